This design comes from an exercise in tuning for small area on the open sky130 flow, not from production work. At most, simulation tests tie the RTL to the original design; equivalence was not proved. Runs are listed by start time; runs that overlapped did not see each other's results, and the first one shown may already differ from the original design. The series may have gaps, and a smaller design here may also do less where the tests do not look. For runs 7 to 9, 17, 18 and 26 to 28, only the layout was checked, not whether the RTL still works. The clock port is modelled as an ideal driver; clocking choices that lean on that would not hold on a real chip. Power figures rest on the tool's default switching activity, not on a simulated workload.

`flow/config.mk`:
```
export PLATFORM = sky130hd
export DESIGN_NAME = cache
export DESIGN_NICKNAME = cache
export VERILOG_FILES = /design/flow/design.v
export SDC_FILE = /design/flow/constraint.sdc
export NUM_CORES = 4
export LEC_CHECK = 0
export CAP_MARGIN = 20
export CORE_MARGIN = 2
export CORE_UTILIZATION = 40
export SLEW_MARGIN = 20
```
`flow/constraint.sdc`:
```
create_clock -name core_clock -period 7.0 [get_ports {clk}]
set_input_delay 1.4000 -clock core_clock [delete_from_list [all_inputs] [get_ports {clk}]]
set_output_delay 1.4000 -clock core_clock [all_outputs]
set_load 0.01 [all_outputs]
```
`flow/design.v`:
```
module cache(
    input clk,
    input reset,
    input i_fetch_valid,
    input i_rfread_valid,
    input [5:0] i_current_pc,
    input i_is_br_instr_rfread,
    input [5:0] i_target_pc,
    output logic [5:0] o_prediction_pc,
	output logic o_prediction_fastcall,
	output logic fastz_d,
	output logic fastz_dd,
	input [15:0] i_ir_rfread
);
	localparam OP_MV_X = 4'b0000, OP_ADD_X = 4'b0001, OP_SUB_X = 4'b0010, OP_CMP_X = 4'b0011, OP_LD = 4'b0100, OP_ST = 4'b0101, OP_MVHI = 4'b0110, OP_J_X = 4'b1000, OP_JZ_X = 4'b1001, OP_JN_X = 4'b1010, OP_CALL_X = 4'b1100;
	logic [5:0][14:0] lut;
	logic [5:0] current_pc_rfread;
	logic [5:0] current_pc_rfread_d;
	logic is_br_instr_execute;
	logic [2:0] counter;
	logic [5:0] o_current_pc_execute;
	logic [5:0] o_current_pc_rfread_dd;
	logic [5:0] final_o_current_pc_execute;
	logic fastcall;
	logic fastz;
	logic o_prediction_fastz;
	always_ff @(posedge clk) begin
		if(reset) begin
			fastz_d <= 1'b0;
			fastz_dd <= 1'b0;
		end
		else begin
			fastz_d <= o_prediction_fastz;
			fastz_dd <= fastz_d;
		end
	end
	always_comb begin
		final_o_current_pc_execute = o_current_pc_execute;
		fastcall = 1'b0;
		fastz = 1'b0;
		case(i_ir_rfread[3:0])
			OP_J_X: begin
				if(i_ir_rfread[4]) final_o_current_pc_execute = o_current_pc_rfread_dd;
			end
			OP_JZ_X: begin
				if(i_ir_rfread[4]) begin 
					fastz = 1'b1; 
					final_o_current_pc_execute = o_current_pc_rfread_dd;
				end	
			end
			OP_CALL_X: begin 
				if(i_ir_rfread[4]) begin 
					fastcall = 1'b1; 
					final_o_current_pc_execute = o_current_pc_rfread_dd;
				end	
			end
		endcase  
	end	
	always_ff @(posedge clk) begin
		if (reset) begin
			current_pc_rfread <= 6'd0;
			current_pc_rfread_d <= 6'd0;
			o_current_pc_rfread_dd <= 6'd0;
		end
		else begin
			current_pc_rfread <= i_current_pc;
			current_pc_rfread_d <= current_pc_rfread;
			o_current_pc_rfread_dd <= current_pc_rfread_d;
		end
	end
	always_ff @(posedge clk) begin
		if (reset) begin
			o_current_pc_execute <= 6'd0;
			is_br_instr_execute <= 1'b0;
		end
		else begin			
			if (i_fetch_valid) begin
				is_br_instr_execute <= i_is_br_instr_rfread;
				o_current_pc_execute <= current_pc_rfread;
			end
		end
	end
	always_comb begin
		if (lut[0][0] & (i_current_pc[5:0] == lut[0][6:1])) begin
			o_prediction_pc = lut[0][12:7];
			o_prediction_fastcall = lut[0][13];
			o_prediction_fastz = lut[0][14];
		end
		else if (lut[1][0] & (i_current_pc[5:0] == lut[1][6:1])) begin
			o_prediction_pc = lut[1][12:7];
			o_prediction_fastcall = lut[1][13];
			o_prediction_fastz = lut[1][14];
		end
		else if (lut[2][0] & (i_current_pc[5:0] == lut[2][6:1])) begin
			o_prediction_pc = lut[2][12:7];
			o_prediction_fastcall = lut[2][13];
			o_prediction_fastz = lut[2][14];
		end
		else if (lut[3][0] & (i_current_pc[5:0] == lut[3][6:1])) begin
			o_prediction_pc = lut[3][12:7];
			o_prediction_fastcall = lut[3][13];
			o_prediction_fastz = lut[3][14];
		end
		else if (lut[4][0] & (i_current_pc[5:0] == lut[4][6:1])) begin
			o_prediction_pc = lut[4][12:7];
			o_prediction_fastcall = lut[4][13];
			o_prediction_fastz = lut[4][14];
		end
		else if (lut[5][0] & (i_current_pc[5:0] == lut[5][6:1])) begin
			o_prediction_pc = lut[5][12:7];
			o_prediction_fastcall = lut[5][13];
			o_prediction_fastz = lut[5][14];
		end
		else begin
			o_prediction_pc = i_current_pc + 1'b1;
			o_prediction_fastcall = 1'b0;
			o_prediction_fastz = 1'b0;
		end
	end
	always_ff @(posedge clk) begin
		if (reset) begin
			counter <= 3'd0;
			lut[0] <= 15'd0;
			lut[1] <= 15'd0;
			lut[2] <= 15'd0;
			lut[3] <= 15'd0;
			lut[4] <= 15'd0;
			lut[5] <= 15'd0;
		end
		else if (i_rfread_valid & is_br_instr_execute) begin
				if (counter == 3'd7) begin
					counter <= 3'd7;
				end
				else begin
					counter <= counter + 1'b1;
					case (counter)
						3'd0: begin
							lut[0][0] <= 1'b1;
							lut[0][6:1] <= final_o_current_pc_execute[5:0];
							lut[0][12:7] <= i_target_pc[5:0];
							lut[0][13] <= fastcall;
							lut[0][14] <= fastz;
						end
						3'd1: begin
							lut[1][0] <= 1'b1;
							lut[1][6:1] <= final_o_current_pc_execute[5:0];
							lut[1][12:7] <= i_target_pc[5:0];
							lut[1][13] <= fastcall;
							lut[1][14] <= fastz;
						end
						3'd2: begin
							lut[2][0] <= 1'b1;
							lut[2][6:1] <= final_o_current_pc_execute[5:0];
							lut[2][12:7] <= i_target_pc[5:0];
							lut[2][13] <= fastcall;
							lut[2][14] <= fastz;
						end
						3'd3: begin
							lut[3][0] <= 1'b1;
							lut[3][6:1] <= final_o_current_pc_execute[5:0];
							lut[3][12:7] <= i_target_pc[5:0];
							lut[3][13] <= fastcall;
							lut[3][14] <= fastz;
						end
						3'd4: begin
							lut[4][0] <= 1'b1;
							lut[4][6:1] <= final_o_current_pc_execute[5:0];
							lut[4][12:7] <= i_target_pc[5:0];
							lut[4][13] <= fastcall;
							lut[4][14] <= fastz;
						end
						3'd5: begin
							lut[5][0] <= 1'b1;
							lut[5][6:1] <=  final_o_current_pc_execute[5:0];
							lut[5][12:7] <= i_target_pc[5:0];
							lut[5][13] <= fastcall;
							lut[5][14] <= fastz;
						end
					endcase
				end
			end
		end
endmodule
```
`flow/run.sh`:
```
#!/bin/bash
# synth_recipe.tcl (not shown) runs the flow's synth.tcl, then flattens the netlist and writes it again
# the make line also repeats each setting of config.mk as NAME=value (left out here)
make -C /OpenROAD-flow-scripts/flow DESIGN_CONFIG=/design/flow/config.mk WORK_HOME=/design/flow/orfs CLKGATE_MAP_FILE= SYNTH_SCRIPT=/design/flow/synth_recipe.tcl finish
```
==> implementation parameters, run 1 <==
Parameter                              Value

Outcome
  Outcome ... complete, no violations

Synth
  Number of enable flip-flop cells after synthesis ... 0
  Mean Syn Cell Area ... between 8 and 9 um^2
  Area fraction of the dominant cell type after synthesis ... 46.7%
  Register bit total from synthesis ... 120
  Area leader, netlist ... dfxtp_1
  Share of the yosys chip area belonging to registers ... 46.7%
  Combined area of all synthesized cells ... 5150 um^2
  Ranking of synthesized cells by area ... dfxtp_1 (47%), nand2_1 (8.5%), a211oi_1 (6.1%)
  Flip-flop cell with the highest count after synthesis ... dfxtp_1
  Synth unique cells ... 51
  Mapped Nets ... 628
  Async S/R FF share, synth ... 0%
  Synth warn ... 1
  Number of instances in the synthesized netlist ... 590

GRT
  Antenna violations before repair ... 0
  Via count of the first global-routing pass ... 3953
  First-pass GRT wire length ... 20700 um
  Total global routing overflow ... 0
  GRT Total Usage ... roughly a fifth
  Largest net degree at the start of global routing ... 74

Floorplan
  Die extent in y ... 117 um
  Floorplan core area ... around 13000 um^2
  Standard-cell rows ... a little over 40
  Chip width ... 117 um
  Starting utilization of the core area ... 40.9%
  I/O pin count ... 42
  Total Die Area ... 13800 um^2

CTS
  Clock tree from TritonCTS ... yes
  Post-CTS Hold Buffers ... 0
  Number of setup buffers added after CTS ... 0
  Number of clock buffers inserted by TritonCTS ... 17
  Clock Sink Count ... between 100 and 150
  Clock buffer depth ... 2
  Clk latency of the worst-skew pair ... between 400 and 500 ps
  Number of gates given a new drive strength after cts ... 0
  Clock input transition at the sequential cells of the worst setup and hold paths ... 50 ps
  # H-tree levels ... 4
  Root buffer selected by CTS ... clkbuf_16

STA
  RSZ-0062 raised after global routing ... no
  FMAX ... 159 MHz
  Relative slew slack ... 33.7%
  Post-route fraction of the period consumed by the critical path ... roughly nine tenths
  Post-Route Setup TNS ... 0 ps
  Clock Skews ... roughly 3.8 ps
  Final setup viols ... 0
  Shortest clock period the worst path allows after layout ... between 6000 and 7000 ps
  Final slew viol count ... 0
  Worst Setup Slack, final ... between 600 and 700 ps
  Hold Violations, Final ... 0
  Worst Tran Pin Value ... about 970 ps

Finish
  Layout fillers ... 1235
  Layout overhead on the synthesized area ... 19.9%
  Final non-filler cell total ... 796
  Utilization after layout ... between 40% and 50%
  Diode insertion count for antenna repair ... 0
  Layout Cell Area excl Fill ... between 6000 and 7000 um^2
  Area of combinational cells with multiple inputs ... 2540 um^2
  Fraction of final layout cells sized beyond drive strength 1 ... 8.01%
  NumNets Final ... 649
  Storage cell area ... 2400 um^2

Placed design
  Worst slack after detailed placement ... 773 ps
  DP Area ... 5550 um^2
  Routability cong. ... 0.885
  Cell count after placement ... 764
  Sum of net half-perimeters after detailed placement ... 8500 um
  Port bufs ... 30

Critical path
  Data required time of the worst path ... 5600 ps
  Arrival time worst endpoint ... 4910 ps
  Critical path launch point type ... input pin
  Critical path class ... input pin to output pin
  Crit Path Max Fanout ... 16
  Nature of the critical path endpoint ... output pin

Pwr
  Power per standard cell area ... 278 nW/um^2
  Leakage ... 2.13 nW
  Worst IR drop on VDD ... ~0.00019 V

Routing
  Via density ... 5.21
  Number of detailed-route iterations in the first pass ... 5
  DRC violation count after routing ... 0
  Remaining antenna violation count ... 0
  Starting DRT DRC Count ... 412
  Total wirelength of the detailed-routed design ... about 13000 um
  Overall via count from detail_route ... just over 4000
  Routed wire length per instance ... 16.0 um

Min path
  Hold/Removal Path Class ... flop to flop

Job
  Maxcap violations ... 0
-- through the flow --
| stage | total power [mW] | hold WS (ps) |
|---|---|---|
| floorplan | 0.773 | 414 |
| global placement | 0.809 | 420 |
| detailed placement | 0.811 | 428 |
| CTS | 1.73 | 447 |
| global route | 1.77 | 451 |
| finish | 1.71 | 440 |
-- critical path, cell delays in order --
cell,delay [ps]
clkdlybuf4s50_1,850
xnor2_1,180
nand4_1,170
nor4_4,710
a22oi_1,200
o211a_1,170
o41ai_1,570
clkdlybuf4s50_1,650
-- cell families (layout without fill, tap and decap cells) --
| logic type | count (synthesis) | after routing | share of synthesized area (%) |
|---|---|---|---|
| compound gates | 129 | 129 | 16.4 |
| xor+xnor | 38 | 38 | 7.12 |
| fa+ha+maj | 5 | 5 | 1.22 |
| buf+inv | 43 | 77 | 3.96 |
| flops | 120 | 120 | 46.7 |
| mux | 18 | 18 | 3.53 |
| simple gates | 237 | 237 | 21.1 |
-- cell usage after synthesis, types with 3 or more instances --
cell / instances
nor2b_1: 18
nand3b_1: 3
nand2_1: 117
nand4_1: 6
o22ai_1: 6
a211o_1: 3
dfxtp_1: 120
nor2_1: 64
xor2_1: 14
clkbuf_1: 27
nor3b_1: 5
and2_1: 6
a211oi_1: 42
buf_6: 5
o221ai_1: 3
mux2i_1: 17
inv_1: 6
a21oi_1: 58
buf_2: 4
xnor2_1: 21
ha_1: 5
-- worst paths after layout --
path	startpoint	end	slack [ps]	cells after the start
worst min-delay path	current_pc_rfread_d[1]	o_current_pc_rfread_dd[1]	440	1
worst max register to register	lut[62]	fastz_d	4790	6
worst max-delay path	i_current_pc[1]	o_prediction_pc[4]	690	8
worst min register to register	current_pc_rfread_d[1]	o_current_pc_rfread_dd[1]	440	1
-- routing by layer --
layer | vias to the layer above | track usage [%] | share of wire [%] | wire (um)
li1 | 2062 | - | - | -
met1 | 1973 | 26.1 | 48 | 6070
met2 | 93 | 30.1 | 46 | 5890
met3 | 17 | 5.89 | 4.7 | 600
met4 | 0 | 5.95 | 1.4 | 181
met5 | - | 0 | 0 | 0
-- placed cells by master, fill, tap and decap left out, types with 6 or more instances in the layout --
| cell type | n |
|---|---|
| inv_1 | 6 |
| nor2_1 | 64 |
| xnor2_1 | 21 |
| nand2_1 | 117 |
| mux2i_1 | 17 |
| clkdlybuf4s50_1 | 29 |
| buf_4 | 10 |
| nand4_1 | 6 |
| a211oi_1 | 42 |
| o22ai_1 | 6 |
| dfxtp_1 | 120 |
| a21oi_1 | 58 |
| clkbuf_16 | 17 |
| nor2b_1 | 18 |
| and2_1 | 6 |
| xor2_1 | 14 |
-- registers in the layout, summed over array words and instances (netlist names) --
name / count
counter: 3
fastz_d: 1
is_br_instr_execute: 1
o_current_pc_rfread_dd: 6
fastz_dd: 1
current_pc_rfread: 6
current_pc_rfread_d: 6
lut: 90
o_current_pc_execute: 6
-- cell type report --
class | instances | share of cell area (%)
inverters | 6 | 0.365
clock inverters | 8 | 2.31
multi-input cells | 427 | 41.2
repair buffers | 39 | 5.92
flip-flops and latches | 120 | 38.9
clock buffers | 24 | 7.81
well taps | 172 | 3.49
-- where the power goes --
part           internal, mW  switching (mW)  total, mW
clock                 0.621           0.294      0.916
combinational        0.0417          0.0556     0.0973
sequential            0.694         0.00523      0.699
total                  1.36           0.355       1.71
==> run 2: changes to the inputs <==
==> flow/design.v (replaced) <==
module cache(
    input clk,
    input reset,
    input i_fetch_valid,
    input i_rfread_valid,
    input [5:0] i_current_pc,
    input i_is_br_instr_rfread,
    input [5:0] i_target_pc,
    output logic [5:0] o_prediction_pc,
	output logic o_prediction_fastcall,
	output logic fastz_d,
	output logic fastz_dd,
	input [15:0] i_ir_rfread
);
	logic [5:0] e_pc  [0:5];
	logic [5:0] e_tgt [0:5];
	logic [5:0] e_call;
	logic [5:0] e_z;
	logic [5:0] v;
	logic [5:0] pc1, pc2, pc3, pc_ex;
	logic br_ex;
	wire f = i_ir_rfread[4];
	wire [3:0] op = i_ir_rfread[3:0];
	wire use_pc3 = f & ((op == 4'b1000) | (op == 4'b1001) | (op == 4'b1100));
	wire rec_call = f & (op == 4'b1100);
	wire rec_z = f & (op == 4'b1001);
	wire [5:0] rec_pc = use_pc3 ? pc3 : pc_ex;
	wire rec = i_rfread_valid & br_ex;
	always_ff @(posedge clk) begin
		if (reset) begin
			pc1 <= 6'd0;
			pc2 <= 6'd0;
			pc_ex <= 6'd0;
			br_ex <= 1'b0;
		end else begin
			pc1 <= i_current_pc;
			pc2 <= pc1;
			if (i_fetch_valid) begin
				pc_ex <= pc1;
				br_ex <= i_is_br_instr_rfread;
			end
		end
	end
	always_ff @(posedge clk)
		pc3 <= pc2;
	wire [5:0] we = {6{rec}} & v ^ {6{rec}} & {v[4:0], 1'b1};
	always_ff @(posedge clk) begin
		if (reset) v <= 6'd0;
		else if (rec) v <= {v[4:0], 1'b1};
	end
	genvar i;
	generate
		for (i = 0; i < 6; i = i + 1) begin : g_ent
			always_ff @(posedge clk) begin
				if (we[i]) begin
					e_pc[i] <= rec_pc;
					e_tgt[i] <= i_target_pc;
					e_call[i] <= rec_call;
					e_z[i] <= rec_z;
				end
			end
		end
	endgenerate
	logic fz;
	always_comb begin
		o_prediction_pc = i_current_pc + 6'd1;
		o_prediction_fastcall = 1'b0;
		fz = 1'b0;
		for (int k = 5; k >= 0; k = k - 1) begin
			if (v[k] && e_pc[k] == i_current_pc) begin
				o_prediction_pc = e_tgt[k];
				o_prediction_fastcall = e_call[k];
				fz = e_z[k];
			end
		end
	end
	always_ff @(posedge clk) begin
		if (reset) begin
			fastz_d <= 1'b0;
			fastz_dd <= 1'b0;
		end else begin
			fastz_d <= fz;
			fastz_dd <= fastz_d;
		end
	end
endmodule
==> run 2 against run 1 <==
Largest power group unchanged. Die area is 8.8% lower. Synthesized cell count down 43%. Sequential power grew 7.9%. Largest cell class is now sequential cells. Sequential share of layout area is 17 points higher. Register-to-register slack about the same. Fmax is 8.4% higher. Clock skew increased by 3.1 ps. Critical path depth unchanged. Worst hold slack worse by 120 ps. Clock power decreased by 7.9%.
==> implementation parameters, run 2 <==
Parameter                              Value

Critical path
  Nature of the critical path endpoint ... output pin (unchanged)
  Worst R2R Start ... e_pc[5][5] (was lut[62])
  Arrival time worst endpoint ... 4420 ps (was 4910 ps)
  Reg2reg setup slack ... 4800 ps (was 4790 ps)
  Crit Path Max Fanout ... 10 (was 16)
  Critical path class ... input pin to output pin (unchanged)
  Terminus of the critical flop-to-flop path ... fastz_d (unchanged)
  Worst reg-to-reg path cell count ... 6 (unchanged)
  Data required time of the worst path ... 5600 ps (about the same)
  Critical path launch point type ... input pin (unchanged)

Synth
  List of most frequent post-synthesis cells ... edfxtp_1 (84), xnor2_1 (37), dfxtp_1 (33) (was dfxtp_1 (120), nand2_1 (117), nor2_1 (64))
  Area fraction of the dominant cell type after synthesis ... 53.9% (was 46.7%)
  Share of the yosys chip area belonging to registers ... 68.0% (was 46.7%)
  Number of instances in the synthesized netlist ... 337 (was 590)
  Flip-flop cell with the highest count after synthesis ... edfxtp_1 (was dfxtp_1)
  Register bit total from synthesis ... 117 (was 120)
  Mapped Nets ... 371 (was 628)
  Area leader, netlist ... edfxtp_1 (was dfxtp_1)
  Combined area of all synthesized cells ... 4680 um^2 (was 5150 um^2)
  Number of enable flip-flop cells after synthesis ... 84 (was 0)
  Cell with the most instances after synthesis ... edfxtp_1 (was dfxtp_1)
  Mean Syn Cell Area ... 13.9 um^2 (was 8.72 um^2)
  Synth unique cells ... 43 (was 51)
  Synth warn ... 3 (was 1)
  Ranking of synthesized cells by area ... edfxtp_1 (54%), dfxtp_1 (14%), xnor2_1 (6.9%) (was dfxtp_1 (47%), nand2_1 (8.5%), a211oi_1 (6.1%))
  Async S/R FF share, synth ... 0% (unchanged)

STA
  Worst Tran Pin Value ... 1080 ps (was 967 ps)
  Worst Setup Slack, final ... 1180 ps (was 691 ps)
  Final setup viols ... 0 (unchanged)
  Shortest clock period the worst path allows after layout ... 5820 ps (was 6310 ps)
  FMAX ... 172 MHz (was 159 MHz)
  RSZ-0062 raised after global routing ... no (unchanged)
  Final slew viol count ... 0 (unchanged)
  Relative slew slack ... 28.0% (was 33.7%)
  Post-Route Setup TNS ... 0 ps (unchanged)
  Post-route fraction of the period consumed by the critical path ... 83.1% (was 90.1%)
  Clock Skews ... 6.82 ps (was 3.77 ps)
  Hold Violations, Final ... 0 (unchanged)

Routing
  Number of detailed-route iterations in the first pass ... 4 (was 5)
  Starting DRT DRC Count ... 164 (was 412)
  Remaining antenna violation count ... 0 (unchanged)
  Via density ... 5.12 (was 5.21)
  Total wirelength of the detailed-routed design ... 9600 um (was 12700 um)
  DRC violation count after routing ... 0 (unchanged)
  Routed wire length per instance ... 18.0 um (was 16.0 um)
  Overall via count from detail_route ... 2722 (was 4145)

Floorplan
  Chip width ... 112 um (was 117 um)
  Floorplan core area ... 11400 um^2 (was 12600 um^2)
  Total Die Area ... 12600 um^2 (was 13800 um^2)
  I/O pin count ... 42 (unchanged)
  Die extent in y ... 112 um (was 117 um)
  Starting utilization of the core area ... 41.0% (was 40.9%)
  Standard-cell rows ... 39 (was 41)

Min path
  Hold/Removal Path Class ... flop to flop (unchanged)
  Hold Path Origin ... pc2[3] (was current_pc_rfread_d[1])
  Terminating pin of the worst hold path ... pc3[3] (was o_current_pc_rfread_dd[1])
  Hold Crit Depth ... 0 (was 1)

Finish
  Area of combinational cells with multiple inputs ... 1390 um^2 (was 2540 um^2)
  Layout fillers ... 999 (was 1235)
  Diode insertion count for antenna repair ... 0 (unchanged)
  Most common library cell in the layout ignoring fill and taps ... edfxtp_1 (was dfxtp_1)
  Storage cell area ... 3180 um^2 (was 2400 um^2)
  Biggest regs ... e_pc (36), e_tgt (36)
  Layout overhead on the synthesized area ... 21.6% (was 19.9%)
  Fraction of final layout cells sized beyond drive strength 1 ... 12.1% (was 8.01%)
  NumNets Final ... 410 (was 649)
  Commonest non-fill, non-tap cells in the layout ... edfxtp_1 (84), xnor2_1 (37), dfxtp_1 (33), clkdlybuf4s50_1 (30), nor2_1 (27) (was dfxtp_1 (120), nand2_1 (117), nor2_1 (64), a21oi_1 (58), a211oi_1 (42))

Placed design
  Routability cong. ... 0.781 (was 0.885)
  Sum of net half-perimeters after detailed placement ... 6240 um (was 8500 um)
  Worst slack after detailed placement ... 1140 ps (was 773 ps)
  Port bufs ... 30 (unchanged)

Pwr
  Power per standard cell area ... 293 nW/um^2 (was 278 nW/um^2)
  Leakage ... 1.92 nW (was 2.13 nW)
  Worst IR drop on VDD ... 0.000124 V (was 0.000188 V)

CTS
  Clock input transition at the sequential cells of the worst setup and hold paths ... 50 ps (about the same)
  Post-CTS Hold Buffers ... 0 (unchanged)
  Number of gates given a new drive strength after cts ... 0 (unchanged)
  Clk latency of the worst-skew pair ... 410 ps (was 420 ps)
  Root buffer selected by CTS ... clkbuf_16 (unchanged)
  Number of clock buffers inserted by TritonCTS ... 17 (unchanged)
  Clock tree from TritonCTS ... yes (unchanged)
  Number of setup buffers added after CTS ... 0 (unchanged)
  # H-tree levels ... 4 (unchanged)
  Clock Sink Count ... 117 (was 120)
  Clock buffer depth ... 2 (unchanged)

Outcome
  Outcome ... complete, no violations (unchanged)

Job
  Maxcap violations ... 0 (unchanged)

GRT
  GRT Total Usage ... 16.4% (was 19.4%)
  Via count of the first global-routing pass ... 2754 (was 3953)
  First-pass GRT wire length ... 15100 um (was 20700 um)
  Largest net degree at the start of global routing ... 28 (was 74)
  Total global routing overflow ... 0 (unchanged)
  Antenna violations before repair ... 0 (unchanged)
run 2: cell count changes in the layout (fill, tap and decap cells not counted), sizes merged, moves of 14 or more:
cell / change
nor2: -34
dfxtp: -87
xnor2: +14
a211oi: -41
edfxtp: +84
a21oi: -43
nand2: -99
run 2: worst max-delay path by stage:
stage	end	slack, ps	cells after the start	from
6_report	o_prediction_pc[3]	1180	8	i_current_pc[2]
5_1_grt	o_prediction_pc[1]	990	8	i_current_pc[2]
4_1_cts	o_prediction_pc[3]	1130	8	i_current_pc[2]
3_5_place_dp	o_prediction_pc[3]	1140	8	i_current_pc[2]
3_3_place_gp	o_prediction_pc[4]	1190	8	i_current_pc[2]
2_1_floorplan	o_prediction_fastcall	2710	8	i_current_pc[4]
run 2: layout make-up:
class	instances	area share (%)
flip-flops and latches	117	56.0
multi-input cells	203	24.4
clock buffers	24	9.24
repair buffers	36	6.07
well taps	143	3.15
clock inverters	8	1.17
inverters	1	0.0660
run 2: metal layers:
| metal | track usage [%] | routed length (um) | vias up |
|---|---|---|---|
| li1 | - | - | 1316 |
| met1 | 21.1 | 4420 | 1321 |
| met2 | 25.7 | 4590 | 62 |
| met3 | 4.86 | 368 | 23 |
| met4 | 7.80 | 222 | 0 |
| met5 | 0 | 0 | - |
run 2: logic make-up (layout without fill, tap and decap cells):
group,count (synthesis),count (layout),share of synthesized area (%)
flops,117,117,68.0
xor+xnor,45,45,8.58
simple gates,92,92,9.81
compound gates,48,48,7.01
fa+ha+maj,1,1,0.267
mux,17,17,3.82
buf+inv,17,69,2.49
run 2: power by group:
part / switching (mW) / total [mW] / internal, mW
sequential: 0.00353 / 0.754 / 0.750
combinational: 0.0360 / 0.0696 / 0.0336
clock: 0.288 / 0.844 / 0.556
run 2: critical path, stage by stage:
cell             delay, ps
clkdlybuf4s50_1        740
xor2_1                 300
nor3_1                 300
nand4_1                400
nor2_1                 390
a221oi_1               140
o32ai_1                170
clkdlybuf4s50_1        580
run 2: metrics by stage:
step                instances  instance area [um^2]  power (mW)  utilization [%]  hold WS, ps
finish                    532                  5690        1.67             49.8          325
global route              532                  5690        1.72             49.8          335
CTS                       532                  5690        1.68             49.8          327
detailed placement        500                  5100       0.838             44.6          315
global placement          500                  5100       0.837             44.6          310
floorplan                 337                  4680       0.809                -          310
==> run 3: changes to the inputs <==
==> flow/flow/run.sh (new file) <==
#!/bin/bash
# Standard ORFS layout with extra make variables, one per line in flow/args.txt.
mapfile -t ARGS < flow/args.txt
bash standard.sh "${ARGS[@]}" finish > standard.log 2>&1
==> flow/flow/args.txt (new file) <==
CTS_ARGS=-sink_clustering_enable -repair_clock_nets -dont_use_dummy_load
BUFFER_PORTS_ARGS=-buffer_cell sky130_fd_sc_hd__buf_1
==> flow/standard.sh (new file) <==
#!/bin/bash
# synth_recipe.tcl (not shown) runs the flow's synth.tcl, then flattens the netlist and writes it again
# the make line also repeats each setting of config.mk as NAME=value (left out here)
make -C /OpenROAD-flow-scripts/flow DESIGN_CONFIG=/design/flow/config.mk WORK_HOME=/design/flow/orfs CLKGATE_MAP_FILE= SYNTH_SCRIPT=/design/flow/synth_recipe.tcl "${@:-finish}"
removed: flow/run.sh
==> run 3 against run 2 <==
Still clean on timing, DRC and antenna. Cell area down 6.2%. Routed wire length is 0.42% higher. Synthesized cell count did not move. Clock-buffer cell count fell by 7. Clock power is 22% lower. Die area is the same. Sequential share of layout area is 3.7 points higher. Power shrank 12%. Non-clock buffer count stayed put. Global-route usage rose by 0.17 points. Critical path type unchanged. Critical endpoint is now o_prediction_pc[4].
==> implementation parameters, run 3 <==
Parameter                              Value

Synth
  Xor and xnor fraction of the mapped netlist area ... 8.58% (unchanged)
  Area fraction of the dominant cell type after synthesis ... 53.9% (unchanged)
  Cell with the most instances after synthesis ... edfxtp_1 (unchanged)
  Register bit total from synthesis ... 117 (unchanged)
  Largest family of logic cells by synthesized area ... simple AND/OR/NAND/NOR gates (unchanged)
  Adder-Cell Fraction of Synth Area ... 0.267% (unchanged)
  Synth unique cells ... 43 (unchanged)
  Mean Syn Cell Area ... 13.9 um^2 (unchanged)
  Mapped Nets ... 371 (unchanged)
  List of most frequent post-synthesis cells ... edfxtp_1 (84), xnor2_1 (37), dfxtp_1 (33) (unchanged)
  Compound-Gate Fraction of Synth Area ... 7.01% (unchanged)
  Simple-gate portion of the synthesized area ... 9.81% (unchanged)
  Multiplexer fraction of the synthesized cell area ... 3.82% (unchanged)
  Flip-flop cell with the highest count after synthesis ... edfxtp_1 (unchanged)
  Combined area of all synthesized cells ... 4680 um^2 (unchanged)
  Number of enable flip-flop cells after synthesis ... 84 (unchanged)
  Number of instances in the synthesized netlist ... 337 (unchanged)
  Share of the yosys chip area belonging to registers ... 68.0% (unchanged)
  Async S/R FF share, synth ... 0% (unchanged)
  Area leader, netlist ... edfxtp_1 (unchanged)
  Ranking of synthesized cells by area ... edfxtp_1 (54%), dfxtp_1 (14%), xnor2_1 (6.9%) (unchanged)
  Synth warn ... 3 (unchanged)

GRT
  Total global routing overflow ... 0 (unchanged)
  First-pass GRT wire length ... 15200 um (was 15100 um)
  Via count of the first global-routing pass ... 2736 (was 2754)
  Antenna violations before repair ... 0 (unchanged)
  Largest net degree at the start of global routing ... 28 (unchanged)
  GRT Total Usage ... 16.6% (was 16.4%)

STA
  Relative slew slack ... 30.1% (was 28.0%)
  Post-Route Setup TNS ... 0 ps (unchanged)
  Final setup viols ... 0 (unchanged)
  FMAX ... 186 MHz (was 172 MHz)
  Clock Skews ... 16.5 ps (was 6.82 ps)
  Post-route fraction of the period consumed by the critical path ... 76.8% (was 83.1%)
  Final slew viol count ... 0 (unchanged)
  Hold Violations, Final ... 0 (unchanged)
  Worst Tran Pin Value ... 1040 ps (was 1080 ps)
  Shortest clock period the worst path allows after layout ... 5370 ps (was 5820 ps)
  Worst Setup Slack, final ... 1630 ps (was 1180 ps)
  RSZ-0062 raised after global routing ... no (unchanged)

Floorplan
  I/O pin count ... 42 (unchanged)
  Chip width ... 112 um (unchanged)
  Standard-cell rows ... 39 (unchanged)
  Starting utilization of the core area ... 41.0% (unchanged)
  Total Die Area ... 12600 um^2 (unchanged)
  Die extent in y ... 112 um (unchanged)
  Floorplan core area ... 11400 um^2 (unchanged)

CTS
  # H-tree levels ... 4 (unchanged)
  Clock buffer depth ... 2 (unchanged)
  Number of gates given a new drive strength after cts ... 0 (unchanged)
  Clk latency of the worst-skew pair ... 400 ps (was 410 ps)
  Clock Sink Count ... 117 (unchanged)
  Root buffer selected by CTS ... clkbuf_16 (unchanged)
  Number of clock buffers inserted by TritonCTS ... 17 (unchanged)
  Post-CTS Hold Buffers ... 0 (unchanged)
  Clock input transition at the sequential cells of the worst setup and hold paths ... 50 ps (about the same)
  Number of setup buffers added after CTS ... 0 (unchanged)
  Clock tree from TritonCTS ... yes (unchanged)

Routing
  Via density ... 5.24 (was 5.12)
  Routed wire length per instance ... 18.6 um (was 18.0 um)
  Total wirelength of the detailed-routed design ... 9640 um (was 9600 um)
  Overall via count from detail_route ... 2710 (was 2722)
  DRC violation count after routing ... 0 (unchanged)
  Starting DRT DRC Count ... 151 (was 164)
  Remaining antenna violation count ... 0 (unchanged)
  Number of detailed-route iterations in the first pass ... 4 (unchanged)

Placed design
  Port bufs ... 30 (unchanged)
  Cell count after placement ... 500 (unchanged)
  DP Area ... 4910 um^2 (was 5100 um^2)
  Sum of net half-perimeters after detailed placement ... 6290 um (was 6240 um)
  Worst slack after detailed placement ... 1640 ps (was 1140 ps)
  Routability cong. ... 0.775 (was 0.781)

Critical path
  Critical path launch point type ... input pin (unchanged)
  Arrival time worst endpoint ... 3970 ps (was 4420 ps)
  Data required time of the worst path ... 5600 ps (about the same)
  Critical path class ... input pin to output pin (unchanged)
  Crit Path Max Fanout ... 10 (unchanged)
  Nature of the critical path endpoint ... output pin (unchanged)

Finish
  Layout Cell Area excl Fill ... 5330 um^2 (was 5690 um^2)
  Fraction of final layout cells sized beyond drive strength 1 ... 9.63% (was 12.1%)
  Commonest non-fill, non-tap cells in the layout ... edfxtp_1 (84), xnor2_1 (37), dfxtp_1 (33), buf_1 (30), nor2_1 (27) (was edfxtp_1 (84), xnor2_1 (37), dfxtp_1 (33), clkdlybuf4s50_1 (30), nor2_1 (27))
  Diode insertion count for antenna repair ... 0 (unchanged)
  Final non-filler cell total ... 517 (was 532)
  NumNets Final ... 410 (unchanged)
  Biggest regs ... e_pc (36), e_tgt (36) (unchanged)
  Layout fillers ... 1033 (was 999)
  Layout overhead on the synthesized area ... 14.0% (was 21.6%)
  Most common library cell in the layout ignoring fill and taps ... edfxtp_1 (unchanged)

Pwr
  Power per standard cell area ... 276 nW/um^2 (was 293 nW/um^2)
  Leakage ... 1.76 nW (was 1.92 nW)
  Worst IR drop on VDD ... 0.000130 V (was 0.000124 V)

Outcome
  Outcome ... complete, no violations (unchanged)

Min path
  Hold/Removal Path Class ... flop to flop (unchanged)

Job
  Maxcap violations ... 0 (unchanged)
==> run 3: report_power, final <==
group          switching, mW  internal, mW  leakage (nW)
Sequential           0.00343         0.752          1.05
Clock                  0.240         0.416         0.209
Combinational         0.0364        0.0227         0.498
==> run 3: final cells by class <==
class	count	area (um^2)	area share, %
clock buffers	17	425	7.98
inverters	1	3.75	0.0704
multi-input cells	203	1390	26.0
flip-flops and latches	117	3180	59.7
well taps	143	179	3.35
repair buffers	36	158	2.96
==> run 3: logic make-up after synthesis <==
| logic type | after synthesis |
|---|---|
| AOI/OAI and AO/OA | 48 |
| buffers and inverters | 17 |
| and+or+nand+nor | 92 |
| DFF | 117 |
| xor gates and xnor gates | 45 |
| adders and majority gates | 1 |
| muxes | 17 |
==> run 3: metal layers <==
layer / GRT usage, % / routed length (um)
met1: 21.0 / 4290
met2: 27.1 / 4800
met3: 4.32 / 439
met4: 6.99 / 111
met5: 0 / 0
==> run 3: path summary, 6_finish.rpt <==
path	from	slack, ps	end	cells past startpoint
max reg2reg	e_pc[1][5]	4710	fastz_d	6
min reg2reg	pc2[2]	320	pc3[2]	0
min	pc2[2]	320	pc3[2]	0
max	i_current_pc[3]	1630	o_prediction_pc[4]	8
==> run 3: critical path: stages <==
cell	delay, ps
buf_1	560
xnor2_1	190
nand4_1	160
nor2_1	820
nor2_1	250
a221oi_1	310
o32ai_1	130
buf_1	140
==> run 3: per-stage QoR <==
stage | utilization, % | hold WS [ps] | power, mW
2_1_floorplan | - | 310 | 0.809
3_3_place_gp | 43.0 | 310 | 0.826
3_5_place_dp | 43.0 | 314 | 0.828
4_1_cts | 46.7 | 315 | 1.49
5_1_grt | 46.7 | 332 | 1.52
6_report | 46.7 | 319 | 1.47
==> run 4: changes to the inputs <==
==> flow/flow/args.txt (replaced) <==
CTS_ARGS=-sink_clustering_enable -repair_clock_nets -dont_use_dummy_load -buf_list sky130_fd_sc_hd__clkbuf_8 -sink_clustering_size 30 -sink_clustering_max_diameter 100
BUFFER_PORTS_ARGS=-buffer_cell sky130_fd_sc_hd__buf_1
==> run 4 against run 3 <==
Worst hold slack worse by 5.8 ps. Clock power is 35% lower. Worst setup slack better by 22 ps. Routed wire length is 0.64% lower. Highest routed layer unchanged. Area after synthesis stayed put. Utilization is 1.7 points lower. Final cell count stayed put. Sequential power hardly changed. Largest cell class unchanged. Cell area is 3.6% lower.
==> implementation parameters, run 4 <==
Parameter                              Value

Critical path
  Nature of the critical path endpoint ... output pin (unchanged)
  Critical path launch point type ... input pin (unchanged)
  Data required time of the worst path ... 5600 ps (about the same)
  Reg2reg setup slack ... 4750 ps (was 4710 ps)
  Critical path class ... input pin to output pin (unchanged)
  Crit Path Max Fanout ... 10 (unchanged)
  Arrival time worst endpoint ... 3950 ps (was 3970 ps)

Synth
  Number of instances in the synthesized netlist ... 337 (unchanged)
  Combined area of all synthesized cells ... 4680 um^2 (unchanged)
  Register bit total from synthesis ... 117 (unchanged)
  Number of enable flip-flop cells after synthesis ... 84 (unchanged)
  List of most frequent post-synthesis cells ... edfxtp_1 (84), xnor2_1 (37), dfxtp_1 (33) (unchanged)
  Synth warn ... 3 (unchanged)
  Share of the yosys chip area belonging to registers ... 68.0% (unchanged)
  Async S/R FF share, synth ... 0% (unchanged)
  Flip-flop cell with the highest count after synthesis ... edfxtp_1 (unchanged)
  Synth unique cells ... 43 (unchanged)
  Area fraction of the dominant cell type after synthesis ... 53.9% (unchanged)
  Mean Syn Cell Area ... 13.9 um^2 (unchanged)
  Mapped Nets ... 371 (unchanged)
  Ranking of synthesized cells by area ... edfxtp_1 (54%), dfxtp_1 (14%), xnor2_1 (6.9%) (unchanged)
  Area leader, netlist ... edfxtp_1 (unchanged)
  Cell with the most instances after synthesis ... edfxtp_1 (unchanged)

CTS
  Number of clock buffers inserted by TritonCTS ... 17 (unchanged)
  Clock Sink Count ... 117 (unchanged)
  # H-tree levels ... 4 (unchanged)
  Clock tree from TritonCTS ... yes (unchanged)
  Number of setup buffers added after CTS ... 0 (unchanged)
  Post-CTS Hold Buffers ... 0 (unchanged)
  Clock input transition at the sequential cells of the worst setup and hold paths ... 60 ps (was 50 ps)
  Root buffer selected by CTS ... clkbuf_8 (was clkbuf_16)
  Clock buffer depth ... 2 (unchanged)
  Number of gates given a new drive strength after cts ... 0 (unchanged)
  Clk latency of the worst-skew pair ... 420 ps (was 400 ps)

GRT
  Global Route met2 Usage ... 27.1% (about the same)
  Met1 Usage GRT ... 20.8% (was 21.0%)
  Total global routing overflow ... 0 (unchanged)
  Antenna violations before repair ... 0 (unchanged)
  Met3 global-route usage ... 4.48% (was 4.32%)
  Via count of the first global-routing pass ... 2736 (unchanged)
  GRT Total Usage ... 16.4% (was 16.6%)
  First-pass GRT wire length ... 15100 um (was 15200 um)
  Most heavily used metal layer in global routing ... met2 (unchanged)
  Largest net degree at the start of global routing ... 28 (unchanged)

STA
  Final setup viols ... 0 (unchanged)
  Post-Route Setup TNS ... 0 ps (unchanged)
  Clock Skews ... 19.8 ps (was 16.5 ps)
  Hold Violations, Final ... 0 (unchanged)
  Worst Tran Pin Value ... 1050 ps (was 1040 ps)
  RSZ-0062 raised after global routing ... no (unchanged)
  Final slew viol count ... 0 (unchanged)
  Relative slew slack ... 30.2% (was 30.1%)
  Post-route fraction of the period consumed by the critical path ... 76.5% (was 76.8%)
  Shortest clock period the worst path allows after layout ... 5350 ps (was 5370 ps)
  FMAX ... 187 MHz (was 186 MHz)

Routing
  Total wirelength of the detailed-routed design ... 9580 um (was 9640 um)
  DRC violation count after routing ... 0 (unchanged)
  Number of detailed-route iterations in the first pass ... 4 (unchanged)
  Remaining antenna violation count ... 0 (unchanged)
  Via density ... 5.26 (was 5.24)
  Overall via count from detail_route ... 2719 (was 2710)
  Starting DRT DRC Count ... 131 (was 151)
  Routed wire length per instance ... 18.5 um (was 18.6 um)

Pwr
  Internal power of the cells ... 0.985 mW (was 1.19 mW)
  Power per standard cell area ... 240 nW/um^2 (was 276 nW/um^2)
  Fraction of power spent switching nets ... 20.3% (was 19.0%)
  Share of power burned in the clock network ... 34.3% (was 44.6%)
  Comb pwr share ... 4.8% (was 4.0%)
  Reported net switching power ... 0.251 mW (was 0.280 mW)
  Worst IR drop on VDD ... 0.0000960 V (was 0.000130 V)
  Leakage ... 1.67 nW (was 1.76 nW)
  Sequential Power Share ... 60.9% (was 51.3%)

Placed design
  Sum of net half-perimeters after detailed placement ... 6290 um (unchanged)
  Routability cong. ... 0.775 (unchanged)
  Port bufs ... 30 (unchanged)

Finish
  Most common library cell in the layout ignoring fill and taps ... edfxtp_1 (unchanged)
  Layout overhead on the synthesized area ... 9.89% (was 14.0%)
  Diode insertion count for antenna repair ... 0 (unchanged)
  Utilization after layout ... 45.0% (was 46.7%)
  Biggest regs ... e_pc (36), e_tgt (36) (unchanged)
  Commonest non-fill, non-tap cells in the layout ... edfxtp_1 (84), xnor2_1 (37), dfxtp_1 (33), buf_1 (30), nor2_1 (27) (unchanged)
  NumNets Final ... 410 (unchanged)
  Fraction of final layout cells sized beyond drive strength 1 ... 9.63% (unchanged)

Min path
  Hold/Removal Path Class ... flop to flop (unchanged)

Floorplan
  Starting utilization of the core area ... 41.0% (unchanged)
  Die extent in y ... 112 um (unchanged)
  Floorplan core area ... 11400 um^2 (unchanged)
  Chip width ... 112 um (unchanged)
  I/O pin count ... 42 (unchanged)
  Total Die Area ... 12600 um^2 (unchanged)
  Standard-cell rows ... 39 (unchanged)

Job
  Maxcap violations ... 0 (unchanged)

Outcome
  Outcome ... complete, no violations (unchanged)
-- run 4: layout make-up --
cell class,count,area (um^2)
repair buffers,36,158
well taps,143,179
inverters,1,3.75
fillers,1052,6280
flip-flops and latches,117,3180
multi-input cells,203,1390
clock buffers,17,234
-- run 4: per-layer routing --
layer	wire length [um]	up-vias	part of all wire (%)
li1	-	1297	-
met5	0	-	0
met1	4430	1353	46
met3	377	12	3.9
met4	106	0	1.1
met2	4670	57	49
-- run 4: final timing paths --
path                        endpoint  cells after the start             from
setup / recovery  o_prediction_pc[4]                      8  i_current_pc[3]
hold / removal                pc3[2]                      0           pc2[2]
setup reg to reg             fastz_d                      6       e_pc[1][5]
hold reg to reg               pc3[2]                      0           pc2[2]
-- run 4: power groups by stage --
stage | sequential (mW) | clock [mW] | combinational (mW)
6_report | 0.753 | 0.424 | 0.0591
5_1_grt | 0.754 | 0.460 | 0.0660
4_1_cts | 0.753 | 0.436 | 0.0603
3_5_place_dp | 0.768 | 0 | 0.0601
3_3_place_gp | 0.767 | 0 | 0.0588
2_1_floorplan | 0.767 | 0 | 0.0423
-- run 4: metrics by stage --
step                      hold slack, ps  worst slack [ps]  cells  area (um^2)  power (mW)
after CTS                            315              1630    517         5140        1.25
final                                313              1650    517         5140        1.24
after global placement               310              1720    500         4910       0.826
after global routing                 332              1390    517         5140        1.28
after floorplan                      310              2710    337         4680       0.809
after detailed placement             314              1640    500         4910       0.828
-- run 4: critical path: stages --
cell      delay [ps]
buf_1            560
xnor2_1          190
nand4_1          160
nor2_1           790
nor2_1           260
a221oi_1         310
o32ai_1          130
buf_1            140
-- run 4: logic make-up (layout without fill, tap and decap cells) --
| logic type | count (synthesis) | in the layout | share of synthesized area, % |
|---|---|---|---|
| flip-flops | 117 | 117 | 68.0 |
| multiplexers | 17 | 17 | 3.82 |
| XOR/XNOR | 45 | 45 | 8.58 |
| buffers and inverters | 17 | 54 | 2.49 |
| AND/OR/NAND/NOR | 92 | 92 | 9.81 |
| adder cells (fa/ha/maj) | 1 | 1 | 0.267 |
| AO/OA/AOI/OAI | 48 | 48 | 7.01 |
==> run 5: changes to the inputs <==
==> flow/flow/args.txt (replaced) <==
CTS_ARGS=-repair_clock_nets -dont_use_dummy_load -buf_list sky130_fd_sc_hd__clkbuf_16
BUFFER_PORTS_ARGS=-buffer_cell sky130_fd_sc_hd__buf_1
==> run 5 against run 4 <==
Via count fell by 0.33%. Worst setup slack got worse by 22 ps. Combinational power barely moved. Largest cell class unchanged.
==> implementation parameters, run 5 <==
Parameter                              Value

GRT
  Met1 Usage GRT ... 21.0% (was 20.8%)
  Total global routing overflow ... 0 (unchanged)
  Global Route met2 Usage ... 27.1% (about the same)
  Most heavily used metal layer in global routing ... met2 (unchanged)
  GRT Total Usage ... 16.6% (was 16.4%)
  Antenna violations before repair ... 0 (unchanged)
  Met3 global-route usage ... 4.32% (was 4.48%)
  Largest net degree at the start of global routing ... 28 (unchanged)
  Via count of the first global-routing pass ... 2736 (unchanged)
  First-pass GRT wire length ... 15200 um (was 15100 um)

CTS
  Number of clock buffers inserted by TritonCTS ... 17 (unchanged)
  Clock tree from TritonCTS ... yes (unchanged)
  Clock buffer depth ... 2 (unchanged)
  # H-tree levels ... 4 (unchanged)
  Clk latency of the worst-skew pair ... 400 ps (was 420 ps)
  Number of gates given a new drive strength after cts ... 0 (unchanged)
  Number of setup buffers added after CTS ... 0 (unchanged)
  Clock Sink Count ... 117 (unchanged)
  Post-CTS Hold Buffers ... 0 (unchanged)
  Root buffer selected by CTS ... clkbuf_16 (was clkbuf_8)
  Clock input transition at the sequential cells of the worst setup and hold paths ... 50 ps (was 60 ps)

Synth
  Mean Syn Cell Area ... 13.9 um^2 (unchanged)
  Combined area of all synthesized cells ... 4680 um^2 (unchanged)
  Register bit total from synthesis ... 117 (unchanged)
  Async S/R FF share, synth ... 0% (unchanged)
  List of most frequent post-synthesis cells ... edfxtp_1 (84), xnor2_1 (37), dfxtp_1 (33) (unchanged)
  Flip-flop cell with the highest count after synthesis ... edfxtp_1 (unchanged)
  Synth unique cells ... 43 (unchanged)
  Area fraction of the dominant cell type after synthesis ... 53.9% (unchanged)
  Cell with the most instances after synthesis ... edfxtp_1 (unchanged)
  Synth warn ... 3 (unchanged)
  Number of instances in the synthesized netlist ... 337 (unchanged)
  Share of the yosys chip area belonging to registers ... 68.0% (unchanged)
  Ranking of synthesized cells by area ... edfxtp_1 (54%), dfxtp_1 (14%), xnor2_1 (6.9%) (unchanged)
  Number of enable flip-flop cells after synthesis ... 84 (unchanged)
  Mapped Nets ... 371 (unchanged)
  Area leader, netlist ... edfxtp_1 (unchanged)

Pwr
  Post-layout power ... 1.47 mW (was 1.24 mW)
  Power per standard cell area ... 276 nW/um^2 (was 240 nW/um^2)
  Worst IR drop on VDD ... 0.000130 V (was 0.0000960 V)
  Leakage ... 1.76 nW (was 1.67 nW)

Critical path
  Cell type of the slowest stage on the worst timing path ... nor2_1 (unchanged)
  Critical path launch point type ... input pin (unchanged)
  Data required time of the worst path ... 5600 ps (about the same)
  Critical path cell sequence ... buf_1 > xnor2_1 > nand4_1 > nor2_1 > nor2_1 > a221oi_1 > o32ai_1 > buf_1 (unchanged)
  Crit Path Max Fanout ... 10 (unchanged)
  Arrival time worst endpoint ... 3970 ps (was 3950 ps)
  Critical path class ... input pin to output pin (unchanged)
  Longest individual stage delay on the worst path ... 820 ps (was 790 ps)
  Nature of the critical path endpoint ... output pin (unchanged)

Finish
  Fraction of final layout cells sized beyond drive strength 1 ... 9.63% (unchanged)
  Biggest regs ... e_pc (36), e_tgt (36) (unchanged)
  Storage cell area ... 3180 um^2 (unchanged)
  Commonest non-fill, non-tap cells in the layout ... edfxtp_1 (84), xnor2_1 (37), dfxtp_1 (33), buf_1 (30), nor2_1 (27) (unchanged)
  Diode insertion count for antenna repair ... 0 (unchanged)
  Layout fillers ... 1033 (was 1052)
  Area of combinational cells with multiple inputs ... 1390 um^2 (unchanged)
  Layout overhead on the synthesized area ... 14.0% (was 9.89%)
  NumNets Final ... 410 (unchanged)
  Layout Cell Area excl Fill ... 5330 um^2 (was 5140 um^2)
  Most common library cell in the layout ignoring fill and taps ... edfxtp_1 (unchanged)

Placed design
  Port bufs ... 30 (unchanged)
  DP Area ... 4910 um^2 (unchanged)
  Routability cong. ... 0.775 (unchanged)
  Sum of net half-perimeters after detailed placement ... 6290 um (unchanged)
  Worst slack after detailed placement ... 1640 ps (unchanged)

STA
  Clock Skews ... 16.5 ps (was 19.8 ps)
  RSZ-0062 raised after global routing ... no (unchanged)
  Worst Tran Pin Value ... 1040 ps (was 1050 ps)
  Relative slew slack ... 30.1% (was 30.2%)
  Hold Violations, Final ... 0 (unchanged)
  FMAX ... 186 MHz (was 187 MHz)
  Post-Route Setup TNS ... 0 ps (unchanged)
  Worst Setup Slack, final ... 1630 ps (was 1650 ps)
  Final slew viol count ... 0 (unchanged)
  Final setup viols ... 0 (unchanged)
  Shortest clock period the worst path allows after layout ... 5370 ps (was 5350 ps)
  Post-route fraction of the period consumed by the critical path ... 76.8% (was 76.5%)

Min path
  Hold/Removal Path Class ... flop to flop (unchanged)

Routing
  Total wirelength of the detailed-routed design ... 9640 um (was 9580 um)
  Starting DRT DRC Count ... 151 (was 131)
  Via density ... 5.24 (was 5.26)
  Number of detailed-route iterations in the first pass ... 4 (unchanged)
  Routed wire length per instance ... 18.6 um (was 18.5 um)
  Remaining antenna violation count ... 0 (unchanged)
  Overall via count from detail_route ... 2710 (was 2719)
  DRC violation count after routing ... 0 (unchanged)

Floorplan
  Standard-cell rows ... 39 (unchanged)
  I/O pin count ... 42 (unchanged)
  Chip width ... 112 um (unchanged)
  Total Die Area ... 12600 um^2 (unchanged)
  Starting utilization of the core area ... 41.0% (unchanged)
  Floorplan core area ... 11400 um^2 (unchanged)
  Die extent in y ... 112 um (unchanged)

Job
  Maxcap violations ... 0 (unchanged)

Outcome
  Outcome ... complete, no violations (unchanged)
[run 5: cell counts after synthesis]
No cell type changed its count.
[run 5: area by class of cell]
type,count,share of cell area [%]
multi-input cells,203,26.0
clock buffers,17,7.98
flip-flops and latches,117,59.7
inverters,1,0.0704
repair buffers,36,2.96
well taps,143,3.35
[run 5: worst max-delay path, delay by kind of cell]
kind,cells,cell delay [ps]
AOI/OAI and AO/OA,2,440
and+or+nand+nor,3,1230
buffers and inverters,2,700
xor gates and xnor gates,1,190
[run 5: path summary, 6_finish.rpt]
kind	startpoint	endpoint	slack (ps)	cells after the start
hold / removal	pc2[2]	pc3[2]	320	0
setup / recovery	i_current_pc[3]	o_prediction_pc[4]	1630	8
setup reg to reg	e_pc[1][5]	fastz_d	4710	6
hold reg to reg	pc2[2]	pc3[2]	320	0
[run 5: metrics by stage]
step | instances | hold WS (ps) | util, %
2_1_floorplan | 337 | 310 | -
3_3_place_gp | 500 | 310 | 43.0
3_5_place_dp | 500 | 314 | 43.0
4_1_cts | 517 | 315 | 46.7
5_1_grt | 517 | 332 | 46.7
6_report | 517 | 319 | 46.7
[run 5: kinds of logic after synthesis]
logic type               share of synthesized area, %
AO/OA/AOI/OAI                                    7.01
XOR/XNOR                                         8.58
buffers and inverters                            2.49
adder cells (fa/ha/maj)                         0.267
AND/OR/NAND/NOR                                  9.81
multiplexers                                     3.82
flip-flops                                       68.0
[run 5: report_power, final]
group          total [mW]  internal [mW]  switching, mW
Combinational      0.0591         0.0227         0.0364
Clock               0.657          0.416          0.240
Sequential          0.755          0.752        0.00343
Total                1.47           1.19          0.280
[run 5: per-layer routing]
metal | vias to the layer above | share of wire, %
li1 | 1301 | -
met1 | 1331 | 44
met2 | 70 | 50
met3 | 8 | 4.6
met4 | 0 | 1.2
met5 | - | 0
==> run 6: changes to the inputs <==
==> flow/flow/args.txt (replaced) <==
CTS_ARGS=-sink_clustering_enable -repair_clock_nets -dont_use_dummy_load -buf_list sky130_fd_sc_hd__clkbuf_16 -sink_clustering_size 60 -sink_clustering_max_diameter 300
BUFFER_PORTS_ARGS=-buffer_cell sky130_fd_sc_hd__buf_1
==> run 6 against run 5 <==
First-iteration DRC count is the same. Global-route usage is the same. Cell area is the same. Power is the same. Combinational power is essentially flat. Worst hold slack is the same. Area after synthesis is the same. Sequential share of layout area is the same. Clock skew is the same. Worst setup slack is the same. Synthesized cell count is the same. Clock power is essentially flat. Critical path type unchanged. Critical endpoint unchanged.
==> implementation parameters, run 6 <==
Parameter                              Value

Pwr
  Power per standard cell area ... 276 nW/um^2 (unchanged)
  Worst IR drop on VDD ... 0.000130 V (unchanged)
  Leakage ... 1.76 nW (unchanged)

GRT
  GRT Total Usage ... 16.6% (unchanged)
  Via count of the first global-routing pass ... 2736 (unchanged)
  Total global routing overflow ... 0 (unchanged)
  First-pass GRT wire length ... 15200 um (unchanged)
  Met3 global-route usage ... 4.32% (unchanged)
  Most heavily used metal layer in global routing ... met2 (unchanged)
  Global Route met2 Usage ... 27.1% (unchanged)
  Met1 Usage GRT ... 21.0% (unchanged)
  Antenna violations before repair ... 0 (unchanged)
  Largest net degree at the start of global routing ... 28 (unchanged)

STA
  Relative slew slack ... 30.1% (unchanged)
  Worst hold margin ... 319 ps (unchanged)
  Post-route fraction of the period consumed by the critical path ... 76.8% (unchanged)
  Clock Skews ... 16.5 ps (unchanged)
  Worst Setup Slack, final ... 1630 ps (unchanged)
  Hold Violations, Final ... 0 (unchanged)
  FMAX ... 186 MHz (unchanged)
  RSZ-0062 raised after global routing ... no (unchanged)
  Post-Route Setup TNS ... 0 ps (unchanged)
  Final slew viol count ... 0 (unchanged)
  Final setup viols ... 0 (unchanged)
  Shortest clock period the worst path allows after layout ... 5370 ps (unchanged)
  Worst Tran Pin Value ... 1040 ps (unchanged)

Synth
  Mean Syn Cell Area ... 13.9 um^2 (unchanged)
  Number of instances in the synthesized netlist ... 337 (unchanged)
  Register bit total from synthesis ... 117 (unchanged)
  Mapped Nets ... 371 (unchanged)
  Async S/R FF share, synth ... 0% (unchanged)
  Ranking of synthesized cells by area ... edfxtp_1 (54%), dfxtp_1 (14%), xnor2_1 (6.9%) (unchanged)
  List of most frequent post-synthesis cells ... edfxtp_1 (84), xnor2_1 (37), dfxtp_1 (33) (unchanged)
  Area fraction of the dominant cell type after synthesis ... 53.9% (unchanged)
  Synth unique cells ... 43 (unchanged)
  Area leader, netlist ... edfxtp_1 (unchanged)
  Share of the yosys chip area belonging to registers ... 68.0% (unchanged)
  Synth warn ... 3 (unchanged)
  Cell with the most instances after synthesis ... edfxtp_1 (unchanged)
  Number of enable flip-flop cells after synthesis ... 84 (unchanged)
  Flip-flop cell with the highest count after synthesis ... edfxtp_1 (unchanged)
  Combined area of all synthesized cells ... 4680 um^2 (unchanged)

Critical path
  Cell type of the slowest stage on the worst timing path ... nor2_1 (unchanged)
  WP buf/inv ... 2 (unchanged)
  Nature of the critical path endpoint ... output pin (unchanged)
  Worst reg-to-reg path cell count ... 6 (unchanged)
  Stages on the worst setup path ... 8 (unchanged)
  Data required time of the worst path ... 5600 ps (about the same)
  Top delay family on crit path ... simple AND/OR/NAND/NOR gates (unchanged)
  Longest individual stage delay on the worst path ... 820 ps (about the same)
  Critical path cell sequence ... buf_1 > xnor2_1 > nand4_1 > nor2_1 > nor2_1 > a221oi_1 > o32ai_1 > buf_1 (unchanged)
  Arrival time worst endpoint ... 3970 ps (about the same)
  Critical path class ... input pin to output pin (unchanged)
  Critical path launch point type ... input pin (unchanged)
  Crit Path Max Fanout ... 10 (unchanged)

CTS
  Number of setup buffers added after CTS ... 0 (unchanged)
  Post-CTS Hold Buffers ... 0 (unchanged)
  Root buffer selected by CTS ... clkbuf_16 (unchanged)
  Clock Sink Count ... 117 (unchanged)
  Clk latency of the worst-skew pair ... 400 ps (about the same)
  Clock tree from TritonCTS ... yes (unchanged)
  Clock buffer depth ... 2 (unchanged)
  Number of gates given a new drive strength after cts ... 0 (unchanged)
  Number of clock buffers inserted by TritonCTS ... 17 (unchanged)
  # H-tree levels ... 4 (unchanged)
  Clock input transition at the sequential cells of the worst setup and hold paths ... 50 ps (about the same)

Routing
  DRC violation count after routing ... 0 (unchanged)
  Number of detailed-route iterations in the first pass ... 4 (unchanged)
  Starting DRT DRC Count ... 151 (unchanged)
  Total wirelength of the detailed-routed design ... 9640 um (unchanged)
  Via density ... 5.24 (unchanged)
  Remaining antenna violation count ... 0 (unchanged)
  Routed wire length per instance ... 18.6 um (unchanged)
  Overall via count from detail_route ... 2710 (unchanged)

Floorplan
  Floorplan core area ... 11400 um^2 (unchanged)
  Die extent in y ... 112 um (unchanged)
  Standard-cell rows ... 39 (unchanged)
  I/O pin count ... 42 (unchanged)
  Starting utilization of the core area ... 41.0% (unchanged)
  Total Die Area ... 12600 um^2 (unchanged)
  Chip width ... 112 um (unchanged)

Placed design
  Sum of net half-perimeters after detailed placement ... 6290 um (unchanged)
  Cell count after placement ... 500 (unchanged)
  Routability cong. ... 0.775 (unchanged)
  Port bufs ... 30 (unchanged)
  Worst slack after detailed placement ... 1640 ps (unchanged)
  DP Area ... 4910 um^2 (unchanged)

Finish
  Layout overhead on the synthesized area ... 14.0% (unchanged)
  Diode insertion count for antenna repair ... 0 (unchanged)
  Most common library cell in the layout ignoring fill and taps ... edfxtp_1 (unchanged)
  Layout Cell Area excl Fill ... 5330 um^2 (unchanged)
  NumNets Final ... 410 (unchanged)
  Final non-filler cell total ... 517 (unchanged)
  Commonest non-fill, non-tap cells in the layout ... edfxtp_1 (84), xnor2_1 (37), dfxtp_1 (33), buf_1 (30), nor2_1 (27) (unchanged)
  Biggest regs ... e_pc (36), e_tgt (36) (unchanged)
  Layout fillers ... 1033 (unchanged)
  Fraction of final layout cells sized beyond drive strength 1 ... 9.63% (unchanged)

Outcome
  Outcome ... complete, no violations (unchanged)

Job
  Maxcap violations ... 0 (unchanged)

Min path
  Hold Crit Depth ... 0 (unchanged)
  Hold/Removal Path Class ... flop to flop (unchanged)
[run 6: cell families after synthesis]
| logic type | after synthesis | share of synthesized area, % |
|---|---|---|
| XOR/XNOR | 45 | 8.58 |
| adder cells (fa/ha/maj) | 1 | 0.267 |
| AO/OA/AOI/OAI | 48 | 7.01 |
| multiplexers | 17 | 3.82 |
| AND/OR/NAND/NOR | 92 | 9.81 |
| buffers and inverters | 17 | 2.49 |
| flip-flops | 117 | 68.0 |
[run 6: layout make-up]
cell class	instances	area [um^2]	area share (%)
tap	143	179	3.35
clock buffer	17	425	7.98
timing repair buffer	36	158	2.96
inverter	1	3.75	0.0704
multi-input combinational	203	1390	26.0
sequential	117	3180	59.7
[run 6: power breakdown]
group | leakage [nW] | switching (mW) | internal (mW)
Combinational | 0.498 | 0.0364 | 0.0227
Clock | 0.209 | 0.240 | 0.416
Sequential | 1.05 | 0.00343 | 0.752
Total | 1.76 | 0.280 | 1.19
[run 6: per-layer routing]
metal  vias to the layer above  routed length (um)
met4                         0                 111
met2                        70                4800
met1                      1331                4290
met3                         8                 439
met5                         -                   0
li1                       1301                   -
[run 6: worst paths after layout]
| kind | startpoint | end | slack, ps |
|---|---|---|---|
| setup / recovery | i_current_pc[3] | o_prediction_pc[4] | 1630 |
| hold / removal | pc2[2] | pc3[2] | 320 |
| setup reg to reg | e_pc[1][5] | fastz_d | 4710 |
| hold reg to reg | pc2[2] | pc3[2] | 320 |
[run 6: metrics by stage]
stage | utilization [%] | power (mW)
floorplan | - | 0.809
global placement | 43.0 | 0.826
detailed placement | 43.0 | 0.828
CTS | 46.7 | 1.49
global route | 46.7 | 1.52
finish | 46.7 | 1.47
==> run 7: changes to the inputs <==
==> flow/design.v (replaced) <==
module cache(
    input clk,
    input reset,
    input i_fetch_valid,
    input i_rfread_valid,
    input [5:0] i_current_pc,
    input i_is_br_instr_rfread,
    input [5:0] i_target_pc,
    output logic [5:0] o_prediction_pc,
	output logic o_prediction_fastcall,
	output logic fastz_d,
	output logic fastz_dd,
	input [15:0] i_ir_rfread
);
	logic [13:0] ent [0:5];
	logic [5:0] v;
	logic [5:0] pc1, pc2, pc3, pc_ex;
	logic br_ex;
	wire f = i_ir_rfread[4];
	wire [3:0] op = i_ir_rfread[3:0];
	wire use_pc3 = f & ((op == 4'b1000) | (op == 4'b1001) | (op == 4'b1100));
	wire rec_call = f & (op == 4'b1100);
	wire rec_z = f & (op == 4'b1001);
	wire [5:0] rec_pc = use_pc3 ? pc3 : pc_ex;
	wire [13:0] rec_data = {rec_z, rec_call, i_target_pc, rec_pc};
	wire rec = i_rfread_valid & br_ex;
	always_ff @(posedge clk) begin
		if (reset) begin
			pc1 <= 6'd0;
			pc2 <= 6'd0;
			br_ex <= 1'b0;
		end else begin
			pc1 <= i_current_pc;
			pc2 <= pc1;
			if (i_fetch_valid)
				br_ex <= i_is_br_instr_rfread;
		end
	end
	always_ff @(posedge clk) begin
		pc3 <= pc2;
		if (i_fetch_valid)
			pc_ex <= pc1;
	end
	always_ff @(posedge clk) begin
		if (reset) v <= 6'd0;
		else if (rec) v <= {v[4:0], 1'b1};
	end
	genvar i;
	generate
		for (i = 0; i < 6; i = i + 1) begin : g_ent
			always_ff @(posedge clk)
				if (!v[i])
					ent[i] <= rec_data;
		end
	endgenerate
	logic fz;
	always_comb begin
		o_prediction_pc = i_current_pc + 6'd1;
		o_prediction_fastcall = 1'b0;
		fz = 1'b0;
		for (int k = 5; k >= 0; k = k - 1) begin
			if (v[k] && ent[k][5:0] == i_current_pc) begin
				o_prediction_pc = ent[k][11:6];
				o_prediction_fastcall = ent[k][12];
				fz = ent[k][13];
			end
		end
	end
	always_ff @(posedge clk) begin
		if (reset) begin
			fastz_d <= 1'b0;
			fastz_dd <= 1'b0;
		end else begin
			fastz_d <= fz;
			fastz_dd <= fastz_d;
		end
	end
endmodule
==> flow/flow/args.txt (replaced) <==
CTS_ARGS=-sink_clustering_enable -repair_clock_nets -dont_use_dummy_load -buf_list sky130_fd_sc_hd__clkbuf_4
BUFFER_PORTS_ARGS=-buffer_cell sky130_fd_sc_hd__buf_1
==> run 7 against run 6 <==
Sequential share of layout area up 6.6 points. Worst hold slack worse by 15 ps. Synthesized cell count down 11%. Power down 20%. First-iteration DRC count up 7.3%. Largest cell class unchanged. Critical endpoint is now o_prediction_pc[0]. Combinational power up 14%. Clock power down 53%. Clock-buffer cell count unchanged. Flip-flop and latch count unchanged.
==> implementation parameters, run 7 <==
Parameter                              Value

GRT
  Via count of the first global-routing pass ... 2597 (was 2736)
  Antenna violations before repair ... 0 (unchanged)
  Largest net degree at the start of global routing ... 22 (was 28)
  First-pass GRT wire length ... 14200 um (was 15200 um)
  Total global routing overflow ... 0 (unchanged)
  GRT Total Usage ... 15.3% (was 16.6%)

Synth
  List of most frequent post-synthesis cells ... edfxtp_1 (90), dfxtp_1 (27), xnor2_1 (20), xor2_1 (20), nand2_1 (14) (was edfxtp_1 (84), xnor2_1 (37), dfxtp_1 (33))
  Mapped Nets ... 335 (was 371)
  Share of the yosys chip area belonging to registers ... 71.2% (was 68.0%)
  Synth unique cells ... 45 (was 43)
  Flip-flop cell with the highest count after synthesis ... edfxtp_1 (unchanged)
  Synth warn ... 2 (was 3)
  Ranking of synthesized cells by area ... edfxtp_1 (59%), dfxtp_1 (12%), xnor2_1 (3.8%) (was edfxtp_1 (54%), dfxtp_1 (14%), xnor2_1 (6.9%))
  Area fraction of the dominant cell type after synthesis ... 59.3% (was 53.9%)
  Combined area of all synthesized cells ... 4550 um^2 (was 4680 um^2)
  Cell with the most instances after synthesis ... edfxtp_1 (unchanged)
  Async S/R FF share, synth ... 0% (unchanged)
  Number of enable flip-flop cells after synthesis ... 90 (was 84)
  Mean Syn Cell Area ... 15.1 um^2 (was 13.9 um^2)
  Area leader, netlist ... edfxtp_1 (unchanged)
  Number of instances in the synthesized netlist ... 301 (was 337)
  Register bit total from synthesis ... 117 (unchanged)

Finish
  Diode insertion count for antenna repair ... 0 (unchanged)
  Most common library cell in the layout ignoring fill and taps ... edfxtp_1 (unchanged)
  Layout fillers ... 980 (was 1033)
  Top reg by flops ... ent
  Storage cell area ... 3240 um^2 (was 3180 um^2)
  Layout overhead on the synthesized area ... 7.42% (was 14.0%)
  Flip-flop count of the largest register, all copies and words added ... 84
  Area of combinational cells with multiple inputs ... 1190 um^2 (was 1390 um^2)
  Commonest non-fill, non-tap cells in the layout ... edfxtp_1 (90), buf_1 (30), dfxtp_1 (27), xor2_1 (20), xnor2_1 (20) (was edfxtp_1 (84), xnor2_1 (37), dfxtp_1 (33), buf_1 (30), nor2_1 (27))
  NumNets Final ... 373 (was 410)
  Fraction of final layout cells sized beyond drive strength 1 ... 10.1% (was 9.63%)

Floorplan
  Floorplan core area ... 11000 um^2 (was 11400 um^2)
  I/O pin count ... 42 (unchanged)
  Starting utilization of the core area ... 41.5% (was 41.0%)
  Chip width ... 111 um (was 112 um)
  Standard-cell rows ... 38 (was 39)
  Die extent in y ... 111 um (was 112 um)
  Total Die Area ... 12300 um^2 (was 12600 um^2)

Routing
  Number of detailed-route iterations in the first pass ... 8 (was 4)
  Via density ... 5.27 (was 5.24)
  DRC violation count after routing ... 0 (unchanged)
  Starting DRT DRC Count ... 162 (was 151)
  Total wirelength of the detailed-routed design ... 8960 um (was 9640 um)
  Remaining antenna violation count ... 0 (unchanged)
  Overall via count from detail_route ... 2512 (was 2710)
  Routed wire length per instance ... 18.8 um (was 18.6 um)

STA
  Shortest clock period the worst path allows after layout ... 5490 ps (was 5370 ps)
  Relative slew slack ... 18.8% (was 30.1%)
  Worst Tran Pin Value ... 1210 ps (was 1040 ps)
  Clock Skews ... 46.3 ps (was 16.5 ps)
  FMAX ... 182 MHz (was 186 MHz)
  Final slew viol count ... 0 (unchanged)
  Post-route fraction of the period consumed by the critical path ... 78.5% (was 76.8%)
  Worst hold margin ... 304 ps (was 319 ps)
  RSZ-0062 raised after global routing ... no (unchanged)
  Hold Violations, Final ... 0 (unchanged)
  Post-Route Setup TNS ... 0 ps (unchanged)
  Final setup viols ... 0 (unchanged)

CTS
  # H-tree levels ... 4 (unchanged)
  Clock tree from TritonCTS ... yes (unchanged)
  Root buffer selected by CTS ... clkbuf_4 (was clkbuf_16)
  Clock input transition at the sequential cells of the worst setup and hold paths ... 110 ps (was 50 ps)
  Number of clock buffers inserted by TritonCTS ... 17 (unchanged)
  Clock buffer depth ... 2 (unchanged)
  Number of gates given a new drive strength after cts ... 0 (unchanged)
  Clk latency of the worst-skew pair ... 480 ps (was 400 ps)
  Post-CTS Hold Buffers ... 0 (unchanged)
  Number of setup buffers added after CTS ... 0 (unchanged)
  Clock Sink Count ... 117 (unchanged)

Placed design
  Routability cong. ... 0.708 (was 0.775)
  Sum of net half-perimeters after detailed placement ... 5910 um (was 6290 um)
  Port bufs ... 30 (unchanged)

Pwr
  Worst IR drop on VDD ... 0.000130 V (about the same)
  Power per standard cell area ... 239 nW/um^2 (was 276 nW/um^2)
  Post-layout power ... 1.17 mW (was 1.47 mW)
  Leakage ... 1.71 nW (was 1.76 nW)

Job
  Maxcap violations ... 0 (unchanged)

Critical path
  Critical path launch point type ... input pin (unchanged)
  Crit Path Max Fanout ... 10 (unchanged)
  Critical path class ... input pin to output pin (unchanged)
  Nature of the critical path endpoint ... output pin (unchanged)
  Data required time of the worst path ... 5600 ps (about the same)
  Arrival time worst endpoint ... 4090 ps (was 3970 ps)

Min path
  Hold/Removal Path Class ... flop to flop (unchanged)

Outcome
  Outcome ... complete, no violations (unchanged)
-- run 7: cell types whose count changed after synthesis, moves of 5 or more --
cell      delta
a21oi_1      -7
a22oi_1      +6
clkbuf_1     -5
dfxtp_1      -6
edfxtp_1     +6
inv_1        +7
mux2i_1      -7
nor2_1      -20
nor3_1       -5
xnor2_1     -17
xor2_1      +13
-- run 7: where the power goes --
group | switching, mW | internal [mW]
Combinational | 0.0398 | 0.0275
Sequential | 0.0126 | 0.783
Clock | 0.198 | 0.111
-- run 7: worst paths after layout --
| path | startpoint | endpoint | slack [ps] | depth (start not counted) |
|---|---|---|---|---|
| setup / recovery | i_current_pc[0] | o_prediction_pc[0] | 1510 | 7 |
| hold / removal | pc2[1] | pc3[1] | 300 | 0 |
| setup reg to reg | ent[4][4] | fastz_d | 4640 | 6 |
| hold reg to reg | pc2[1] | pc3[1] | 300 | 0 |
-- run 7: area by class of cell --
cell class	instances	area share, %
timing repair buffer	32	2.61
clock buffer	17	2.61
tap	140	3.58
multi-input combinational	163	24.3
inverter	8	0.614
sequential	117	66.3
-- run 7: logic make-up after synthesis --
logic type / synth area share [%]
flops: 71.2
simple gates: 8.68
compound gates: 6.92
xor+xnor: 7.69
buf+inv: 2.83
mux: 2.39
fa+ha+maj: 0.275
-- run 7: critical path: stages --
cell	delay, ps
buf_1	550
xnor2_1	190
nand4_1	160
nor4_1	940
nor2_1	390
a32oi_1	300
buf_1	170
-- run 7: metal layers --
layer | GRT usage, % | part of all wire [%] | vias up
li1 | - | - | 1193
met1 | 19.7 | 45 | 1247
met2 | 25.6 | 50 | 68
met3 | 4.10 | 4.8 | 4
met4 | 4.33 | 0.69 | 0
met5 | 0 | 0 | -
-- run 7: stage by stage --
stage          std cells  setup slack (ps)  utilization, %  instance area, um^2
2_1_floorplan        301              2470               -                 4550
3_3_place_gp         460              1650            43.4                 4760
3_5_place_dp         460              1540            43.4                 4760
4_1_cts              477              1540            44.5                 4890
5_1_grt              477              1390            44.5                 4890
6_report             477              1510            44.5                 4890
==> run 8: changes to the inputs <==
==> flow/flow/run.sh (replaced) <==
#!/bin/bash
# Standard ORFS layout with extra make variables, one per line in flow/args.txt.
mapfile -t ARGS < flow/args.txt
for i in "${!ARGS[@]}"; do ARGS[$i]=${ARGS[$i]//@FLOW@/$PWD/flow}; done
bash standard.sh "${ARGS[@]}" finish > standard.log 2>&1
==> flow/flow/args.txt (replaced) <==
CTS_ARGS=-sink_clustering_enable -repair_clock_nets -dont_use_dummy_load -buf_list sky130_fd_sc_hd__clkbuf_4
BUFFER_PORTS_ARGS=-buffer_cell sky130_fd_sc_hd__buf_1
SYNTH_SCRIPT=@FLOW@/my_synth.tcl
MY_ABC_SCRIPT=@FLOW@/c1.abc
==> flow/flow/c1.abc (new file) <==
strash
dch -f
amap
topo
==> flow/flow/my_synth.tcl (new file) <==
proc synth {args} { yosys synth -nofsm -noshare {*}$args }
proc abc {args} {
  if {[info exists ::env(MY_ABC_SCRIPT)] && $::env(MY_ABC_SCRIPT) ne ""} {
    set i [lsearch -exact $args -script]
    if {$i >= 0} { lset args [expr {$i + 1}] $::env(MY_ABC_SCRIPT) }
  }
  yosys abc {*}$args
}
source $::env(SCRIPTS_DIR)/synth.tcl
# left out here: clear keep_hierarchy, flatten, clean up, hide names made inside functions, write 1_2_yosys.v
==> run 8 against run 7 <==
Register-to-register slack lost 460 ps. Critical path type unchanged. Worst hold slack improved by 28 ps. Via count up 8.4%. Power rose by 2.8%. First-iteration DRC count increased by 22%. Die area shrank 4.3%. Synthesized cell count is 6.6% higher. Critical path depth up 7. Utilization hardly changed. Sequential power up 3.0%. Clock skew fell by 9.8 ps. Area after synthesis is 4.5% lower.
==> implementation parameters, run 8 <==
Parameter                              Value

Outcome
  Outcome ... complete, no violations (unchanged)

GRT
  Largest net degree at the start of global routing ... 22 (unchanged)
  First-pass GRT wire length ... 13600 um (was 14200 um)
  GRT Total Usage ... 16.1% (was 15.3%)
  Via count of the first global-routing pass ... 2658 (was 2597)
  Antenna violations before repair ... 1 (was 0)
  Total global routing overflow ... 0 (unchanged)

Synth
  Register bit total from synthesis ... 117 (unchanged)
  Cell with the most instances after synthesis ... edfxtp_1 (unchanged)
  Flip-flop cell with the highest count after synthesis ... edfxtp_1 (unchanged)
  List of most frequent post-synthesis cells ... edfxtp_1 (90), nor2_1 (37), dfxtp_1 (27), o21ai_0 (27), clkinv_1 (24) (was edfxtp_1 (90), dfxtp_1 (27), xnor2_1 (20), xor2_1 (20), nand2_1 (14))
  Mean Syn Cell Area ... 13.5 um^2 (was 15.1 um^2)
  Area leader, netlist ... edfxtp_1 (unchanged)
  Synth unique cells ... 26 (was 45)
  Mapped Nets ... 355 (was 335)
  Synth warn ... 2 (unchanged)
  Number of instances in the synthesized netlist ... 321 (was 301)
  Area fraction of the dominant cell type after synthesis ... 62.1% (was 59.3%)
  Async S/R FF share, synth ... 0% (unchanged)
  Ranking of synthesized cells by area ... edfxtp_1 (62%), dfxtp_1 (12%), nor2_1 (3.2%) (was edfxtp_1 (59%), dfxtp_1 (12%), xnor2_1 (3.8%))
  Share of the yosys chip area belonging to registers ... 74.6% (was 71.2%)
  Combined area of all synthesized cells ... 4350 um^2 (was 4550 um^2)
  Number of enable flip-flop cells after synthesis ... 90 (unchanged)

Routing
  Total wirelength of the detailed-routed design ... 8640 um (was 8960 um)
  Via density ... 5.34 (was 5.27)
  Remaining antenna violation count ... 0 (unchanged)
  DRC violation count after routing ... 0 (unchanged)
  Starting DRT DRC Count ... 198 (was 162)
  Routed wire length per instance ... 16.9 um (was 18.8 um)
  Number of detailed-route iterations in the first pass ... 4 (was 8)
  Overall via count from detail_route ... 2722 (was 2512)

Pwr
  Worst IR drop on VDD ... 0.000111 V (was 0.000130 V)
  Power per standard cell area ... 251 nW/um^2 (was 239 nW/um^2)
  Reported net switching power ... 0.265 mW (was 0.250 mW)
  Post-layout power ... 1.20 mW (was 1.17 mW)
  Share of power burned in the clock network ... 25.2% (was 26.4%)
  Fraction of power spent switching nets ... 22.0% (was 21.3%)
  Sequential Power Share ... 68.1% (was 67.9%)
  Internal power of the cells ... 0.939 mW (was 0.921 mW)
  Comb pwr share ... 6.8% (was 5.7%)
  Leakage ... 1.63 nW (was 1.71 nW)

CTS
  # H-tree levels ... 4 (unchanged)
  Clock tree from TritonCTS ... yes (unchanged)
  Number of clock buffers inserted by TritonCTS ... 17 (unchanged)
  Number of setup buffers added after CTS ... 0 (unchanged)
  Clock buffer depth ... 2 (unchanged)
  Clk latency of the worst-skew pair ... 500 ps (was 480 ps)
  Number of gates given a new drive strength after cts ... 0 (unchanged)
  Clock Sink Count ... 117 (unchanged)
  Clock input transition at the sequential cells of the worst setup and hold paths ... 80 ps (was 110 ps)
  Root buffer selected by CTS ... clkbuf_4 (unchanged)
  Post-CTS Hold Buffers ... 0 (unchanged)

STA
  RSZ-0062 raised after global routing ... no (unchanged)
  Shortest clock period the worst path allows after layout ... 5470 ps (was 5490 ps)
  Final setup viols ... 0 (unchanged)
  Post-Route Setup TNS ... 0 ps (unchanged)
  Worst Tran Pin Value ... 906 ps (was 1210 ps)
  Hold Violations, Final ... 0 (unchanged)
  Relative slew slack ... 39.6% (was 18.8%)
  Clock Skews ... 36.5 ps (was 46.3 ps)
  Final slew viol count ... 0 (unchanged)
  Post-route fraction of the period consumed by the critical path ... 78.1% (was 78.5%)
  FMAX ... 183 MHz (was 182 MHz)

Critical path
  Arrival time worst endpoint ... 4070 ps (was 4090 ps)
  Crit Path Max Fanout ... 14 (was 10)
  Critical path class ... input pin to output pin (unchanged)
  Nature of the critical path endpoint ... output pin (unchanged)
  Critical path launch point type ... input pin (unchanged)
  Data required time of the worst path ... 5600 ps (about the same)

Finish
  Most common library cell in the layout ignoring fill and taps ... edfxtp_1 (unchanged)
  Fraction of final layout cells sized beyond drive strength 1 ... 5.42% (was 10.1%)
  Commonest non-fill, non-tap cells in the layout ... edfxtp_1 (90), nor2_1 (37), buf_1 (30), o21ai_0 (27), dfxtp_1 (27) (was edfxtp_1 (90), buf_1 (30), dfxtp_1 (27), xor2_1 (20), xnor2_1 (20))
  Top reg by flops ... ent (unchanged)
  Flip-flop count of the largest register, all copies and words added ... 84 (unchanged)
  NumNets Final ... 405 (was 373)
  Layout overhead on the synthesized area ... 10.1% (was 7.42%)

Floorplan
  Starting utilization of the core area ... 40.5% (was 41.5%)
  Standard-cell rows ... 38 (unchanged)
  Chip width ... 108 um (was 111 um)
  I/O pin count ... 42 (unchanged)
  Total Die Area ... 11700 um^2 (was 12300 um^2)
  Die extent in y ... 108 um (was 111 um)
  Floorplan core area ... 10700 um^2 (was 11000 um^2)

Job
  Maxcap violations ... 0 (unchanged)

Placed design
  Sum of net half-perimeters after detailed placement ... 5770 um (was 5910 um)
  Routability cong. ... 0.789 (was 0.708)
  Port bufs ... 30 (unchanged)

Min path
  Hold/Removal Path Class ... flop to flop (unchanged)
==> run 8: cell count changes in the layout (fill, tap and decap cells not counted), moves of 10 or more <==
cell / before / now
xnor2_1: 20 / 0
o22ai_1: 4 / 17
o21ai_0: 2 / 27
xor2_1: 20 / 0
a221oi_1: 1 / 11
nor2_1: 9 / 37
clkinv_1: 0 / 24
==> run 8: layout make-up <==
| type | count | area [um^2] |
|---|---|---|
| fillers | 1020 | 5960 |
| flip-flops and latches | 117 | 3240 |
| multi-input cells | 180 | 1030 |
| well taps | 140 | 175 |
| clock buffers | 17 | 128 |
| repair buffers | 31 | 120 |
| inverters | 24 | 90.1 |
| diodes | 1 | 2.50 |
==> run 8: metal layers <==
layer  share of wire, %  vias up  track usage (%)  routed length [um]
met3                4.9       12             5.97                 419
met5                  0        -                0                   0
met4                2.1        0             7.42                 180
met1                 47     1305             20.6                4030
met2                 46       66             24.3                4010
li1                   -     1339                -                   -
==> run 8: worst max-delay path: stages <==
cell and delay, ps:
buf_1 160, clkinv_1 390, o22ai_1 290, a211oi_1 70
nand4_1 280, clkinv_1 330, a221oi_1 310, a21oi_1 70
o21ai_0 150, o22ai_1 100, nor2_1 100, a211oi_1 70
o21ai_0 170, buf_1 170
==> run 8: metrics by stage <==
step	instances	hold slack, ps	instance area, um^2	utilization (%)	setup slack, ps
finish	510	331	4790	44.6	1530
global route	510	336	4790	44.6	1010
global placement	492	310	4650	43.3	1510
floorplan	321	310	4350	-	1580
detailed placement	492	314	4650	43.3	1510
CTS	509	334	4780	44.5	1510
==> run 8: path summary, 6_finish.rpt <==
path,from,cells after the start,end,slack [ps]
max,i_current_pc[3],14,o_prediction_pc[2],1530
min,pc2[5],0,pc3[5],330
max reg2reg,v[4],8,fastz_d,4180
min reg2reg,pc2[5],0,pc3[5],330
==> run 8: cells by family after synthesis <==
logic type               after synthesis  synth area share [%]
adder cells (fa/ha/maj)                1                 0.288
flip-flops                           117                  74.6
AND/OR/NAND/NOR                       79                  7.83
buffers and inverters                 24                  2.07
AO/OA/AOI/OAI                        100                  15.2
==> run 8: power groups by stage <==
stage               clock network [mW]  logic [mW]  registers, mW
floorplan                            0      0.0506          0.830
global placement                     0      0.0801          0.832
detailed placement                   0      0.0827          0.835
CTS                              0.315      0.0830          0.819
global route                     0.343      0.0932          0.825
finish                           0.303      0.0818          0.819
==> run 9: changes to the inputs <==
--- a/flow/design.v
+++ b/flow/design.v
@@ -45,12 +45,12 @@
 		if (reset) v <= 6'd0;
 		else if (rec) v <= {v[4:0], 1'b1};
 	end
+	wire [5:0] nxt = ~v & {v[4:0], 1'b1};
 	genvar i;
 	generate
 		for (i = 0; i < 6; i = i + 1) begin : g_ent
 			always_ff @(posedge clk)
-				if (!v[i])
-					ent[i] <= rec_data;
+				ent[i] <= (ent[i] & {14{v[i]}}) | (rec_data & {14{nxt[i]}});
 		end
 	endgenerate
 	logic fz;
--- a/flow/flow/args.txt
+++ b/flow/flow/args.txt
@@ -2,3 +2,4 @@
 BUFFER_PORTS_ARGS=-buffer_cell sky130_fd_sc_hd__buf_1
 SYNTH_SCRIPT=@FLOW@/my_synth.tcl
 MY_ABC_SCRIPT=@FLOW@/c1.abc
+CORE_UTILIZATION=65
==> run 9 against run 8 <==
Still clean. Fmax fell by 6.5%. Die area fell by 38%. Global-route usage rose by 14 points. Critical endpoint is now o_prediction_pc[3].
==> implementation parameters, run 9 <==
Parameter                              Value

Finish
  Fraction of final layout cells sized beyond drive strength 1 ... 4.63% (was 5.42%)
  Most common library cell in the layout ignoring fill and taps ... dfxtp_1 (was edfxtp_1)
  Commonest non-fill, non-tap cells in the layout ... dfxtp_1 (97), clkinv_1 (75), o22ai_1 (75), nand2_1 (53), o21ai_0 (36) (was edfxtp_1 (90), nor2_1 (37), buf_1 (30), o21ai_0 (27), dfxtp_1 (27))
  NumNets Final ... 533 (was 405)
  Layout overhead on the synthesized area ... 8.84% (was 10.1%)
  Diode insertion count for antenna repair ... 0 (was 1)
  Final non-filler cell total ... 574 (was 510)

CTS
  # H-tree levels ... 4 (unchanged)
  Number of setup buffers added after CTS ... 0 (unchanged)
  Clock buffer depth ... 2 (unchanged)
  Clock Sink Count ... 117 (unchanged)
  Post-CTS Hold Buffers ... 0 (unchanged)
  Number of gates given a new drive strength after cts ... 0 (unchanged)
  Number of clock buffers inserted by TritonCTS ... 17 (unchanged)
  Root buffer selected by CTS ... clkbuf_4 (unchanged)
  Clk latency of the worst-skew pair ... 520 ps (was 500 ps)
  Clock input transition at the sequential cells of the worst setup and hold paths ... 100 ps (was 80 ps)
  Clock tree from TritonCTS ... yes (unchanged)

Pwr
  Post-layout power ... 1.12 mW (was 1.20 mW)
  Leakage ... 1.54 nW (was 1.63 nW)
  Power per standard cell area ... 240 nW/um^2 (was 251 nW/um^2)
  Worst IR drop on VDD ... 0.000215 V (was 0.000111 V)

Routing
  Total wirelength of the detailed-routed design ... 10300 um (was 8640 um)
  Overall via count from detail_route ... 3660 (was 2722)
  DRC violation count after routing ... 0 (unchanged)
  Routed wire length per instance ... 18.0 um (was 16.9 um)
  Starting DRT DRC Count ... 312 (was 198)
  Remaining antenna violation count ... 0 (unchanged)
  Via density ... 6.38 (was 5.34)
  Number of detailed-route iterations in the first pass ... 5 (was 4)

Synth
  Synth unique cells ... 29 (was 26)
  Share of the yosys chip area belonging to registers ... 59.1% (was 74.6%)
  Adder-Cell Fraction of Synth Area ... 0.291% (was 0.288%)
  Multiplexer fraction of the synthesized cell area ... 0% (unchanged)
  Register bit total from synthesis ... 117 (unchanged)
  Synth warn ... 2 (unchanged)
  List of most frequent post-synthesis cells ... dfxtp_1 (97), clkinv_1 (75), o22ai_1 (75) (was edfxtp_1 (90), nor2_1 (37), dfxtp_1 (27), o21ai_0 (27), clkinv_1 (24))
  Number of instances in the synthesized netlist ... 445 (was 321)
  Compound-Gate Fraction of Synth Area ... 25.3% (was 15.2%)
  Cell with the most instances after synthesis ... dfxtp_1 (was edfxtp_1)
  Area leader, netlist ... dfxtp_1 (was edfxtp_1)
  Mapped Nets ... 479 (was 355)
  Mean Syn Cell Area ... 9.67 um^2 (was 13.5 um^2)
  Async S/R FF share, synth ... 0% (unchanged)
  Combined area of all synthesized cells ... 4300 um^2 (was 4350 um^2)
  Ranking of synthesized cells by area ... dfxtp_1 (45%), edfxtp_1 (14%), o22ai_1 (11%) (was edfxtp_1 (62%), dfxtp_1 (12%), nor2_1 (3.2%))
  Xor and xnor fraction of the mapped netlist area ... 0% (unchanged)
  Area fraction of the dominant cell type after synthesis ... 45.1% (was 62.1%)
  Flip-flop cell with the highest count after synthesis ... dfxtp_1 (was edfxtp_1)
  Simple-gate portion of the synthesized area ... 8.81% (was 7.83%)
  Largest family of logic cells by synthesized area ... compound AO/OA/AOI/OAI gates (unchanged)
  Number of enable flip-flop cells after synthesis ... 20 (was 90)

Floorplan
  Total Die Area ... 7290 um^2 (was 11700 um^2)
  Starting utilization of the core area ... 67.4% (was 40.5%)
  Standard-cell rows ... 29 (was 38)
  Floorplan core area ... 6390 um^2 (was 10700 um^2)
  Die extent in y ... 85.4 um (was 108 um)
  I/O pin count ... 42 (unchanged)
  Chip width ... 85.4 um (was 108 um)

Critical path
  Worst reg-to-reg path cell count ... 10 (was 8)
  Critical path cell sequence ... buf_1 > clkinv_1 > o22ai_1 > a221oi_1 > nand4_1 > clkinv_1 > a221oi_1 > a21oi_1 > a221oi_1 > o32ai_1 > o22ai_1 > o21ai_0 > buf_1 (was buf_1 > clkinv_1 > o22ai_1 > a211oi_1 > nand4_1 > clkinv_1 > a221oi_1 > a21oi_1 > o21ai_0 > o22ai_1 > nor2_1 > a211oi_1 > o21ai_0 > buf_1)
  Longest individual stage delay on the worst path ... 490 ps (was 390 ps)
  Reg2reg setup slack ... 4420 ps (was 4180 ps)
  Critical Path Start ... i_current_pc[2] (was i_current_pc[3])
  CP most frequent cell ... a221oi_1
  Critical path class ... input pin to output pin (unchanged)
  Crit Path Max Fanout ... 11 (was 14)
  Cell type of the slowest stage on the worst timing path ... clkinv_1 (unchanged)
  Data required time of the worst path ... 5600 ps (about the same)
  Critical Path Sink ... o_prediction_pc[3] (was o_prediction_pc[2])
  Nature of the critical path endpoint ... output pin (unchanged)
  Worst R2R Start ... v[4] (unchanged)
  Critical path launch point type ... input pin (unchanged)
  Terminus of the critical flop-to-flop path ... fastz_d (unchanged)
  Arrival time worst endpoint ... 4450 ps (was 4070 ps)

Placed design
  Cell count after placement ... 557 (was 492)
  Port bufs ... 30 (unchanged)
  Worst slack after detailed placement ... 1260 ps (was 1510 ps)
  Routability cong. ... 0.849 (was 0.789)
  Sum of net half-perimeters after detailed placement ... 7050 um (was 5770 um)

STA
  Final setup viols ... 0 (unchanged)
  Worst Tran Pin Value ... 939 ps (was 906 ps)
  Post-Route Setup TNS ... 0 ps (unchanged)
  Worst Setup Slack, final ... 1150 ps (was 1530 ps)
  Hold Violations, Final ... 0 (unchanged)
  Final slew viol count ... 0 (unchanged)
  Relative slew slack ... 37.4% (was 39.6%)
  Post-route fraction of the period consumed by the critical path ... 83.5% (was 78.1%)
  Shortest clock period the worst path allows after layout ... 5850 ps (was 5470 ps)
  FMAX ... 171 MHz (was 183 MHz)
  RSZ-0062 raised after global routing ... no (unchanged)
  Clock Skews ... 57.8 ps (was 36.5 ps)

GRT
  Largest net degree at the start of global routing ... 22 (unchanged)
  First-pass GRT wire length ... 16700 um (was 13600 um)
  Total global routing overflow ... 0 (unchanged)
  Via count of the first global-routing pass ... 3393 (was 2658)
  Antenna violations before repair ... 0 (was 1)
  GRT Total Usage ... 30.4% (was 16.1%)

Outcome
  Outcome ... complete, no violations (unchanged)

Min path
  Hold/Removal Path Class ... flop to flop (unchanged)

Job
  Maxcap violations ... 0 (unchanged)
[run 9: where the power goes]
group	total (mW)	leakage (nW)	internal, mW	switching, mW
Sequential	0.723	1.00	0.709	0.0134
Clock	0.311	0.0782	0.111	0.200
Combinational	0.0914	0.464	0.0296	0.0618
[run 9: worst min path at each step]
stage,start,endpoint,slack (ps),depth (start not counted)
3_5_place_dp,pc2[3],pc3[3],310,0
4_1_cts,pc2[1],pc3[1],340,0
6_report,pc2[1],pc3[1],340,0
5_1_grt,pc2[3],pc3[3],340,0
3_3_place_gp,pc2[4],pc3[4],310,0
2_1_floorplan,pc2[0],pc3[0],310,0
[run 9: logic make-up (layout without fill, tap and decap cells)]
logic type,after synthesis,count (layout)
AO/OA/AOI/OAI,163,163
flip-flops,117,117
AND/OR/NAND/NOR,89,89
buffers and inverters,75,127
adder cells (fa/ha/maj),1,1
[run 9: through the flow]
step / area (um^2) / hold WS (ps) / util [%]
finish: 4680 / 342 / 73.4
CTS: 4680 / 339 / 73.4
floorplan: 4300 / 310 / -
global placement: 4560 / 310 / 71.4
detailed placement: 4560 / 313 / 71.4
global route: 4680 / 345 / 73.4
[run 9: worst max-delay path: cells and delay by family]
kind | cells | cell delay (ps)
and+or+nand+nor | 1 | 260
buffers and inverters | 4 | 1260
AOI/OAI and AO/OA | 8 | 1520
[run 9: final cells by class]
type                       instances  area, um^2
sequential                       117        2540
fill                             514        1700
multi-input combinational        253        1490
inverter                          75         282
timing repair buffer              35         150
clock buffer                      17         128
tap                               77        96.3
[run 9: per-layer routing]
metal / track usage, % / wire length, um / vias to the layer above
met1: 41.3 / 4360 / 1711
met5: 0 / 0 / -
met4: 8.66 / 106 / 0
li1: - / - / 1760
met2: 46.0 / 4760 / 176
met3: 11.2 / 1080 / 13
==> run 10: changes to the inputs <==
==> flow/design.v (replaced) <==
module cache(
    input clk,
    input reset,
    input i_fetch_valid,
    input i_rfread_valid,
    input [5:0] i_current_pc,
    input i_is_br_instr_rfread,
    input [5:0] i_target_pc,
    output logic [5:0] o_prediction_pc,
	output logic o_prediction_fastcall,
	output logic fastz_d,
	output logic fastz_dd,
	input [15:0] i_ir_rfread
);
	logic [5:0] pc1_n, pc2, pc3, pc_ex;
	logic br_ex;
	logic [5:0] v;
	logic [13:0] ent0, ent1, ent2, ent3, ent4, ent5;
	wire rst_n;
	wire [5:0] pc1_n_d, pc2_d;
	g_inv u_rst_n (.a(reset), .y(rst_n));
	genvar k;
	generate
		for (k = 0; k < 6; k = k + 1) begin : g_pc
			g_nand2 u_pc1 (.a(rst_n), .b(i_current_pc[k]), .y(pc1_n_d[k]));
			g_nor2 u_pc2 (.a(reset), .b(pc1_n[k]), .y(pc2_d[k]));
		end
	endgenerate
	always_ff @(posedge clk) begin
		pc1_n <= pc1_n_d;
		pc2 <= pc2_d;
		pc3 <= pc2;
		if (i_fetch_valid)
			pc_ex <= pc2_d;
	end
	wire br_mux_n, br_ex_d;
	g_mux2i u_br_mux (.s(i_fetch_valid), .a0(br_ex), .a1(i_is_br_instr_rfread), .y(br_mux_n));
	g_nor2 u_br_rst (.a(reset), .b(br_mux_n), .y(br_ex_d));
	always_ff @(posedge clk)
		br_ex <= br_ex_d;
	wire rec;
	g_and2 u_rec (.a(i_rfread_valid), .b(br_ex), .y(rec));
	wire use_pc3, rec_call, rec_z;
	rec_decode u_dec (.ir(i_ir_rfread[4:0]), .use_pc3(use_pc3), .call(rec_call), .z(rec_z));
	wire [5:0] rec_pc_n;
	generate
		for (k = 0; k < 6; k = k + 1) begin : g_recpc
			g_mux2i u_m (.s(use_pc3), .a0(pc_ex[k]), .a1(pc3[k]), .y(rec_pc_n[k]));
		end
	endgenerate
	wire [13:0] rec_data = {rec_z, rec_call, i_target_pc, rec_pc_n};
	wire [5:0] v_d, nxt;
	valid_ctl u_vc (.reset(reset), .rst_n(rst_n), .rec(rec), .v(v), .v_d(v_d), .nxt(nxt));
	always_ff @(posedge clk)
		v <= v_d;
	wire [13:0] ent0_d, ent1_d, ent2_d, ent3_d, ent4_d, ent5_d;
	generate
		for (k = 0; k < 14; k = k + 1) begin : g_tab
			g_a22o u_e0 (.a1(ent0[k]), .a2(v[0]), .b1(rec_data[k]), .b2(nxt[0]), .x(ent0_d[k]));
			g_a22o u_e1 (.a1(ent1[k]), .a2(v[1]), .b1(rec_data[k]), .b2(nxt[1]), .x(ent1_d[k]));
			g_a22o u_e2 (.a1(ent2[k]), .a2(v[2]), .b1(rec_data[k]), .b2(nxt[2]), .x(ent2_d[k]));
			g_a22o u_e3 (.a1(ent3[k]), .a2(v[3]), .b1(rec_data[k]), .b2(nxt[3]), .x(ent3_d[k]));
			g_a22o u_e4 (.a1(ent4[k]), .a2(v[4]), .b1(rec_data[k]), .b2(nxt[4]), .x(ent4_d[k]));
			g_a22o u_e5 (.a1(ent5[k]), .a2(v[5]), .b1(rec_data[k]), .b2(nxt[5]), .x(ent5_d[k]));
		end
	endgenerate
	always_ff @(posedge clk) begin
		ent0 <= ent0_d;
		ent1 <= ent1_d;
		ent2 <= ent2_d;
		ent3 <= ent3_d;
		ent4 <= ent4_d;
		ent5 <= ent5_d;
	end
	wire [5:0] hit, sel;
	wire nohit;
	hit_cmp u_h0 (.p_n(ent0[5:0]), .cur(i_current_pc), .v(v[0]), .hit(hit[0]));
	hit_cmp u_h1 (.p_n(ent1[5:0]), .cur(i_current_pc), .v(v[1]), .hit(hit[1]));
	hit_cmp u_h2 (.p_n(ent2[5:0]), .cur(i_current_pc), .v(v[2]), .hit(hit[2]));
	hit_cmp u_h3 (.p_n(ent3[5:0]), .cur(i_current_pc), .v(v[3]), .hit(hit[3]));
	hit_cmp u_h4 (.p_n(ent4[5:0]), .cur(i_current_pc), .v(v[4]), .hit(hit[4]));
	hit_cmp u_h5 (.p_n(ent5[5:0]), .cur(i_current_pc), .v(v[5]), .hit(hit[5]));
	first_hit u_fh (.hit(hit), .sel(sel[5:1]), .nohit(nohit));
	assign sel[0] = hit[0];
	wire [5:0] inc_n;
	inc_gate u_inc (.cur(i_current_pc), .en(nohit), .y_n(inc_n));
	generate
		for (k = 0; k < 6; k = k + 1) begin : g_out
			sel_or7 u_o (.sel(sel),
				.t({ent5[6 + k], ent4[6 + k], ent3[6 + k], ent2[6 + k], ent1[6 + k], ent0[6 + k]}),
				.extra_n(inc_n[k]), .y(o_prediction_pc[k]));
		end
	endgenerate
	sel_or6 u_call (.sel(sel),
		.t({ent5[12], ent4[12], ent3[12], ent2[12], ent1[12], ent0[12]}),
		.y(o_prediction_fastcall));
	wire fz_a_n, fz_b_n, fastz_d_d, fastz_dd_d;
	g_a222oi u_fz_a (.a1(sel[0]), .a2(ent0[13]), .b1(sel[1]), .b2(ent1[13]), .c1(sel[2]), .c2(ent2[13]), .y(fz_a_n));
	g_a222oi u_fz_b (.a1(sel[3]), .a2(ent3[13]), .b1(sel[4]), .b2(ent4[13]), .c1(sel[5]), .c2(ent5[13]), .y(fz_b_n));
	g_a21oi u_fz_d (.a1(fz_a_n), .a2(fz_b_n), .b1(reset), .y(fastz_d_d));
	g_nor2b u_fz_dd (.a(reset), .b_n(fastz_d), .y(fastz_dd_d));
	always_ff @(posedge clk) begin
		fastz_d <= fastz_d_d;
		fastz_dd <= fastz_dd_d;
	end
endmodule
module g_inv(input a, output y);
	assign y = ~a;
endmodule
module g_and2(input a, input b, output y);
	assign y = a & b;
endmodule
module g_nand2(input a, input b, output y);
	assign y = ~(a & b);
endmodule
module g_nor2(input a, input b, output y);
	assign y = ~(a | b);
endmodule
module g_nor2b(input a, input b_n, output y);
	assign y = ~(a | ~b_n);
endmodule
module g_nor3(input a, input b, input c, output y);
	assign y = ~(a | b | c);
endmodule
module g_nor3b(input a, input b, input c_n, output y);
	assign y = ~(a | b | ~c_n);
endmodule
module g_nor4b(input a, input b, input c, input d_n, output y);
	assign y = ~(a | b | c | ~d_n);
endmodule
module g_or4(input a, input b, input c, input d, output x);
	assign x = a | b | c | d;
endmodule
module g_nand3b(input a_n, input b, input c, output y);
	assign y = ~(~a_n & b & c);
endmodule
module g_mux2i(input s, input a0, input a1, output y);
	assign y = ~(s ? a1 : a0);
endmodule
module g_a21oi(input a1, input a2, input b1, output y);
	assign y = ~((a1 & a2) | b1);
endmodule
module g_o21a(input a1, input a2, input b1, output x);
	assign x = (a1 | a2) & b1;
endmodule
module g_a22o(input a1, input a2, input b1, input b2, output x);
	assign x = (a1 & a2) | (b1 & b2);
endmodule
module g_a222oi(input a1, input a2, input b1, input b2, input c1, input c2, output y);
	assign y = ~((a1 & a2) | (b1 & b2) | (c1 & c2));
endmodule
module rec_decode(input [4:0] ir, output use_pc3, output call, output z);
	wire g_n;
	g_nand3b u_g (.a_n(ir[1]), .b(ir[4]), .c(ir[3]), .y(g_n));
	g_a21oi u_p (.a1(ir[2]), .a2(ir[0]), .b1(g_n), .y(use_pc3));
	g_nor3b u_c (.a(g_n), .b(ir[0]), .c_n(ir[2]), .y(call));
	g_nor3b u_z (.a(g_n), .b(ir[2]), .c_n(ir[0]), .y(z));
endmodule
module valid_ctl(input reset, input rst_n, input rec, input [5:0] v,
		output [5:0] v_d, output [5:0] nxt);
	g_o21a u_v0 (.a1(v[0]), .a2(rec), .b1(rst_n), .x(v_d[0]));
	g_inv u_n0 (.a(v[0]), .y(nxt[0]));
	genvar i;
	generate
		for (i = 1; i < 6; i = i + 1) begin : g_v
			wire keep_n;
			g_a21oi u_k (.a1(rec), .a2(v[i - 1]), .b1(v[i]), .y(keep_n));
			g_nor2 u_r (.a(reset), .b(keep_n), .y(v_d[i]));
			g_nor2b u_n (.a(v[i]), .b_n(v[i - 1]), .y(nxt[i]));
		end
	endgenerate
endmodule
module hit_cmp(input [5:0] p_n, input [5:0] cur, input v, output hit);
	assign hit = v & ((p_n ^ cur) == 6'b111111);
endmodule
module first_hit(input [5:0] hit, output [5:1] sel, output nohit);
	wire any4;
	g_nor2b u_s1 (.a(hit[0]), .b_n(hit[1]), .y(sel[1]));
	g_nor3b u_s2 (.a(hit[0]), .b(hit[1]), .c_n(hit[2]), .y(sel[2]));
	g_nor4b u_s3 (.a(hit[0]), .b(hit[1]), .c(hit[2]), .d_n(hit[3]), .y(sel[3]));
	g_or4 u_a4 (.a(hit[0]), .b(hit[1]), .c(hit[2]), .d(hit[3]), .x(any4));
	g_nor2b u_s4 (.a(any4), .b_n(hit[4]), .y(sel[4]));
	g_nor3b u_s5 (.a(any4), .b(hit[4]), .c_n(hit[5]), .y(sel[5]));
	g_nor3 u_nh (.a(any4), .b(hit[4]), .c(hit[5]), .y(nohit));
endmodule
module inc_gate(input [5:0] cur, input en, output [5:0] y_n);
	assign y_n = ~({6{en}} & (cur + 6'd1));
endmodule
module sel_or7(input [5:0] sel, input [5:0] t, input extra_n, output y);
	assign y = (|(sel & t)) | ~extra_n;
endmodule
module sel_or6(input [5:0] sel, input [5:0] t, output y);
	wire a_n, b_n;
	g_a222oi u_a (.a1(sel[0]), .a2(t[0]), .b1(sel[1]), .b2(t[1]), .c1(sel[2]), .c2(t[2]), .y(a_n));
	g_a222oi u_b (.a1(sel[3]), .a2(t[3]), .b1(sel[4]), .b2(t[4]), .c1(sel[5]), .c2(t[5]), .y(b_n));
	g_nand2 u_o (.a(a_n), .b(b_n), .y(y));
endmodule
==> flow/flow/run.sh (replaced) <==
#!/bin/bash
# Layout flow: the standard ORFS flow (standard.sh), with
#  - synthesis through flow/my_synth.tcl: synth_recipe.tcl plus an area-oriented
#    ABC script (flow/area.abc) for the logic mapping; registers are mapped by
#    the standard dfflibmap step as before;
#  - buf_1 port buffers;
#  - clock tree built from clkbuf_4 buffers, without dummy loads.
# Each tool's output goes to logs under orfs/logs (ORFS) and standard.log here.
set -e
F=$PWD/flow
EXTRA=()
[ -f "$F/extra.txt" ] && mapfile -t EXTRA < "$F/extra.txt"
bash standard.sh \
  SYNTH_SCRIPT=$F/my_synth.tcl \
  MY_ABC_SCRIPT=$F/area.abc \
  "BUFFER_PORTS_ARGS=-buffer_cell sky130_fd_sc_hd__buf_1" \
  "CTS_ARGS=-sink_clustering_enable -repair_clock_nets -dont_use_dummy_load -buf_list sky130_fd_sc_hd__clkbuf_4" \
  "${EXTRA[@]}" \
  finish > standard.log 2>&1
==> flow/flow/area.abc (new file) <==
strash
dch -f
amap
topo
--- a/flow/config.mk
+++ b/flow/config.mk
@@ -7,5 +7,7 @@
 export LEC_CHECK = 0
 export CAP_MARGIN = 20
 export CORE_MARGIN = 2
-export CORE_UTILIZATION = 40
+export CORE_UTILIZATION = 65
 export SLEW_MARGIN = 20
+export SYNTH_HIERARCHICAL = 1
+export SYNTH_MINIMUM_KEEP_SIZE = 0
removed: flow/flow/args.txt
removed: flow/flow/c1.abc
==> run 10 against run 9 <==
First-iteration DRC count rose by 45%. Non-clock buffer count increased by 4. Area after synthesis fell by 4.6%. Critical path type unchanged. Clock skew is 29 ps lower. Cell area down 3.4%. Still clean on timing, DRC and antenna. Critical path depth shrank 4. Largest cell class unchanged. Power down 4.0%.
==> implementation parameters, run 10 <==
Parameter                              Value

Routing
  Via density ... 7.01 (was 6.38)
  Remaining antenna violation count ... 0 (unchanged)
  Starting DRT DRC Count ... 452 (was 312)
  DRC violation count after routing ... 0 (unchanged)
  Number of detailed-route iterations in the first pass ... 6 (was 5)
  Routed wire length per instance ... 21.5 um (was 18.0 um)
  Overall via count from detail_route ... 3478 (was 3660)
  Total wirelength of the detailed-routed design ... 10700 um (was 10300 um)

STA
  Clock Skews ... 28.6 ps (was 57.8 ps)
  Post-Route Setup TNS ... 0 ps (unchanged)
  Final slew viol count ... 0 (unchanged)
  Worst Setup Slack, final ... 1200 ps (was 1150 ps)
  Worst Tran Pin Value ... 1140 ps (was 939 ps)
  Hold Violations, Final ... 0 (unchanged)
  Final setup viols ... 0 (unchanged)
  RSZ-0062 raised after global routing ... no (unchanged)
  Shortest clock period the worst path allows after layout ... 5800 ps (was 5850 ps)
  Post-route fraction of the period consumed by the critical path ... 82.8% (was 83.5%)
  Relative slew slack ... 23.6% (was 37.4%)
  FMAX ... 172 MHz (was 171 MHz)

Pwr
  Post-layout power ... 1.08 mW (was 1.12 mW)
  Leakage ... 1.64 nW (was 1.54 nW)
  Power per standard cell area ... 239 nW/um^2 (was 240 nW/um^2)
  Worst IR drop on VDD ... 0.000159 V (was 0.000215 V)

Critical path
  Nature of the critical path endpoint ... output pin (unchanged)
  Longest individual stage delay on the worst path ... 650 ps (was 490 ps)
  Top delay family on crit path ... simple AND/OR/NAND/NOR gates (was compound AO/OA/AOI/OAI gates)
  Critical path cell sequence ... buf_1 > a221oi_1 > nor4b_2 > buf_4 > or4_1 > nor3b_2 > a222oi_1 > nand4_1 > buf_1 (was buf_1 > clkinv_1 > o22ai_1 > a221oi_1 > nand4_1 > clkinv_1 > a221oi_1 > a21oi_1 > a221oi_1 > o32ai_1 > o22ai_1 > o21ai_0 > buf_1)
  Arrival time worst endpoint ... 4400 ps (was 4450 ps)
  Critical Path Start ... i_current_pc[0] (was i_current_pc[2])
  CP most frequent cell ... buf_1 (was a221oi_1)
  Crit Path Max Fanout ... 16 (was 11)
  Worst R2R Start ... v[1] (was v[4])
  Critical path launch point type ... input pin (unchanged)
  Data required time of the worst path ... 5600 ps (about the same)
  Critical path class ... input pin to output pin (unchanged)
  Cell type of the slowest stage on the worst timing path ... nor3b_2 (was clkinv_1)
  WP buf/inv ... 3 (was 4)

Synth
  Async S/R FF share, synth ... 0% (unchanged)
  Synth unique cells ... 26 (was 29)
  Synth warn ... 7 (was 2)
  Number of instances in the synthesized netlist ... 365 (was 445)
  Number of enable flip-flop cells after synthesis ... 6 (was 20)
  Mapped Nets ... 399 (was 479)
  Share of the yosys chip area belonging to registers ... 58.5% (was 59.1%)
  Area fraction of the dominant cell type after synthesis ... 54.1% (was 45.1%)
  Area leader, netlist ... dfxtp_1 (unchanged)
  Cell with the most instances after synthesis ... dfxtp_1 (unchanged)
  Mean Syn Cell Area ... 11.3 um^2 (was 9.67 um^2)
  Ranking of synthesized cells by area ... dfxtp_1 (54%), a22o_1 (18%), edfxtp_1 (4.4%) (was dfxtp_1 (45%), edfxtp_1 (14%), o22ai_1 (11%))
  List of most frequent post-synthesis cells ... dfxtp_1 (111), a22o_1 (84), nand2_1 (28) (was dfxtp_1 (97), clkinv_1 (75), o22ai_1 (75))
  Combined area of all synthesized cells ... 4110 um^2 (was 4300 um^2)
  Register bit total from synthesis ... 117 (unchanged)
  Flip-flop cell with the highest count after synthesis ... dfxtp_1 (unchanged)

Floorplan
  I/O pin count ... 42 (unchanged)
  Starting utilization of the core area ... 68.1% (was 67.4%)
  Chip width ... 83.5 um (was 85.4 um)
  Total Die Area ... 6970 um^2 (was 7290 um^2)
  Floorplan core area ... 6030 um^2 (was 6390 um^2)
  Standard-cell rows ... 28 (was 29)
  Die extent in y ... 83.5 um (was 85.4 um)

GRT
  Via count of the first global-routing pass ... 3304 (was 3393)
  First-pass GRT wire length ... 16900 um (was 16700 um)
  Largest net degree at the start of global routing ... 20 (was 22)
  Antenna violations before repair ... 0 (unchanged)
  GRT Total Usage ... 31.7% (was 30.4%)
  Total global routing overflow ... 0 (unchanged)

CTS
  Number of gates given a new drive strength after cts ... 0 (unchanged)
  Clock Sink Count ... 117 (unchanged)
  Post-CTS Hold Buffers ... 0 (unchanged)
  Clock tree from TritonCTS ... yes (unchanged)
  Number of clock buffers inserted by TritonCTS ... 17 (unchanged)
  Clock input transition at the sequential cells of the worst setup and hold paths ... 100 ps (about the same)
  Number of setup buffers added after CTS ... 0 (unchanged)
  # H-tree levels ... 4 (unchanged)
  Root buffer selected by CTS ... clkbuf_4 (unchanged)
  Clock buffer depth ... 2 (unchanged)
  Clk latency of the worst-skew pair ... 510 ps (was 520 ps)

Job
  Maxcap violations ... 0 (unchanged)

Finish
  Diode insertion count for antenna repair ... 0 (unchanged)
  Most common library cell in the layout ignoring fill and taps ... dfxtp_1 (unchanged)
  Fraction of final layout cells sized beyond drive strength 1 ... 7.36% (was 4.63%)
  Layout overhead on the synthesized area ... 10.2% (was 8.84%)
  Commonest non-fill, non-tap cells in the layout ... dfxtp_1 (111), a22o_1 (84), buf_1 (30), nand2_1 (28), nor2_1 (20) (was dfxtp_1 (97), clkinv_1 (75), o22ai_1 (75), nand2_1 (53), o21ai_0 (36))
  NumNets Final ... 457 (was 533)
  Final non-filler cell total ... 496 (was 574)
  Layout fillers ... 425 (was 514)

Placed design
  Cell count after placement ... 479 (was 557)
  Port bufs ... 30 (unchanged)
  Routability cong. ... 0.845 (was 0.849)
  Sum of net half-perimeters after detailed placement ... 6690 um (was 7050 um)
  Worst slack after detailed placement ... 804 ps (was 1260 ps)

Min path
  Hold/Removal Path Class ... flop to flop (unchanged)
  Hold Path Origin ... pc2[1] (unchanged)

Outcome
  Outcome ... complete, no violations (unchanged)
run 10: worst reg2reg max path: cells and delay by family, from the launching register on:
| family | cells | cell delay, ps |
|---|---|---|
| flip-flops | 1 | 810 |
| AND/OR/NAND/NOR | 2 | 1250 |
| AO/OA/AOI/OAI | 3 | 590 |
run 10: stage by stage:
step           area, um^2  util, %  hold WS (ps)
2_1_floorplan        4110        -           310
3_3_place_gp         4390     72.8           310
3_5_place_dp         4390     72.8           315
4_1_cts              4520     75.0           325
5_1_grt              4530     75.1           330
6_report             4530     75.1           322
run 10: cells by family after synthesis:
logic type | after synthesis | share of synthesized area [%]
buf+inv | 12 | 1.10
flops | 117 | 58.5
fa+ha+maj | 1 | 0.305
compound gates | 156 | 30.4
simple gates | 79 | 9.66
run 10: modules after synthesis (local to each module, per instance), excerpt:
module | times used | cell area (um^2) | cells inside | flops+latches
g_and2 | 1 | 6.26 | 1 | 0
g_nor3b | 4 | 7.51 | 1 | 0
cache | 1 | 2400 | 117 | 117
g_inv | 2 | 3.75 | 1 | 0
g_a222oi | 4 | 10.0 | 1 | 0
g_nor2 | 12 | 3.75 | 1 | 0
g_or4 | 1 | 7.51 | 1 | 0
hit_cmp | 6 | 61.3 | 10 | 0
g_nand2 | 7 | 3.75 | 1 | 0
g_o21a | 1 | 7.51 | 1 | 0
g_nand3b | 1 | 7.51 | 1 | 0
g_nor4b | 1 | 8.76 | 1 | 0
run 10: per-layer routing:
layer | GRT usage [%] | part of all wire, %
met1 | 43.2 | 42
met2 | 46.8 | 44
met3 | 10.5 | 12
met4 | 12.9 | 1.5
met5 | 0 | 0
run 10: final cells by class:
| class | instances | area (um^2) | share of cell area [%] |
|---|---|---|---|
| timing repair buffer | 39 | 180 | 3.98 |
| sequential | 117 | 2400 | 53.1 |
| inverter | 12 | 45.0 | 0.995 |
| multi-input combinational | 236 | 1680 | 37.1 |
| tap | 75 | 93.8 | 2.07 |
| clock buffer | 17 | 128 | 2.82 |
run 10: power by group:
part	switching (mW)	leakage, nW	total (mW)	internal [mW]
clock	0.200	0.0782	0.310	0.111
sequential	0.00980	0.967	0.699	0.689
combinational	0.0458	0.599	0.0712	0.0254
total	0.255	1.64	1.08	0.825
run 10: path summary, 6_finish.rpt:
kind	end	slack, ps	cells after the start
worst max-delay path	o_prediction_pc[3]	1200	9
worst min-delay path	pc3[1]	320	0
worst max register to register	fastz_d	4260	5
worst min register to register	pc3[1]	320	0
==> run 11: changes to the inputs <==
--- a/flow/config.mk
+++ b/flow/config.mk
@@ -8,6 +8,7 @@
 export CAP_MARGIN = 20
 export CORE_MARGIN = 2
 export CORE_UTILIZATION = 65
+export GPL_TIMING_DRIVEN = 0
 export SLEW_MARGIN = 20
 export SYNTH_HIERARCHICAL = 1
 export SYNTH_MINIMUM_KEEP_SIZE = 0
==> run 11 against run 10 <==
Cell area fell by 0.86%. Combinational power is 5.9% lower. Worst hold slack better by 15 ps. Via count shrank 2.6%. Final cell count shrank 1.2%. Critical path depth rose by 5. Die area unchanged. Utilization fell by 0.64 points. Clock skew up 5.9 ps. First-iteration DRC count fell by 28%. Clock power fell by 2%. Critical endpoint is now o_prediction_pc[5]. Largest cell class unchanged. Largest power group unchanged.
==> implementation parameters, run 11 <==
Parameter                              Value

Min path
  Hold/Removal Path Class ... flop to flop (unchanged)

Finish
  Storage cell area ... 2400 um^2 (unchanged)
  NumNets Final ... 451 (was 457)
  Commonest non-fill, non-tap cells in the layout ... dfxtp_1 (111), a22o_1 (84), buf_1 (30), nand2_1 (28), nor2_1 (20) (unchanged)
  Fraction of final layout cells sized beyond drive strength 1 ... 6.51% (was 7.36%)
  Most common library cell in the layout ignoring fill and taps ... dfxtp_1 (unchanged)
  Area of combinational cells with multiple inputs ... 1690 um^2 (was 1680 um^2)
  Layout overhead on the synthesized area ... 9.29% (was 10.2%)
  Diode insertion count for antenna repair ... 0 (unchanged)
  Layout fillers ... 440 (was 425)

Job
  Maxcap violations ... 0 (unchanged)

STA
  RSZ-0062 raised after global routing ... no (unchanged)
  Post-route fraction of the period consumed by the critical path ... 86.0% (was 82.8%)
  Worst hold margin ... 337 ps (was 322 ps)
  Worst Tran Pin Value ... 1160 ps (was 1140 ps)
  Post-Route Setup TNS ... 0 ps (unchanged)
  Hold Violations, Final ... 0 (unchanged)
  Relative slew slack ... 22.5% (was 23.6%)
  FMAX ... 166 MHz (was 172 MHz)
  Clock Skews ... 34.5 ps (was 28.6 ps)
  Shortest clock period the worst path allows after layout ... 6020 ps (was 5800 ps)
  Final slew viol count ... 0 (unchanged)
  Final setup viols ... 0 (unchanged)

Critical path
  Longest individual stage delay on the worst path ... 610 ps (was 650 ps)
  Critical path launch point type ... input pin (unchanged)
  Arrival time worst endpoint ... 4620 ps (was 4400 ps)
  Critical path class ... input pin to output pin (unchanged)
  Nature of the critical path endpoint ... output pin (unchanged)
  Crit Path Max Fanout ... 16 (unchanged)
  WP buf/inv ... 4 (was 3)
  Critical path cell sequence ... buf_1 > nand2_1 > o21ai_0 > a221oi_1 > o211ai_1 > nor4b_2 > buf_2 > or4_1 > nor3_1 > clkinv_1 > a21oi_1 > o21ai_0 > nand4_1 > buf_1 (was buf_1 > a221oi_1 > nor4b_2 > buf_4 > or4_1 > nor3b_2 > a222oi_1 > nand4_1 > buf_1)
  Cell type of the slowest stage on the worst timing path ... or4_1 (was nor3b_2)
  Top delay family on crit path ... simple AND/OR/NAND/NOR gates (unchanged)
  Data required time of the worst path ... 5600 ps (about the same)

CTS
  Clock input transition at the sequential cells of the worst setup and hold paths ... 90 ps (was 100 ps)
  Number of gates given a new drive strength after cts ... 0 (unchanged)
  Post-CTS Hold Buffers ... 0 (unchanged)
  Clk latency of the worst-skew pair ... 500 ps (was 510 ps)
  Number of clock buffers inserted by TritonCTS ... 17 (unchanged)
  Clock Sink Count ... 117 (unchanged)
  Clock buffer depth ... 2 (unchanged)
  Root buffer selected by CTS ... clkbuf_4 (unchanged)
  # H-tree levels ... 4 (unchanged)
  Clock tree from TritonCTS ... yes (unchanged)
  Number of setup buffers added after CTS ... 0 (unchanged)

Routing
  DRC violation count after routing ... 0 (unchanged)
  Remaining antenna violation count ... 0 (unchanged)
  Total wirelength of the detailed-routed design ... 10300 um (was 10700 um)
  Starting DRT DRC Count ... 325 (was 452)
  Via density ... 6.92 (was 7.01)
  Overall via count from detail_route ... 3389 (was 3478)
  Number of detailed-route iterations in the first pass ... 5 (was 6)
  Routed wire length per instance ... 20.9 um (was 21.5 um)

Floorplan
  Chip width ... 83.5 um (unchanged)
  Die extent in y ... 83.5 um (unchanged)
  I/O pin count ... 42 (unchanged)
  Total Die Area ... 6970 um^2 (unchanged)
  Standard-cell rows ... 28 (unchanged)
  Starting utilization of the core area ... 68.1% (unchanged)
  Floorplan core area ... 6030 um^2 (unchanged)

GRT
  Via count of the first global-routing pass ... 3199 (was 3304)
  GRT Total Usage ... 30.4% (was 31.7%)
  Total global routing overflow ... 0 (unchanged)
  Largest net degree at the start of global routing ... 20 (unchanged)
  Antenna violations before repair ... 0 (unchanged)
  First-pass GRT wire length ... 16400 um (was 16900 um)

Pwr
  Share of power burned in the clock network ... 28.4% (was 28.7%)
  Sequential Power Share ... 65.4% (was 64.7%)
  Leakage ... 1.62 nW (was 1.64 nW)
  Reported net switching power ... 0.247 mW (was 0.255 mW)
  Comb pwr share ... 6.3% (was 6.6%)
  Power per standard cell area ... 239 nW/um^2 (about the same)
  Fraction of power spent switching nets ... 23.1% (was 23.6%)
  Internal power of the cells ... 0.824 mW (was 0.825 mW)
  Worst IR drop on VDD ... 0.000160 V (was 0.000159 V)

Placed design
  Routability cong. ... 0.826 (was 0.845)
  Port bufs ... 30 (unchanged)
  Sum of net half-perimeters after detailed placement ... 6360 um (was 6690 um)

Synth
  Mapped Nets ... 399 (unchanged)
  Combined area of all synthesized cells ... 4110 um^2 (unchanged)
  Flip-flop cell with the highest count after synthesis ... dfxtp_1 (unchanged)
  Ranking of synthesized cells by area ... dfxtp_1 (54%), a22o_1 (18%), edfxtp_1 (4.4%) (unchanged)
  List of most frequent post-synthesis cells ... dfxtp_1 (111), a22o_1 (84), nand2_1 (28) (unchanged)
  Register bit total from synthesis ... 117 (unchanged)
  Mean Syn Cell Area ... 11.3 um^2 (unchanged)
  Synth unique cells ... 26 (unchanged)
  Async S/R FF share, synth ... 0% (unchanged)
  Cell with the most instances after synthesis ... dfxtp_1 (unchanged)
  Number of enable flip-flop cells after synthesis ... 6 (unchanged)
  Synth warn ... 7 (unchanged)
  Area fraction of the dominant cell type after synthesis ... 54.1% (unchanged)
  Number of instances in the synthesized netlist ... 365 (unchanged)
  Area leader, netlist ... dfxtp_1 (unchanged)
  Share of the yosys chip area belonging to registers ... 58.5% (unchanged)

Outcome
  Outcome ... complete, no violations (unchanged)
## run 11: changes by cell type in the layout (fill, tap and decap cells not counted)
cell,previous run,this run
buf_4,9,0
nor3b_1,3,2
nor4b_1,6,5
nor3b_2,1,2
buf_2,0,2
clkbuf_4,17,18
nor4b_2,1,2
## run 11: final cells by class
cell class	instances	area share [%]
flip-flops and latches	117	53.5
multi-input cells	236	37.6
repair buffers	33	2.90
clock buffers	17	2.84
well taps	75	2.09
inverters	12	1.00
## run 11: cell families after synthesis
logic type	share of synthesized area [%]
simple gates	9.66
compound gates	30.4
flops	58.5
buf+inv	1.10
fa+ha+maj	0.305
## run 11: power groups by stage
stage / Clock [mW] / Combinational (mW) / Sequential, mW
floorplan: 0 / 0.0359 / 0.712
global placement: 0 / 0.0633 / 0.715
detailed placement: 0 / 0.0654 / 0.716
CTS: 0.309 / 0.0657 / 0.700
global route: 0.340 / 0.0728 / 0.703
finish: 0.304 / 0.0670 / 0.701
## run 11: through the flow
stage               setup WS, ps  total power [mW]  cells  utilization (%)  cell area [um^2]
floorplan                   1840             0.748    365                -              4110
global placement            18.6             0.778    470             71.6              4310
detailed placement           698             0.781    472             72.0              4340
CTS                          683              1.08    489             74.1              4470
global route                 677              1.12    490             74.5              4490
finish                       979              1.07    490             74.5              4490
## run 11: worst paths after layout
| kind | from | depth (start not counted) | end | slack, ps |
|---|---|---|---|---|
| worst min register to register | pc2[2] | 0 | pc3[2] | 340 |
| worst min-delay path | pc2[2] | 0 | pc3[2] | 340 |
| worst max-delay path | i_current_pc[2] | 14 | o_prediction_pc[5] | 980 |
| worst max register to register | v[0] | 7 | fastz_d | 3860 |
## run 11: per-layer routing
layer | vias to the layer above | global-route usage, % | routed length (um)
met4 | 0 | 8.21 | 169
met3 | 25 | 9.30 | 883
li1 | 1571 | - | -
met5 | - | 0 | 0
met2 | 167 | 47.1 | 4690
met1 | 1626 | 41.9 | 4520
## run 11: Yosys stat by module, one instance, submodules excluded, excerpt
module | flops+latches | cell area (um^2) | cells inside
cache | 117 | 2400 | 117
inc_gate | 0 | 88.8 | 16
sel_or7 | 0 | 27.5 | 4
g_a222oi | 0 | 10.0 | 1
g_a22o | 0 | 8.76 | 1
g_nor3b | 0 | 7.51 | 1
g_nand3b | 0 | 7.51 | 1
g_a21oi | 0 | 5.00 | 1
g_nand2 | 0 | 3.75 | 1
g_inv | 0 | 3.75 | 1
==> run 12: changes to the inputs <==
--- a/flow/design.v
+++ b/flow/design.v
@@ -166,7 +166,7 @@
 			wire keep_n;
 			g_a21oi u_k (.a1(rec), .a2(v[i - 1]), .b1(v[i]), .y(keep_n));
 			g_nor2 u_r (.a(reset), .b(keep_n), .y(v_d[i]));
-			g_nor2b u_n (.a(v[i]), .b_n(v[i - 1]), .y(nxt[i]));
+			g_inv u_n (.a(v[i]), .y(nxt[i]));
 		end
 	endgenerate
 endmodule
==> run 12 against run 11 <==
Combinational power is 33% higher. Clock power is essentially flat. Cell area down 0.56%. Synthesized cell count is the same.
==> implementation parameters, run 12 <==
Parameter                              Value

CTS
  Clock Sink Count ... 117 (unchanged)
  Clock input transition at the sequential cells of the worst setup and hold paths ... 70 ps (was 90 ps)
  Number of clock buffers inserted by TritonCTS ... 17 (unchanged)
  Clk latency of the worst-skew pair ... 480 ps (was 500 ps)
  Clock buffer depth ... 2 (unchanged)
  Post-CTS Hold Buffers ... 0 (unchanged)
  Number of gates given a new drive strength after cts ... 0 (unchanged)
  Root buffer selected by CTS ... clkbuf_4 (unchanged)
  Clock tree from TritonCTS ... yes (unchanged)
  Number of setup buffers added after CTS ... 0 (unchanged)
  # H-tree levels ... 4 (unchanged)

Synth
  Number of instances in the synthesized netlist ... 365 (unchanged)
  Share of the yosys chip area belonging to registers ... 58.7% (was 58.5%)
  Async S/R FF share, synth ... 0% (unchanged)
  Flip-flop cell with the highest count after synthesis ... dfxtp_1 (unchanged)
  Cell with the most instances after synthesis ... dfxtp_1 (unchanged)
  Mapped Nets ... 399 (unchanged)
  Synth warn ... 7 (unchanged)
  Area leader, netlist ... dfxtp_1 (unchanged)
  Combined area of all synthesized cells ... 4090 um^2 (was 4110 um^2)
  Ranking of synthesized cells by area ... dfxtp_1 (54%), a22o_1 (18%), edfxtp_1 (4.4%) (unchanged)
  Number of enable flip-flop cells after synthesis ... 6 (unchanged)
  Register bit total from synthesis ... 117 (unchanged)
  Area fraction of the dominant cell type after synthesis ... 54.3% (was 54.1%)
  Mean Syn Cell Area ... 11.2 um^2 (was 11.3 um^2)
  Synth unique cells ... 26 (unchanged)
  List of most frequent post-synthesis cells ... dfxtp_1 (111), a22o_1 (84), nand2_1 (28) (unchanged)

Routing
  DRC violation count after routing ... 0 (unchanged)
  Starting DRT DRC Count ... 430 (was 325)
  Remaining antenna violation count ... 0 (unchanged)
  Via density ... 6.82 (was 6.92)
  Routed wire length per instance ... 20.6 um (was 20.9 um)
  Total wirelength of the detailed-routed design ... 10100 um (was 10300 um)
  Number of detailed-route iterations in the first pass ... 5 (unchanged)
  Overall via count from detail_route ... 3342 (was 3389)

Placed design
  Sum of net half-perimeters after detailed placement ... 6290 um (was 6360 um)
  Routability cong. ... 0.798 (was 0.826)
  Cell count after placement ... 472 (unchanged)
  Port bufs ... 30 (unchanged)

STA
  Final slew viol count ... 0 (unchanged)
  Relative slew slack ... 33.1% (was 22.5%)
  Shortest clock period the worst path allows after layout ... 6000 ps (was 6020 ps)
  Worst Tran Pin Value ... 1000 ps (was 1160 ps)
  Final setup viols ... 0 (unchanged)
  Post-route fraction of the period consumed by the critical path ... 85.8% (was 86.0%)
  Hold Violations, Final ... 0 (unchanged)
  RSZ-0062 raised after global routing ... no (unchanged)
  Worst hold margin ... 330 ps (was 337 ps)
  Clock Skews ... 38.1 ps (was 34.5 ps)
  FMAX ... 167 MHz (was 166 MHz)

Finish
  Diode insertion count for antenna repair ... 0 (unchanged)
  Fraction of final layout cells sized beyond drive strength 1 ... 5.54% (was 6.51%)
  Area of combinational cells with multiple inputs ... 1650 um^2 (was 1690 um^2)
  Most common library cell in the layout ignoring fill and taps ... dfxtp_1 (unchanged)
  Layout overhead on the synthesized area ... 9.02% (was 9.29%)
  Storage cell area ... 2400 um^2 (unchanged)
  NumNets Final ... 451 (unchanged)
  Commonest non-fill, non-tap cells in the layout ... dfxtp_1 (111), a22o_1 (84), buf_1 (30), nand2_1 (28), nor2_1 (20) (unchanged)
  Final non-filler cell total ... 490 (unchanged)
  Layout fillers ... 432 (was 440)

Critical path
  Cell type of the slowest stage on the worst timing path ... nor4b_2 (was or4_1)
  Worst R2R Start ... v[0] (unchanged)
  Data required time of the worst path ... 5600 ps (about the same)
  Arrival time worst endpoint ... 4600 ps (was 4620 ps)
  Longest individual stage delay on the worst path ... 610 ps (about the same)
  Critical path class ... input pin to output pin (unchanged)
  CP most frequent cell ... buf_1
  Critical path launch point type ... input pin (unchanged)
  Nature of the critical path endpoint ... output pin (unchanged)
  Critical path cell sequence ... buf_1 > o21ai_0 > a221oi_1 > o211ai_1 > nor4b_2 > buf_4 > or4_1 > nor3b_1 > buf_2 > a222oi_1 > nand4_1 > buf_1 (was buf_1 > nand2_1 > o21ai_0 > a221oi_1 > o211ai_1 > nor4b_2 > buf_2 > or4_1 > nor3_1 > clkinv_1 > a21oi_1 > o21ai_0 > nand4_1 > buf_1)
  Reg2reg setup slack ... 3970 ps (was 3860 ps)
  Crit Path Max Fanout ... 15 (was 16)
  Critical Path Start ... i_current_pc[5] (was i_current_pc[2])

Floorplan
  Total Die Area ... 6950 um^2 (was 6970 um^2)
  Starting utilization of the core area ... 68.3% (was 68.1%)
  Chip width ... 83.4 um (was 83.5 um)
  Standard-cell rows ... 28 (unchanged)
  Die extent in y ... 83.4 um (was 83.5 um)
  Floorplan core area ... 5990 um^2 (was 6030 um^2)
  I/O pin count ... 42 (unchanged)

GRT
  Antenna violations before repair ... 0 (unchanged)
  Global Route met2 Usage ... 45.9% (was 47.1%)
  Met1 Usage GRT ... 41.7% (was 41.9%)
  Met3 global-route usage ... 9.34% (was 9.30%)
  First-pass GRT wire length ... 16200 um (was 16400 um)
  Largest net degree at the start of global routing ... 19 (was 20)
  Total global routing overflow ... 0 (unchanged)
  Via count of the first global-routing pass ... 3144 (was 3199)
  Most heavily used metal layer in global routing ... met2 (unchanged)
  GRT Total Usage ... 30.1% (was 30.4%)

Min path
  Hold/Removal Path Class ... flop to flop (unchanged)
  Hold Path Origin ... pc2[0] (was pc2[2])

Pwr
  Sequential Power Share ... 65.2% (was 65.4%)
  Internal power of the cells ... 0.864 mW (was 0.824 mW)
  Power per standard cell area ... 253 nW/um^2 (was 239 nW/um^2)
  Leakage ... 1.66 nW (was 1.62 nW)
  Reported net switching power ... 0.264 mW (was 0.247 mW)
  Fraction of power spent switching nets ... 23.4% (was 23.1%)
  Worst IR drop on VDD ... 0.000188 V (was 0.000160 V)
  Comb pwr share ... 7.9% (was 6.3%)
  Share of power burned in the clock network ... 26.9% (was 28.4%)

Job
  Maxcap violations ... 0 (unchanged)

Outcome
  Outcome ... complete, no violations (unchanged)
run 12: changes by cell type after synthesis:
cell,delta
nor2b_1,-5
clkinv_1,+5
run 12: path summary, 6_finish.rpt:
| check | to | cells past startpoint |
|---|---|---|
| max | o_prediction_pc[3] | 12 |
| min | pc3[0] | 0 |
| max reg2reg | fastz_d | 8 |
| min reg2reg | pc3[0] | 0 |
run 12: routing by layer:
| layer | up-vias | routed length (um) |
|---|---|---|
| met4 | 0 | 99 |
| met3 | 10 | 942 |
| met1 | 1596 | 4340 |
| li1 | 1560 | - |
| met5 | - | 0 |
| met2 | 176 | 4720 |
run 12: cell families (layout without fill, tap and decap cells):
family                   after synthesis  in the layout  synth area share [%]
AO/OA/AOI/OAI                        156            156                  30.5
flip-flops                           117            117                  58.7
AND/OR/NAND/NOR                       74             74                  8.92
buffers and inverters                 17             67                  1.56
adder cells (fa/ha/maj)                1              1                 0.306
run 12: power groups by stage:
| stage | registers [mW] | logic (mW) | clock network [mW] |
|---|---|---|---|
| after floorplan | 0.742 | 0.0583 | 0 |
| after global placement | 0.748 | 0.0856 | 0 |
| after detailed placement | 0.749 | 0.0886 | 0 |
| after CTS | 0.735 | 0.0886 | 0.310 |
| after global routing | 0.740 | 0.0982 | 0.339 |
| final | 0.735 | 0.0893 | 0.303 |
run 12: layout make-up:
| cell class | instances | area share, % |
|---|---|---|
| inverters | 17 | 1.43 |
| repair buffers | 33 | 2.92 |
| well taps | 75 | 2.10 |
| clock buffers | 17 | 2.86 |
| multi-input cells | 231 | 36.9 |
| flip-flops and latches | 117 | 53.8 |
run 12: critical path, delay by kind of cell:
family,cells,cell delay [ps]
simple gates,4,1050
buf+inv,4,1180
compound gates,4,940
run 12: modules after synthesis, one instance, submodules excluded, a selection:
module | flops+latches | area (um^2)
g_and2 | 0 | 6.26
g_nor2 | 0 | 3.75
inc_gate | 0 | 88.8
g_mux2i | 0 | 10.0
g_nor3 | 0 | 5.00
g_a22o | 0 | 8.76
g_nand3b | 0 | 7.51
hit_cmp | 0 | 61.3
g_o21a | 0 | 7.51
g_nand2 | 0 | 3.75
g_a21oi | 0 | 5.00
g_or4 | 0 | 7.51
g_nor2b | 0 | 6.26
g_a222oi | 0 | 10.0
g_nor3b | 0 | 7.51
run 12: metrics by stage:
stage	setup slack, ps	TNS, ps	utilization (%)	total power [mW]	instance area [um^2]
final	995	0	74.5	1.13	4460
after global routing	787	0	74.5	1.18	4460
after CTS	776	0	74.3	1.13	4450
after detailed placement	784	0	72.2	0.838	4330
after global placement	-23.3	-46.4	71.8	0.834	4300
after floorplan	1840	0	-	0.801	4090
==> run 13: changes to the inputs <==
--- a/flow/flow/run.sh
+++ b/flow/flow/run.sh
@@ -10,6 +10,7 @@
 F=$PWD/flow
 EXTRA=()
 [ -f "$F/extra.txt" ] && mapfile -t EXTRA < "$F/extra.txt"
+for i in "${!EXTRA[@]}"; do EXTRA[$i]=${EXTRA[$i]//@FLOW@/$F}; done
 bash standard.sh \
   SYNTH_SCRIPT=$F/my_synth.tcl \
   MY_ABC_SCRIPT=$F/area.abc \
==> flow/flow/clock_tree.tcl (new file) <==
# Clock tree built before CTS (PRE_CTS_TCL): the flip-flops are split by
# recursive bisection of their positions into groups of at most
# CLOCK_TREE_GROUP sinks; each group gets a leaf cell (CLOCK_TREE_LEAF) at
# its centre, and one root cell (CLOCK_TREE_ROOT), the only cell the clock
# port drives, drives all leaves. Root and leaves are both buffers or both
# inverters, so the flip-flops see the clock's own polarity. TritonCTS then
# finds the clock already buffered and leaves it alone.
set group_max $::env(CLOCK_TREE_GROUP)
set leaf_cell $::env(CLOCK_TREE_LEAF)
set root_cell $::env(CLOCK_TREE_ROOT)
set db [ord::get_db]
set block [ord::get_db_block]
set dbu [$block getDbUnitsPerMicron]
set clk_net [$block findNet clk]

proc io_pins {master} {
  set in ""; set out ""
  foreach mt [$master getMTerms] {
    set sig [$mt getSigType]
    if {$sig eq "POWER" || $sig eq "GROUND"} continue
    if {[$mt getIoType] eq "OUTPUT"} { set out [$mt getName] } else { set in [$mt getName] }
  }
  return [list $in $out]
}

# insert a cell driven by net $from that drives the iterms $loads
proc add_driver {cell name net_name from loads x y} {
  global db block dbu
  set master [$db findMaster $cell]
  lassign [io_pins $master] in out
  set inst [odb::dbInst_create $block $master $name]
  set net [odb::dbNet_create $block $net_name]
  $net setSigType CLOCK
  foreach it $loads { $it disconnect; $it connect $net }
  [$inst findITerm $in] connect $from
  [$inst findITerm $out] connect $net
  $inst setLocation [expr {int($x * $dbu - [$master getWidth] / 2)}] [expr {int($y * $dbu)}]
  $inst setPlacementStatus PLACED
  return $inst
}

set sinks {}
foreach it [$clk_net getITerms] {
  set bb [[$it getInst] getBBox]
  lappend sinks [list $it [expr {([$bb xMin] + [$bb xMax]) / 2.0 / $dbu}] \
                          [expr {([$bb yMin] + [$bb yMax]) / 2.0 / $dbu}]]
}
set n [llength $sinks]
set k_total [expr {($n + $group_max - 1) / $group_max}]

proc split_groups {sinks k} {
  if {$k <= 1} { return [list $sinks] }
  set xs [lmap s $sinks {lindex $s 1}]
  set ys [lmap s $sinks {lindex $s 2}]
  set w [expr {[tcl::mathfunc::max {*}$xs] - [tcl::mathfunc::min {*}$xs]}]
  set h [expr {[tcl::mathfunc::max {*}$ys] - [tcl::mathfunc::min {*}$ys]}]
  set sorted [lsort -real -index [expr {$w >= $h ? 1 : 2}] $sinks]
  set k1 [expr {$k / 2}]
  set n1 [expr {int(round([llength $sorted] * double($k1) / $k))}]
  return [concat [split_groups [lrange $sorted 0 [expr {$n1 - 1}]] $k1] \
                 [split_groups [lrange $sorted $n1 end] [expr {$k - $k1}]]]
}

set groups [split_groups $sinks $k_total]
puts "clock_tree: $n sinks in [llength $groups] groups of $leaf_cell, root $root_cell"
set leaves {}
set lx 0.0; set ly 0.0; set i 0
foreach g $groups {
  set cx [expr {[tcl::mathop::+ {*}[lmap s $g {lindex $s 1}]] / [llength $g]}]
  set cy [expr {[tcl::mathop::+ {*}[lmap s $g {lindex $s 2}]] / [llength $g]}]
  set lx [expr {$lx + $cx}]; set ly [expr {$ly + $cy}]
  puts "clock_tree: leaf $i: [llength $g] sinks at [format %.1f $cx] [format %.1f $cy]"
  set inst [add_driver $leaf_cell clk_leaf_$i clk_leaf_net_$i $clk_net [lmap s $g {lindex $s 0}] $cx $cy]
  lassign [io_pins [$inst getMaster]] in out
  lappend leaves [$inst findITerm $in]
  incr i
}
set ng [llength $groups]
add_driver $root_cell clk_root clk_root_net $clk_net $leaves [expr {$lx / $ng}] [expr {$ly / $ng}]
# The port now drives only the root; the root's input stays on net clk.
==> flow/flow/extra.txt (new file) <==
PRE_CTS_TCL=@FLOW@/clock_tree.tcl
CLOCK_TREE_GROUP=8
CLOCK_TREE_LEAF=sky130_fd_sc_hd__clkbuf_4
CLOCK_TREE_ROOT=sky130_fd_sc_hd__clkbuf_8
--- a/flow/config.mk
+++ b/flow/config.mk
@@ -5,10 +5,10 @@
 export SDC_FILE = /design/flow/constraint.sdc
 export NUM_CORES = 4
 export LEC_CHECK = 0
-export CAP_MARGIN = 20
+export CAP_MARGIN = 0
 export CORE_MARGIN = 2
 export CORE_UTILIZATION = 65
 export GPL_TIMING_DRIVEN = 0
-export SLEW_MARGIN = 20
+export SLEW_MARGIN = 0
 export SYNTH_HIERARCHICAL = 1
 export SYNTH_MINIMUM_KEEP_SIZE = 0
==> run 13 against run 12 <==
The flow now stops in clock tree synthesis. Area after synthesis did not move. Synthesized cell count stayed put.
==> implementation parameters, run 13 <==
Parameter                              Value

Outcome
  Outcome ... stopped before the end (was complete, no violations)
  Failing step ... clock tree synthesis
  Tool Error ... Error: cts.tcl, 6 can't read "db": no such variable

Synth
  Share of the yosys chip area belonging to registers ... 58.7% (unchanged)
  Combined area of all synthesized cells ... 4090 um^2 (unchanged)
  List of most frequent post-synthesis cells ... dfxtp_1 (111), a22o_1 (84), nand2_1 (28) (unchanged)
  Mean Syn Cell Area ... 11.2 um^2 (unchanged)
  Mapped Nets ... 399 (unchanged)
  Number of instances in the synthesized netlist ... 365 (unchanged)
  Register bit total from synthesis ... 117 (unchanged)
  Async S/R FF share, synth ... 0% (unchanged)
  Number of enable flip-flop cells after synthesis ... 6 (unchanged)
  Synth warn ... 7 (unchanged)
  Flip-flop cell with the highest count after synthesis ... dfxtp_1 (unchanged)
  Area leader, netlist ... dfxtp_1 (unchanged)
  Cell with the most instances after synthesis ... dfxtp_1 (unchanged)
  Ranking of synthesized cells by area ... dfxtp_1 (54%), a22o_1 (18%), edfxtp_1 (4.4%) (unchanged)
  Area fraction of the dominant cell type after synthesis ... 54.3% (unchanged)
  Synth unique cells ... 26 (unchanged)

Placed design
  Sum of net half-perimeters after detailed placement ... 6250 um (was 6290 um)
  Port bufs ... 30 (unchanged)
  Routability cong. ... 0.798 (unchanged)
  DP Area ... 4320 um^2 (was 4330 um^2)
  Cell count after placement ... 471 (was 472)

Floorplan
  Standard-cell rows ... 28 (unchanged)
  Die extent in y ... 83.4 um (unchanged)
  Chip width ... 83.4 um (unchanged)
  Starting utilization of the core area ... 68.3% (unchanged)
  I/O pin count ... 42 (unchanged)
==> run 13: cell counts after synthesis <==
No cell type changed its count.
==> run 13: logic make-up after synthesis <==
kind of cell	share of synthesized area, %
AOI/OAI and AO/OA	30.5
adders and majority gates	0.306
and+or+nand+nor	8.92
DFF	58.7
buffers and inverters	1.56
==> run 13: worst max-delay path by stage <==
stage / start / end / slack (ps) / cells after the start
floorplan: i_current_pc[2] / o_prediction_pc[0] / 1840 / 9
global placement: i_current_pc[5] / o_prediction_pc[3] / -20 / 9
detailed placement: i_current_pc[2] / o_prediction_pc[3] / 770 / 12
==> run 13: stage by stage <==
stage,hold WS [ps],worst slack [ps]
after floorplan,310,1840
after detailed placement,315,775
after global placement,310,-23.3
==> run 13: Yosys stat by module (local to each module, per instance), excerpt <==
module    cells  copies in the design  flops+latches
hit_cmp      10                     6              0
g_nand3b      1                     1              0
g_or4         1                     1              0
g_a222oi      1                     4              0
g_o21a        1                     1              0
g_a22o        1                    84              0
g_nor2        1                    12              0
g_inv         1                     7              0
g_nor4b       1                     1              0
g_nor2b       1                     3              0
==> run 13: power groups by stage <==
stage                     clock, mW  combinational, mW  sequential (mW)
after floorplan                   0             0.0583            0.742
after global placement            0             0.0856            0.748
after detailed placement          0             0.0888            0.749
==> run 14: changes to the inputs <==
==> flow/flow/extra.txt (replaced) <==
PRE_CTS_TCL=@FLOW@/clock_tree.tcl
CLOCK_TREE_GROUP=8
CLOCK_TREE_LEAF=sky130_fd_sc_hd__inv_4
CLOCK_TREE_ROOT=sky130_fd_sc_hd__inv_12
==> run 14 against run 13 <==
The flow again stops in clock tree synthesis. Area after synthesis unchanged. Synthesized cell count unchanged.
==> implementation parameters, run 14 <==
Parameter                              Value

Outcome
  Outcome ... stopped before the end (unchanged)
  Failing step ... clock tree synthesis (unchanged)
  Tool Error ... Error: cts.tcl, 6 can't read "db": no such variable (unchanged)

Placed design
  Port bufs ... 30 (unchanged)
  Cell count after placement ... 471 (unchanged)
  Sum of net half-perimeters after detailed placement ... 6250 um (unchanged)
  DP Area ... 4320 um^2 (unchanged)
  Worst slack after detailed placement ... 775 ps (unchanged)
  Routability cong. ... 0.798 (unchanged)

Synth
  Flip-flop cell with the highest count after synthesis ... dfxtp_1 (unchanged)
  Synth warn ... 7 (unchanged)
  Share of the yosys chip area belonging to registers ... 58.7% (unchanged)
  Synth unique cells ... 26 (unchanged)
  Area fraction of the dominant cell type after synthesis ... 54.3% (unchanged)
  List of most frequent post-synthesis cells ... dfxtp_1 (111), a22o_1 (84), nand2_1 (28) (unchanged)
  Combined area of all synthesized cells ... 4090 um^2 (unchanged)
  Number of instances in the synthesized netlist ... 365 (unchanged)
  Area leader, netlist ... dfxtp_1 (unchanged)
  Register bit total from synthesis ... 117 (unchanged)
  Number of enable flip-flop cells after synthesis ... 6 (unchanged)
  Mapped Nets ... 399 (unchanged)
  Async S/R FF share, synth ... 0% (unchanged)
  Ranking of synthesized cells by area ... dfxtp_1 (54%), a22o_1 (18%), edfxtp_1 (4.4%) (unchanged)
  Mean Syn Cell Area ... 11.2 um^2 (unchanged)
  Cell with the most instances after synthesis ... dfxtp_1 (unchanged)

Floorplan
  Starting utilization of the core area ... 68.3% (unchanged)
  I/O pin count ... 42 (unchanged)
  Standard-cell rows ... 28 (unchanged)
  Die extent in y ... 83.4 um (unchanged)
  Chip width ... 83.4 um (unchanged)
run 14: cell counts after synthesis:
No cell type changed its count.
run 14: worst max-delay path by stage:
stage | end | depth (start not counted) | from | slack, ps
after floorplan | o_prediction_pc[0] | 9 | i_current_pc[2] | 1840
after global placement | o_prediction_pc[3] | 9 | i_current_pc[5] | -20
after detailed placement | o_prediction_pc[3] | 12 | i_current_pc[2] | 770
run 14: logic make-up after synthesis:
kind of cell / share of synthesized area [%]
buffers and inverters: 1.56
AO/OA/AOI/OAI: 30.5
AND/OR/NAND/NOR: 8.92
adder cells (fa/ha/maj): 0.306
flip-flops: 58.7
run 14: per-stage QoR:
step                setup TNS, ps  hold slack (ps)
floorplan                       0              310
global placement            -46.4              310
detailed placement              0              315
run 14: power by group through the flow:
stage	clock network [mW]	registers, mW	logic (mW)
3_5_place_dp	0	0.749	0.0888
3_3_place_gp	0	0.748	0.0856
2_1_floorplan	0	0.742	0.0583
run 14: per-module statistics from Yosys, one instance, submodules excluded, a selection:
module	cells inside	area (um^2)	times used	flops+latches
g_or4	1	7.51	1	0
cache	117	2400	1	117
g_nor3b	1	7.51	4	0
hit_cmp	10	61.3	6	0
g_nor2b	1	6.26	3	0
g_o21a	1	7.51	1	0
==> run 15: changes to the inputs <==
--- a/flow/flow/clock_tree.tcl
+++ b/flow/flow/clock_tree.tcl
@@ -25,8 +25,9 @@
 
 # insert a cell driven by net $from that drives the iterms $loads
 proc add_driver {cell name net_name from loads x y} {
-  global db block dbu
-  set master [$db findMaster $cell]
+  set block [ord::get_db_block]
+  set dbu [$block getDbUnitsPerMicron]
+  set master [[ord::get_db] findMaster $cell]
   lassign [io_pins $master] in out
   set inst [odb::dbInst_create $block $master $name]
   set net [odb::dbNet_create $block $net_name]
==> flow/flow/extra.txt (replaced) <==
PRE_CTS_TCL=@FLOW@/clock_tree.tcl
CLOCK_TREE_GROUP=8
CLOCK_TREE_LEAF=sky130_fd_sc_hd__clkbuf_4
CLOCK_TREE_ROOT=sky130_fd_sc_hd__clkbuf_8
==> run 15 against run 14 <==
Now clean on timing, DRC and antenna. Area after synthesis unchanged. Synthesized cell count did not move.
==> implementation parameters, run 15 <==
Parameter                              Value

Outcome
  Outcome ... complete, no violations (was stopped before the end)

Critical path
  Longest individual stage delay on the worst path ... between 900 and 1000 ps
  Top delay family on crit path ... simple AND/OR/NAND/NOR gates
  Crit Path Max Fanout ... 16
  Terminus of the critical flop-to-flop path ... fastz_d
  CP most frequent cell ... buf_1
  Reg2reg setup slack ... 3840 ps
  Critical path launch point type ... input pin
  Data required time of the worst path ... approximately 5600 ps
  Critical path cell sequence ... buf_1 > nand2_1 > o21ai_0 > a221oi_1 > o211ai_1 > nor4b_2 > buf_4 > or4_1 > nor3b_1 > a222oi_1 > nand4_1 > buf_1
  Arrival time worst endpoint ... roughly 5000 ps
  WP buf/inv ... 3
  Nature of the critical path endpoint ... output pin
  Worst R2R Start ... v[0]
  Cell type of the slowest stage on the worst timing path ... nor3b_1
  Critical path class ... input pin to output pin
  Worst reg-to-reg path cell count ... 7

Routing
  Via density ... between 6 and 7
  Number of detailed-route iterations in the first pass ... 5
  Total wirelength of the detailed-routed design ... between 10000 and 15000 um
  DRC violation count after routing ... 0
  Routed wire length per instance ... 20.7 um
  Remaining antenna violation count ... 0
  Overall via count from detail_route ... 3676
  Starting DRT DRC Count ... 530

Finish
  Fraction of final layout cells sized beyond drive strength 1 ... 14.6%
  Layout Cell Area excl Fill ... slightly below 5000 um^2
  Diode insertion count for antenna repair ... 0
  Most common library cell in the layout ignoring fill and taps ... dfxtp_1
  Commonest non-fill, non-tap cells in the layout ... dfxtp_1 (111), a22o_1 (84), clkbuf_4 (63), buf_1 (30), nand2_1 (28)
  NumNets Final ... 496
  Layout overhead on the synthesized area ... 17.4%
  Layout fillers ... around 400

GRT
  GRT Total Usage ... around a third
  Antenna violations before repair ... 0
  Largest net degree at the start of global routing ... 19
  Via count of the first global-routing pass ... 3757
  First-pass GRT wire length ... 17700 um
  Total global routing overflow ... 0

Synth
  Synth warn ... 7 (unchanged)
  Number of enable flip-flop cells after synthesis ... 6 (unchanged)
  Combined area of all synthesized cells ... 4090 um^2 (unchanged)
  Register bit total from synthesis ... 117 (unchanged)
  Ranking of synthesized cells by area ... dfxtp_1 (54%), a22o_1 (18%), edfxtp_1 (4.4%) (unchanged)
  Cell with the most instances after synthesis ... dfxtp_1 (unchanged)
  Number of instances in the synthesized netlist ... 365 (unchanged)
  Synth unique cells ... 26 (unchanged)
  Mapped Nets ... 399 (unchanged)
  Area fraction of the dominant cell type after synthesis ... 54.3% (unchanged)
  List of most frequent post-synthesis cells ... dfxtp_1 (111), a22o_1 (84), nand2_1 (28) (unchanged)
  Async S/R FF share, synth ... 0% (unchanged)
  Flip-flop cell with the highest count after synthesis ... dfxtp_1 (unchanged)
  Area leader, netlist ... dfxtp_1 (unchanged)
  Mean Syn Cell Area ... 11.2 um^2 (unchanged)
  Share of the yosys chip area belonging to registers ... 58.7% (unchanged)

Placed design
  DP Area ... 4320 um^2 (unchanged)
  Port bufs ... 30 (unchanged)
  Sum of net half-perimeters after detailed placement ... 6250 um (unchanged)
  Worst slack after detailed placement ... 775 ps (unchanged)
  Routability cong. ... 0.798 (unchanged)

CTS
  Clock input transition at the sequential cells of the worst setup and hold paths ... 50 ps
  Number of setup buffers added after CTS ... 0
  Clock tree from TritonCTS ... yes
  Number of gates given a new drive strength after cts ... 0
  Clk latency of the worst-skew pair ... 840 ps
  Post-CTS Hold Buffers ... 0

STA
  Shortest clock period the worst path allows after layout ... 6350 ps
  Hold Violations, Final ... 0
  FMAX ... between 150 and 200 MHz
  RSZ-0062 raised after global routing ... no
  Post-route fraction of the period consumed by the critical path ... 90.8%
  Relative slew slack ... between 20% and 30%
  Clock Skews ... 43.5 ps
  Post-Route Setup TNS ... 0 ps
  Final slew viol count ... 0
  Worst Tran Pin Value ... 1190 ps
  Worst Setup Slack, final ... ~650 ps
  Final setup viols ... 0

Floorplan
  Standard-cell rows ... 28 (unchanged)
  I/O pin count ... 42 (unchanged)
  Die extent in y ... 83.4 um (unchanged)
  Total Die Area ... slightly below 7000 um^2
  Starting utilization of the core area ... 68.3% (unchanged)
  Chip width ... 83.4 um (unchanged)
  Floorplan core area ... 5990 um^2

Min path
  Terminating pin of the worst hold path ... pc3[1]
  Hold Crit Depth ... 0
  Hold/Removal Path Class ... flop to flop
  Hold Path Origin ... pc2[1]

Pwr
  Worst IR drop on VDD ... 0.000252 V
  Power per standard cell area ... ~320 nW/um^2
  Leakage ... roughly 1.9 nW

Job
  Maxcap violations ... 0
-- run 15: cell counts after synthesis --
Identical to the previous run, type by type.
-- run 15: layout make-up, without the clock buffers --
class                      count  area [um^2]  share of cell area (%)
inverter                      17         63.8                    1.33
timing repair buffer          31          120                    2.50
buffer                        16          126                    2.63
sequential                   117         2400                    50.0
multi-input combinational    231         1640                    34.1
tap                           75         93.8                    1.95
-- run 15: metal layers --
metal / track usage (%) / vias up / share of wire (%)
met5: 0 / - / 0
met4: 20.3 / 0 / 2.8
met3: 12.3 / 41 / 9.4
met2: 48.1 / 210 / 45
met1: 40.4 / 1759 / 43
li1: - / 1666 / -
-- run 15: modules after synthesis, one instance, submodules excluded, a selection --
module,copies in the design,cells inside,flip-flops and latches,area [um^2]
g_and2,1,1,0,6.26
sel_or7,6,4,0,27.5
g_nand3b,1,1,0,7.51
hit_cmp,6,10,0,61.3
g_or4,1,1,0,7.51
g_nor2,12,1,0,3.75
g_o21a,1,1,0,7.51
g_nor3b,4,1,0,7.51
g_a222oi,4,1,0,10.0
g_a21oi,7,1,0,5.00
g_nor2b,3,1,0,6.26
g_nand2,7,1,0,3.75
cache,1,117,117,2400
g_mux2i,7,2,0,10.0
-- run 15: cells by family after synthesis --
| kind of cell | count (synthesis) | share of synthesized area [%] |
|---|---|---|
| AOI/OAI and AO/OA | 156 | 30.5 |
| adders and majority gates | 1 | 0.306 |
| buffers and inverters | 17 | 1.56 |
| DFF | 117 | 58.7 |
| and+or+nand+nor | 74 | 8.92 |
-- run 15: through the flow --
stage	total power [mW]	hold WS, ps	cells	utilization (%)
3_5_place_dp	0.838	315	471	72.1
2_1_floorplan	0.801	310	365	-
4_1_cts	1.56	318	535	80.2
5_1_grt	1.61	324	535	80.2
6_report	1.54	315	535	80.2
3_3_place_gp	0.834	310	470	71.8
-- run 15: worst max path at each step --
stage / start / to / slack, ps / depth (start not counted)
2_1_floorplan: i_current_pc[2] / o_prediction_pc[0] / 1840 / 9
3_3_place_gp: i_current_pc[5] / o_prediction_pc[3] / -20 / 9
5_1_grt: i_current_pc[2] / o_prediction_pc[3] / 490 / 12
4_1_cts: i_current_pc[2] / o_prediction_pc[3] / 770 / 12
6_report: i_current_pc[2] / o_prediction_pc[3] / 650 / 12
3_5_place_dp: i_current_pc[2] / o_prediction_pc[3] / 770 / 12
-- run 15: worst register-to-register path: stages, from the launching register on --
cell      delay, ps
dfxtp_1         560
o211ai_1        240
nor4b_2         130
buf_4           190
or4_1           580
nor3b_1         990
a222oi_1        210
a21oi_1         190
-- run 15: power by group --
group	switching (mW)	internal [mW]
clock	0.296	0.417
combinational	0.0473	0.0432
sequential	0.0261	0.712
total	0.369	1.17
==> run 16: changes to the inputs <==
--- a/flow/flow/run.sh
+++ b/flow/flow/run.sh
@@ -10,7 +10,6 @@
 F=$PWD/flow
 EXTRA=()
 [ -f "$F/extra.txt" ] && mapfile -t EXTRA < "$F/extra.txt"
-for i in "${!EXTRA[@]}"; do EXTRA[$i]=${EXTRA[$i]//@FLOW@/$F}; done
 bash standard.sh \
   SYNTH_SCRIPT=$F/my_synth.tcl \
   MY_ABC_SCRIPT=$F/area.abc \
removed: flow/flow/clock_tree.tcl
removed: flow/flow/extra.txt
==> run 16 against run 15 <==
Fmax about the same. Routed wire length decreased by 8.9%. Register-to-register slack about the same. Worst setup slack got worse by 5.1 ps. Power decreased by 27%. Combinational power decreased by 0.9%. Critical endpoint unchanged. Via count decreased by 8.4%. Highest routed layer unchanged. Die area unchanged. Utilization decreased by 6.0 points. Still clean. Sequential power about the same. First-iteration DRC count decreased by 38%. Clock skew increased by 4.5 ps. Critical path type unchanged.
==> implementation parameters, run 16 <==
Parameter                              Value

Synth
  Cell with the most instances after synthesis ... dfxtp_1 (unchanged)
  Async S/R FF share, synth ... 0% (unchanged)
  Combined area of all synthesized cells ... 4090 um^2 (unchanged)
  Mapped Nets ... 399 (unchanged)
  Area leader, netlist ... dfxtp_1 (unchanged)
  Mean Syn Cell Area ... 11.2 um^2 (unchanged)
  Area fraction of the dominant cell type after synthesis ... 54.3% (unchanged)
  Flip-flop cell with the highest count after synthesis ... dfxtp_1 (unchanged)
  Number of instances in the synthesized netlist ... 365 (unchanged)
  Share of the yosys chip area belonging to registers ... 58.7% (unchanged)
  Ranking of synthesized cells by area ... dfxtp_1 (54%), a22o_1 (18%), edfxtp_1 (4.4%) (unchanged)
  Number of enable flip-flop cells after synthesis ... 6 (unchanged)
  Synth unique cells ... 26 (unchanged)
  Register bit total from synthesis ... 117 (unchanged)
  List of most frequent post-synthesis cells ... dfxtp_1 (111), a22o_1 (84), nand2_1 (28) (unchanged)
  Synth warn ... 7 (unchanged)

GRT
  First-pass GRT wire length ... 16000 um (was 17700 um)
  Antenna violations before repair ... 0 (unchanged)
  Largest net degree at the start of global routing ... 19 (unchanged)
  Via count of the first global-routing pass ... 3138 (was 3757)
  GRT Total Usage ... 29.6% (was 32.6%)
  Total global routing overflow ... 0 (unchanged)

Pwr
  Reported net switching power ... 0.269 mW (was 0.369 mW)
  Sequential Power Share ... 64.9% (was 47.9%)
  Worst IR drop on VDD ... 0.000185 V (was 0.000252 V)
  Post-layout power ... 1.13 mW (was 1.54 mW)
  Internal power of the cells ... 0.864 mW (was 1.17 mW)
  Fraction of power spent switching nets ... 23.7% (was 24.0%)
  Comb pwr share ... 7.9% (was 5.9%)
  Leakage ... 1.64 nW (was 1.86 nW)
  Share of power burned in the clock network ... 27.1% (was 46.3%)
  Power per standard cell area ... 255 nW/um^2 (was 321 nW/um^2)

CTS
  Clock buffer depth ... 2
  Number of clock buffers inserted by TritonCTS ... 17
  Root buffer selected by CTS ... clkbuf_4
  Number of gates given a new drive strength after cts ... 0 (unchanged)
  Number of setup buffers added after CTS ... 0 (unchanged)
  Clk latency of the worst-skew pair ... 490 ps (was 840 ps)
  Clock tree from TritonCTS ... yes (unchanged)
  # H-tree levels ... 4
  Clock Sink Count ... 117
  Clock input transition at the sequential cells of the worst setup and hold paths ... 110 ps (was 50 ps)
  Post-CTS Hold Buffers ... 0 (unchanged)

STA
  Worst Setup Slack, final ... 641 ps (was 646 ps)
  Worst hold margin ... 339 ps (was 315 ps)
  Worst Tran Pin Value ... 1200 ps (was 1190 ps)
  Hold Violations, Final ... 0 (unchanged)
  FMAX ... 157 MHz (about the same)
  Final slew viol count ... 0 (unchanged)
  Clock Skews ... 47.9 ps (was 43.5 ps)
  Post-Route Setup TNS ... 0 ps (unchanged)
  Shortest clock period the worst path allows after layout ... 6360 ps (was 6350 ps)
  Post-route fraction of the period consumed by the critical path ... 90.8% (about the same)
  RSZ-0062 raised after global routing ... no (unchanged)
  Final setup viols ... 0 (unchanged)
  Relative slew slack ... 19.7% (was 20.3%)

Floorplan
  Chip width ... 83.4 um (unchanged)
  Die extent in y ... 83.4 um (unchanged)
  Standard-cell rows ... 28 (unchanged)
  Starting utilization of the core area ... 68.3% (unchanged)
  Floorplan core area ... 5990 um^2 (unchanged)
  I/O pin count ... 42 (unchanged)
  Total Die Area ... 6950 um^2 (unchanged)

Min path
  Hold/Removal Path Class ... flop to flop (unchanged)

Finish
  Most common library cell in the layout ignoring fill and taps ... dfxtp_1 (unchanged)
  Layout overhead on the synthesized area ... 8.65% (was 17.4%)
  Diode insertion count for antenna repair ... 0 (unchanged)
  Layout fillers ... 439 (was 399)
  Layout Cell Area excl Fill ... 4450 um^2 (was 4810 um^2)
  Fraction of final layout cells sized beyond drive strength 1 ... 4.84% (was 14.6%)
  Commonest non-fill, non-tap cells in the layout ... dfxtp_1 (111), a22o_1 (84), buf_1 (30), nand2_1 (28), nor2_1 (20) (was dfxtp_1 (111), a22o_1 (84), clkbuf_4 (63), buf_1 (30), nand2_1 (28))
  NumNets Final ... 449 (was 496)

Placed design
  Worst slack after detailed placement ... 775 ps (unchanged)
  Routability cong. ... 0.798 (unchanged)
  Sum of net half-perimeters after detailed placement ... 6250 um (unchanged)
  Port bufs ... 30 (unchanged)
  DP Area ... 4320 um^2 (unchanged)

Job
  Maxcap violations ... 0 (unchanged)

Critical path
  Nature of the critical path endpoint ... output pin (unchanged)
  Crit Path Max Fanout ... 16 (unchanged)
  Arrival time worst endpoint ... 4960 ps (was 4950 ps)
  Critical path launch point type ... input pin (unchanged)
  Data required time of the worst path ... 5600 ps (about the same)
  Critical path class ... input pin to output pin (unchanged)

Routing
  DRC violation count after routing ... 0 (unchanged)
  Remaining antenna violation count ... 0 (unchanged)
  Total wirelength of the detailed-routed design ... 10100 um (was 11000 um)
  Routed wire length per instance ... 20.6 um (was 20.7 um)
  Overall via count from detail_route ... 3368 (was 3676)
  Starting DRT DRC Count ... 327 (was 530)
  Via density ... 6.90 (was 6.87)
  Number of detailed-route iterations in the first pass ... 5 (unchanged)

Outcome
  Outcome ... complete, no violations (unchanged)
run 16: cell count changes in the layout (fill, tap and decap cells not counted), sizes merged:
cell / before / now
clkbuf: 64 / 17
run 16: path summary, 6_finish.rpt:
check	start	end	slack (ps)	cells after the start
max	i_current_pc[2]	o_prediction_pc[3]	640	12
min	pc2[2]	pc3[2]	340	0
max reg2reg	v[0]	fastz_d	3840	7
min reg2reg	pc2[2]	pc3[2]	340	0
run 16: critical path, stage by stage:
cell	delay (ps)
buf_1	620
nand2_1	90
o21ai_0	100
a221oi_1	70
o211ai_1	150
nor4b_2	130
buf_4	190
or4_1	570
nor3b_1	1000
a222oi_1	300
nand4_1	160
buf_1	160
run 16: routing by layer:
layer  GRT usage (%)  vias to the layer above  part of all wire, %
li1                -                     1561                    -
met5               0                        -                    0
met2            47.0                      160                   46
met3            9.64                       14                  9.3
met4            7.00                        0                 0.90
met1            39.6                     1633                   44
run 16: stage by stage:
stage | util, % | std cells
finish | 74.2 | 488
CTS | 74.2 | 488
global route | 74.2 | 488
floorplan | - | 365
global placement | 71.8 | 470
detailed placement | 72.1 | 471
run 16: cells by family after synthesis:
kind of cell               after synthesis  synth area share, %
and+or+nand+nor                         74                 8.92
buffers and inverters                   17                 1.56
AOI/OAI and AO/OA                      156                 30.5
DFF                                    117                 58.7
adders and majority gates                1                0.306
run 16: layout make-up:
cell class	count	area [um^2]	area share [%]
flip-flops and latches	117	2400	54.0
multi-input cells	231	1640	36.9
clock buffers	17	128	2.87
repair buffers	31	120	2.70
well taps	75	93.8	2.11
inverters	17	63.8	1.43
run 16: Yosys stat by module, one instance, submodules excluded, excerpt:
module	flip-flops and latches	area, um^2
g_or4	0	7.51
g_a222oi	0	10.0
g_nor2	0	3.75
g_and2	0	6.26
g_inv	0	3.75
g_a21oi	0	5.00
g_nor3	0	5.00
g_mux2i	0	10.0
g_a22o	0	8.76
inc_gate	0	88.8
g_nor3b	0	7.51
g_nand3b	0	7.51
g_nor4b	0	8.76
cache	117	2400
run 16: power by group through the flow:
stage	sequential, mW	clock (mW)	combinational, mW
finish	0.735	0.307	0.0897
global route	0.739	0.337	0.0984
CTS	0.735	0.311	0.0888
detailed placement	0.749	0	0.0888
global placement	0.748	0	0.0856
floorplan	0.742	0	0.0583
==> run 17: changes to the inputs <==
--- a/flow/design.v
+++ b/flow/design.v
@@ -134,6 +134,12 @@
 module g_nand3b(input a_n, input b, input c, output y);
 	assign y = ~(~a_n & b & c);
 endmodule
+module g_nand2b(input a_n, input b, output y);
+	assign y = ~(~a_n & b);
+endmodule
+module g_o211ai(input a1, input a2, input b1, input c1, output y);
+	assign y = ~((a1 | a2) & b1 & c1);
+endmodule
 module g_mux2i(input s, input a0, input a1, output y);
 	assign y = ~(s ? a1 : a0);
 endmodule
@@ -184,7 +190,19 @@
 	g_nor3 u_nh (.a(any4), .b(hit[4]), .c(hit[5]), .y(nohit));
 endmodule
 module inc_gate(input [5:0] cur, input en, output [5:0] y_n);
-	assign y_n = ~({6{en}} & (cur + 6'd1));
+	wire [6:2] k_n;
+	wire [5:2] k;
+	g_nand2b u_y0 (.a_n(cur[0]), .b(en), .y(y_n[0]));
+	g_nand2 u_k2 (.a(cur[1]), .b(cur[0]), .y(k_n[2]));
+	g_o211ai u_y1 (.a1(cur[1]), .a2(cur[0]), .b1(en), .c1(k_n[2]), .y(y_n[1]));
+	genvar b;
+	generate
+		for (b = 2; b < 6; b = b + 1) begin : g_b
+			g_inv u_k (.a(k_n[b]), .y(k[b]));
+			g_nand2 u_kn (.a(cur[b]), .b(k[b]), .y(k_n[b + 1]));
+			g_o211ai u_y (.a1(cur[b]), .a2(k[b]), .b1(en), .c1(k_n[b + 1]), .y(y_n[b]));
+		end
+	endgenerate
 endmodule
 module sel_or7(input [5:0] sel, input [5:0] t, input extra_n, output y);
 	assign y = (|(sel & t)) | ~extra_n;
--- a/flow/flow/run.sh
+++ b/flow/flow/run.sh
@@ -10,6 +10,7 @@
 F=$PWD/flow
 EXTRA=()
 [ -f "$F/extra.txt" ] && mapfile -t EXTRA < "$F/extra.txt"
+for i in "${!EXTRA[@]}"; do EXTRA[$i]=${EXTRA[$i]//@FLOW@/$F}; done
 bash standard.sh \
   SYNTH_SCRIPT=$F/my_synth.tcl \
   MY_ABC_SCRIPT=$F/area.abc \
==> flow/flow/clock_tree.tcl: back to that of run 15 <==
==> flow/flow/extra.txt (new file) <==
PRE_CTS_TCL=@FLOW@/clock_tree.tcl
CTS_ARGS=-clk_nets clk -repair_clock_nets -dont_use_dummy_load -buf_list sky130_fd_sc_hd__clkbuf_4
CLOCK_TREE_GROUP=8
CLOCK_TREE_LEAF=sky130_fd_sc_hd__clkbuf_4
CLOCK_TREE_ROOT=sky130_fd_sc_hd__clkbuf_8
==> run 17 against run 16 <==
Routed wire length up 0.69%. Synthesized cell count decreased by 0.27%. Combinational power decreased by 2%. Cell area shrank 0.28%. Fmax is 2.9% higher. Largest cell class unchanged.
==> implementation parameters, run 17 <==
Parameter                              Value

Synth
  Cell with the most instances after synthesis ... dfxtp_1 (unchanged)
  Area leader, netlist ... dfxtp_1 (unchanged)
  Register bit total from synthesis ... 117 (unchanged)
  Number of instances in the synthesized netlist ... 364 (was 365)
  Mapped Nets ... 397 (was 399)
  Mean Syn Cell Area ... 11.2 um^2 (about the same)
  Flip-flop cell with the highest count after synthesis ... dfxtp_1 (unchanged)
  Synth unique cells ... 23 (was 26)
  List of most frequent post-synthesis cells ... dfxtp_1 (111), a22o_1 (84), nand2_1 (30) (was dfxtp_1 (111), a22o_1 (84), nand2_1 (28))
  Combined area of all synthesized cells ... 4080 um^2 (was 4090 um^2)
  Share of the yosys chip area belonging to registers ... 58.8% (was 58.7%)
  Area fraction of the dominant cell type after synthesis ... 54.4% (was 54.3%)
  Ranking of synthesized cells by area ... dfxtp_1 (54%), a22o_1 (18%), edfxtp_1 (4.4%) (unchanged)
  Synth warn ... 7 (unchanged)
  Number of enable flip-flop cells after synthesis ... 6 (unchanged)
  Async S/R FF share, synth ... 0% (unchanged)

Finish
  NumNets Final ... 446 (was 449)
  Fraction of final layout cells sized beyond drive strength 1 ... 4.62% (was 4.84%)
  Most common library cell in the layout ignoring fill and taps ... dfxtp_1 (unchanged)
  Storage cell area ... 2400 um^2 (unchanged)
  Layout fillers ... 435 (was 439)
  Utilization after layout ... 74.0% (was 74.2%)
  Area of combinational cells with multiple inputs ... 1630 um^2 (was 1640 um^2)
  Layout overhead on the synthesized area ... 8.64% (was 8.65%)
  Commonest non-fill, non-tap cells in the layout ... dfxtp_1 (111), a22o_1 (84), nand2_1 (30), buf_1 (30) (was dfxtp_1 (111), a22o_1 (84), buf_1 (30), nand2_1 (28), nor2_1 (20))
  Diode insertion count for antenna repair ... 0 (unchanged)
  Final non-filler cell total ... 486 (was 488)

Critical path
  Crit Path Max Fanout ... 15 (was 16)
  Critical path class ... input pin to output pin (unchanged)
  Data required time of the worst path ... 5600 ps (about the same)
  Critical path launch point type ... input pin (unchanged)
  Cell type of the slowest stage on the worst timing path ... nor3b_1 (unchanged)
  Nature of the critical path endpoint ... output pin (unchanged)
  WP buf/inv ... 2 (was 3)
  CP most frequent cell ... buf_1 (unchanged)
  Top delay family on crit path ... simple AND/OR/NAND/NOR gates (unchanged)
  Arrival time worst endpoint ... 4780 ps (was 4960 ps)
  Critical path cell sequence ... buf_1 > o21ai_0 > a221oi_1 > o211ai_1 > nor4b_1 > nor3b_1 > a22oi_1 > nand4_1 > buf_1 (was buf_1 > nand2_1 > o21ai_0 > a221oi_1 > o211ai_1 > nor4b_2 > buf_4 > or4_1 > nor3b_1 > a222oi_1 > nand4_1 > buf_1)
  Longest individual stage delay on the worst path ... 1110 ps (was 1000 ps)

Pwr
  Power per standard cell area ... 256 nW/um^2 (was 255 nW/um^2)
  Leakage ... 1.63 nW (was 1.64 nW)
  Worst IR drop on VDD ... 0.000193 V (was 0.000185 V)

STA
  Shortest clock period the worst path allows after layout ... 6180 ps (was 6360 ps)
  RSZ-0062 raised after global routing ... no (unchanged)
  Worst Tran Pin Value ... 1310 ps (was 1200 ps)
  Post-route fraction of the period consumed by the critical path ... 88.2% (was 90.8%)
  Hold Violations, Final ... 0 (unchanged)
  Clock Skews ... 11.8 ps (was 47.9 ps)
  Final slew viol count ... 0 (unchanged)
  Final setup viols ... 0 (unchanged)
  Post-Route Setup TNS ... 0 ps (unchanged)
  FMAX ... 162 MHz (was 157 MHz)
  Relative slew slack ... 12.5% (was 19.7%)

Routing
  Remaining antenna violation count ... 0 (unchanged)
  Routed wire length per instance ... 20.8 um (was 20.6 um)
  Starting DRT DRC Count ... 381 (was 327)
  Number of detailed-route iterations in the first pass ... 5 (unchanged)
  Total wirelength of the detailed-routed design ... 10100 um (about the same)
  Overall via count from detail_route ... 3409 (was 3368)
  Via density ... 7.01 (was 6.90)
  DRC violation count after routing ... 0 (unchanged)

Floorplan
  Chip width ... 83.3 um (was 83.4 um)
  Total Die Area ... 6930 um^2 (was 6950 um^2)
  Floorplan core area ... 5990 um^2 (unchanged)
  I/O pin count ... 42 (unchanged)
  Die extent in y ... 83.3 um (was 83.4 um)
  Standard-cell rows ... 28 (unchanged)
  Starting utilization of the core area ... 68.1% (was 68.3%)

GRT
  Total global routing overflow ... 0 (unchanged)
  Antenna violations before repair ... 0 (unchanged)
  Largest net degree at the start of global routing ... 19 (unchanged)
  GRT Total Usage ... 27.9% (was 29.6%)
  First-pass GRT wire length ... 15900 um (was 16000 um)
  Via count of the first global-routing pass ... 3186 (was 3138)

CTS
  Number of gates given a new drive strength after cts ... 0 (unchanged)
  Post-CTS Hold Buffers ... 0 (unchanged)
  Clk latency of the worst-skew pair ... 410 ps (was 490 ps)
  Number of setup buffers added after CTS ... 0 (unchanged)
  Clock input transition at the sequential cells of the worst setup and hold paths ... 80 ps (was 110 ps)

Min path
  Hold/Removal Path Class ... flop to flop (unchanged)

Job
  Maxcap violations ... 0 (unchanged)

Placed design
  Cell count after placement ... 470 (was 471)
  Sum of net half-perimeters after detailed placement ... 6310 um (was 6250 um)
  Routability cong. ... 0.815 (was 0.798)
  Port bufs ... 30 (unchanged)

Outcome
  Outcome ... complete, no violations (unchanged)
-- run 17: final cells by class --
class	instances	area share [%]
plain buffers	16	2.85
flip-flops and latches	117	54.2
repair buffers	31	2.71
inverters	18	1.52
well taps	75	2.12
multi-input cells	229	36.6
-- run 17: worst register-to-register path, delay by kind of cell, from the launching register on --
kind | cells | cell delay [ps]
flip-flops | 1 | 850
AO/OA/AOI/OAI | 3 | 570
AND/OR/NAND/NOR | 2 | 1710
-- run 17: kinds of logic (layout without fill, tap and decap cells) --
group                  count (synthesis)  after routing  synth area share, %
AO/OA/AOI/OAI                        156            156                 30.7
buffers and inverters                 18             65                 1.65
AND/OR/NAND/NOR                       73             73                 8.83
flip-flops                           117            117                 58.8
-- run 17: worst paths after layout --
kind / from / cells past startpoint / to / slack [ps]
setup / recovery: i_current_pc[5] / 9 / o_prediction_pc[2] / 820
hold / removal: pc2[0] / 0 / pc3[0] / 330
setup reg to reg: v[2] / 5 / fastz_d / 3800
hold reg to reg: pc2[0] / 0 / pc3[0] / 330
-- run 17: per-module statistics from Yosys (local to each module, per instance), excerpt --
module | cells inside | copies in the design
hit_cmp | 10 | 6
g_a222oi | 1 | 4
g_a22o | 1 | 84
g_nor4b | 1 | 1
g_o211ai | 1 | 5
g_o21a | 1 | 1
g_nand3b | 1 | 1
g_or4 | 1 | 1
g_nand2b | 1 | 1
g_a21oi | 1 | 7
g_nor2 | 1 | 12
g_inv | 1 | 11
-- run 17: report_power, final --
| part | switching [mW] | internal, mW |
|---|---|---|
| Sequential | 0.0262 | 0.709 |
| Clock | 0.201 | 0.112 |
| Combinational | 0.0453 | 0.0429 |
-- run 17: layer usage --
layer  global-route usage, %  part of all wire, %  vias to the layer above
met5                       0                    0                        -
met4                    9.09                  2.3                        0
met3                    2.49                  9.7                       27
met2                    44.9                   46                      192
met1                    40.0                   42                     1643
li1                        -                    -                     1547
-- run 17: metrics by stage --
stage / hold WS [ps] / cell area, um^2 / power [mW] / setup slack [ps]
6_report: 331 / 4440 / 1.14 / 823
5_1_grt: 335 / 4440 / 1.18 / 615
4_1_cts: 312 / 4440 / 1.07 / 932
3_5_place_dp: 312 / 4310 / 0.837 / 953
3_3_place_gp: 310 / 4290 / 0.832 / -76.4
2_1_floorplan: 310 / 4080 / 0.800 / 1840
==> run 18: changes to the inputs <==
==> flow/flow/extra.txt (replaced) <==
PRE_CTS_TCL=@FLOW@/clock_tree.tcl
CTS_ARGS=-clk_nets clk -repair_clock_nets -dont_use_dummy_load -buf_list sky130_fd_sc_hd__clkbuf_4
CLOCK_TREE_GROUP=8
CLOCK_TREE_LEAF=sky130_fd_sc_hd__inv_4
CLOCK_TREE_ROOT=sky130_fd_sc_hd__inv_12
==> run 18 against run 17 <==
The layout now fails its checks (max-capacitance violations, max-slew violations). Routed wire length grew 25%. Worst hold slack lost 14 ps. Utilization is 15 points higher. Sequential share of layout area is 8.9 points lower. Register-to-register slack got worse by 180 ps. Worst setup slack got worse by 300 ps. Sequential power rose by 1%. Largest cell class unchanged.
==> implementation parameters, run 18 <==
Parameter                              Value

Routing
  Remaining antenna violation count ... 0 (unchanged)
  Total wirelength of the detailed-routed design ... 12700 um (was 10100 um)
  Overall via count from detail_route ... 4082 (was 3409)
  Starting DRT DRC Count ... 507 (was 381)
  Number of detailed-route iterations in the first pass ... 6 (was 5)
  Via density ... 6.75 (was 7.01)
  DRC violation count after routing ... 0 (unchanged)
  Routed wire length per instance ... 20.9 um (was 20.8 um)

Synth
  List of most frequent post-synthesis cells ... dfxtp_1 (111), a22o_1 (84), nand2_1 (30) (unchanged)
  Area leader, netlist ... dfxtp_1 (unchanged)
  Number of instances in the synthesized netlist ... 364 (unchanged)
  Flip-flop cell with the highest count after synthesis ... dfxtp_1 (unchanged)
  Combined area of all synthesized cells ... 4080 um^2 (unchanged)
  Cell with the most instances after synthesis ... dfxtp_1 (unchanged)
  Share of the yosys chip area belonging to registers ... 58.8% (unchanged)
  Ranking of synthesized cells by area ... dfxtp_1 (54%), a22o_1 (18%), edfxtp_1 (4.4%) (unchanged)
  Register bit total from synthesis ... 117 (unchanged)
  Number of enable flip-flop cells after synthesis ... 6 (unchanged)
  Mean Syn Cell Area ... 11.2 um^2 (unchanged)
  Mapped Nets ... 397 (unchanged)
  Async S/R FF share, synth ... 0% (unchanged)
  Area fraction of the dominant cell type after synthesis ... 54.4% (unchanged)
  Synth unique cells ... 23 (unchanged)
  Synth warn ... 7 (unchanged)

Critical path
  Data required time of the worst path ... 5600 ps (about the same)
  Worst reg-to-reg path cell count ... 5 (unchanged)
  Critical path class ... input pin to output pin (unchanged)
  Cell type of the slowest stage on the worst timing path ... nor3b_1 (unchanged)
  Arrival time worst endpoint ... 5070 ps (was 4780 ps)
  Longest individual stage delay on the worst path ... 1260 ps (was 1110 ps)
  Critical path launch point type ... input pin (unchanged)
  Nature of the critical path endpoint ... output pin (unchanged)
  Terminus of the critical flop-to-flop path ... fastz_d (unchanged)
  Top delay family on crit path ... simple AND/OR/NAND/NOR gates (unchanged)
  Critical path cell sequence ... buf_1 > o21ai_0 > a221oi_1 > o211ai_1 > nor4b_1 > nor3b_1 > a22oi_1 > nand4_1 > buf_1 (unchanged)
  Reg2reg setup slack ... 3620 ps (was 3800 ps)
  Crit Path Max Fanout ... 15 (unchanged)
  WP buf/inv ... 2 (unchanged)
  CP most frequent cell ... buf_1 (unchanged)
  Worst R2R Start ... v[2] (unchanged)

Min path
  Hold/Removal Path Class ... flop to flop (unchanged)
  Hold Crit Depth ... 0 (unchanged)
  Hold Path Origin ... pc2[4] (was pc2[0])
  Terminating pin of the worst hold path ... pc3[4] (was pc3[0])

STA
  Hold Violations, Final ... 0 (unchanged)
  Shortest clock period the worst path allows after layout ... 6470 ps (was 6180 ps)
  Clock Skews ... 106 ps (was 11.8 ps)
  RSZ-0062 raised after global routing ... no (unchanged)
  Final setup viols ... 0 (unchanged)
  Post-Route Setup TNS ... 0 ps (unchanged)
  FMAX ... 154 MHz (was 162 MHz)
  Worst Tran Pin Value ... 1510 ps (was 1310 ps)
  Final slew viol count ... 9 (was 0)
  Worst Setup Slack, final ... 526 ps (was 823 ps)
  Relative slew slack ... -0.625% (was 12.5%)
  Post-route fraction of the period consumed by the critical path ... 92.5% (was 88.2%)

Floorplan
  Standard-cell rows ... 28 (unchanged)
  Total Die Area ... 6930 um^2 (unchanged)
  Floorplan core area ... 5990 um^2 (unchanged)
  Chip width ... 83.3 um (unchanged)
  I/O pin count ... 42 (unchanged)
  Starting utilization of the core area ... 68.1% (unchanged)
  Die extent in y ... 83.3 um (unchanged)

CTS
  Clk latency of the worst-skew pair ... 940 ps (was 410 ps)
  Clock tree from TritonCTS ... yes
  Number of gates given a new drive strength after cts ... 0 (unchanged)
  Number of setup buffers added after CTS ... 0 (unchanged)
  Number of clock buffers inserted by TritonCTS ... 3
  Clock input transition at the sequential cells of the worst setup and hold paths ... 40 ps (was 80 ps)
  Post-CTS Hold Buffers ... 0 (unchanged)

Pwr
  Worst IR drop on VDD ... 0.000330 V (was 0.000193 V)
  Power per standard cell area ... 418 nW/um^2 (was 256 nW/um^2)
  Leakage ... 2.20 nW (was 1.63 nW)

Job
  Maxcap violations ... 1 (was 0)

Finish
  Fraction of final layout cells sized beyond drive strength 1 ... 26.0% (was 4.62%)
  NumNets Final ... 565 (was 446)
  Diode insertion count for antenna repair ... 0 (unchanged)
  Layout fillers ... 285 (was 435)
  Commonest non-fill, non-tap cells in the layout ... inv_4 (117), dfxtp_1 (111), a22o_1 (84), nand2_1 (30), buf_1 (30) (was dfxtp_1 (111), a22o_1 (84), nand2_1 (30), buf_1 (30))
  Layout overhead on the synthesized area ... 30.0% (was 8.64%)
  Most common library cell in the layout ignoring fill and taps ... inv_4 (was dfxtp_1)

GRT
  Antenna violations before repair ... 0 (unchanged)
  GRT Total Usage ... 36.7% (was 27.9%)
  Largest net degree at the start of global routing ... 19 (unchanged)
  Via count of the first global-routing pass ... 4260 (was 3186)
  Total global routing overflow ... 0 (unchanged)
  First-pass GRT wire length ... 20300 um (was 15900 um)

Outcome
  Layout check failures ... max-capacitance violations, max-slew violations
  Outcome ... complete, but fails checks (was complete, no violations)

Placed design
  Port bufs ... 30 (unchanged)
  Sum of net half-perimeters after detailed placement ... 6310 um (unchanged)
  Worst slack after detailed placement ... 953 ps (unchanged)
  Routability cong. ... 0.815 (unchanged)
run 18: report_power, final:
part           internal, mW  switching (mW)
clock                 0.394           0.989
sequential            0.715          0.0276
combinational        0.0429          0.0485
run 18: cell type report, without the clock buffers:
| class | count | area [um^2] | area share [%] |
|---|---|---|---|
| Tap cell | 75 | 93.8 | 1.77 |
| Sequential cell | 117 | 2400 | 45.3 |
| Timing Repair Buffer | 31 | 120 | 2.26 |
| Clock inverter | 132 | 976 | 18.4 |
| Inverter | 18 | 67.6 | 1.27 |
| Multi-Input combinational cell | 229 | 1630 | 30.6 |
run 18: kinds of logic after synthesis:
family                 Yosys count  share of synthesized area (%)
AO/OA/AOI/OAI                  156                           30.7
buffers and inverters           18                           1.65
AND/OR/NAND/NOR                 73                           8.83
flip-flops                     117                           58.8
run 18: through the flow:
| step | hold WS, ps | total power, mW | utilization, % | cells | cell area, um^2 |
|---|---|---|---|---|---|
| floorplan | 310 | 0.800 | - | 364 | 4080 |
| global placement | 310 | 0.832 | 71.6 | 469 | 4290 |
| detailed placement | 312 | 0.837 | 71.9 | 470 | 4310 |
| CTS | 320 | 2.24 | 88.6 | 605 | 5310 |
| global route | 326 | 2.33 | 88.6 | 605 | 5310 |
| finish | 317 | 2.22 | 88.6 | 605 | 5310 |
run 18: how the worst max path moves through the flow:
stage | start | endpoint | slack (ps) | cells past startpoint
after global routing | i_current_pc[5] | o_prediction_fastcall | 470 | 9
after global placement | i_current_pc[5] | o_prediction_pc[2] | -80 | 9
after CTS | i_current_pc[5] | o_prediction_pc[2] | 780 | 9
after floorplan | i_current_pc[2] | o_prediction_pc[0] | 1840 | 9
final | i_current_pc[5] | o_prediction_pc[2] | 530 | 9
after detailed placement | i_current_pc[2] | o_prediction_pc[2] | 950 | 11
run 18: per-layer routing:
layer,global-route usage [%],routed length (um),vias to the layer above
met2,57.2,6150,312
met4,20.7,271,0
met3,14.1,1580,45
met1,43.4,4660,1919
met5,0,0,-
li1,-,-,1806
run 18: worst reg2reg max path, delay by kind of cell, from the launching register on:
family             cells  cell delay, ps
AOI/OAI and AO/OA      3             630
and+or+nand+nor        2            1930
DFF                    1             830
run 18: modules after synthesis, one instance, submodules excluded, a selection:
module	flops+latches	cells	times used	area (um^2)
g_nor3	0	1	1	5.00
sel_or7	0	4	6	27.5
hit_cmp	0	10	6	61.3
g_and2	0	1	1	6.26
g_a22o	0	1	84	8.76
g_nor2b	0	1	3	6.26
g_mux2i	0	2	7	10.0
g_o21a	0	1	1	7.51
g_nand2	0	1	12	3.75
g_nor3b	0	1	4	7.51
g_nand2b	0	1	1	6.26
g_or4	0	1	1	7.51
g_a21oi	0	1	7	5.00
g_nand3b	0	1	1	7.51
==> run 19: changes to the inputs <==
--- a/flow/design.v
+++ b/flow/design.v
@@ -14,7 +14,6 @@
 );
 	logic [5:0] pc1_n, pc2, pc3, pc_ex;
 	logic br_ex;
-	logic [5:0] v;
 	logic [13:0] ent0, ent1, ent2, ent3, ent4, ent5;
 	wire rst_n;
 	wire [5:0] pc1_n_d, pc2_d;
@@ -49,19 +48,30 @@
 		end
 	endgenerate
 	wire [13:0] rec_data = {rec_z, rec_call, i_target_pc, rec_pc_n};
-	wire [5:0] v_d, nxt;
-	valid_ctl u_vc (.reset(reset), .rst_n(rst_n), .rec(rec), .v(v), .v_d(v_d), .nxt(nxt));
-	always_ff @(posedge clk)
-		v <= v_d;
+	wire [5:0] v, ld, hold;
+	slot_first u_s0 (.rec(rec), .call(ent0[12]), .z(ent0[13]), .v(v[0]), .ld(ld[0]), .hold(hold[0]));
+	slot_next u_s1 (.rec(rec), .prev_v(v[0]), .call(ent1[12]), .z(ent1[13]), .v(v[1]), .ld(ld[1]), .hold(hold[1]));
+	slot_next u_s2 (.rec(rec), .prev_v(v[1]), .call(ent2[12]), .z(ent2[13]), .v(v[2]), .ld(ld[2]), .hold(hold[2]));
+	slot_next u_s3 (.rec(rec), .prev_v(v[2]), .call(ent3[12]), .z(ent3[13]), .v(v[3]), .ld(ld[3]), .hold(hold[3]));
+	slot_next u_s4 (.rec(rec), .prev_v(v[3]), .call(ent4[12]), .z(ent4[13]), .v(v[4]), .ld(ld[4]), .hold(hold[4]));
+	slot_next u_s5 (.rec(rec), .prev_v(v[4]), .call(ent5[12]), .z(ent5[13]), .v(v[5]), .ld(ld[5]), .hold(hold[5]));
 	wire [13:0] ent0_d, ent1_d, ent2_d, ent3_d, ent4_d, ent5_d;
 	generate
-		for (k = 0; k < 14; k = k + 1) begin : g_tab
-			g_a22o u_e0 (.a1(ent0[k]), .a2(v[0]), .b1(rec_data[k]), .b2(nxt[0]), .x(ent0_d[k]));
-			g_a22o u_e1 (.a1(ent1[k]), .a2(v[1]), .b1(rec_data[k]), .b2(nxt[1]), .x(ent1_d[k]));
-			g_a22o u_e2 (.a1(ent2[k]), .a2(v[2]), .b1(rec_data[k]), .b2(nxt[2]), .x(ent2_d[k]));
-			g_a22o u_e3 (.a1(ent3[k]), .a2(v[3]), .b1(rec_data[k]), .b2(nxt[3]), .x(ent3_d[k]));
-			g_a22o u_e4 (.a1(ent4[k]), .a2(v[4]), .b1(rec_data[k]), .b2(nxt[4]), .x(ent4_d[k]));
-			g_a22o u_e5 (.a1(ent5[k]), .a2(v[5]), .b1(rec_data[k]), .b2(nxt[5]), .x(ent5_d[k]));
+		for (k = 0; k < 12; k = k + 1) begin : g_tab
+			g_a22o u_e0 (.a1(ent0[k]), .a2(hold[0]), .b1(rec_data[k]), .b2(ld[0]), .x(ent0_d[k]));
+			g_a22o u_e1 (.a1(ent1[k]), .a2(hold[1]), .b1(rec_data[k]), .b2(ld[1]), .x(ent1_d[k]));
+			g_a22o u_e2 (.a1(ent2[k]), .a2(hold[2]), .b1(rec_data[k]), .b2(ld[2]), .x(ent2_d[k]));
+			g_a22o u_e3 (.a1(ent3[k]), .a2(hold[3]), .b1(rec_data[k]), .b2(ld[3]), .x(ent3_d[k]));
+			g_a22o u_e4 (.a1(ent4[k]), .a2(hold[4]), .b1(rec_data[k]), .b2(ld[4]), .x(ent4_d[k]));
+			g_a22o u_e5 (.a1(ent5[k]), .a2(hold[5]), .b1(rec_data[k]), .b2(ld[5]), .x(ent5_d[k]));
+		end
+		for (k = 12; k < 14; k = k + 1) begin : g_flag
+			g_a221o u_e0 (.a1(ent0[k]), .a2(hold[0]), .b1(rec_data[k]), .b2(ld[0]), .c1(reset), .x(ent0_d[k]));
+			g_a221o u_e1 (.a1(ent1[k]), .a2(hold[1]), .b1(rec_data[k]), .b2(ld[1]), .c1(reset), .x(ent1_d[k]));
+			g_a221o u_e2 (.a1(ent2[k]), .a2(hold[2]), .b1(rec_data[k]), .b2(ld[2]), .c1(reset), .x(ent2_d[k]));
+			g_a221o u_e3 (.a1(ent3[k]), .a2(hold[3]), .b1(rec_data[k]), .b2(ld[3]), .c1(reset), .x(ent3_d[k]));
+			g_a221o u_e4 (.a1(ent4[k]), .a2(hold[4]), .b1(rec_data[k]), .b2(ld[4]), .c1(reset), .x(ent4_d[k]));
+			g_a221o u_e5 (.a1(ent5[k]), .a2(hold[5]), .b1(rec_data[k]), .b2(ld[5]), .c1(reset), .x(ent5_d[k]));
 		end
 	endgenerate
 	always_ff @(posedge clk) begin
@@ -140,14 +150,20 @@
 module g_o211ai(input a1, input a2, input b1, input c1, output y);
 	assign y = ~((a1 | a2) & b1 & c1);
 endmodule
+module g_nand3(input a, input b, input c, output y);
+	assign y = ~(a & b & c);
+endmodule
+module g_nand4(input a, input b, input c, input d, output y);
+	assign y = ~(a & b & c & d);
+endmodule
+module g_a221o(input a1, input a2, input b1, input b2, input c1, output x);
+	assign x = (a1 & a2) | (b1 & b2) | c1;
+endmodule
 module g_mux2i(input s, input a0, input a1, output y);
 	assign y = ~(s ? a1 : a0);
 endmodule
 module g_a21oi(input a1, input a2, input b1, output y);
 	assign y = ~((a1 & a2) | b1);
-endmodule
-module g_o21a(input a1, input a2, input b1, output x);
-	assign x = (a1 | a2) & b1;
 endmodule
 module g_a22o(input a1, input a2, input b1, input b2, output x);
 	assign x = (a1 & a2) | (b1 & b2);
@@ -162,19 +178,15 @@
 	g_nor3b u_c (.a(g_n), .b(ir[0]), .c_n(ir[2]), .y(call));
 	g_nor3b u_z (.a(g_n), .b(ir[2]), .c_n(ir[0]), .y(z));
 endmodule
-module valid_ctl(input reset, input rst_n, input rec, input [5:0] v,
-		output [5:0] v_d, output [5:0] nxt);
-	g_o21a u_v0 (.a1(v[0]), .a2(rec), .b1(rst_n), .x(v_d[0]));
-	g_inv u_n0 (.a(v[0]), .y(nxt[0]));
-	genvar i;
-	generate
-		for (i = 1; i < 6; i = i + 1) begin : g_v
-			wire keep_n;
-			g_a21oi u_k (.a1(rec), .a2(v[i - 1]), .b1(v[i]), .y(keep_n));
-			g_nor2 u_r (.a(reset), .b(keep_n), .y(v_d[i]));
-			g_inv u_n (.a(v[i]), .y(nxt[i]));
-		end
-	endgenerate
+module slot_first(input rec, input call, input z, output v, output ld, output hold);
+	g_nand2 u_v (.a(call), .b(z), .y(v));
+	g_nand3 u_h (.a(rec), .b(call), .c(z), .y(hold));
+	g_inv u_l (.a(hold), .y(ld));
+endmodule
+module slot_next(input rec, input prev_v, input call, input z, output v, output ld, output hold);
+	g_nand2 u_v (.a(call), .b(z), .y(v));
+	g_nand4 u_h (.a(rec), .b(prev_v), .c(call), .d(z), .y(hold));
+	g_inv u_l (.a(hold), .y(ld));
 endmodule
 module hit_cmp(input [5:0] p_n, input [5:0] cur, input v, output hit);
 	assign hit = v & ((p_n ^ cur) == 6'b111111);
==> flow/flow/extra.txt (replaced) <==
PRE_CTS_TCL=@FLOW@/clock_tree.tcl
CTS_ARGS=-clk_nets clk -repair_clock_nets -dont_use_dummy_load -buf_list sky130_fd_sc_hd__clkbuf_4
CLOCK_TREE_GROUP=10
CLOCK_TREE_LEAF=sky130_fd_sc_hd__clkbuf_4
CLOCK_TREE_ROOT=sky130_fd_sc_hd__clkbuf_8
==> run 19 against run 18 <==
Routed wire length fell by 20%. Sequential share of layout area rose by 7.6 points. Combinational power rose by 58%. Now clean on timing, DRC and antenna. Highest routed layer unchanged. Worst hold slack improved by 15 ps. Register-to-register slack barely moved. Worst setup slack got worse by 180 ps. Die area fell by 2.3%. Synthesized cell count fell by 1.4%. Power fell by 46%. Utilization fell by 16 points.
==> implementation parameters, run 19 <==
Parameter                              Value

Critical path
  Nature of the critical path endpoint ... output pin (unchanged)
  Data required time of the worst path ... 5600 ps (about the same)
  Critical path class ... input pin to output pin (unchanged)
  Arrival time worst endpoint ... 5260 ps (was 5070 ps)
  Critical path launch point type ... input pin (unchanged)
  Reg2reg setup slack ... 3610 ps (was 3620 ps)
  Crit Path Max Fanout ... 15 (unchanged)

Synth
  Flip-flop cell with the highest count after synthesis ... dfxtp_1 (unchanged)
  Synth unique cells ... 24 (was 23)
  Cell with the most instances after synthesis ... dfxtp_1 (unchanged)
  Synth warn ... 7 (unchanged)
  Share of the yosys chip area belonging to registers ... 57.3% (was 58.8%)
  Area leader, netlist ... dfxtp_1 (unchanged)
  Area fraction of the dominant cell type after synthesis ... 52.7% (was 54.4%)
  Number of enable flip-flop cells after synthesis ... 6 (unchanged)
  Combined area of all synthesized cells ... 3990 um^2 (was 4080 um^2)
  Mapped Nets ... 392 (was 397)
  Register bit total from synthesis ... 111 (was 117)
  Ranking of synthesized cells by area ... dfxtp_1 (53%), a22o_1 (16%), edfxtp_1 (4.5%) (was dfxtp_1 (54%), a22o_1 (18%), edfxtp_1 (4.4%))
  List of most frequent post-synthesis cells ... dfxtp_1 (105), a22o_1 (72), nand2_1 (36) (was dfxtp_1 (111), a22o_1 (84), nand2_1 (30))
  Mean Syn Cell Area ... 11.1 um^2 (was 11.2 um^2)
  Async S/R FF share, synth ... 0% (unchanged)
  Number of instances in the synthesized netlist ... 359 (was 364)

Floorplan
  Starting utilization of the core area ... 67.3% (was 68.1%)
  Standard-cell rows ... 28 (unchanged)
  Total Die Area ... 6770 um^2 (was 6930 um^2)
  I/O pin count ... 42 (unchanged)
  Die extent in y ... 82.3 um (was 83.3 um)
  Chip width ... 82.3 um (was 83.3 um)
  Floorplan core area ... 5920 um^2 (was 5990 um^2)

Pwr
  Power per standard cell area ... 277 nW/um^2 (was 418 nW/um^2)
  Reported net switching power ... 0.307 mW (was 1.06 mW)
  Internal power of the cells ... 0.890 mW (was 1.15 mW)
  Sequential Power Share ... 64.7% (was 33.5%)
  Worst IR drop on VDD ... 0.000165 V (was 0.000330 V)
  Share of power burned in the clock network ... 23.2% (was 62.4%)
  Fraction of power spent switching nets ... 25.7% (was 48.0%)
  Post-layout power ... 1.20 mW (was 2.22 mW)
  Comb pwr share ... 12.1% (was 4.1%)
  Leakage ... 1.63 nW (was 2.20 nW)

Placed design
  Worst slack after detailed placement ... 663 ps (was 953 ps)
  Sum of net half-perimeters after detailed placement ... 6600 um (was 6310 um)
  DP Area ... 4210 um^2 (was 4310 um^2)
  Port bufs ... 30 (unchanged)
  Routability cong. ... 0.861 (was 0.815)
  Cell count after placement ... 465 (was 470)

STA
  Post-route fraction of the period consumed by the critical path ... 95.1% (was 92.5%)
  Worst Tran Pin Value ... 1440 ps (was 1510 ps)
  FMAX ... 150 MHz (was 154 MHz)
  Worst hold margin ... 332 ps (was 317 ps)
  Post-Route Setup TNS ... 0 ps (unchanged)
  Hold Violations, Final ... 0 (unchanged)
  Final slew viol count ... 0 (was 9)
  Final setup viols ... 0 (unchanged)
  RSZ-0062 raised after global routing ... no (unchanged)
  Worst Setup Slack, final ... 344 ps (was 526 ps)
  Clock Skews ... 13.2 ps (was 106 ps)
  Relative slew slack ... 3.96% (was -0.625%)
  Shortest clock period the worst path allows after layout ... 6660 ps (was 6470 ps)

CTS
  Clk latency of the worst-skew pair ... 400 ps (was 940 ps)
  Number of gates given a new drive strength after cts ... 0 (unchanged)
  Post-CTS Hold Buffers ... 0 (unchanged)
  Clock input transition at the sequential cells of the worst setup and hold paths ... 80 ps (was 40 ps)
  Number of setup buffers added after CTS ... 0 (unchanged)

Routing
  Starting DRT DRC Count ... 428 (was 507)
  Overall via count from detail_route ... 3372 (was 4082)
  Via density ... 7.05 (was 6.75)
  Remaining antenna violation count ... 0 (unchanged)
  Number of detailed-route iterations in the first pass ... 6 (unchanged)
  Total wirelength of the detailed-routed design ... 10200 um (was 12700 um)
  DRC violation count after routing ... 0 (unchanged)
  Routed wire length per instance ... 21.3 um (was 20.9 um)

Finish
  Commonest non-fill, non-tap cells in the layout ... dfxtp_1 (105), a22o_1 (72), nand2_1 (36), buf_1 (30), clkinv_1 (18) (was inv_4 (117), dfxtp_1 (111), a22o_1 (84), nand2_1 (30), buf_1 (30))
  Layout Cell Area excl Fill ... 4320 um^2 (was 5310 um^2)
  Fraction of final layout cells sized beyond drive strength 1 ... 3.97% (was 26.0%)
  NumNets Final ... 438 (was 565)
  Layout overhead on the synthesized area ... 8.29% (was 30.0%)
  Most common library cell in the layout ignoring fill and taps ... dfxtp_1 (was inv_4)
  Layout fillers ... 438 (was 285)
  Utilization after layout ... 72.9% (was 88.6%)
  Diode insertion count for antenna repair ... 0 (unchanged)
  Final non-filler cell total ... 478 (was 605)

Min path
  Hold/Removal Path Class ... flop to flop (unchanged)

GRT
  Antenna violations before repair ... 0 (unchanged)
  Via count of the first global-routing pass ... 2876 (was 4260)
  Total global routing overflow ... 0 (unchanged)
  GRT Total Usage ... 30.1% (was 36.7%)
  Largest net degree at the start of global routing ... 23 (was 19)
  First-pass GRT wire length ... 15600 um (was 20300 um)

Outcome
  Outcome ... complete, no violations (was complete, but fails checks)

Job
  Maxcap violations ... 0 (was 1)
[run 19: layout make-up]
cell class,count,area [um^2],share of cell area [%]
buffer,13,104,2.41
inverter,18,67.6,1.57
multi-input combinational,230,1650,38.2
sequential,111,2280,52.9
tap,75,93.8,2.17
timing repair buffer,31,120,2.78
[run 19: final timing paths]
| kind | startpoint | to | cells after the start |
|---|---|---|---|
| setup reg to reg | ent0[2] | fastz_d | 10 |
| setup / recovery | i_current_pc[2] | o_prediction_pc[4] | 12 |
| hold / removal | pc2[0] | pc3[0] | 0 |
| hold reg to reg | pc2[0] | pc3[0] | 0 |
[run 19: power groups by stage]
| stage | Clock (mW) | Sequential, mW | Combinational (mW) |
|---|---|---|---|
| 2_1_floorplan | 0 | 0.770 | 0.103 |
| 3_3_place_gp | 0 | 0.782 | 0.136 |
| 3_5_place_dp | 0 | 0.784 | 0.144 |
| 4_1_cts | 0.203 | 0.788 | 0.143 |
| 5_1_grt | 0.301 | 0.783 | 0.160 |
| 6_report | 0.278 | 0.775 | 0.144 |
[run 19: critical path, stage by stage]
cell      delay (ps)
buf_1            600
nand2_1          130
o21ai_0          140
a221oi_1         110
o211ai_1         170
nor4b_2          100
buf_4            190
or4_1            560
nor3b_1         1170
a222oi_1         330
nand4_1          170
buf_1            160
[run 19: per-layer routing]
metal  vias up  global-route usage (%)  routed length, um
li1       1553                       -                  -
met1      1587                    49.1               4680
met2       211                    42.2               4230
met3        21                    3.59               1120
met4         0                    6.67                168
met5         -                       0                  0
[run 19: Yosys stat by module (local to each module, per instance), a selection]
module    copies in the design  flip-flops and latches  cell area [um^2]  cells inside
g_nand3                      1                       0              5.00             1
g_nor3b                      4                       0              7.51             1
g_nor3                       1                       0              5.00             1
cache                        1                     111              2280           111
g_or4                        1                       0              7.51             1
hit_cmp                      6                       0              61.3            10
g_nor2                       7                       0              3.75             1
g_and2                       1                       0              6.26             1
g_a22o                      72                       0              8.76             1
g_o211ai                     5                       0              7.51             1
g_a221o                     12                       0              10.0             1
g_nand4                      5                       0              6.26             1
[run 19: logic make-up (layout without fill, tap and decap cells)]
family / after synthesis / after routing / synth area share, %
compound gates: 150 / 150 / 31.0
buf+inv: 18 / 62 / 1.70
flops: 111 / 111 / 57.3
simple gates: 80 / 80 / 10.0
==> run 20: changes to the inputs <==
==> flow/flow/extra.txt (replaced) <==
PRE_CTS_TCL=@FLOW@/clock_tree.tcl
CTS_ARGS=-clk_nets clk -repair_clock_nets -dont_use_dummy_load -buf_list sky130_fd_sc_hd__clkbuf_4
CLOCK_TREE_GROUP=11
CLOCK_TREE_LEAF=sky130_fd_sc_hd__clkbuf_4
CLOCK_TREE_ROOT=sky130_fd_sc_hd__clkbuf_8
--- a/flow/config.mk
+++ b/flow/config.mk
@@ -5,10 +5,10 @@
 export SDC_FILE = /design/flow/constraint.sdc
 export NUM_CORES = 4
 export LEC_CHECK = 0
-export CAP_MARGIN = 0
+export CAP_MARGIN = 10
 export CORE_MARGIN = 2
 export CORE_UTILIZATION = 65
 export GPL_TIMING_DRIVEN = 0
-export SLEW_MARGIN = 0
+export SLEW_MARGIN = 5
 export SYNTH_HIERARCHICAL = 1
 export SYNTH_MINIMUM_KEEP_SIZE = 0
==> run 20 against run 19 <==
Still clean on timing, DRC and antenna. Combinational power hardly changed. Sequential share of layout area hardly changed. Routed wire length is 0.64% higher. Global-route usage is 0.058 points lower. Area after synthesis stayed put. Clock skew is 2.5 ps higher. Critical endpoint unchanged. Largest cell class unchanged. Largest power group unchanged.
==> implementation parameters, run 20 <==
Parameter                              Value

Routing
  Remaining antenna violation count ... 0 (unchanged)
  Total wirelength of the detailed-routed design ... 10300 um (was 10200 um)
  Overall via count from detail_route ... 3397 (was 3372)
  Routed wire length per instance ... 21.4 um (was 21.3 um)
  DRC violation count after routing ... 0 (unchanged)
  Via density ... 7.11 (was 7.05)
  Number of detailed-route iterations in the first pass ... 6 (unchanged)
  Starting DRT DRC Count ... 434 (was 428)

STA
  Worst Tran Pin Value ... 1290 ps (was 1440 ps)
  Post-route fraction of the period consumed by the critical path ... 92.9% (was 95.1%)
  RSZ-0062 raised after global routing ... no (unchanged)
  FMAX ... 154 MHz (was 150 MHz)
  Relative slew slack ... 13.8% (was 3.96%)
  Worst Setup Slack, final ... 498 ps (was 344 ps)
  Hold Violations, Final ... 0 (unchanged)
  Worst hold margin ... 334 ps (was 332 ps)
  Final setup viols ... 0 (unchanged)
  Post-Route Setup TNS ... 0 ps (unchanged)
  Clock Skews ... 15.7 ps (was 13.2 ps)
  Final slew viol count ... 0 (unchanged)
  Shortest clock period the worst path allows after layout ... 6500 ps (was 6660 ps)

GRT
  GRT Total Usage ... 30.0% (was 30.1%)
  Largest net degree at the start of global routing ... 23 (unchanged)
  Via count of the first global-routing pass ... 2938 (was 2876)
  First-pass GRT wire length ... 15600 um (about the same)
  Total global routing overflow ... 0 (unchanged)
  Antenna violations before repair ... 0 (unchanged)

Min path
  Hold Path Origin ... pc2[0] (unchanged)
  Terminating pin of the worst hold path ... pc3[0] (unchanged)
  Hold/Removal Path Class ... flop to flop (unchanged)
  Hold Crit Depth ... 0 (unchanged)

Finish
  Layout overhead on the synthesized area ... 8.23% (was 8.29%)
  NumNets Final ... 438 (unchanged)
  Area of combinational cells with multiple inputs ... 1650 um^2 (unchanged)
  Diode insertion count for antenna repair ... 0 (unchanged)
  Commonest non-fill, non-tap cells in the layout ... dfxtp_1 (105), a22o_1 (72), nand2_1 (36), buf_1 (30), clkinv_1 (18) (unchanged)
  Fraction of final layout cells sized beyond drive strength 1 ... 3.97% (unchanged)
  Most common library cell in the layout ignoring fill and taps ... dfxtp_1 (unchanged)
  Utilization after layout ... 72.8% (was 72.9%)
  Layout fillers ... 443 (was 438)
  Storage cell area ... 2280 um^2 (unchanged)

Placed design
  Worst slack after detailed placement ... 656 ps (was 663 ps)
  Sum of net half-perimeters after detailed placement ... 6610 um (was 6600 um)
  Port bufs ... 30 (unchanged)
  Routability cong. ... 0.861 (unchanged)

Synth
  Register bit total from synthesis ... 111 (unchanged)
  Mean Syn Cell Area ... 11.1 um^2 (unchanged)
  Number of instances in the synthesized netlist ... 359 (unchanged)
  Combined area of all synthesized cells ... 3990 um^2 (unchanged)
  Async S/R FF share, synth ... 0% (unchanged)
  Area fraction of the dominant cell type after synthesis ... 52.7% (unchanged)
  Number of enable flip-flop cells after synthesis ... 6 (unchanged)
  Area leader, netlist ... dfxtp_1 (unchanged)
  Synth unique cells ... 24 (unchanged)
  List of most frequent post-synthesis cells ... dfxtp_1 (105), a22o_1 (72), nand2_1 (36) (unchanged)
  Flip-flop cell with the highest count after synthesis ... dfxtp_1 (unchanged)
  Synth warn ... 7 (unchanged)
  Mapped Nets ... 392 (unchanged)
  Ranking of synthesized cells by area ... dfxtp_1 (53%), a22o_1 (16%), edfxtp_1 (4.5%) (unchanged)
  Share of the yosys chip area belonging to registers ... 57.3% (unchanged)
  Cell with the most instances after synthesis ... dfxtp_1 (unchanged)

Floorplan
  Starting utilization of the core area ... 67.3% (unchanged)
  I/O pin count ... 42 (unchanged)
  Floorplan core area ... 5920 um^2 (unchanged)
  Standard-cell rows ... 28 (unchanged)
  Chip width ... 82.3 um (unchanged)
  Total Die Area ... 6770 um^2 (unchanged)
  Die extent in y ... 82.3 um (unchanged)

Outcome
  Outcome ... complete, no violations (unchanged)

Pwr
  Power per standard cell area ... 276 nW/um^2 (was 277 nW/um^2)
  Leakage ... 1.63 nW (about the same)
  Worst IR drop on VDD ... 0.000169 V (was 0.000165 V)

CTS
  Post-CTS Hold Buffers ... 0 (unchanged)
  Clock input transition at the sequential cells of the worst setup and hold paths ... 90 ps (was 80 ps)
  Number of gates given a new drive strength after cts ... 0 (unchanged)
  Number of setup buffers added after CTS ... 0 (unchanged)
  Clk latency of the worst-skew pair ... 390 ps (was 400 ps)

Critical path
  Critical path class ... input pin to output pin (unchanged)
  Data required time of the worst path ... 5600 ps (about the same)
  Terminus of the critical flop-to-flop path ... fastz_d (unchanged)
  Nature of the critical path endpoint ... output pin (unchanged)
  Worst R2R Start ... ent0[2] (unchanged)
  Arrival time worst endpoint ... 5100 ps (was 5260 ps)
  Critical path launch point type ... input pin (unchanged)
  Crit Path Max Fanout ... 15 (unchanged)
  Worst reg-to-reg path cell count ... 10 (unchanged)
  Reg2reg setup slack ... 3720 ps (was 3610 ps)

Job
  Maxcap violations ... 0 (unchanged)
## run 20: cell counts after synthesis
No cell type changed its count.
## run 20: power by group
| group | total [mW] | internal [mW] | switching (mW) |
|---|---|---|---|
| Combinational | 0.146 | 0.0773 | 0.0686 |
| Clock | 0.269 | 0.0866 | 0.183 |
| Sequential | 0.774 | 0.720 | 0.0541 |
## run 20: final cells by class
class / count / share of cell area [%]
inverters: 18 / 1.57
plain buffers: 12 / 2.23
repair buffers: 32 / 2.90
flip-flops and latches: 111 / 52.9
well taps: 75 / 2.18
multi-input cells: 230 / 38.2
## run 20: routing by layer
metal	GRT usage (%)	vias to the layer above	share of wire, %
met4	8.00	0	2.3
li1	-	1551	-
met2	42.3	200	41
met3	3.37	20	10
met5	0	-	0
met1	48.3	1626	46
## run 20: Yosys stat by module, one instance, submodules excluded, excerpt
module	cell area (um^2)	flip-flops and latches
g_inv	3.75	0
g_nand2	3.75	0
g_mux2i	10.0	0
g_nor3b	7.51	0
g_nand3b	7.51	0
g_a221o	10.0	0
cache	2280	111
g_nor2b	6.26	0
g_nand2b	6.26	0
g_o211ai	7.51	0
## run 20: through the flow
| stage | cells | area [um^2] | total power, mW |
|---|---|---|---|
| after floorplan | 359 | 3990 | 0.873 |
| after global placement | 464 | 4190 | 0.917 |
| after detailed placement | 465 | 4210 | 0.929 |
| after CTS | 477 | 4310 | 1.13 |
| after global routing | 478 | 4310 | 1.24 |
| final | 478 | 4310 | 1.19 |
## run 20: logic make-up after synthesis
group,synth area share [%]
flops,57.3
simple gates,10.0
compound gates,31.0
buf+inv,1.70
## run 20: worst max path at each step
| stage | start | endpoint | cells past startpoint |
|---|---|---|---|
| after detailed placement | i_current_pc[2] | o_prediction_pc[4] | 12 |
| after global placement | i_current_pc[5] | o_prediction_fastcall | 9 |
| after global routing | i_current_pc[2] | o_prediction_pc[1] | 12 |
| after CTS | i_current_pc[2] | o_prediction_pc[4] | 12 |
| after floorplan | i_current_pc[2] | o_prediction_pc[0] | 9 |
| final | i_current_pc[2] | o_prediction_pc[4] | 12 |
## run 20: critical path: stages
cell      delay (ps)
buf_1            580
nand2_1          130
o21ai_0          140
a221oi_1         110
o211ai_1         160
nor4b_2          110
buf_4            190
or4_1            560
nor3b_1         1060
a222oi_1         320
nand4_1          160
buf_1            160
==> run 21: changes to the inputs <==
==> flow/flow/extra.txt (replaced) <==
PRE_CTS_TCL=@FLOW@/clock_tree.tcl
CTS_ARGS=-clk_nets clk -repair_clock_nets -dont_use_dummy_load -buf_list sky130_fd_sc_hd__clkbuf_4
CLOCK_TREE_GROUP=12
CLOCK_TREE_LEAF=sky130_fd_sc_hd__clkbuf_4
CLOCK_TREE_ROOT=sky130_fd_sc_hd__clkbuf_8
--- a/flow/config.mk
+++ b/flow/config.mk
@@ -7,7 +7,7 @@
 export LEC_CHECK = 0
 export CAP_MARGIN = 10
 export CORE_MARGIN = 2
-export CORE_UTILIZATION = 65
+export CORE_UTILIZATION = 80
 export GPL_TIMING_DRIVEN = 0
 export SLEW_MARGIN = 5
 export SYNTH_HIERARCHICAL = 1
==> run 21 against run 20 <==
Final cell count down 2.1%. Via count up 7.5%. Clock power down 2%. Synthesized cell count unchanged. Cell area down 0.41%. Area after synthesis unchanged. Flip-flop and latch count unchanged. Global-route usage up 11 points. Die area down 18%. Largest power group unchanged.
==> implementation parameters, run 21 <==
Parameter                              Value

Synth
  Number of instances in the synthesized netlist ... 359 (unchanged)
  Ranking of synthesized cells by area ... dfxtp_1 (53%), a22o_1 (16%), edfxtp_1 (4.5%) (unchanged)
  Cell with the most instances after synthesis ... dfxtp_1 (unchanged)
  Register bit total from synthesis ... 111 (unchanged)
  Combined area of all synthesized cells ... 3990 um^2 (unchanged)
  Mapped Nets ... 392 (unchanged)
  Async S/R FF share, synth ... 0% (unchanged)
  Area leader, netlist ... dfxtp_1 (unchanged)
  Number of enable flip-flop cells after synthesis ... 6 (unchanged)
  Flip-flop cell with the highest count after synthesis ... dfxtp_1 (unchanged)
  Share of the yosys chip area belonging to registers ... 57.3% (unchanged)
  List of most frequent post-synthesis cells ... dfxtp_1 (105), a22o_1 (72), nand2_1 (36) (unchanged)
  Area fraction of the dominant cell type after synthesis ... 52.7% (unchanged)
  Synth warn ... 7 (unchanged)
  Synth unique cells ... 24 (unchanged)
  Mean Syn Cell Area ... 11.1 um^2 (unchanged)

Critical path
  Worst reg-to-reg path cell count ... 10 (unchanged)
  Critical path cell sequence ... buf_1 > nand2_1 > o21ai_0 > a221oi_1 > o211ai_1 > nor4b_2 > buf_4 > or4_1 > nor3b_1 > a222oi_1 > nand4_1 > buf_1 (unchanged)
  Nature of the critical path endpoint ... output pin (unchanged)
  Data required time of the worst path ... 5600 ps (about the same)
  CP most frequent cell ... buf_1 (unchanged)
  Critical path launch point type ... input pin (unchanged)
  Critical path class ... input pin to output pin (unchanged)
  Top delay family on crit path ... simple AND/OR/NAND/NOR gates (unchanged)
  Crit Path Max Fanout ... 15 (unchanged)
  WP buf/inv ... 3 (unchanged)
  Arrival time worst endpoint ... 5070 ps (was 5100 ps)
  Longest individual stage delay on the worst path ... 1010 ps (was 1060 ps)
  Cell type of the slowest stage on the worst timing path ... nor3b_1 (unchanged)
  Stages on the worst setup path ... 12 (unchanged)

Finish
  Commonest non-fill, non-tap cells in the layout ... dfxtp_1 (105), a22o_1 (72), nand2_1 (36), buf_1 (30), clkinv_1 (18) (unchanged)
  Most common library cell in the layout ignoring fill and taps ... dfxtp_1 (unchanged)
  Layout fillers ... 221 (was 443)
  Diode insertion count for antenna repair ... 0 (unchanged)
  Layout Cell Area excl Fill ... 4300 um^2 (was 4310 um^2)
  Storage cell area ... 2280 um^2 (unchanged)
  Final non-filler cell total ... 468 (was 478)
  Fraction of final layout cells sized beyond drive strength 1 ... 3.74% (was 3.97%)
  Utilization after layout ... 90.3% (was 72.8%)
  Layout overhead on the synthesized area ... 7.79% (was 8.23%)
  NumNets Final ... 436 (was 438)
  Area of combinational cells with multiple inputs ... 1650 um^2 (about the same)

Pwr
  Power per standard cell area ... 279 nW/um^2 (was 276 nW/um^2)
  Post-layout power ... 1.20 mW (was 1.19 mW)
  Share of power burned in the clock network ... 22.1% (was 22.7%)
  Reported net switching power ... 0.319 mW (was 0.306 mW)
  Sequential Power Share ... 65.2% (was 65.1%)
  Internal power of the cells ... 0.877 mW (was 0.883 mW)
  Fraction of power spent switching nets ... 26.7% (was 25.7%)
  Leakage ... 1.62 nW (was 1.63 nW)
  Comb pwr share ... 12.7% (was 12.3%)
  Worst IR drop on VDD ... 0.000223 V (was 0.000169 V)

STA
  Final setup viols ... 0 (unchanged)
  Post-Route Setup TNS ... 0 ps (unchanged)
  FMAX ... 155 MHz (was 154 MHz)
  Worst hold margin ... 339 ps (was 334 ps)
  Hold Violations, Final ... 0 (unchanged)
  Worst Tran Pin Value ... 1270 ps (was 1290 ps)
  Clock Skews ... 9.86 ps (was 15.7 ps)
  Shortest clock period the worst path allows after layout ... 6470 ps (was 6500 ps)
  Worst Setup Slack, final ... 533 ps (was 498 ps)
  Post-route fraction of the period consumed by the critical path ... 92.4% (was 92.9%)
  Relative slew slack ... 15.1% (was 13.8%)
  Final slew viol count ... 0 (unchanged)
  RSZ-0062 raised after global routing ... no (unchanged)

Placed design
  Cell count after placement ... 457 (was 465)
  Port bufs ... 30 (unchanged)
  Routability cong. ... 0.893 (was 0.861)
  Worst slack after detailed placement ... 699 ps (was 656 ps)
  Sum of net half-perimeters after detailed placement ... 7310 um (was 6610 um)
  DP Area ... 4200 um^2 (was 4210 um^2)

CTS
  Clk latency of the worst-skew pair ... 390 ps (about the same)
  Post-CTS Hold Buffers ... 0 (unchanged)
  Clock input transition at the sequential cells of the worst setup and hold paths ... 110 ps (was 90 ps)
  Number of setup buffers added after CTS ... 0 (unchanged)
  Number of gates given a new drive strength after cts ... 0 (unchanged)

Floorplan
  Total Die Area ... 5560 um^2 (was 6770 um^2)
  Die extent in y ... 74.6 um (was 82.3 um)
  I/O pin count ... 42 (unchanged)
  Starting utilization of the core area ... 83.8% (was 67.3%)
  Standard-cell rows ... 25 (was 28)
  Chip width ... 74.6 um (was 82.3 um)
  Floorplan core area ... 4750 um^2 (was 5920 um^2)

Routing
  DRC violation count after routing ... 0 (unchanged)
  Starting DRT DRC Count ... 576 (was 434)
  Via density ... 7.80 (was 7.11)
  Remaining antenna violation count ... 0 (unchanged)
  Number of detailed-route iterations in the first pass ... 5 (was 6)
  Total wirelength of the detailed-routed design ... 11400 um (was 10300 um)
  Routed wire length per instance ... 24.4 um (was 21.4 um)
  Overall via count from detail_route ... 3651 (was 3397)

Min path
  Hold Crit Depth ... 0 (unchanged)
  Hold/Removal Path Class ... flop to flop (unchanged)

GRT
  Largest net degree at the start of global routing ... 23 (unchanged)
  Total global routing overflow ... 0 (unchanged)
  First-pass GRT wire length ... 17300 um (was 15600 um)
  Via count of the first global-routing pass ... 3387 (was 2938)
  Antenna violations before repair ... 0 (unchanged)
  GRT Total Usage ... 40.9% (was 30.0%)

Job
  Maxcap violations ... 0 (unchanged)

Outcome
  Outcome ... complete, no violations (unchanged)
-- run 21: cell count changes in the layout (fill, tap and decap cells not counted), sizes merged --
| cell | previous run | this run |
|---|---|---|
| clkbuf | 12 | 11 |
| buf | 32 | 31 |
-- run 21: Yosys stat by module (local to each module, per instance), excerpt --
module,copies in the design,flops+latches,cells inside,area [um^2]
hit_cmp,6,0,10,61.3
g_nand2,18,0,1,3.75
g_a221o,12,0,1,10.0
g_a21oi,2,0,1,5.00
g_nor4b,1,0,1,8.76
g_nor2,7,0,1,3.75
g_nand3b,1,0,1,7.51
g_nand2b,1,0,1,6.26
g_a222oi,4,0,1,10.0
-- run 21: final timing paths --
kind,end,slack (ps),from
max,o_prediction_pc[4],530,i_current_pc[2]
min,pc3[5],340,pc2[5]
max reg2reg,fastz_d,3770,ent0[2]
min reg2reg,pc3[5],340,pc2[5]
-- run 21: cell families after synthesis --
group	synth area share, %
AOI/OAI and AO/OA	31.0
buffers and inverters	1.70
DFF	57.3
and+or+nand+nor	10.0
-- run 21: layout make-up --
type	count	share of cell area, %
Sequential cell	111	53.1
Multi-Input combinational cell	230	38.5
Timing Repair Buffer	31	2.80
Buffer	11	2.07
Tap cell	67	1.95
Inverter	18	1.57
-- run 21: power groups by stage --
| stage | combinational [mW] | sequential [mW] | clock [mW] |
|---|---|---|---|
| after floorplan | 0.103 | 0.770 | 0 |
| after global placement | 0.134 | 0.781 | 0 |
| after detailed placement | 0.147 | 0.789 | 0 |
| after CTS | 0.148 | 0.792 | 0.188 |
| after global routing | 0.162 | 0.786 | 0.279 |
| final | 0.152 | 0.781 | 0.264 |
-- run 21: per-layer routing --
metal,global-route usage (%),vias to the layer above,wire length [um]
met5,0,-,0
met4,13.9,0,451
met3,6.23,54,1490
met2,66.0,336,5210
met1,56.8,1708,4280
li1,-,1553,-
==> run 22: changes to the inputs <==
--- a/flow/config.mk
+++ b/flow/config.mk
@@ -7,7 +7,7 @@
 export LEC_CHECK = 0
 export CAP_MARGIN = 10
 export CORE_MARGIN = 2
-export CORE_UTILIZATION = 80
+export CORE_UTILIZATION = 90
 export GPL_TIMING_DRIVEN = 0
 export SLEW_MARGIN = 5
 export SYNTH_HIERARCHICAL = 1
==> run 22 against run 21 <==
The flow now stops in global placement without I/O. Area after synthesis stayed put. Synthesized cell count did not move.
==> implementation parameters, run 22 <==
Parameter                              Value

Outcome
  Outcome ... stopped before the end (was complete, no violations)
  Failing step ... global placement without I/O
  Tool Error ... [ERROR GPL-0301] Utilization 105.152 % exceeds 100%.

Synth
  Area leader, netlist ... dfxtp_1 (unchanged)
  Flip-flop cell with the highest count after synthesis ... dfxtp_1 (unchanged)
  Synth unique cells ... 24 (unchanged)
  List of most frequent post-synthesis cells ... dfxtp_1 (105), a22o_1 (72), nand2_1 (36) (unchanged)
  Cell with the most instances after synthesis ... dfxtp_1 (unchanged)
  Ranking of synthesized cells by area ... dfxtp_1 (53%), a22o_1 (16%), edfxtp_1 (4.5%) (unchanged)
  Number of enable flip-flop cells after synthesis ... 6 (unchanged)
  Combined area of all synthesized cells ... 3990 um^2 (unchanged)
  Synth warn ... 7 (unchanged)
  Mapped Nets ... 392 (unchanged)
  Mean Syn Cell Area ... 11.1 um^2 (unchanged)
  Area fraction of the dominant cell type after synthesis ... 52.7% (unchanged)
  Share of the yosys chip area belonging to registers ... 57.3% (unchanged)
  Number of instances in the synthesized netlist ... 359 (unchanged)
  Async S/R FF share, synth ... 0% (unchanged)
  Register bit total from synthesis ... 111 (unchanged)

Floorplan
  Standard-cell rows ... 24 (was 25)
  Die extent in y ... 70.5 um (was 74.6 um)
  Chip width ... 70.5 um (was 74.6 um)
  Starting utilization of the core area ... 92.2% (was 83.8%)
-- run 22: cell counts after synthesis --
Identical to the previous run, type by type.
-- run 22: logic make-up after synthesis --
kind of cell,share of synthesized area [%]
buf+inv,1.70
flops,57.3
compound gates,31.0
simple gates,10.0
-- run 22: Yosys stat by module, one instance, submodules excluded, a selection --
module | cells | flip-flops and latches | area, um^2 | copies in the design
g_a221o | 1 | 0 | 10.0 | 12
g_and2 | 1 | 0 | 6.26 | 1
g_nand4 | 1 | 0 | 6.26 | 5
g_o211ai | 1 | 0 | 7.51 | 5
g_nand2 | 1 | 0 | 3.75 | 18
g_nor2 | 1 | 0 | 3.75 | 7
==> run 23: changes to the inputs <==
--- a/flow/config.mk
+++ b/flow/config.mk
@@ -7,7 +7,7 @@
 export LEC_CHECK = 0
 export CAP_MARGIN = 10
 export CORE_MARGIN = 2
-export CORE_UTILIZATION = 90
+export CORE_UTILIZATION = 65
 export GPL_TIMING_DRIVEN = 0
 export SLEW_MARGIN = 5
 export SYNTH_HIERARCHICAL = 1
==> run 23 against run 22 <==
Now clean on timing, DRC and antenna. Synthesized cell count unchanged. Area after synthesis unchanged.
==> implementation parameters, run 23 <==
Parameter                              Value

STA
  Relative slew slack ... 11.8%
  Final setup viols ... 0
  Worst Tran Pin Value ... 1320 ps
  FMAX ... 153 MHz
  Worst Setup Slack, final ... 444 ps
  RSZ-0062 raised after global routing ... no
  Post-Route Setup TNS ... 0 ps
  Shortest clock period the worst path allows after layout ... about 6600 ps
  Final slew viol count ... 0
  Post-route fraction of the period consumed by the critical path ... about 94%
  Clock Skews ... 10.6 ps
  Hold Violations, Final ... 0
  Worst hold margin ... 337 ps

Pwr
  Fraction of power spent switching nets ... roughly 26%
  Comb pwr share ... 12.4%
  Internal power of the cells ... about 0.9 mW
  Share of power burned in the clock network ... 22.1%
  Reported net switching power ... around 0.3 mW
  Sequential Power Share ... 65.5%
  Post-layout power ... 1.18 mW
  Worst IR drop on VDD ... 0.000220 V
  Leakage ... 1.62 nW
  Power per standard cell area ... roughly 270 nW/um^2

Critical path
  Critical path class ... input pin to output pin
  Arrival time worst endpoint ... 5160 ps
  Crit Path Max Fanout ... 15
  Nature of the critical path endpoint ... output pin
  Critical path launch point type ... input pin
  Data required time of the worst path ... 5600 ps

Floorplan
  Starting utilization of the core area ... 67.3% (was 92.2%)
  Die extent in y ... 82.3 um (was 70.5 um)
  Total Die Area ... between 6000 and 7000 um^2
  Standard-cell rows ... 28 (was 24)
  Chip width ... 82.3 um (was 70.5 um)
  I/O pin count ... 42
  Floorplan core area ... ~5900 um^2

Finish
  Commonest non-fill, non-tap cells in the layout ... dfxtp_1 (105), a22o_1 (72), nand2_1 (36), buf_1 (30), clkinv_1 (18)
  Diode insertion count for antenna repair ... 0
  Most common library cell in the layout ignoring fill and taps ... dfxtp_1
  Storage cell area ... ~2300 um^2
  Fraction of final layout cells sized beyond drive strength 1 ... 3.73%
  Layout fillers ... about 440
  Area of combinational cells with multiple inputs ... 1650 um^2
  NumNets Final ... 437
  Layout overhead on the synthesized area ... 8.04%

Placed design
  Worst slack after detailed placement ... 656 ps
  Sum of net half-perimeters after detailed placement ... around 6600 um
  Routability cong. ... roughly 0.86
  Port bufs ... 30

CTS
  Post-CTS Hold Buffers ... 0
  Clock input transition at the sequential cells of the worst setup and hold paths ... about 100 ps
  Number of gates given a new drive strength after cts ... 0
  Clk latency of the worst-skew pair ... a little under 400 ps
  Number of setup buffers added after CTS ... 0

Synth
  Flip-flop cell with the highest count after synthesis ... dfxtp_1 (unchanged)
  Mean Syn Cell Area ... 11.1 um^2 (unchanged)
  Number of enable flip-flop cells after synthesis ... 6 (unchanged)
  Register bit total from synthesis ... 111 (unchanged)
  Async S/R FF share, synth ... 0% (unchanged)
  Area leader, netlist ... dfxtp_1 (unchanged)
  Share of the yosys chip area belonging to registers ... 57.3% (unchanged)
  Mapped Nets ... 392 (unchanged)
  Synth warn ... 7 (unchanged)
  Ranking of synthesized cells by area ... dfxtp_1 (53%), a22o_1 (16%), edfxtp_1 (4.5%) (unchanged)
  Number of instances in the synthesized netlist ... 359 (unchanged)
  Area fraction of the dominant cell type after synthesis ... 52.7% (unchanged)
  List of most frequent post-synthesis cells ... dfxtp_1 (105), a22o_1 (72), nand2_1 (36) (unchanged)
  Combined area of all synthesized cells ... 3990 um^2 (unchanged)
  Synth unique cells ... 24 (unchanged)
  Cell with the most instances after synthesis ... dfxtp_1 (unchanged)

Routing
  Routed wire length per instance ... about 22 um
  Total wirelength of the detailed-routed design ... about 10000 um
  DRC violation count after routing ... 0
  Via density ... approximately 7
  Remaining antenna violation count ... 0
  Number of detailed-route iterations in the first pass ... 6
  Starting DRT DRC Count ... 423
  Overall via count from detail_route ... between 3000 and 4000

GRT
  Largest net degree at the start of global routing ... 23
  GRT Total Usage ... 30.1%
  First-pass GRT wire length ... approximately 16000 um
  Antenna violations before repair ... 0
  Via count of the first global-routing pass ... 2926
  Total global routing overflow ... 0

Job
  Maxcap violations ... 0

Min path
  Hold/Removal Path Class ... flop to flop

Outcome
  Outcome ... complete, no violations (was stopped before the end)
run 23: cell counts after synthesis:
Identical to the previous run, type by type.
run 23: power by group through the flow:
stage | clock network, mW | registers [mW] | logic [mW]
3_5_place_dp | 0 | 0.785 | 0.144
6_report | 0.261 | 0.774 | 0.146
4_1_cts | 0.188 | 0.787 | 0.144
3_3_place_gp | 0 | 0.782 | 0.136
2_1_floorplan | 0 | 0.770 | 0.103
5_1_grt | 0.287 | 0.781 | 0.160
run 23: per-layer routing:
| metal | global-route usage, % | part of all wire (%) |
|---|---|---|
| met3 | 3.26 | 11 |
| met2 | 42.5 | 42 |
| met4 | 8.67 | 2.7 |
| met5 | 0 | 0 |
| met1 | 48.3 | 45 |
run 23: per-stage QoR:
stage | area, um^2 | instances | utilization (%)
2_1_floorplan | 3990 | 359 | -
3_3_place_gp | 4190 | 464 | 70.8
3_5_place_dp | 4210 | 465 | 71.1
4_1_cts | 4300 | 476 | 72.6
5_1_grt | 4310 | 477 | 72.7
6_report | 4310 | 477 | 72.7
run 23: final cells by class:
cell class                      instances  share of cell area (%)
Timing Repair Buffer                   32                    2.91
Tap cell                               75                    2.18
Multi-Input combinational cell        230                    38.3
Inverter                               18                    1.57
Sequential cell                       111                    53.0
Buffer                                 11                    2.06
run 23: worst paths after layout:
kind                         from                 end  slack [ps]  cells after the start
setup reg to reg          ent0[2]             fastz_d        3700                     10
hold reg to reg            pc2[0]              pc3[0]         340                      0
setup / recovery  i_current_pc[2]  o_prediction_pc[4]         440                     12
hold / removal             pc2[0]              pc3[0]         340                      0
run 23: worst max-delay path: stages:
cell	delay, ps
buf_1	590
nand2_1	130
o21ai_0	140
a221oi_1	110
o211ai_1	170
nor4b_2	120
buf_4	190
or4_1	560
nor3b_1	1080
a222oi_1	320
nand4_1	170
buf_1	160
run 23: modules after synthesis (local to each module, per instance), excerpt:
module	cells inside	flip-flops and latches
hit_cmp	10	0
g_nor2b	1	0
g_nand2b	1	0
sel_or7	4	0
cache	111	111
g_and2	1	0
g_nand4	1	0
g_a222oi	1	0
g_o211ai	1	0
g_nor3b	1	0
g_a21oi	1	0
g_inv	1	0
g_nand2	1	0
g_nor3	1	0
g_nor2	1	0
g_a221o	1	0
run 23: cells by family after synthesis:
logic type | synth area share, %
compound gates | 31.0
simple gates | 10.0
flops | 57.3
buf+inv | 1.70
==> run 24: changes to the inputs <==
==> flow/flow/run.sh (replaced) <==
#!/bin/bash
# Layout flow: the standard ORFS flow (standard.sh) with these changes:
#  - synthesis runs flow/my_synth.tcl, which is synth_recipe.tcl with the ABC
#    logic-mapping script replaced by an area-oriented one (flow/area.abc);
#    registers are mapped by the standard dfflibmap step, as before;
#  - port buffers are buf_1;
#  - the clock tree is built before CTS by flow/clock_tree.tcl when
#    PRE_CTS_TCL is given in flow/extra.txt (clkbuf leaves, one clkbuf root
#    driven by the clock port); TritonCTS is then limited to net clk, which
#    it skips, and adds no dummy loads.
# Extra make variables come one per line from flow/extra.txt (@FLOW@ is
# replaced by this flow folder). ORFS writes each step's log under
# orfs/logs; standard.sh's own output goes to standard.log here.
set -e
F=$PWD/flow
EXTRA=()
[ -f "$F/extra.txt" ] && mapfile -t EXTRA < "$F/extra.txt"
for i in "${!EXTRA[@]}"; do EXTRA[$i]=${EXTRA[$i]//@FLOW@/$F}; done
bash standard.sh \
  SYNTH_SCRIPT=$F/my_synth.tcl \
  MY_ABC_SCRIPT=$F/area.abc \
  "BUFFER_PORTS_ARGS=-buffer_cell sky130_fd_sc_hd__buf_1" \
  "CTS_ARGS=-sink_clustering_enable -repair_clock_nets -dont_use_dummy_load -buf_list sky130_fd_sc_hd__clkbuf_4" \
  "${EXTRA[@]}" \
  finish > standard.log 2>&1
--- a/flow/flow/my_synth.tcl
+++ b/flow/flow/my_synth.tcl
@@ -1,4 +1,6 @@
 proc synth {args} { yosys synth -nofsm -noshare {*}$args }
+# synth_recipe.tcl, except that ABC's logic mapping uses the script named by
+# MY_ABC_SCRIPT (an area-oriented one) instead of ORFS's speed script.
 proc abc {args} {
   if {[info exists ::env(MY_ABC_SCRIPT)] && $::env(MY_ABC_SCRIPT) ne ""} {
     set i [lsearch -exact $args -script]
--- a/flow/config.mk
+++ b/flow/config.mk
@@ -7,7 +7,7 @@
 export LEC_CHECK = 0
 export CAP_MARGIN = 10
 export CORE_MARGIN = 2
-export CORE_UTILIZATION = 65
+export CORE_UTILIZATION = 80
 export GPL_TIMING_DRIVEN = 0
 export SLEW_MARGIN = 5
 export SYNTH_HIERARCHICAL = 1
==> run 24 against run 23 <==
Critical endpoint unchanged. Critical path depth stayed put. Final cell count fell by 1.9%. Power is 1.3% higher. Fmax increased by 1.4%. Highest routed layer unchanged. Clock skew fell by 0.71 ps. Combinational power rose by 4%. Die area fell by 18%.
==> implementation parameters, run 24 <==
Parameter                              Value

STA
  Worst Setup Slack, final ... 533 ps (was 444 ps)
  Post-Route Setup TNS ... 0 ps (unchanged)
  Clock Skews ... 9.86 ps (was 10.6 ps)
  Worst hold margin ... 339 ps (was 337 ps)
  Final slew viol count ... 0 (unchanged)
  Final setup viols ... 0 (unchanged)
  Hold Violations, Final ... 0 (unchanged)
  Worst Tran Pin Value ... 1270 ps (was 1320 ps)
  Post-route fraction of the period consumed by the critical path ... 92.4% (was 93.7%)
  RSZ-0062 raised after global routing ... no (unchanged)
  Shortest clock period the worst path allows after layout ... 6470 ps (was 6560 ps)
  FMAX ... 155 MHz (was 153 MHz)
  Relative slew slack ... 15.1% (was 11.8%)

Synth
  Adder-Cell Fraction of Synth Area ... 0% (unchanged)
  Mean Syn Cell Area ... 11.1 um^2 (unchanged)
  Xor and xnor fraction of the mapped netlist area ... 0% (unchanged)
  Number of instances in the synthesized netlist ... 359 (unchanged)
  Compound-Gate Fraction of Synth Area ... 31.0% (unchanged)
  Number of enable flip-flop cells after synthesis ... 6 (unchanged)
  Flip-flop cell with the highest count after synthesis ... dfxtp_1 (unchanged)
  Register bit total from synthesis ... 111 (unchanged)
  Simple-gate portion of the synthesized area ... 10.0% (unchanged)
  Ranking of synthesized cells by area ... dfxtp_1 (53%), a22o_1 (16%), edfxtp_1 (4.5%) (unchanged)
  Area fraction of the dominant cell type after synthesis ... 52.7% (unchanged)
  Mapped Nets ... 392 (unchanged)
  Area leader, netlist ... dfxtp_1 (unchanged)
  List of most frequent post-synthesis cells ... dfxtp_1 (105), a22o_1 (72), nand2_1 (36) (unchanged)
  Multiplexer fraction of the synthesized cell area ... 0% (unchanged)
  Async S/R FF share, synth ... 0% (unchanged)
  Cell with the most instances after synthesis ... dfxtp_1 (unchanged)
  Combined area of all synthesized cells ... 3990 um^2 (unchanged)
  Largest family of logic cells by synthesized area ... compound AO/OA/AOI/OAI gates (unchanged)
  Share of the yosys chip area belonging to registers ... 57.3% (unchanged)
  Synth unique cells ... 24 (unchanged)
  Synth warn ... 7 (unchanged)

Pwr
  Worst IR drop on VDD ... 0.000223 V (was 0.000220 V)
  Leakage ... 1.62 nW (about the same)
  Power per standard cell area ... 279 nW/um^2 (was 274 nW/um^2)
  Post-layout power ... 1.20 mW (was 1.18 mW)

Critical path
  Critical path launch point type ... input pin (unchanged)
  Worst R2R Start ... ent0[2] (unchanged)
  Critical path class ... input pin to output pin (unchanged)
  Arrival time worst endpoint ... 5070 ps (was 5160 ps)
  Nature of the critical path endpoint ... output pin (unchanged)
  Data required time of the worst path ... 5600 ps (about the same)
  Crit Path Max Fanout ... 15 (unchanged)
  Critical Path Start ... i_current_pc[2] (unchanged)

Routing
  Number of detailed-route iterations in the first pass ... 5 (was 6)
  DRC violation count after routing ... 0 (unchanged)
  Via density ... 7.80 (was 7.16)
  Routed wire length per instance ... 24.4 um (was 21.5 um)
  Overall via count from detail_route ... 3651 (was 3417)
  Remaining antenna violation count ... 0 (unchanged)
  Total wirelength of the detailed-routed design ... 11400 um (was 10300 um)
  Starting DRT DRC Count ... 576 (was 423)

GRT
  GRT Total Usage ... 40.9% (was 30.1%)
  Total global routing overflow ... 0 (unchanged)
  Largest net degree at the start of global routing ... 23 (unchanged)
  First-pass GRT wire length ... 17300 um (was 15700 um)
  Via count of the first global-routing pass ... 3387 (was 2926)
  Antenna violations before repair ... 0 (unchanged)

Finish
  NumNets Final ... 436 (was 437)
  Fraction of final layout cells sized beyond drive strength 1 ... 3.74% (was 3.73%)
  Final non-filler cell total ... 468 (was 477)
  Layout fillers ... 221 (was 441)
  Layout Cell Area excl Fill ... 4300 um^2 (was 4310 um^2)
  Layout overhead on the synthesized area ... 7.79% (was 8.04%)
  Commonest non-fill, non-tap cells in the layout ... dfxtp_1 (105), a22o_1 (72), nand2_1 (36), buf_1 (30), clkinv_1 (18) (unchanged)
  Most common library cell in the layout ignoring fill and taps ... dfxtp_1 (unchanged)
  Utilization after layout ... 90.3% (was 72.7%)
  Diode insertion count for antenna repair ... 0 (unchanged)

Job
  Maxcap violations ... 0 (unchanged)

Min path
  Hold/Removal Path Class ... flop to flop (unchanged)
  Hold Path Origin ... pc2[5] (was pc2[0])

Floorplan
  I/O pin count ... 42 (unchanged)
  Starting utilization of the core area ... 83.8% (was 67.3%)
  Floorplan core area ... 4750 um^2 (was 5920 um^2)
  Standard-cell rows ... 25 (was 28)
  Chip width ... 74.6 um (was 82.3 um)
  Total Die Area ... 5560 um^2 (was 6770 um^2)
  Die extent in y ... 74.6 um (was 82.3 um)

Placed design
  Port bufs ... 30 (unchanged)
  Sum of net half-perimeters after detailed placement ... 7310 um (was 6610 um)
  Cell count after placement ... 457 (was 465)
  DP Area ... 4200 um^2 (was 4210 um^2)
  Worst slack after detailed placement ... 699 ps (was 656 ps)
  Routability cong. ... 0.893 (was 0.861)

CTS
  Number of setup buffers added after CTS ... 0 (unchanged)
  Clk latency of the worst-skew pair ... 390 ps (about the same)
  Number of gates given a new drive strength after cts ... 0 (unchanged)
  Post-CTS Hold Buffers ... 0 (unchanged)
  Clock input transition at the sequential cells of the worst setup and hold paths ... 110 ps (was 100 ps)

Outcome
  Outcome ... complete, no violations (unchanged)
## run 24: metal layers
layer	track usage (%)	part of all wire, %	routed length, um
met5	0	0	0
met2	66.0	46	5210
met4	13.9	3.9	451
met3	6.23	13	1490
met1	56.8	37	4280
## run 24: worst paths after layout
check | end | slack (ps) | depth (start not counted)
worst max-delay path | o_prediction_pc[4] | 530 | 12
worst min-delay path | pc3[5] | 340 | 0
worst max register to register | fastz_d | 3770 | 10
worst min register to register | pc3[5] | 340 | 0
## run 24: modules after synthesis, one instance, submodules excluded, excerpt
module,cells,times used,area [um^2],flops+latches
g_nand4,1,5,6.26,0
g_nand2b,1,1,6.26,0
g_mux2i,2,7,10.0,0
g_nor2,1,7,3.75,0
g_nand3,1,1,5.00,0
g_inv,1,11,3.75,0
hit_cmp,10,6,61.3,0
g_nand3b,1,1,7.51,0
g_nor2b,1,3,6.26,0
g_a21oi,1,2,5.00,0
g_a22o,1,72,8.76,0
g_a222oi,1,4,10.0,0
g_nor3,1,1,5.00,0
## run 24: power breakdown
group | internal (mW) | leakage (nW) | switching (mW) | total [mW]
clock network | 0.0801 | 0.0532 | 0.184 | 0.264
logic | 0.0776 | 0.643 | 0.0740 | 0.152
registers | 0.720 | 0.927 | 0.0609 | 0.781
## run 24: area by class of cell
cell class	instances	area, um^2	share of cell area (%)
Sequential cell	111	2280	53.1
Multi-Input combinational cell	230	1650	38.5
Timing Repair Buffer	31	120	2.80
Buffer	11	88.8	2.07
Tap cell	67	83.8	1.95
Inverter	18	67.6	1.57
## run 24: worst max-delay path, cell delays in order
cell and delay (ps):
buf_1 560, nand2_1 130, o21ai_0 110, a221oi_1 90, o211ai_1 170, nor4b_2 150
buf_4 200, or4_1 570, nor3b_1 1010, a222oi_1 320, nand4_1 170, buf_1 160
## run 24: cells by family (layout without fill, tap and decap cells)
logic type	after synthesis	count (layout)
compound gates	150	150
simple gates	80	80
buf+inv	18	60
flops	111	111
==> run 25: changes to the inputs <==
==> flow/flow/extra.txt (replaced) <==
PRE_CTS_TCL=@FLOW@/clock_tree.tcl
CTS_ARGS=-clk_nets clk -repair_clock_nets -dont_use_dummy_load -buf_list sky130_fd_sc_hd__clkbuf_4
CLOCK_TREE_GROUP=12
CLOCK_TREE_LEAF=sky130_fd_sc_hd__clkbuf_4
CLOCK_TREE_ROOT=sky130_fd_sc_hd__clkbuf_4
==> run 25 against run 24 <==
Still clean. Global-route usage decreased by 0.51 points. Register-to-register slack got worse by 30 ps. Sequential power about the same. Power decreased by 0.93%. Fmax decreased by 0.91%. Clock power decreased by 4%. Via count decreased by 0.63%. Critical path type unchanged. Largest power group unchanged.
==> implementation parameters, run 25 <==
Parameter                              Value

Outcome
  Outcome ... complete, no violations (unchanged)

Synth
  Register bit total from synthesis ... 111 (unchanged)
  Area leader, netlist ... dfxtp_1 (unchanged)
  Synth unique cells ... 24 (unchanged)
  Ranking of synthesized cells by area ... dfxtp_1 (53%), a22o_1 (16%), edfxtp_1 (4.5%) (unchanged)
  List of most frequent post-synthesis cells ... dfxtp_1 (105), a22o_1 (72), nand2_1 (36) (unchanged)
  Combined area of all synthesized cells ... 3990 um^2 (unchanged)
  Number of enable flip-flop cells after synthesis ... 6 (unchanged)
  Number of instances in the synthesized netlist ... 359 (unchanged)
  Mapped Nets ... 392 (unchanged)
  Async S/R FF share, synth ... 0% (unchanged)
  Flip-flop cell with the highest count after synthesis ... dfxtp_1 (unchanged)
  Mean Syn Cell Area ... 11.1 um^2 (unchanged)
  Synth warn ... 7 (unchanged)
  Share of the yosys chip area belonging to registers ... 57.3% (unchanged)
  Area fraction of the dominant cell type after synthesis ... 52.7% (unchanged)
  Cell with the most instances after synthesis ... dfxtp_1 (unchanged)

Critical path
  Worst R2R Start ... ent0[2] (unchanged)
  Terminus of the critical flop-to-flop path ... fastz_d (unchanged)
  Critical path launch point type ... input pin (unchanged)
  Crit Path Max Fanout ... 15 (unchanged)
  Stages on the worst setup path ... 12 (unchanged)
  Critical path cell sequence ... buf_1 > nand2_1 > o21ai_0 > a221oi_1 > o211ai_1 > nor4b_2 > buf_4 > or4_1 > nor3b_1 > a222oi_1 > nand4_1 > buf_1 (unchanged)
  WP buf/inv ... 3 (unchanged)
  Arrival time worst endpoint ... 5130 ps (was 5070 ps)
  Nature of the critical path endpoint ... output pin (unchanged)
  Top delay family on crit path ... simple AND/OR/NAND/NOR gates (unchanged)
  Critical path class ... input pin to output pin (unchanged)
  Reg2reg setup slack ... 3740 ps (was 3770 ps)
  Longest individual stage delay on the worst path ... 1030 ps (was 1010 ps)
  CP most frequent cell ... buf_1 (unchanged)
  Cell type of the slowest stage on the worst timing path ... nor3b_1 (unchanged)
  Worst reg-to-reg path cell count ... 10 (unchanged)
  Data required time of the worst path ... 5600 ps (about the same)
  Critical Path Start ... i_current_pc[2] (unchanged)
  Critical Path Sink ... o_prediction_pc[4] (unchanged)

CTS
  Clock input transition at the sequential cells of the worst setup and hold paths ... 110 ps (about the same)
  Post-CTS Hold Buffers ... 0 (unchanged)
  Clk latency of the worst-skew pair ... 470 ps (was 390 ps)
  Number of setup buffers added after CTS ... 0 (unchanged)
  Number of gates given a new drive strength after cts ... 0 (unchanged)

Floorplan
  Standard-cell rows ... 25 (unchanged)
  Chip width ... 74.6 um (unchanged)
  Starting utilization of the core area ... 83.8% (unchanged)
  Total Die Area ... 5560 um^2 (unchanged)
  Floorplan core area ... 4750 um^2 (unchanged)
  Die extent in y ... 74.6 um (unchanged)
  I/O pin count ... 42 (unchanged)

STA
  Final setup viols ... 0 (unchanged)
  Clock Skews ... 11.7 ps (was 9.86 ps)
  Hold Violations, Final ... 0 (unchanged)
  Post-Route Setup TNS ... 0 ps (unchanged)
  FMAX ... 153 MHz (was 155 MHz)
  Final slew viol count ... 0 (unchanged)
  Relative slew slack ... 17.2% (was 15.1%)
  Worst Tran Pin Value ... 1240 ps (was 1270 ps)
  Shortest clock period the worst path allows after layout ... 6530 ps (was 6470 ps)
  Worst hold margin ... 339 ps (about the same)
  RSZ-0062 raised after global routing ... no (unchanged)
  Post-route fraction of the period consumed by the critical path ... 93.2% (was 92.4%)

GRT
  First-pass GRT wire length ... 17100 um (was 17300 um)
  Largest net degree at the start of global routing ... 23 (unchanged)
  Antenna violations before repair ... 0 (unchanged)
  Via count of the first global-routing pass ... 3351 (was 3387)
  Total global routing overflow ... 0 (unchanged)
  GRT Total Usage ... 40.4% (was 40.9%)

Routing
  Remaining antenna violation count ... 0 (unchanged)
  Starting DRT DRC Count ... 546 (was 576)
  Number of detailed-route iterations in the first pass ... 5 (unchanged)
  DRC violation count after routing ... 0 (unchanged)
  Via density ... 7.75 (was 7.80)
  Routed wire length per instance ... 23.8 um (was 24.4 um)
  Overall via count from detail_route ... 3628 (was 3651)
  Total wirelength of the detailed-routed design ... 11100 um (was 11400 um)

Finish
  Final non-filler cell total ... 468 (unchanged)
  Layout overhead on the synthesized area ... 7.63% (was 7.79%)
  Utilization after layout ... 90.2% (was 90.3%)
  Diode insertion count for antenna repair ... 0 (unchanged)
  NumNets Final ... 436 (unchanged)
  Fraction of final layout cells sized beyond drive strength 1 ... 3.74% (unchanged)
  Commonest non-fill, non-tap cells in the layout ... dfxtp_1 (105), a22o_1 (72), nand2_1 (36), buf_1 (30), clkinv_1 (18) (unchanged)
  Most common library cell in the layout ignoring fill and taps ... dfxtp_1 (unchanged)

Pwr
  Worst IR drop on VDD ... 0.000221 V (was 0.000223 V)
  Leakage ... 1.62 nW (about the same)
  Power per standard cell area ... 276 nW/um^2 (was 279 nW/um^2)

Min path
  Hold Crit Depth ... 0 (unchanged)
  Hold/Removal Path Class ... flop to flop (unchanged)

Placed design
  Port bufs ... 30 (unchanged)
  Cell count after placement ... 457 (unchanged)
  Sum of net half-perimeters after detailed placement ... 7310 um (unchanged)
  Routability cong. ... 0.893 (unchanged)

Job
  Maxcap violations ... 0 (unchanged)
run 25: cell types whose count changed in the layout (fill, tap and decap cells not counted):
cell      before  now
clkbuf_4      10   11
clkbuf_8       1    0
run 25: per-layer routing:
layer	up-vias	wire length, um	track usage, %
met5	-	0	0
li1	1547	-	-
met3	39	1420	5.56
met2	322	5100	65.2
met4	0	354	12.7
met1	1720	4260	56.9
run 25: logic make-up (layout without fill, tap and decap cells):
group,after synthesis,count (layout),share of synthesized area [%]
AO/OA/AOI/OAI,150,150,31.0
flip-flops,111,111,57.3
AND/OR/NAND/NOR,80,80,10.0
buffers and inverters,18,60,1.70
run 25: cell type report:
cell class	count	area, um^2
plain buffers	11	82.6
fillers	222	465
multi-input cells	230	1650
inverters	18	67.6
repair buffers	31	120
flip-flops and latches	111	2280
well taps	67	83.8
run 25: per-module statistics from Yosys, one instance, submodules excluded, excerpt:
module   flops+latches  cells  cell area, um^2
g_or4                0      1             7.51
g_a221o              0      1             10.0
g_nor2               0      1             3.75
g_inv                0      1             3.75
g_nand3              0      1             5.00
sel_or7              0      4             27.5
g_nor3               0      1             5.00
run 25: worst min-delay path by stage:
stage / start / endpoint / slack (ps)
CTS: pc2[5] / pc3[5] / 310
finish: pc2[5] / pc3[5] / 340
floorplan: pc2[0] / pc3[0] / 310
global placement: pc2[3] / pc3[3] / 310
detailed placement: pc2[5] / pc3[5] / 310
global route: pc2[5] / pc3[5] / 350
run 25: metrics by stage:
| stage | setup slack [ps] | total power [mW] | instance area, um^2 |
|---|---|---|---|
| after global routing | 391 | 1.22 | 4290 |
| after global placement | 37.5 | 0.915 | 4180 |
| after detailed placement | 699 | 0.935 | 4200 |
| after floorplan | 1850 | 0.873 | 3990 |
| final | 473 | 1.19 | 4290 |
| after CTS | 704 | 1.12 | 4280 |
run 25: report_power, final:
group | internal [mW] | switching, mW
registers | 0.720 | 0.0603
clock network | 0.0727 | 0.181
logic | 0.0776 | 0.0744
run 25: worst reg2reg max path, cell delays in order, from the launching register on:
cell	delay, ps
dfxtp_1	410
nand2_1	80
o21ai_0	110
a221oi_1	90
o211ai_1	170
nor4b_2	150
buf_4	200
or4_1	570
nor3b_1	1030
a222oi_1	150
a21oi_1	200
==> run 26: changes to the inputs <==
--- a/flow/design.v
+++ b/flow/design.v
@@ -217,7 +217,10 @@
 	endgenerate
 endmodule
 module sel_or7(input [5:0] sel, input [5:0] t, input extra_n, output y);
-	assign y = (|(sel & t)) | ~extra_n;
+	wire a_n, b_n;
+	g_a222oi u_a (.a1(sel[0]), .a2(t[0]), .b1(sel[1]), .b2(t[1]), .c1(sel[2]), .c2(t[2]), .y(a_n));
+	g_a222oi u_b (.a1(sel[3]), .a2(t[3]), .b1(sel[4]), .b2(t[4]), .c1(sel[5]), .c2(t[5]), .y(b_n));
+	g_nand3 u_o (.a(a_n), .b(b_n), .c(extra_n), .y(y));
 endmodule
 module sel_or6(input [5:0] sel, input [5:0] t, output y);
 	wire a_n, b_n;
==> flow/flow/extra.txt (replaced) <==
PRE_CTS_TCL=@FLOW@/clock_tree.tcl
CTS_ARGS=-clk_nets clk -repair_clock_nets -dont_use_dummy_load -buf_list sky130_fd_sc_hd__clkbuf_4
CLOCK_TREE_GROUP=12
CLOCK_TREE_LEAF=sky130_fd_sc_hd__clkbuf_4
CLOCK_TREE_ROOT=sky130_fd_sc_hd__clkbuf_8
==> run 26 against run 25 <==
Largest power group unchanged. Worst setup slack improved by 190 ps. Global-route usage rose by 0.77 points. Routed wire length rose by 2.3%. Flip-flop and latch count did not move. Cell area fell by 0.32%. Clock skew rose by 3.0 ps. Synthesized cell count fell by 1.7%.
==> implementation parameters, run 26 <==
Parameter                              Value

Critical path
  Arrival time worst endpoint ... 4930 ps (was 5130 ps)
  Worst R2R Start ... ent0[2] (unchanged)
  Crit Path Max Fanout ... 15 (unchanged)
  Critical path launch point type ... input pin (unchanged)
  Critical path class ... input pin to output pin (unchanged)
  Worst reg-to-reg path cell count ... 10 (unchanged)
  Critical Path Start ... i_current_pc[2] (unchanged)
  Data required time of the worst path ... 5600 ps (about the same)
  Nature of the critical path endpoint ... output pin (unchanged)

CTS
  Post-CTS Hold Buffers ... 0 (unchanged)
  Clock input transition at the sequential cells of the worst setup and hold paths ... 100 ps (was 110 ps)
  Number of gates given a new drive strength after cts ... 0 (unchanged)
  Number of setup buffers added after CTS ... 0 (unchanged)
  Clk latency of the worst-skew pair ... 380 ps (was 470 ps)

Placed design
  Cell count after placement ... 451 (was 457)
  Worst slack after detailed placement ... 898 ps (was 699 ps)
  Routability cong. ... 0.887 (was 0.893)
  Port bufs ... 30 (unchanged)
  Sum of net half-perimeters after detailed placement ... 7390 um (was 7310 um)

GRT
  Largest net degree at the start of global routing ... 23 (unchanged)
  Via count of the first global-routing pass ... 3449 (was 3351)
  GRT Total Usage ... 41.2% (was 40.4%)
  First-pass GRT wire length ... 17500 um (was 17100 um)
  Antenna violations before repair ... 0 (unchanged)
  Total global routing overflow ... 0 (unchanged)

Pwr
  Worst IR drop on VDD ... 0.000228 V (was 0.000221 V)
  Leakage ... 1.62 nW (about the same)
  Power per standard cell area ... 279 nW/um^2 (was 276 nW/um^2)

STA
  Worst Setup Slack, final ... 667 ps (was 473 ps)
  Relative slew slack ... 22.0% (was 17.2%)
  Worst Tran Pin Value ... 1170 ps (was 1240 ps)
  Post-Route Setup TNS ... 0 ps (unchanged)
  RSZ-0062 raised after global routing ... no (unchanged)
  Clock Skews ... 14.7 ps (was 11.7 ps)
  Post-route fraction of the period consumed by the critical path ... 90.5% (was 93.2%)
  Shortest clock period the worst path allows after layout ... 6330 ps (was 6530 ps)
  Final slew viol count ... 0 (unchanged)
  FMAX ... 158 MHz (was 153 MHz)
  Final setup viols ... 0 (unchanged)
  Hold Violations, Final ... 0 (unchanged)
  Worst hold margin ... 339 ps (about the same)

Floorplan
  Standard-cell rows ... 25 (unchanged)
  Chip width ... 74.4 um (was 74.6 um)
  Die extent in y ... 74.4 um (was 74.6 um)
  I/O pin count ... 42 (unchanged)
  Floorplan core area ... 4750 um^2 (unchanged)
  Starting utilization of the core area ... 83.5% (was 83.8%)
  Total Die Area ... 5540 um^2 (was 5560 um^2)

Min path
  Hold Path Origin ... pc2[2] (was pc2[5])
  Hold Crit Depth ... 0 (unchanged)
  Hold/Removal Path Class ... flop to flop (unchanged)

Synth
  List of most frequent post-synthesis cells ... dfxtp_1 (105), a22o_1 (72), nand2_1 (30) (was dfxtp_1 (105), a22o_1 (72), nand2_1 (36))
  Cell with the most instances after synthesis ... dfxtp_1 (unchanged)
  Synth unique cells ... 23 (was 24)
  Synth warn ... 7 (unchanged)
  Number of instances in the synthesized netlist ... 353 (was 359)
  Area leader, netlist ... dfxtp_1 (unchanged)
  Area fraction of the dominant cell type after synthesis ... 52.9% (was 52.7%)
  Number of enable flip-flop cells after synthesis ... 6 (unchanged)
  Mapped Nets ... 386 (was 392)
  Mean Syn Cell Area ... 11.2 um^2 (was 11.1 um^2)
  Share of the yosys chip area belonging to registers ... 57.5% (was 57.3%)
  Async S/R FF share, synth ... 0% (unchanged)
  Register bit total from synthesis ... 111 (unchanged)
  Flip-flop cell with the highest count after synthesis ... dfxtp_1 (unchanged)
  Combined area of all synthesized cells ... 3970 um^2 (was 3990 um^2)
  Ranking of synthesized cells by area ... dfxtp_1 (53%), a22o_1 (16%), edfxtp_1 (4.5%) (unchanged)

Outcome
  Outcome ... complete, no violations (unchanged)

Job
  Maxcap violations ... 0 (unchanged)

Routing
  Total wirelength of the detailed-routed design ... 11400 um (was 11100 um)
  Via density ... 7.88 (was 7.75)
  DRC violation count after routing ... 0 (unchanged)
  Starting DRT DRC Count ... 614 (was 546)
  Remaining antenna violation count ... 0 (unchanged)
  Routed wire length per instance ... 24.7 um (was 23.8 um)
  Number of detailed-route iterations in the first pass ... 8 (was 5)
  Overall via count from detail_route ... 3641 (was 3628)

Finish
  NumNets Final ... 430 (was 436)
  Final non-filler cell total ... 462 (was 468)
  Most common library cell in the layout ignoring fill and taps ... dfxtp_1 (unchanged)
  Layout overhead on the synthesized area ... 7.69% (was 7.63%)
  Commonest non-fill, non-tap cells in the layout ... dfxtp_1 (105), a22o_1 (72), nand2_1 (30), buf_1 (30), clkinv_1 (18) (was dfxtp_1 (105), a22o_1 (72), nand2_1 (36), buf_1 (30), clkinv_1 (18))
  Diode insertion count for antenna repair ... 0 (unchanged)
  Fraction of final layout cells sized beyond drive strength 1 ... 3.54% (was 3.74%)
==> run 26: changes by cell type in the layout (fill, tap and decap cells not counted), sizes merged <==
cell | previous run | this run
a222oi | 10 | 16
a22oi | 6 | 0
nand2 | 36 | 30
nand3 | 1 | 7
nand4 | 11 | 5
==> run 26: metal layers <==
metal	GRT usage [%]	wire length [um]	up-vias
li1	-	-	1530
met1	53.0	3900	1682
met2	68.2	5370	339
met3	9.35	1510	90
met4	15.5	621	0
met5	0	0	-
==> run 26: critical path, cell delays in order <==
cell and delay [ps]:
buf_1 610, nand2_1 100, o21ai_0 120, a221oi_1 90
o211ai_1 170, nor4b_2 140, buf_4 190, or4_1 570
nor3b_1 930, a222oi_1 270, nand2_1 160, buf_1 160
==> run 26: cells by family after synthesis <==
| logic type | after synthesis | synth area share (%) |
|---|---|---|
| flops | 111 | 57.5 |
| simple gates | 74 | 9.33 |
| compound gates | 150 | 31.5 |
| buf+inv | 18 | 1.70 |
==> run 26: metrics by stage <==
stage	cell area [um^2]	util (%)	total power, mW
finish	4280	89.9	1.19
global route	4280	89.9	1.23
CTS	4280	89.9	1.13
detailed placement	4190	88.1	0.932
global placement	4170	87.6	0.914
floorplan	3970	-	0.873
==> run 26: final cells by class <==
cell class                 count  area (um^2)
fill                         212          479
inverter                      18         67.6
timing repair buffer          31          120
buffer                        11         88.8
multi-input combinational    224         1630
sequential                   111         2280
tap                           67         83.8
==> run 26: worst paths after layout <==
check / slack [ps] / endpoint
max: 670 / o_prediction_fastcall
min: 340 / pc3[2]
max reg2reg: 3910 / fastz_d
min reg2reg: 340 / pc3[2]
==> run 26: per-module statistics from Yosys (local to each module, per instance), excerpt <==
module | flops+latches | cells | cell area (um^2)
g_a22o | 0 | 1 | 8.76
g_nand2b | 0 | 1 | 6.26
g_and2 | 0 | 1 | 6.26
g_nand3b | 0 | 1 | 7.51
g_mux2i | 0 | 2 | 10.0
g_nor3b | 0 | 1 | 7.51
==> run 26: power by group <==
group | switching [mW] | internal (mW)
sequential | 0.0604 | 0.720
combinational | 0.0741 | 0.0778
clock | 0.182 | 0.0801
total | 0.316 | 0.878
==> run 27: changes to the inputs <==
==> flow/flow/clock_tree.tcl (replaced) <==
# Clock tree built before CTS (PRE_CTS_TCL). The flip-flops are split by
# recursive bisection of their positions into K groups; each group gets a
# leaf buffer (CLOCK_TREE_LEAF) at its centre, and one root buffer
# (CLOCK_TREE_ROOT), the only cell the clock port drives, drives all leaves.
# K starts at ceil(sinks / CLOCK_TREE_GROUP) and grows until every leaf's
# worst sink slew, estimated with placement parasitics, is at most
# CLOCK_TREE_SLEW_PS. TritonCTS then finds the clock already buffered.
set group_max $::env(CLOCK_TREE_GROUP)
set leaf_cell $::env(CLOCK_TREE_LEAF)
set root_cell $::env(CLOCK_TREE_ROOT)
set slew_max_ps $::env(CLOCK_TREE_SLEW_PS)
set block [ord::get_db_block]
set dbu [$block getDbUnitsPerMicron]
set clk_net [$block findNet clk]

proc io_pins {master} {
  set in ""; set out ""
  foreach mt [$master getMTerms] {
    set sig [$mt getSigType]
    if {$sig eq "POWER" || $sig eq "GROUND"} continue
    if {[$mt getIoType] eq "OUTPUT"} { set out [$mt getName] } else { set in [$mt getName] }
  }
  return [list $in $out]
}

# insert a cell driven by net $from that drives the iterms $loads
proc add_driver {cell name net_name from loads x y} {
  set block [ord::get_db_block]
  set dbu [$block getDbUnitsPerMicron]
  set master [[ord::get_db] findMaster $cell]
  lassign [io_pins $master] in out
  set inst [odb::dbInst_create $block $master $name]
  set net [odb::dbNet_create $block $net_name]
  $net setSigType CLOCK
  foreach it $loads { $it disconnect; $it connect $net }
  [$inst findITerm $in] connect $from
  [$inst findITerm $out] connect $net
  $inst setLocation [expr {int($x * $dbu - [$master getWidth] / 2)}] [expr {int($y * $dbu)}]
  $inst setPlacementStatus PLACED
  return $inst
}

# mode 0 cuts across the wider side; modes 1 and 2 alternate, starting with
# a cut across x or across y
proc split_groups {sinks k {mode 0} {depth 0}} {
  if {$k <= 1} { return [list $sinks] }
  set xs [lmap s $sinks {lindex $s 1}]
  set ys [lmap s $sinks {lindex $s 2}]
  set w [expr {[tcl::mathfunc::max {*}$xs] - [tcl::mathfunc::min {*}$xs]}]
  set h [expr {[tcl::mathfunc::max {*}$ys] - [tcl::mathfunc::min {*}$ys]}]
  if {$mode == 0} {
    set idx [expr {$w >= $h ? 1 : 2}]
  } else {
    set idx [expr {($mode + $depth) % 2 == 1 ? 1 : 2}]
  }
  set sorted [lsort -real -index $idx $sinks]
  set k1 [expr {$k / 2}]
  set n1 [expr {int(round([llength $sorted] * double($k1) / $k))}]
  incr depth
  return [concat [split_groups [lrange $sorted 0 [expr {$n1 - 1}]] $k1 $mode $depth] \
                 [split_groups [lrange $sorted $n1 end] [expr {$k - $k1}] $mode $depth]]
}

proc build_tree {sinks k mode} {
  global leaf_cell root_cell clk_net
  set groups [split_groups $sinks $k $mode]
  set leaves {}
  set lx 0.0; set ly 0.0; set i 0
  foreach g $groups {
    set cx [expr {[tcl::mathop::+ {*}[lmap s $g {lindex $s 1}]] / [llength $g]}]
    set cy [expr {[tcl::mathop::+ {*}[lmap s $g {lindex $s 2}]] / [llength $g]}]
    set lx [expr {$lx + $cx}]; set ly [expr {$ly + $cy}]
    puts "clock_tree: leaf $i: [llength $g] sinks at [format %.1f $cx] [format %.1f $cy]"
    set inst [add_driver $leaf_cell clk_leaf_$i clk_leaf_net_$i $clk_net [lmap s $g {lindex $s 0}] $cx $cy]
    lassign [io_pins [$inst getMaster]] in out
    lappend leaves [$inst findITerm $in]
    incr i
  }
  set ng [llength $groups]
  add_driver $root_cell clk_root clk_root_net $clk_net $leaves [expr {$lx / $ng}] [expr {$ly / $ng}]
  return $ng
}

proc remove_tree {ng} {
  global clk_net
  set block [ord::get_db_block]
  for {set i 0} {$i < $ng} {incr i} {
    set net [$block findNet clk_leaf_net_$i]
    foreach it [$net getITerms] {
      if {[[$it getInst] getName] eq "clk_leaf_$i"} continue
      $it disconnect; $it connect $clk_net
    }
    odb::dbInst_destroy [$block findInst clk_leaf_$i]
    odb::dbNet_destroy $net
  }
  odb::dbInst_destroy [$block findInst clk_root]
  odb::dbNet_destroy [$block findNet clk_root_net]
}

# worst sink slew of each leaf (ps), placement parasitics
proc leaf_slews {ng} {
  estimate_parasitics -placement
  set res {}
  for {set i 0} {$i < $ng} {incr i} {
    set worst 0.0
    foreach pin [get_pins -of_objects [get_nets clk_leaf_net_$i] -filter "direction == input"] {
      foreach p {slew_max_rise slew_max_fall} {
        set s [get_property $pin $p]
        if {$s > $worst} { set worst $s }
      }
    }
    lappend res [expr {$worst * 1000}]
  }
  return $res
}

set sinks {}
foreach it [$clk_net getITerms] {
  set bb [[$it getInst] getBBox]
  lappend sinks [list $it [expr {([$bb xMin] + [$bb xMax]) / 2.0 / $dbu}] \
                          [expr {([$bb yMin] + [$bb yMax]) / 2.0 / $dbu}]]
}
set n [llength $sinks]
set k [expr {($n + $group_max - 1) / $group_max}]
set_propagated_clock [all_clocks]
while 1 {
  set best_mode -1; set best_slew 1e9
  foreach mode {0 1 2} {
    set ng [build_tree $sinks $k $mode]
    set slews [leaf_slews $ng]
    set worst [tcl::mathfunc::max {*}$slews]
    puts "clock_tree: $k leaves, grouping $mode: leaf slews (placement estimate, ps): [lmap s $slews {format %.0f $s}]"
    remove_tree $ng
    if {$worst < $best_slew} { set best_slew $worst; set best_mode $mode }
  }
  if {$best_slew <= $slew_max_ps || $k >= $n} break
  incr k
}
puts "clock_tree: $n sinks, $k leaves of $leaf_cell with grouping $best_mode, root $root_cell"
set ng [build_tree $sinks $k $best_mode]
unset_propagated_clock [all_clocks]
--- a/flow/flow/extra.txt
+++ b/flow/flow/extra.txt
@@ -3,3 +3,4 @@
 CLOCK_TREE_GROUP=12
 CLOCK_TREE_LEAF=sky130_fd_sc_hd__clkbuf_4
 CLOCK_TREE_ROOT=sky130_fd_sc_hd__clkbuf_8
+CLOCK_TREE_SLEW_PS=110
--- a/flow/config.mk
+++ b/flow/config.mk
@@ -7,7 +7,7 @@
 export LEC_CHECK = 0
 export CAP_MARGIN = 10
 export CORE_MARGIN = 2
-export CORE_UTILIZATION = 80
+export CORE_UTILIZATION = 75
 export GPL_TIMING_DRIVEN = 0
 export SLEW_MARGIN = 5
 export SYNTH_HIERARCHICAL = 1
==> run 27 against run 26 <==
The flow now stops in clock tree synthesis. Synthesized cell count is the same. Area after synthesis is the same.
==> implementation parameters, run 27 <==
Parameter                              Value

Outcome
  Outcome ... stopped before the end (was complete, no violations)
  Failing step ... clock tree synthesis
  Tool Error ... Error: cts.tcl, 6 can't read "leaf_cell": no such variable

Floorplan
  I/O pin count ... 42 (unchanged)
  Chip width ... 76.8 um (was 74.4 um)
  Standard-cell rows ... 26 (was 25)
  Starting utilization of the core area ... 77.7% (was 83.5%)
  Die extent in y ... 76.8 um (was 74.4 um)

Synth
  Combined area of all synthesized cells ... 3970 um^2 (unchanged)
  Async S/R FF share, synth ... 0% (unchanged)
  Area fraction of the dominant cell type after synthesis ... 52.9% (unchanged)
  Number of instances in the synthesized netlist ... 353 (unchanged)
  Register bit total from synthesis ... 111 (unchanged)
  Share of the yosys chip area belonging to registers ... 57.5% (unchanged)
  Flip-flop cell with the highest count after synthesis ... dfxtp_1 (unchanged)
  Ranking of synthesized cells by area ... dfxtp_1 (53%), a22o_1 (16%), edfxtp_1 (4.5%) (unchanged)
  Synth unique cells ... 23 (unchanged)
  Cell with the most instances after synthesis ... dfxtp_1 (unchanged)
  Mean Syn Cell Area ... 11.2 um^2 (unchanged)
  List of most frequent post-synthesis cells ... dfxtp_1 (105), a22o_1 (72), nand2_1 (30) (unchanged)
  Mapped Nets ... 386 (unchanged)
  Area leader, netlist ... dfxtp_1 (unchanged)
  Synth warn ... 7 (unchanged)
  Number of enable flip-flop cells after synthesis ... 6 (unchanged)

Placed design
  Routability cong. ... 0.861 (was 0.887)
  Sum of net half-perimeters after detailed placement ... 6820 um (was 7390 um)
  Port bufs ... 30 (unchanged)
==> run 27: cell counts after synthesis <==
Identical to the previous run, type by type.
==> run 27: worst max-delay path by stage <==
stage | endpoint | slack (ps)
3_5_place_dp | o_prediction_fastcall | 900
3_3_place_gp | o_prediction_pc[1] | 210
2_1_floorplan | o_prediction_pc[0] | 1900
==> run 27: cell families after synthesis <==
kind of cell | count (synthesis) | synth area share [%]
buffers and inverters | 18 | 1.70
flip-flops | 111 | 57.5
AND/OR/NAND/NOR | 74 | 9.33
AO/OA/AOI/OAI | 150 | 31.5
==> run 27: power groups by stage <==
stage	clock, mW	combinational, mW	sequential, mW
after floorplan	0	0.103	0.770
after global placement	0	0.133	0.781
after detailed placement	0	0.145	0.786
==> run 27: through the flow <==
| step | power (mW) | utilization (%) | cells | area, um^2 | setup slack [ps] |
|---|---|---|---|---|---|
| 3_3_place_gp | 0.914 | 81.7 | 453 | 4170 | 207 |
| 3_5_place_dp | 0.931 | 82.0 | 454 | 4190 | 898 |
| 2_1_floorplan | 0.873 | - | 353 | 3970 | 1900 |
==> run 27: per-module statistics from Yosys (local to each module, per instance), excerpt <==
module	copies in the design	flops+latches	area (um^2)	cells inside
hit_cmp	6	0	61.3	10
g_a222oi	16	0	10.0	1
g_a22o	72	0	8.76	1
g_nand3b	1	0	7.51	1
g_nor3b	4	0	7.51	1
g_and2	1	0	6.26	1
g_nand2b	1	0	6.26	1
g_nand3	7	0	5.00	1
g_nand2	18	0	3.75	1
g_nor2	7	0	3.75	1
==> run 28: changes to the inputs <==
--- a/flow/config.mk
+++ b/flow/config.mk
@@ -7,7 +7,7 @@
 export LEC_CHECK = 0
 export CAP_MARGIN = 10
 export CORE_MARGIN = 2
-export CORE_UTILIZATION = 75
+export CORE_UTILIZATION = 80
 export GPL_TIMING_DRIVEN = 0
 export SLEW_MARGIN = 5
 export SYNTH_HIERARCHICAL = 1
==> run 28 against run 27 <==
Area after synthesis did not move. The run again fails in clock tree synthesis. Synthesized cell count did not move.
==> implementation parameters, run 28 <==
Parameter                              Value

Synth
  Cell with the most instances after synthesis ... dfxtp_1 (unchanged)
  List of most frequent post-synthesis cells ... dfxtp_1 (105), a22o_1 (72), nand2_1 (30) (unchanged)
  Number of enable flip-flop cells after synthesis ... 6 (unchanged)
  Synth warn ... 7 (unchanged)
  Flip-flop cell with the highest count after synthesis ... dfxtp_1 (unchanged)
  Mean Syn Cell Area ... 11.2 um^2 (unchanged)
  Mapped Nets ... 386 (unchanged)
  Area fraction of the dominant cell type after synthesis ... 52.9% (unchanged)
  Register bit total from synthesis ... 111 (unchanged)
  Number of instances in the synthesized netlist ... 353 (unchanged)
  Area leader, netlist ... dfxtp_1 (unchanged)
  Combined area of all synthesized cells ... 3970 um^2 (unchanged)
  Synth unique cells ... 23 (unchanged)
  Ranking of synthesized cells by area ... dfxtp_1 (53%), a22o_1 (16%), edfxtp_1 (4.5%) (unchanged)
  Share of the yosys chip area belonging to registers ... 57.5% (unchanged)
  Async S/R FF share, synth ... 0% (unchanged)

Outcome
  Failing step ... clock tree synthesis (unchanged)
  Tool Error ... Error: cts.tcl, 6 can't read "leaf_cell": no such variable (unchanged)
  Outcome ... stopped before the end (unchanged)

Placed design
  Worst slack after detailed placement ... 898 ps (about the same)
  Sum of net half-perimeters after detailed placement ... 7390 um (was 6820 um)
  Routability cong. ... 0.887 (was 0.861)
  Port bufs ... 30 (unchanged)
  DP Area ... 4190 um^2 (about the same)

Floorplan
  Chip width ... 74.4 um (was 76.8 um)
  Standard-cell rows ... 25 (was 26)
  I/O pin count ... 42 (unchanged)
  Die extent in y ... 74.4 um (was 76.8 um)
  Starting utilization of the core area ... 83.5% (was 77.7%)
## run 28: cell families after synthesis
| group | count (synthesis) | share of synthesized area [%] |
|---|---|---|
| compound gates | 150 | 31.5 |
| flops | 111 | 57.5 |
| simple gates | 74 | 9.33 |
| buf+inv | 18 | 1.70 |
## run 28: how the worst min path moves through the flow
| stage | from | endpoint |
|---|---|---|
| after detailed placement | pc2[2] | pc3[2] |
| after global placement | pc2[1] | pc3[1] |
| after floorplan | pc2[0] | pc3[0] |
## run 28: stage by stage
stage               hold slack, ps  power, mW  cells  util (%)
floorplan                      310      0.873    353         -
global placement               310      0.914    450      87.6
detailed placement             316      0.932    451      88.1
## run 28: power groups by stage
| stage | clock network [mW] | registers (mW) | logic (mW) |
|---|---|---|---|
| after floorplan | 0 | 0.770 | 0.103 |
| after global placement | 0 | 0.780 | 0.134 |
| after detailed placement | 0 | 0.787 | 0.146 |
## run 28: Yosys stat by module (local to each module, per instance), a selection
module,flops+latches,cells inside
g_nor2,0,1
g_a221o,0,1
g_a22o,0,1
cache,111,111
g_inv,0,1
g_nor3b,0,1
g_nand4,0,1
g_nor2b,0,1
g_nor3,0,1
g_a222oi,0,1
g_nand3b,0,1
g_o211ai,0,1
hit_cmp,0,10
g_nand3,0,1
==> run 29: changes to the inputs <==
--- a/flow/design.v
+++ b/flow/design.v
@@ -16,21 +16,23 @@
 	logic br_ex;
 	logic [13:0] ent0, ent1, ent2, ent3, ent4, ent5;
 	wire rst_n;
-	wire [5:0] pc1_n_d, pc2_d;
+	wire [5:0] pc1_n_d, pc2_d, pc_ex_d;
+	wire fetch_n;
 	g_inv u_rst_n (.a(reset), .y(rst_n));
+	g_inv u_fetch_n (.a(i_fetch_valid), .y(fetch_n));
 	genvar k;
 	generate
 		for (k = 0; k < 6; k = k + 1) begin : g_pc
 			g_nand2 u_pc1 (.a(rst_n), .b(i_current_pc[k]), .y(pc1_n_d[k]));
 			g_nor2 u_pc2 (.a(reset), .b(pc1_n[k]), .y(pc2_d[k]));
+			g_a22o u_pc_ex (.a1(pc_ex[k]), .a2(fetch_n), .b1(pc2_d[k]), .b2(i_fetch_valid), .x(pc_ex_d[k]));
 		end
 	endgenerate
 	always_ff @(posedge clk) begin
 		pc1_n <= pc1_n_d;
 		pc2 <= pc2_d;
 		pc3 <= pc2;
-		if (i_fetch_valid)
-			pc_ex <= pc2_d;
+		pc_ex <= pc_ex_d;
 	end
 	wire br_mux_n, br_ex_d;
 	g_mux2i u_br_mux (.s(i_fetch_valid), .a0(br_ex), .a1(i_is_br_instr_rfread), .y(br_mux_n));
--- a/flow/flow/clock_tree.tcl
+++ b/flow/flow/clock_tree.tcl
@@ -6,12 +6,14 @@
 # worst sink slew, estimated with placement parasitics, is at most
 # CLOCK_TREE_SLEW_PS. TritonCTS then finds the clock already buffered.
 set group_max $::env(CLOCK_TREE_GROUP)
-set leaf_cell $::env(CLOCK_TREE_LEAF)
-set root_cell $::env(CLOCK_TREE_ROOT)
+# (ORFS sources this file inside a proc, so the procs below read these
+# through the global namespace)
+set leaf_cell [set ::leaf_cell $::env(CLOCK_TREE_LEAF)]
+set root_cell [set ::root_cell $::env(CLOCK_TREE_ROOT)]
 set slew_max_ps $::env(CLOCK_TREE_SLEW_PS)
 set block [ord::get_db_block]
 set dbu [$block getDbUnitsPerMicron]
-set clk_net [$block findNet clk]
+set clk_net [set ::clk_net [$block findNet clk]]
 
 proc io_pins {master} {
   set in ""; set out ""
--- a/flow/config.mk
+++ b/flow/config.mk
@@ -7,7 +7,7 @@
 export LEC_CHECK = 0
 export CAP_MARGIN = 10
 export CORE_MARGIN = 2
-export CORE_UTILIZATION = 80
+export CORE_UTILIZATION = 75
 export GPL_TIMING_DRIVEN = 0
 export SLEW_MARGIN = 5
 export SYNTH_HIERARCHICAL = 1
==> run 29 against run 28 <==
Now clean on timing, DRC and antenna. Synthesized cell count increased by 2.0%. Area after synthesis about the same.
==> implementation parameters, run 29 <==
Parameter                              Value

Outcome
  Outcome ... complete, no violations (was stopped before the end)

Placed design
  Port bufs ... 30 (unchanged)
  Sum of net half-perimeters after detailed placement ... 7060 um (was 7390 um)
  Worst slack after detailed placement ... 1170 ps (was 898 ps)
  DP Area ... 4190 um^2 (about the same)
  Routability cong. ... 0.874 (was 0.887)
  Cell count after placement ... 462 (was 451)

Synth
  Number of enable flip-flop cells after synthesis ... 0 (was 6)
  Register bit total from synthesis ... 111 (unchanged)
  Area fraction of the dominant cell type after synthesis ... 56.0% (was 52.9%)
  Multiplexer fraction of the synthesized cell area ... 0% (unchanged)
  Area leader, netlist ... dfxtp_1 (unchanged)
  Simple-gate portion of the synthesized area ... 9.34% (was 9.33%)
  Combined area of all synthesized cells ... 3970 um^2 (about the same)
  Synth unique cells ... 22 (was 23)
  Ranking of synthesized cells by area ... dfxtp_1 (56%), a22o_1 (17%), a222oi_1 (4.0%) (was dfxtp_1 (53%), a22o_1 (16%), edfxtp_1 (4.5%))
  Adder-Cell Fraction of Synth Area ... 0% (unchanged)
  Compound-Gate Fraction of Synth Area ... 32.8% (was 31.5%)
  Mapped Nets ... 393 (was 386)
  Number of instances in the synthesized netlist ... 360 (was 353)
  List of most frequent post-synthesis cells ... dfxtp_1 (111), a22o_1 (78), nand2_1 (30) (was dfxtp_1 (105), a22o_1 (72), nand2_1 (30))
  Share of the yosys chip area belonging to registers ... 56.0% (was 57.5%)
  Mean Syn Cell Area ... 11.0 um^2 (was 11.2 um^2)
  Largest family of logic cells by synthesized area ... compound AO/OA/AOI/OAI gates (unchanged)
  Async S/R FF share, synth ... 0% (unchanged)
  Xor and xnor fraction of the mapped netlist area ... 0% (unchanged)
  Synth warn ... 7 (unchanged)
  Flip-flop cell with the highest count after synthesis ... dfxtp_1 (unchanged)
  Cell with the most instances after synthesis ... dfxtp_1 (unchanged)

Floorplan
  Standard-cell rows ... 26 (was 25)
  Total Die Area ... 5890 um^2
  Starting utilization of the core area ... 77.7% (was 83.5%)
  Die extent in y ... 76.7 um (was 74.4 um)
  Floorplan core area ... 5110 um^2
  I/O pin count ... 42 (unchanged)
  Chip width ... 76.7 um (was 74.4 um)

Critical path
  WP buf/inv ... 2
  Nature of the critical path endpoint ... output pin
  Top delay family on crit path ... simple AND/OR/NAND/NOR gates
  Crit Path Max Fanout ... 15
  Longest individual stage delay on the worst path ... 980 ps
  Terminus of the critical flop-to-flop path ... fastz_d
  Cell type of the slowest stage on the worst timing path ... nor3b_1
  CP most frequent cell ... buf_1
  Critical path class ... input pin to output pin
  Arrival time worst endpoint ... approximately 4700 ps
  Worst reg-to-reg path cell count ... 8
  Worst R2R Start ... ent2[2]
  Critical path launch point type ... input pin
  Critical path cell sequence ... buf_1 > o21ai_0 > a221oi_1 > o211ai_1 > nor4b_1 > nor3b_1 > a222oi_1 > nand3_1 > buf_1
  Data required time of the worst path ... 5600 ps
  Reg2reg setup slack ... approximately 4000 ps
  Critical Path Start ... i_current_pc[5]

STA
  Final setup viols ... 0
  Post-route fraction of the period consumed by the critical path ... 87.3%
  FMAX ... 164 MHz
  Post-Route Setup TNS ... 0 ps
  RSZ-0062 raised after global routing ... no
  Hold Violations, Final ... 0
  Worst Setup Slack, final ... 891 ps
  Final slew viol count ... 0
  Clock Skews ... slightly below 10 ps
  Shortest clock period the worst path allows after layout ... 6110 ps
  Relative slew slack ... 23.7%
  Worst Tran Pin Value ... 1140 ps

Finish
  Storage cell area ... 2220 um^2
  Layout fillers ... 311
  Layout overhead on the synthesized area ... 8.14%
  Area of combinational cells with multiple inputs ... 1680 um^2
  Commonest non-fill, non-tap cells in the layout ... dfxtp_1 (111), a22o_1 (78), nand2_1 (30), buf_1 (30), clkinv_1 (19)
  Fraction of final layout cells sized beyond drive strength 1 ... 3.95%
  NumNets Final ... 440
  Diode insertion count for antenna repair ... 0
  Final non-filler cell total ... 475
  Layout Cell Area excl Fill ... 4290 um^2
  Most common library cell in the layout ignoring fill and taps ... dfxtp_1

CTS
  Number of setup buffers added after CTS ... 0
  Number of gates given a new drive strength after cts ... 0
  Post-CTS Hold Buffers ... 0
  Clock input transition at the sequential cells of the worst setup and hold paths ... 90 ps
  Clk latency of the worst-skew pair ... 400 ps

GRT
  GRT Total Usage ... roughly a third
  Largest net degree at the start of global routing ... 23
  Antenna violations before repair ... 0
  Total global routing overflow ... 0
  Via count of the first global-routing pass ... 3356
  First-pass GRT wire length ... 16700 um

Pwr
  Leakage ... roughly 1.6 nW
  Reported net switching power ... about 0.32 mW
  Share of power burned in the clock network ... about 23%
  Sequential Power Share ... 64.0%
  Power per standard cell area ... 284 nW/um^2
  Fraction of power spent switching nets ... 26.3%
  Post-layout power ... 1.22 mW
  Internal power of the cells ... 0.896 mW
  Comb pwr share ... 13.1%
  Worst IR drop on VDD ... ~0.00023 V

Job
  Maxcap violations ... 0

Min path
  Hold Crit Depth ... 0
  Hold/Removal Path Class ... flop to flop
  Hold Path Origin ... pc2[2]
  Terminating pin of the worst hold path ... pc3[2]

Routing
  Remaining antenna violation count ... 0
  Number of detailed-route iterations in the first pass ... 7
  Total wirelength of the detailed-routed design ... approximately 11000 um
  Starting DRT DRC Count ... 500
  Overall via count from detail_route ... 3557
  Via density ... between 7 and 8
  Routed wire length per instance ... 22.4 um
  DRC violation count after routing ... 0
-- run 29: worst max-delay path by stage --
| stage | endpoint | slack, ps | depth (start not counted) |
|---|---|---|---|
| final | o_prediction_pc[1] | 890 | 9 |
| after global routing | o_prediction_pc[3] | 830 | 9 |
| after CTS | o_prediction_fastcall | 1160 | 9 |
| after detailed placement | o_prediction_fastcall | 1170 | 9 |
| after global placement | o_prediction_pc[1] | 150 | 9 |
| after floorplan | o_prediction_pc[0] | 1900 | 9 |
-- run 29: through the flow --
| step | hold WS (ps) | utilization [%] |
|---|---|---|
| finish | 332 | 84.0 |
| global route | 342 | 84.0 |
| CTS | 313 | 84.0 |
| detailed placement | 313 | 81.9 |
| global placement | 310 | 81.6 |
| floorplan | 310 | - |
-- run 29: worst reg2reg max path, delay by kind of cell (launching register included) --
kind | cells | cell delay (ps)
AND/OR/NAND/NOR | 3 | 1560
AO/OA/AOI/OAI | 5 | 990
flip-flops | 1 | 340
-- run 29: per-module statistics from Yosys (local to each module, per instance), a selection --
| module | cells inside | flip-flops and latches | copies in the design |
|---|---|---|---|
| hit_cmp | 10 | 0 | 6 |
| g_nor3 | 1 | 0 | 1 |
| g_nor3b | 1 | 0 | 4 |
| g_a22o | 1 | 0 | 78 |
| g_nand3 | 1 | 0 | 7 |
| g_inv | 1 | 0 | 12 |
| g_o211ai | 1 | 0 | 5 |
| g_a222oi | 1 | 0 | 16 |
| cache | 111 | 111 | 1 |
| g_a21oi | 1 | 0 | 2 |
| g_or4 | 1 | 0 | 1 |
| g_nand3b | 1 | 0 | 1 |
| g_nor2b | 1 | 0 | 3 |
-- run 29: power by group through the flow --
stage	logic, mW	clock network [mW]	registers, mW
3_5_place_dp	0.156	0	0.788
6_report	0.160	0.278	0.779
2_1_floorplan	0.112	0	0.773
3_3_place_gp	0.144	0	0.784
5_1_grt	0.173	0.297	0.786
4_1_cts	0.157	0.203	0.791
-- run 29: area by class of cell --
cell class	count	share of cell area [%]
timing repair buffer	32	2.92
sequential	111	51.8
multi-input combinational	230	39.1
inverter	19	1.66
buffer	13	2.42
tap	70	2.04
-- run 29: kinds of logic after synthesis --
group           after synthesis
compound gates              156
flops                       111
simple gates                 74
buf+inv                      19
-- run 29: metal layers --
layer	GRT usage (%)	share of wire [%]	vias up
li1	-	-	1570
met1	48.8	39	1680
met2	58.0	47	268
met3	4.24	12	39
met4	9.45	2.6	0
met5	0	0	-
==> run 30: changes to the inputs <==
--- a/flow/config.mk
+++ b/flow/config.mk
@@ -7,7 +7,7 @@
 export LEC_CHECK = 0
 export CAP_MARGIN = 10
 export CORE_MARGIN = 2
-export CORE_UTILIZATION = 75
+export CORE_UTILIZATION = 80
 export GPL_TIMING_DRIVEN = 0
 export SLEW_MARGIN = 5
 export SYNTH_HIERARCHICAL = 1
==> run 30 against run 29 <==
Still clean on timing, DRC and antenna. Routed wire length up 6.3%. Cell area is 0.23% lower. Sequential share of layout area grew 0.12 points. Final cell count decreased by 1.1%. Sequential power up 0.6%. Combinational power about the same. Flip-flop and latch count unchanged. Utilization rose by 6.0 points. Register-to-register slack lost 270 ps. Global-route usage is 5.6 points higher. Clock power decreased by 3%.
==> implementation parameters, run 30 <==
Parameter                              Value

Floorplan
  Standard-cell rows ... 25 (was 26)
  Chip width ... 74.4 um (was 76.7 um)
  I/O pin count ... 42 (unchanged)
  Starting utilization of the core area ... 83.4% (was 77.7%)
  Total Die Area ... 5540 um^2 (was 5890 um^2)
  Floorplan core area ... 4750 um^2 (was 5110 um^2)
  Die extent in y ... 74.4 um (was 76.7 um)

STA
  FMAX ... 157 MHz (was 164 MHz)
  Post-Route Setup TNS ... 0 ps (unchanged)
  Shortest clock period the worst path allows after layout ... 6380 ps (was 6110 ps)
  Clock Skews ... 14.1 ps (was 9.82 ps)
  Post-route fraction of the period consumed by the critical path ... 91.1% (was 87.3%)
  Hold Violations, Final ... 0 (unchanged)
  Final slew viol count ... 0 (unchanged)
  Worst Tran Pin Value ... 1300 ps (was 1140 ps)
  Relative slew slack ... 13.1% (was 23.7%)
  RSZ-0062 raised after global routing ... no (unchanged)
  Final setup viols ... 0 (unchanged)

Finish
  Layout fillers ... 208 (was 311)
  Area of combinational cells with multiple inputs ... 1690 um^2 (was 1680 um^2)
  Layout overhead on the synthesized area ... 7.89% (was 8.14%)
  Storage cell area ... 2220 um^2 (unchanged)
  Most common library cell in the layout ignoring fill and taps ... dfxtp_1 (unchanged)
  Commonest non-fill, non-tap cells in the layout ... dfxtp_1 (111), a22o_1 (78), nand2_1 (30), buf_1 (30), clkinv_1 (19) (unchanged)
  NumNets Final ... 438 (was 440)
  Fraction of final layout cells sized beyond drive strength 1 ... 3.72% (was 3.95%)
  Diode insertion count for antenna repair ... 0 (unchanged)
  Utilization after layout ... 90.0% (was 84.0%)

Pwr
  Sequential Power Share ... 64.6% (was 64.0%)
  Leakage ... 1.64 nW (was 1.65 nW)
  Reported net switching power ... 0.323 mW (was 0.320 mW)
  Share of power burned in the clock network ... 22.1% (was 22.8%)
  Comb pwr share ... 13.2% (was 13.1%)
  Fraction of power spent switching nets ... 26.6% (was 26.3%)
  Worst IR drop on VDD ... 0.000208 V (was 0.000227 V)
  Internal power of the cells ... 0.890 mW (was 0.896 mW)
  Power per standard cell area ... 283 nW/um^2 (was 284 nW/um^2)

GRT
  First-pass GRT wire length ... 17100 um (was 16700 um)
  Most heavily used metal layer in global routing ... met2 (unchanged)
  Antenna violations before repair ... 0 (unchanged)
  GRT Total Usage ... 40.6% (was 35.0%)
  Global Route met2 Usage ... 63.0% (was 58.0%)
  Total global routing overflow ... 0 (unchanged)
  Largest net degree at the start of global routing ... 23 (unchanged)
  Met1 Usage GRT ... 55.2% (was 48.8%)
  Met3 global-route usage ... 8.67% (was 4.24%)
  Via count of the first global-routing pass ... 3367 (was 3356)

Critical path
  Arrival time worst endpoint ... 4980 ps (was 4710 ps)
  Cell type of the slowest stage on the worst timing path ... nor3b_1 (unchanged)
  Nature of the critical path endpoint ... output pin (unchanged)
  Critical path class ... input pin to output pin (unchanged)
  CP most frequent cell ... buf_1 (unchanged)
  Top delay family on crit path ... simple AND/OR/NAND/NOR gates (unchanged)
  Crit Path Max Fanout ... 15 (unchanged)
  Data required time of the worst path ... 5600 ps (about the same)
  Longest individual stage delay on the worst path ... 1100 ps (was 980 ps)
  Critical path launch point type ... input pin (unchanged)
  WP buf/inv ... 2 (unchanged)
  Critical path cell sequence ... buf_1 > o21ai_0 > a221oi_1 > o211ai_1 > nor4b_1 > nor3b_1 > a222oi_1 > nand3_1 > buf_1 (unchanged)

Synth
  Cell with the most instances after synthesis ... dfxtp_1 (unchanged)
  Mean Syn Cell Area ... 11.0 um^2 (unchanged)
  Async S/R FF share, synth ... 0% (unchanged)
  List of most frequent post-synthesis cells ... dfxtp_1 (111), a22o_1 (78), nand2_1 (30) (unchanged)
  Share of the yosys chip area belonging to registers ... 56.0% (unchanged)
  Area fraction of the dominant cell type after synthesis ... 56.0% (unchanged)
  Synth unique cells ... 22 (unchanged)
  Area leader, netlist ... dfxtp_1 (unchanged)
  Number of enable flip-flop cells after synthesis ... 0 (unchanged)
  Combined area of all synthesized cells ... 3970 um^2 (unchanged)
  Register bit total from synthesis ... 111 (unchanged)
  Number of instances in the synthesized netlist ... 360 (unchanged)
  Flip-flop cell with the highest count after synthesis ... dfxtp_1 (unchanged)
  Synth warn ... 7 (unchanged)
  Mapped Nets ... 393 (unchanged)
  Ranking of synthesized cells by area ... dfxtp_1 (56%), a22o_1 (17%), a222oi_1 (4.0%) (unchanged)

Min path
  Hold/Removal Path Class ... flop to flop (unchanged)

Routing
  Remaining antenna violation count ... 0 (unchanged)
  Total wirelength of the detailed-routed design ... 11300 um (was 10700 um)
  Starting DRT DRC Count ... 650 (was 500)
  Routed wire length per instance ... 24.1 um (was 22.4 um)
  Overall via count from detail_route ... 3656 (was 3557)
  Via density ... 7.78 (was 7.49)
  Number of detailed-route iterations in the first pass ... 9 (was 7)
  DRC violation count after routing ... 0 (unchanged)

CTS
  Post-CTS Hold Buffers ... 0 (unchanged)
  Clk latency of the worst-skew pair ... 390 ps (was 400 ps)
  Number of gates given a new drive strength after cts ... 0 (unchanged)
  Number of setup buffers added after CTS ... 0 (unchanged)
  Clock input transition at the sequential cells of the worst setup and hold paths ... 100 ps (was 90 ps)

Outcome
  Outcome ... complete, no violations (unchanged)

Placed design
  Port bufs ... 30 (unchanged)
  Sum of net half-perimeters after detailed placement ... 7500 um (was 7060 um)
  Routability cong. ... 0.860 (was 0.874)

Job
  Maxcap violations ... 0 (unchanged)
==> run 30: cell counts after synthesis <==
Identical to the previous run, type by type.
==> run 30: logic make-up (layout without fill, tap and decap cells) <==
kind of cell | after synthesis | count (layout) | share of synthesized area [%]
flip-flops | 111 | 111 | 56.0
AND/OR/NAND/NOR | 74 | 74 | 9.34
buffers and inverters | 19 | 62 | 1.80
AO/OA/AOI/OAI | 156 | 156 | 32.8
==> run 30: final timing paths <==
| check | start | to | slack, ps | depth (start not counted) |
|---|---|---|---|---|
| setup / recovery | i_current_pc[5] | o_prediction_pc[2] | 620 | 9 |
| setup reg to reg | ent2[2] | fastz_d | 3760 | 8 |
| hold reg to reg | pc2[0] | pc3[0] | 340 | 0 |
| hold / removal | pc2[0] | pc3[0] | 340 | 0 |
==> run 30: metrics by stage <==
step                std cells  total power, mW  area (um^2)  setup WS, ps  hold WS [ps]
floorplan                 360            0.884         3970          1900           310
global placement          457            0.927         4160           331           310
detailed placement        458            0.947         4180           979           316
CTS                       470             1.15         4280           905           316
global route              470             1.25         4280           631           347
finish                    470             1.21         4280           620           339
==> run 30: Yosys stat by module, one instance, submodules excluded, a selection <==
module / cells / cell area, um^2 / copies in the design
cache: 111 / 2220 / 1
g_nor2b: 1 / 6.26 / 3
g_nor4b: 1 / 8.76 / 1
g_nand3b: 1 / 7.51 / 1
g_a22o: 1 / 8.76 / 78
g_o211ai: 1 / 7.51 / 5
g_a221o: 1 / 10.0 / 12
hit_cmp: 10 / 61.3 / 6
g_nor3: 1 / 5.00 / 1
g_nor3b: 1 / 7.51 / 4
g_nand3: 1 / 5.00 / 7
g_mux2i: 2 / 10.0 / 7
g_a21oi: 1 / 5.00 / 2
==> run 30: area by class of cell <==
cell class                 instances  share of cell area, %
buffer                            12                   2.25
inverter                          19                   1.67
multi-input combinational        230                   39.4
sequential                       111                   51.9
tap                               67                   1.96
timing repair buffer              31                   2.81
==> run 30: power by group through the flow <==
stage                     registers (mW)  clock network [mW]  logic (mW)
final                              0.784               0.269       0.161
after global routing               0.791               0.289       0.173
after CTS                          0.795               0.196       0.157
after detailed placement           0.791                   0       0.156
after global placement             0.784                   0       0.144
after floorplan                    0.773                   0       0.112
==> run 30: routing by layer <==
layer | part of all wire (%) | vias to the layer above
met3 | 13 | 70
met1 | 36 | 1703
met2 | 46 | 320
met5 | 0 | -
met4 | 4.9 | 0
li1 | - | 1563
==> run 31: changes to the inputs <==
==> flow/flow/extra.txt (replaced) <==
PRE_CTS_TCL=@FLOW@/clock_tree.tcl
CTS_ARGS=-clk_nets clk -repair_clock_nets -dont_use_dummy_load -buf_list sky130_fd_sc_hd__clkbuf_4
CLOCK_TREE_GROUP=12
CLOCK_TREE_LEAF=sky130_fd_sc_hd__buf_4
CLOCK_TREE_ROOT=sky130_fd_sc_hd__buf_4
CLOCK_TREE_SLEW_PS=108
--- a/flow/config.mk
+++ b/flow/config.mk
@@ -7,7 +7,7 @@
 export LEC_CHECK = 0
 export CAP_MARGIN = 10
 export CORE_MARGIN = 2
-export CORE_UTILIZATION = 80
+export CORE_UTILIZATION = 75
 export GPL_TIMING_DRIVEN = 0
 export SLEW_MARGIN = 5
 export SYNTH_HIERARCHICAL = 1
==> run 31 against run 30 <==
Fmax increased by 5.8%. Clock skew decreased by 0.53 ps. Still clean. Register-to-register slack improved by 340 ps.
==> implementation parameters, run 31 <==
Parameter                              Value

Placed design
  Sum of net half-perimeters after detailed placement ... 7060 um (was 7500 um)
  Worst slack after detailed placement ... 1170 ps (was 979 ps)
  Routability cong. ... 0.874 (was 0.860)
  Cell count after placement ... 462 (was 458)
  DP Area ... 4190 um^2 (was 4180 um^2)
  Port bufs ... 30 (unchanged)

Pwr
  Share of power burned in the clock network ... 21.8% (was 22.1%)
  Sequential Power Share ... 64.9% (was 64.6%)
  Comb pwr share ... 13.3% (was 13.2%)
  Leakage ... 1.64 nW (about the same)
  Reported net switching power ... 0.315 mW (was 0.323 mW)
  Power per standard cell area ... 281 nW/um^2 (was 283 nW/um^2)
  Internal power of the cells ... 0.883 mW (was 0.890 mW)
  Worst IR drop on VDD ... 0.000205 V (was 0.000208 V)
  Fraction of power spent switching nets ... 26.3% (was 26.6%)

Finish
  Most common library cell in the layout ignoring fill and taps ... dfxtp_1 (unchanged)
  Fraction of final layout cells sized beyond drive strength 1 ... 3.47% (was 3.72%)
  Layout Cell Area excl Fill ... 4270 um^2 (was 4280 um^2)
  Diode insertion count for antenna repair ... 0 (unchanged)
  NumNets Final ... 438 (unchanged)
  Commonest non-fill, non-tap cells in the layout ... dfxtp_1 (111), a22o_1 (78), nand2_1 (30), buf_1 (30), clkinv_1 (19) (unchanged)
  Layout overhead on the synthesized area ... 7.60% (was 7.89%)
  Final non-filler cell total ... 473 (was 470)

Floorplan
  Total Die Area ... 5890 um^2 (was 5540 um^2)
  Chip width ... 76.7 um (was 74.4 um)
  Die extent in y ... 76.7 um (was 74.4 um)
  I/O pin count ... 42 (unchanged)
  Floorplan core area ... 5110 um^2 (was 4750 um^2)
  Standard-cell rows ... 26 (was 25)
  Starting utilization of the core area ... 77.7% (was 83.4%)

Routing
  DRC violation count after routing ... 0 (unchanged)
  Via density ... 7.38 (was 7.78)
  Routed wire length per instance ... 22.1 um (was 24.1 um)
  Starting DRT DRC Count ... 426 (was 650)
  Overall via count from detail_route ... 3490 (was 3656)
  Remaining antenna violation count ... 0 (unchanged)
  Total wirelength of the detailed-routed design ... 10400 um (was 11300 um)
  Number of detailed-route iterations in the first pass ... 8 (was 9)

STA
  FMAX ... 166 MHz (was 157 MHz)
  Clock Skews ... 13.5 ps (was 14.1 ps)
  Post-Route Setup TNS ... 0 ps (unchanged)
  Relative slew slack ... 27.3% (was 13.1%)
  Worst Setup Slack, final ... 972 ps (was 620 ps)
  Final setup viols ... 0 (unchanged)
  Worst hold margin ... 335 ps (was 339 ps)
  RSZ-0062 raised after global routing ... no (unchanged)
  Hold Violations, Final ... 0 (unchanged)
  Post-route fraction of the period consumed by the critical path ... 86.1% (was 91.1%)
  Final slew viol count ... 0 (unchanged)
  Shortest clock period the worst path allows after layout ... 6030 ps (was 6380 ps)
  Worst Tran Pin Value ... 1090 ps (was 1300 ps)

Synth
  Mapped Nets ... 393 (unchanged)
  Area leader, netlist ... dfxtp_1 (unchanged)
  Flip-flop cell with the highest count after synthesis ... dfxtp_1 (unchanged)
  List of most frequent post-synthesis cells ... dfxtp_1 (111), a22o_1 (78), nand2_1 (30) (unchanged)
  Cell with the most instances after synthesis ... dfxtp_1 (unchanged)
  Async S/R FF share, synth ... 0% (unchanged)
  Mean Syn Cell Area ... 11.0 um^2 (unchanged)
  Ranking of synthesized cells by area ... dfxtp_1 (56%), a22o_1 (17%), a222oi_1 (4.0%) (unchanged)
  Synth warn ... 7 (unchanged)
  Area fraction of the dominant cell type after synthesis ... 56.0% (unchanged)
  Share of the yosys chip area belonging to registers ... 56.0% (unchanged)
  Combined area of all synthesized cells ... 3970 um^2 (unchanged)
  Number of enable flip-flop cells after synthesis ... 0 (unchanged)
  Synth unique cells ... 22 (unchanged)
  Register bit total from synthesis ... 111 (unchanged)
  Number of instances in the synthesized netlist ... 360 (unchanged)

CTS
  Post-CTS Hold Buffers ... 0 (unchanged)
  Clock input transition at the sequential cells of the worst setup and hold paths ... 100 ps (about the same)
  Clk latency of the worst-skew pair ... 400 ps (was 390 ps)
  Number of gates given a new drive strength after cts ... 0 (unchanged)
  Number of setup buffers added after CTS ... 0 (unchanged)

Min path
  Hold Path Origin ... pc2[5] (was pc2[0])
  Terminating pin of the worst hold path ... pc3[5] (was pc3[0])
  Hold/Removal Path Class ... flop to flop (unchanged)
  Hold Crit Depth ... 0 (unchanged)

Critical path
  Arrival time worst endpoint ... 4630 ps (was 4980 ps)
  Worst reg-to-reg path cell count ... 8 (unchanged)
  Nature of the critical path endpoint ... output pin (unchanged)
  Critical path launch point type ... input pin (unchanged)
  Terminus of the critical flop-to-flop path ... fastz_d (unchanged)
  Critical Path Start ... i_current_pc[2] (was i_current_pc[5])
  Crit Path Max Fanout ... 15 (unchanged)
  Reg2reg setup slack ... 4100 ps (was 3760 ps)
  Critical path class ... input pin to output pin (unchanged)
  Worst R2R Start ... ent2[2] (unchanged)
  Data required time of the worst path ... 5600 ps (about the same)

Job
  Maxcap violations ... 0 (unchanged)

GRT
  Total global routing overflow ... 0 (unchanged)
  First-pass GRT wire length ... 16700 um (was 17100 um)
  Antenna violations before repair ... 0 (unchanged)
  Largest net degree at the start of global routing ... 23 (unchanged)
  Via count of the first global-routing pass ... 3354 (was 3367)
  GRT Total Usage ... 35.0% (was 40.6%)

Outcome
  Outcome ... complete, no violations (unchanged)
run 31: power groups by stage:
stage / clock [mW] / combinational (mW) / sequential (mW)
after floorplan: 0 / 0.112 / 0.773
after global placement: 0 / 0.144 / 0.784
after global routing: 0.286 / 0.173 / 0.787
after detailed placement: 0 / 0.156 / 0.788
final: 0.261 / 0.159 / 0.778
after CTS: 0.190 / 0.157 / 0.791
run 31: worst max-delay path, cell delays in order:
cell,delay (ps)
buf_1,590
nand2_1,140
o21ai_0,130
a221oi_1,90
o211ai_1,160
nor4b_1,110
or4_1,530
nor3b_1,910
a222oi_1,250
nand2_1,150
buf_1,160
run 31: layer usage:
metal,wire length [um],GRT usage (%),up-vias
met5,0,0,-
met4,319,9.27,0
met3,1260,3.65,42
met2,4740,56.9,267
met1,4130,50.2,1624
li1,-,-,1557
run 31: cell families (layout without fill, tap and decap cells):
logic type	count (synthesis)	count (layout)	synth area share, %
flip-flops	111	111	56.0
buffers and inverters	19	62	1.80
AO/OA/AOI/OAI	156	156	32.8
AND/OR/NAND/NOR	74	74	9.34
run 31: per-module statistics from Yosys (local to each module, per instance), excerpt:
module	cells inside	flip-flops and latches	copies in the design	cell area (um^2)
g_or4	1	0	1	7.51
g_inv	1	0	12	3.75
g_nor3	1	0	1	5.00
g_nor2	1	0	7	3.75
g_a222oi	1	0	16	10.0
g_mux2i	2	0	7	10.0
g_nor3b	1	0	4	7.51
g_nand2	1	0	18	3.75
hit_cmp	10	0	6	61.3
g_nand3b	1	0	1	7.51
run 31: area by class of cell:
cell class | count | area [um^2]
inverters | 19 | 71.3
fillers | 320 | 840
flip-flops and latches | 111 | 2220
multi-input cells | 230 | 1680
plain buffers | 11 | 82.6
repair buffers | 32 | 125
well taps | 70 | 87.6
run 31: worst max path at each step:
stage / endpoint / slack, ps / cells past startpoint
6_report: o_prediction_fastcall / 970 / 11
5_1_grt: o_prediction_pc[3] / 830 / 9
4_1_cts: o_prediction_pc[1] / 1160 / 9
3_5_place_dp: o_prediction_fastcall / 1170 / 9
3_3_place_gp: o_prediction_pc[1] / 150 / 9
2_1_floorplan: o_prediction_pc[0] / 1900 / 9
run 31: per-stage QoR:
stage / total power, mW / utilization [%]
after floorplan: 0.884 / -
final: 1.20 / 83.6
after detailed placement: 0.943 / 81.9
after CTS: 1.14 / 83.6
after global placement: 0.928 / 81.6
after global routing: 1.25 / 83.6
==> run 32: changes to the inputs <==
--- a/flow/config.mk
+++ b/flow/config.mk
@@ -7,7 +7,7 @@
 export LEC_CHECK = 0
 export CAP_MARGIN = 10
 export CORE_MARGIN = 2
-export CORE_UTILIZATION = 75
+export CORE_UTILIZATION = 80
 export GPL_TIMING_DRIVEN = 0
 export SLEW_MARGIN = 5
 export SYNTH_HIERARCHICAL = 1
==> run 32 against run 31 <==
Still clean on timing, DRC and antenna. Die area is 5.9% lower. Area after synthesis did not move. Cell area barely moved. Flip-flop and latch count stayed put. First-iteration DRC count is 48% higher. Worst setup slack worse by 130 ps. Worst hold slack got worse by 1.9 ps. Combinational power is essentially flat.
==> implementation parameters, run 32 <==
Parameter                              Value

Placed design
  Sum of net half-perimeters after detailed placement ... 7500 um (was 7060 um)
  Routability cong. ... 0.860 (was 0.874)
  Port bufs ... 30 (unchanged)
  DP Area ... 4180 um^2 (was 4190 um^2)

Critical path
  Arrival time worst endpoint ... 4760 ps (was 4630 ps)
  Worst R2R Start ... ent2[2] (unchanged)
  Crit Path Max Fanout ... 15 (unchanged)
  Data required time of the worst path ... 5600 ps (about the same)
  Critical path class ... input pin to output pin (unchanged)
  Critical Path Start ... i_current_pc[5] (was i_current_pc[2])
  Critical path launch point type ... input pin (unchanged)
  Nature of the critical path endpoint ... output pin (unchanged)

STA
  Post-Route Setup TNS ... 0 ps (unchanged)
  Post-route fraction of the period consumed by the critical path ... 88.0% (was 86.1%)
  Worst Tran Pin Value ... 1240 ps (was 1090 ps)
  Relative slew slack ... 17.1% (was 27.3%)
  Clock Skews ... 18.7 ps (was 13.5 ps)
  Final slew viol count ... 0 (unchanged)
  Hold Violations, Final ... 0 (unchanged)
  Final setup viols ... 0 (unchanged)
  FMAX ... 162 MHz (was 166 MHz)
  RSZ-0062 raised after global routing ... no (unchanged)
  Worst hold margin ... 333 ps (was 335 ps)
  Shortest clock period the worst path allows after layout ... 6160 ps (was 6030 ps)

Routing
  Number of detailed-route iterations in the first pass ... 9 (was 8)
  Remaining antenna violation count ... 0 (unchanged)
  Total wirelength of the detailed-routed design ... 11400 um (was 10400 um)
  Via density ... 7.82 (was 7.38)
  DRC violation count after routing ... 0 (unchanged)
  Routed wire length per instance ... 24.3 um (was 22.1 um)
  Starting DRT DRC Count ... 632 (was 426)
  Overall via count from detail_route ... 3667 (was 3490)

Finish
  Layout fillers ... 206 (was 320)
  NumNets Final ... 437 (was 438)
  Layout overhead on the synthesized area ... 7.54% (was 7.60%)
  Diode insertion count for antenna repair ... 0 (unchanged)
  Layout Cell Area excl Fill ... 4270 um^2 (about the same)
  Utilization after layout ... 89.7% (was 83.6%)
  Most common library cell in the layout ignoring fill and taps ... dfxtp_1 (unchanged)
  Fraction of final layout cells sized beyond drive strength 1 ... 3.48% (was 3.47%)
  Commonest non-fill, non-tap cells in the layout ... dfxtp_1 (111), a22o_1 (78), nand2_1 (30), buf_1 (30), clkinv_1 (19) (unchanged)

Synth
  Synth warn ... 7 (unchanged)
  Share of the yosys chip area belonging to registers ... 56.0% (unchanged)
  Area leader, netlist ... dfxtp_1 (unchanged)
  Cell with the most instances after synthesis ... dfxtp_1 (unchanged)
  Adder-Cell Fraction of Synth Area ... 0% (unchanged)
  Synth unique cells ... 22 (unchanged)
  Xor and xnor fraction of the mapped netlist area ... 0% (unchanged)
  Largest family of logic cells by synthesized area ... compound AO/OA/AOI/OAI gates (unchanged)
  Number of instances in the synthesized netlist ... 360 (unchanged)
  Compound-Gate Fraction of Synth Area ... 32.8% (unchanged)
  Register bit total from synthesis ... 111 (unchanged)
  Multiplexer fraction of the synthesized cell area ... 0% (unchanged)
  Number of enable flip-flop cells after synthesis ... 0 (unchanged)
  List of most frequent post-synthesis cells ... dfxtp_1 (111), a22o_1 (78), nand2_1 (30) (unchanged)
  Mean Syn Cell Area ... 11.0 um^2 (unchanged)
  Flip-flop cell with the highest count after synthesis ... dfxtp_1 (unchanged)
  Ranking of synthesized cells by area ... dfxtp_1 (56%), a22o_1 (17%), a222oi_1 (4.0%) (unchanged)
  Area fraction of the dominant cell type after synthesis ... 56.0% (unchanged)
  Simple-gate portion of the synthesized area ... 9.34% (unchanged)
  Combined area of all synthesized cells ... 3970 um^2 (unchanged)
  Mapped Nets ... 393 (unchanged)
  Async S/R FF share, synth ... 0% (unchanged)

Floorplan
  Starting utilization of the core area ... 83.4% (was 77.7%)
  Die extent in y ... 74.4 um (was 76.7 um)
  Standard-cell rows ... 25 (was 26)
  Chip width ... 74.4 um (was 76.7 um)
  Total Die Area ... 5540 um^2 (was 5890 um^2)
  I/O pin count ... 42 (unchanged)
  Floorplan core area ... 4750 um^2 (was 5110 um^2)

GRT
  Largest net degree at the start of global routing ... 23 (unchanged)
  Antenna violations before repair ... 0 (unchanged)
  Via count of the first global-routing pass ... 3364 (was 3354)
  First-pass GRT wire length ... 17300 um (was 16700 um)
  Total global routing overflow ... 0 (unchanged)
  GRT Total Usage ... 41.1% (was 35.0%)

CTS
  Number of setup buffers added after CTS ... 0 (unchanged)
  Post-CTS Hold Buffers ... 0 (unchanged)
  Number of gates given a new drive strength after cts ... 0 (unchanged)
  Clk latency of the worst-skew pair ... 400 ps (about the same)
  Clock input transition at the sequential cells of the worst setup and hold paths ... 110 ps (was 100 ps)

Pwr
  Leakage ... 1.63 nW (was 1.64 nW)
  Worst IR drop on VDD ... 0.000226 V (was 0.000205 V)
  Power per standard cell area ... 283 nW/um^2 (was 281 nW/um^2)

Min path
  Hold/Removal Path Class ... flop to flop (unchanged)
  Hold Path Origin ... pc2[1] (was pc2[5])

Outcome
  Outcome ... complete, no violations (unchanged)

Job
  Maxcap violations ... 0 (unchanged)
## run 32: cell counts after synthesis
Identical to the previous run, type by type.
## run 32: cell families (layout without fill, tap and decap cells)
family | Yosys count | after routing
and+or+nand+nor | 74 | 74
AOI/OAI and AO/OA | 156 | 156
DFF | 111 | 111
buffers and inverters | 19 | 61
## run 32: final cells by class
type,instances,area [um^2],share of cell area [%]
Buffer,11,82.6,1.94
Inverter,19,71.3,1.67
Multi-Input combinational cell,230,1690,39.5
Sequential cell,111,2220,52.1
Tap cell,67,83.8,1.97
Timing Repair Buffer,31,120,2.82
## run 32: worst paths after layout
path / to / slack, ps / cells after the start
min reg2reg: pc3[1] / 330 / 0
min: pc3[1] / 330 / 0
max reg2reg: fastz_d / 3930 / 8
max: o_prediction_pc[2] / 840 / 9
## run 32: power breakdown
| part | leakage (nW) | switching, mW | internal (mW) |
|---|---|---|---|
| clock | 0.0529 | 0.182 | 0.0802 |
| sequential | 0.914 | 0.0644 | 0.719 |
| combinational | 0.668 | 0.0769 | 0.0840 |
| total | 1.63 | 0.323 | 0.883 |
## run 32: through the flow
stage	power [mW]	setup WS, ps	instances
4_1_cts	1.14	978	469
2_1_floorplan	0.884	1900	360
3_3_place_gp	0.927	331	457
5_1_grt	1.25	702	469
3_5_place_dp	0.947	979	458
6_report	1.21	841	469
## run 32: routing by layer
layer | global-route usage, % | up-vias | share of wire, %
li1 | - | 1558 | -
met3 | 6.64 | 67 | 13
met5 | 0 | - | 0
met2 | 66.7 | 332 | 47
met1 | 55.3 | 1710 | 35
met4 | 16.3 | 0 | 4.6
## run 32: worst max-delay path: stages
cell and delay, ps:
buf_1 540, o21ai_0 180, a221oi_1 250, o211ai_1 130, nor4b_1 560, nor3b_1 1060
a222oi_1 300, nand3_1 170, buf_1 170
## run 32: modules after synthesis, one instance, submodules excluded, excerpt
module | area (um^2) | times used | flip-flops and latches
cache | 2220 | 1 | 111
g_a21oi | 5.00 | 2 | 0
g_a221o | 10.0 | 12 | 0
g_and2 | 6.26 | 1 | 0
g_inv | 3.75 | 12 | 0
g_mux2i | 10.0 | 7 | 0
g_nand2 | 3.75 | 18 | 0
g_nand2b | 6.26 | 1 | 0
g_nand3 | 5.00 | 7 | 0
g_nand3b | 7.51 | 1 | 0
g_nand4 | 6.26 | 5 | 0
g_nor3b | 7.51 | 4 | 0
g_o211ai | 7.51 | 5 | 0
g_or4 | 7.51 | 1 | 0
hit_cmp | 61.3 | 6 | 0
==> run 33: changes to the inputs <==
--- a/flow/flow/run.sh
+++ b/flow/flow/run.sh
@@ -5,7 +5,7 @@
 #    registers are mapped by the standard dfflibmap step, as before;
 #  - port buffers are buf_1;
 #  - the clock tree is built before CTS by flow/clock_tree.tcl when
-#    PRE_CTS_TCL is given in flow/extra.txt (clkbuf leaves, one clkbuf root
+#    PRE_CTS_TCL is given in flow/extra.txt (leaf buffers, one root buffer
 #    driven by the clock port); TritonCTS is then limited to net clk, which
 #    it skips, and adds no dummy loads.
 # Extra make variables come one per line from flow/extra.txt (@FLOW@ is
--- a/flow/flow/clock_tree.tcl
+++ b/flow/flow/clock_tree.tcl
@@ -4,7 +4,9 @@
 # (CLOCK_TREE_ROOT), the only cell the clock port drives, drives all leaves.
 # K starts at ceil(sinks / CLOCK_TREE_GROUP) and grows until every leaf's
 # worst sink slew, estimated with placement parasitics, is at most
-# CLOCK_TREE_SLEW_PS. TritonCTS then finds the clock already buffered.
+# CLOCK_TREE_SLEW_PS; for each K three bisection orders are tried and the
+# one with the lowest worst estimate is kept. TritonCTS then finds the clock
+# already buffered.
 set group_max $::env(CLOCK_TREE_GROUP)
 # (ORFS sources this file inside a proc, so the procs below read these
 # through the global namespace)
--- a/flow/config.mk
+++ b/flow/config.mk
@@ -7,7 +7,7 @@
 export LEC_CHECK = 0
 export CAP_MARGIN = 10
 export CORE_MARGIN = 2
-export CORE_UTILIZATION = 80
+export CORE_UTILIZATION = 75
 export GPL_TIMING_DRIVEN = 0
 export SLEW_MARGIN = 5
 export SYNTH_HIERARCHICAL = 1
==> run 33 against run 32 <==
Synthesized cell count stayed put. Still clean. Final cell count rose by 0.85%. Die area is 6.3% higher. Via count decreased by 4.8%. Flip-flop and latch count unchanged. First-iteration DRC count fell by 33%.
==> implementation parameters, run 33 <==
Parameter                              Value

Synth
  Async S/R FF share, synth ... 0% (unchanged)
  Number of enable flip-flop cells after synthesis ... 0 (unchanged)
  Ranking of synthesized cells by area ... dfxtp_1 (56%), a22o_1 (17%), a222oi_1 (4.0%) (unchanged)
  Area fraction of the dominant cell type after synthesis ... 56.0% (unchanged)
  Multiplexer fraction of the synthesized cell area ... 0% (unchanged)
  Flip-flop cell with the highest count after synthesis ... dfxtp_1 (unchanged)
  Synth warn ... 7 (unchanged)
  Adder-Cell Fraction of Synth Area ... 0% (unchanged)
  Mean Syn Cell Area ... 11.0 um^2 (unchanged)
  Mapped Nets ... 393 (unchanged)
  Share of the yosys chip area belonging to registers ... 56.0% (unchanged)
  Register bit total from synthesis ... 111 (unchanged)
  Simple-gate portion of the synthesized area ... 9.34% (unchanged)
  List of most frequent post-synthesis cells ... dfxtp_1 (111), a22o_1 (78), nand2_1 (30) (unchanged)
  Largest family of logic cells by synthesized area ... compound AO/OA/AOI/OAI gates (unchanged)
  Synth unique cells ... 22 (unchanged)
  Cell with the most instances after synthesis ... dfxtp_1 (unchanged)
  Combined area of all synthesized cells ... 3970 um^2 (unchanged)
  Area leader, netlist ... dfxtp_1 (unchanged)
  Compound-Gate Fraction of Synth Area ... 32.8% (unchanged)
  Xor and xnor fraction of the mapped netlist area ... 0% (unchanged)
  Number of instances in the synthesized netlist ... 360 (unchanged)

Min path
  Hold Path Origin ... pc2[5] (was pc2[1])
  Terminating pin of the worst hold path ... pc3[5] (was pc3[1])
  Hold/Removal Path Class ... flop to flop (unchanged)
  Hold Crit Depth ... 0 (unchanged)

Finish
  Storage cell area ... 2220 um^2 (unchanged)
  Most common library cell in the layout ignoring fill and taps ... dfxtp_1 (unchanged)
  Fraction of final layout cells sized beyond drive strength 1 ... 3.47% (was 3.48%)
  Layout Cell Area excl Fill ... 4270 um^2 (about the same)
  Commonest non-fill, non-tap cells in the layout ... dfxtp_1 (111), a22o_1 (78), nand2_1 (30), buf_1 (30), clkinv_1 (19) (unchanged)
  Area of combinational cells with multiple inputs ... 1680 um^2 (was 1690 um^2)
  Layout fillers ... 320 (was 206)
  NumNets Final ... 438 (was 437)
  Layout overhead on the synthesized area ... 7.60% (was 7.54%)
  Diode insertion count for antenna repair ... 0 (unchanged)

Routing
  Number of detailed-route iterations in the first pass ... 8 (was 9)
  Via density ... 7.38 (was 7.82)
  Total wirelength of the detailed-routed design ... 10400 um (was 11400 um)
  DRC violation count after routing ... 0 (unchanged)
  Starting DRT DRC Count ... 426 (was 632)
  Remaining antenna violation count ... 0 (unchanged)
  Overall via count from detail_route ... 3490 (was 3667)
  Routed wire length per instance ... 22.1 um (was 24.3 um)

Pwr
  Share of power burned in the clock network ... 21.8% (was 21.7%)
  Power per standard cell area ... 281 nW/um^2 (was 283 nW/um^2)
  Internal power of the cells ... 0.883 mW (about the same)
  Sequential Power Share ... 64.9% (was 65.0%)
  Reported net switching power ... 0.315 mW (was 0.323 mW)
  Leakage ... 1.64 nW (was 1.63 nW)
  Comb pwr share ... 13.3% (about the same)
  Fraction of power spent switching nets ... 26.3% (was 26.8%)
  Post-layout power ... 1.20 mW (was 1.21 mW)
  Worst IR drop on VDD ... 0.000205 V (was 0.000226 V)

STA
  Shortest clock period the worst path allows after layout ... 6030 ps (was 6160 ps)
  Relative slew slack ... 27.3% (was 17.1%)
  FMAX ... 166 MHz (was 162 MHz)
  Hold Violations, Final ... 0 (unchanged)
  Post-route fraction of the period consumed by the critical path ... 86.1% (was 88.0%)
  Final setup viols ... 0 (unchanged)
  RSZ-0062 raised after global routing ... no (unchanged)
  Final slew viol count ... 0 (unchanged)
  Worst Tran Pin Value ... 1090 ps (was 1240 ps)
  Clock Skews ... 13.5 ps (was 18.7 ps)
  Post-Route Setup TNS ... 0 ps (unchanged)

Floorplan
  Standard-cell rows ... 26 (was 25)
  Chip width ... 76.7 um (was 74.4 um)
  Floorplan core area ... 5110 um^2 (was 4750 um^2)
  Total Die Area ... 5890 um^2 (was 5540 um^2)
  I/O pin count ... 42 (unchanged)
  Die extent in y ... 76.7 um (was 74.4 um)
  Starting utilization of the core area ... 77.7% (was 83.4%)

Placed design
  Routability cong. ... 0.874 (was 0.860)
  Sum of net half-perimeters after detailed placement ... 7060 um (was 7500 um)
  DP Area ... 4190 um^2 (was 4180 um^2)
  Port bufs ... 30 (unchanged)

Critical path
  Nature of the critical path endpoint ... output pin (unchanged)
  Critical path class ... input pin to output pin (unchanged)
  Top delay family on crit path ... simple AND/OR/NAND/NOR gates (unchanged)
  Worst R2R Start ... ent2[2] (unchanged)
  Cell type of the slowest stage on the worst timing path ... nor3b_1 (unchanged)
  Worst reg-to-reg path cell count ... 8 (unchanged)
  Critical path launch point type ... input pin (unchanged)
  Crit Path Max Fanout ... 15 (unchanged)
  Longest individual stage delay on the worst path ... 910 ps (was 1060 ps)
  Terminus of the critical flop-to-flop path ... fastz_d (unchanged)
  Arrival time worst endpoint ... 4630 ps (was 4760 ps)
  Critical path cell sequence ... buf_1 > nand2_1 > o21ai_0 > a221oi_1 > o211ai_1 > nor4b_1 > or4_1 > nor3b_1 > a222oi_1 > nand2_1 > buf_1 (was buf_1 > o21ai_0 > a221oi_1 > o211ai_1 > nor4b_1 > nor3b_1 > a222oi_1 > nand3_1 > buf_1)
  WP buf/inv ... 2 (unchanged)
  Data required time of the worst path ... 5600 ps (about the same)
  Reg2reg setup slack ... 4100 ps (was 3930 ps)

GRT
  Total global routing overflow ... 0 (unchanged)
  First-pass GRT wire length ... 16700 um (was 17300 um)
  Most heavily used metal layer in global routing ... met2 (unchanged)
  Global Route met2 Usage ... 56.9% (was 66.7%)
  Antenna violations before repair ... 0 (unchanged)
  Via count of the first global-routing pass ... 3354 (was 3364)
  Met1 Usage GRT ... 50.2% (was 55.3%)
  GRT Total Usage ... 35.0% (was 41.1%)
  Largest net degree at the start of global routing ... 23 (unchanged)
  Met3 global-route usage ... 3.65% (was 6.64%)

CTS
  Number of gates given a new drive strength after cts ... 0 (unchanged)
  Clk latency of the worst-skew pair ... 400 ps (about the same)
  Post-CTS Hold Buffers ... 0 (unchanged)
  Clock input transition at the sequential cells of the worst setup and hold paths ... 100 ps (was 110 ps)
  Number of setup buffers added after CTS ... 0 (unchanged)

Outcome
  Outcome ... complete, no violations (unchanged)

Job
  Maxcap violations ... 0 (unchanged)
-- run 33: worst max-delay path by stage --
stage                    startpoint                     to  slack (ps)  cells past startpoint
CTS                 i_current_pc[5]     o_prediction_pc[1]        1160                      9
finish              i_current_pc[2]  o_prediction_fastcall         970                     11
global route        i_current_pc[5]     o_prediction_pc[3]         830                      9
floorplan           i_current_pc[2]     o_prediction_pc[0]        1900                      9
detailed placement  i_current_pc[5]  o_prediction_fastcall        1170                      9
global placement    i_current_pc[5]     o_prediction_pc[1]         150                      9
-- run 33: final cells by class --
cell class	count	share of cell area [%]
inverters	19	1.67
well taps	70	2.05
multi-input cells	230	39.3
plain buffers	11	1.93
repair buffers	32	2.93
flip-flops and latches	111	52.1
-- run 33: metrics by stage --
| step | hold WS [ps] | worst slack [ps] | util (%) | std cells |
|---|---|---|---|---|
| floorplan | 310 | 1900 | - | 360 |
| global placement | 310 | 147 | 81.6 | 460 |
| detailed placement | 313 | 1170 | 81.9 | 462 |
| CTS | 313 | 1160 | 83.6 | 473 |
| global route | 343 | 830 | 83.6 | 473 |
| finish | 335 | 972 | 83.6 | 473 |
-- run 33: per-module statistics from Yosys (local to each module, per instance), a selection --
module | cells | times used
g_nor3b | 1 | 4
g_nor3 | 1 | 1
g_o211ai | 1 | 5
g_nor2 | 1 | 7
g_nand2b | 1 | 1
g_a21oi | 1 | 2
g_a22o | 1 | 78
g_nand3b | 1 | 1
g_nand4 | 1 | 5
g_nor2b | 1 | 3
g_mux2i | 2 | 7
cache | 111 | 1
hit_cmp | 10 | 6
g_nand2 | 1 | 18
g_a221o | 1 | 12
g_a222oi | 1 | 16
-- run 33: per-layer routing --
layer	routed length, um	vias up	part of all wire (%)
li1	-	1557	-
met1	4130	1624	40
met2	4740	267	45
met3	1260	42	12
met4	319	0	3.1
met5	0	-	0
-- run 33: kinds of logic after synthesis --
logic type      count (synthesis)
buf+inv                        19
compound gates                156
simple gates                   74
flops                         111
-- run 33: power by group through the flow --
stage | registers (mW) | logic (mW) | clock network, mW
floorplan | 0.773 | 0.112 | 0
global placement | 0.784 | 0.144 | 0
detailed placement | 0.788 | 0.156 | 0
CTS | 0.791 | 0.157 | 0.190
global route | 0.787 | 0.173 | 0.286
finish | 0.778 | 0.159 | 0.261
==> run 34: changes to the inputs <==
--- a/flow/design.v
+++ b/flow/design.v
@@ -161,6 +161,15 @@
 module g_a221o(input a1, input a2, input b1, input b2, input c1, output x);
 	assign x = (a1 & a2) | (b1 & b2) | c1;
 endmodule
+module g_and4(input a, input b, input c, input d, output x);
+	assign x = a & b & c & d;
+endmodule
+module g_o22ai(input a1, input a2, input b1, input b2, output y);
+	assign y = ~((a1 | a2) & (b1 | b2));
+endmodule
+module g_a221oi(input a1, input a2, input b1, input b2, input c1, output y);
+	assign y = ~((a1 & a2) | (b1 & b2) | c1);
+endmodule
 module g_mux2i(input s, input a0, input a1, output y);
 	assign y = ~(s ? a1 : a0);
 endmodule
@@ -191,7 +200,16 @@
 	g_inv u_l (.a(hold), .y(ld));
 endmodule
 module hit_cmp(input [5:0] p_n, input [5:0] cur, input v, output hit);
-	assign hit = v & ((p_n ^ cur) == 6'b111111);
+	wire [2:0] o, x;
+	genvar j;
+	generate
+		for (j = 0; j < 3; j = j + 1) begin : g_pair
+			g_o22ai u_o (.a1(p_n[2 * j]), .a2(cur[2 * j]), .b1(p_n[2 * j + 1]), .b2(cur[2 * j + 1]), .y(o[j]));
+			g_a221oi u_x (.a1(p_n[2 * j]), .a2(cur[2 * j]), .b1(p_n[2 * j + 1]), .b2(cur[2 * j + 1]),
+				.c1(o[j]), .y(x[j]));
+		end
+	endgenerate
+	g_and4 u_h (.a(x[0]), .b(x[1]), .c(x[2]), .d(v), .x(hit));
 endmodule
 module first_hit(input [5:0] hit, output [5:1] sel, output nohit);
 	wire any4;
==> run 34 against run 33 <==
Flip-flop and latch count unchanged. Worst hold slack worse by 1.5 ps. Cell area down 1.3%. Final cell count down 4.2%. First-iteration DRC count up 15%. Combinational power about the same. Critical path depth down 3. Utilization down 0.60 points. Routed wire length up 2.0%. Global-route usage up 1.0 points. Critical path type unchanged.
==> implementation parameters, run 34 <==
Parameter                              Value

Floorplan
  Die extent in y ... 76.3 um (was 76.7 um)
  Starting utilization of the core area ... 77.3% (was 77.7%)
  Floorplan core area ... 5070 um^2 (was 5110 um^2)
  Standard-cell rows ... 26 (unchanged)
  I/O pin count ... 42 (unchanged)
  Chip width ... 76.3 um (was 76.7 um)
  Total Die Area ... 5820 um^2 (was 5890 um^2)

GRT
  First-pass GRT wire length ... 17000 um (was 16700 um)
  Antenna violations before repair ... 0 (unchanged)
  Largest net degree at the start of global routing ... 23 (unchanged)
  Total global routing overflow ... 0 (unchanged)
  GRT Total Usage ... 36.0% (was 35.0%)
  Via count of the first global-routing pass ... 3426 (was 3354)

Synth
  Async S/R FF share, synth ... 0% (unchanged)
  Combined area of all synthesized cells ... 3920 um^2 (was 3970 um^2)
  Mean Syn Cell Area ... 11.5 um^2 (was 11.0 um^2)
  Synth unique cells ... 22 (unchanged)
  Share of the yosys chip area belonging to registers ... 56.7% (was 56.0%)
  Register bit total from synthesis ... 111 (unchanged)
  Cell with the most instances after synthesis ... dfxtp_1 (unchanged)
  List of most frequent post-synthesis cells ... dfxtp_1 (111), a22o_1 (78), o22ai_1 (25) (was dfxtp_1 (111), a22o_1 (78), nand2_1 (30))
  Ranking of synthesized cells by area ... dfxtp_1 (57%), a22o_1 (17%), a222oi_1 (4.1%) (was dfxtp_1 (56%), a22o_1 (17%), a222oi_1 (4.0%))
  Flip-flop cell with the highest count after synthesis ... dfxtp_1 (unchanged)
  Number of enable flip-flop cells after synthesis ... 0 (unchanged)
  Area leader, netlist ... dfxtp_1 (unchanged)
  Synth warn ... 7 (unchanged)
  Area fraction of the dominant cell type after synthesis ... 56.7% (was 56.0%)
  Number of instances in the synthesized netlist ... 342 (was 360)
  Mapped Nets ... 375 (was 393)

Finish
  Diode insertion count for antenna repair ... 0 (unchanged)
  Storage cell area ... 2220 um^2 (unchanged)
  Area of combinational cells with multiple inputs ... 1630 um^2 (was 1680 um^2)
  Fraction of final layout cells sized beyond drive strength 1 ... 3.13% (was 3.47%)
  Layout overhead on the synthesized area ... 7.37% (was 7.60%)
  NumNets Final ... 418 (was 438)
  Commonest non-fill, non-tap cells in the layout ... dfxtp_1 (111), a22o_1 (78), buf_1 (30), o22ai_1 (25), clkinv_1 (19) (was dfxtp_1 (111), a22o_1 (78), nand2_1 (30), buf_1 (30), clkinv_1 (19))
  Final non-filler cell total ... 453 (was 473)
  Layout Cell Area excl Fill ... 4210 um^2 (was 4270 um^2)
  Layout fillers ... 307 (was 320)
  Most common library cell in the layout ignoring fill and taps ... dfxtp_1 (unchanged)

Pwr
  Leakage ... 1.63 nW (was 1.64 nW)
  Worst IR drop on VDD ... 0.000250 V (was 0.000205 V)
  Power per standard cell area ... 283 nW/um^2 (was 281 nW/um^2)

Placed design
  DP Area ... 4130 um^2 (was 4190 um^2)
  Routability cong. ... 0.860 (was 0.874)
  Sum of net half-perimeters after detailed placement ... 6900 um (was 7060 um)
  Port bufs ... 30 (unchanged)
  Cell count after placement ... 442 (was 462)

Outcome
  Outcome ... complete, no violations (unchanged)

STA
  Shortest clock period the worst path allows after layout ... 6300 ps (was 6030 ps)
  Hold Violations, Final ... 0 (unchanged)
  Post-route fraction of the period consumed by the critical path ... 89.9% (was 86.1%)
  Relative slew slack ... 5.55% (was 27.3%)
  FMAX ... 159 MHz (was 166 MHz)
  RSZ-0062 raised after global routing ... no (unchanged)
  Post-Route Setup TNS ... 0 ps (unchanged)
  Clock Skews ... 11.6 ps (was 13.5 ps)
  Final slew viol count ... 0 (unchanged)
  Final setup viols ... 0 (unchanged)
  Worst Tran Pin Value ... 1410 ps (was 1090 ps)

Min path
  Hold/Removal Path Class ... flop to flop (unchanged)

Routing
  Number of detailed-route iterations in the first pass ... 8 (unchanged)
  Routed wire length per instance ... 23.5 um (was 22.1 um)
  Remaining antenna violation count ... 0 (unchanged)
  Via density ... 7.69 (was 7.38)
  Overall via count from detail_route ... 3482 (was 3490)
  Total wirelength of the detailed-routed design ... 10700 um (was 10400 um)
  DRC violation count after routing ... 0 (unchanged)
  Starting DRT DRC Count ... 492 (was 426)

CTS
  Number of gates given a new drive strength after cts ... 0 (unchanged)
  Clock input transition at the sequential cells of the worst setup and hold paths ... 90 ps (was 100 ps)
  Number of setup buffers added after CTS ... 0 (unchanged)
  Post-CTS Hold Buffers ... 0 (unchanged)
  Clk latency of the worst-skew pair ... 380 ps (was 400 ps)

Critical path
  Critical path launch point type ... input pin (unchanged)
  Critical path class ... input pin to output pin (unchanged)
  Arrival time worst endpoint ... 4900 ps (was 4630 ps)
  Crit Path Max Fanout ... 15 (unchanged)
  Nature of the critical path endpoint ... output pin (unchanged)
  Data required time of the worst path ... 5600 ps (about the same)

Job
  Maxcap violations ... 0 (unchanged)
-- run 34: logic make-up after synthesis --
group           share of synthesized area (%)
flops                                    56.7
buf+inv                                  1.82
compound gates                           33.8
simple gates                             7.72
-- run 34: Yosys stat by module (local to each module, per instance), a selection --
module    cells  times used  area [um^2]  flops+latches
g_a221o       1          12         10.0              0
g_a221oi      1          18         8.76              0
g_a222oi      1          16         10.0              0
g_and2        1           1         6.26              0
g_nor2        1           7         3.75              0
g_nor3b       1           4         7.51              0
-- run 34: final timing paths --
check                                      from                  to  slack (ps)  cells after the start
worst max-delay path            i_current_pc[4]  o_prediction_pc[1]         700                      8
worst min-delay path                     pc2[1]              pc3[1]         330                      0
worst max register to register          ent0[3]             fastz_d        3740                      7
worst min register to register           pc2[1]              pc3[1]         330                      0
-- run 34: per-stage QoR --
| step | hold slack (ps) | util (%) | worst slack (ps) | total power [mW] |
|---|---|---|---|---|
| CTS | 318 | 83.0 | 866 | 1.14 |
| floorplan | 310 | - | 2310 | 0.883 |
| global route | 344 | 83.0 | 640 | 1.24 |
| global placement | 310 | 81.2 | 1030 | 0.927 |
| detailed placement | 318 | 81.3 | 876 | 0.943 |
| finish | 333 | 83.0 | 705 | 1.19 |
-- run 34: area by class of cell --
type	count	share of cell area [%]
multi-input cells	212	38.8
plain buffers	11	1.96
well taps	70	2.08
flip-flops and latches	111	52.8
repair buffers	30	2.67
inverters	19	1.69
-- run 34: power by group --
part | switching (mW) | internal [mW] | leakage (nW) | total, mW
Sequential | 0.0608 | 0.719 | 0.914 | 0.780
Combinational | 0.0719 | 0.0843 | 0.666 | 0.156
Clock | 0.174 | 0.0802 | 0.0529 | 0.254
-- run 34: metal layers --
| metal | track usage [%] | share of wire [%] | wire (um) | up-vias |
|---|---|---|---|---|
| met5 | 0 | 0 | 0 | - |
| met4 | 15.6 | 3.6 | 386 | 0 |
| met3 | 3.44 | 10 | 1110 | 48 |
| met2 | 62.2 | 49 | 5260 | 253 |
| met1 | 46.2 | 37 | 3900 | 1661 |
| li1 | - | - | - | 1520 |
-- run 34: worst max-delay path: stages --
cell      delay, ps
buf_1           530
a221oi_1        200
and4_1          430
or4_1           620
nor3b_1        1150
a222oi_1        220
nand3_1         170
buf_1           160
==> run 35: changes to the inputs <==
--- a/flow/design.v
+++ b/flow/design.v
@@ -35,7 +35,7 @@
 		pc_ex <= pc_ex_d;
 	end
 	wire br_mux_n, br_ex_d;
-	g_mux2i u_br_mux (.s(i_fetch_valid), .a0(br_ex), .a1(i_is_br_instr_rfread), .y(br_mux_n));
+	g_a22oi u_br_mux (.a1(i_fetch_valid), .a2(i_is_br_instr_rfread), .b1(fetch_n), .b2(br_ex), .y(br_mux_n));
 	g_nor2 u_br_rst (.a(reset), .b(br_mux_n), .y(br_ex_d));
 	always_ff @(posedge clk)
 		br_ex <= br_ex_d;
@@ -84,16 +84,15 @@
 		ent4 <= ent4_d;
 		ent5 <= ent5_d;
 	end
-	wire [5:0] hit, sel;
+	wire [5:0] hit_n, sel;
 	wire nohit;
-	hit_cmp u_h0 (.p_n(ent0[5:0]), .cur(i_current_pc), .v(v[0]), .hit(hit[0]));
-	hit_cmp u_h1 (.p_n(ent1[5:0]), .cur(i_current_pc), .v(v[1]), .hit(hit[1]));
-	hit_cmp u_h2 (.p_n(ent2[5:0]), .cur(i_current_pc), .v(v[2]), .hit(hit[2]));
-	hit_cmp u_h3 (.p_n(ent3[5:0]), .cur(i_current_pc), .v(v[3]), .hit(hit[3]));
-	hit_cmp u_h4 (.p_n(ent4[5:0]), .cur(i_current_pc), .v(v[4]), .hit(hit[4]));
-	hit_cmp u_h5 (.p_n(ent5[5:0]), .cur(i_current_pc), .v(v[5]), .hit(hit[5]));
-	first_hit u_fh (.hit(hit), .sel(sel[5:1]), .nohit(nohit));
-	assign sel[0] = hit[0];
+	hit_cmp u_h0 (.p_n(ent0[5:0]), .cur(i_current_pc), .v(v[0]), .hit_n(hit_n[0]));
+	hit_cmp u_h1 (.p_n(ent1[5:0]), .cur(i_current_pc), .v(v[1]), .hit_n(hit_n[1]));
+	hit_cmp u_h2 (.p_n(ent2[5:0]), .cur(i_current_pc), .v(v[2]), .hit_n(hit_n[2]));
+	hit_cmp u_h3 (.p_n(ent3[5:0]), .cur(i_current_pc), .v(v[3]), .hit_n(hit_n[3]));
+	hit_cmp u_h4 (.p_n(ent4[5:0]), .cur(i_current_pc), .v(v[4]), .hit_n(hit_n[4]));
+	hit_cmp u_h5 (.p_n(ent5[5:0]), .cur(i_current_pc), .v(v[5]), .hit_n(hit_n[5]));
+	first_hit u_fh (.hit_n(hit_n), .sel(sel), .nohit(nohit));
 	wire [5:0] inc_n;
 	inc_gate u_inc (.cur(i_current_pc), .en(nohit), .y_n(inc_n));
 	generate
@@ -170,6 +169,18 @@
 module g_a221oi(input a1, input a2, input b1, input b2, input c1, output y);
 	assign y = ~((a1 & a2) | (b1 & b2) | c1);
 endmodule
+module g_and3(input a, input b, input c, output x);
+	assign x = a & b & c;
+endmodule
+module g_and3b(input a_n, input b, input c, output x);
+	assign x = ~a_n & b & c;
+endmodule
+module g_and4b(input a_n, input b, input c, input d, output x);
+	assign x = ~a_n & b & c & d;
+endmodule
+module g_a22oi(input a1, input a2, input b1, input b2, output y);
+	assign y = ~((a1 & a2) | (b1 & b2));
+endmodule
 module g_mux2i(input s, input a0, input a1, output y);
 	assign y = ~(s ? a1 : a0);
 endmodule
@@ -199,7 +210,7 @@
 	g_nand4 u_h (.a(rec), .b(prev_v), .c(call), .d(z), .y(hold));
 	g_inv u_l (.a(hold), .y(ld));
 endmodule
-module hit_cmp(input [5:0] p_n, input [5:0] cur, input v, output hit);
+module hit_cmp(input [5:0] p_n, input [5:0] cur, input v, output hit_n);
 	wire [2:0] o, x;
 	genvar j;
 	generate
@@ -209,17 +220,18 @@
 				.c1(o[j]), .y(x[j]));
 		end
 	endgenerate
-	g_and4 u_h (.a(x[0]), .b(x[1]), .c(x[2]), .d(v), .x(hit));
-endmodule
-module first_hit(input [5:0] hit, output [5:1] sel, output nohit);
-	wire any4;
-	g_nor2b u_s1 (.a(hit[0]), .b_n(hit[1]), .y(sel[1]));
-	g_nor3b u_s2 (.a(hit[0]), .b(hit[1]), .c_n(hit[2]), .y(sel[2]));
-	g_nor4b u_s3 (.a(hit[0]), .b(hit[1]), .c(hit[2]), .d_n(hit[3]), .y(sel[3]));
-	g_or4 u_a4 (.a(hit[0]), .b(hit[1]), .c(hit[2]), .d(hit[3]), .x(any4));
-	g_nor2b u_s4 (.a(any4), .b_n(hit[4]), .y(sel[4]));
-	g_nor3b u_s5 (.a(any4), .b(hit[4]), .c_n(hit[5]), .y(sel[5]));
-	g_nor3 u_nh (.a(any4), .b(hit[4]), .c(hit[5]), .y(nohit));
+	g_nand4 u_h (.a(x[0]), .b(x[1]), .c(x[2]), .d(v), .y(hit_n));
+endmodule
+module first_hit(input [5:0] hit_n, output [5:0] sel, output nohit);
+	wire none4;
+	g_inv u_s0 (.a(hit_n[0]), .y(sel[0]));
+	g_nor2b u_s1 (.a(hit_n[1]), .b_n(hit_n[0]), .y(sel[1]));
+	g_and3b u_s2 (.a_n(hit_n[2]), .b(hit_n[0]), .c(hit_n[1]), .x(sel[2]));
+	g_and4b u_s3 (.a_n(hit_n[3]), .b(hit_n[0]), .c(hit_n[1]), .d(hit_n[2]), .x(sel[3]));
+	g_and4 u_n4 (.a(hit_n[0]), .b(hit_n[1]), .c(hit_n[2]), .d(hit_n[3]), .x(none4));
+	g_nor2b u_s4 (.a(hit_n[4]), .b_n(none4), .y(sel[4]));
+	g_and3b u_s5 (.a_n(hit_n[5]), .b(hit_n[4]), .c(none4), .x(sel[5]));
+	g_and3 u_nh (.a(none4), .b(hit_n[4]), .c(hit_n[5]), .x(nohit));
 endmodule
 module inc_gate(input [5:0] cur, input en, output [5:0] y_n);
 	wire [6:2] k_n;
==> run 35 against run 34 <==
Critical endpoint is now o_prediction_fastcall. Final cell count rose by 0.66%. Clock skew is 1.1 ps lower. Largest cell class unchanged. Still clean on timing, DRC and antenna. Critical path depth rose by 1. Clock power is 4% higher. Sequential power is 5.3% lower. Register-to-register slack improved by 650 ps.
==> implementation parameters, run 35 <==
Parameter                              Value

STA
  RSZ-0062 raised after global routing ... no (unchanged)
  Relative slew slack ... 29.6% (was 5.55%)
  Shortest clock period the worst path allows after layout ... 5380 ps (was 6300 ps)
  Clock Skews ... 10.5 ps (was 11.6 ps)
  Worst Setup Slack, final ... 1620 ps (was 705 ps)
  Final slew viol count ... 0 (unchanged)
  Hold Violations, Final ... 0 (unchanged)
  Post-route fraction of the period consumed by the critical path ... 76.9% (was 89.9%)
  Post-Route Setup TNS ... 0 ps (unchanged)
  Worst Tran Pin Value ... 1060 ps (was 1410 ps)
  Final setup viols ... 0 (unchanged)
  FMAX ... 186 MHz (was 159 MHz)

Synth
  Share of the yosys chip area belonging to registers ... 56.8% (was 56.7%)
  Number of enable flip-flop cells after synthesis ... 0 (unchanged)
  Async S/R FF share, synth ... 0% (unchanged)
  Ranking of synthesized cells by area ... dfxtp_1 (57%), a22o_1 (17%), a222oi_1 (4.1%) (unchanged)
  Area fraction of the dominant cell type after synthesis ... 56.8% (was 56.7%)
  Mean Syn Cell Area ... 11.4 um^2 (was 11.5 um^2)
  Synth unique cells ... 22 (unchanged)
  Cell with the most instances after synthesis ... dfxtp_1 (unchanged)
  Register bit total from synthesis ... 111 (unchanged)
  Number of instances in the synthesized netlist ... 344 (was 342)
  Combined area of all synthesized cells ... 3910 um^2 (was 3920 um^2)
  Flip-flop cell with the highest count after synthesis ... dfxtp_1 (unchanged)
  Mapped Nets ... 377 (was 375)
  Area leader, netlist ... dfxtp_1 (unchanged)
  Synth warn ... 7 (unchanged)
  List of most frequent post-synthesis cells ... dfxtp_1 (111), a22o_1 (78), o22ai_1 (24) (was dfxtp_1 (111), a22o_1 (78), o22ai_1 (25))

Floorplan
  Floorplan core area ... 5070 um^2 (unchanged)
  Chip width ... 76.2 um (was 76.3 um)
  Total Die Area ... 5810 um^2 (was 5820 um^2)
  Die extent in y ... 76.2 um (was 76.3 um)
  I/O pin count ... 42 (unchanged)
  Standard-cell rows ... 26 (unchanged)
  Starting utilization of the core area ... 77.1% (was 77.3%)

GRT
  Total global routing overflow ... 0 (unchanged)
  Antenna violations before repair ... 0 (unchanged)
  Via count of the first global-routing pass ... 3215 (was 3426)
  Largest net degree at the start of global routing ... 23 (unchanged)
  GRT Total Usage ... 34.7% (was 36.0%)
  First-pass GRT wire length ... 16500 um (was 17000 um)

Routing
  Via density ... 7.53 (was 7.69)
  Number of detailed-route iterations in the first pass ... 6 (was 8)
  Routed wire length per instance ... 22.7 um (was 23.5 um)
  Starting DRT DRC Count ... 454 (was 492)
  Remaining antenna violation count ... 0 (unchanged)
  Overall via count from detail_route ... 3435 (was 3482)
  Total wirelength of the detailed-routed design ... 10400 um (was 10700 um)
  DRC violation count after routing ... 0 (unchanged)

Finish
  Layout overhead on the synthesized area ... 7.42% (was 7.37%)
  NumNets Final ... 421 (was 418)
  Most common library cell in the layout ignoring fill and taps ... dfxtp_1 (unchanged)
  Diode insertion count for antenna repair ... 0 (unchanged)
  Commonest non-fill, non-tap cells in the layout ... dfxtp_1 (111), a22o_1 (78), buf_1 (30), o22ai_1 (24), nand2_1 (20) (was dfxtp_1 (111), a22o_1 (78), buf_1 (30), o22ai_1 (25), clkinv_1 (19))
  Fraction of final layout cells sized beyond drive strength 1 ... 3.11% (was 3.13%)

CTS
  Clock input transition at the sequential cells of the worst setup and hold paths ... 100 ps (was 90 ps)
  Clk latency of the worst-skew pair ... 400 ps (was 380 ps)
  Post-CTS Hold Buffers ... 0 (unchanged)
  Number of gates given a new drive strength after cts ... 0 (unchanged)
  Number of setup buffers added after CTS ... 0 (unchanged)

Critical path
  Crit Path Max Fanout ... 15 (unchanged)
  Arrival time worst endpoint ... 3980 ps (was 4900 ps)
  Nature of the critical path endpoint ... output pin (unchanged)
  Critical path class ... input pin to output pin (unchanged)
  Data required time of the worst path ... 5600 ps (about the same)
  Critical path launch point type ... input pin (unchanged)
  Reg2reg setup slack ... 4390 ps (was 3740 ps)
  Worst R2R Start ... br_ex (was ent0[3])
  Critical Path Start ... i_current_pc[4] (unchanged)

Pwr
  Power per standard cell area ... 269 nW/um^2 (was 283 nW/um^2)
  Worst IR drop on VDD ... 0.000205 V (was 0.000250 V)
  Leakage ... 1.61 nW (was 1.63 nW)

Min path
  Hold Path Origin ... pc2[4] (was pc2[1])
  Hold/Removal Path Class ... flop to flop (unchanged)

Placed design
  Routability cong. ... 0.832 (was 0.860)
  Sum of net half-perimeters after detailed placement ... 6680 um (was 6900 um)
  Port bufs ... 30 (unchanged)
  Worst slack after detailed placement ... 1740 ps (was 876 ps)

Job
  Maxcap violations ... 0 (unchanged)

Outcome
  Outcome ... complete, no violations (unchanged)
==> run 35: cell count changes in the layout (fill, tap and decap cells not counted), sizes merged, moves of 2 or more <==
cell and change:
nor3b -2, nand4 +6, nor2 +2, nand2 +2, and4 -5
==> run 35: cells by family (layout without fill, tap and decap cells) <==
kind of cell           after synthesis  in the layout  share of synthesized area [%]
DFF                                111            111                           56.8
AOI/OAI and AO/OA                  156            156                           33.9
and+or+nand+nor                     58             58                           7.45
buffers and inverters               19             61                           1.82
==> run 35: final timing paths <==
kind,end,depth (start not counted)
worst max-delay path,o_prediction_fastcall,9
worst min-delay path,pc3[4],0
worst max register to register,ent5[12],4
worst min register to register,pc3[4],0
==> run 35: critical path, stage by stage <==
cell,delay (ps)
buf_1,550
o22ai_1,180
a221oi_1,370
nand4_1,250
and4_1,270
nor2b_1,250
a222oi_1,440
nand2_1,110
buf_1,150
==> run 35: metal layers <==
| layer | wire length (um) | global-route usage (%) | share of wire (%) | vias to the layer above |
|---|---|---|---|---|
| met4 | 359 | 11.8 | 3.5 | 0 |
| met2 | 4720 | 55.8 | 46 | 215 |
| li1 | - | - | - | 1518 |
| met5 | 0 | 0 | 0 | - |
| met1 | 4330 | 49.6 | 42 | 1663 |
| met3 | 944 | 3.55 | 9.1 | 39 |
==> run 35: per-module statistics from Yosys, one instance, submodules excluded, a selection <==
module	cells inside	area, um^2	flops+latches
g_nand3b	1	7.51	0
g_nand4	1	6.26	0
g_mux2i	2	10.0	0
g_a22oi	1	7.51	0
g_nor2	1	3.75	0
g_a222oi	1	10.0	0
g_o22ai	1	6.26	0
g_inv	1	3.75	0
g_a21oi	1	5.00	0
g_nor3b	1	7.51	0
g_nand2b	1	6.26	0
g_and2	1	6.26	0
g_a221o	1	10.0	0
==> run 35: final cells by class <==
| class | instances | area, um^2 |
|---|---|---|
| Timing Repair Buffer | 31 | 120 |
| Tap cell | 70 | 87.6 |
| Multi-Input combinational cell | 214 | 1620 |
| Inverter | 19 | 71.3 |
| Buffer | 11 | 82.6 |
| Fill cell | 334 | 873 |
| Sequential cell | 111 | 2220 |
==> run 35: report_power, final <==
group          internal (mW)  switching (mW)
registers              0.695          0.0436
logic                 0.0645          0.0615
clock network         0.0801           0.183
==> run 35: stage by stage <==
step	util [%]	std cells	total power [mW]	hold slack, ps	area, um^2
6_report	82.8	456	1.13	338	4200
5_1_grt	82.8	456	1.17	345	4200
4_1_cts	82.6	455	1.07	314	4190
3_5_place_dp	81.0	444	0.873	314	4110
3_3_place_gp	81.0	444	0.862	310	4110
2_1_floorplan	-	344	0.825	310	3910

==> separate check: timing with driven ports <==
No port has a modelled driver above. Below, the same layouts with a new extraction and two added sets of constraints. Step 1 sets driving cells, clkbuf_16 on the clock port and buf_2 on the other inputs (assumed; they add their load-dependent delay and slew). Step 2 also shifts input and output timing later by t, the mid clock arrival at the registers, as if the neighbouring blocks saw the same clock. Three values: no drivers, after step 1, after step 2; two values: the first two.
| run | t, ns | setup slack, ns | worst slew at a driven data input, ns |
|---|---|---|---|
| run 1 | 0.457 | 0.691 / 0.664 / 0.664 | 0.04 |
| run 2 | 0.442 | 1.181 / 1.161 / 1.161 | 0.04 |
| run 3 | 0.428 | 1.625 / 1.601 / 1.601 | 0.03 |
| run 4 | 0.443 | 1.647 / 1.623 / 1.623 | 0.03 |
| run 5 | 0.428 | 1.625 / 1.601 / 1.601 | 0.03 |
| run 6 | 0.428 | 1.625 / 1.601 / 1.601 | 0.03 |
| run 7 | 0.485 | 1.506 / 1.481 / 1.481 | 0.03 |
| run 8 | 0.509 | 1.534 / 1.505 / 1.505 | 0.03 |
| run 9 | 0.522 | 1.152 / 1.129 / 1.129 | 0.04 |
| run 10 | 0.524 | 1.201 / 1.175 / 1.175 | 0.03 |
| run 11 | 0.514 | 0.979 / 0.954 / 0.954 | 0.03 |
| run 12 | 0.485 | 0.995 / 0.968 / 0.968 | 0.03 |
| run 15 | 0.855 | 0.646 / 0.621 / 0.621 | 0.04 |
| run 16 | 0.497 | 0.641 / 0.616 / 0.616 | 0.03 |
| run 17 | 0.436 | 0.823 / 0.799 / 0.799 | 0.03 |
| run 18 | 0.914 | 0.526 / 0.491 / 0.491 | 0.05 |
| run 19 | 0.419 | 0.344 / 0.319 / 0.319 | 0.03 |
| run 20 | 0.410 | 0.498 / 0.472 / 0.472 | 0.03 |
| run 21 | 0.419 | 0.533 / 0.505 / 0.505 | 0.04 |
| run 23 | 0.418 | 0.444 / 0.418 / 0.418 | 0.03 |
| run 24 | 0.419 | 0.533 / 0.505 / 0.505 | 0.04 |
| run 25 | 0.497 | 0.473 / 0.446 / 0.446 | 0.04 |
| run 26 | 0.406 | 0.667 / 0.618 / 0.618 | 0.05 |
| run 29 | 0.424 | 0.891 / 0.864 / 0.864 | 0.04 |
| run 30 | 0.412 | 0.620 / 0.594 / 0.594 | 0.03 |
| run 31 | 0.423 | 0.972 / 0.943 / 0.943 | 0.04 |
| run 32 | 0.422 | 0.841 / 0.815 / 0.815 | 0.05 |
| run 33 | 0.423 | 0.972 / 0.943 / 0.943 | 0.04 |
| run 34 | 0.406 | 0.705 / 0.670 / 0.670 | 0.03 |
| run 35 | 0.424 | 1.615 / 1.590 / 1.590 | 0.03 |
For run 26, which loses most, drivers alone change the setup slack by -0.049 ns; drivers and shift together by -0.049 ns.
